What follows belongs to an exercise in optimizing a design on an open flow for small area; a production flow would make more cautious choices. Function was checked by simulation only, so behaviour that the tests miss may differ from the original. Order is by start time. A run may have started before the one above it ended, and the first run may already hold edits. Not every run is shown, and edits may drop behaviour that the tests do not exercise. No activity file was given, so power comes from the tool's default toggle rates.

==> flow/design.v <==
module MUX8(s,l,r,o);
input signed [7:0] l, r;
input s;
output signed [7:0] o;
reg signed [7:0] o;
always @ (*)
begin
    case(s)
        1'b0 : o = l;
        1'b1 : o = r;
    endcase
end
endmodule
module MUX16(s,l,r,o);
input signed [15:0] l, r;
input s;
output signed [15:0] o;
reg signed [15:0] o;
always @ (*)
begin
    case(s)
        1'b0 : o = l;
        1'b1 : o = r;
    endcase
end
endmodule
module MUX24(s,l,r,o);
input signed [23:0] l, r;
input s;
output signed [23:0] o;
reg signed [23:0] o;
always @ (*)
begin
    case(s)
        1'b0 : o = l;
        1'b1 : o = r;
    endcase
end
endmodule
module REG8_hold(clk,rst_n,in,out,s);
parameter N=8;
input clk,s,rst_n;
input signed [N-1:0] in;
output signed [N-1:0] out;
reg signed [N-1:0] in_wire;
reg signed [N-1:0] out;
always @ (*)
begin
    case(s)
    1'b0:in_wire <= in;
    1'b1:in_wire <= out;
    endcase
end
always @ (posedge clk or negedge rst_n)
begin
    if (!rst_n) out <= {N{1'b0}};
    else out <= in_wire;
end
endmodule
module REG24_hold(clk,rst_n,in,out,s);
parameter N=24;
input clk,s,rst_n;
input signed [N-1:0] in;
output signed [N-1:0] out;
reg signed [N-1:0] in_wire;
reg signed [N-1:0] out;
always @ (*)
begin
    case(s)
    1'b0:in_wire <= in;
    1'b1:in_wire <= out;
    endcase
end
always @ (posedge clk or negedge rst_n)
begin
    if (!rst_n) out <= {N{1'b0}};
    else out <= in_wire;
end
endmodule
module PE(Err_mac, Err_mult, w_in, a_in, c_in, c_out);
input signed [7:0] w_in, a_in;
input signed [23:0] c_in;
input Err_mac , Err_mult;
output signed [23:0] c_out;
wire signed [15:0] product;
wire signed [7:0] shift;
wire signed [15:0] acc_in;
wire signed [23:0] acc_out;
assign product = w_in * a_in;
MUX8 sft(w_in[1],{1'b0,a_in[6:0]},{a_in[6:0],1'b0},shift);
MUX16 bypass_mult(Err_mult,product,{8'h00,shift},acc_in);
MUX24 bypass_MAC(Err_mac,acc_out,c_in,c_out);
assign acc_out = c_in + acc_in;
endmodule
module PEreg(Err_mac, Err_mult, w_in, a_in, c_in, w_out, a_out, c_out, clk, rst_n, hold);
input signed [7:0] w_in, a_in;
input signed [23:0] c_in;
input Err_mac , Err_mult;
input clk;
input rst_n;
input hold;
output signed [7:0] w_out, a_out;
output signed [23:0] c_out;
wire signed [23:0] p_sum;
PE PE_no_reg(Err_mac, Err_mult, w_out, a_out, c_in, p_sum);
REG8_hold regW(clk, rst_n, w_in, w_out, hold);
REG8_hold regA(clk, rst_n, a_in, a_out, 1'b0);
REG24_hold regC(clk, rst_n, p_sum, c_out, 1'b0);
endmodule
module Arr4x4(Err_mac, Err_mult,
             w1_in, w2_in, w3_in, w4_in,
             a1_in, a2_in, a3_in, a4_in,
             w1_out, w2_out, w3_out, w4_out,
             a1_out, a2_out, a3_out, a4_out,
             c1_out, c2_out, c3_out, c4_out,
             clk, rst_n, hold);
input [7:0] w1_in, w2_in, w3_in, w4_in;
input [7:0] a1_in, a2_in, a3_in, a4_in;
input clk, rst_n, hold;
input [15:0] Err_mac, Err_mult;
output [7:0] w1_out, w2_out, w3_out, w4_out;
output [7:0] a1_out, a2_out, a3_out, a4_out;
output [23:0] c1_out, c2_out, c3_out, c4_out;
wire [7:0]  w11_out, w21_out, w31_out, w41_out,
            w12_out, w22_out, w32_out, w42_out,
            w13_out, w23_out, w33_out, w43_out,
            w14_out, w24_out, w34_out, w44_out;
wire [7:0]  a11_out, a21_out, a31_out, a41_out,
            a12_out, a22_out, a32_out, a42_out,
            a13_out, a23_out, a33_out, a43_out,
            a14_out, a24_out, a34_out, a44_out;
wire [23:0] c11_out, c21_out, c31_out, c41_out,
            c12_out, c22_out, c32_out, c42_out,
            c13_out, c23_out, c33_out, c43_out,
            c14_out, c24_out, c34_out, c44_out;
PEreg PE11( Err_mac[0],  Err_mult[0], w1_in, a1_in,   24'sh00_0000, w11_out, a11_out, c11_out, clk, rst_n, hold);
PEreg PE21( Err_mac[1],  Err_mult[1], w2_in, a11_out, 24'sh00_0000, w21_out, a21_out, c21_out, clk, rst_n, hold);
PEreg PE31( Err_mac[2],  Err_mult[2], w3_in, a21_out, 24'sh00_0000, w31_out, a31_out, c31_out, clk, rst_n, hold);
PEreg PE41( Err_mac[3],  Err_mult[3], w4_in, a31_out, 24'sh00_0000, w41_out, a41_out, c41_out, clk, rst_n, hold);
PEreg PE12( Err_mac[4],  Err_mult[4], w11_out, a2_in,   c11_out, w12_out, a12_out, c12_out, clk, rst_n, hold);
PEreg PE22( Err_mac[5],  Err_mult[5], w21_out, a12_out, c21_out, w22_out, a22_out, c22_out, clk, rst_n, hold);
PEreg PE32( Err_mac[6],  Err_mult[6], w31_out, a22_out, c31_out, w32_out, a32_out, c32_out, clk, rst_n, hold);
PEreg PE42( Err_mac[7],  Err_mult[7], w41_out, a32_out, c41_out, w42_out, a42_out, c42_out, clk, rst_n, hold);
PEreg PE13( Err_mac[8],  Err_mult[8], w12_out, a3_in,   c12_out, w13_out, a13_out, c13_out, clk, rst_n, hold);
PEreg PE23( Err_mac[9],  Err_mult[9], w22_out, a13_out, c22_out, w23_out, a23_out, c23_out, clk, rst_n, hold);
PEreg PE33(Err_mac[10], Err_mult[10], w32_out, a23_out, c32_out, w33_out, a33_out, c33_out, clk, rst_n, hold);
PEreg PE43(Err_mac[11], Err_mult[11], w42_out, a33_out, c42_out, w43_out, a43_out, c43_out, clk, rst_n, hold);
PEreg PE14(Err_mac[12], Err_mult[12], w13_out, a4_in,   c13_out, w14_out, a14_out, c14_out, clk, rst_n, hold);
PEreg PE24(Err_mac[13], Err_mult[13], w23_out, a14_out, c23_out, w24_out, a24_out, c24_out, clk, rst_n, hold);
PEreg PE34(Err_mac[14], Err_mult[14], w33_out, a24_out, c33_out, w34_out, a34_out, c34_out, clk, rst_n, hold);
PEreg PE44(Err_mac[15], Err_mult[15], w43_out, a34_out, c43_out, w44_out, a44_out, c44_out, clk, rst_n, hold);
assign c1_out = c14_out;
assign c2_out = c24_out;
assign c3_out = c34_out;
assign c4_out = c44_out;
assign w1_out = w14_out;
assign w2_out = w24_out;
assign w3_out = w34_out;
assign w4_out = w44_out;
assign a1_out = a41_out;
assign a2_out = a42_out;
assign a3_out = a43_out;
assign a4_out = a44_out;
endmodule
==> flow/run.sh <==
#!/bin/bash
# synth_recipe.tcl (not shown) runs the flow's synth.tcl, then flattens the netlist and writes it again
# the make line also repeats each setting of config.mk as NAME=value (left out here)
make -C /OpenROAD-flow-scripts/flow DESIGN_CONFIG=/design/flow/config.mk WORK_HOME=/design/flow/orfs CLKGATE_MAP_FILE= SYNTH_SCRIPT=/design/flow/synth_recipe.tcl finish
==> flow/config.mk <==
export PLATFORM = sky130hd
export DESIGN_NAME = Arr4x4
export DESIGN_NICKNAME = Arr4x4
export VERILOG_FILES = /design/flow/design.v
export SDC_FILE = /design/flow/constraint.sdc
export NUM_CORES = 4
export LEC_CHECK = 0
export CAP_MARGIN = 20
export CORE_MARGIN = 2
export CORE_UTILIZATION = 40
export SLEW_MARGIN = 20
==> flow/constraint.sdc <==
create_clock -name core_clock -period 7.5 [get_ports {clk}]
set_input_delay 1.5000 -clock core_clock [delete_from_list [all_inputs] [get_ports {clk}]]
set_output_delay 1.5000 -clock core_clock [all_outputs]
set_load 0.01 [all_outputs]
==> qor.log, run 1 <==
INFO  status         status=no timing/DRC/antenna violations
INFO  setup_path     cp_top_delay_family=adder cells
INFO  setup_path     criticalPathCategory=flip-flop to flip-flop
INFO  global_route   first_global_vias=55.5k
INFO  drt            route.detailed.wl_per_inst=17.0um
INFO  synth          synth_sequential_area_ratio=20.9%
INFO  synth          synth_async_sr_flop_share=100%
INFO  sta            period_minus_slack=7.01ns
INFO  drt            dr.first_iter.drc_count=2724
INFO  synth          netlist_area_before_placement=72800um^2
INFO  clocking       clock_sinks=608
INFO  clocking       cts_tree=done
INFO  sta            max_slew_margin_vs_limit=33.4%
INFO  clocking       post-cts-setup-buffers=0
INFO  global_route   gr-usage-all-layers=19.7%
INFO  floorplanning  fp-row-count=156
INFO  setup_path     critical-path-max-stage-delay=0.54ns
INFO  final_layout   mostFrequentLayoutCells=1436 x sky130_fd_sc_hd__inv_1, 892 x sky130_fd_sc_hd__fa_1, 712 x sky130_fd_sc_hd__ha_1
INFO  sta            setup_violations=0
INFO  global_route   met3_track_demand_over_resource_in_global_routing=1.82%
INFO  worst_hold_path path_class_of_the_lowest_slack_min_delay_path=flip-flop to flip-flop
INFO  setup_path     worst_path_max_delay_cell=sky130_fd_sc_hd__fa_1
INFO  global_route   globalRoute.totalOverflow=0
INFO  synth          synth-edff-count=0
INFO  sta            rsz0062_at_grt=no
INFO  setup_path     cp.required=8.11ns
INFO  placed_design  gp_congestion=0.872
INFO  drt            first_pass_iters=7
INFO  final_layout   final_layout_size_suffix_gt1_share=4.83%
INFO  clocking       buffer_type_at_the_clock_tree_root=sky130_fd_sc_hd__clkbuf_16
INFO  drt            route.vias.total=53.1k
INFO  placed_design  placed_area=78000um^2
INFO  drt            vias_per_cell=5.05
INFO  global_route   grtUsageMet2=34.8%
INFO  final_layout   final_common_cell=sky130_fd_sc_hd__inv_1
INFO  floorplanning  die_area=186000um^2
INFO  sta            layout_worst_path_cycle_share=93.5%
INFO  clocking       cts_hold_repair.buffers=0
INFO  placed_design  portBuffers=258
INFO  drt            route.antenna.remaining_nets=0
INFO  clocking       cts.htree.levels=3
INFO  global_route   antenna_found_initial=27
INFO  floorplanning  die_y=431um
INFO  clocking       post_cts_resized=0
INFO  setup_path     cp-start-kind=flip-flop
INFO  synth          synth.ff_latch_count=608
INFO  floorplanning  initial_core_util=40.3%
INFO  clocking       clk_transition_reported_paths=0.06ns
INFO  synth          synthFlopType=sky130_fd_sc_hd__dfrtp_1
INFO  run            drv.max_cap_violation_count=0
INFO  synth          netlist-cell-type-count=81
INFO  floorplanning  coreArea=181000um^2
INFO  global_route   grt.met1_usage=25.8%
INFO  sta            final-max-slew-violation-count=0
INFO  global_route   global_route.peak_usage_layer=met2
INFO  final_layout   fin_nets=9774
INFO  sta            tightest_slew=0.995ns
INFO  sta            tns=0ns
INFO  drt            route.final.wire_length=179mm
INFO  setup_path     arrival=7.63ns
INFO  setup_path     worstSetupEndpointType=flip-flop
INFO  sta            max_clock_freq=143MHz
INFO  sta            worst_clock_skew=0.0379ns
INFO  synth          ys_warn_count=5
INFO  setup_path     critPathBufInv=4
INFO  placed_design  detailed_place_hpwl=144mm
INFO  clocking       ctsLongestPathBuffers=3
INFO  floorplanning  dieWidth=431um
INFO  clocking       cts-buffers-inserted=79
INFO  setup_path     cp_max_fo=10
INFO  final_layout   area_growth_syn_to_layout=11.0%
INFO  synth          syn_avg_cell_area=9.23um^2
INFO  drt            drc=0
INFO  global_route   grt_start_max_net_pins=168
INFO  final_layout   stdcell_area=80900um^2
INFO  clocking       clk_latency=0.72ns
INFO  global_route   grt_first_pass_wirelength=295mm
INFO  synth          synthesized_netlist_cell_count=7893
INFO  sta            hold_viol_final=0
INFO  floorplanning  num_io_pins=259
## cell families (layout without fill, tap and decap cells)
group / count (synthesis) / after routing / synth area share (%)
compound gates: 1310 / 1310 / 11.1
xor+xnor: 414 / 414 / 4.98
mux: 199 / 199 / 3.02
fa+ha+maj: 1604 / 1604 / 36.7
other cells: 0 / 12 / 0
buf+inv: 1642 / 1886 / 8.48
simple gates: 2116 / 2116 / 14.8
flops: 608 / 608 / 20.9
## registers in the layout, indices dropped and copies added (netlist names), 16 cells and up
register	flops
PE11.regC.out	16
PE14.regC.out	24
PE31.regC.out	16
PE44.regC.out	24
PE34.regC.out	24
PE13.regC.out	24
PE32.regC.out	24
PE41.regC.out	16
PE21.regC.out	16
PE43.regC.out	24
PE33.regC.out	24
PE23.regC.out	24
PE42.regC.out	24
PE24.regC.out	24
PE22.regC.out	24
PE12.regC.out	24
## worst register-to-register path: cells and delay by family (launching register included)
family / cells / cell delay [ns]
mux: 1 / 0.35
buf+inv: 4 / 0.20
flops: 1 / 0.52
compound gates: 12 / 2.29
xor+xnor: 1 / 0.16
fa+ha+maj: 6 / 2.68
simple gates: 4 / 0.73
## synth_stat cells (125+ instances only)
library cell	instances	share of area, %
sky130_fd_sc_hd__and2_1	690	5.9
sky130_fd_sc_hd__xnor2_1	289	3.5
sky130_fd_sc_hd__o21ai_0	312	2.1
sky130_fd_sc_hd__clkbuf_1	184	0.95
sky130_fd_sc_hd__fa_1	892	25
sky130_fd_sc_hd__mux2_2	167	2.6
sky130_fd_sc_hd__ha_1	712	12
sky130_fd_sc_hd__inv_1	1436	7.4
sky130_fd_sc_hd__a21oi_1	437	3.0
sky130_fd_sc_hd__nand2_1	601	3.1
sky130_fd_sc_hd__nor2_1	332	1.7
sky130_fd_sc_hd__xor2_1	125	1.5
sky130_fd_sc_hd__dfrtp_1	608	21
## layer usage
metal	vias to the layer above	wire [um]
li1	25600	-
met1	26300	79400
met2	878	89700
met3	225	5360
met4	2	4090
met5	-	11
## per-stage QoR
step,setup slack [ns],hold slack (ns),util (%),instances
3_5_place_dp,0.356,0.431,43.1,10400
3_3_place_gp,0.322,0.428,43.1,10400
6_report,0.487,0.440,44.7,10500
5_1_grt,0.0412,0.464,44.7,10500
2_1_floorplan,0.923,0.352,-,7893
4_1_cts,0.322,0.443,44.7,10500
## final timing paths
kind / startpoint / to / slack (ns) / cells after the start
worst max-delay path: PE44.regW.out[4] / PE44.regC.out[23] / 0.49 / 28
worst min-delay path: PE43.regC.out[23] / PE44.regC.out[23] / 0.44 / 1
worst max register to register: PE44.regW.out[4] / PE44.regC.out[23] / 0.49 / 28
worst min register to register: PE43.regC.out[23] / PE44.regC.out[23] / 0.44 / 1
max in group asynchronous: rst_n / PE24.regW.out[2] / 5.18 / 2
min in group asynchronous: rst_n / PE11.regA.out[6] / 0.82 / 1
## layout make-up
| cell class | count | area (um^2) |
|---|---|---|
| Inverter | 1440 | 5410 |
| Timing Repair Buffer | 299 | 2920 |
| Clock inverter | 48 | 661 |
| Sequential cell | 608 | 15200 |
| Multi-Input combinational cell | 5643 | 51500 |
| Clock buffer | 99 | 2180 |
| Antenna cell | 12 | 30.0 |
| Tap cell | 2370 | 2970 |
| Fill cell | 17300 | 100000 |
Power of run 1 is not shown: default switching activity piles up to over one toggle a cycle in this logic, so the estimate is an artifact.
==> run 2: changes to the inputs <==
==> flow/design.v (replaced) <==
module REG8_hold(clk,rst_n,in,out,s);
parameter N=8;
input clk,s,rst_n;
input [N-1:0] in;
output [N-1:0] out;
reg [N-1:0] out;
always @ (posedge clk or negedge rst_n)
begin
    if (!rst_n) out <= {N{1'b0}};
    else if (!s) out <= in;
end
endmodule
module REG24_hold(clk,rst_n,in,out);
parameter N=24;
input clk,rst_n;
input [N-1:0] in;
output [N-1:0] out;
reg [N-1:0] out;
always @ (posedge clk or negedge rst_n)
begin
    if (!rst_n) out <= {N{1'b0}};
    else out <= in;
end
endmodule
module FA(a, b, c, s, co);
input a, b, c;
output s, co;
assign s = a ^ b ^ c;
assign co = (a & b) | (a & c) | (b & c);
endmodule
module HA(a, b, s, co);
input a, b;
output s, co;
assign s = a ^ b;
assign co = a & b;
endmodule
module PE_c1(Err_mac, Err_mult, w, a, c_out);
input Err_mac, Err_mult;
input [7:0] w, a;
output [15:0] c_out;
wire [7:0] x = {a[7] & ~(Err_mac | Err_mult), a[6:0] & {7{~Err_mac}}};
wire [7:0] y = {w[7:2] & {6{~Err_mult}}, w[1], Err_mult ? ~w[1] : w[0]};
  wire n65, n66, n67, n68, n69, n70, n71, n72, n73, n74, n75, n76, n77, n78, n79, n80, n81, n82, n83, n84, n85, n86, n87, n88, n89, n90, n91, n92, n93, n94, n95, n96, n97, n98, n99, n100, n101, n102, n103, n104, n105, n106, n107, n108, n109, n110, n111, n112, n113, n114, n115, n116, n117, n118, n119, n120, n121, n122, n123, n124, n125, n126, n127, n128, n129, n130, n131, n132, n133, n134, n135, n136, n137, n138, n139, n140, n141, n142, n143, n144, n145, n146, n147, n148, n150, n151, n152, n153, n154, n155, n156, n157, n158, n159, n160, n161, n162, n163, n164, n165, n166, n167, n168, n169, n170, n171, n172, n173, n174, n175, n176, n177;
  wire n1 = (x[0] & y[0]);
  wire n2 = (x[0] & y[1]);
  wire n3 = (x[1] & y[0]);
  wire n4 = (x[0] & y[2]);
  wire n5 = (x[1] & y[1]);
  wire n6 = (x[2] & y[0]);
  wire n7 = (x[0] & y[3]);
  wire n8 = (x[1] & y[2]);
  wire n9 = (x[2] & y[1]);
  wire n10 = (x[3] & y[0]);
  wire n11 = (x[0] & y[4]);
  wire n12 = (x[1] & y[3]);
  wire n13 = (x[2] & y[2]);
  wire n14 = (x[3] & y[1]);
  wire n15 = (x[4] & y[0]);
  wire n16 = (x[0] & y[5]);
  wire n17 = (x[1] & y[4]);
  wire n18 = (x[2] & y[3]);
  wire n19 = (x[3] & y[2]);
  wire n20 = (x[4] & y[1]);
  wire n21 = (x[5] & y[0]);
  wire n22 = (x[0] & y[6]);
  wire n23 = (x[1] & y[5]);
  wire n24 = (x[2] & y[4]);
  wire n25 = (x[3] & y[3]);
  wire n26 = (x[4] & y[2]);
  wire n27 = (x[5] & y[1]);
  wire n28 = (x[6] & y[0]);
  wire n29 = ~(x[0] & y[7]);
  wire n30 = (x[1] & y[6]);
  wire n31 = (x[2] & y[5]);
  wire n32 = (x[3] & y[4]);
  wire n33 = (x[4] & y[3]);
  wire n34 = (x[5] & y[2]);
  wire n35 = (x[6] & y[1]);
  wire n36 = ~(x[7] & y[0]);
  wire n37 = ~(x[1] & y[7]);
  wire n38 = (x[2] & y[6]);
  wire n39 = (x[3] & y[5]);
  wire n40 = (x[4] & y[4]);
  wire n41 = (x[5] & y[3]);
  wire n42 = (x[6] & y[2]);
  wire n43 = ~(x[7] & y[1]);
  wire n44 = ~(x[2] & y[7]);
  wire n45 = (x[3] & y[6]);
  wire n46 = (x[4] & y[5]);
  wire n47 = (x[5] & y[4]);
  wire n48 = (x[6] & y[3]);
  wire n49 = ~(x[7] & y[2]);
  wire n50 = ~(x[3] & y[7]);
  wire n51 = (x[4] & y[6]);
  wire n52 = (x[5] & y[5]);
  wire n53 = (x[6] & y[4]);
  wire n54 = ~(x[7] & y[3]);
  wire n55 = ~(x[4] & y[7]);
  wire n56 = (x[5] & y[6]);
  wire n57 = (x[6] & y[5]);
  wire n58 = ~(x[7] & y[4]);
  wire n59 = ~(x[5] & y[7]);
  wire n60 = (x[6] & y[6]);
  wire n61 = ~(x[7] & y[5]);
  wire n62 = ~(x[6] & y[7]);
  wire n63 = ~(x[7] & y[6]);
  wire n64 = (x[7] & y[7]);
  HA u_n65 (n22, n23, n65, n66);
  FA u_n67 (n29, n30, n31, n67, n68);
  HA u_n69 (n32, n33, n69, n70);
  FA u_n71 (n37, n38, n39, n71, n72);
  FA u_n73 (n40, n41, n42, n73, n74);
  FA u_n75 (n44, n45, n46, n75, n76);
  HA u_n77 (n11, n12, n77, n78);
  FA u_n79 (n16, n17, n18, n79, n80);
  HA u_n81 (n19, n20, n81, n82);
  FA u_n83 (n65, n24, n25, n83, n84);
  FA u_n85 (n26, n27, n28, n85, n86);
  FA u_n87 (n66, n67, n69, n87, n88);
  FA u_n89 (n34, n35, n36, n89, n90);
  FA u_n91 (n68, n70, n71, n91, n92);
  FA u_n93 (n73, n43, 1'b1, n93, n94);
  FA u_n95 (n72, n74, n75, n95, n96);
  FA u_n97 (n47, n48, n49, n97, n98);
  FA u_n99 (n76, n50, n51, n99, n100);
  FA u_n101 (n52, n53, n54, n101, n102);
  FA u_n103 (n55, n56, n57, n103, n104);
  HA u_n105 (n7, n8, n105, n106);
  FA u_n107 (n77, n13, n14, n107, n108);
  FA u_n109 (n78, n79, n81, n109, n110);
  FA u_n111 (n80, n82, n83, n111, n112);
  FA u_n113 (n84, n86, n87, n113, n114);
  FA u_n115 (n88, n90, n91, n115, n116);
  FA u_n117 (n92, n94, n95, n117, n118);
  FA u_n119 (n96, n98, n99, n119, n120);
  FA u_n121 (n100, n102, n103, n121, n122);
  FA u_n123 (n104, n59, n60, n123, n124);
  HA u_n125 (n4, n5, n125, n126);
  FA u_n127 (n105, n9, n10, n127, n128);
  FA u_n129 (n106, n107, n15, n129, n130);
  FA u_n131 (n108, n109, n21, n131, n132);
  FA u_n133 (n110, n111, n85, n133, n134);
  FA u_n135 (n112, n113, n89, n135, n136);
  FA u_n137 (n114, n115, n93, n137, n138);
  FA u_n139 (n116, n117, n97, n139, n140);
  FA u_n141 (n118, n119, n101, n141, n142);
  FA u_n143 (n120, n121, n58, n143, n144);
  FA u_n145 (n122, n123, n61, n145, n146);
  FA u_n147 (n124, n62, n63, n147, n148);
  wire n149 = n1;
  HA u_n150 (n2, n3, n150, n151);
  FA u_n152 (n125, n6, n151, n152, n153);
  FA u_n154 (n126, n127, n153, n154, n155);
  FA u_n156 (n128, n129, n155, n156, n157);
  FA u_n158 (n130, n131, n157, n158, n159);
  FA u_n160 (n132, n133, n159, n160, n161);
  FA u_n162 (n134, n135, n161, n162, n163);
  FA u_n164 (n136, n137, n163, n164, n165);
  FA u_n166 (n138, n139, n165, n166, n167);
  FA u_n168 (n140, n141, n167, n168, n169);
  FA u_n170 (n142, n143, n169, n170, n171);
  FA u_n172 (n144, n145, n171, n172, n173);
  FA u_n174 (n146, n147, n173, n174, n175);
  FA u_n176 (n148, n64, n175, n176, n177);
  wire n178 = 1'b1 ^ n177;
assign c_out = {n178, n176, n174, n172, n170, n168, n166, n164, n162, n160, n158, n156, n154, n152, n150, n149};
endmodule
module PE_c2(Err_mac, Err_mult, w, a, c_in, c_out);
input Err_mac, Err_mult;
input [7:0] w, a;
input [15:0] c_in;
output [16:0] c_out;
wire [7:0] x = {a[7] & ~(Err_mac | Err_mult), a[6:0] & {7{~Err_mac}}};
wire [7:0] y = {w[7:2] & {6{~Err_mult}}, w[1], Err_mult ? ~w[1] : w[0]};
  wire n66, n67, n68, n69, n70, n71, n72, n73, n74, n75, n76, n77, n78, n79, n80, n81, n82, n83, n84, n85, n86, n87, n88, n89, n90, n91, n92, n93, n94, n95, n96, n97, n98, n99, n100, n101, n102, n103, n104, n105, n106, n107, n108, n109, n110, n111, n112, n113, n114, n115, n116, n117, n118, n119, n120, n121, n122, n123, n124, n125, n126, n127, n128, n129, n130, n131, n132, n133, n134, n135, n136, n137, n138, n139, n140, n141, n142, n143, n144, n145, n146, n147, n148, n149, n150, n151, n152, n153, n154, n155, n156, n157, n158, n159, n160, n161, n162, n163, n164, n165, n166, n167, n168, n169, n170, n171, n172, n173, n174, n175, n176, n177, n178, n179, n180, n181, n182, n183, n184, n185, n186, n187, n188, n189, n190, n191, n192, n193, n194, n195, n196, n197, n198, n199, n200, n201, n202, n203, n204, n205, n206, n207, n208, n209;
  wire n1 = (x[0] & y[0]);
  wire n2 = (x[0] & y[1]);
  wire n3 = (x[1] & y[0]);
  wire n4 = (x[0] & y[2]);
  wire n5 = (x[1] & y[1]);
  wire n6 = (x[2] & y[0]);
  wire n7 = (x[0] & y[3]);
  wire n8 = (x[1] & y[2]);
  wire n9 = (x[2] & y[1]);
  wire n10 = (x[3] & y[0]);
  wire n11 = (x[0] & y[4]);
  wire n12 = (x[1] & y[3]);
  wire n13 = (x[2] & y[2]);
  wire n14 = (x[3] & y[1]);
  wire n15 = (x[4] & y[0]);
  wire n16 = (x[0] & y[5]);
  wire n17 = (x[1] & y[4]);
  wire n18 = (x[2] & y[3]);
  wire n19 = (x[3] & y[2]);
  wire n20 = (x[4] & y[1]);
  wire n21 = (x[5] & y[0]);
  wire n22 = (x[0] & y[6]);
  wire n23 = (x[1] & y[5]);
  wire n24 = (x[2] & y[4]);
  wire n25 = (x[3] & y[3]);
  wire n26 = (x[4] & y[2]);
  wire n27 = (x[5] & y[1]);
  wire n28 = (x[6] & y[0]);
  wire n29 = ~(x[0] & y[7]);
  wire n30 = (x[1] & y[6]);
  wire n31 = (x[2] & y[5]);
  wire n32 = (x[3] & y[4]);
  wire n33 = (x[4] & y[3]);
  wire n34 = (x[5] & y[2]);
  wire n35 = (x[6] & y[1]);
  wire n36 = ~(x[7] & y[0]);
  wire n37 = ~(x[1] & y[7]);
  wire n38 = (x[2] & y[6]);
  wire n39 = (x[3] & y[5]);
  wire n40 = (x[4] & y[4]);
  wire n41 = (x[5] & y[3]);
  wire n42 = (x[6] & y[2]);
  wire n43 = ~(x[7] & y[1]);
  wire n44 = ~(x[2] & y[7]);
  wire n45 = (x[3] & y[6]);
  wire n46 = (x[4] & y[5]);
  wire n47 = (x[5] & y[4]);
  wire n48 = (x[6] & y[3]);
  wire n49 = ~(x[7] & y[2]);
  wire n50 = ~(x[3] & y[7]);
  wire n51 = (x[4] & y[6]);
  wire n52 = (x[5] & y[5]);
  wire n53 = (x[6] & y[4]);
  wire n54 = ~(x[7] & y[3]);
  wire n55 = ~(x[4] & y[7]);
  wire n56 = (x[5] & y[6]);
  wire n57 = (x[6] & y[5]);
  wire n58 = ~(x[7] & y[4]);
  wire n59 = ~(x[5] & y[7]);
  wire n60 = (x[6] & y[6]);
  wire n61 = ~(x[7] & y[5]);
  wire n62 = ~(x[6] & y[7]);
  wire n63 = ~(x[7] & y[6]);
  wire n64 = (x[7] & y[7]);
  wire n65 = ~c_in[15];
  HA u_n66 (n16, n17, n66, n67);
  FA u_n68 (n22, n23, n24, n68, n69);
  HA u_n70 (n25, n26, n70, n71);
  FA u_n72 (n29, n30, n31, n72, n73);
  FA u_n74 (n32, n33, n34, n74, n75);
  HA u_n76 (n35, n36, n76, n77);
  FA u_n78 (n37, n38, n39, n78, n79);
  FA u_n80 (n40, n41, n42, n80, n81);
  FA u_n82 (n43, c_in[8], 1'b1, n82, n83);
  FA u_n84 (n44, n45, n46, n84, n85);
  FA u_n86 (n47, n48, n49, n86, n87);
  FA u_n88 (n50, n51, n52, n88, n89);
  HA u_n90 (n7, n8, n90, n91);
  FA u_n92 (n11, n12, n13, n92, n93);
  HA u_n94 (n14, n15, n94, n95);
  FA u_n96 (n66, n18, n19, n96, n97);
  FA u_n98 (n20, n21, c_in[5], n98, n99);
  FA u_n100 (n67, n68, n70, n100, n101);
  FA u_n102 (n27, n28, c_in[6], n102, n103);
  FA u_n104 (n69, n71, n72, n104, n105);
  FA u_n106 (n74, n76, c_in[7], n106, n107);
  FA u_n108 (n73, n75, n77, n108, n109);
  FA u_n110 (n78, n80, n82, n110, n111);
  FA u_n112 (n79, n81, n83, n112, n113);
  FA u_n114 (n84, n86, c_in[9], n114, n115);
  FA u_n116 (n85, n87, n88, n116, n117);
  FA u_n118 (n53, n54, c_in[10], n118, n119);
  FA u_n120 (n89, n55, n56, n120, n121);
  FA u_n122 (n57, n58, c_in[11], n122, n123);
  FA u_n124 (n59, n60, n61, n124, n125);
  HA u_n126 (n4, n5, n126, n127);
  FA u_n128 (n90, n9, n10, n128, n129);
  FA u_n130 (n91, n92, n94, n130, n131);
  FA u_n132 (n93, n95, n96, n132, n133);
  FA u_n134 (n97, n99, n100, n134, n135);
  FA u_n136 (n101, n103, n104, n136, n137);
  FA u_n138 (n105, n107, n108, n138, n139);
  FA u_n140 (n109, n111, n112, n140, n141);
  FA u_n142 (n113, n115, n116, n142, n143);
  FA u_n144 (n117, n119, n120, n144, n145);
  FA u_n146 (n121, n123, n124, n146, n147);
  FA u_n148 (n125, n62, n63, n148, n149);
  HA u_n150 (n2, n3, n150, n151);
  FA u_n152 (n126, n6, c_in[2], n152, n153);
  FA u_n154 (n127, n128, c_in[3], n154, n155);
  FA u_n156 (n129, n130, c_in[4], n156, n157);
  FA u_n158 (n131, n132, n98, n158, n159);
  FA u_n160 (n133, n134, n102, n160, n161);
  FA u_n162 (n135, n136, n106, n162, n163);
  FA u_n164 (n137, n138, n110, n164, n165);
  FA u_n166 (n139, n140, n114, n166, n167);
  FA u_n168 (n141, n142, n118, n168, n169);
  FA u_n170 (n143, n144, n122, n170, n171);
  FA u_n172 (n145, n146, c_in[12], n172, n173);
  FA u_n174 (n147, n148, c_in[13], n174, n175);
  FA u_n176 (n149, n64, c_in[14], n176, n177);
  HA u_n178 (n1, c_in[0], n178, n179);
  FA u_n180 (n150, c_in[1], n179, n180, n181);
  FA u_n182 (n151, n152, n181, n182, n183);
  FA u_n184 (n153, n154, n183, n184, n185);
  FA u_n186 (n155, n156, n185, n186, n187);
  FA u_n188 (n157, n158, n187, n188, n189);
  FA u_n190 (n159, n160, n189, n190, n191);
  FA u_n192 (n161, n162, n191, n192, n193);
  FA u_n194 (n163, n164, n193, n194, n195);
  FA u_n196 (n165, n166, n195, n196, n197);
  FA u_n198 (n167, n168, n197, n198, n199);
  FA u_n200 (n169, n170, n199, n200, n201);
  FA u_n202 (n171, n172, n201, n202, n203);
  FA u_n204 (n173, n174, n203, n204, n205);
  FA u_n206 (n175, n176, n205, n206, n207);
  FA u_n208 (n177, n65, n207, n208, n209);
  wire n210 = 1'b1 ^ n209;
assign c_out = {n210, n208, n206, n204, n202, n200, n198, n196, n194, n192, n190, n188, n186, n184, n182, n180, n178};
endmodule
module PE_c3(Err_mac, Err_mult, w, a, c_in, c_out);
input Err_mac, Err_mult;
input [7:0] w, a;
input [16:0] c_in;
output [16:0] c_out;
wire [7:0] x = {a[7] & ~(Err_mac | Err_mult), a[6:0] & {7{~Err_mac}}};
wire [7:0] y = {w[7:2] & {6{~Err_mult}}, w[1], Err_mult ? ~w[1] : w[0]};
  wire n66, n67, n68, n69, n70, n71, n72, n73, n74, n75, n76, n77, n78, n79, n80, n81, n82, n83, n84, n85, n86, n87, n88, n89, n90, n91, n92, n93, n94, n95, n96, n97, n98, n99, n100, n101, n102, n103, n104, n105, n106, n107, n108, n109, n110, n111, n112, n113, n114, n115, n116, n117, n118, n119, n120, n121, n122, n123, n124, n125, n126, n127, n128, n129, n130, n131, n132, n133, n134, n135, n136, n137, n138, n139, n140, n141, n142, n143, n144, n145, n146, n147, n148, n149, n150, n151, n152, n153, n154, n155, n156, n157, n158, n159, n160, n161, n162, n163, n164, n165, n166, n167, n168, n169, n170, n171, n172, n173, n174, n175, n176, n177, n178, n179, n180, n181, n182, n183, n184, n185, n186, n187, n188, n189, n190, n191, n192, n193, n194, n195, n196, n197, n198, n199, n200, n201, n202, n203, n204, n205, n206, n207, n208, n209, n210, n211;
  wire n1 = (x[0] & y[0]);
  wire n2 = (x[0] & y[1]);
  wire n3 = (x[1] & y[0]);
  wire n4 = (x[0] & y[2]);
  wire n5 = (x[1] & y[1]);
  wire n6 = (x[2] & y[0]);
  wire n7 = (x[0] & y[3]);
  wire n8 = (x[1] & y[2]);
  wire n9 = (x[2] & y[1]);
  wire n10 = (x[3] & y[0]);
  wire n11 = (x[0] & y[4]);
  wire n12 = (x[1] & y[3]);
  wire n13 = (x[2] & y[2]);
  wire n14 = (x[3] & y[1]);
  wire n15 = (x[4] & y[0]);
  wire n16 = (x[0] & y[5]);
  wire n17 = (x[1] & y[4]);
  wire n18 = (x[2] & y[3]);
  wire n19 = (x[3] & y[2]);
  wire n20 = (x[4] & y[1]);
  wire n21 = (x[5] & y[0]);
  wire n22 = (x[0] & y[6]);
  wire n23 = (x[1] & y[5]);
  wire n24 = (x[2] & y[4]);
  wire n25 = (x[3] & y[3]);
  wire n26 = (x[4] & y[2]);
  wire n27 = (x[5] & y[1]);
  wire n28 = (x[6] & y[0]);
  wire n29 = ~(x[0] & y[7]);
  wire n30 = (x[1] & y[6]);
  wire n31 = (x[2] & y[5]);
  wire n32 = (x[3] & y[4]);
  wire n33 = (x[4] & y[3]);
  wire n34 = (x[5] & y[2]);
  wire n35 = (x[6] & y[1]);
  wire n36 = ~(x[7] & y[0]);
  wire n37 = ~(x[1] & y[7]);
  wire n38 = (x[2] & y[6]);
  wire n39 = (x[3] & y[5]);
  wire n40 = (x[4] & y[4]);
  wire n41 = (x[5] & y[3]);
  wire n42 = (x[6] & y[2]);
  wire n43 = ~(x[7] & y[1]);
  wire n44 = ~(x[2] & y[7]);
  wire n45 = (x[3] & y[6]);
  wire n46 = (x[4] & y[5]);
  wire n47 = (x[5] & y[4]);
  wire n48 = (x[6] & y[3]);
  wire n49 = ~(x[7] & y[2]);
  wire n50 = ~(x[3] & y[7]);
  wire n51 = (x[4] & y[6]);
  wire n52 = (x[5] & y[5]);
  wire n53 = (x[6] & y[4]);
  wire n54 = ~(x[7] & y[3]);
  wire n55 = ~(x[4] & y[7]);
  wire n56 = (x[5] & y[6]);
  wire n57 = (x[6] & y[5]);
  wire n58 = ~(x[7] & y[4]);
  wire n59 = ~(x[5] & y[7]);
  wire n60 = (x[6] & y[6]);
  wire n61 = ~(x[7] & y[5]);
  wire n62 = ~(x[6] & y[7]);
  wire n63 = ~(x[7] & y[6]);
  wire n64 = (x[7] & y[7]);
  wire n65 = ~c_in[16];
  HA u_n66 (n16, n17, n66, n67);
  FA u_n68 (n22, n23, n24, n68, n69);
  HA u_n70 (n25, n26, n70, n71);
  FA u_n72 (n29, n30, n31, n72, n73);
  FA u_n74 (n32, n33, n34, n74, n75);
  HA u_n76 (n35, n36, n76, n77);
  FA u_n78 (n37, n38, n39, n78, n79);
  FA u_n80 (n40, n41, n42, n80, n81);
  FA u_n82 (n43, c_in[8], 1'b1, n82, n83);
  FA u_n84 (n44, n45, n46, n84, n85);
  FA u_n86 (n47, n48, n49, n86, n87);
  FA u_n88 (n50, n51, n52, n88, n89);
  HA u_n90 (n7, n8, n90, n91);
  FA u_n92 (n11, n12, n13, n92, n93);
  HA u_n94 (n14, n15, n94, n95);
  FA u_n96 (n66, n18, n19, n96, n97);
  FA u_n98 (n20, n21, c_in[5], n98, n99);
  FA u_n100 (n67, n68, n70, n100, n101);
  FA u_n102 (n27, n28, c_in[6], n102, n103);
  FA u_n104 (n69, n71, n72, n104, n105);
  FA u_n106 (n74, n76, c_in[7], n106, n107);
  FA u_n108 (n73, n75, n77, n108, n109);
  FA u_n110 (n78, n80, n82, n110, n111);
  FA u_n112 (n79, n81, n83, n112, n113);
  FA u_n114 (n84, n86, c_in[9], n114, n115);
  FA u_n116 (n85, n87, n88, n116, n117);
  FA u_n118 (n53, n54, c_in[10], n118, n119);
  FA u_n120 (n89, n55, n56, n120, n121);
  FA u_n122 (n57, n58, c_in[11], n122, n123);
  FA u_n124 (n59, n60, n61, n124, n125);
  HA u_n126 (n4, n5, n126, n127);
  FA u_n128 (n90, n9, n10, n128, n129);
  FA u_n130 (n91, n92, n94, n130, n131);
  FA u_n132 (n93, n95, n96, n132, n133);
  FA u_n134 (n97, n99, n100, n134, n135);
  FA u_n136 (n101, n103, n104, n136, n137);
  FA u_n138 (n105, n107, n108, n138, n139);
  FA u_n140 (n109, n111, n112, n140, n141);
  FA u_n142 (n113, n115, n116, n142, n143);
  FA u_n144 (n117, n119, n120, n144, n145);
  FA u_n146 (n121, n123, n124, n146, n147);
  FA u_n148 (n125, n62, n63, n148, n149);
  HA u_n150 (n2, n3, n150, n151);
  FA u_n152 (n126, n6, c_in[2], n152, n153);
  FA u_n154 (n127, n128, c_in[3], n154, n155);
  FA u_n156 (n129, n130, c_in[4], n156, n157);
  FA u_n158 (n131, n132, n98, n158, n159);
  FA u_n160 (n133, n134, n102, n160, n161);
  FA u_n162 (n135, n136, n106, n162, n163);
  FA u_n164 (n137, n138, n110, n164, n165);
  FA u_n166 (n139, n140, n114, n166, n167);
  FA u_n168 (n141, n142, n118, n168, n169);
  FA u_n170 (n143, n144, n122, n170, n171);
  FA u_n172 (n145, n146, c_in[12], n172, n173);
  FA u_n174 (n147, n148, c_in[13], n174, n175);
  FA u_n176 (n149, n64, c_in[14], n176, n177);
  HA u_n178 (c_in[15], 1'b1, n178, n179);
  HA u_n180 (n1, c_in[0], n180, n181);
  FA u_n182 (n150, c_in[1], n181, n182, n183);
  FA u_n184 (n151, n152, n183, n184, n185);
  FA u_n186 (n153, n154, n185, n186, n187);
  FA u_n188 (n155, n156, n187, n188, n189);
  FA u_n190 (n157, n158, n189, n190, n191);
  FA u_n192 (n159, n160, n191, n192, n193);
  FA u_n194 (n161, n162, n193, n194, n195);
  FA u_n196 (n163, n164, n195, n196, n197);
  FA u_n198 (n165, n166, n197, n198, n199);
  FA u_n200 (n167, n168, n199, n200, n201);
  FA u_n202 (n169, n170, n201, n202, n203);
  FA u_n204 (n171, n172, n203, n204, n205);
  FA u_n206 (n173, n174, n205, n206, n207);
  FA u_n208 (n175, n176, n207, n208, n209);
  FA u_n210 (n177, n178, n209, n210, n211);
  wire n212 = n179 ^ n65 ^ n211;
assign c_out = {n212, n210, n208, n206, n204, n202, n200, n198, n196, n194, n192, n190, n188, n186, n184, n182, n180};
endmodule
module PE_c4(Err_mac, Err_mult, w, a, c_in, c_out);
input Err_mac, Err_mult;
input [7:0] w, a;
input [16:0] c_in;
output [17:0] c_out;
wire [7:0] x = {a[7] & ~(Err_mac | Err_mult), a[6:0] & {7{~Err_mac}}};
wire [7:0] y = {w[7:2] & {6{~Err_mult}}, w[1], Err_mult ? ~w[1] : w[0]};
  wire n66, n67, n68, n69, n70, n71, n72, n73, n74, n75, n76, n77, n78, n79, n80, n81, n82, n83, n84, n85, n86, n87, n88, n89, n90, n91, n92, n93, n94, n95, n96, n97, n98, n99, n100, n101, n102, n103, n104, n105, n106, n107, n108, n109, n110, n111, n112, n113, n114, n115, n116, n117, n118, n119, n120, n121, n122, n123, n124, n125, n126, n127, n128, n129, n130, n131, n132, n133, n134, n135, n136, n137, n138, n139, n140, n141, n142, n143, n144, n145, n146, n147, n148, n149, n150, n151, n152, n153, n154, n155, n156, n157, n158, n159, n160, n161, n162, n163, n164, n165, n166, n167, n168, n169, n170, n171, n172, n173, n174, n175, n176, n177, n178, n179, n180, n181, n182, n183, n184, n185, n186, n187, n188, n189, n190, n191, n192, n193, n194, n195, n196, n197, n198, n199, n200, n201, n202, n203, n204, n205, n206, n207, n208, n209, n210, n211, n212, n213;
  wire n1 = (x[0] & y[0]);
  wire n2 = (x[0] & y[1]);
  wire n3 = (x[1] & y[0]);
  wire n4 = (x[0] & y[2]);
  wire n5 = (x[1] & y[1]);
  wire n6 = (x[2] & y[0]);
  wire n7 = (x[0] & y[3]);
  wire n8 = (x[1] & y[2]);
  wire n9 = (x[2] & y[1]);
  wire n10 = (x[3] & y[0]);
  wire n11 = (x[0] & y[4]);
  wire n12 = (x[1] & y[3]);
  wire n13 = (x[2] & y[2]);
  wire n14 = (x[3] & y[1]);
  wire n15 = (x[4] & y[0]);
  wire n16 = (x[0] & y[5]);
  wire n17 = (x[1] & y[4]);
  wire n18 = (x[2] & y[3]);
  wire n19 = (x[3] & y[2]);
  wire n20 = (x[4] & y[1]);
  wire n21 = (x[5] & y[0]);
  wire n22 = (x[0] & y[6]);
  wire n23 = (x[1] & y[5]);
  wire n24 = (x[2] & y[4]);
  wire n25 = (x[3] & y[3]);
  wire n26 = (x[4] & y[2]);
  wire n27 = (x[5] & y[1]);
  wire n28 = (x[6] & y[0]);
  wire n29 = ~(x[0] & y[7]);
  wire n30 = (x[1] & y[6]);
  wire n31 = (x[2] & y[5]);
  wire n32 = (x[3] & y[4]);
  wire n33 = (x[4] & y[3]);
  wire n34 = (x[5] & y[2]);
  wire n35 = (x[6] & y[1]);
  wire n36 = ~(x[7] & y[0]);
  wire n37 = ~(x[1] & y[7]);
  wire n38 = (x[2] & y[6]);
  wire n39 = (x[3] & y[5]);
  wire n40 = (x[4] & y[4]);
  wire n41 = (x[5] & y[3]);
  wire n42 = (x[6] & y[2]);
  wire n43 = ~(x[7] & y[1]);
  wire n44 = ~(x[2] & y[7]);
  wire n45 = (x[3] & y[6]);
  wire n46 = (x[4] & y[5]);
  wire n47 = (x[5] & y[4]);
  wire n48 = (x[6] & y[3]);
  wire n49 = ~(x[7] & y[2]);
  wire n50 = ~(x[3] & y[7]);
  wire n51 = (x[4] & y[6]);
  wire n52 = (x[5] & y[5]);
  wire n53 = (x[6] & y[4]);
  wire n54 = ~(x[7] & y[3]);
  wire n55 = ~(x[4] & y[7]);
  wire n56 = (x[5] & y[6]);
  wire n57 = (x[6] & y[5]);
  wire n58 = ~(x[7] & y[4]);
  wire n59 = ~(x[5] & y[7]);
  wire n60 = (x[6] & y[6]);
  wire n61 = ~(x[7] & y[5]);
  wire n62 = ~(x[6] & y[7]);
  wire n63 = ~(x[7] & y[6]);
  wire n64 = (x[7] & y[7]);
  wire n65 = ~c_in[16];
  HA u_n66 (n16, n17, n66, n67);
  FA u_n68 (n22, n23, n24, n68, n69);
  HA u_n70 (n25, n26, n70, n71);
  FA u_n72 (n29, n30, n31, n72, n73);
  FA u_n74 (n32, n33, n34, n74, n75);
  HA u_n76 (n35, n36, n76, n77);
  FA u_n78 (n37, n38, n39, n78, n79);
  FA u_n80 (n40, n41, n42, n80, n81);
  FA u_n82 (n43, c_in[8], 1'b1, n82, n83);
  FA u_n84 (n44, n45, n46, n84, n85);
  FA u_n86 (n47, n48, n49, n86, n87);
  FA u_n88 (n50, n51, n52, n88, n89);
  HA u_n90 (n7, n8, n90, n91);
  FA u_n92 (n11, n12, n13, n92, n93);
  HA u_n94 (n14, n15, n94, n95);
  FA u_n96 (n66, n18, n19, n96, n97);
  FA u_n98 (n20, n21, c_in[5], n98, n99);
  FA u_n100 (n67, n68, n70, n100, n101);
  FA u_n102 (n27, n28, c_in[6], n102, n103);
  FA u_n104 (n69, n71, n72, n104, n105);
  FA u_n106 (n74, n76, c_in[7], n106, n107);
  FA u_n108 (n73, n75, n77, n108, n109);
  FA u_n110 (n78, n80, n82, n110, n111);
  FA u_n112 (n79, n81, n83, n112, n113);
  FA u_n114 (n84, n86, c_in[9], n114, n115);
  FA u_n116 (n85, n87, n88, n116, n117);
  FA u_n118 (n53, n54, c_in[10], n118, n119);
  FA u_n120 (n89, n55, n56, n120, n121);
  FA u_n122 (n57, n58, c_in[11], n122, n123);
  FA u_n124 (n59, n60, n61, n124, n125);
  HA u_n126 (n4, n5, n126, n127);
  FA u_n128 (n90, n9, n10, n128, n129);
  FA u_n130 (n91, n92, n94, n130, n131);
  FA u_n132 (n93, n95, n96, n132, n133);
  FA u_n134 (n97, n99, n100, n134, n135);
  FA u_n136 (n101, n103, n104, n136, n137);
  FA u_n138 (n105, n107, n108, n138, n139);
  FA u_n140 (n109, n111, n112, n140, n141);
  FA u_n142 (n113, n115, n116, n142, n143);
  FA u_n144 (n117, n119, n120, n144, n145);
  FA u_n146 (n121, n123, n124, n146, n147);
  FA u_n148 (n125, n62, n63, n148, n149);
  HA u_n150 (n2, n3, n150, n151);
  FA u_n152 (n126, n6, c_in[2], n152, n153);
  FA u_n154 (n127, n128, c_in[3], n154, n155);
  FA u_n156 (n129, n130, c_in[4], n156, n157);
  FA u_n158 (n131, n132, n98, n158, n159);
  FA u_n160 (n133, n134, n102, n160, n161);
  FA u_n162 (n135, n136, n106, n162, n163);
  FA u_n164 (n137, n138, n110, n164, n165);
  FA u_n166 (n139, n140, n114, n166, n167);
  FA u_n168 (n141, n142, n118, n168, n169);
  FA u_n170 (n143, n144, n122, n170, n171);
  FA u_n172 (n145, n146, c_in[12], n172, n173);
  FA u_n174 (n147, n148, c_in[13], n174, n175);
  FA u_n176 (n149, n64, c_in[14], n176, n177);
  HA u_n178 (c_in[15], 1'b1, n178, n179);
  HA u_n180 (n1, c_in[0], n180, n181);
  FA u_n182 (n150, c_in[1], n181, n182, n183);
  FA u_n184 (n151, n152, n183, n184, n185);
  FA u_n186 (n153, n154, n185, n186, n187);
  FA u_n188 (n155, n156, n187, n188, n189);
  FA u_n190 (n157, n158, n189, n190, n191);
  FA u_n192 (n159, n160, n191, n192, n193);
  FA u_n194 (n161, n162, n193, n194, n195);
  FA u_n196 (n163, n164, n195, n196, n197);
  FA u_n198 (n165, n166, n197, n198, n199);
  FA u_n200 (n167, n168, n199, n200, n201);
  FA u_n202 (n169, n170, n201, n202, n203);
  FA u_n204 (n171, n172, n203, n204, n205);
  FA u_n206 (n173, n174, n205, n206, n207);
  FA u_n208 (n175, n176, n207, n208, n209);
  FA u_n210 (n177, n178, n209, n210, n211);
  FA u_n212 (n179, n65, n211, n212, n213);
  wire n214 = 1'b1 ^ n213;
assign c_out = {n214, n212, n210, n208, n206, n204, n202, n200, n198, n196, n194, n192, n190, n188, n186, n184, n182, n180};
endmodule
module PEreg_c1(Err_mac, Err_mult, w_in, a_in, w_out, a_out, c_out, clk, rst_n, hold);
input [7:0] w_in, a_in;
input Err_mac, Err_mult, clk, rst_n, hold;
output [7:0] w_out, a_out;
output [15:0] c_out;
wire [15:0] p_sum;
PE_c1 PE_no_reg(Err_mac, Err_mult, w_out, a_out, p_sum);
REG8_hold regW(clk, rst_n, w_in, w_out, hold);
REG8_hold regA(clk, rst_n, a_in, a_out, 1'b0);
REG24_hold #(16) regC(clk, rst_n, p_sum, c_out);
endmodule
module PEreg_c2(Err_mac, Err_mult, w_in, a_in, c_in, w_out, a_out, c_out, clk, rst_n, hold);
input [7:0] w_in, a_in;
input [15:0] c_in;
input Err_mac, Err_mult, clk, rst_n, hold;
output [7:0] w_out, a_out;
output [16:0] c_out;
wire [16:0] p_sum;
PE_c2 PE_no_reg(Err_mac, Err_mult, w_out, a_out, c_in, p_sum);
REG8_hold regW(clk, rst_n, w_in, w_out, hold);
REG8_hold regA(clk, rst_n, a_in, a_out, 1'b0);
REG24_hold #(17) regC(clk, rst_n, p_sum, c_out);
endmodule
module PEreg_c3(Err_mac, Err_mult, w_in, a_in, c_in, w_out, a_out, c_out, clk, rst_n, hold);
input [7:0] w_in, a_in;
input [16:0] c_in;
input Err_mac, Err_mult, clk, rst_n, hold;
output [7:0] w_out, a_out;
output [16:0] c_out;
wire [16:0] p_sum;
PE_c3 PE_no_reg(Err_mac, Err_mult, w_out, a_out, c_in, p_sum);
REG8_hold regW(clk, rst_n, w_in, w_out, hold);
REG8_hold regA(clk, rst_n, a_in, a_out, 1'b0);
REG24_hold #(17) regC(clk, rst_n, p_sum, c_out);
endmodule
module PEreg_c4(Err_mac, Err_mult, w_in, a_in, c_in, w_out, a_out, c_out, clk, rst_n, hold);
input [7:0] w_in, a_in;
input [16:0] c_in;
input Err_mac, Err_mult, clk, rst_n, hold;
output [7:0] w_out, a_out;
output [17:0] c_out;
wire [17:0] p_sum;
PE_c4 PE_no_reg(Err_mac, Err_mult, w_out, a_out, c_in, p_sum);
REG8_hold regW(clk, rst_n, w_in, w_out, hold);
REG8_hold regA(clk, rst_n, a_in, a_out, 1'b0);
REG24_hold #(18) regC(clk, rst_n, p_sum, c_out);
endmodule
module Arr4x4(Err_mac, Err_mult,
             w1_in, w2_in, w3_in, w4_in,
             a1_in, a2_in, a3_in, a4_in,
             w1_out, w2_out, w3_out, w4_out,
             a1_out, a2_out, a3_out, a4_out,
             c1_out, c2_out, c3_out, c4_out,
             clk, rst_n, hold);
input [7:0] w1_in, w2_in, w3_in, w4_in;
input [7:0] a1_in, a2_in, a3_in, a4_in;
input clk, rst_n, hold;
input [15:0] Err_mac, Err_mult;
output [7:0] w1_out, w2_out, w3_out, w4_out;
output [7:0] a1_out, a2_out, a3_out, a4_out;
output [23:0] c1_out, c2_out, c3_out, c4_out;
wire [7:0] w11, a11;
wire [15:0] c11;
wire [7:0] w12, a12;
wire [16:0] c12;
wire [7:0] w13, a13;
wire [16:0] c13;
wire [7:0] w14, a14;
wire [17:0] c14;
wire [7:0] w21, a21;
wire [15:0] c21;
wire [7:0] w22, a22;
wire [16:0] c22;
wire [7:0] w23, a23;
wire [16:0] c23;
wire [7:0] w24, a24;
wire [17:0] c24;
wire [7:0] w31, a31;
wire [15:0] c31;
wire [7:0] w32, a32;
wire [16:0] c32;
wire [7:0] w33, a33;
wire [16:0] c33;
wire [7:0] w34, a34;
wire [17:0] c34;
wire [7:0] w41, a41;
wire [15:0] c41;
wire [7:0] w42, a42;
wire [16:0] c42;
wire [7:0] w43, a43;
wire [16:0] c43;
wire [7:0] w44, a44;
wire [17:0] c44;
PEreg_c1 PE11(Err_mac[0], Err_mult[0], w1_in, a1_in, w11, a11, c11, clk, rst_n, hold);
PEreg_c1 PE21(Err_mac[1], Err_mult[1], w2_in, a11, w21, a21, c21, clk, rst_n, hold);
PEreg_c1 PE31(Err_mac[2], Err_mult[2], w3_in, a21, w31, a31, c31, clk, rst_n, hold);
PEreg_c1 PE41(Err_mac[3], Err_mult[3], w4_in, a31, w41, a41, c41, clk, rst_n, hold);
PEreg_c2 PE12(Err_mac[4], Err_mult[4], w11, a2_in, c11, w12, a12, c12, clk, rst_n, hold);
PEreg_c2 PE22(Err_mac[5], Err_mult[5], w21, a12, c21, w22, a22, c22, clk, rst_n, hold);
PEreg_c2 PE32(Err_mac[6], Err_mult[6], w31, a22, c31, w32, a32, c32, clk, rst_n, hold);
PEreg_c2 PE42(Err_mac[7], Err_mult[7], w41, a32, c41, w42, a42, c42, clk, rst_n, hold);
PEreg_c3 PE13(Err_mac[8], Err_mult[8], w12, a3_in, c12, w13, a13, c13, clk, rst_n, hold);
PEreg_c3 PE23(Err_mac[9], Err_mult[9], w22, a13, c22, w23, a23, c23, clk, rst_n, hold);
PEreg_c3 PE33(Err_mac[10], Err_mult[10], w32, a23, c32, w33, a33, c33, clk, rst_n, hold);
PEreg_c3 PE43(Err_mac[11], Err_mult[11], w42, a33, c42, w43, a43, c43, clk, rst_n, hold);
PEreg_c4 PE14(Err_mac[12], Err_mult[12], w13, a4_in, c13, w14, a14, c14, clk, rst_n, hold);
PEreg_c4 PE24(Err_mac[13], Err_mult[13], w23, a14, c23, w24, a24, c24, clk, rst_n, hold);
PEreg_c4 PE34(Err_mac[14], Err_mult[14], w33, a24, c33, w34, a34, c34, clk, rst_n, hold);
PEreg_c4 PE44(Err_mac[15], Err_mult[15], w43, a34, c43, w44, a44, c44, clk, rst_n, hold);
assign c1_out = {{6{c14[17]}}, c14};
assign w1_out = w14;
assign a1_out = a41;
assign c2_out = {{6{c24[17]}}, c24};
assign w2_out = w24;
assign a2_out = a42;
assign c3_out = {{6{c34[17]}}, c34};
assign w3_out = w34;
assign a3_out = a43;
assign c4_out = {{6{c44[17]}}, c44};
assign w4_out = w44;
assign a4_out = a44;
endmodule
==> qor.log, run 2 <==
INFO  setup_path     cp.required=8.07ns [was 8.11 ns]
INFO  placed_design  gp_congestion=0.908 [was 0.872]
INFO  final_layout   fillers=10.6k [was 17.3k]
INFO  placed_design  detailed_place_hpwl=94.0mm [was 144 mm]
INFO  setup_path     crit-reg2reg-launch=PE24.regA.out[0] [was PE44.regW.out[4]]
INFO  drt            drc=0 [unchanged]
INFO  drt            route.detailed.wl_per_inst=17.3um [was 17.0 um]
INFO  pwr            p_int=10900uW
INFO  placed_design  place_worst_setup_slack=-1.48ns [was 0.356 ns]
INFO  setup_path     cp_num_cells=24 [was 28]
INFO  setup_path     crit_path_top_cell_by_count=sky130_fd_sc_hd__fa_2
INFO  global_route   globalRoute.totalOverflow=0 [unchanged]
INFO  synth          synth.ff_latch_count=528 [was 608]
INFO  synth          post-synth-top-area-fraction=40.0% [was 24.5%]
INFO  setup_path     critPathBufInv=5 [was 4]
INFO  synth          netlist_area_before_placement=47600um^2 [was 72800 um^2]
INFO  clocking       clk_latency=0.64ns [was 0.72 ns]
INFO  final_layout   multi_input_comb_area=30900um^2 [was 51500 um^2]
INFO  global_route   antenna_found_initial=6 [was 27]
INFO  pwr            seqPwrFrac=25.9%
INFO  drt            route.final.wire_length=113mm [was 179 mm]
INFO  floorplanning  num_io_pins=259 [unchanged]
INFO  pwr            clock_network_fraction_of_design_power=20.3%
INFO  worst_hold_path timing.hold.worst_endpoint=PE24.regA.out[7] [was PE44.regC.out[23]]
INFO  final_layout   final_common_cell=sky130_fd_sc_hd__inv_1 [unchanged]
INFO  final_layout   fin_nets=6096 [was 9774]
INFO  pwr            power_switching=6900uW
INFO  sta            hold_viol_final=0 [unchanged]
INFO  synth          ys_top_cells_by_count=1064 x sky130_fd_sc_hd__inv_1, 952 x sky130_fd_sc_hd__fa_1, 528 x sky130_fd_sc_hd__dfrtp_1 [was 1436 x sky130_fd_sc_hd__inv_1, 892 x sky130_fd_sc_hd__fa_1, 712 x sky130_fd_sc_hd__ha_1]
INFO  sta            rsz0062_at_grt=yes [was no]
INFO  final_layout   area_growth_syn_to_layout=21.9% [was 11.0%]
INFO  sta            period_minus_slack=7.85ns [was 7.01 ns]
INFO  setup_path     r2r_setup_slack=0.16ns [was 0.49 ns]
INFO  sta            worst_clock_skew=0.0290ns [was 0.0379 ns]
INFO  setup_path     criticalPathCategory=primary input to flip-flop [was flip-flop to flip-flop]
INFO  floorplanning  dieWidth=349um [was 431 um]
INFO  drt            dr.first_iter.drc_count=1546 [was 2724]
INFO  synth          synthFlopType=sky130_fd_sc_hd__dfrtp_1 [unchanged]
INFO  sta            layout_worst_path_cycle_share=105% [was 93.5%]
INFO  drt            vias_per_cell=4.56 [was 5.05]
INFO  worst_hold_path holdCritStartpoint=PE14.regA.out[7] [was PE43.regC.out[23]]
INFO  sta            tns=-0.992ns [was 0 ns]
INFO  setup_path     reg2reg_to=PE24.regC.out[16] [was PE44.regC.out[23]]
INFO  drt            first_pass_iters=5 [was 7]
INFO  sta            finalWorstSetupSlack=-0.346ns [was 0.487 ns]
INFO  setup_path     cp_cell_sequence=buf_12, nor3b_4, and2_1, ha_1, inv_2, fa_1, inv_1, fa_1, fa_2, fa_2, fa_2, fa_2, fa_2, fa_2, fa_2, fa_2, fa_2, fa_2, fa_2, fa_2, fa_2, inv_2, fa_2, inv_2
INFO  synth          synth.largest_area_cell=sky130_fd_sc_hd__fa_1 [unchanged]
INFO  clocking       cts-buffers-inserted=69 [was 79]
INFO  setup_path     cp-start-kind=primary input [was flip-flop]
INFO  clocking       ctsLongestPathBuffers=3 [unchanged]
INFO  setup_path     cp_top_delay_family=adder cells [unchanged]
INFO  global_route   gr-usage-all-layers=19.4% [was 19.7%]
INFO  synth          ys_warn_count=4 [was 5]
INFO  pwr            tot_pwr=17800uW
INFO  floorplanning  die_area=122000um^2 [was 186000 um^2]
INFO  synth          syn_avg_cell_area=11.0um^2 [was 9.23 um^2]
INFO  synth          synth_async_sr_flop_share=100% [unchanged]
INFO  final_layout   layout.cells.non_filler=6495 [was 10.5k]
INFO  clocking       clock_sinks=528 [was 608]
INFO  final_layout   sequential_cell_area=13200um^2 [was 15200 um^2]
INFO  setup_path     length_in_cells_of_the_worst_reg_to_reg_path=23 [was 28]
INFO  drt            route.antenna.remaining_nets=0 [unchanged]
INFO  setup_path     worstSetupEndpointType=flip-flop [unchanged]
INFO  synth          yosysMostFrequentCell=sky130_fd_sc_hd__inv_1 [unchanged]
INFO  clocking       cts.htree.levels=3 [unchanged]
INFO  synth          post_synth_main_area_contributors=sky130_fd_sc_hd__fa_1 40%, sky130_fd_sc_hd__dfrtp_1 28%, sky130_fd_sc_hd__inv_1 8.4% [was sky130_fd_sc_hd__fa_1 25%, sky130_fd_sc_hd__dfrtp_1 21%, sky130_fd_sc_hd__ha_1 12%]
INFO  status           check.faults=setup timing
INFO  synth          synth-edff-count=0 [unchanged]
INFO  setup_path     cp_max_fo=5 [was 10]
INFO  setup_path     critical-path-max-stage-delay=0.53ns [was 0.54 ns]
INFO  floorplanning  die_y=349um [was 431 um]
INFO  floorplanning  initial_core_util=40.3% [about the same]
INFO  run            drv.max_cap_violation_count=0 [unchanged]
INFO  global_route   first_global_vias=33.1k [was 55.5k]
INFO  final_layout   mostFrequentLayoutCells=1040 x sky130_fd_sc_hd__inv_1, 756 x sky130_fd_sc_hd__fa_1, 528 x sky130_fd_sc_hd__dfrtp_1 [was 1436 x sky130_fd_sc_hd__inv_1, 892 x sky130_fd_sc_hd__fa_1, 712 x sky130_fd_sc_hd__ha_1]
INFO  worst_hold_path path_class_of_the_lowest_slack_min_delay_path=flip-flop to flip-flop [unchanged]
INFO  pwr            comb_power_share=53.8%
INFO  pwr            power_switching_share=38.7%
INFO  sta            final-max-slew-violation-count=0 [unchanged]
INFO  sta            setup_violations=6 [was 0]
INFO  pwr            vdd.ir_drop.worst=0.000194V
INFO  sta            max_clock_freq=127MHz [was 143 MHz]
INFO  clocking       buffer_type_at_the_clock_tree_root=sky130_fd_sc_hd__clkbuf_16 [unchanged]
INFO  pwr            power-per-cell-area=307nW/um^2
INFO  clocking       clk_transition_reported_paths=0.06ns [about the same]
INFO  sta            tightest_slew=0.920ns [was 0.995 ns]
INFO  pwr            leakage=0.0271uW
INFO  final_layout   final_layout_size_suffix_gt1_share=21.0% [was 4.83%]
INFO  final_layout   antenna_cells=0 [was 12]
INFO  status         status=complete, but fails checks [was no timing/DRC/antenna violations]
INFO  placed_design  post-place-cells=6354 [was 10.4k]
INFO  clocking       cts_tree=done [unchanged]
INFO  floorplanning  coreArea=118000um^2 [was 181000 um^2]
INFO  floorplanning  fp-row-count=126 [was 156]
INFO  synth          netlist-cell-type-count=39 [was 81]
INFO  synth          synthesized_netlist_cell_count=4324 [was 7893]
INFO  worst_hold_path worst_hold_path.num_cells=0 [was 1]
INFO  global_route   grt_first_pass_wirelength=184mm [was 295 mm]
INFO  drt            route.vias.total=29.6k [was 53.1k]
INFO  sta            max_slew_margin_vs_limit=38.7% [was 33.4%]
INFO  synth          synth_sequential_area_ratio=27.8% [was 20.9%]
INFO  global_route   grt_start_max_net_pins=146 [was 168]
INFO  setup_path     worst_path_max_delay_cell=sky130_fd_sc_hd__fa_1 [unchanged]
INFO  placed_design  portBuffers=258 [unchanged]
INFO  setup_path     arrival=8.42ns [was 7.63 ns]
run 2: changes by cell type after synthesis, moves of 136 or more:
cell and change:
sky130_fd_sc_hd__and2_1 -574, sky130_fd_sc_hd__ha_1 -572, sky130_fd_sc_hd__nand2_1 -519, sky130_fd_sc_hd__inv_1 -372, sky130_fd_sc_hd__a21oi_1 -364, sky130_fd_sc_hd__o21ai_0 -287
sky130_fd_sc_hd__xnor2_1 -284, sky130_fd_sc_hd__nand2b_1 +207, sky130_fd_sc_hd__clkbuf_1 -136
run 2: kinds of logic after synthesis:
family                     after synthesis  synth area share, %
xor gates and xnor gates                 8                0.147
buffers and inverters                 1188                 9.80
muxes                                  126                 2.98
and+or+nand+nor                       1275                 14.4
DFF                                    528                 27.8
adders and majority gates             1092                 43.7
AOI/OAI and AO/OA                      107                 1.18
run 2: worst max path at each step:
stage                             from                end  slack (ns)
after floorplan           Err_mult[13]  PE24.regC.out[16]       -0.68
after global placement    Err_mult[13]  PE24.regC.out[16]       -1.45
after detailed placement  Err_mult[13]  PE24.regC.out[16]       -1.48
after CTS                  Err_mac[13]  PE24.regC.out[16]       -0.46
after global routing      Err_mult[13]  PE24.regC.out[16]       -0.58
final                     Err_mult[13]  PE24.regC.out[16]       -0.35
run 2: per-stage QoR:
step	hold WS, ns	util [%]	cell area (um^2)
2_1_floorplan	0.355	-	48700
5_1_grt	0.394	49.1	58000
3_3_place_gp	0.381	46.6	55000
6_report	0.387	49.1	58000
3_5_place_dp	0.385	46.6	55000
4_1_cts	0.391	48.9	57700
run 2: timing repair:
action,4_1_cts,5_1_grt
setup endpoints to repair,37,31
pin swaps,53,50
setup buffers,8,8
gates cloned,0,1
hold buffers,0,0
gates resized for setup,147,115
run 2: final cells by class:
type | count | area share (%)
clock buffers | 91 | 3.38
clock inverters | 34 | 0.929
inverters | 1064 | 6.88
multi-input cells | 2608 | 53.2
flip-flops and latches | 528 | 22.8
well taps | 1536 | 3.31
repair buffers | 634 | 9.52
run 2: routing by layer:
layer  vias up  wire length [um]  GRT usage (%)
met4        10              3530           6.16
met1     15200             52200           27.6
met2       509             52200           30.8
met5         -                63              0
li1      13700                 -              -
met3       181              4550           2.94
run 2: power groups by stage:
| stage | Sequential (uW) | Clock [uW] | Combinational (uW) |
|---|---|---|---|
| finish | 4630 | 3610 | 9600 |
| global route | 4720 | 3860 | 11300 |
| CTS | 4630 | 3730 | 9920 |
| detailed placement | 4670 | 0 | 9880 |
| global placement | 4670 | 0 | 9530 |
| floorplan | 4480 | 0 | 6330 |
==> run 3: changes to the inputs <==
--- a/flow/config.mk
+++ b/flow/config.mk
@@ -6,4 +6,5 @@
 export NUM_CORES = 4
 export LEC_CHECK = 0
+export ABC_AREA = 1
 export CAP_MARGIN = 20
 export CORE_MARGIN = 2
==> qor.log, run 3 <==
INFO  placed_design  detailed_place_hpwl=98.3mm [was 94.0 mm]
INFO  final_layout   mostFrequentLayoutCells=1265 x sky130_fd_sc_hd__inv_1, 769 x sky130_fd_sc_hd__fa_1, 766 x sky130_fd_sc_hd__nor2_1 [was 1040 x sky130_fd_sc_hd__inv_1, 756 x sky130_fd_sc_hd__fa_1, 528 x sky130_fd_sc_hd__dfrtp_1]
INFO  clocking       clock_sinks=528 [unchanged]
INFO  synth          ys_top_cells_by_count=1330 x sky130_fd_sc_hd__inv_1, 952 x sky130_fd_sc_hd__fa_1, 828 x sky130_fd_sc_hd__nor2_1 [was 1064 x sky130_fd_sc_hd__inv_1, 952 x sky130_fd_sc_hd__fa_1, 528 x sky130_fd_sc_hd__dfrtp_1]
INFO  status           check.faults=setup timing [unchanged]
INFO  sta            tightest_slew=0.947ns [was 0.920 ns]
INFO  synth          post_synth_main_area_contributors=sky130_fd_sc_hd__fa_1 42%, sky130_fd_sc_hd__dfrtp_1 29%, sky130_fd_sc_hd__inv_1 11% [was sky130_fd_sc_hd__fa_1 40%, sky130_fd_sc_hd__dfrtp_1 28%, sky130_fd_sc_hd__inv_1 8.4%]
INFO  sta            layout_worst_path_cycle_share=103% [was 105%]
INFO  clocking       cts_tree=done [unchanged]
INFO  pwr            tot_pwr=16800uW [was 17800 uW]
INFO  drt            route.antenna.remaining_nets=0 [unchanged]
INFO  final_layout   antenna_cells=0 [unchanged]
INFO  placed_design  place_worst_setup_slack=-1.42ns [was -1.48 ns]
INFO  placed_design  placed_area=54400um^2 [was 55000 um^2]
INFO  floorplanning  fp-row-count=123 [was 126]
INFO  synth          synthesized_netlist_cell_count=4586 [was 4324]
INFO  drt            vias_per_cell=4.44 [was 4.56]
INFO  floorplanning  die_area=117000um^2 [was 122000 um^2]
INFO  floorplanning  coreArea=113000um^2 [was 118000 um^2]
INFO  floorplanning  initial_core_util=40.5% [was 40.3%]
INFO  sta            hold_viol_final=0 [unchanged]
INFO  sta            setup_violations=5 [was 6]
INFO  synth          synth.largest_area_cell=sky130_fd_sc_hd__fa_1 [unchanged]
INFO  pwr            leakage=0.0281uW [was 0.0271 uW]
INFO  synth          syn_avg_cell_area=9.96um^2 [was 11.0 um^2]
INFO  setup_path     r2r_setup_slack=0.33ns [was 0.16 ns]
INFO  global_route   first_global_vias=34.4k [was 33.1k]
INFO  placed_design  gp_congestion=0.945 [was 0.908]
INFO  clocking       cts.htree.levels=3 [unchanged]
INFO  clocking       clk_transition_reported_paths=0.06ns [about the same]
INFO  sta            final-max-slew-violation-count=0 [unchanged]
INFO  drt            route.detailed.wl_per_inst=16.7um [was 17.3 um]
INFO  global_route   grt_start_max_net_pins=132 [was 146]
INFO  final_layout   area_growth_syn_to_layout=25.9% [was 21.9%]
INFO  worst_hold_path holdCritStartpoint=PE11.regA.out[5] [was PE14.regA.out[7]]
INFO  global_route   grt.met1_usage=28.8% [was 27.6%]
INFO  sta            finalWorstSetupSlack=-0.233ns [was -0.346 ns]
INFO  drt            dr.first_iter.drc_count=1542 [was 1546]
INFO  sta            rsz0062_at_grt=yes [unchanged]
INFO  global_route   globalRoute.totalOverflow=0 [unchanged]
INFO  synth          synth_async_sr_flop_share=100% [unchanged]
INFO  setup_path     cp.required=8.07ns [about the same]
INFO  synth          netlist-cell-type-count=19 [was 39]
INFO  synth          synthFlopType=sky130_fd_sc_hd__dfrtp_1 [unchanged]
INFO  drt            route.vias.total=30.8k [was 29.6k]
INFO  sta            max_clock_freq=129MHz [was 127 MHz]
INFO  global_route   met3_track_demand_over_resource_in_global_routing=2.96% [was 2.94%]
INFO  synth          yosysMostFrequentCell=sky130_fd_sc_hd__inv_1 [unchanged]
INFO  global_route   grtUsageMet2=33.6% [was 30.8%]
INFO  drt            drc=0 [unchanged]
INFO  synth          netlist_area_before_placement=45700um^2 [was 47600 um^2]
INFO  pwr            power-per-cell-area=292nW/um^2 [was 307 nW/um^2]
INFO  synth          synth_sequential_area_ratio=28.9% [was 27.8%]
INFO  worst_hold_path timing.hold.worst_endpoint=PE21.regA.out[5] [was PE24.regA.out[7]]
INFO  clocking       cts-buffers-inserted=68 [was 69]
INFO  pwr            vdd.ir_drop.worst=0.000191V [was 0.000194 V]
INFO  setup_path     length_in_cells_of_the_worst_reg_to_reg_path=23 [unchanged]
INFO  setup_path     criticalPathCategory=primary input to flip-flop [unchanged]
INFO  setup_path     reg2reg_to=PE34.regC.out[16] [was PE24.regC.out[16]]
INFO  synth          synth.ff_latch_count=528 [unchanged]
INFO  drt            route.final.wire_length=116mm [was 113 mm]
INFO  setup_path     crit-reg2reg-launch=PE34.regA.out[0] [was PE24.regA.out[0]]
INFO  global_route   global_route.peak_usage_layer=met2 [unchanged]
INFO  final_layout   final_common_cell=sky130_fd_sc_hd__inv_1 [unchanged]
INFO  clocking       clk_latency=0.63ns [was 0.64 ns]
INFO  global_route   antenna_found_initial=3 [was 6]
INFO  drt            first_pass_iters=5 [unchanged]
INFO  worst_hold_path worst_hold_path.num_cells=0 [unchanged]
INFO  run            drv.max_cap_violation_count=0 [unchanged]
INFO  sta            max_slew_margin_vs_limit=36.8% [was 38.7%]
INFO  floorplanning  num_io_pins=259 [unchanged]
INFO  floorplanning  die_y=342um [was 349 um]
INFO  clocking       ctsLongestPathBuffers=3 [unchanged]
INFO  final_layout   stdcell_area=57500um^2 [was 58000 um^2]
INFO  sta            period_minus_slack=7.73ns [was 7.85 ns]
INFO  synth          post-synth-top-area-fraction=41.7% [was 40.0%]
INFO  final_layout   final_layout_size_suffix_gt1_share=19.7% [was 21.0%]
INFO  placed_design  portBuffers=258 [unchanged]
INFO  final_layout   fin_nets=6568 [was 6096]
INFO  status         status=complete, but fails checks [unchanged]
INFO  synth          synth-edff-count=0 [unchanged]
INFO  setup_path     cp_max_fo=6 [was 5]
INFO  setup_path     arrival=8.31ns [was 8.42 ns]
INFO  floorplanning  dieWidth=342um [was 349 um]
INFO  global_route   gr-usage-all-layers=20.7% [was 19.4%]
INFO  global_route   grt_first_pass_wirelength=187mm [was 184 mm]
INFO  sta            worst_clock_skew=0.0192ns [was 0.0290 ns]
INFO  setup_path     cp-start-kind=primary input [unchanged]
INFO  setup_path     worstSetupEndpointType=flip-flop [unchanged]
INFO  worst_hold_path path_class_of_the_lowest_slack_min_delay_path=flip-flop to flip-flop [unchanged]
INFO  clocking       buffer_type_at_the_clock_tree_root=sky130_fd_sc_hd__clkbuf_16 [unchanged]
INFO  synth          ys_warn_count=4 [unchanged]
[run 3: kinds of logic (layout without fill, tap and decap cells)]
family          Yosys count  count (layout)  synth area share (%)
compound gates          141             141                  1.58
fa+ha+maj              1092            1092                  45.6
buf+inv                1399            2240                  11.9
flops                   528             528                  28.9
simple gates           1426            1426                  12.0
[run 3: layer usage]
metal	vias up	wire, um
li1	14500	-
met1	15500	52300
met2	631	54600
met3	187	4860
met4	6	4140
met5	-	44
[run 3: final cells by class]
cell class / instances / area [um^2]
Clock inverter: 26 / 345
Fill cell: 10300 / 55300
Tap cell: 1500 / 1880
Multi-Input combinational cell: 2659 / 28300
Sequential cell: 528 / 13200
Timing Repair Buffer: 775 / 6560
Clock buffer: 94 / 2010
Inverter: 1345 / 5210
[run 3: power by group]
part	switching, uW	internal (uW)
clock	1310	2110
combinational	4610	4280
sequential	579	3880
total	6500	10300
[run 3: what timing repair did]
item	in CTS	in global routing
setup buffers	28	16
gates resized for setup	154	170
pin swaps	47	70
endpoints found under the setup margin	44	33
hold buffers	0	0
[run 3: worst max-delay path by stage]
stage            startpoint                 to  slack (ns)
2_1_floorplan  Err_mult[15]  PE44.regC.out[16]       -0.62
3_3_place_gp   Err_mult[13]  PE24.regC.out[16]       -1.39
3_5_place_dp   Err_mult[14]  PE34.regC.out[16]       -1.42
4_1_cts          Err_mac[9]  PE23.regC.out[15]       -0.27
5_1_grt        Err_mult[13]  PE24.regC.out[16]       -0.43
6_report       Err_mult[13]  PE24.regC.out[16]       -0.23
[run 3: worst max-delay path, cell delays in order]
cell	delay [ns]
sky130_fd_sc_hd__buf_8	0.10
sky130_fd_sc_hd__buf_4	0.13
sky130_fd_sc_hd__buf_4	0.13
sky130_fd_sc_hd__nand2_1	0.05
sky130_fd_sc_hd__o21ai_1	0.06
sky130_fd_sc_hd__buf_4	0.16
sky130_fd_sc_hd__inv_2	0.05
sky130_fd_sc_hd__nand2_1	0.06
sky130_fd_sc_hd__fa_1	0.48
sky130_fd_sc_hd__inv_1	0.05
sky130_fd_sc_hd__fa_1	0.46
sky130_fd_sc_hd__fa_2	0.37
sky130_fd_sc_hd__fa_2	0.35
sky130_fd_sc_hd__fa_2	0.35
sky130_fd_sc_hd__fa_2	0.35
sky130_fd_sc_hd__fa_2	0.36
sky130_fd_sc_hd__fa_2	0.35
sky130_fd_sc_hd__fa_2	0.35
sky130_fd_sc_hd__fa_2	0.35
sky130_fd_sc_hd__fa_2	0.35
sky130_fd_sc_hd__fa_2	0.34
sky130_fd_sc_hd__fa_2	0.35
sky130_fd_sc_hd__fa_2	0.36
sky130_fd_sc_hd__fa_2	0.36
sky130_fd_sc_hd__inv_2	0.06
sky130_fd_sc_hd__fa_1	0.38
sky130_fd_sc_hd__inv_1	0.06
[run 3: stage by stage]
step | TNS, ns | cells | hold WS [ns] | util, %
floorplan | -8.65 | 4586 | 0.354 | -
global placement | -53.65 | 6766 | 0.362 | 48.2
detailed placement | -56.68 | 6766 | 0.370 | 48.2
CTS | -1.60 | 6914 | 0.383 | 50.5
global route | -2.70 | 6927 | 0.394 | 51.0
finish | -0.798 | 6927 | 0.380 | 51.0
--- run 4: outline of the changes from run 3 ---
flow/design.v: 736 -> 805 lines; modules unchanged: 4
  PE_c1: edited, 131 -> 132 lines, not shown
  PE_c2: edited, 148 -> 156 lines, not shown
  PE_c3: edited, 149 -> 156 lines, not shown
  PE_c4: edited, 150 -> 157 lines, shown in part
  CSUM_out: new, 15 lines
  PEreg_c1: edited, 11 -> 14 lines
  PEreg_c2: edited, 12 -> 16 lines
  PEreg_c3: edited, 12 -> 16 lines, not shown
  PEreg_c4: edited, 12 -> 16 lines, not shown
  Arr4x4: edited, 75 -> 91 lines, not shown
==> module PE_c4 as of run 4, first 19 of 157 lines <==
module PE_c4(Err_mac, Err_mult, w, a, c_in, k_in, c_out, k_out);
input Err_mac, Err_mult;
input [7:0] w, a;
input [16:0] c_in;
input [0:0] k_in;
output [17:0] c_out;
output [0:0] k_out;
wire [7:0] x = {a[7] & ~(Err_mac | Err_mult), a[6:0] & {7{~Err_mac}}};
wire [7:0] y = {w[7:2] & {6{~Err_mult}}, w[1], Err_mult ? ~w[1] : w[0]};
wire n1, n2, n3, n4, n5, n6, n7, n8, n9, n10, n11, n12, n13, n14, n15, n16, n17, n18, n19, n20, n21, n22, n23, n24, n25, n26, n27, n28, n29, n30, n31, n32, n33, n34, n35, n36, n37, n38, n39, n40, n41, n42, n43, n44, n45, n46, n47, n48, n49, n50, n51, n52, n53, n54, n55, n56, n57, n58, n59, n60, n61, n62, n63, n64, n65, n66, n67, n68, n69, n70, n71, n72, n73, n74, n75, n76, n77, n78, n79, n80, n81, n82, n83, n84, n85, n86, n87, n88, n89, n90, n91, n92, n93, n94, n95, n96, n97, n98, n99, n100, n101, n102, n103, n104, n105, n106, n107, n108, n109, n110, n111, n112, n113, n114, n115, n116, n117, n118, n119, n120, n121, n122, n123, n124, n125, n126, n127, n128, n129, n130, n131, n132, n133, n134, n135, n136, n137, n138, n139, n140, n141, n142, n143, n144, n145, n146, n147, n148, n149, n150, n151, n152, n153, n154, n155, n156, n157, n158, n159, n160, n161, n162, n163, n164, n165, n166, n167, n168, n169, n170, n171, n172, n173, n174, n175, n176, n177, n178, n179, n180, n181, n182, n183, n184, n185, n186, n187, n188, n189, n190, n191, n192, n193, n194, n195, n196, n197, n198, n199, n200, n201, n202, n203, n204, n205, n206, n207, n208, n209, n210, n211, n212, n213, n214, n215, n216, n217, n218, n219, n220, n221, n222;
assign n1 = x[0] & y[0];
assign n2 = x[0] & y[1];
assign n3 = x[0] & y[2];
assign n4 = x[0] & y[3];
assign n5 = x[0] & y[4];
assign n6 = x[0] & y[5];
assign n7 = x[0] & y[6];
assign n8 = ~(x[0] & y[7]);
assign n9 = x[1] & y[0];
==> module CSUM_out as of run 4 <==
module CSUM_out(s, k, c);
input [17:0] s;
input [0:0] k;
output [23:0] c;
wire n1, n2, n3, n4, n5, n6, n7, n8, n9, n10, n11, n12, n13;
HA u_n1 (s[11], k[0], n1, n2);
HA u_n3 (s[12], n2, n3, n4);
HA u_n5 (s[13], n4, n5, n6);
HA u_n7 (s[14], n6, n7, n8);
HA u_n9 (s[15], n8, n9, n10);
HA u_n11 (s[16], n10, n11, n12);
assign n13 = s[17] ^ n12;
wire [17:0] r = {n13, n11, n9, n7, n5, n3, n1, s[10], s[9], s[8], s[7], s[6], s[5], s[4], s[3], s[2], s[1], s[0]};
assign c = {{6{r[17]}}, r};
endmodule
==> module PEreg_c1 as of run 4 <==
module PEreg_c1(Err_mac, Err_mult, w_in, a_in, w_out, a_out, c_out, k_out, clk, rst_n, hold);
input [7:0] w_in, a_in;
input Err_mac, Err_mult, clk, rst_n, hold;
output [7:0] w_out, a_out;
output [15:0] c_out;
output [0:0] k_out;
wire [15:0] p_sum;
wire [0:0] p_k;
PE_c1 PE_no_reg(Err_mac, Err_mult, w_out, a_out, p_sum, p_k);
REG8_hold regW(clk, rst_n, w_in, w_out, hold);
REG8_hold regA(clk, rst_n, a_in, a_out, 1'b0);
REG24_hold #(16) regC(clk, rst_n, p_sum, c_out);
REG24_hold #(1) regK(clk, rst_n, p_k, k_out);
endmodule
==> module PEreg_c2 as of run 4 <==
module PEreg_c2(Err_mac, Err_mult, w_in, a_in, c_in, k_in, w_out, a_out, c_out, k_out, clk, rst_n, hold);
input [7:0] w_in, a_in;
input [15:0] c_in;
input [0:0] k_in;
input Err_mac, Err_mult, clk, rst_n, hold;
output [7:0] w_out, a_out;
output [16:0] c_out;
output [0:0] k_out;
wire [16:0] p_sum;
wire [0:0] p_k;
PE_c2 PE_no_reg(Err_mac, Err_mult, w_out, a_out, c_in, k_in, p_sum, p_k);
REG8_hold regW(clk, rst_n, w_in, w_out, hold);
REG8_hold regA(clk, rst_n, a_in, a_out, 1'b0);
REG24_hold #(17) regC(clk, rst_n, p_sum, c_out);
REG24_hold #(1) regK(clk, rst_n, p_k, k_out);
endmodule
new, not shown: flow/flow/invpush.py
removed: flow/run.sh
==> flow/flow/run.sh (new file) <==
#!/bin/bash
# Standard layout, with one netlist step added after synthesis: invpush.py
# removes inverters around full-adder cells (a full adder is self-dual), which
# leaves the logic and every register unchanged.
set -euo pipefail
W=$(pwd)
R=$W/orfs/results/$FLOW_PLATFORM/Arr4x4/base
bash standard.sh synth > $W/synth.log 2>&1
python3 $W/flow/invpush.py $R/1_2_yosys.v $R/1_2_yosys_invpush.v > $W/invpush.log 2>&1
cp $R/1_2_yosys.v $W/1_2_yosys_standard.v
mv $R/1_2_yosys_invpush.v $R/1_2_yosys.v
rm -f $R/1_synth.odb $R/1_synth.sdc
bash standard.sh > $W/layout.log 2>&1
==> flow/standard.sh (new file) <==
#!/bin/bash
# synth_recipe.tcl (not shown) runs the flow's synth.tcl, then flattens the netlist and writes it again
# the make line also repeats each setting of config.mk as NAME=value (left out here)
make -C /OpenROAD-flow-scripts/flow DESIGN_CONFIG=/design/flow/config.mk WORK_HOME=/design/flow/orfs CLKGATE_MAP_FILE= SYNTH_SCRIPT=/design/flow/synth_recipe.tcl "${@:-finish}"
==> qor.log, run 4 <==
INFO  status         status=no timing/DRC/antenna violations [was complete, but fails checks]
INFO  floorplanning  coreArea=112000um^2 [was 113000 um^2]
INFO  placed_design  detailed_place_hpwl=95.9mm [was 98.3 mm]
INFO  drt            first_pass_iters=5 [unchanged]
INFO  global_route   grt_first_pass_wirelength=183mm [was 187 mm]
INFO  drt            dr.first_iter.drc_count=1662 [was 1542]
INFO  clocking       cts.htree.levels=3 [unchanged]
INFO  worst_hold_path path_class_of_the_lowest_slack_min_delay_path=flip-flop to flip-flop [unchanged]
INFO  floorplanning  die_area=116000um^2 [was 117000 um^2]
INFO  clocking       ctsLongestPathBuffers=3 [unchanged]
INFO  sta            tightest_slew=0.952ns [was 0.947 ns]
INFO  final_layout   final_layout_size_suffix_gt1_share=4.64% [was 19.7%]
INFO  sta            finalHoldWorstSlack=0.383ns [was 0.380 ns]
INFO  sta            period_minus_slack=6.85ns [was 7.73 ns]
INFO  sta            rsz0062_at_grt=no [was yes]
INFO  clocking       post_cts_resized=0 [was 154]
INFO  pwr            leakage=0.0261uW [was 0.0281 uW]
INFO  setup_path     arrival=7.35ns [was 8.31 ns]
INFO  final_layout   fin_nets=5748 [was 6568]
INFO  sta            max_clock_freq=146MHz [was 129 MHz]
INFO  placed_design  portBuffers=258 [unchanged]
INFO  placed_design  placed_area=49600um^2 [was 54400 um^2]
INFO  synth          ys_warn_count=5 [was 4]
INFO  clocking       cts_tree=done [unchanged]
INFO  setup_path     cp_max_fo=5 [was 6]
INFO  sta            layout_worst_path_cycle_share=91.4% [was 103%]
INFO  final_layout   final_common_cell=sky130_fd_sc_hd__fa_1 [was sky130_fd_sc_hd__inv_1]
INFO  floorplanning  fp-row-count=123 [unchanged]
INFO  floorplanning  num_io_pins=259 [unchanged]
INFO  drt            route.vias.total=28.1k [was 30.8k]
INFO  setup_path     criticalPathCategory=primary input to flip-flop [unchanged]
INFO  final_layout   area_growth_syn_to_layout=14.7% [was 25.9%]
INFO  clocking       buffer_type_at_the_clock_tree_root=sky130_fd_sc_hd__clkbuf_16 [unchanged]
INFO  drt            route.final.wire_length=113mm [was 116 mm]
INFO  floorplanning  initial_core_util=40.3% [was 40.5%]
INFO  drt            route.antenna.remaining_nets=0 [unchanged]
INFO  global_route   grt_start_max_net_pins=153 [was 132]
INFO  floorplanning  die_y=341um [was 342 um]
INFO  sta            max_slew_margin_vs_limit=36.5% [was 36.8%]
INFO  run            drv.max_cap_violation_count=0 [unchanged]
INFO  setup_path     cp-start-kind=primary input [unchanged]
INFO  placed_design  place_worst_setup_slack=-0.0441ns [was -1.42 ns]
INFO  final_layout   fillers=10.5k [was 10.3k]
INFO  setup_path     cp.required=8.00ns [was 8.07 ns]
INFO  setup_path     worstSetupEndpointType=flip-flop [unchanged]
INFO  synth          syn_avg_cell_area=10.8um^2 [was 9.96 um^2]
INFO  global_route   gr-usage-all-layers=20.5% [was 20.7%]
INFO  clocking       cts_hold_repair.buffers=0 [unchanged]
INFO  global_route   antenna_found_initial=2 [was 3]
INFO  floorplanning  dieWidth=341um [was 342 um]
INFO  sta            worst_clock_skew=0.0231ns [was 0.0192 ns]
INFO  sta            setup_violations=0 [was 5]
INFO  sta            hold_viol_final=0 [unchanged]
INFO  global_route   globalRoute.totalOverflow=0 [unchanged]
INFO  synth          synthesized_netlist_cell_count=4185 [was 4586]
INFO  synth          netlist_area_before_placement=45400um^2 [was 45700 um^2]
INFO  drt            vias_per_cell=4.67 [was 4.44]
INFO  global_route   first_global_vias=31.9k [was 34.4k]
INFO  drt            drc=0 [unchanged]
INFO  clocking       post-cts-setup-buffers=0 [was 28]
INFO  clocking       clk_transition_reported_paths=0.06ns [about the same]
INFO  clocking       cts-buffers-inserted=70 [was 68]
INFO  placed_design  gp_congestion=0.936 [was 0.945]
INFO  pwr            power-per-cell-area=319nW/um^2 [was 292 nW/um^2]
INFO  clocking       clock_sinks=544 [was 528]
INFO  final_layout   mostFrequentLayoutCells=936 x sky130_fd_sc_hd__fa_1, 750 x sky130_fd_sc_hd__inv_1, 687 x sky130_fd_sc_hd__nor2_1 [was 1265 x sky130_fd_sc_hd__inv_1, 769 x sky130_fd_sc_hd__fa_1, 766 x sky130_fd_sc_hd__nor2_1]
INFO  final_layout   layout.core_utilization=46.3% [was 51.0%]
INFO  sta            finalWorstSetupSlack=0.647ns [was -0.233 ns]
INFO  pwr            vdd.ir_drop.worst=0.000206V [was 0.000191 V]
INFO  sta            final-max-slew-violation-count=0 [unchanged]
INFO  drt            route.detailed.wl_per_inst=18.8um [was 16.7 um]
INFO  clocking       clk_latency=0.64ns [was 0.63 ns]
INFO  final_layout   stdcell_area=52000um^2 [was 57500 um^2]
## run 4: changes by cell type in the layout (fill, tap and decap cells not counted), moves of 32 or more
cell / previous run / this run
sky130_fd_sc_hd__fa_2: 183 / 0
sky130_fd_sc_hd__nor2_2: 47 / 2
sky130_fd_sc_hd__inv_1: 1265 / 750
sky130_fd_sc_hd__fa_1: 769 / 936
sky130_fd_sc_hd__clkdlybuf4s50_1: 224 / 256
sky130_fd_sc_hd__ha_1: 135 / 240
sky130_fd_sc_hd__nand2_1: 429 / 662
sky130_fd_sc_hd__nor2_1: 766 / 687
sky130_fd_sc_hd__inv_2: 47 / 0
sky130_fd_sc_hd__nand2_4: 51 / 0
sky130_fd_sc_hd__buf_4: 509 / 88
## run 4: power by group
part	switching (uW)	total [uW]	internal (uW)
combinational	4440	8440	4000
sequential	586	4600	4020
clock	1330	3540	2210
## run 4: critical path, stage by stage
cell                              delay (ns)
sky130_fd_sc_hd__clkdlybuf4s50_1        0.52
sky130_fd_sc_hd__buf_4                  0.20
sky130_fd_sc_hd__nor2_1                 0.24
sky130_fd_sc_hd__nand2_1                0.12
sky130_fd_sc_hd__fa_1                   0.49
sky130_fd_sc_hd__inv_1                  0.06
sky130_fd_sc_hd__fa_1                   0.53
sky130_fd_sc_hd__fa_1                   0.45
sky130_fd_sc_hd__fa_1                   0.44
sky130_fd_sc_hd__fa_1                   0.47
sky130_fd_sc_hd__fa_1                   0.46
sky130_fd_sc_hd__fa_1                   0.47
sky130_fd_sc_hd__fa_1                   0.46
sky130_fd_sc_hd__fa_1                   0.46
sky130_fd_sc_hd__fa_1                   0.49
## run 4: path summary, 6_finish.rpt
path | from | end | slack [ns] | cells past startpoint
max | Err_mult[8] | PE13.regC.out[10] | 0.65 | 15
min | PE21.regA.out[1] | PE31.regA.out[1] | 0.38 | 0
max reg2reg | PE12.regW.out[1] | PE12.regC.out[10] | 1.58 | 15
min reg2reg | PE21.regA.out[1] | PE31.regA.out[1] | 0.38 | 0
max in group asynchronous | rst_n | PE44.regC.out[9] | 5.24 | 2
min in group asynchronous | rst_n | PE11.regC.out[15] | 0.90 | 1
## run 4: metal layers
layer	routed length [um]	share of wire [%]	global-route usage, %
met1	51600	46	28.9
met2	53200	47	32.7
met3	4870	4.3	2.81
met4	3750	3.3	6.87
met5	13	0.011	0
## run 4: metrics by stage
step                      TNS (ns)  total power, uW  cells
after CTS                        0            17000   6022
final                            0            16600   6023
after detailed placement   -0.0521            13300   5901
after global placement           0            13000   5901
after floorplan                  0            10300   4185
after global routing             0            18300   6022
## run 4: cell type report
cell class / count / area, um^2 / area share (%)
Clock inverter: 33 / 457 / 0.878
Timing Repair Buffer: 348 / 3290 / 6.33
Tap cell: 1500 / 1880 / 3.61
Sequential cell: 544 / 13600 / 26.2
Clock buffer: 88 / 1970 / 3.79
Antenna cell: 1 / 2.50 / 0.00481
Inverter: 755 / 2830 / 5.45
Multi-Input combinational cell: 2754 / 28000 / 53.8
--- run 5: outline of the changes from run 4 ---
flow/design.v: 805 -> 817 lines; modules unchanged: 4
  PE_c1: edited, 132 -> 132 lines, not shown
  PE_c2: edited, 156 -> 159 lines, not shown
  PE_c3: edited, 156 -> 159 lines, not shown
  PE_c4: edited, 157 -> 160 lines, shown in part
  CSUM_out: edited, 15 -> 18 lines, not shown
  PEreg_c1: edited, 14 -> 14 lines
  PEreg_c2: edited, 16 -> 16 lines
  PEreg_c3: edited, 16 -> 16 lines
  PEreg_c4: edited, 16 -> 16 lines
  Arr4x4: edited, 91 -> 91 lines, not shown
==> module PE_c4 as of run 5, first 18 of 160 lines <==
module PE_c4(Err_mac, Err_mult, w, a, c_in, k_in, c_out, k_out);
input Err_mac, Err_mult;
input [7:0] w, a;
input [16:0] c_in;
input [1:0] k_in;
output [17:0] c_out;
output [1:0] k_out;
wire [7:0] x = {a[7] & ~(Err_mac | Err_mult), a[6:0] & {7{~Err_mac}}};
wire [7:0] y = {w[7:2] & {6{~Err_mult}}, w[1], Err_mult ? ~w[1] : w[0]};
wire n1, n2, n3, n4, n5, n6, n7, n8, n9, n10, n11, n12, n13, n14, n15, n16, n17, n18, n19, n20, n21, n22, n23, n24, n25, n26, n27, n28, n29, n30, n31, n32, n33, n34, n35, n36, n37, n38, n39, n40, n41, n42, n43, n44, n45, n46, n47, n48, n49, n50, n51, n52, n53, n54, n55, n56, n57, n58, n59, n60, n61, n62, n63, n64, n65, n66, n67, n68, n69, n70, n71, n72, n73, n74, n75, n76, n77, n78, n79, n80, n81, n82, n83, n84, n85, n86, n87, n88, n89, n90, n91, n92, n93, n94, n95, n96, n97, n98, n99, n100, n101, n102, n103, n104, n105, n106, n107, n108, n109, n110, n111, n112, n113, n114, n115, n116, n117, n118, n119, n120, n121, n122, n123, n124, n125, n126, n127, n128, n129, n130, n131, n132, n133, n134, n135, n136, n137, n138, n139, n140, n141, n142, n143, n144, n145, n146, n147, n148, n149, n150, n151, n152, n153, n154, n155, n156, n157, n158, n159, n160, n161, n162, n163, n164, n165, n166, n167, n168, n169, n170, n171, n172, n173, n174, n175, n176, n177, n178, n179, n180, n181, n182, n183, n184, n185, n186, n187, n188, n189, n190, n191, n192, n193, n194, n195, n196, n197, n198, n199, n200, n201, n202, n203, n204, n205, n206, n207, n208, n209, n210, n211, n212, n213, n214, n215, n216, n217, n218, n219, n220, n221, n222, n223, n224, n225, n226, n227, n228;
assign n1 = x[0] & y[0];
assign n2 = x[0] & y[1];
assign n3 = x[0] & y[2];
assign n4 = x[0] & y[3];
assign n5 = x[0] & y[4];
assign n6 = x[0] & y[5];
assign n7 = x[0] & y[6];
assign n8 = ~(x[0] & y[7]);
==> module PEreg_c1 as of run 5 <==
module PEreg_c1(Err_mac, Err_mult, w_in, a_in, w_out, a_out, c_out, k_out, clk, rst_n, hold);
input [7:0] w_in, a_in;
input Err_mac, Err_mult, clk, rst_n, hold;
output [7:0] w_out, a_out;
output [15:0] c_out;
output [1:0] k_out;
wire [15:0] p_sum;
wire [1:0] p_k;
PE_c1 PE_no_reg(Err_mac, Err_mult, w_out, a_out, p_sum, p_k);
REG8_hold regW(clk, rst_n, w_in, w_out, hold);
REG8_hold regA(clk, rst_n, a_in, a_out, 1'b0);
REG24_hold #(16) regC(clk, rst_n, p_sum, c_out);
REG24_hold #(2) regK(clk, rst_n, p_k, k_out);
endmodule
==> module PEreg_c2 as of run 5 <==
module PEreg_c2(Err_mac, Err_mult, w_in, a_in, c_in, k_in, w_out, a_out, c_out, k_out, clk, rst_n, hold);
input [7:0] w_in, a_in;
input [15:0] c_in;
input [1:0] k_in;
input Err_mac, Err_mult, clk, rst_n, hold;
output [7:0] w_out, a_out;
output [16:0] c_out;
output [1:0] k_out;
wire [16:0] p_sum;
wire [1:0] p_k;
PE_c2 PE_no_reg(Err_mac, Err_mult, w_out, a_out, c_in, k_in, p_sum, p_k);
REG8_hold regW(clk, rst_n, w_in, w_out, hold);
REG8_hold regA(clk, rst_n, a_in, a_out, 1'b0);
REG24_hold #(17) regC(clk, rst_n, p_sum, c_out);
REG24_hold #(2) regK(clk, rst_n, p_k, k_out);
endmodule
==> module PEreg_c3 as of run 5 <==
module PEreg_c3(Err_mac, Err_mult, w_in, a_in, c_in, k_in, w_out, a_out, c_out, k_out, clk, rst_n, hold);
input [7:0] w_in, a_in;
input [16:0] c_in;
input [1:0] k_in;
input Err_mac, Err_mult, clk, rst_n, hold;
output [7:0] w_out, a_out;
output [16:0] c_out;
output [1:0] k_out;
wire [16:0] p_sum;
wire [1:0] p_k;
PE_c3 PE_no_reg(Err_mac, Err_mult, w_out, a_out, c_in, k_in, p_sum, p_k);
REG8_hold regW(clk, rst_n, w_in, w_out, hold);
REG8_hold regA(clk, rst_n, a_in, a_out, 1'b0);
REG24_hold #(17) regC(clk, rst_n, p_sum, c_out);
REG24_hold #(2) regK(clk, rst_n, p_k, k_out);
endmodule
==> module PEreg_c4 as of run 5 <==
module PEreg_c4(Err_mac, Err_mult, w_in, a_in, c_in, k_in, w_out, a_out, c_out, k_out, clk, rst_n, hold);
input [7:0] w_in, a_in;
input [16:0] c_in;
input [1:0] k_in;
input Err_mac, Err_mult, clk, rst_n, hold;
output [7:0] w_out, a_out;
output [17:0] c_out;
output [1:0] k_out;
wire [17:0] p_sum;
wire [1:0] p_k;
PE_c4 PE_no_reg(Err_mac, Err_mult, w_out, a_out, c_in, k_in, p_sum, p_k);
REG8_hold regW(clk, rst_n, w_in, w_out, hold);
REG8_hold regA(clk, rst_n, a_in, a_out, 1'b0);
REG24_hold #(18) regC(clk, rst_n, p_sum, c_out);
REG24_hold #(2) regK(clk, rst_n, p_k, k_out);
endmodule
==> qor.log, run 5 <==
INFO  status         status=no timing/DRC/antenna violations [unchanged]
INFO  drt            vias_per_cell=4.75 [was 4.67]
INFO  floorplanning  fp-row-count=124 [was 123]
INFO  placed_design  detailed_place_hpwl=95.7mm [was 95.9 mm]
INFO  pwr            vdd.ir_drop.worst=0.000191V [was 0.000206 V]
INFO  pwr            leakage=0.0255uW [was 0.0261 uW]
INFO  drt            drc=0 [unchanged]
INFO  final_layout   fillers=10.6k [was 10.5k]
INFO  setup_path     arrival=6.79ns [was 7.35 ns]
INFO  clocking       clock_sinks=560 [was 544]
INFO  placed_design  placed_area=49700um^2 [was 49600 um^2]
INFO  floorplanning  die_y=344um [was 341 um]
INFO  final_layout   area_growth_syn_to_layout=12.9% [was 14.7%]
INFO  synth          ys_warn_count=5 [unchanged]
INFO  placed_design  gp_congestion=0.937 [was 0.936]
INFO  sta            max_slew_margin_vs_limit=32.4% [was 36.5%]
INFO  clocking       cts-buffers-inserted=70 [unchanged]
INFO  placed_design  place_worst_setup_slack=0.556ns [was -0.0441 ns]
INFO  setup_path     startpoint=Err_mac[10] [was Err_mult[8]]
INFO  final_layout   final_layout_size_suffix_gt1_share=2.95% [was 4.64%]
INFO  clocking       post-cts-setup-buffers=0 [unchanged]
INFO  clocking       clk_latency=0.64ns [about the same]
INFO  clocking       ctsLongestPathBuffers=3 [unchanged]
INFO  sta            setup_violations=0 [unchanged]
INFO  sta            max_clock_freq=159MHz [was 146 MHz]
INFO  sta            rsz0062_at_grt=no [unchanged]
INFO  placed_design  post-place-cells=5789 [was 5901]
INFO  sta            final-max-slew-violation-count=0 [unchanged]
INFO  setup_path     reg2reg_to=PE14.regC.out[12] [was PE12.regC.out[10]]
INFO  sta            finalWorstSetupSlack=1.22ns [was 0.647 ns]
INFO  global_route   first_global_vias=31.4k [was 31.9k]
INFO  clocking       buffer_type_at_the_clock_tree_root=sky130_fd_sc_hd__clkbuf_16 [unchanged]
INFO  drt            route.final.wire_length=114mm [was 113 mm]
INFO  sta            period_minus_slack=6.28ns [was 6.85 ns]
INFO  setup_path     criticalPathCategory=primary input to flip-flop [unchanged]
INFO  sta            tns=0ns [unchanged]
INFO  clocking       cts_tree=done [unchanged]
INFO  synth          synthesized_netlist_cell_count=4145 [was 4185]
INFO  pwr            power-per-cell-area=330nW/um^2 [was 319 nW/um^2]
INFO  setup_path     cp-start-kind=primary input [unchanged]
INFO  global_route   globalRoute.totalOverflow=0 [unchanged]
INFO  global_route   antenna_found_initial=4 [was 2]
INFO  setup_path     r2r_setup_slack=2.31ns [was 1.58 ns]
INFO  worst_hold_path timing.hold.worst_endpoint=PE31.regA.out[1] [unchanged]
INFO  clocking       post_cts_resized=0 [unchanged]
INFO  sta            tightest_slew=1.01ns [was 0.952 ns]
INFO  final_layout   mostFrequentLayoutCells=936 x sky130_fd_sc_hd__fa_1, 756 x sky130_fd_sc_hd__nor2_1, 641 x sky130_fd_sc_hd__inv_1 [was 936 x sky130_fd_sc_hd__fa_1, 750 x sky130_fd_sc_hd__inv_1, 687 x sky130_fd_sc_hd__nor2_1]
INFO  worst_hold_path holdCritStartpoint=PE21.regA.out[1] [unchanged]
INFO  drt            route.vias.total=28.1k [about the same]
INFO  worst_hold_path worst_hold_path.num_cells=0 [unchanged]
INFO  setup_path     cp.required=8.01ns [was 8.00 ns]
INFO  floorplanning  die_area=118000um^2 [was 116000 um^2]
INFO  synth          syn_avg_cell_area=11.1um^2 [was 10.8 um^2]
INFO  setup_path     crit-reg2reg-launch=PE14.regW.out[7] [was PE12.regW.out[1]]
INFO  drt            dr.first_iter.drc_count=1717 [was 1662]
INFO  final_layout   fin_nets=5672 [was 5748]
INFO  clocking       cts.htree.levels=3 [unchanged]
INFO  final_layout   layout.cells.non_filler=5914 [was 6023]
INFO  floorplanning  initial_core_util=40.3% [about the same]
INFO  floorplanning  dieWidth=344um [was 341 um]
INFO  worst_hold_path path_class_of_the_lowest_slack_min_delay_path=flip-flop to flip-flop [unchanged]
INFO  pwr            tot_pwr=17200uW [was 16600 uW]
INFO  final_layout   final_common_cell=sky130_fd_sc_hd__fa_1 [unchanged]
INFO  sta            worst_clock_skew=0.0219ns [was 0.0231 ns]
INFO  run            drv.max_cap_violation_count=0 [unchanged]
INFO  drt            route.antenna.remaining_nets=0 [unchanged]
INFO  floorplanning  num_io_pins=259 [unchanged]
INFO  clocking       cts_hold_repair.buffers=0 [unchanged]
INFO  sta            layout_worst_path_cycle_share=83.8% [was 91.4%]
INFO  sta            hold_viol_final=0 [unchanged]
INFO  setup_path     cp_max_fo=10 [was 5]
INFO  setup_path     worstSetupEndpointType=flip-flop [unchanged]
INFO  setup_path     length_in_cells_of_the_worst_reg_to_reg_path=12 [was 15]
INFO  global_route   grt_start_max_net_pins=147 [was 153]
INFO  final_layout   stdcell_area=52100um^2 [was 52000 um^2]
INFO  drt            route.detailed.wl_per_inst=19.2um [was 18.8 um]
INFO  clocking       clk_transition_reported_paths=0.05ns [was 0.06 ns]
INFO  floorplanning  coreArea=114000um^2 [was 112000 um^2]
INFO  drt            first_pass_iters=6 [was 5]
INFO  placed_design  portBuffers=258 [unchanged]
INFO  synth          netlist_area_before_placement=46100um^2 [was 45400 um^2]
INFO  global_route   grt_first_pass_wirelength=182mm [was 183 mm]
INFO  global_route   gr-usage-all-layers=20.2% [was 20.5%]
## run 5: worst max-delay path by stage
stage	end	cells after the start
2_1_floorplan	PE11.regC.out[12]	13
3_3_place_gp	PE33.regC.out[12]	14
3_5_place_dp	PE33.regC.out[12]	14
4_1_cts	PE33.regC.out[12]	14
5_1_grt	PE33.regC.out[12]	14
6_report	PE33.regC.out[12]	14
## run 5: area by class of cell
type,instances,area (um^2),share of cell area (%)
multi-input combinational,2797,28600,55.0
sequential,560,14000,26.9
timing repair buffer,269,2710,5.21
inverter,651,2440,4.69
clock buffer,97,2030,3.89
tap,1512,1890,3.63
clock inverter,27,338,0.649
antenna,1,2.50,0.00481
## run 5: metal layers
metal,GRT usage (%),routed length (um),vias to the layer above
li1,-,-,12700
met1,29.4,52700,14500
met2,31.4,52200,689
met3,2.74,5220,178
met4,6.81,3640,4
met5,0,32,-
## run 5: critical path, stage by stage
cell	delay, ns
sky130_fd_sc_hd__clkdlybuf4s50_1	0.65
sky130_fd_sc_hd__clkinv_1	0.33
sky130_fd_sc_hd__nand2_1	0.32
sky130_fd_sc_hd__inv_1	0.09
sky130_fd_sc_hd__nand2_1	0.07
sky130_fd_sc_hd__ha_1	0.25
sky130_fd_sc_hd__fa_1	0.51
sky130_fd_sc_hd__fa_1	0.46
sky130_fd_sc_hd__fa_1	0.54
sky130_fd_sc_hd__fa_1	0.44
sky130_fd_sc_hd__fa_1	0.42
sky130_fd_sc_hd__fa_1	0.38
sky130_fd_sc_hd__fa_1	0.39
sky130_fd_sc_hd__fa_1	0.43
## run 5: stage by stage
stage                     utilization, %  hold slack [ns]
final                               45.5            0.377
after global routing                45.5            0.396
after CTS                           45.5            0.377
after detailed placement            43.5            0.365
after global placement              43.5            0.365
after floorplan                        -            0.354
## run 5: where the power goes
group | internal [uW] | switching [uW] | total (uW)
Combinational | 4250 | 4750 | 9000
Sequential | 4130 | 584 | 4720
Clock | 2130 | 1340 | 3470
==> run 6: changes to the inputs <==
==> flow/design.v (replaced) <==
module REG8_hold(clk,rst_n,in,out,s);
parameter N=8;
input clk,s,rst_n;
input [N-1:0] in;
output [N-1:0] out;
reg [N-1:0] out;
always @ (posedge clk or negedge rst_n)
begin
    if (!rst_n) out <= {N{1'b0}};
    else if (!s) out <= in;
end
endmodule
module REG24_hold(clk,rst_n,in,out);
parameter N=24;
input clk,rst_n;
input [N-1:0] in;
output [N-1:0] out;
reg [N-1:0] out;
always @ (posedge clk or negedge rst_n)
begin
    if (!rst_n) out <= {N{1'b0}};
    else out <= in;
end
endmodule
module FA(a, b, c, s, co);
input a, b, c;
output s, co;
assign s = a ^ b ^ c;
assign co = (a & b) | (a & c) | (b & c);
endmodule
module HA(a, b, s, co);
input a, b;
output s, co;
assign s = a ^ b;
assign co = a & b;
endmodule
module PE_c2(Err_mac, Err_mult, w, a, w1, a1, mac1, mult1, c_out, k_out);
input Err_mac, Err_mult;
input [7:0] w, a;
output [16:0] c_out;
output [0:0] k_out;
wire [7:0] x = {a[7] & ~(Err_mac | Err_mult), a[6:0] & {7{~Err_mac}}};
wire [7:0] y = {w[7:2] & {6{~Err_mult}}, w[1], Err_mult ? ~w[1] : w[0]};
input [7:0] w1, a1;
input mac1, mult1;
wire [7:0] x1 = {a1[7] & ~(mac1 | mult1), a1[6:0] & {7{~mac1}}};
wire [7:0] y1 = {w1[7:2] & {6{~mult1}}, w1[1], mult1 ? ~w1[1] : w1[0]};
wire n1, n2, n3, n4, n5, n6, n7, n8, n9, n10, n11, n12, n13, n14, n15, n16, n17, n18, n19, n20, n21, n22, n23, n24, n25, n26, n27, n28, n29, n30, n31, n32, n33, n34, n35, n36, n37, n38, n39, n40, n41, n42, n43, n44, n45, n46, n47, n48, n49, n50, n51, n52, n53, n54, n55, n56, n57, n58, n59, n60, n61, n62, n63, n64, n65, n66, n67, n68, n69, n70, n71, n72, n73, n74, n75, n76, n77, n78, n79, n80, n81, n82, n83, n84, n85, n86, n87, n88, n89, n90, n91, n92, n93, n94, n95, n96, n97, n98, n99, n100, n101, n102, n103, n104, n105, n106, n107, n108, n109, n110, n111, n112, n113, n114, n115, n116, n117, n118, n119, n120, n121, n122, n123, n124, n125, n126, n127, n128, n129, n130, n131, n132, n133, n134, n135, n136, n137, n138, n139, n140, n141, n142, n143, n144, n145, n146, n147, n148, n149, n150, n151, n152, n153, n154, n155, n156, n157, n158, n159, n160, n161, n162, n163, n164, n165, n166, n167, n168, n169, n170, n171, n172, n173, n174, n175, n176, n177, n178, n179, n180, n181, n182, n183, n184, n185, n186, n187, n188, n189, n190, n191, n192, n193, n194, n195, n196, n197, n198, n199, n200, n201, n202, n203, n204, n205, n206, n207, n208, n209, n210, n211, n212, n213, n214, n215, n216, n217, n218, n219, n220, n221, n222, n223, n224, n225, n226, n227, n228, n229, n230, n231, n232, n233, n234, n235, n236, n237, n238, n239, n240, n241, n242, n243, n244, n245, n246, n247, n248, n249, n250, n251, n252, n253, n254, n255, n256, n257, n258, n259, n260, n261, n262, n263, n264, n265, n266, n267, n268, n269, n270, n271, n272, n273, n274, n275, n276, n277, n278, n279, n280, n281, n282, n283, n284, n285, n286, n287, n288, n289, n290, n291, n292, n293, n294, n295, n296, n297, n298, n299, n300, n301, n302, n303, n304, n305, n306, n307, n308, n309, n310, n311, n312, n313, n314, n315, n316, n317, n318, n319, n320, n321, n322, n323, n324, n325, n326, n327, n328, n329, n330, n331, n332, n333, n334, n335, n336, n337, n338, n339, n340, n341, n342, n343, n344, n345, n346, n347, n348, n349, n350, n351, n352, n353, n354, n355, n356, n357, n358, n359, n360, n361, n362, n363, n364, n365, n366, n367, n368, n369, n370, n371;
assign n1 = x[0] & y[0];
assign n2 = x[0] & y[1];
assign n3 = x[0] & y[2];
assign n4 = x[0] & y[3];
assign n5 = x[0] & y[4];
assign n6 = x[0] & y[5];
assign n7 = x[0] & y[6];
assign n8 = ~(x[0] & y[7]);
assign n9 = x[1] & y[0];
assign n10 = x[1] & y[1];
assign n11 = x[1] & y[2];
assign n12 = x[1] & y[3];
assign n13 = x[1] & y[4];
assign n14 = x[1] & y[5];
assign n15 = x[1] & y[6];
assign n16 = ~(x[1] & y[7]);
assign n17 = x[2] & y[0];
assign n18 = x[2] & y[1];
assign n19 = x[2] & y[2];
assign n20 = x[2] & y[3];
assign n21 = x[2] & y[4];
assign n22 = x[2] & y[5];
assign n23 = x[2] & y[6];
assign n24 = ~(x[2] & y[7]);
assign n25 = x[3] & y[0];
assign n26 = x[3] & y[1];
assign n27 = x[3] & y[2];
assign n28 = x[3] & y[3];
assign n29 = x[3] & y[4];
assign n30 = x[3] & y[5];
assign n31 = x[3] & y[6];
assign n32 = ~(x[3] & y[7]);
assign n33 = x[4] & y[0];
assign n34 = x[4] & y[1];
assign n35 = x[4] & y[2];
assign n36 = x[4] & y[3];
assign n37 = x[4] & y[4];
assign n38 = x[4] & y[5];
assign n39 = x[4] & y[6];
assign n40 = ~(x[4] & y[7]);
assign n41 = x[5] & y[0];
assign n42 = x[5] & y[1];
assign n43 = x[5] & y[2];
assign n44 = x[5] & y[3];
assign n45 = x[5] & y[4];
assign n46 = x[5] & y[5];
assign n47 = x[5] & y[6];
assign n48 = ~(x[5] & y[7]);
assign n49 = x[6] & y[0];
assign n50 = x[6] & y[1];
assign n51 = x[6] & y[2];
assign n52 = x[6] & y[3];
assign n53 = x[6] & y[4];
assign n54 = x[6] & y[5];
assign n55 = x[6] & y[6];
assign n56 = ~(x[6] & y[7]);
assign n57 = ~(x[7] & y[0]);
assign n58 = ~(x[7] & y[1]);
assign n59 = ~(x[7] & y[2]);
assign n60 = ~(x[7] & y[3]);
assign n61 = ~(x[7] & y[4]);
assign n62 = ~(x[7] & y[5]);
assign n63 = ~(x[7] & y[6]);
assign n64 = x[7] & y[7];
assign n65 = x1[0] & y1[0];
assign n66 = x1[0] & y1[1];
assign n67 = x1[0] & y1[2];
assign n68 = x1[0] & y1[3];
assign n69 = x1[0] & y1[4];
assign n70 = x1[0] & y1[5];
assign n71 = x1[0] & y1[6];
assign n72 = ~(x1[0] & y1[7]);
assign n73 = x1[1] & y1[0];
assign n74 = x1[1] & y1[1];
assign n75 = x1[1] & y1[2];
assign n76 = x1[1] & y1[3];
assign n77 = x1[1] & y1[4];
assign n78 = x1[1] & y1[5];
assign n79 = x1[1] & y1[6];
assign n80 = ~(x1[1] & y1[7]);
assign n81 = x1[2] & y1[0];
assign n82 = x1[2] & y1[1];
assign n83 = x1[2] & y1[2];
assign n84 = x1[2] & y1[3];
assign n85 = x1[2] & y1[4];
assign n86 = x1[2] & y1[5];
assign n87 = x1[2] & y1[6];
assign n88 = ~(x1[2] & y1[7]);
assign n89 = x1[3] & y1[0];
assign n90 = x1[3] & y1[1];
assign n91 = x1[3] & y1[2];
assign n92 = x1[3] & y1[3];
assign n93 = x1[3] & y1[4];
assign n94 = x1[3] & y1[5];
assign n95 = x1[3] & y1[6];
assign n96 = ~(x1[3] & y1[7]);
assign n97 = x1[4] & y1[0];
assign n98 = x1[4] & y1[1];
assign n99 = x1[4] & y1[2];
assign n100 = x1[4] & y1[3];
assign n101 = x1[4] & y1[4];
assign n102 = x1[4] & y1[5];
assign n103 = x1[4] & y1[6];
assign n104 = ~(x1[4] & y1[7]);
assign n105 = x1[5] & y1[0];
assign n106 = x1[5] & y1[1];
assign n107 = x1[5] & y1[2];
assign n108 = x1[5] & y1[3];
assign n109 = x1[5] & y1[4];
assign n110 = x1[5] & y1[5];
assign n111 = x1[5] & y1[6];
assign n112 = ~(x1[5] & y1[7]);
assign n113 = x1[6] & y1[0];
assign n114 = x1[6] & y1[1];
assign n115 = x1[6] & y1[2];
assign n116 = x1[6] & y1[3];
assign n117 = x1[6] & y1[4];
assign n118 = x1[6] & y1[5];
assign n119 = x1[6] & y1[6];
assign n120 = ~(x1[6] & y1[7]);
assign n121 = ~(x1[7] & y1[0]);
assign n122 = ~(x1[7] & y1[1]);
assign n123 = ~(x1[7] & y1[2]);
assign n124 = ~(x1[7] & y1[3]);
assign n125 = ~(x1[7] & y1[4]);
assign n126 = ~(x1[7] & y1[5]);
assign n127 = ~(x1[7] & y1[6]);
assign n128 = x1[7] & y1[7];
HA u_n129 (n7, n14, n129, n130);
FA u_n131 (n8, n15, n22, n131, n132);
FA u_n133 (n29, n36, n43, n133, n134);
FA u_n135 (n16, n23, n30, n135, n136);
HA u_n137 (n37, n44, n137, n138);
FA u_n139 (n24, n31, n38, n139, n140);
HA u_n141 (n5, n12, n141, n142);
FA u_n143 (n6, n13, n20, n143, n144);
FA u_n145 (n27, n34, n41, n145, n146);
FA u_n147 (n129, n21, n28, n147, n148);
FA u_n149 (n35, n42, n49, n149, n150);
FA u_n151 (n71, n78, n85, n151, n152);
FA u_n153 (n130, n131, n133, n153, n154);
FA u_n155 (n50, n57, n72, n155, n156);
FA u_n157 (n79, n86, n93, n157, n158);
HA u_n159 (n100, n107, n159, n160);
FA u_n161 (n132, n134, n135, n161, n162);
FA u_n163 (n137, n51, n58, n163, n164);
FA u_n165 (n80, n87, n94, n165, n166);
FA u_n167 (n101, n108, n115, n167, n168);
FA u_n169 (n136, n138, n139, n169, n170);
FA u_n171 (n45, n52, n59, n171, n172);
FA u_n173 (n88, n95, n102, n173, n174);
FA u_n175 (n109, n116, n123, n175, n176);
FA u_n177 (n140, n32, n39, n177, n178);
FA u_n179 (n46, n53, n60, n179, n180);
FA u_n181 (n96, n103, n110, n181, n182);
FA u_n183 (n40, n47, n54, n183, n184);
FA u_n185 (n4, n11, n18, n185, n186);
FA u_n187 (n141, n19, n26, n187, n188);
FA u_n189 (n33, n69, n76, n189, n190);
FA u_n191 (n142, n143, n145, n191, n192);
FA u_n193 (n70, n77, n84, n193, n194);
HA u_n195 (n91, n98, n195, n196);
FA u_n197 (n144, n146, n147, n197, n198);
FA u_n199 (n149, n151, n92, n199, n200);
FA u_n201 (n99, n106, n113, n201, n202);
FA u_n203 (n148, n150, n152, n203, n204);
FA u_n205 (n153, n155, n157, n205, n206);
FA u_n207 (n159, n114, n121, n207, n208);
FA u_n209 (n154, n156, n158, n209, n210);
FA u_n211 (n160, n161, n163, n211, n212);
FA u_n213 (n165, n167, n122, n213, n214);
FA u_n215 (n162, n164, n166, n215, n216);
FA u_n217 (n168, n169, n171, n217, n218);
FA u_n219 (n173, n175, 1'b1, n219, n220);
FA u_n221 (n170, n172, n174, n221, n222);
FA u_n223 (n176, n177, n179, n223, n224);
FA u_n225 (n181, n117, n124, n225, n226);
FA u_n227 (n178, n180, n182, n227, n228);
FA u_n229 (n183, n61, n104, n229, n230);
FA u_n231 (n111, n118, n125, n231, n232);
FA u_n233 (n184, n48, n55, n233, n234);
FA u_n235 (n62, n112, n119, n235, n236);
FA u_n237 (n3, n10, n17, n237, n238);
FA u_n239 (n185, n25, n68, n239, n240);
HA u_n241 (n75, n82, n241, n242);
FA u_n243 (n186, n187, n189, n243, n244);
FA u_n245 (n83, n90, n97, n245, n246);
FA u_n247 (n188, n190, n191, n247, n248);
FA u_n249 (n193, n195, n105, n249, n250);
FA u_n251 (n192, n194, n196, n251, n252);
FA u_n253 (n197, n199, n201, n253, n254);
FA u_n255 (n198, n200, n202, n255, n256);
FA u_n257 (n203, n205, n207, n257, n258);
FA u_n259 (n204, n206, n208, n259, n260);
FA u_n261 (n209, n211, n213, n261, n262);
FA u_n263 (n210, n212, n214, n263, n264);
FA u_n265 (n215, n217, n219, n265, n266);
FA u_n267 (n216, n218, n220, n267, n268);
FA u_n269 (n221, n223, n225, n269, n270);
FA u_n271 (n222, n224, n226, n271, n272);
FA u_n273 (n227, n229, n231, n273, n274);
FA u_n275 (n228, n230, n232, n275, n276);
FA u_n277 (n233, n235, n126, n277, n278);
FA u_n279 (n234, n236, n56, n279, n280);
FA u_n281 (n63, n120, n127, n281, n282);
HA u_n283 (n2, n9, n283, n284);
FA u_n285 (n237, n67, n74, n285, n286);
FA u_n287 (n238, n239, n241, n287, n288);
FA u_n289 (n240, n242, n243, n289, n290);
FA u_n291 (n244, n246, n247, n291, n292);
FA u_n293 (n248, n250, n251, n293, n294);
FA u_n295 (n252, n254, n255, n295, n296);
FA u_n297 (n256, n258, n259, n297, n298);
FA u_n299 (n260, n262, n263, n299, n300);
FA u_n301 (n264, n266, n267, n301, n302);
FA u_n303 (n268, n270, n271, n303, n304);
FA u_n305 (n272, n274, n275, n305, n306);
FA u_n307 (n276, n278, n279, n307, n308);
FA u_n309 (n280, n282, n64, n309, n310);
HA u_n311 (n283, n66, n311, n312);
FA u_n313 (n284, n285, n81, n313, n314);
FA u_n315 (n286, n287, n89, n315, n316);
FA u_n317 (n288, n289, n245, n317, n318);
FA u_n319 (n290, n291, n249, n319, n320);
FA u_n321 (n292, n293, n253, n321, n322);
FA u_n323 (n294, n295, n257, n323, n324);
FA u_n325 (n296, n297, n261, n325, n326);
FA u_n327 (n298, n299, n265, n327, n328);
FA u_n329 (n300, n301, n269, n329, n330);
FA u_n331 (n302, n303, n273, n331, n332);
FA u_n333 (n304, n305, n277, n333, n334);
FA u_n335 (n306, n307, n281, n335, n336);
FA u_n337 (n308, n309, n128, n337, n338);
HA u_n339 (n1, n65, n339, n340);
FA u_n341 (n311, n73, n340, n341, n342);
FA u_n343 (n312, n313, n342, n343, n344);
FA u_n345 (n314, n315, n344, n345, n346);
FA u_n347 (n316, n317, n346, n347, n348);
FA u_n349 (n318, n319, n348, n349, n350);
FA u_n351 (n320, n321, n350, n351, n352);
FA u_n353 (n322, n323, n352, n353, n354);
FA u_n355 (n324, n325, n354, n355, n356);
FA u_n357 (n326, n327, n356, n357, n358);
FA u_n359 (n328, n329, n358, n359, n360);
HA u_n361 (n330, n331, n361, n362);
FA u_n363 (n332, n333, n362, n363, n364);
FA u_n365 (n334, n335, n364, n365, n366);
FA u_n367 (n336, n337, n366, n367, n368);
FA u_n369 (n338, n310, n368, n369, n370);
assign n371 = 1'b1 ^ n370;
assign c_out = {n371, n369, n367, n365, n363, n361, n359, n357, n355, n353, n351, n349, n347, n345, n343, n341, n339};
assign k_out = {n360};
endmodule
module PE_c3(Err_mac, Err_mult, w, a, c_in, k_in, c_out, k_out);
input Err_mac, Err_mult;
input [7:0] w, a;
input [16:0] c_in;
input [0:0] k_in;
output [16:0] c_out;
output [0:0] k_out;
wire [7:0] x = {a[7] & ~(Err_mac | Err_mult), a[6:0] & {7{~Err_mac}}};
wire [7:0] y = {w[7:2] & {6{~Err_mult}}, w[1], Err_mult ? ~w[1] : w[0]};
wire n1, n2, n3, n4, n5, n6, n7, n8, n9, n10, n11, n12, n13, n14, n15, n16, n17, n18, n19, n20, n21, n22, n23, n24, n25, n26, n27, n28, n29, n30, n31, n32, n33, n34, n35, n36, n37, n38, n39, n40, n41, n42, n43, n44, n45, n46, n47, n48, n49, n50, n51, n52, n53, n54, n55, n56, n57, n58, n59, n60, n61, n62, n63, n64, n65, n66, n67, n68, n69, n70, n71, n72, n73, n74, n75, n76, n77, n78, n79, n80, n81, n82, n83, n84, n85, n86, n87, n88, n89, n90, n91, n92, n93, n94, n95, n96, n97, n98, n99, n100, n101, n102, n103, n104, n105, n106, n107, n108, n109, n110, n111, n112, n113, n114, n115, n116, n117, n118, n119, n120, n121, n122, n123, n124, n125, n126, n127, n128, n129, n130, n131, n132, n133, n134, n135, n136, n137, n138, n139, n140, n141, n142, n143, n144, n145, n146, n147, n148, n149, n150, n151, n152, n153, n154, n155, n156, n157, n158, n159, n160, n161, n162, n163, n164, n165, n166, n167, n168, n169, n170, n171, n172, n173, n174, n175, n176, n177, n178, n179, n180, n181, n182, n183, n184, n185, n186, n187, n188, n189, n190, n191, n192, n193, n194, n195, n196, n197, n198, n199, n200, n201, n202, n203, n204, n205, n206, n207, n208, n209, n210, n211, n212, n213, n214, n215, n216, n217, n218, n219, n220;
assign n1 = x[0] & y[0];
assign n2 = x[0] & y[1];
assign n3 = x[0] & y[2];
assign n4 = x[0] & y[3];
assign n5 = x[0] & y[4];
assign n6 = x[0] & y[5];
assign n7 = x[0] & y[6];
assign n8 = ~(x[0] & y[7]);
assign n9 = x[1] & y[0];
assign n10 = x[1] & y[1];
assign n11 = x[1] & y[2];
assign n12 = x[1] & y[3];
assign n13 = x[1] & y[4];
assign n14 = x[1] & y[5];
assign n15 = x[1] & y[6];
assign n16 = ~(x[1] & y[7]);
assign n17 = x[2] & y[0];
assign n18 = x[2] & y[1];
assign n19 = x[2] & y[2];
assign n20 = x[2] & y[3];
assign n21 = x[2] & y[4];
assign n22 = x[2] & y[5];
assign n23 = x[2] & y[6];
assign n24 = ~(x[2] & y[7]);
assign n25 = x[3] & y[0];
assign n26 = x[3] & y[1];
assign n27 = x[3] & y[2];
assign n28 = x[3] & y[3];
assign n29 = x[3] & y[4];
assign n30 = x[3] & y[5];
assign n31 = x[3] & y[6];
assign n32 = ~(x[3] & y[7]);
assign n33 = x[4] & y[0];
assign n34 = x[4] & y[1];
assign n35 = x[4] & y[2];
assign n36 = x[4] & y[3];
assign n37 = x[4] & y[4];
assign n38 = x[4] & y[5];
assign n39 = x[4] & y[6];
assign n40 = ~(x[4] & y[7]);
assign n41 = x[5] & y[0];
assign n42 = x[5] & y[1];
assign n43 = x[5] & y[2];
assign n44 = x[5] & y[3];
assign n45 = x[5] & y[4];
assign n46 = x[5] & y[5];
assign n47 = x[5] & y[6];
assign n48 = ~(x[5] & y[7]);
assign n49 = x[6] & y[0];
assign n50 = x[6] & y[1];
assign n51 = x[6] & y[2];
assign n52 = x[6] & y[3];
assign n53 = x[6] & y[4];
assign n54 = x[6] & y[5];
assign n55 = x[6] & y[6];
assign n56 = ~(x[6] & y[7]);
assign n57 = ~(x[7] & y[0]);
assign n58 = ~(x[7] & y[1]);
assign n59 = ~(x[7] & y[2]);
assign n60 = ~(x[7] & y[3]);
assign n61 = ~(x[7] & y[4]);
assign n62 = ~(x[7] & y[5]);
assign n63 = ~(x[7] & y[6]);
assign n64 = x[7] & y[7];
assign n65 = ~c_in[16];
HA u_n66 (n6, n13, n66, n67);
FA u_n68 (n7, n14, n21, n68, n69);
HA u_n70 (n28, n35, n70, n71);
FA u_n72 (n8, n15, n22, n72, n73);
FA u_n74 (n29, n36, n43, n74, n75);
HA u_n76 (n50, n57, n76, n77);
FA u_n78 (n16, n23, n30, n78, n79);
FA u_n80 (n37, n44, n51, n80, n81);
FA u_n82 (n58, c_in[8], 1'b1, n82, n83);
FA u_n84 (n24, n31, n38, n84, n85);
FA u_n86 (n45, n52, n59, n86, n87);
FA u_n88 (n32, n39, n46, n88, n89);
HA u_n90 (n40, n47, n90, n91);
HA u_n92 (n4, n11, n92, n93);
FA u_n94 (n5, n12, n19, n94, n95);
HA u_n96 (n26, n33, n96, n97);
FA u_n98 (n66, n20, n27, n98, n99);
FA u_n100 (n34, n41, c_in[5], n100, n101);
FA u_n102 (n67, n68, n70, n102, n103);
FA u_n104 (n42, n49, c_in[6], n104, n105);
FA u_n106 (n69, n71, n72, n106, n107);
FA u_n108 (n74, n76, c_in[7], n108, n109);
FA u_n110 (n73, n75, n77, n110, n111);
FA u_n112 (n78, n80, n82, n112, n113);
FA u_n114 (n79, n81, n83, n114, n115);
FA u_n116 (n84, n86, c_in[9], n116, n117);
FA u_n118 (n85, n87, n88, n118, n119);
FA u_n120 (n53, n60, c_in[10], n120, n121);
FA u_n122 (n89, n90, n54, n122, n123);
FA u_n124 (n61, c_in[11], k_in[0], n124, n125);
FA u_n126 (n91, n48, n55, n126, n127);
HA u_n128 (n62, c_in[12], n128, n129);
HA u_n130 (n56, n63, n130, n131);
HA u_n132 (n3, n10, n132, n133);
FA u_n134 (n92, n18, n25, n134, n135);
FA u_n136 (n93, n94, n96, n136, n137);
FA u_n138 (n95, n97, n98, n138, n139);
FA u_n140 (n99, n101, n102, n140, n141);
FA u_n142 (n103, n105, n106, n142, n143);
FA u_n144 (n107, n109, n110, n144, n145);
FA u_n146 (n111, n113, n114, n146, n147);
FA u_n148 (n115, n117, n118, n148, n149);
FA u_n150 (n119, n121, n122, n150, n151);
FA u_n152 (n123, n125, n126, n152, n153);
FA u_n154 (n127, n129, n130, n154, n155);
HA u_n156 (n131, n64, n156, n157);
HA u_n158 (n2, n9, n158, n159);
FA u_n160 (n132, n17, c_in[2], n160, n161);
FA u_n162 (n133, n134, c_in[3], n162, n163);
FA u_n164 (n135, n136, c_in[4], n164, n165);
FA u_n166 (n137, n138, n100, n166, n167);
FA u_n168 (n139, n140, n104, n168, n169);
FA u_n170 (n141, n142, n108, n170, n171);
FA u_n172 (n143, n144, n112, n172, n173);
FA u_n174 (n145, n146, n116, n174, n175);
FA u_n176 (n147, n148, n120, n176, n177);
FA u_n178 (n149, n150, n124, n178, n179);
FA u_n180 (n151, n152, n128, n180, n181);
FA u_n182 (n153, n154, c_in[13], n182, n183);
FA u_n184 (n155, n156, c_in[14], n184, n185);
FA u_n186 (n157, c_in[15], 1'b1, n186, n187);
HA u_n188 (n1, c_in[0], n188, n189);
FA u_n190 (n158, c_in[1], n189, n190, n191);
FA u_n192 (n159, n160, n191, n192, n193);
FA u_n194 (n161, n162, n193, n194, n195);
FA u_n196 (n163, n164, n195, n196, n197);
FA u_n198 (n165, n166, n197, n198, n199);
FA u_n200 (n167, n168, n199, n200, n201);
FA u_n202 (n169, n170, n201, n202, n203);
FA u_n204 (n171, n172, n203, n204, n205);
FA u_n206 (n173, n174, n205, n206, n207);
FA u_n208 (n175, n176, n207, n208, n209);
HA u_n210 (n177, n178, n210, n211);
FA u_n212 (n179, n180, n211, n212, n213);
FA u_n214 (n181, n182, n213, n214, n215);
FA u_n216 (n183, n184, n215, n216, n217);
FA u_n218 (n185, n186, n217, n218, n219);
assign n220 = n187 ^ n65 ^ n219;
assign c_out = {n220, n218, n216, n214, n212, n210, n208, n206, n204, n202, n200, n198, n196, n194, n192, n190, n188};
assign k_out = {n209};
endmodule
module PE_c4(Err_mac, Err_mult, w, a, c_in, k_in, c_out, k_out);
input Err_mac, Err_mult;
input [7:0] w, a;
input [16:0] c_in;
input [0:0] k_in;
output [17:0] c_out;
output [0:0] k_out;
wire [7:0] x = {a[7] & ~(Err_mac | Err_mult), a[6:0] & {7{~Err_mac}}};
wire [7:0] y = {w[7:2] & {6{~Err_mult}}, w[1], Err_mult ? ~w[1] : w[0]};
wire n1, n2, n3, n4, n5, n6, n7, n8, n9, n10, n11, n12, n13, n14, n15, n16, n17, n18, n19, n20, n21, n22, n23, n24, n25, n26, n27, n28, n29, n30, n31, n32, n33, n34, n35, n36, n37, n38, n39, n40, n41, n42, n43, n44, n45, n46, n47, n48, n49, n50, n51, n52, n53, n54, n55, n56, n57, n58, n59, n60, n61, n62, n63, n64, n65, n66, n67, n68, n69, n70, n71, n72, n73, n74, n75, n76, n77, n78, n79, n80, n81, n82, n83, n84, n85, n86, n87, n88, n89, n90, n91, n92, n93, n94, n95, n96, n97, n98, n99, n100, n101, n102, n103, n104, n105, n106, n107, n108, n109, n110, n111, n112, n113, n114, n115, n116, n117, n118, n119, n120, n121, n122, n123, n124, n125, n126, n127, n128, n129, n130, n131, n132, n133, n134, n135, n136, n137, n138, n139, n140, n141, n142, n143, n144, n145, n146, n147, n148, n149, n150, n151, n152, n153, n154, n155, n156, n157, n158, n159, n160, n161, n162, n163, n164, n165, n166, n167, n168, n169, n170, n171, n172, n173, n174, n175, n176, n177, n178, n179, n180, n181, n182, n183, n184, n185, n186, n187, n188, n189, n190, n191, n192, n193, n194, n195, n196, n197, n198, n199, n200, n201, n202, n203, n204, n205, n206, n207, n208, n209, n210, n211, n212, n213, n214, n215, n216, n217, n218, n219, n220, n221, n222;
assign n1 = x[0] & y[0];
assign n2 = x[0] & y[1];
assign n3 = x[0] & y[2];
assign n4 = x[0] & y[3];
assign n5 = x[0] & y[4];
assign n6 = x[0] & y[5];
assign n7 = x[0] & y[6];
assign n8 = ~(x[0] & y[7]);
assign n9 = x[1] & y[0];
assign n10 = x[1] & y[1];
assign n11 = x[1] & y[2];
assign n12 = x[1] & y[3];
assign n13 = x[1] & y[4];
assign n14 = x[1] & y[5];
assign n15 = x[1] & y[6];
assign n16 = ~(x[1] & y[7]);
assign n17 = x[2] & y[0];
assign n18 = x[2] & y[1];
assign n19 = x[2] & y[2];
assign n20 = x[2] & y[3];
assign n21 = x[2] & y[4];
assign n22 = x[2] & y[5];
assign n23 = x[2] & y[6];
assign n24 = ~(x[2] & y[7]);
assign n25 = x[3] & y[0];
assign n26 = x[3] & y[1];
assign n27 = x[3] & y[2];
assign n28 = x[3] & y[3];
assign n29 = x[3] & y[4];
assign n30 = x[3] & y[5];
assign n31 = x[3] & y[6];
assign n32 = ~(x[3] & y[7]);
assign n33 = x[4] & y[0];
assign n34 = x[4] & y[1];
assign n35 = x[4] & y[2];
assign n36 = x[4] & y[3];
assign n37 = x[4] & y[4];
assign n38 = x[4] & y[5];
assign n39 = x[4] & y[6];
assign n40 = ~(x[4] & y[7]);
assign n41 = x[5] & y[0];
assign n42 = x[5] & y[1];
assign n43 = x[5] & y[2];
assign n44 = x[5] & y[3];
assign n45 = x[5] & y[4];
assign n46 = x[5] & y[5];
assign n47 = x[5] & y[6];
assign n48 = ~(x[5] & y[7]);
assign n49 = x[6] & y[0];
assign n50 = x[6] & y[1];
assign n51 = x[6] & y[2];
assign n52 = x[6] & y[3];
assign n53 = x[6] & y[4];
assign n54 = x[6] & y[5];
assign n55 = x[6] & y[6];
assign n56 = ~(x[6] & y[7]);
assign n57 = ~(x[7] & y[0]);
assign n58 = ~(x[7] & y[1]);
assign n59 = ~(x[7] & y[2]);
assign n60 = ~(x[7] & y[3]);
assign n61 = ~(x[7] & y[4]);
assign n62 = ~(x[7] & y[5]);
assign n63 = ~(x[7] & y[6]);
assign n64 = x[7] & y[7];
assign n65 = ~c_in[16];
HA u_n66 (n6, n13, n66, n67);
FA u_n68 (n7, n14, n21, n68, n69);
HA u_n70 (n28, n35, n70, n71);
FA u_n72 (n8, n15, n22, n72, n73);
FA u_n74 (n29, n36, n43, n74, n75);
HA u_n76 (n50, n57, n76, n77);
FA u_n78 (n16, n23, n30, n78, n79);
FA u_n80 (n37, n44, n51, n80, n81);
FA u_n82 (n58, c_in[8], 1'b1, n82, n83);
FA u_n84 (n24, n31, n38, n84, n85);
FA u_n86 (n45, n52, n59, n86, n87);
FA u_n88 (n32, n39, n46, n88, n89);
HA u_n90 (n40, n47, n90, n91);
HA u_n92 (n4, n11, n92, n93);
FA u_n94 (n5, n12, n19, n94, n95);
HA u_n96 (n26, n33, n96, n97);
FA u_n98 (n66, n20, n27, n98, n99);
FA u_n100 (n34, n41, c_in[5], n100, n101);
FA u_n102 (n67, n68, n70, n102, n103);
FA u_n104 (n42, n49, c_in[6], n104, n105);
FA u_n106 (n69, n71, n72, n106, n107);
FA u_n108 (n74, n76, c_in[7], n108, n109);
FA u_n110 (n73, n75, n77, n110, n111);
FA u_n112 (n78, n80, n82, n112, n113);
FA u_n114 (n79, n81, n83, n114, n115);
FA u_n116 (n84, n86, c_in[9], n116, n117);
FA u_n118 (n85, n87, n88, n118, n119);
FA u_n120 (n53, n60, c_in[10], n120, n121);
FA u_n122 (n89, n90, n54, n122, n123);
FA u_n124 (n61, c_in[11], k_in[0], n124, n125);
FA u_n126 (n91, n48, n55, n126, n127);
HA u_n128 (n62, c_in[12], n128, n129);
HA u_n130 (n56, n63, n130, n131);
HA u_n132 (n3, n10, n132, n133);
FA u_n134 (n92, n18, n25, n134, n135);
FA u_n136 (n93, n94, n96, n136, n137);
FA u_n138 (n95, n97, n98, n138, n139);
FA u_n140 (n99, n101, n102, n140, n141);
FA u_n142 (n103, n105, n106, n142, n143);
FA u_n144 (n107, n109, n110, n144, n145);
FA u_n146 (n111, n113, n114, n146, n147);
FA u_n148 (n115, n117, n118, n148, n149);
FA u_n150 (n119, n121, n122, n150, n151);
FA u_n152 (n123, n125, n126, n152, n153);
FA u_n154 (n127, n129, n130, n154, n155);
HA u_n156 (n131, n64, n156, n157);
HA u_n158 (n2, n9, n158, n159);
FA u_n160 (n132, n17, c_in[2], n160, n161);
FA u_n162 (n133, n134, c_in[3], n162, n163);
FA u_n164 (n135, n136, c_in[4], n164, n165);
FA u_n166 (n137, n138, n100, n166, n167);
FA u_n168 (n139, n140, n104, n168, n169);
FA u_n170 (n141, n142, n108, n170, n171);
FA u_n172 (n143, n144, n112, n172, n173);
FA u_n174 (n145, n146, n116, n174, n175);
FA u_n176 (n147, n148, n120, n176, n177);
FA u_n178 (n149, n150, n124, n178, n179);
FA u_n180 (n151, n152, n128, n180, n181);
FA u_n182 (n153, n154, c_in[13], n182, n183);
FA u_n184 (n155, n156, c_in[14], n184, n185);
FA u_n186 (n157, c_in[15], 1'b1, n186, n187);
HA u_n188 (n1, c_in[0], n188, n189);
FA u_n190 (n158, c_in[1], n189, n190, n191);
FA u_n192 (n159, n160, n191, n192, n193);
FA u_n194 (n161, n162, n193, n194, n195);
FA u_n196 (n163, n164, n195, n196, n197);
FA u_n198 (n165, n166, n197, n198, n199);
FA u_n200 (n167, n168, n199, n200, n201);
FA u_n202 (n169, n170, n201, n202, n203);
FA u_n204 (n171, n172, n203, n204, n205);
FA u_n206 (n173, n174, n205, n206, n207);
FA u_n208 (n175, n176, n207, n208, n209);
HA u_n210 (n177, n178, n210, n211);
FA u_n212 (n179, n180, n211, n212, n213);
FA u_n214 (n181, n182, n213, n214, n215);
FA u_n216 (n183, n184, n215, n216, n217);
FA u_n218 (n185, n186, n217, n218, n219);
FA u_n220 (n187, n65, n219, n220, n221);
assign n222 = 1'b1 ^ n221;
assign c_out = {n222, n220, n218, n216, n214, n212, n210, n208, n206, n204, n202, n200, n198, n196, n194, n192, n190, n188};
assign k_out = {n209};
endmodule
module CSUM_out(s, k, c);
input [17:0] s;
input [0:0] k;
output [23:0] c;
wire n1, n2, n3, n4, n5, n6, n7, n8, n9, n10, n11, n12, n13;
HA u_n1 (s[11], k[0], n1, n2);
HA u_n3 (s[12], n2, n3, n4);
HA u_n5 (s[13], n4, n5, n6);
HA u_n7 (s[14], n6, n7, n8);
HA u_n9 (s[15], n8, n9, n10);
HA u_n11 (s[16], n10, n11, n12);
assign n13 = s[17] ^ n12;
wire [17:0] r = {n13, n11, n9, n7, n5, n3, n1, s[10], s[9], s[8], s[7], s[6], s[5], s[4], s[3], s[2], s[1], s[0]};
assign c = {{6{r[17]}}, r};
endmodule
module PEreg_c1(Err_mac, Err_mult, w_in, a_in, w_out, a_out, mac_d, mult_d, clk, rst_n, hold);
input [7:0] w_in, a_in;
input Err_mac, Err_mult, clk, rst_n, hold;
output [7:0] w_out, a_out;
output mac_d, mult_d;
REG8_hold regW(clk, rst_n, w_in, w_out, hold);
REG8_hold regA(clk, rst_n, a_in, a_out, 1'b0);
REG24_hold #(2) regE(clk, rst_n, {Err_mac, Err_mult}, {mac_d, mult_d});
endmodule
module PEreg_c2(Err_mac, Err_mult, w_in, a_in, a1, mac1, mult1, hold_d, w_out, a_out, c_out, k_out, clk, rst_n, hold);
input [7:0] w_in, a_in;
input Err_mac, Err_mult, clk, rst_n, hold;
output [7:0] w_out, a_out;
output [16:0] c_out;
output [0:0] k_out;
wire [16:0] p_sum;
wire [0:0] p_k;
input [7:0] a1;
input mac1, mult1, hold_d;
wire [7:0] w1 = hold_d ? w_in : w_out;
PE_c2 PE_no_reg(Err_mac, Err_mult, w_out, a_out, w1, a1, mac1, mult1, p_sum, p_k);
REG8_hold regW(clk, rst_n, w_in, w_out, hold);
REG8_hold regA(clk, rst_n, a_in, a_out, 1'b0);
REG24_hold #(17) regC(clk, rst_n, p_sum, c_out);
REG24_hold #(1) regK(clk, rst_n, p_k, k_out);
endmodule
module PEreg_c3(Err_mac, Err_mult, w_in, a_in, c_in, k_in, w_out, a_out, c_out, k_out, clk, rst_n, hold);
input [7:0] w_in, a_in;
input [16:0] c_in;
input [0:0] k_in;
input Err_mac, Err_mult, clk, rst_n, hold;
output [7:0] w_out, a_out;
output [16:0] c_out;
output [0:0] k_out;
wire [16:0] p_sum;
wire [0:0] p_k;
PE_c3 PE_no_reg(Err_mac, Err_mult, w_out, a_out, c_in, k_in, p_sum, p_k);
REG8_hold regW(clk, rst_n, w_in, w_out, hold);
REG8_hold regA(clk, rst_n, a_in, a_out, 1'b0);
REG24_hold #(17) regC(clk, rst_n, p_sum, c_out);
REG24_hold #(1) regK(clk, rst_n, p_k, k_out);
endmodule
module PEreg_c4(Err_mac, Err_mult, w_in, a_in, c_in, k_in, w_out, a_out, c_out, k_out, clk, rst_n, hold);
input [7:0] w_in, a_in;
input [16:0] c_in;
input [0:0] k_in;
input Err_mac, Err_mult, clk, rst_n, hold;
output [7:0] w_out, a_out;
output [17:0] c_out;
output [0:0] k_out;
wire [17:0] p_sum;
wire [0:0] p_k;
PE_c4 PE_no_reg(Err_mac, Err_mult, w_out, a_out, c_in, k_in, p_sum, p_k);
REG8_hold regW(clk, rst_n, w_in, w_out, hold);
REG8_hold regA(clk, rst_n, a_in, a_out, 1'b0);
REG24_hold #(18) regC(clk, rst_n, p_sum, c_out);
REG24_hold #(1) regK(clk, rst_n, p_k, k_out);
endmodule
module Arr4x4(Err_mac, Err_mult,
             w1_in, w2_in, w3_in, w4_in,
             a1_in, a2_in, a3_in, a4_in,
             w1_out, w2_out, w3_out, w4_out,
             a1_out, a2_out, a3_out, a4_out,
             c1_out, c2_out, c3_out, c4_out,
             clk, rst_n, hold);
input [7:0] w1_in, w2_in, w3_in, w4_in;
input [7:0] a1_in, a2_in, a3_in, a4_in;
input clk, rst_n, hold;
input [15:0] Err_mac, Err_mult;
output [7:0] w1_out, w2_out, w3_out, w4_out;
output [7:0] a1_out, a2_out, a3_out, a4_out;
output [23:0] c1_out, c2_out, c3_out, c4_out;
wire [7:0] w11, a11;
wire [15:0] c11;
wire [0:0] k11;
wire [7:0] w12, a12;
wire [16:0] c12;
wire [0:0] k12;
wire [7:0] w13, a13;
wire [16:0] c13;
wire [0:0] k13;
wire [7:0] w14, a14;
wire [17:0] c14;
wire [0:0] k14;
wire [7:0] w21, a21;
wire [15:0] c21;
wire [0:0] k21;
wire [7:0] w22, a22;
wire [16:0] c22;
wire [0:0] k22;
wire [7:0] w23, a23;
wire [16:0] c23;
wire [0:0] k23;
wire [7:0] w24, a24;
wire [17:0] c24;
wire [0:0] k24;
wire [7:0] w31, a31;
wire [15:0] c31;
wire [0:0] k31;
wire [7:0] w32, a32;
wire [16:0] c32;
wire [0:0] k32;
wire [7:0] w33, a33;
wire [16:0] c33;
wire [0:0] k33;
wire [7:0] w34, a34;
wire [17:0] c34;
wire [0:0] k34;
wire [7:0] w41, a41;
wire [15:0] c41;
wire [0:0] k41;
wire [7:0] w42, a42;
wire [16:0] c42;
wire [0:0] k42;
wire [7:0] w43, a43;
wire [16:0] c43;
wire [0:0] k43;
wire [7:0] w44, a44;
wire [17:0] c44;
wire [0:0] k44;
wire hold_d;
wire [7:0] a51;
REG24_hold #(1) regH(clk, rst_n, hold, hold_d);
REG8_hold regA5(clk, rst_n, a41, a51, 1'b0);
wire mac11, mult11;
wire mac21, mult21;
wire mac31, mult31;
wire mac41, mult41;
PEreg_c1 PE11(Err_mac[0], Err_mult[0], w1_in, a1_in, w11, a11, mac11, mult11, clk, rst_n, hold);
PEreg_c1 PE21(Err_mac[1], Err_mult[1], w2_in, a11, w21, a21, mac21, mult21, clk, rst_n, hold);
PEreg_c1 PE31(Err_mac[2], Err_mult[2], w3_in, a21, w31, a31, mac31, mult31, clk, rst_n, hold);
PEreg_c1 PE41(Err_mac[3], Err_mult[3], w4_in, a31, w41, a41, mac41, mult41, clk, rst_n, hold);
PEreg_c2 PE12(Err_mac[4], Err_mult[4], w11, a2_in, a21, mac11, mult11, hold_d, w12, a12, c12, k12, clk, rst_n, hold);
PEreg_c2 PE22(Err_mac[5], Err_mult[5], w21, a12, a31, mac21, mult21, hold_d, w22, a22, c22, k22, clk, rst_n, hold);
PEreg_c2 PE32(Err_mac[6], Err_mult[6], w31, a22, a41, mac31, mult31, hold_d, w32, a32, c32, k32, clk, rst_n, hold);
PEreg_c2 PE42(Err_mac[7], Err_mult[7], w41, a32, a51, mac41, mult41, hold_d, w42, a42, c42, k42, clk, rst_n, hold);
PEreg_c3 PE13(Err_mac[8], Err_mult[8], w12, a3_in, c12, k12, w13, a13, c13, k13, clk, rst_n, hold);
PEreg_c3 PE23(Err_mac[9], Err_mult[9], w22, a13, c22, k22, w23, a23, c23, k23, clk, rst_n, hold);
PEreg_c3 PE33(Err_mac[10], Err_mult[10], w32, a23, c32, k32, w33, a33, c33, k33, clk, rst_n, hold);
PEreg_c3 PE43(Err_mac[11], Err_mult[11], w42, a33, c42, k42, w43, a43, c43, k43, clk, rst_n, hold);
PEreg_c4 PE14(Err_mac[12], Err_mult[12], w13, a4_in, c13, k13, w14, a14, c14, k14, clk, rst_n, hold);
PEreg_c4 PE24(Err_mac[13], Err_mult[13], w23, a14, c23, k23, w24, a24, c24, k24, clk, rst_n, hold);
PEreg_c4 PE34(Err_mac[14], Err_mult[14], w33, a24, c33, k33, w34, a34, c34, k34, clk, rst_n, hold);
PEreg_c4 PE44(Err_mac[15], Err_mult[15], w43, a34, c43, k43, w44, a44, c44, k44, clk, rst_n, hold);
CSUM_out out1(c14, k14, c1_out);
assign w1_out = w14;
assign a1_out = a41;
CSUM_out out2(c24, k24, c2_out);
assign w2_out = w24;
assign a2_out = a42;
CSUM_out out3(c34, k34, c3_out);
assign w3_out = w34;
assign a3_out = a43;
CSUM_out out4(c44, k44, c4_out);
assign w4_out = w44;
assign a4_out = a44;
endmodule
--- a/flow/flow/run.sh
+++ b/flow/flow/run.sh
@@ -2,5 +2,5 @@
 # Standard layout, with one netlist step added after synthesis: invpush.py
 # removes inverters around full-adder cells (a full adder is self-dual), which
-# leaves the logic and every register unchanged.
+# leaves the logic and every register unchanged. Ports are buffered with buf_1.
 set -euo pipefail
 W=$(pwd)
@@ -11,3 +11,3 @@
 mv $R/1_2_yosys_invpush.v $R/1_2_yosys.v
 rm -f $R/1_synth.odb $R/1_synth.sdc
-bash standard.sh > $W/layout.log 2>&1
+bash standard.sh "BUFFER_PORTS_ARGS=-buffer_cell sky130_fd_sc_hd__buf_1" finish > $W/layout.log 2>&1
==> qor.log, run 6 <==
INFO  placed_design  place_worst_setup_slack=-0.0922ns [was 0.556 ns]
INFO  clocking       clk_latency=0.69ns [was 0.64 ns]
INFO  setup_path     startpoint=Err_mac[5] [was Err_mac[10]]
INFO  global_route   antenna_found_initial=5 [was 4]
INFO  final_layout   final_layout_size_suffix_gt1_share=4.60% [was 2.95%]
INFO  placed_design  portBuffers=258 [unchanged]
INFO  clocking       buffer_type_at_the_clock_tree_root=sky130_fd_sc_hd__clkbuf_16 [unchanged]
INFO  placed_design  detailed_place_hpwl=102mm [was 95.7 mm]
INFO  global_route   first_global_vias=31.2k [was 31.4k]
INFO  drt            route.final.wire_length=119mm [was 114 mm]
INFO  worst_hold_path path_class_of_the_lowest_slack_min_delay_path=flip-flop to flip-flop [unchanged]
INFO  sta            tns=0ns [unchanged]
INFO  drt            route.vias.total=28.3k [was 28.1k]
INFO  setup_path     cp.required=8.03ns [was 8.01 ns]
INFO  sta            tightest_slew=0.900ns [was 1.01 ns]
INFO  synth          syn_avg_cell_area=10.6um^2 [was 11.1 um^2]
INFO  global_route   grt_start_max_net_pins=148 [was 147]
INFO  setup_path     crit-reg2reg-launch=regH.out [was PE14.regW.out[7]]
INFO  clocking       ctsLongestPathBuffers=3 [unchanged]
INFO  floorplanning  fp-row-count=121 [was 124]
INFO  sta            hold_viol_final=0 [unchanged]
INFO  drt            vias_per_cell=4.81 [was 4.75]
INFO  setup_path     cp_max_fo=5 [was 10]
INFO  final_layout   stdcell_area=48500um^2 [was 52100 um^2]
INFO  clocking       cts_hold_repair.buffers=0 [unchanged]
INFO  setup_path     worstSetupEndpointType=flip-flop [unchanged]
INFO  setup_path     cp-start-kind=primary input [unchanged]
INFO  floorplanning  dieWidth=335um [was 344 um]
INFO  drt            route.antenna.remaining_nets=0 [unchanged]
INFO  clocking       cts_tree=done [unchanged]
INFO  sta            worst_clock_skew=0.0392ns [was 0.0219 ns]
INFO  drt            first_pass_iters=6 [unchanged]
INFO  floorplanning  die_area=113000um^2 [was 118000 um^2]
INFO  synth          ys_warn_count=5 [unchanged]
INFO  final_layout   final_common_cell=sky130_fd_sc_hd__fa_1 [unchanged]
INFO  clocking       post_cts_resized=0 [unchanged]
INFO  synth          netlist_area_before_placement=43900um^2 [was 46100 um^2]
INFO  global_route   grt_first_pass_wirelength=187mm [was 182 mm]
INFO  setup_path     arrival=7.45ns [was 6.79 ns]
INFO  clocking       clock_sinks=493 [was 560]
INFO  setup_path     criticalPathCategory=primary input to flip-flop [unchanged]
INFO  clocking       clk_transition_reported_paths=0.06ns [was 0.05 ns]
INFO  run            drv.max_cap_violation_count=0 [unchanged]
INFO  drt            route.detailed.wl_per_inst=20.3um [was 19.2 um]
INFO  pwr            vdd.ir_drop.worst=0.000227V [was 0.000191 V]
INFO  sta            period_minus_slack=6.92ns [was 6.28 ns]
INFO  clocking       cts.htree.levels=2 [was 3]
INFO  final_layout   mostFrequentLayoutCells=940 x sky130_fd_sc_hd__fa_1, 719 x sky130_fd_sc_hd__inv_1, 716 x sky130_fd_sc_hd__nor2_1 [was 936 x sky130_fd_sc_hd__fa_1, 756 x sky130_fd_sc_hd__nor2_1, 641 x sky130_fd_sc_hd__inv_1]
INFO  sta            layout_worst_path_cycle_share=92.3% [was 83.8%]
INFO  floorplanning  initial_core_util=40.4% [was 40.3%]
INFO  placed_design  placed_area=46300um^2 [was 49700 um^2]
INFO  status         status=no timing/DRC/antenna violations [unchanged]
INFO  sta            setup_violations=0 [unchanged]
INFO  floorplanning  die_y=335um [was 344 um]
INFO  sta            final-max-slew-violation-count=0 [unchanged]
INFO  global_route   globalRoute.totalOverflow=0 [unchanged]
INFO  sta            max_slew_margin_vs_limit=40.0% [was 32.4%]
INFO  drt            drc=0 [unchanged]
INFO  global_route   gr-usage-all-layers=22.1% [was 20.2%]
INFO  final_layout   fin_nets=5638 [was 5672]
INFO  sta            finalWorstSetupSlack=0.581ns [was 1.22 ns]
INFO  drt            dr.first_iter.drc_count=1898 [was 1717]
INFO  clocking       cts-buffers-inserted=59 [was 70]
INFO  sta            rsz0062_at_grt=no [unchanged]
INFO  sta            max_clock_freq=145MHz [was 159 MHz]
INFO  pwr            leakage=0.0240uW [was 0.0255 uW]
INFO  clocking       post-cts-setup-buffers=0 [unchanged]
INFO  pwr            power-per-cell-area=311nW/um^2 [was 330 nW/um^2]
INFO  placed_design  gp_congestion=0.962 [was 0.937]
INFO  floorplanning  coreArea=109000um^2 [was 114000 um^2]
INFO  final_layout   area_growth_syn_to_layout=10.4% [was 12.9%]
INFO  synth          synthesized_netlist_cell_count=4162 [was 4145]
INFO  floorplanning  num_io_pins=259 [unchanged]
INFO  worst_hold_path holdCritStartpoint=PE11.regA.out[3] [was PE21.regA.out[1]]
run 6: worst paths after layout:
kind	endpoint	slack [ns]	cells after the start
max	PE22.regC.out[10]	0.58	18
min	PE21.regA.out[3]	0.34	0
max reg2reg	PE42.regC.out[10]	0.80	17
min reg2reg	PE21.regA.out[3]	0.34	0
max in group asynchronous	PE23.regC.out[1]	5.51	2
min in group asynchronous	PE13.regC.out[16]	0.78	1
run 6: final cells by class:
type                    instances  area (um^2)
fillers                     10500        60300
multi-input cells            2808        27900
flip-flops and latches        493        12300
inverters                     723         2710
well taps                    1414         1770
clock buffers                  73         1630
repair buffers                326         1530
clock inverters                35          584
diodes                          1         2.50
run 6: power breakdown:
group          leakage, uW  internal, uW  switching [uW]
logic               0.0172          3380            4370
registers          0.00578          3580             484
clock network      0.00109          2030            1240
run 6: through the flow:
stage               util [%]  power [uW]  std cells  hold WS, ns
global placement        42.5       11800       5764        0.335
detailed placement      42.5       12100       5764        0.336
global route            44.6       16700       5873        0.354
CTS                     44.6       15400       5872        0.354
floorplan                  -        9640       4162        0.331
finish                  44.6       15100       5873        0.345
run 6: layer usage:
metal	vias up	GRT usage (%)	routed length [um]
met2	771	34.6	55400
met3	140	3.75	7210
met1	14700	32.0	53700
met5	-	0	10
li1	12700	-	-
met4	2	5.63	3060
run 6: worst max-delay path, stage by stage:
cell,delay [ns]
sky130_fd_sc_hd__buf_1,0.16
sky130_fd_sc_hd__inv_1,0.20
sky130_fd_sc_hd__nand2_1,0.10
sky130_fd_sc_hd__inv_1,0.09
sky130_fd_sc_hd__nand2_1,0.08
sky130_fd_sc_hd__fa_1,0.51
sky130_fd_sc_hd__fa_1,0.57
sky130_fd_sc_hd__inv_1,0.06
sky130_fd_sc_hd__fa_1,0.52
sky130_fd_sc_hd__fa_1,0.44
sky130_fd_sc_hd__fa_1,0.42
sky130_fd_sc_hd__fa_1,0.39
sky130_fd_sc_hd__fa_1,0.40
sky130_fd_sc_hd__fa_1,0.39
sky130_fd_sc_hd__fa_1,0.39
sky130_fd_sc_hd__fa_1,0.38
sky130_fd_sc_hd__fa_1,0.38
sky130_fd_sc_hd__fa_1,0.43
==> run 7: changes to the inputs <==
--- a/flow/config.mk
+++ b/flow/config.mk
@@ -9,4 +9,4 @@
 export CAP_MARGIN = 20
 export CORE_MARGIN = 2
-export CORE_UTILIZATION = 40
+export CORE_UTILIZATION = 60
 export SLEW_MARGIN = 20
==> qor.log, run 7 <==
INFO  setup_path     crit_path_top_cell_by_count=sky130_fd_sc_hd__fa_1 [unchanged]
INFO  floorplanning  num_io_pins=259 [unchanged]
INFO  sta            tightest_slew=1.01ns [was 0.900 ns]
INFO  floorplanning  fp-row-count=99 [was 121]
INFO  synth          netlist_area_before_placement=43900um^2 [unchanged]
INFO  pwr            vdd.ir_drop.worst=0.000328V [was 0.000227 V]
INFO  sta            hold_viol_final=0 [unchanged]
INFO  global_route   gr-usage-all-layers=31.9% [was 22.1%]
INFO  clocking       cts.htree.levels=2 [unchanged]
INFO  sta            period_minus_slack=6.97ns [was 6.92 ns]
INFO  setup_path     critical-path-max-stage-delay=0.55ns [was 0.57 ns]
INFO  sta            tns=0ns [unchanged]
INFO  sta            final-max-slew-violation-count=0 [unchanged]
INFO  sta            worst_clock_skew=0.0214ns [was 0.0392 ns]
INFO  worst_hold_path path_class_of_the_lowest_slack_min_delay_path=flip-flop to flip-flop [unchanged]
INFO  setup_path     critPathBufInv=4 [unchanged]
INFO  drt            route.antenna.remaining_nets=0 [unchanged]
INFO  global_route   globalRoute.totalOverflow=0 [unchanged]
INFO  pwr            power-per-cell-area=306nW/um^2 [was 311 nW/um^2]
INFO  drt            vias_per_cell=5.31 [was 4.81]
INFO  sta            layout_worst_path_cycle_share=93.0% [was 92.3%]
INFO  placed_design  place_worst_setup_slack=-0.0749ns [was -0.0922 ns]
INFO  pwr            tot_pwr=14600uW [was 15100 uW]
INFO  final_layout   final_common_cell=sky130_fd_sc_hd__fa_1 [unchanged]
INFO  status         status=no timing/DRC/antenna violations [unchanged]
INFO  synth          synthesized_netlist_cell_count=4162 [unchanged]
INFO  placed_design  gp_congestion=0.983 [was 0.962]
INFO  setup_path     cp.required=7.99ns [was 8.03 ns]
INFO  global_route   grt_start_max_net_pins=189 [was 148]
INFO  sta            max_clock_freq=143MHz [was 145 MHz]
INFO  sta            finalWorstSetupSlack=0.526ns [was 0.581 ns]
INFO  sta            setup_violations=0 [unchanged]
INFO  clocking       ctsLongestPathBuffers=3 [unchanged]
INFO  run            drv.max_cap_violation_count=0 [unchanged]
INFO  clocking       buffer_type_at_the_clock_tree_root=sky130_fd_sc_hd__clkbuf_16 [unchanged]
INFO  final_layout   layout.cells.non_filler=5422 [was 5873]
INFO  floorplanning  initial_core_util=60.4% [was 40.4%]
INFO  global_route   first_global_vias=31.0k [was 31.2k]
INFO  drt            route.vias.total=28.8k [was 28.3k]
INFO  drt            route.final.wire_length=114mm [was 119 mm]
INFO  sta            max_slew_margin_vs_limit=32.8% [was 40.0%]
INFO  global_route   grt_first_pass_wirelength=178mm [was 187 mm]
INFO  final_layout   stdcell_area=47700um^2 [was 48500 um^2]
INFO  placed_design  detailed_place_hpwl=96.6mm [was 102 mm]
INFO  pwr            leakage=0.0239uW [was 0.0240 uW]
INFO  clocking       cts-buffers-inserted=56 [was 59]
INFO  setup_path     worst_path_max_delay_cell=sky130_fd_sc_hd__fa_1 [unchanged]
INFO  setup_path     worstSetupEndpointType=flip-flop [unchanged]
INFO  clocking       post-cts-setup-buffers=0 [unchanged]
INFO  placed_design  portBuffers=258 [unchanged]
INFO  clocking       cts_tree=done [unchanged]
INFO  clocking       clk_transition_reported_paths=0.06ns [about the same]
INFO  drt            dr.first_iter.drc_count=2534 [was 1898]
INFO  synth          ys_warn_count=5 [unchanged]
INFO  clocking       cts_hold_repair.buffers=0 [unchanged]
INFO  setup_path     cp_max_fo=4 [was 5]
INFO  drt            route.detailed.wl_per_inst=21.0um [was 20.3 um]
INFO  placed_design  placed_area=45800um^2 [was 46300 um^2]
INFO  final_layout   final_layout_size_suffix_gt1_share=4.66% [was 4.60%]
INFO  setup_path     criticalPathCategory=primary input to flip-flop [unchanged]
INFO  floorplanning  coreArea=72700um^2 [was 109000 um^2]
INFO  final_layout   mostFrequentLayoutCells=940 x sky130_fd_sc_hd__fa_1, 719 x sky130_fd_sc_hd__inv_1, 716 x sky130_fd_sc_hd__nor2_1 [unchanged]
INFO  drt            first_pass_iters=6 [unchanged]
INFO  drt            drc=0 [unchanged]
INFO  setup_path     arrival=7.47ns [was 7.45 ns]
INFO  setup_path     cp_cell_sequence=buf_1, inv_1, nand2_1, inv_1, nand2_1, fa_1, fa_1, inv_1, fa_1, fa_1, fa_1, fa_1, fa_1, fa_1, fa_1, fa_1, fa_1, fa_1 [unchanged]
INFO  placed_design  post-place-cells=5315 [was 5764]
INFO  final_layout   area_growth_syn_to_layout=8.65% [was 10.4%]
INFO  synth          syn_avg_cell_area=10.6um^2 [unchanged]
INFO  clocking       clk_latency=0.64ns [was 0.69 ns]
INFO  floorplanning  die_area=75400um^2 [was 113000 um^2]
INFO  global_route   antenna_found_initial=4 [was 5]
INFO  clocking       post_cts_resized=0 [unchanged]
INFO  setup_path     cp_top_delay_family=adder cells [unchanged]
INFO  floorplanning  die_y=275um [was 335 um]
INFO  sta            rsz0062_at_grt=no [unchanged]
INFO  clocking       clock_sinks=493 [unchanged]
INFO  setup_path     cp-start-kind=primary input [unchanged]
INFO  final_layout   fin_nets=5641 [was 5638]
INFO  floorplanning  dieWidth=275um [was 335 um]
-- run 7: changes by cell type in the layout (fill, tap and decap cells not counted), sizes merged --
cell / previous run / this run
buf: 324 / 330
bufinv: 14 / 8
clkbuf: 75 / 71
clkinv: 16 / 19
clkinvlp: 1 / 4
diode: 1 / 2
inv: 727 / 728
-- run 7: final timing paths --
path / from / to / slack [ns] / cells after the start
max: Err_mult[7] / PE42.regC.out[10] / 0.53 / 18
min: PE11.regA.out[0] / PE21.regA.out[0] / 0.34 / 0
max reg2reg: PE41.regE.out[0] / PE42.regC.out[10] / 0.79 / 16
min reg2reg: PE11.regA.out[0] / PE21.regA.out[0] / 0.34 / 0
max in group asynchronous: rst_n / PE13.regW.out[5] / 4.92 / 3
min in group asynchronous: rst_n / PE24.regC.out[10] / 0.95 / 1
-- run 7: area by class of cell --
class	instances	area, um^2
diodes	2	5.00
clock buffers	69	1520
clock inverters	36	453
fillers	5821	25000
inverters	723	2710
multi-input cells	2808	27900
flip-flops and latches	493	12300
well taps	959	1200
repair buffers	332	1570
-- run 7: stage by stage --
| step | hold slack [ns] | utilization, % |
|---|---|---|
| 3_5_place_dp | 0.336 | 62.9 |
| 4_1_cts | 0.346 | 65.7 |
| 5_1_grt | 0.355 | 65.7 |
| 3_3_place_gp | 0.334 | 62.9 |
| 6_report | 0.345 | 65.7 |
| 2_1_floorplan | 0.331 | - |
-- run 7: worst reg2reg max path, stage by stage, from the launching register on --
cell	delay [ns]
sky130_fd_sc_hd__dfrtp_1	0.60
sky130_fd_sc_hd__inv_1	0.42
sky130_fd_sc_hd__o21ai_0	0.15
sky130_fd_sc_hd__nor2_1	0.40
sky130_fd_sc_hd__nand2_1	0.13
sky130_fd_sc_hd__fa_1	0.50
sky130_fd_sc_hd__inv_1	0.05
sky130_fd_sc_hd__fa_1	0.53
sky130_fd_sc_hd__fa_1	0.44
sky130_fd_sc_hd__fa_1	0.41
sky130_fd_sc_hd__fa_1	0.39
sky130_fd_sc_hd__fa_1	0.48
sky130_fd_sc_hd__fa_1	0.42
sky130_fd_sc_hd__fa_1	0.39
sky130_fd_sc_hd__fa_1	0.39
sky130_fd_sc_hd__fa_1	0.40
sky130_fd_sc_hd__fa_1	0.44
-- run 7: power by group --
group | switching [uW] | internal, uW
clock network | 1190 | 1730
logic | 4290 | 3370
registers | 476 | 3580
-- run 7: per-layer routing --
metal  wire length (um)  GRT usage, %  up-vias
li1                   -             -    12700
met1              50400          48.4    14700
met2              50100          46.5     1188
met3              10000          7.86      195
met4               3510          8.78        2
met5                 13             0        -
==> run 8: changes to the inputs <==
--- a/flow/design.v
+++ b/flow/design.v
@@ -40,10 +40,10 @@
 output [16:0] c_out;
 output [0:0] k_out;
-wire [7:0] x = {a[7] & ~(Err_mac | Err_mult), a[6:0] & {7{~Err_mac}}};
-wire [7:0] y = {w[7:2] & {6{~Err_mult}}, w[1], Err_mult ? ~w[1] : w[0]};
+wire [7:0] x = {a[7] & ~Err_mult, a[6:0]};
+wire [7:0] y = {w[7:2] & {6{~(Err_mac | Err_mult)}}, w[1] & ~Err_mac, ~Err_mac & (Err_mult ? ~w[1] : w[0])};
 input [7:0] w1, a1;
 input mac1, mult1;
-wire [7:0] x1 = {a1[7] & ~(mac1 | mult1), a1[6:0] & {7{~mac1}}};
-wire [7:0] y1 = {w1[7:2] & {6{~mult1}}, w1[1], mult1 ? ~w1[1] : w1[0]};
+wire [7:0] x1 = {a1[7] & ~mult1, a1[6:0]};
+wire [7:0] y1 = {w1[7:2] & {6{~(mac1 | mult1)}}, w1[1] & ~mac1, ~mac1 & (mult1 ? ~w1[1] : w1[0])};
 wire n1, n2, n3, n4, n5, n6, n7, n8, n9, n10, n11, n12, n13, n14, n15, n16, n17, n18, n19, n20, n21, n22, n23, n24, n25, n26, n27, n28, n29, n30, n31, n32, n33, n34, n35, n36, n37, n38, n39, n40, n41, n42, n43, n44, n45, n46, n47, n48, n49, n50, n51, n52, n53, n54, n55, n56, n57, n58, n59, n60, n61, n62, n63, n64, n65, n66, n67, n68, n69, n70, n71, n72, n73, n74, n75, n76, n77, n78, n79, n80, n81, n82, n83, n84, n85, n86, n87, n88, n89, n90, n91, n92, n93, n94, n95, n96, n97, n98, n99, n100, n101, n102, n103, n104, n105, n106, n107, n108, n109, n110, n111, n112, n113, n114, n115, n116, n117, n118, n119, n120, n121, n122, n123, n124, n125, n126, n127, n128, n129, n130, n131, n132, n133, n134, n135, n136, n137, n138, n139, n140, n141, n142, n143, n144, n145, n146, n147, n148, n149, n150, n151, n152, n153, n154, n155, n156, n157, n158, n159, n160, n161, n162, n163, n164, n165, n166, n167, n168, n169, n170, n171, n172, n173, n174, n175, n176, n177, n178, n179, n180, n181, n182, n183, n184, n185, n186, n187, n188, n189, n190, n191, n192, n193, n194, n195, n196, n197, n198, n199, n200, n201, n202, n203, n204, n205, n206, n207, n208, n209, n210, n211, n212, n213, n214, n215, n216, n217, n218, n219, n220, n221, n222, n223, n224, n225, n226, n227, n228, n229, n230, n231, n232, n233, n234, n235, n236, n237, n238, n239, n240, n241, n242, n243, n244, n245, n246, n247, n248, n249, n250, n251, n252, n253, n254, n255, n256, n257, n258, n259, n260, n261, n262, n263, n264, n265, n266, n267, n268, n269, n270, n271, n272, n273, n274, n275, n276, n277, n278, n279, n280, n281, n282, n283, n284, n285, n286, n287, n288, n289, n290, n291, n292, n293, n294, n295, n296, n297, n298, n299, n300, n301, n302, n303, n304, n305, n306, n307, n308, n309, n310, n311, n312, n313, n314, n315, n316, n317, n318, n319, n320, n321, n322, n323, n324, n325, n326, n327, n328, n329, n330, n331, n332, n333, n334, n335, n336, n337, n338, n339, n340, n341, n342, n343, n344, n345, n346, n347, n348, n349, n350, n351, n352, n353, n354, n355, n356, n357, n358, n359, n360, n361, n362, n363, n364, n365, n366, n367, n368, n369, n370, n371;
 assign n1 = x[0] & y[0];
@@ -307,6 +307,6 @@
 output [16:0] c_out;
 output [0:0] k_out;
-wire [7:0] x = {a[7] & ~(Err_mac | Err_mult), a[6:0] & {7{~Err_mac}}};
-wire [7:0] y = {w[7:2] & {6{~Err_mult}}, w[1], Err_mult ? ~w[1] : w[0]};
+wire [7:0] x = {a[7] & ~Err_mult, a[6:0]};
+wire [7:0] y = {w[7:2] & {6{~(Err_mac | Err_mult)}}, w[1] & ~Err_mac, ~Err_mac & (Err_mult ? ~w[1] : w[0])};
 wire n1, n2, n3, n4, n5, n6, n7, n8, n9, n10, n11, n12, n13, n14, n15, n16, n17, n18, n19, n20, n21, n22, n23, n24, n25, n26, n27, n28, n29, n30, n31, n32, n33, n34, n35, n36, n37, n38, n39, n40, n41, n42, n43, n44, n45, n46, n47, n48, n49, n50, n51, n52, n53, n54, n55, n56, n57, n58, n59, n60, n61, n62, n63, n64, n65, n66, n67, n68, n69, n70, n71, n72, n73, n74, n75, n76, n77, n78, n79, n80, n81, n82, n83, n84, n85, n86, n87, n88, n89, n90, n91, n92, n93, n94, n95, n96, n97, n98, n99, n100, n101, n102, n103, n104, n105, n106, n107, n108, n109, n110, n111, n112, n113, n114, n115, n116, n117, n118, n119, n120, n121, n122, n123, n124, n125, n126, n127, n128, n129, n130, n131, n132, n133, n134, n135, n136, n137, n138, n139, n140, n141, n142, n143, n144, n145, n146, n147, n148, n149, n150, n151, n152, n153, n154, n155, n156, n157, n158, n159, n160, n161, n162, n163, n164, n165, n166, n167, n168, n169, n170, n171, n172, n173, n174, n175, n176, n177, n178, n179, n180, n181, n182, n183, n184, n185, n186, n187, n188, n189, n190, n191, n192, n193, n194, n195, n196, n197, n198, n199, n200, n201, n202, n203, n204, n205, n206, n207, n208, n209, n210, n211, n212, n213, n214, n215, n216, n217, n218, n219, n220;
 assign n1 = x[0] & y[0];
@@ -463,6 +463,6 @@
 output [17:0] c_out;
 output [0:0] k_out;
-wire [7:0] x = {a[7] & ~(Err_mac | Err_mult), a[6:0] & {7{~Err_mac}}};
-wire [7:0] y = {w[7:2] & {6{~Err_mult}}, w[1], Err_mult ? ~w[1] : w[0]};
+wire [7:0] x = {a[7] & ~Err_mult, a[6:0]};
+wire [7:0] y = {w[7:2] & {6{~(Err_mac | Err_mult)}}, w[1] & ~Err_mac, ~Err_mac & (Err_mult ? ~w[1] : w[0])};
 wire n1, n2, n3, n4, n5, n6, n7, n8, n9, n10, n11, n12, n13, n14, n15, n16, n17, n18, n19, n20, n21, n22, n23, n24, n25, n26, n27, n28, n29, n30, n31, n32, n33, n34, n35, n36, n37, n38, n39, n40, n41, n42, n43, n44, n45, n46, n47, n48, n49, n50, n51, n52, n53, n54, n55, n56, n57, n58, n59, n60, n61, n62, n63, n64, n65, n66, n67, n68, n69, n70, n71, n72, n73, n74, n75, n76, n77, n78, n79, n80, n81, n82, n83, n84, n85, n86, n87, n88, n89, n90, n91, n92, n93, n94, n95, n96, n97, n98, n99, n100, n101, n102, n103, n104, n105, n106, n107, n108, n109, n110, n111, n112, n113, n114, n115, n116, n117, n118, n119, n120, n121, n122, n123, n124, n125, n126, n127, n128, n129, n130, n131, n132, n133, n134, n135, n136, n137, n138, n139, n140, n141, n142, n143, n144, n145, n146, n147, n148, n149, n150, n151, n152, n153, n154, n155, n156, n157, n158, n159, n160, n161, n162, n163, n164, n165, n166, n167, n168, n169, n170, n171, n172, n173, n174, n175, n176, n177, n178, n179, n180, n181, n182, n183, n184, n185, n186, n187, n188, n189, n190, n191, n192, n193, n194, n195, n196, n197, n198, n199, n200, n201, n202, n203, n204, n205, n206, n207, n208, n209, n210, n211, n212, n213, n214, n215, n216, n217, n218, n219, n220, n221, n222;
 assign n1 = x[0] & y[0];
--- a/flow/config.mk
+++ b/flow/config.mk
@@ -10,3 +10,4 @@
 export CORE_MARGIN = 2
 export CORE_UTILIZATION = 60
+export CTS_BUF_LIST = sky130_fd_sc_hd__clkbuf_4
 export SLEW_MARGIN = 20
==> qor.log, run 8 <==
INFO  clocking       clk_latency=1.03ns [was 0.64 ns]
INFO  clocking       clk_transition_reported_paths=0.07ns [was 0.06 ns]
INFO  synth          synthesized_netlist_cell_count=4007 [was 4162]
INFO  sta            rsz0062_at_grt=no [unchanged]
INFO  final_layout   stdcell_area=47100um^2 [was 47700 um^2]
INFO  setup_path     criticalPathCategory=primary input to flip-flop [unchanged]
INFO  global_route   globalRoute.totalOverflow=0 [unchanged]
INFO  pwr            power_switching_share=42.4% [was 40.7%]
INFO  drt            route.final.wire_length=108mm [was 114 mm]
INFO  synth          netlist_area_before_placement=43500um^2 [was 43900 um^2]
INFO  pwr            vdd.ir_drop.worst=0.000409V [was 0.000328 V]
INFO  global_route   first_global_vias=30.6k [was 31.0k]
INFO  setup_path     crit-reg2reg-launch=regH.out [was PE41.regE.out[0]]
INFO  clocking       clock_sinks=493 [unchanged]
INFO  clocking       ctsLongestPathBuffers=3 [unchanged]
INFO  run            drv.max_cap_violation_count=0 [unchanged]
INFO  sta            final-max-slew-violation-count=0 [unchanged]
INFO  setup_path     worstSetupEndpointType=flip-flop [unchanged]
INFO  setup_path     reg2reg_to=PE22.regC.out[10] [was PE42.regC.out[10]]
INFO  global_route   antenna_found_initial=5 [was 4]
INFO  pwr            power_switching=6270uW [was 5950 uW]
INFO  setup_path     r2r_setup_slack=0.95ns [was 0.79 ns]
INFO  clocking       post-cts-setup-buffers=0 [unchanged]
INFO  sta            setup_violations=0 [unchanged]
INFO  sta            hold_viol_final=0 [unchanged]
INFO  setup_path     startpoint=Err_mac[5] [was Err_mult[7]]
INFO  placed_design  post-place-cells=5152 [was 5315]
INFO  floorplanning  initial_core_util=60.8% [was 60.4%]
INFO  final_layout   layout.cells.non_filler=5395 [was 5422]
INFO  sta            period_minus_slack=6.60ns [was 6.97 ns]
INFO  setup_path     cp-start-kind=primary input [unchanged]
INFO  final_layout   final_common_cell=sky130_fd_sc_hd__fa_1 [unchanged]
INFO  drt            route.antenna.remaining_nets=0 [unchanged]
INFO  status         status=no timing/DRC/antenna violations [unchanged]
INFO  floorplanning  die_area=74700um^2 [was 75400 um^2]
INFO  clocking       cts.htree.levels=4 [was 2]
INFO  drt            first_pass_iters=6 [unchanged]
INFO  floorplanning  num_io_pins=259 [unchanged]
INFO  sta            tightest_slew=0.920ns [was 1.01 ns]
INFO  final_layout   final_layout_size_suffix_gt1_share=7.91% [was 4.66%]
INFO  drt            dr.first_iter.drc_count=2403 [was 2534]
INFO  setup_path     arrival=7.43ns [was 7.47 ns]
INFO  clocking       cts_hold_repair.buffers=0 [unchanged]
INFO  global_route   grt_first_pass_wirelength=172mm [was 178 mm]
INFO  setup_path     cp.required=8.34ns [was 7.99 ns]
INFO  drt            drc=0 [unchanged]
INFO  clocking       cts-buffers-inserted=138 [was 56]
INFO  sta            layout_worst_path_cycle_share=88.0% [was 93.0%]
INFO  pwr            clock_network_fraction_of_design_power=17.4% [was 19.9%]
INFO  sta            max_slew_margin_vs_limit=38.7% [was 32.8%]
INFO  pwr            leakage=0.0241uW [was 0.0239 uW]
INFO  final_layout   fillers=5892 [was 5821]
INFO  pwr            power-per-cell-area=314nW/um^2 [was 306 nW/um^2]
INFO  pwr            p_int=8520uW [was 8680 uW]
INFO  final_layout   area_growth_syn_to_layout=8.19% [was 8.65%]
INFO  worst_hold_path path_class_of_the_lowest_slack_min_delay_path=flip-flop to flip-flop [unchanged]
INFO  drt            route.detailed.wl_per_inst=20.0um [was 21.0 um]
INFO  global_route   grt_start_max_net_pins=176 [was 189]
INFO  setup_path     length_in_cells_of_the_worst_reg_to_reg_path=18 [was 16]
INFO  floorplanning  die_y=273um [was 275 um]
INFO  floorplanning  coreArea=71600um^2 [was 72700 um^2]
INFO  final_layout   multi_input_comb_area=27600um^2 [was 27900 um^2]
INFO  final_layout   sequential_cell_area=12300um^2 [about the same]
INFO  sta            finalWorstSetupSlack=0.901ns [was 0.526 ns]
INFO  clocking       cts_tree=done [unchanged]
INFO  final_layout   mostFrequentLayoutCells=940 x sky130_fd_sc_hd__fa_1, 753 x sky130_fd_sc_hd__nor2_1, 675 x sky130_fd_sc_hd__inv_1 [was 940 x sky130_fd_sc_hd__fa_1, 719 x sky130_fd_sc_hd__inv_1, 716 x sky130_fd_sc_hd__nor2_1]
INFO  placed_design  detailed_place_hpwl=90.1mm [was 96.6 mm]
INFO  final_layout   fin_nets=5569 [was 5641]
INFO  sta            max_clock_freq=152MHz [was 143 MHz]
INFO  pwr            comb_power_share=54.8% [was 52.3%]
INFO  drt            vias_per_cell=5.22 [was 5.31]
INFO  clocking       buffer_type_at_the_clock_tree_root=sky130_fd_sc_hd__clkbuf_4 [was sky130_fd_sc_hd__clkbuf_16]
INFO  placed_design  gp_congestion=0.978 [was 0.983]
INFO  synth          syn_avg_cell_area=10.9um^2 [was 10.6 um^2]
INFO  placed_design  placed_area=45300um^2 [was 45800 um^2]
INFO  sta            finalHoldWorstSlack=0.326ns [was 0.345 ns]
INFO  placed_design  portBuffers=258 [unchanged]
INFO  sta            tns=0ns [unchanged]
INFO  sta            worst_clock_skew=0.0760ns [was 0.0214 ns]
INFO  setup_path     cp-endpoint=PE22.regC.out[10] [was PE42.regC.out[10]]
INFO  drt            route.vias.total=28.2k [was 28.8k]
INFO  floorplanning  dieWidth=273um [was 275 um]
INFO  clocking       post_cts_resized=0 [unchanged]
INFO  global_route   gr-usage-all-layers=30.8% [was 31.9%]
INFO  setup_path     cp_max_fo=4 [unchanged]
INFO  placed_design  place_worst_setup_slack=-0.0409ns [was -0.0749 ns]
INFO  pwr            seqPwrFrac=27.8% [was 27.7%]
INFO  synth          ys_warn_count=5 [unchanged]
INFO  floorplanning  fp-row-count=98 [was 99]
==> run 8: power groups by stage <==
| stage | clock (uW) | combinational (uW) | sequential (uW) |
|---|---|---|---|
| CTS | 2650 | 8260 | 4100 |
| floorplan | 0 | 5690 | 3900 |
| detailed placement | 0 | 8240 | 4150 |
| global route | 2800 | 9350 | 4180 |
| global placement | 0 | 7950 | 4140 |
| finish | 2580 | 8110 | 4110 |
==> run 8: through the flow <==
stage,total power (uW),utilization [%]
global placement,12100,63.2
global route,16300,65.8
floorplan,9590,-
CTS,15000,65.7
detailed placement,12400,63.2
finish,14800,65.8
==> run 8: worst min path at each step <==
stage	slack, ns	cells past startpoint	to	startpoint
2_1_floorplan	0.33	0	PE21.regA.out[0]	PE11.regA.out[0]
3_3_place_gp	0.33	0	PE21.regA.out[1]	PE11.regA.out[1]
3_5_place_dp	0.33	0	PE21.regA.out[2]	PE11.regA.out[2]
4_1_cts	0.33	0	PE21.regA.out[1]	PE11.regA.out[1]
5_1_grt	0.34	0	PE21.regA.out[1]	PE11.regA.out[1]
6_report	0.33	0	PE21.regA.out[1]	PE11.regA.out[1]
==> run 8: final cells by class <==
cell class                      count  share of cell area [%]
Antenna cell                        8                  0.0425
Clock buffer                      191                    3.04
Clock inverter                     44                   0.749
Inverter                          689                    5.51
Multi-Input combinational cell   2695                    58.7
Sequential cell                   493                    26.2
Tap cell                          950                    2.52
Timing Repair Buffer              325                    3.25
==> run 8: worst max-delay path: stages <==
cell                      delay [ns]
sky130_fd_sc_hd__buf_1          0.10
sky130_fd_sc_hd__nor2_1         0.21
sky130_fd_sc_hd__nand2_1        0.16
sky130_fd_sc_hd__nor2_1         0.16
sky130_fd_sc_hd__fa_1           0.48
sky130_fd_sc_hd__fa_1           0.58
sky130_fd_sc_hd__fa_1           0.46
sky130_fd_sc_hd__fa_1           0.50
sky130_fd_sc_hd__fa_1           0.42
sky130_fd_sc_hd__fa_1           0.39
sky130_fd_sc_hd__fa_1           0.47
sky130_fd_sc_hd__fa_1           0.41
sky130_fd_sc_hd__fa_1           0.39
sky130_fd_sc_hd__fa_1           0.39
sky130_fd_sc_hd__fa_1           0.39
sky130_fd_sc_hd__fa_1           0.43
==> run 8: per-layer routing <==
| metal | vias up | global-route usage (%) | routed length [um] |
|---|---|---|---|
| met2 | 1146 | 42.9 | 46100 |
| met1 | 14400 | 47.3 | 48700 |
| met4 | 4 | 9.36 | 2720 |
| met5 | - | 0 | 23 |
| met3 | 201 | 8.96 | 10100 |
| li1 | 12500 | - | - |
==> run 9: changes to the inputs <==
--- a/flow/config.mk
+++ b/flow/config.mk
@@ -7,7 +7,7 @@
 export LEC_CHECK = 0
 export ABC_AREA = 1
-export CAP_MARGIN = 20
+export CAP_MARGIN = 10
 export CORE_MARGIN = 2
 export CORE_UTILIZATION = 60
-export CTS_BUF_LIST = sky130_fd_sc_hd__clkbuf_4
-export SLEW_MARGIN = 20
+export CTS_BUF_LIST = sky130_fd_sc_hd__clkbuf_8
+export SLEW_MARGIN = 10
==> qor.log, run 9 <==
INFO  synth          ys_warn_count=5 [unchanged]
INFO  global_route   gr-usage-all-layers=30.5% [was 30.8%]
INFO  sta            layout_worst_path_cycle_share=91.3% [was 88.0%]
INFO  setup_path     criticalPathCategory=primary input to flip-flop [unchanged]
INFO  floorplanning  dieWidth=273um [unchanged]
INFO  clocking       buffer_type_at_the_clock_tree_root=sky130_fd_sc_hd__clkbuf_8 [was sky130_fd_sc_hd__clkbuf_4]
INFO  placed_design  detailed_place_hpwl=90.1mm [unchanged]
INFO  floorplanning  num_io_pins=259 [unchanged]
INFO  drt            route.detailed.wl_per_inst=20.2um [was 20.0 um]
INFO  pwr            power-per-cell-area=317nW/um^2 [was 314 nW/um^2]
INFO  drt            route.vias.total=27.9k [was 28.2k]
INFO  clocking       post-cts-setup-buffers=0 [unchanged]
INFO  setup_path     worst_path_max_delay_cell=sky130_fd_sc_hd__fa_1 [unchanged]
INFO  setup_path     cp_cell_sequence=buf_1, nor2_1, nand2_1, nor2_1, fa_1, fa_1, fa_1, fa_1, fa_1, fa_1, fa_1, fa_1, fa_1, fa_1, fa_1, fa_1 [unchanged]
INFO  sta            setup_violations=0 [unchanged]
INFO  sta            hold_viol_final=0 [unchanged]
INFO  floorplanning  coreArea=71600um^2 [unchanged]
INFO  synth          syn_avg_cell_area=10.9um^2 [unchanged]
INFO  setup_path     arrival=7.40ns [was 7.43 ns]
INFO  clocking       cts_hold_repair.buffers=0 [unchanged]
INFO  clocking       clk_latency=0.70ns [was 1.03 ns]
INFO  setup_path     critPathBufInv=1 [unchanged]
INFO  sta            tightest_slew=0.932ns [was 0.920 ns]
INFO  global_route   grt_start_max_net_pins=176 [unchanged]
INFO  drt            dr.first_iter.drc_count=2313 [was 2403]
INFO  synth          synthesized_netlist_cell_count=4007 [unchanged]
INFO  pwr            leakage=0.0241uW [about the same]
INFO  final_layout   final_common_cell=sky130_fd_sc_hd__fa_1 [unchanged]
INFO  global_route   globalRoute.totalOverflow=0 [unchanged]
INFO  floorplanning  initial_core_util=60.8% [unchanged]
INFO  final_layout   final_layout_size_suffix_gt1_share=6.18% [was 7.91%]
INFO  sta            rsz0062_at_grt=no [unchanged]
INFO  sta            finalWorstSetupSlack=0.654ns [was 0.901 ns]
INFO  final_layout   area_growth_syn_to_layout=8.33% [was 8.19%]
INFO  clocking       ctsLongestPathBuffers=3 [unchanged]
INFO  setup_path     crit_path_top_cell_by_count=sky130_fd_sc_hd__fa_1 [unchanged]
INFO  sta            max_slew_margin_vs_limit=37.9% [was 38.7%]
INFO  global_route   antenna_found_initial=5 [unchanged]
INFO  clocking       cts_tree=done [unchanged]
INFO  drt            first_pass_iters=5 [was 6]
INFO  pwr            vdd.ir_drop.worst=0.000404V [was 0.000409 V]
INFO  synth          netlist_area_before_placement=43500um^2 [unchanged]
INFO  setup_path     cp_top_delay_family=adder cells [unchanged]
INFO  setup_path     cp.required=8.05ns [was 8.34 ns]
INFO  setup_path     critical-path-max-stage-delay=0.58ns [about the same]
INFO  floorplanning  die_y=273um [unchanged]
INFO  drt            drc=0 [unchanged]
INFO  sta            worst_clock_skew=0.0488ns [was 0.0760 ns]
INFO  clocking       clk_transition_reported_paths=0.06ns [was 0.07 ns]
INFO  clocking       cts-buffers-inserted=87 [was 138]
INFO  run            drv.max_cap_violation_count=0 [unchanged]
INFO  worst_hold_path path_class_of_the_lowest_slack_min_delay_path=flip-flop to flip-flop [unchanged]
INFO  global_route   grt_first_pass_wirelength=171mm [was 172 mm]
INFO  drt            route.antenna.remaining_nets=0 [unchanged]
INFO  floorplanning  fp-row-count=98 [unchanged]
INFO  setup_path     cp-start-kind=primary input [unchanged]
INFO  setup_path     worstSetupEndpointType=flip-flop [unchanged]
INFO  sta            finalHoldWorstSlack=0.345ns [was 0.326 ns]
INFO  sta            period_minus_slack=6.85ns [was 6.60 ns]
INFO  final_layout   mostFrequentLayoutCells=940 x sky130_fd_sc_hd__fa_1, 753 x sky130_fd_sc_hd__nor2_1, 697 x sky130_fd_sc_hd__inv_1 [was 940 x sky130_fd_sc_hd__fa_1, 753 x sky130_fd_sc_hd__nor2_1, 675 x sky130_fd_sc_hd__inv_1]
INFO  floorplanning  die_area=74700um^2 [unchanged]
INFO  placed_design  portBuffers=258 [unchanged]
INFO  sta            final-max-slew-violation-count=0 [unchanged]
INFO  drt            vias_per_cell=5.25 [was 5.22]
INFO  setup_path     r2r_setup_slack=0.95ns [about the same]
INFO  clocking       post_cts_resized=0 [unchanged]
INFO  final_layout   fin_nets=5518 [was 5569]
INFO  global_route   first_global_vias=30.1k [was 30.6k]
INFO  sta            tns=0ns [unchanged]
INFO  clocking       cts.htree.levels=3 [was 4]
INFO  placed_design  gp_congestion=0.978 [unchanged]
INFO  setup_path     cp_max_fo=4 [unchanged]
INFO  placed_design  place_worst_setup_slack=-0.0409ns [unchanged]
INFO  sta            max_clock_freq=146MHz [was 152 MHz]
INFO  status         status=no timing/DRC/antenna violations [unchanged]
INFO  drt            route.final.wire_length=107mm [was 108 mm]
INFO  clocking       clock_sinks=493 [unchanged]
## run 9: final timing paths
check,end,start,cells past startpoint
max,PE22.regC.out[10],Err_mac[5],16
min,PE21.regA.out[7],PE11.regA.out[7],0
max reg2reg,PE42.regC.out[10],regH.out,14
min reg2reg,PE21.regA.out[7],PE11.regA.out[7],0
max in group asynchronous,PE12.regW.out[2],rst_n,3
min in group asynchronous,PE14.regC.out[8],rst_n,1
## run 9: layout make-up
class / count / area (um^2)
fillers: 5840 / 24500
well taps: 950 / 1190
clock buffers: 104 / 1430
clock inverters: 48 / 430
multi-input cells: 2695 / 27600
diodes: 2 / 5.00
flip-flops and latches: 493 / 12300
repair buffers: 325 / 1530
inverters: 689 / 2590
## run 9: per-stage QoR
stage	total power (uW)	cell area (um^2)	util, %	std cells
CTS	15100	47100	65.8	5304
floorplan	9590	43500	-	4007
global placement	12100	45300	63.2	5152
finish	14900	47200	65.8	5306
global route	16400	47200	65.8	5306
detailed placement	12400	45300	63.2	5152
## run 9: routing by layer
metal / global-route usage, % / part of all wire (%) / vias up
met2: 43.0 / 43 / 1114
li1: - / - / 12300
met5: 0 / 0.037 / -
met1: 47.7 / 45 / 14300
met3: 7.68 / 9.1 / 181
met4: 8.20 / 2.5 / 6
## run 9: report_power, final
group	internal, uW	total (uW)	switching (uW)
registers	3590	4110	526
logic	3560	8150	4590
clock network	1530	2670	1140
total	8680	14900	6250
==> run 10: changes to the inputs <==
==> flow/flow/run.sh (replaced) <==
#!/bin/bash
# Standard layout, with one netlist step added after synthesis: invpush2.py
# removes inverters around full-adder cells (a full adder is self-dual), which
# leaves the logic and every register unchanged. Ports are buffered with buf_1.
set -euo pipefail
W=$(pwd)
R=$W/orfs/results/$FLOW_PLATFORM/Arr4x4/base
bash standard.sh synth > $W/synth.log 2>&1
python3 $W/flow/invpush2.py $R/1_2_yosys.v $R/1_2_yosys_invpush.v > $W/invpush.log 2>&1
cp $R/1_2_yosys.v $W/1_2_yosys_standard.v
mv $R/1_2_yosys_invpush.v $R/1_2_yosys.v
rm -f $R/1_synth.odb $R/1_synth.sdc
bash standard.sh "BUFFER_PORTS_ARGS=-buffer_cell sky130_fd_sc_hd__buf_1" REMOVE_ABC_BUFFERS=1 finish > $W/layout.log 2>&1
==> flow/flow/invpush2.py (new file) <==
#!/usr/bin/env python3
"""Remove inverters around full-adder cells in a flat Yosys netlist.

A full adder is self-dual: FA(~a, ~b, ~c) = (~sum, ~cout). Synthesis leaves
inverters on many full-adder inputs and outputs. This pass flips the polarity
of full adders (the inversion moves from inputs to outputs or back) whenever
that lowers the cell area: an inverter that is no longer needed is removed, a
single-load driver gate is swapped for its complement (xor2/xnor2, nand2/and2,
nor2/or2) instead of adding an inverter, and an xor2/xnor2 load takes the
inversion by swapping type. The logic function does not change; registers are
not touched.

usage: invpush2.py IN.v OUT.v
"""
import random
import re
import sys
from collections import defaultdict

P = "sky130_fd_sc_hd__"
OUT_PINS = {"X", "Y", "Q", "Q_N", "SUM", "COUT", "HI", "LO"}
INV_RE = re.compile(P + r"(inv|clkinv)_\d+$")
FA_RE = re.compile(P + r"fa_\d+$")
AREA = {"inv_1": 3.7536, "xor2_1": 8.7584, "xnor2_1": 8.7584, "nand2_1": 3.7536,
        "and2_1": 6.256, "and2_0": 6.256, "nor2_1": 3.7536, "or2_1": 6.256, "or2_0": 6.256}
# complement cell (same inputs, inverted output) and output pin names
COMP = {"xor2_1": ("xnor2_1", "X", "Y"), "xnor2_1": ("xor2_1", "Y", "X"),
        "nand2_1": ("and2_1", "Y", "X"), "and2_1": ("nand2_1", "X", "Y"),
        "and2_0": ("nand2_1", "X", "Y"),
        "nor2_1": ("or2_1", "Y", "X"), "or2_1": ("nor2_1", "X", "Y"), "or2_0": ("nor2_1", "X", "Y")}
# cells where inverting one input equals taking the complement cell
INPUT_COMP = {"xor2_1", "xnor2_1"}
INV_A = AREA["inv_1"]

src = open(sys.argv[1]).read()
src = re.sub(r"^\s*\(\*.*?\*\)\s*\n", "", src, flags=re.M)
m = re.search(r"^module\s+(\S+)\s*\(", src, re.M)
mod_start = m.start()
end = src.index("endmodule", mod_start)
body = src[mod_start:end]

cell_re = re.compile(r"^  (" + P + r"\w+)\s+(\S+)\s*\((.*?)\);\n", re.M | re.S)
pin_re = re.compile(r"\.(\w+)\(([^()]*)\)")
cells = {}
order = []
spans = []
for cm in cell_re.finditer(body):
    typ, name, pins = cm.group(1), cm.group(2), cm.group(3)
    cells[name] = [typ, {p: n.strip() for p, n in pin_re.findall(pins)}]
    order.append(name)
    spans.append((cm.start(), cm.end()))
rest = body
for s, e in reversed(spans):
    rest = rest[:s] + rest[e:]
fixed = set()
for am in re.finditer(r"assign\s+(.*?);", rest, re.S):
    for tok in re.findall(r"\\\S+(?:\s*\[\d+\])?|[A-Za-z_][\w$]*(?:\s*\[\d+\])?", am.group(1)):
        fixed.add(tok.strip())
for pm in re.finditer(r"^\s*(input|output|inout)\s+(?:\[(\d+):(\d+)\]\s+)?(\S+)\s*;", rest, re.M):
    nm = pm.group(4)
    if pm.group(2) is not None:
        a, b = int(pm.group(2)), int(pm.group(3))
        for i in range(min(a, b), max(a, b) + 1):
            fixed.add(f"{nm} [{i}]")
            fixed.add(f"{nm}[{i}]")
    else:
        fixed.add(nm)

drv = {}
loads = defaultdict(set)
for name, (typ, pd) in cells.items():
    for p, n in pd.items():
        if p in OUT_PINS:
            drv[n] = (name, p)
        else:
            loads[n].add((name, p))

cnt = [0]
new_wires = []


def fresh():
    cnt[0] += 1
    w = f"_ip_{cnt[0]}_"
    new_wires.append(w)
    return w


def short(c):
    return cells[c][0][len(P):]


def is_inv(c):
    return c in cells and INV_RE.match(cells[c][0])


def outnet(c):
    for p, n in cells[c][1].items():
        if p in OUT_PINS:
            return n


def inv_of(net):
    for (c, p) in loads.get(net, ()):
        if is_inv(c) and outnet(c) not in fixed:
            return c
    return None


def connect(c, p, net):
    old = cells[c][1][p]
    loads[old].discard((c, p))
    cells[c][1][p] = net
    loads[net].add((c, p))


def remove(c):
    for p, n in cells[c][1].items():
        if p in OUT_PINS:
            drv.pop(n, None)
        else:
            loads[n].discard((c, p))
    del cells[c]


def add_inv(a, y=None):
    cnt[0] += 1
    name = f"_ip_inv_{cnt[0]}_"
    if y is None:
        y = fresh()
    cells[name] = [P + "inv_1", {"A": a, "Y": y}]
    loads[a].add((name, "A"))
    drv[y] = (name, "Y")
    order.append(name)
    return name, y


def swap_type(c):
    """replace c by its complement cell, keeping its output net name"""
    typ, pd = cells[c]
    new, op, np_ = COMP[short(c)]
    n = pd.pop(op)
    pd[np_] = n
    cells[c][0] = P + new
    drv[n] = (c, np_)


def in_cost(n):
    """area change to make ~n available for one load that now takes n"""
    if n in fixed:
        return INV_A
    d = drv.get(n)
    if d and is_inv(d[0]):
        return -INV_A if len(loads[n]) == 1 else 0.0
    if d and short(d[0]) in COMP and len(loads[n]) == 1:
        new = COMP[short(d[0])][0]
        return AREA[new] - AREA[short(d[0])]
    if inv_of(n) is not None:
        return 0.0
    return INV_A


def out_cost(o):
    """area change when the net o (driven by a flipped FA) changes polarity"""
    g = 0.0
    other = o in fixed
    for (c, q) in loads[o]:
        if is_inv(c) and outnet(c) not in fixed:
            g -= INV_A
        elif short(c) in INPUT_COMP:
            g += 0.0
        else:
            other = True
    if other:
        g += INV_A
    return g


def gain(f):
    pd = cells[f][1]
    ins = [pd["A"], pd["B"], pd["CIN"]]
    cost = 0.0
    seen = defaultdict(int)
    for n in ins:
        seen[n] += 1
    for n, k in seen.items():
        d = drv.get(n)
        if d and is_inv(d[0]) and n not in fixed:
            cost += -INV_A if len(loads[n]) == k else 0.0
        elif k == 1:
            cost += in_cost(n)
        else:
            cost += INV_A if inv_of(n) is None else 0.0
    cost += out_cost(pd["SUM"]) + out_cost(pd["COUT"])
    return -cost


def flip(f):
    pd = cells[f][1]
    for p in ("A", "B", "CIN"):
        n = pd[p]
        d = drv.get(n)
        if d and is_inv(d[0]) and n not in fixed:
            i = d[0]
            connect(f, p, cells[i][1]["A"])
            if not loads[n]:
                remove(i)
        elif d and short(d[0]) in COMP and len(loads[n]) == 1 and n not in fixed \
                and AREA[COMP[short(d[0])][0]] - AREA[short(d[0])] < INV_A and inv_of(n) is None:
            swap_type(d[0])
        else:
            j = inv_of(n)
            if j is None:
                j, _ = add_inv(n)
            connect(f, p, outnet(j))
    for p in ("SUM", "COUT"):
        o = pd[p]
        no = fresh()
        drv.pop(o, None)
        pd[p] = no
        drv[no] = (f, p)
        keep = o in fixed
        for (c, q) in list(loads[o]):
            if is_inv(c) and outnet(c) not in fixed:
                y = outnet(c)
                for (c2, q2) in list(loads[y]):
                    connect(c2, q2, no)
                remove(c)
            elif short(c) in INPUT_COMP:
                connect(c, q, no)
                swap_type(c)
            else:
                keep = True
        if keep:
            add_inv(no, o)


def area():
    return sum(AREA.get(short(c), 0.0) for c in cells)


def ninv():
    return sum(1 for c in cells if is_inv(c))


before = (ninv(), area())
rng = random.Random(1)
fas = [c for c in cells if FA_RE.match(cells[c][0])]
for it in range(200):
    changed = 0
    for f in fas:
        if f in cells and gain(f) > 1e-6:
            flip(f)
            changed += 1
    if not changed:
        break
for c in list(cells):
    if c in cells and is_inv(c) and not loads[outnet(c)] and outnet(c) not in fixed:
        remove(c)
after = (ninv(), area())
sys.stderr.write(f"invpush2: inverters {before[0]} -> {after[0]}, "
                 f"area of touched cell kinds {before[1]:.1f} -> {after[1]:.1f}\n")

decl = "".join(f"  wire {w};\n" for w in new_wires)
inst = []
for name in order:
    if name not in cells:
        continue
    typ, pd = cells[name]
    pins = ",\n".join(f"    .{p}({n}{' ' if n.startswith(chr(92)) else ''})" for p, n in pd.items())
    inst.append(f"  {typ} {name} (\n{pins}\n  );\n")
hdr_end = rest.index(";") + 1
out_body = rest[:hdr_end] + "\n" + decl + rest[hdr_end:]
out_body = out_body.rstrip() + "\n" + "".join(inst)
open(sys.argv[2], "w").write(src[:mod_start] + out_body + src[end:])
--- a/flow/config.mk
+++ b/flow/config.mk
@@ -7,7 +7,9 @@
 export LEC_CHECK = 0
 export ABC_AREA = 1
-export CAP_MARGIN = 10
+export CAP_MARGIN = 20
 export CORE_MARGIN = 2
 export CORE_UTILIZATION = 60
-export CTS_BUF_LIST = sky130_fd_sc_hd__clkbuf_8
-export SLEW_MARGIN = 10
+export CTS_BUF_LIST = sky130_fd_sc_hd__clkbuf_16
+export CTS_CLUSTER_DIAMETER = 100
+export CTS_CLUSTER_SIZE = 20
+export SLEW_MARGIN = 20
removed: flow/flow/invpush.py
==> qor.log, run 10 <==
INFO  status         status=no timing/DRC/antenna violations [unchanged]
INFO  setup_path     length_in_cells_of_the_worst_reg_to_reg_path=16 [was 14]
INFO  clocking       cts_tree=done [unchanged]
INFO  placed_design  portBuffers=258 [unchanged]
INFO  setup_path     worst_path_max_delay_cell=sky130_fd_sc_hd__fa_1 [unchanged]
INFO  setup_path     cp-start-kind=primary input [unchanged]
INFO  floorplanning  num_io_pins=259 [unchanged]
INFO  clocking       cts_hold_repair.buffers=0 [unchanged]
INFO  global_route   globalRoute.totalOverflow=0 [unchanged]
INFO  final_layout   stdcell_area=46200um^2 [was 47200 um^2]
INFO  final_layout   multi_input_comb_area=28000um^2 [was 27600 um^2]
INFO  placed_design  detailed_place_hpwl=88.9mm [was 90.1 mm]
INFO  sta            max_clock_freq=142MHz [was 146 MHz]
INFO  sta            tightest_slew=0.857ns [was 0.932 ns]
INFO  drt            route.final.wire_length=105mm [was 107 mm]
INFO  clocking       clk_transition_reported_paths=0.08ns [was 0.06 ns]
INFO  sta            period_minus_slack=7.06ns [was 6.85 ns]
INFO  sta            rsz0062_at_grt=no [unchanged]
INFO  setup_path     cp_top_delay_family=adder cells [unchanged]
INFO  synth          ys_warn_count=5 [unchanged]
INFO  setup_path     r2r_setup_slack=1.08ns [was 0.95 ns]
INFO  placed_design  placed_area=45200um^2 [was 45300 um^2]
INFO  run            drv.max_cap_violation_count=0 [unchanged]
INFO  setup_path     arrival=7.51ns [was 7.40 ns]
INFO  clocking       buffer_type_at_the_clock_tree_root=sky130_fd_sc_hd__clkbuf_16 [was sky130_fd_sc_hd__clkbuf_8]
INFO  global_route   grt_start_max_net_pins=170 [was 176]
INFO  sta            hold_viol_final=0 [unchanged]
INFO  clocking       clk_latency=0.58ns [was 0.70 ns]
INFO  final_layout   mostFrequentLayoutCells=940 x sky130_fd_sc_hd__fa_1, 725 x sky130_fd_sc_hd__nor2_1, 539 x sky130_fd_sc_hd__inv_1 [was 940 x sky130_fd_sc_hd__fa_1, 753 x sky130_fd_sc_hd__nor2_1, 697 x sky130_fd_sc_hd__inv_1]
INFO  setup_path     reg2reg_to=PE12.regC.out[10] [was PE42.regC.out[10]]
INFO  pwr            tot_pwr=13500uW [was 14900 uW]
INFO  placed_design  gp_congestion=0.981 [was 0.978]
INFO  setup_path     crit-reg2reg-launch=PE12.regW.out[1] [was regH.out]
INFO  sta            worst_clock_skew=0.0209ns [was 0.0488 ns]
INFO  floorplanning  fp-row-count=98 [unchanged]
INFO  setup_path     startpoint=Err_mac[7] [was Err_mac[5]]
INFO  floorplanning  dieWidth=273um [about the same]
INFO  final_layout   antenna_cells=0 [was 2]
INFO  final_layout   area_growth_syn_to_layout=6.69% [was 8.33%]
INFO  setup_path     criticalPathCategory=primary input to flip-flop [unchanged]
INFO  clocking       cts-buffers-inserted=34 [was 87]
INFO  clocking       post_cts_resized=0 [unchanged]
INFO  drt            route.antenna.remaining_nets=0 [unchanged]
INFO  final_layout   fin_nets=5337 [was 5518]
INFO  pwr            vdd.ir_drop.worst=0.000455V [was 0.000404 V]
INFO  pwr            power-per-cell-area=292nW/um^2 [was 317 nW/um^2]
INFO  setup_path     cp.required=7.96ns [was 8.05 ns]
INFO  final_layout   sequential_cell_area=12300um^2 [unchanged]
INFO  global_route   first_global_vias=29.8k [was 30.1k]
INFO  worst_hold_path path_class_of_the_lowest_slack_min_delay_path=flip-flop to flip-flop [unchanged]
INFO  drt            dr.first_iter.drc_count=2108 [was 2313]
INFO  global_route   gr-usage-all-layers=30.1% [was 30.5%]
INFO  setup_path     cp_cell_sequence=buf_1, nor2_1, nand2_1, nor2_1, fa_1, fa_1, fa_1, fa_1, fa_1, fa_1, fa_1, fa_1, fa_1, fa_1, fa_1, fa_1 [unchanged]
INFO  clocking       cts.htree.levels=2 [was 3]
INFO  sta            max_slew_margin_vs_limit=42.8% [was 37.9%]
INFO  floorplanning  die_y=273um [about the same]
INFO  drt            drc=0 [unchanged]
INFO  setup_path     worstSetupEndpointType=flip-flop [unchanged]
INFO  floorplanning  coreArea=71500um^2 [was 71600 um^2]
INFO  placed_design  place_worst_setup_slack=-0.116ns [was -0.0409 ns]
INFO  global_route   antenna_found_initial=2 [was 5]
INFO  worst_hold_path worst_hold_path.num_cells=0 [unchanged]
INFO  setup_path     critPathBufInv=1 [unchanged]
INFO  drt            vias_per_cell=5.35 [was 5.25]
INFO  final_layout   final_layout_size_suffix_gt1_share=4.73% [was 6.18%]
INFO  drt            route.vias.total=27.1k [was 27.9k]
INFO  sta            final-max-slew-violation-count=0 [unchanged]
INFO  sta            finalWorstSetupSlack=0.443ns [was 0.654 ns]
INFO  sta            finalHoldWorstSlack=0.353ns [was 0.345 ns]
INFO  floorplanning  initial_core_util=60.6% [was 60.8%]
INFO  setup_path     critical-path-max-stage-delay=0.58ns [about the same]
INFO  synth          netlist_area_before_placement=43300um^2 [was 43500 um^2]
INFO  pwr            leakage=0.0228uW [was 0.0241 uW]
INFO  synth          synthesized_netlist_cell_count=3867 [was 4007]
INFO  clocking       post-cts-setup-buffers=0 [unchanged]
INFO  clocking       clock_sinks=493 [unchanged]
INFO  setup_path     cp_max_fo=6 [was 4]
INFO  floorplanning  die_area=74400um^2 [was 74700 um^2]
INFO  sta            setup_violations=0 [unchanged]
INFO  drt            first_pass_iters=6 [was 5]
INFO  drt            route.detailed.wl_per_inst=20.7um [was 20.2 um]
INFO  worst_hold_path holdCritStartpoint=PE11.regA.out[7] [unchanged]
INFO  final_layout   final_common_cell=sky130_fd_sc_hd__fa_1 [unchanged]
INFO  setup_path     crit_path_top_cell_by_count=sky130_fd_sc_hd__fa_1 [unchanged]
INFO  sta            layout_worst_path_cycle_share=94.1% [was 91.3%]
INFO  final_layout   fillers=5844 [was 5840]
INFO  clocking       ctsLongestPathBuffers=3 [unchanged]
INFO  synth          syn_avg_cell_area=11.2um^2 [was 10.9 um^2]
INFO  worst_hold_path timing.hold.worst_endpoint=PE21.regA.out[7] [unchanged]
INFO  global_route   grt_first_pass_wirelength=168mm [was 171 mm]
run 10: area by class of cell:
type | count | share of cell area [%]
inverters | 549 | 4.47
multi-input cells | 2695 | 60.5
well taps | 950 | 2.57
flip-flops and latches | 493 | 26.7
clock buffers | 37 | 2.00
clock inverters | 11 | 0.271
repair buffers | 337 | 3.50
run 10: how the worst max path moves through the flow:
stage | to | slack (ns) | depth (start not counted)
global route | PE42.regC.out[10] | 0.24 | 16
global placement | PE42.regC.out[10] | -0.09 | 16
finish | PE42.regC.out[10] | 0.44 | 16
CTS | PE42.regC.out[10] | 0.51 | 16
detailed placement | PE42.regC.out[10] | -0.12 | 16
floorplan | PE12.regC.out[10] | 0.24 | 15
run 10: power breakdown:
part           internal, uW  total (uW)  switching [uW]
registers              3580        4060             485
logic                  3370        7510            4150
clock network           910        1910             999
run 10: routing by layer:
layer | up-vias | track usage (%) | wire length (um)
met1 | 14300 | 41.0 | 42100
met5 | - | 0 | 21
met4 | 4 | 9.75 | 3730
met2 | 772 | 51.0 | 53900
met3 | 163 | 3.72 | 5290
li1 | 11900 | - | -
run 10: stage by stage:
stage	setup TNS (ns)	utilization [%]	cells
floorplan	0	-	3737
detailed placement	-0.258	63.2	5024
CTS	0	64.7	5072
global placement	-0.112	63.2	5024
finish	0	64.7	5072
global route	0	64.7	5072
==> run 11: changes to the inputs <==
--- a/flow/config.mk
+++ b/flow/config.mk
@@ -10,6 +10,6 @@
 export CORE_MARGIN = 2
 export CORE_UTILIZATION = 60
-export CTS_BUF_LIST = sky130_fd_sc_hd__clkbuf_16
-export CTS_CLUSTER_DIAMETER = 100
-export CTS_CLUSTER_SIZE = 20
+export CTS_BUF_LIST = sky130_fd_sc_hd__clkbuf_8
+export CTS_CLUSTER_DIAMETER = 60
+export CTS_CLUSTER_SIZE = 12
 export SLEW_MARGIN = 20
==> qor.log, run 11 <==
INFO  pwr            power-per-cell-area=292nW/um^2 [about the same]
INFO  clocking       cts_hold_repair.buffers=0 [unchanged]
INFO  sta            hold_viol_final=0 [unchanged]
INFO  setup_path     critical-path-max-stage-delay=0.58ns [about the same]
INFO  setup_path     worstSetupEndpointType=flip-flop [unchanged]
INFO  sta            final-max-slew-violation-count=0 [unchanged]
INFO  clocking       buffer_type_at_the_clock_tree_root=sky130_fd_sc_hd__clkbuf_8 [was sky130_fd_sc_hd__clkbuf_16]
INFO  pwr            comb_power_share=55.1% [was 55.7%]
INFO  floorplanning  coreArea=71500um^2 [unchanged]
INFO  placed_design  detailed_place_hpwl=88.9mm [unchanged]
INFO  placed_design  placed_area=45200um^2 [unchanged]
INFO  setup_path     cp_num_cells=16 [unchanged]
INFO  sta            worst_clock_skew=0.0331ns [was 0.0209 ns]
INFO  pwr            leakage=0.0229uW [was 0.0228 uW]
INFO  setup_path     r2r_setup_slack=1.11ns [was 1.08 ns]
INFO  floorplanning  num_io_pins=259 [unchanged]
INFO  final_layout   final_layout_size_suffix_gt1_share=5.63% [was 4.73%]
INFO  final_layout   fin_nets=5360 [was 5337]
INFO  sta            period_minus_slack=6.95ns [was 7.06 ns]
INFO  global_route   gr-usage-all-layers=30.0% [was 30.1%]
INFO  pwr            power_switching=5650uW [was 5630 uW]
INFO  drt            route.final.wire_length=105mm [about the same]
INFO  final_layout   fillers=5884 [was 5844]
INFO  sta            finalHoldWorstSlack=0.354ns [was 0.353 ns]
INFO  global_route   antenna_found_initial=3 [was 2]
INFO  setup_path     cp.required=8.07ns [was 7.96 ns]
INFO  sta            tightest_slew=0.835ns [was 0.857 ns]
INFO  setup_path     critPathBufInv=1 [unchanged]
INFO  setup_path     cp-start-kind=primary input [unchanged]
INFO  drt            vias_per_cell=5.30 [was 5.35]
INFO  clocking       ctsLongestPathBuffers=3 [unchanged]
INFO  floorplanning  dieWidth=273um [unchanged]
INFO  clocking       cts.htree.levels=2 [unchanged]
INFO  setup_path     cp-endpoint=PE42.regC.out[10] [unchanged]
INFO  pwr            clock_network_fraction_of_design_power=14.9% [was 14.2%]
INFO  setup_path     criticalPathCategory=primary input to flip-flop [unchanged]
INFO  clocking       clk_transition_reported_paths=0.08ns [about the same]
INFO  placed_design  gp_congestion=0.981 [unchanged]
INFO  run            drv.max_cap_violation_count=0 [unchanged]
INFO  sta            max_slew_margin_vs_limit=44.3% [was 42.8%]
INFO  synth          netlist_area_before_placement=43300um^2 [unchanged]
INFO  pwr            p_int=7910uW [was 7850 uW]
INFO  drt            route.vias.total=27.1k [about the same]
INFO  worst_hold_path path_class_of_the_lowest_slack_min_delay_path=flip-flop to flip-flop [unchanged]
INFO  setup_path     crit-reg2reg-launch=PE12.regW.out[1] [unchanged]
INFO  placed_design  portBuffers=258 [unchanged]
INFO  synth          ys_warn_count=5 [unchanged]
INFO  setup_path     crit_path_top_cell_by_count=sky130_fd_sc_hd__fa_1 [unchanged]
INFO  floorplanning  die_y=273um [unchanged]
INFO  global_route   grt_start_max_net_pins=170 [unchanged]
INFO  clocking       clock_sinks=493 [unchanged]
INFO  drt            route.detailed.wl_per_inst=20.5um [was 20.7 um]
INFO  setup_path     length_in_cells_of_the_worst_reg_to_reg_path=16 [unchanged]
INFO  floorplanning  die_area=74400um^2 [unchanged]
INFO  floorplanning  fp-row-count=98 [unchanged]
INFO  final_layout   area_growth_syn_to_layout=6.99% [was 6.69%]
INFO  final_layout   mostFrequentLayoutCells=940 x sky130_fd_sc_hd__fa_1, 725 x sky130_fd_sc_hd__nor2_1, 538 x sky130_fd_sc_hd__inv_1 [was 940 x sky130_fd_sc_hd__fa_1, 725 x sky130_fd_sc_hd__nor2_1, 539 x sky130_fd_sc_hd__inv_1]
INFO  setup_path     startpoint=Err_mac[7] [unchanged]
INFO  status         status=no timing/DRC/antenna violations [unchanged]
INFO  sta            max_clock_freq=144MHz [was 142 MHz]
INFO  drt            drc=0 [unchanged]
INFO  clocking       cts-buffers-inserted=57 [was 34]
INFO  global_route   grt_first_pass_wirelength=168mm [about the same]
INFO  sta            rsz0062_at_grt=no [unchanged]
INFO  setup_path     worst_path_max_delay_cell=sky130_fd_sc_hd__fa_1 [unchanged]
INFO  final_layout   layout.core_utilization=64.9% [was 64.7%]
INFO  drt            dr.first_iter.drc_count=2054 [was 2108]
INFO  global_route   globalRoute.totalOverflow=0 [unchanged]
INFO  sta            setup_violations=0 [unchanged]
INFO  final_layout   final_common_cell=sky130_fd_sc_hd__fa_1 [unchanged]
INFO  drt            first_pass_iters=8 [was 6]
INFO  pwr            power_switching_share=41.7% [was 41.8%]
INFO  clocking       post-cts-setup-buffers=0 [unchanged]
INFO  pwr            seqPwrFrac=30.0% [was 30.1%]
INFO  setup_path     arrival=7.52ns [was 7.51 ns]
INFO  setup_path     cp_top_delay_family=adder cells [unchanged]
INFO  setup_path     cp_cell_sequence=buf_1, nor2_1, nand2_1, nor2_1, fa_1, fa_1, fa_1, fa_1, fa_1, fa_1, fa_1, fa_1, fa_1, fa_1, fa_1, fa_1 [unchanged]
INFO  clocking       cts_tree=done [unchanged]
INFO  synth          syn_avg_cell_area=11.2um^2 [unchanged]
INFO  clocking       clk_latency=0.71ns [was 0.58 ns]
INFO  setup_path     cp_max_fo=6 [unchanged]
INFO  pwr            vdd.ir_drop.worst=0.000469V [was 0.000455 V]
INFO  clocking       post_cts_resized=0 [unchanged]
INFO  drt            route.antenna.remaining_nets=0 [unchanged]
INFO  setup_path     reg2reg_to=PE12.regC.out[10] [unchanged]
INFO  floorplanning  initial_core_util=60.6% [unchanged]
INFO  final_layout   stdcell_area=46400um^2 [was 46200 um^2]
INFO  synth          synthesized_netlist_cell_count=3867 [unchanged]
INFO  sta            layout_worst_path_cycle_share=92.7% [was 94.1%]
INFO  global_route   first_global_vias=29.8k [about the same]
run 11: metrics by stage:
stage | cells | setup WS, ns | power (uW) | setup TNS [ns]
after floorplan | 3737 | 0.240 | 9170 | 0
after global placement | 5024 | -0.0924 | 11600 | -0.112
after detailed placement | 5024 | -0.116 | 11900 | -0.258
after CTS | 5110 | 0.651 | 13900 | 0
after global routing | 5111 | 0.386 | 15100 | 0
final | 5111 | 0.546 | 13600 | 0
run 11: worst min-delay path by stage:
stage	startpoint	to	cells past startpoint
5_1_grt	PE11.regA.out[0]	PE21.regA.out[0]	0
3_5_place_dp	PE11.regA.out[7]	PE21.regA.out[7]	0
6_report	PE11.regA.out[7]	PE21.regA.out[7]	0
4_1_cts	PE11.regA.out[7]	PE21.regA.out[7]	0
2_1_floorplan	PE11.regA.out[0]	PE21.regA.out[0]	0
3_3_place_gp	PE11.regA.out[2]	PE21.regA.out[2]	0
run 11: area by class of cell:
class | count | area [um^2] | share of cell area [%]
Tap cell | 950 | 1190 | 2.56
Antenna cell | 1 | 2.50 | 0.00540
Clock buffer | 61 | 840 | 1.81
Inverter | 549 | 2070 | 4.46
Multi-Input combinational cell | 2695 | 28000 | 60.3
Clock inverter | 25 | 340 | 0.734
Timing Repair Buffer | 337 | 1620 | 3.49
Sequential cell | 493 | 12300 | 26.6
run 11: power by group through the flow:
stage	Combinational [uW]	Clock, uW	Sequential [uW]
floorplan	5200	0	3970
detailed placement	7730	0	4130
global route	8800	2190	4130
global placement	7490	0	4130
CTS	7780	2090	4080
finish	7480	2020	4070
run 11: per-layer routing:
metal | share of wire (%) | wire [um] | GRT usage [%] | vias to the layer above
met5 | 0.017 | 18 | 0 | -
met4 | 3.5 | 3620 | 9.63 | 4
met3 | 5.1 | 5380 | 3.76 | 169
met2 | 51 | 53800 | 50.9 | 801
met1 | 40 | 41900 | 40.9 | 14200
li1 | - | - | - | 11900
==> run 12: changes to the inputs <==
==> flow/flow/run.sh (replaced) <==
#!/bin/bash
# Standard layout, with one netlist step added after synthesis: invpush4.py
# removes inverters around full-adder cells (a full adder is self-dual, and a
# nand2 of two signals is a nor2 of their complements), which
# leaves the logic and every register unchanged. Ports are buffered with buf_1.
set -euo pipefail
W=$(pwd)
R=$W/orfs/results/$FLOW_PLATFORM/Arr4x4/base
bash standard.sh synth > $W/synth.log 2>&1
python3 $W/flow/invpush4.py $R/1_2_yosys.v $R/1_2_yosys_invpush.v > $W/invpush.log 2>&1
cp $R/1_2_yosys.v $W/1_2_yosys_standard.v
mv $R/1_2_yosys_invpush.v $R/1_2_yosys.v
rm -f $R/1_synth.odb $R/1_synth.sdc
bash standard.sh "BUFFER_PORTS_ARGS=-buffer_cell sky130_fd_sc_hd__buf_1" REMOVE_ABC_BUFFERS=1 finish > $W/layout.log 2>&1
==> flow/flow/invpush4.py (new file) <==
#!/usr/bin/env python3
"""Remove inverters around full-adder cells in a flat Yosys netlist.

A full adder is self-dual: FA(~a, ~b, ~c) = (~sum, ~cout). Synthesis leaves
inverters on many full-adder inputs and outputs. This pass flips the polarity
of full adders (the inversion moves from inputs to outputs or back) whenever
that lowers the cell area: an inverter that is no longer needed is removed, a
single-load driver gate is swapped for its complement (xor2/xnor2, nand2/and2,
nor2/or2) instead of adding an inverter, and an xor2/xnor2 load takes the
inversion by swapping type, and a single-load nand2/nor2 whose input
complements already exist is swapped for nor2/nand2 of the complements. The
logic function does not change; registers are not touched.

usage: invpush4.py IN.v OUT.v
"""
import random
import re
import sys
from collections import defaultdict

P = "sky130_fd_sc_hd__"
OUT_PINS = {"X", "Y", "Q", "Q_N", "SUM", "COUT", "HI", "LO"}
INV_RE = re.compile(P + r"(inv|clkinv)_\d+$")
FA_RE = re.compile(P + r"fa_\d+$")
AREA = {"inv_1": 3.7536, "xor2_1": 8.7584, "xnor2_1": 8.7584, "nand2_1": 3.7536,
        "and2_1": 6.256, "and2_0": 6.256, "nor2_1": 3.7536, "or2_1": 6.256, "or2_0": 6.256}
# complement cell (same inputs, inverted output) and output pin names
COMP = {"xor2_1": ("xnor2_1", "X", "Y"), "xnor2_1": ("xor2_1", "Y", "X"),
        "nand2_1": ("and2_1", "Y", "X"), "and2_1": ("nand2_1", "X", "Y"),
        "and2_0": ("nand2_1", "X", "Y"),
        "nor2_1": ("or2_1", "Y", "X"), "or2_1": ("nor2_1", "X", "Y"), "or2_0": ("nor2_1", "X", "Y")}
# cells where inverting one input equals taking the complement cell
INPUT_COMP = {"xor2_1", "xnor2_1"}
INV_A = AREA["inv_1"]

src = open(sys.argv[1]).read()
src = re.sub(r"^\s*\(\*.*?\*\)\s*\n", "", src, flags=re.M)
m = re.search(r"^module\s+(\S+)\s*\(", src, re.M)
mod_start = m.start()
end = src.index("endmodule", mod_start)
body = src[mod_start:end]

cell_re = re.compile(r"^  (" + P + r"\w+)\s+(\S+)\s*\((.*?)\);\n", re.M | re.S)
pin_re = re.compile(r"\.(\w+)\(([^()]*)\)")
cells = {}
order = []
spans = []
for cm in cell_re.finditer(body):
    typ, name, pins = cm.group(1), cm.group(2), cm.group(3)
    cells[name] = [typ, {p: n.strip() for p, n in pin_re.findall(pins)}]
    order.append(name)
    spans.append((cm.start(), cm.end()))
rest = body
for s, e in reversed(spans):
    rest = rest[:s] + rest[e:]
fixed = set()
for am in re.finditer(r"assign\s+(.*?);", rest, re.S):
    for tok in re.findall(r"\\\S+(?:\s*\[\d+\])?|[A-Za-z_][\w$]*(?:\s*\[\d+\])?", am.group(1)):
        fixed.add(tok.strip())
for pm in re.finditer(r"^\s*(input|output|inout)\s+(?:\[(\d+):(\d+)\]\s+)?(\S+)\s*;", rest, re.M):
    nm = pm.group(4)
    if pm.group(2) is not None:
        a, b = int(pm.group(2)), int(pm.group(3))
        for i in range(min(a, b), max(a, b) + 1):
            fixed.add(f"{nm} [{i}]")
            fixed.add(f"{nm}[{i}]")
    else:
        fixed.add(nm)

drv = {}
loads = defaultdict(set)
for name, (typ, pd) in cells.items():
    for p, n in pd.items():
        if p in OUT_PINS:
            drv[n] = (name, p)
        else:
            loads[n].add((name, p))

cnt = [0]
new_wires = []


def fresh():
    cnt[0] += 1
    w = f"_ip_{cnt[0]}_"
    new_wires.append(w)
    return w


def short(c):
    return cells[c][0][len(P):]


def is_inv(c):
    return c in cells and INV_RE.match(cells[c][0])


def outnet(c):
    for p, n in cells[c][1].items():
        if p in OUT_PINS:
            return n


def inv_of(net):
    for (c, p) in loads.get(net, ()):
        if is_inv(c) and outnet(c) not in fixed:
            return c
    return None


def connect(c, p, net):
    old = cells[c][1][p]
    loads[old].discard((c, p))
    cells[c][1][p] = net
    loads[net].add((c, p))


def remove(c):
    for p, n in cells[c][1].items():
        if p in OUT_PINS:
            drv.pop(n, None)
        else:
            loads[n].discard((c, p))
    del cells[c]


def add_inv(a, y=None):
    cnt[0] += 1
    name = f"_ip_inv_{cnt[0]}_"
    if y is None:
        y = fresh()
    cells[name] = [P + "inv_1", {"A": a, "Y": y}]
    loads[a].add((name, "A"))
    drv[y] = (name, "Y")
    order.append(name)
    return name, y


def swap_type(c):
    """replace c by its complement cell, keeping its output net name"""
    typ, pd = cells[c]
    new, op, np_ = COMP[short(c)]
    n = pd.pop(op)
    pd[np_] = n
    cells[c][0] = P + new
    drv[n] = (c, np_)


DEMORGAN = {"nand2_1": "nor2_1", "nor2_1": "nand2_1"}


def comp_net(i):
    """a net that carries ~i without new cells, or None"""
    if i in fixed:
        j = inv_of(i)
        return outnet(j) if j else None
    d = drv.get(i)
    if d and is_inv(d[0]):
        return cells[d[0]][1]["A"]
    j = inv_of(i)
    return outnet(j) if j else None


def demorgan_ok(c):
    if short(c) not in DEMORGAN:
        return False
    pd = cells[c][1]
    return comp_net(pd["A"]) is not None and comp_net(pd["B"]) is not None


def demorgan_gain(c):
    """area freed by inverters that lose their last load when c swaps inputs"""
    pd = cells[c][1]
    g = 0.0
    for p in ("A", "B"):
        i = pd[p]
        d = drv.get(i)
        if d and is_inv(d[0]) and len(loads[i]) == 1 and i not in fixed:
            g += INV_A
    return g


def demorgan(c):
    pd = cells[c][1]
    na, nb = comp_net(pd["A"]), comp_net(pd["B"])
    olds = [pd["A"], pd["B"]]
    connect(c, "A", na)
    connect(c, "B", nb)
    cells[c][0] = P + DEMORGAN[short(c)]
    for i in olds:
        d = drv.get(i)
        if d and is_inv(d[0]) and not loads[i] and i not in fixed:
            remove(d[0])


def in_cost(n):
    """area change to make ~n available for one load that now takes n"""
    if n in fixed:
        return INV_A
    d = drv.get(n)
    if d and is_inv(d[0]):
        return -INV_A if len(loads[n]) == 1 else 0.0
    if d and len(loads[n]) == 1 and demorgan_ok(d[0]):
        return -demorgan_gain(d[0])
    if d and short(d[0]) in COMP and len(loads[n]) == 1:
        new = COMP[short(d[0])][0]
        return AREA[new] - AREA[short(d[0])]
    if inv_of(n) is not None:
        return 0.0
    return INV_A


def out_cost(o):
    """area change when the net o (driven by a flipped FA) changes polarity"""
    g = 0.0
    other = o in fixed
    for (c, q) in loads[o]:
        if is_inv(c) and outnet(c) not in fixed:
            g -= INV_A
        elif short(c) in INPUT_COMP:
            g += 0.0
        else:
            other = True
    if other:
        g += INV_A
    return g


def gain(f):
    pd = cells[f][1]
    ins = [pd["A"], pd["B"], pd["CIN"]]
    cost = 0.0
    seen = defaultdict(int)
    for n in ins:
        seen[n] += 1
    for n, k in seen.items():
        d = drv.get(n)
        if d and is_inv(d[0]) and n not in fixed:
            cost += -INV_A if len(loads[n]) == k else 0.0
        elif k == 1:
            cost += in_cost(n)
        else:
            cost += INV_A if inv_of(n) is None else 0.0
    cost += out_cost(pd["SUM"]) + out_cost(pd["COUT"])
    return -cost


def flip(f):
    pd = cells[f][1]
    for p in ("A", "B", "CIN"):
        n = pd[p]
        d = drv.get(n)
        if d and is_inv(d[0]) and n not in fixed:
            i = d[0]
            connect(f, p, cells[i][1]["A"])
            if not loads[n]:
                remove(i)
        elif d and len(loads[n]) == 1 and n not in fixed and demorgan_ok(d[0]):
            demorgan(d[0])
        elif d and short(d[0]) in COMP and len(loads[n]) == 1 and n not in fixed \
                and AREA[COMP[short(d[0])][0]] - AREA[short(d[0])] < INV_A and inv_of(n) is None:
            swap_type(d[0])
        else:
            j = inv_of(n)
            if j is None:
                j, _ = add_inv(n)
            connect(f, p, outnet(j))
    for p in ("SUM", "COUT"):
        o = pd[p]
        no = fresh()
        drv.pop(o, None)
        pd[p] = no
        drv[no] = (f, p)
        keep = o in fixed
        for (c, q) in list(loads[o]):
            if is_inv(c) and outnet(c) not in fixed:
                y = outnet(c)
                for (c2, q2) in list(loads[y]):
                    connect(c2, q2, no)
                remove(c)
            elif short(c) in INPUT_COMP:
                connect(c, q, no)
                swap_type(c)
            else:
                keep = True
        if keep:
            add_inv(no, o)


def area():
    return sum(AREA.get(short(c), 0.0) for c in cells)


def ninv():
    return sum(1 for c in cells if is_inv(c))


before = (ninv(), area())
rng = random.Random(1)
fas = [c for c in cells if FA_RE.match(cells[c][0])]
for it in range(200):
    changed = 0
    for f in fas:
        if f in cells and gain(f) > 1e-6:
            flip(f)
            changed += 1
    if not changed:
        break


def snapshot():
    return ({k: [v[0], dict(v[1])] for k, v in cells.items()}, list(order), list(new_wires))


def restore(s):
    cells.clear()
    cells.update({k: [v[0], dict(v[1])] for k, v in s[0].items()})
    order[:] = s[1]
    new_wires[:] = s[2]
    drv.clear()
    loads.clear()
    for name, (typ, pd) in cells.items():
        for p, n in pd.items():
            if p in OUT_PINS:
                drv[n] = (name, p)
            else:
                loads[n].add((name, p))


def fa_neighbours(f):
    """full adders joined to f by a net, directly or through one inverter"""
    out = set()
    pd = cells[f][1]
    for p in ("A", "B", "CIN"):
        n = pd[p]
        d = drv.get(n)
        if d and is_inv(d[0]):
            d = drv.get(cells[d[0]][1]["A"])
        if d and FA_RE.match(cells[d[0]][0]):
            out.add(d[0])
    for p in ("SUM", "COUT"):
        for (c, q) in loads[pd[p]]:
            if is_inv(c):
                for (c2, q2) in loads[outnet(c)]:
                    if FA_RE.match(cells[c2][0]):
                        out.add(c2)
            elif FA_RE.match(cells[c][0]):
                out.add(c)
    out.discard(f)
    return out


# neighbourhood moves: flip a full adder even at a loss, then flip its
# neighbours greedily; keep the result only if the total area went down
for rnd in range(3):
    improved = 0
    for f in fas:
        if f not in cells:
            continue
        a0 = area()
        s = snapshot()
        flip(f)
        for g in sorted(fa_neighbours(f)):
            if g in cells and gain(g) > 1e-6:
                flip(g)
        for g in fas:
            pass
        if area() < a0 - 1e-6:
            improved += 1
        else:
            restore(s)
    if not improved:
        break
    for f in fas:
        if f in cells and gain(f) > 1e-6:
            flip(f)

for c in list(cells):
    if c in cells and is_inv(c) and not loads[outnet(c)] and outnet(c) not in fixed:
        remove(c)
after = (ninv(), area())
sys.stderr.write(f"invpush4: inverters {before[0]} -> {after[0]}, "
                 f"area of touched cell kinds {before[1]:.1f} -> {after[1]:.1f}\n")

decl = "".join(f"  wire {w};\n" for w in new_wires)
inst = []
for name in order:
    if name not in cells:
        continue
    typ, pd = cells[name]
    pins = ",\n".join(f"    .{p}({n}{' ' if n.startswith(chr(92)) else ''})" for p, n in pd.items())
    inst.append(f"  {typ} {name} (\n{pins}\n  );\n")
hdr_end = rest.index(";") + 1
out_body = rest[:hdr_end] + "\n" + decl + rest[hdr_end:]
out_body = out_body.rstrip() + "\n" + "".join(inst)
open(sys.argv[2], "w").write(src[:mod_start] + out_body + src[end:])
--- a/flow/config.mk
+++ b/flow/config.mk
@@ -10,6 +10,6 @@
 export CORE_MARGIN = 2
 export CORE_UTILIZATION = 60
-export CTS_BUF_LIST = sky130_fd_sc_hd__clkbuf_8
-export CTS_CLUSTER_DIAMETER = 60
-export CTS_CLUSTER_SIZE = 12
+export CTS_BUF_LIST = sky130_fd_sc_hd__clkbuf_16
+export CTS_CLUSTER_DIAMETER = 100
+export CTS_CLUSTER_SIZE = 30
 export SLEW_MARGIN = 20
removed: flow/flow/invpush2.py
==> qor.log, run 12 <==
INFO  status         status=no timing/DRC/antenna violations [unchanged]
INFO  synth          syn_avg_cell_area=11.4um^2 [was 11.2 um^2]
INFO  sta            setup_violations=0 [unchanged]
INFO  sta            final-max-slew-violation-count=0 [unchanged]
INFO  setup_path     cp_top_delay_family=adder cells [unchanged]
INFO  final_layout   final_layout_size_suffix_gt1_share=4.55% [was 5.63%]
INFO  setup_path     crit-reg2reg-launch=PE12.regW.out[1] [unchanged]
INFO  clocking       cts.htree.levels=1 [was 2]
INFO  drt            route.detailed.wl_per_inst=21.1um [was 20.5 um]
INFO  sta            hold_viol_final=0 [unchanged]
INFO  clocking       cts-buffers-inserted=28 [was 57]
INFO  synth          netlist_area_before_placement=42700um^2 [was 43300 um^2]
INFO  setup_path     arrival=7.34ns [was 7.52 ns]
INFO  setup_path     cp_max_fo=3 [was 6]
INFO  global_route   globalRoute.totalOverflow=0 [unchanged]
INFO  setup_path     critPathBufInv=1 [unchanged]
INFO  drt            route.antenna.remaining_nets=0 [unchanged]
INFO  global_route   first_global_vias=30.5k [was 29.8k]
INFO  clocking       clk_latency=0.62ns [was 0.71 ns]
INFO  clocking       clock_sinks=493 [unchanged]
INFO  global_route   grt_first_pass_wirelength=169mm [was 168 mm]
INFO  global_route   global_route.peak_usage_layer=met2 [unchanged]
INFO  setup_path     cp_cell_sequence=buf_1, nor2_1, nand2_1, nor2_1, fa_1, fa_1, fa_1, fa_1, fa_1, fa_1, fa_1, fa_1, fa_1, fa_1, fa_1, fa_1 [unchanged]
INFO  floorplanning  die_y=271um [was 273 um]
INFO  sta            rsz0062_at_grt=no [unchanged]
INFO  worst_hold_path holdCritStartpoint=PE11.regA.out[1] [was PE11.regA.out[7]]
INFO  setup_path     cp-start-kind=primary input [unchanged]
INFO  final_layout   area_growth_syn_to_layout=6.55% [was 6.99%]
INFO  worst_hold_path path_class_of_the_lowest_slack_min_delay_path=flip-flop to flip-flop [unchanged]
INFO  floorplanning  dieWidth=271um [was 273 um]
INFO  drt            route.vias.total=27.0k [was 27.1k]
INFO  sta            layout_worst_path_cycle_share=91.2% [was 92.7%]
INFO  clocking       cts_hold_repair.buffers=0 [unchanged]
INFO  pwr            power-per-cell-area=295nW/um^2 [was 292 nW/um^2]
INFO  global_route   gr-usage-all-layers=30.2% [was 30.0%]
INFO  drt            dr.first_iter.drc_count=2044 [was 2054]
INFO  pwr            leakage=0.0221uW [was 0.0229 uW]
INFO  floorplanning  coreArea=70100um^2 [was 71500 um^2]
INFO  floorplanning  initial_core_util=60.8% [was 60.6%]
INFO  global_route   grtUsageMet2=52.5% [was 50.9%]
INFO  final_layout   fillers=5581 [was 5884]
INFO  sta            period_minus_slack=6.84ns [was 6.95 ns]
INFO  setup_path     worst_path_max_delay_cell=sky130_fd_sc_hd__fa_1 [unchanged]
INFO  floorplanning  num_io_pins=259 [unchanged]
INFO  global_route   met3_track_demand_over_resource_in_global_routing=3.20% [was 3.76%]
INFO  sta            worst_clock_skew=0.0203ns [was 0.0331 ns]
INFO  setup_path     cp.required=7.99ns [was 8.07 ns]
INFO  final_layout   final_common_cell=sky130_fd_sc_hd__fa_1 [unchanged]
INFO  final_layout   mostFrequentLayoutCells=940 x sky130_fd_sc_hd__fa_1, 893 x sky130_fd_sc_hd__nor2_1, 492 x sky130_fd_sc_hd__dfrtp_1 [was 940 x sky130_fd_sc_hd__fa_1, 725 x sky130_fd_sc_hd__nor2_1, 538 x sky130_fd_sc_hd__inv_1]
INFO  setup_path     worstSetupEndpointType=flip-flop [unchanged]
INFO  floorplanning  fp-row-count=97 [was 98]
INFO  setup_path     crit_path_top_cell_by_count=sky130_fd_sc_hd__fa_1 [unchanged]
INFO  drt            route.final.wire_length=104mm [was 105 mm]
INFO  final_layout   fin_nets=5204 [was 5360]
INFO  placed_design  portBuffers=258 [unchanged]
INFO  global_route   antenna_found_initial=4 [was 3]
INFO  clocking       ctsLongestPathBuffers=3 [unchanged]
INFO  final_layout   multi_input_comb_area=27700um^2 [was 28000 um^2]
INFO  clocking       clk_transition_reported_paths=0.11ns [was 0.08 ns]
INFO  sta            tightest_slew=0.996ns [was 0.835 ns]
INFO  placed_design  gp_congestion=0.956 [was 0.981]
INFO  clocking       post-cts-setup-buffers=0 [unchanged]
INFO  clocking       buffer_type_at_the_clock_tree_root=sky130_fd_sc_hd__clkbuf_16 [was sky130_fd_sc_hd__clkbuf_8]
INFO  drt            vias_per_cell=5.46 [was 5.30]
INFO  drt            drc=0 [unchanged]
INFO  placed_design  detailed_place_hpwl=89.0mm [was 88.9 mm]
INFO  floorplanning  die_area=73200um^2 [was 74400 um^2]
INFO  pwr            tot_pwr=13400uW [was 13600 uW]
INFO  pwr            vdd.ir_drop.worst=0.000340V [was 0.000469 V]
INFO  synth          synthesized_netlist_cell_count=3755 [was 3867]
INFO  drt            first_pass_iters=5 [was 8]
INFO  sta            max_clock_freq=146MHz [was 144 MHz]
INFO  clocking       cts_tree=done [unchanged]
INFO  final_layout   sequential_cell_area=12300um^2 [unchanged]
INFO  run            drv.max_cap_violation_count=0 [unchanged]
INFO  setup_path     critical-path-max-stage-delay=0.57ns [was 0.58 ns]
INFO  clocking       post_cts_resized=0 [unchanged]
INFO  global_route   grt.met1_usage=40.7% [was 40.9%]
INFO  setup_path     criticalPathCategory=primary input to flip-flop [unchanged]
INFO  synth          ys_warn_count=5 [unchanged]
INFO  global_route   grt_start_max_net_pins=179 [was 170]
INFO  setup_path     startpoint=Err_mac[7] [unchanged]
INFO  sta            max_slew_margin_vs_limit=33.6% [was 44.3%]
INFO  final_layout   layout.core_utilization=64.8% [was 64.9%]
-- run 12: layout make-up --
class                           count  area share [%]
Multi-Input combinational cell   2695            61.0
Sequential cell                   493            27.1
Inverter                          437            3.63
Timing Repair Buffer              322            3.33
Tap cell                          940            2.59
Clock buffer                       29            1.60
Clock inverter                     23           0.732
Antenna cell                        2          0.0110
-- run 12: routing by layer --
metal | vias to the layer above | share of wire [%]
met5 | - | 0
li1 | 11600 | -
met3 | 167 | 5.4
met1 | 14300 | 39
met4 | 0 | 3.6
met2 | 912 | 52
-- run 12: worst paths after layout --
path                                endpoint  slack, ns  cells after the start
setup / recovery           PE42.regC.out[10]       0.66                     16
hold / removal              PE21.regA.out[1]       0.36                      0
setup reg to reg           PE12.regC.out[10]       1.10                     16
hold reg to reg             PE21.regA.out[1]       0.36                      0
max in group asynchronous   PE11.regA.out[7]       5.05                      3
min in group asynchronous   PE34.regC.out[6]       0.95                      1
-- run 12: worst register-to-register path, cell delays in order, from the launching register on --
cell and delay (ns):
sky130_fd_sc_hd__dfrtp_1 0.49, sky130_fd_sc_hd__inv_1 0.15, sky130_fd_sc_hd__nor2_1 0.15, sky130_fd_sc_hd__inv_1 0.15
sky130_fd_sc_hd__nor2_1 0.15, sky130_fd_sc_hd__fa_1 0.46, sky130_fd_sc_hd__fa_1 0.58, sky130_fd_sc_hd__fa_1 0.44
sky130_fd_sc_hd__fa_1 0.49, sky130_fd_sc_hd__fa_1 0.42, sky130_fd_sc_hd__fa_1 0.39, sky130_fd_sc_hd__fa_1 0.40
sky130_fd_sc_hd__fa_1 0.40, sky130_fd_sc_hd__fa_1 0.39, sky130_fd_sc_hd__fa_1 0.39, sky130_fd_sc_hd__fa_1 0.39
sky130_fd_sc_hd__fa_1 0.43
-- run 12: power by group --
group | internal [uW] | total [uW] | switching, uW
clock | 825 | 1890 | 1070
sequential | 3570 | 4030 | 453
combinational | 3350 | 7510 | 4160
total | 7750 | 13400 | 5680
-- run 12: metrics by stage --
stage / std cells / worst slack, ns / instance area [um^2] / hold WS (ns) / TNS, ns
3_5_place_dp: 4886 / -0.0000475 / 44400 / 0.335 / -0.0000475
5_1_grt: 4940 / 0.441 / 45400 / 0.367 / 0
4_1_cts: 4938 / 0.658 / 45400 / 0.359 / 0
3_3_place_gp: 4886 / 0.0987 / 44400 / 0.333 / 0
2_1_floorplan: 3625 / 0.221 / 41700 / 0.331 / 0
6_report: 4941 / 0.657 / 45400 / 0.358 / 0
==> run 13: changes to the inputs <==
--- a/flow/config.mk
+++ b/flow/config.mk
@@ -7,9 +7,9 @@
 export LEC_CHECK = 0
 export ABC_AREA = 1
-export CAP_MARGIN = 20
+export CAP_MARGIN = 5
 export CORE_MARGIN = 2
 export CORE_UTILIZATION = 60
 export CTS_BUF_LIST = sky130_fd_sc_hd__clkbuf_16
 export CTS_CLUSTER_DIAMETER = 100
-export CTS_CLUSTER_SIZE = 30
-export SLEW_MARGIN = 20
+export CTS_CLUSTER_SIZE = 20
+export SLEW_MARGIN = 5
==> qor.log, run 13 <==
INFO  status         status=no timing/DRC/antenna violations [unchanged]
INFO  floorplanning  num_io_pins=259 [unchanged]
INFO  sta            period_minus_slack=6.84ns [about the same]
INFO  drt            detailroute.wirelength.met2=54.0mm [was 54.1 mm]
INFO  drt            vias_per_cell=5.47 [was 5.46]
INFO  setup_path     crit_path_top_cell_by_count=sky130_fd_sc_hd__fa_1 [unchanged]
INFO  sta            max_clock_freq=146MHz [about the same]
INFO  sta            tightest_slew=0.980ns [was 0.996 ns]
INFO  floorplanning  coreArea=70100um^2 [unchanged]
INFO  sta            final-max-slew-violation-count=0 [unchanged]
INFO  setup_path     critPathBufInv=2 [was 1]
INFO  synth          ys_warn_count=5 [unchanged]
INFO  setup_path     cp.required=8.01ns [was 7.99 ns]
INFO  setup_path     worstSetupEndpointType=flip-flop [unchanged]
INFO  sta            hold_viol_final=0 [unchanged]
INFO  sta            rsz0062_at_grt=no [unchanged]
INFO  clocking       clk_latency=0.65ns [was 0.62 ns]
INFO  drt            route.antenna.remaining_nets=0 [unchanged]
INFO  drt            top_layer_used_by_detailed_routing=met4 [unchanged]
INFO  final_layout   layout.core_utilization=64.6% [was 64.8%]
INFO  setup_path     startpoint=Err_mult[5] [was Err_mac[7]]
INFO  global_route   first_global_vias=30.6k [was 30.5k]
INFO  floorplanning  dieWidth=271um [unchanged]
INFO  worst_hold_path path_class_of_the_lowest_slack_min_delay_path=flip-flop to flip-flop [unchanged]
INFO  pwr            vdd.ir_drop.worst=0.000337V [was 0.000340 V]
INFO  global_route   globalRoute.totalOverflow=0 [unchanged]
INFO  clocking       buffer_type_at_the_clock_tree_root=sky130_fd_sc_hd__clkbuf_16 [unchanged]
INFO  clocking       cts.htree.levels=1 [unchanged]
INFO  pwr            power-per-cell-area=294nW/um^2 [was 295 nW/um^2]
INFO  synth          syn_avg_cell_area=11.4um^2 [unchanged]
INFO  synth          synthesized_netlist_cell_count=3755 [unchanged]
INFO  setup_path     criticalPathCategory=primary input to flip-flop [unchanged]
INFO  sta            setup_violations=0 [unchanged]
INFO  drt            wl_met1=40.8mm [was 40.7 mm]
INFO  clocking       cts_tree=done [unchanged]
INFO  global_route   grt_first_pass_wirelength=169mm [about the same]
INFO  pwr            leakage=0.0220uW [was 0.0221 uW]
INFO  drt            dr.first_iter.drc_count=1910 [was 2044]
INFO  synth          netlist_area_before_placement=42700um^2 [unchanged]
INFO  setup_path     worst_path_max_delay_cell=sky130_fd_sc_hd__fa_1 [unchanged]
INFO  drt            route.final.wire_length=104mm [about the same]
INFO  floorplanning  fp-row-count=97 [unchanged]
INFO  sta            layout_worst_path_cycle_share=91.2% [about the same]
INFO  setup_path     cp_cell_sequence=buf_1, nor2_1, buf_4, nand2_1, nor2_1, fa_1, fa_1, fa_1, fa_1, fa_1, fa_1, fa_1, fa_1, fa_1, fa_1, fa_1, fa_1 [was buf_1, nor2_1, nand2_1, nor2_1, fa_1, fa_1, fa_1, fa_1, fa_1, fa_1, fa_1, fa_1, fa_1, fa_1, fa_1, fa_1]
INFO  drt            route.detailed.wl_per_inst=21.2um [was 21.1 um]
INFO  drt            route.vias.total=27.0k [about the same]
INFO  sta            worst_clock_skew=0.0375ns [was 0.0203 ns]
INFO  global_route   grt_start_max_net_pins=179 [unchanged]
INFO  global_route   antenna_found_initial=3 [was 4]
INFO  final_layout   fin_nets=5206 [was 5204]
INFO  sta            max_slew_margin_vs_limit=34.7% [was 33.6%]
INFO  setup_path     cp-start-kind=primary input [unchanged]
INFO  floorplanning  die_area=73200um^2 [unchanged]
INFO  clocking       cts_hold_repair.buffers=0 [unchanged]
INFO  clocking       ctsLongestPathBuffers=3 [unchanged]
INFO  clocking       post_cts_resized=0 [unchanged]
INFO  setup_path     crit-reg2reg-launch=PE12.regW.out[1] [unchanged]
INFO  drt            drc=0 [unchanged]
INFO  clocking       clk_transition_reported_paths=0.08ns [was 0.11 ns]
INFO  drt            detailroute.wirelength.met3=5.55mm [was 5.68 mm]
INFO  sta            finalWorstSetupSlack=0.659ns [was 0.657 ns]
INFO  setup_path     arrival=7.35ns [was 7.34 ns]
INFO  placed_design  detailed_place_hpwl=89.0mm [unchanged]
INFO  final_layout   area_growth_syn_to_layout=6.20% [was 6.55%]
INFO  pwr            power_switching=5550uW [was 5680 uW]
INFO  pwr            p_int=7750uW [about the same]
INFO  setup_path     cp_max_fo=6 [was 3]
INFO  pwr            power_switching_share=41.7% [was 42.3%]
INFO  clocking       clock_sinks=493 [unchanged]
INFO  worst_hold_path holdCritStartpoint=PE11.regA.out[1] [unchanged]
INFO  drt            first_pass_iters=7 [was 5]
INFO  placed_design  portBuffers=258 [unchanged]
INFO  floorplanning  die_y=271um [unchanged]
INFO  final_layout   final_common_cell=sky130_fd_sc_hd__fa_1 [unchanged]
INFO  placed_design  place_worst_setup_slack=-0.0000475ns [unchanged]
INFO  setup_path     cp_top_delay_family=adder cells [unchanged]
INFO  setup_path     critical-path-max-stage-delay=0.58ns [was 0.57 ns]
INFO  floorplanning  initial_core_util=60.8% [unchanged]
INFO  final_layout   mostFrequentLayoutCells=940 x sky130_fd_sc_hd__fa_1, 893 x sky130_fd_sc_hd__nor2_1, 492 x sky130_fd_sc_hd__dfrtp_1 [unchanged]
INFO  clocking       post-cts-setup-buffers=0 [unchanged]
INFO  clocking       cts-buffers-inserted=31 [was 28]
INFO  pwr            comb_power_share=56.3% [was 55.9%]
INFO  global_route   gr-usage-all-layers=30.3% [was 30.2%]
INFO  placed_design  gp_congestion=0.956 [unchanged]
INFO  pwr            seqPwrFrac=30.3% [was 30.0%]
INFO  pwr            clock_network_fraction_of_design_power=13.4% [was 14.1%]
INFO  run            drv.max_cap_violation_count=0 [unchanged]
INFO  final_layout   final_layout_size_suffix_gt1_share=4.34% [was 4.55%]
-- run 13: worst paths after layout --
| kind | depth (start not counted) | slack, ns | to |
|---|---|---|---|
| min in group asynchronous | 1 | 0.92 | PE34.regC.out[6] |
| max in group asynchronous | 2 | 5.08 | PE12.regA.out[6] |
| hold / removal | 0 | 0.35 | PE21.regA.out[1] |
| setup reg to reg | 16 | 1.11 | PE12.regC.out[10] |
| setup / recovery | 17 | 0.66 | PE22.regC.out[10] |
| hold reg to reg | 0 | 0.35 | PE21.regA.out[1] |
-- run 13: layout make-up --
class                      instances  area [um^2]
antenna                            2         5.00
clock buffer                      31          776
clock inverter                    12          161
fill                            5607        24900
inverter                         437         1650
multi-input combinational       2695        27700
sequential                       493        12300
tap                              940         1180
timing repair buffer             321         1490
-- run 13: power groups by stage --
stage	registers (uW)	clock network (uW)	logic [uW]
floorplan	3960	0	5200
global placement	4090	0	7490
detailed placement	4100	0	7760
CTS	4050	1830	7820
global route	4090	1940	8810
finish	4030	1780	7490
-- run 13: worst reg2reg max path, stage by stage, from the launching register on --
cell	delay [ns]
sky130_fd_sc_hd__dfrtp_1	0.48
sky130_fd_sc_hd__inv_1	0.15
sky130_fd_sc_hd__nor2_1	0.15
sky130_fd_sc_hd__inv_1	0.15
sky130_fd_sc_hd__nor2_1	0.15
sky130_fd_sc_hd__fa_1	0.46
sky130_fd_sc_hd__fa_1	0.58
sky130_fd_sc_hd__fa_1	0.44
sky130_fd_sc_hd__fa_1	0.49
sky130_fd_sc_hd__fa_1	0.42
sky130_fd_sc_hd__fa_1	0.39
sky130_fd_sc_hd__fa_1	0.40
sky130_fd_sc_hd__fa_1	0.40
sky130_fd_sc_hd__fa_1	0.39
sky130_fd_sc_hd__fa_1	0.39
sky130_fd_sc_hd__fa_1	0.39
sky130_fd_sc_hd__fa_1	0.43
-- run 13: per-stage QoR --
| step | hold WS [ns] | power, uW | setup TNS [ns] | instance area [um^2] | instances |
|---|---|---|---|---|---|
| floorplan | 0.331 | 9170 | 0 | 41700 | 3625 |
| finish | 0.352 | 13300 | 0 | 45300 | 4931 |
| detailed placement | 0.335 | 11900 | -0.0000475 | 44400 | 4886 |
| global route | 0.359 | 14800 | 0 | 45300 | 4930 |
| global placement | 0.333 | 11600 | 0 | 44400 | 4886 |
| CTS | 0.353 | 13700 | 0 | 45300 | 4929 |
-- run 13: per-layer routing --
layer  global-route usage [%]  vias up
li1                         -    11600
met1                     40.6    14200
met2                     52.5      906
met3                     2.94      188
met4                     9.89        0
met5                        0        -
==> run 14: changes to the inputs <==
==> flow/design.v (replaced) <==
module REG8_hold(clk,rst_n,in,out,s);
parameter N=8;
input clk,s,rst_n;
input [N-1:0] in;
output [N-1:0] out;
reg [N-1:0] out;
always @ (posedge clk or negedge rst_n)
begin
    if (!rst_n) out <= {N{1'b0}};
    else if (!s) out <= in;
end
endmodule
module REG24_hold(clk,rst_n,in,out);
parameter N=24;
input clk,rst_n;
input [N-1:0] in;
output [N-1:0] out;
reg [N-1:0] out;
always @ (posedge clk or negedge rst_n)
begin
    if (!rst_n) out <= {N{1'b0}};
    else out <= in;
end
endmodule
module FA(a, b, c, s, co);
input a, b, c;
output s, co;
assign s = a ^ b ^ c;
assign co = (a & b) | (a & c) | (b & c);
endmodule
module HA(a, b, s, co);
input a, b;
output s, co;
assign s = a ^ b;
assign co = a & b;
endmodule
module PE_c2(Err_mac, Err_mult, w, a, w1, a1, mac1, mult1, c_out, k_out);
input Err_mac, Err_mult;
input [7:0] w, a;
output [16:0] c_out;
output [0:0] k_out;
wire [7:0] x = {a[7] & ~Err_mult, a[6:0]};
wire [7:0] y = {w[7:2] & {6{~(Err_mac | Err_mult)}}, w[1] & ~Err_mac, ~Err_mac & (Err_mult ? ~w[1] : w[0])};
input [7:0] w1, a1;
input mac1, mult1;
wire [7:0] x1 = {a1[7] & ~mult1, a1[6:0]};
wire [7:0] y1 = {w1[7:2] & {6{~(mac1 | mult1)}}, w1[1] & ~mac1, ~mac1 & (mult1 ? ~w1[1] : w1[0])};
wire n1, n2, n3, n4, n5, n6, n7, n8, n9, n10, n11, n12, n13, n14, n15, n16, n17, n18, n19, n20, n21, n22, n23, n24, n25, n26, n27, n28, n29, n30, n31, n32, n33, n34, n35, n36, n37, n38, n39, n40, n41, n42, n43, n44, n45, n46, n47, n48, n49, n50, n51, n52, n53, n54, n55, n56, n57, n58, n59, n60, n61, n62, n63, n64, n65, n66, n67, n68, n69, n70, n71, n72, n73, n74, n75, n76, n77, n78, n79, n80, n81, n82, n83, n84, n85, n86, n87, n88, n89, n90, n91, n92, n93, n94, n95, n96, n97, n98, n99, n100, n101, n102, n103, n104, n105, n106, n107, n108, n109, n110, n111, n112, n113, n114, n115, n116, n117, n118, n119, n120, n121, n122, n123, n124, n125, n126, n127, n128, n129, n130, n131, n132, n133, n134, n135, n136, n137, n138, n139, n140, n141, n142, n143, n144, n145, n146, n147, n148, n149, n150, n151, n152, n153, n154, n155, n156, n157, n158, n159, n160, n161, n162, n163, n164, n165, n166, n167, n168, n169, n170, n171, n172, n173, n174, n175, n176, n177, n178, n179, n180, n181, n182, n183, n184, n185, n186, n187, n188, n189, n190, n191, n192, n193, n194, n195, n196, n197, n198, n199, n200, n201, n202, n203, n204, n205, n206, n207, n208, n209, n210, n211, n212, n213, n214, n215, n216, n217, n218, n219, n220, n221, n222, n223, n224, n225, n226, n227, n228, n229, n230, n231, n232, n233, n234, n235, n236, n237, n238, n239, n240, n241, n242, n243, n244, n245, n246, n247, n248, n249, n250, n251, n252, n253, n254, n255, n256, n257, n258, n259, n260, n261, n262, n263, n264, n265, n266, n267, n268, n269, n270, n271, n272, n273, n274, n275, n276, n277, n278, n279, n280, n281, n282, n283, n284, n285, n286, n287, n288, n289, n290, n291, n292, n293, n294, n295, n296, n297, n298, n299, n300, n301, n302, n303, n304, n305, n306, n307, n308, n309, n310, n311, n312, n313, n314, n315, n316, n317, n318, n319, n320, n321, n322, n323, n324, n325, n326, n327, n328, n329, n330, n331, n332, n333, n334, n335, n336, n337, n338, n339, n340, n341, n342, n343, n344, n345, n346, n347, n348, n349, n350, n351, n352, n353, n354, n355, n356, n357, n358, n359, n360, n361, n362, n363, n364, n365, n366, n367, n368, n369;
assign n1 = x[0] & y[0];
assign n2 = x[0] & y[1];
assign n3 = x[0] & y[2];
assign n4 = x[0] & y[3];
assign n5 = x[0] & y[4];
assign n6 = x[0] & y[5];
assign n7 = x[0] & y[6];
assign n8 = ~(x[0] & y[7]);
assign n9 = x[1] & y[0];
assign n10 = x[1] & y[1];
assign n11 = x[1] & y[2];
assign n12 = x[1] & y[3];
assign n13 = x[1] & y[4];
assign n14 = x[1] & y[5];
assign n15 = x[1] & y[6];
assign n16 = ~(x[1] & y[7]);
assign n17 = x[2] & y[0];
assign n18 = x[2] & y[1];
assign n19 = x[2] & y[2];
assign n20 = x[2] & y[3];
assign n21 = x[2] & y[4];
assign n22 = x[2] & y[5];
assign n23 = x[2] & y[6];
assign n24 = ~(x[2] & y[7]);
assign n25 = x[3] & y[0];
assign n26 = x[3] & y[1];
assign n27 = x[3] & y[2];
assign n28 = x[3] & y[3];
assign n29 = x[3] & y[4];
assign n30 = x[3] & y[5];
assign n31 = x[3] & y[6];
assign n32 = ~(x[3] & y[7]);
assign n33 = x[4] & y[0];
assign n34 = x[4] & y[1];
assign n35 = x[4] & y[2];
assign n36 = x[4] & y[3];
assign n37 = x[4] & y[4];
assign n38 = x[4] & y[5];
assign n39 = x[4] & y[6];
assign n40 = ~(x[4] & y[7]);
assign n41 = x[5] & y[0];
assign n42 = x[5] & y[1];
assign n43 = x[5] & y[2];
assign n44 = x[5] & y[3];
assign n45 = x[5] & y[4];
assign n46 = x[5] & y[5];
assign n47 = x[5] & y[6];
assign n48 = ~(x[5] & y[7]);
assign n49 = x[6] & y[0];
assign n50 = x[6] & y[1];
assign n51 = x[6] & y[2];
assign n52 = x[6] & y[3];
assign n53 = x[6] & y[4];
assign n54 = x[6] & y[5];
assign n55 = x[6] & y[6];
assign n56 = ~(x[6] & y[7]);
assign n57 = ~(x[7] & y[0]);
assign n58 = ~(x[7] & y[1]);
assign n59 = ~(x[7] & y[2]);
assign n60 = ~(x[7] & y[3]);
assign n61 = ~(x[7] & y[4]);
assign n62 = ~(x[7] & y[5]);
assign n63 = ~(x[7] & y[6]);
assign n64 = x[7] & y[7];
assign n65 = x1[0] & y1[0];
assign n66 = x1[0] & y1[1];
assign n67 = x1[0] & y1[2];
assign n68 = x1[0] & y1[3];
assign n69 = x1[0] & y1[4];
assign n70 = x1[0] & y1[5];
assign n71 = x1[0] & y1[6];
assign n72 = ~(x1[0] & y1[7]);
assign n73 = x1[1] & y1[0];
assign n74 = x1[1] & y1[1];
assign n75 = x1[1] & y1[2];
assign n76 = x1[1] & y1[3];
assign n77 = x1[1] & y1[4];
assign n78 = x1[1] & y1[5];
assign n79 = x1[1] & y1[6];
assign n80 = ~(x1[1] & y1[7]);
assign n81 = x1[2] & y1[0];
assign n82 = x1[2] & y1[1];
assign n83 = x1[2] & y1[2];
assign n84 = x1[2] & y1[3];
assign n85 = x1[2] & y1[4];
assign n86 = x1[2] & y1[5];
assign n87 = x1[2] & y1[6];
assign n88 = ~(x1[2] & y1[7]);
assign n89 = x1[3] & y1[0];
assign n90 = x1[3] & y1[1];
assign n91 = x1[3] & y1[2];
assign n92 = x1[3] & y1[3];
assign n93 = x1[3] & y1[4];
assign n94 = x1[3] & y1[5];
assign n95 = x1[3] & y1[6];
assign n96 = ~(x1[3] & y1[7]);
assign n97 = x1[4] & y1[0];
assign n98 = x1[4] & y1[1];
assign n99 = x1[4] & y1[2];
assign n100 = x1[4] & y1[3];
assign n101 = x1[4] & y1[4];
assign n102 = x1[4] & y1[5];
assign n103 = x1[4] & y1[6];
assign n104 = ~(x1[4] & y1[7]);
assign n105 = x1[5] & y1[0];
assign n106 = x1[5] & y1[1];
assign n107 = x1[5] & y1[2];
assign n108 = x1[5] & y1[3];
assign n109 = x1[5] & y1[4];
assign n110 = x1[5] & y1[5];
assign n111 = x1[5] & y1[6];
assign n112 = ~(x1[5] & y1[7]);
assign n113 = x1[6] & y1[0];
assign n114 = x1[6] & y1[1];
assign n115 = x1[6] & y1[2];
assign n116 = x1[6] & y1[3];
assign n117 = x1[6] & y1[4];
assign n118 = x1[6] & y1[5];
assign n119 = x1[6] & y1[6];
assign n120 = ~(x1[6] & y1[7]);
assign n121 = ~(x1[7] & y1[0]);
assign n122 = ~(x1[7] & y1[1]);
assign n123 = ~(x1[7] & y1[2]);
assign n124 = ~(x1[7] & y1[3]);
assign n125 = ~(x1[7] & y1[4]);
assign n126 = ~(x1[7] & y1[5]);
assign n127 = ~(x1[7] & y1[6]);
assign n128 = x1[7] & y1[7];
FA u_n129 (n2, n9, n66, n129, n130);
FA u_n131 (n3, n10, n17, n131, n132);
FA u_n133 (n67, n74, n81, n133, n134);
FA u_n135 (n4, n11, n18, n135, n136);
FA u_n137 (n25, n68, n75, n137, n138);
FA u_n139 (n5, n12, n19, n139, n140);
FA u_n141 (n26, n33, n69, n141, n142);
FA u_n143 (n76, n83, n90, n143, n144);
FA u_n145 (n6, n13, n20, n145, n146);
FA u_n147 (n27, n34, n41, n147, n148);
FA u_n149 (n70, n77, n84, n149, n150);
FA u_n151 (n91, n98, n105, n151, n152);
FA u_n153 (n7, n14, n21, n153, n154);
FA u_n155 (n28, n35, n42, n155, n156);
FA u_n157 (n49, n71, n78, n157, n158);
FA u_n159 (n85, n92, n99, n159, n160);
FA u_n161 (n8, n15, n22, n161, n162);
FA u_n163 (n29, n36, n43, n163, n164);
FA u_n165 (n50, n57, n72, n165, n166);
FA u_n167 (n79, n86, n93, n167, n168);
FA u_n169 (n100, n107, n114, n169, n170);
FA u_n171 (n16, n23, n30, n171, n172);
FA u_n173 (n37, n44, n51, n173, n174);
FA u_n175 (n58, n80, n87, n175, n176);
FA u_n177 (n94, n101, n108, n177, n178);
FA u_n179 (n24, n31, n38, n179, n180);
FA u_n181 (n45, n52, n59, n181, n182);
FA u_n183 (n88, n95, n102, n183, n184);
FA u_n185 (n109, n116, n123, n185, n186);
FA u_n187 (n32, n39, n46, n187, n188);
FA u_n189 (n53, n60, n96, n189, n190);
FA u_n191 (n103, n110, n117, n191, n192);
FA u_n193 (n40, n47, n54, n193, n194);
FA u_n195 (n61, n104, n111, n195, n196);
FA u_n197 (n48, n55, n62, n197, n198);
FA u_n199 (n112, n119, n126, n199, n200);
FA u_n201 (n56, n63, n120, n201, n202);
FA u_n203 (n130, n131, n133, n203, n204);
FA u_n205 (n132, n134, n135, n205, n206);
FA u_n207 (n137, n82, n89, n207, n208);
FA u_n209 (n136, n138, n139, n209, n210);
FA u_n211 (n141, n143, n97, n211, n212);
FA u_n213 (n140, n142, n144, n213, n214);
FA u_n215 (n145, n147, n149, n215, n216);
FA u_n217 (n146, n148, n150, n217, n218);
FA u_n219 (n152, n153, n155, n219, n220);
FA u_n221 (n157, n159, n106, n221, n222);
FA u_n223 (n154, n156, n158, n223, n224);
FA u_n225 (n160, n161, n163, n225, n226);
FA u_n227 (n165, n167, n169, n227, n228);
FA u_n229 (n162, n164, n166, n229, n230);
FA u_n231 (n168, n170, n171, n231, n232);
FA u_n233 (n173, n175, n177, n233, n234);
FA u_n235 (n172, n174, n176, n235, n236);
FA u_n237 (n178, n179, n181, n237, n238);
FA u_n239 (n183, n185, 1'b1, n239, n240);
FA u_n241 (n180, n182, n184, n241, n242);
FA u_n243 (n186, n187, n189, n243, n244);
FA u_n245 (n188, n190, n192, n245, n246);
FA u_n247 (n193, n195, n118, n247, n248);
FA u_n249 (n194, n196, n197, n249, n250);
FA u_n251 (n198, n200, n201, n251, n252);
FA u_n253 (n202, n64, n128, n253, n254);
FA u_n255 (n204, n205, n207, n255, n256);
FA u_n257 (n206, n208, n209, n257, n258);
FA u_n259 (n210, n212, n213, n259, n260);
FA u_n261 (n214, n216, n217, n261, n262);
FA u_n263 (n219, n221, n113, n263, n264);
FA u_n265 (n218, n220, n222, n265, n266);
FA u_n267 (n223, n225, n227, n267, n268);
FA u_n269 (n224, n226, n228, n269, n270);
FA u_n271 (n229, n231, n233, n271, n272);
FA u_n273 (n230, n232, n234, n273, n274);
FA u_n275 (n235, n237, n239, n275, n276);
FA u_n277 (n236, n238, n240, n277, n278);
FA u_n279 (n241, n243, n191, n279, n280);
FA u_n281 (n242, n244, n245, n281, n282);
FA u_n283 (n246, n248, n249, n283, n284);
FA u_n285 (n250, n251, n127, n285, n286);
FA u_n287 (n256, n257, n211, n287, n288);
FA u_n289 (n258, n259, n215, n289, n290);
FA u_n291 (n260, n261, n263, n291, n292);
FA u_n293 (n262, n264, n265, n293, n294);
FA u_n295 (n266, n268, n269, n295, n296);
FA u_n297 (n271, n115, n122, n297, n298);
FA u_n299 (n270, n272, n273, n299, n300);
FA u_n301 (n274, n276, n277, n301, n302);
FA u_n303 (n278, n280, n281, n303, n304);
FA u_n305 (n282, n283, n199, n305, n306);
FA u_n307 (n286, n252, n253, n307, n308);
FA u_n309 (n288, n289, n151, n309, n310);
FA u_n311 (n292, n293, n267, n311, n312);
FA u_n313 (n294, n295, n297, n313, n314);
FA u_n315 (n296, n298, n299, n315, n316);
FA u_n317 (n300, n301, n279, n317, n318);
FA u_n319 (n302, n303, n247, n319, n320);
FA u_n321 (n306, n284, n285, n321, n322);
FA u_n323 (n310, n290, n291, n323, n324);
FA u_n325 (n314, n315, n275, n325, n326);
FA u_n327 (n316, n317, n124, n327, n328);
FA u_n329 (n318, n319, n125, n329, n330);
FA u_n331 (n320, n304, n305, n331, n332);
FA u_n333 (n324, n311, n121, n333, n334);
FA u_n335 (n334, n312, n313, n335, n336);
HA u_n337 (n1, n65, n337, n338);
FA u_n339 (n129, n73, n338, n339, n340);
HA u_n341 (n203, n340, n341, n342);
HA u_n343 (n255, n342, n343, n344);
HA u_n345 (n287, n344, n345, n346);
HA u_n347 (n309, n346, n347, n348);
HA u_n349 (n323, n348, n349, n350);
HA u_n351 (n333, n350, n351, n352);
HA u_n353 (n335, n352, n353, n354);
FA u_n355 (n336, n325, n354, n355, n356);
FA u_n357 (n326, n327, n356, n357, n358);
HA u_n359 (n328, n329, n359, n360);
FA u_n361 (n330, n331, n360, n361, n362);
FA u_n363 (n332, n321, n362, n363, n364);
FA u_n365 (n322, n307, n364, n365, n366);
FA u_n367 (n308, n254, n366, n367, n368);
assign n369 = 1'b1 ^ n368;
assign c_out = {n369, n367, n365, n363, n361, n359, n357, n355, n353, n351, n349, n347, n345, n343, n341, n339, n337};
assign k_out = {n358};
endmodule
module PE_c3(Err_mac, Err_mult, w, a, c_in, k_in, c_out, k_out);
input Err_mac, Err_mult;
input [7:0] w, a;
input [16:0] c_in;
input [0:0] k_in;
output [16:0] c_out;
output [0:0] k_out;
wire [7:0] x = {a[7] & ~Err_mult, a[6:0]};
wire [7:0] y = {w[7:2] & {6{~(Err_mac | Err_mult)}}, w[1] & ~Err_mac, ~Err_mac & (Err_mult ? ~w[1] : w[0])};
wire n1, n2, n3, n4, n5, n6, n7, n8, n9, n10, n11, n12, n13, n14, n15, n16, n17, n18, n19, n20, n21, n22, n23, n24, n25, n26, n27, n28, n29, n30, n31, n32, n33, n34, n35, n36, n37, n38, n39, n40, n41, n42, n43, n44, n45, n46, n47, n48, n49, n50, n51, n52, n53, n54, n55, n56, n57, n58, n59, n60, n61, n62, n63, n64, n65, n66, n67, n68, n69, n70, n71, n72, n73, n74, n75, n76, n77, n78, n79, n80, n81, n82, n83, n84, n85, n86, n87, n88, n89, n90, n91, n92, n93, n94, n95, n96, n97, n98, n99, n100, n101, n102, n103, n104, n105, n106, n107, n108, n109, n110, n111, n112, n113, n114, n115, n116, n117, n118, n119, n120, n121, n122, n123, n124, n125, n126, n127, n128, n129, n130, n131, n132, n133, n134, n135, n136, n137, n138, n139, n140, n141, n142, n143, n144, n145, n146, n147, n148, n149, n150, n151, n152, n153, n154, n155, n156, n157, n158, n159, n160, n161, n162, n163, n164, n165, n166, n167, n168, n169, n170, n171, n172, n173, n174, n175, n176, n177, n178, n179, n180, n181, n182, n183, n184, n185, n186, n187, n188, n189, n190, n191, n192, n193, n194, n195, n196, n197, n198, n199, n200, n201, n202, n203, n204, n205, n206, n207, n208, n209, n210, n211, n212;
assign n1 = x[0] & y[0];
assign n2 = x[0] & y[1];
assign n3 = x[0] & y[2];
assign n4 = x[0] & y[3];
assign n5 = x[0] & y[4];
assign n6 = x[0] & y[5];
assign n7 = x[0] & y[6];
assign n8 = ~(x[0] & y[7]);
assign n9 = x[1] & y[0];
assign n10 = x[1] & y[1];
assign n11 = x[1] & y[2];
assign n12 = x[1] & y[3];
assign n13 = x[1] & y[4];
assign n14 = x[1] & y[5];
assign n15 = x[1] & y[6];
assign n16 = ~(x[1] & y[7]);
assign n17 = x[2] & y[0];
assign n18 = x[2] & y[1];
assign n19 = x[2] & y[2];
assign n20 = x[2] & y[3];
assign n21 = x[2] & y[4];
assign n22 = x[2] & y[5];
assign n23 = x[2] & y[6];
assign n24 = ~(x[2] & y[7]);
assign n25 = x[3] & y[0];
assign n26 = x[3] & y[1];
assign n27 = x[3] & y[2];
assign n28 = x[3] & y[3];
assign n29 = x[3] & y[4];
assign n30 = x[3] & y[5];
assign n31 = x[3] & y[6];
assign n32 = ~(x[3] & y[7]);
assign n33 = x[4] & y[0];
assign n34 = x[4] & y[1];
assign n35 = x[4] & y[2];
assign n36 = x[4] & y[3];
assign n37 = x[4] & y[4];
assign n38 = x[4] & y[5];
assign n39 = x[4] & y[6];
assign n40 = ~(x[4] & y[7]);
assign n41 = x[5] & y[0];
assign n42 = x[5] & y[1];
assign n43 = x[5] & y[2];
assign n44 = x[5] & y[3];
assign n45 = x[5] & y[4];
assign n46 = x[5] & y[5];
assign n47 = x[5] & y[6];
assign n48 = ~(x[5] & y[7]);
assign n49 = x[6] & y[0];
assign n50 = x[6] & y[1];
assign n51 = x[6] & y[2];
assign n52 = x[6] & y[3];
assign n53 = x[6] & y[4];
assign n54 = x[6] & y[5];
assign n55 = x[6] & y[6];
assign n56 = ~(x[6] & y[7]);
assign n57 = ~(x[7] & y[0]);
assign n58 = ~(x[7] & y[1]);
assign n59 = ~(x[7] & y[2]);
assign n60 = ~(x[7] & y[3]);
assign n61 = ~(x[7] & y[4]);
assign n62 = ~(x[7] & y[5]);
assign n63 = ~(x[7] & y[6]);
assign n64 = x[7] & y[7];
assign n65 = ~c_in[16];
FA u_n66 (n2, n9, c_in[1], n66, n67);
FA u_n68 (n3, n10, n17, n68, n69);
FA u_n70 (n4, n11, n18, n70, n71);
FA u_n72 (n5, n12, n19, n72, n73);
FA u_n74 (n26, n33, c_in[4], n74, n75);
FA u_n76 (n6, n13, n20, n76, n77);
FA u_n78 (n27, n34, n41, n78, n79);
FA u_n80 (n7, n14, n21, n80, n81);
FA u_n82 (n28, n35, n42, n82, n83);
FA u_n84 (n8, n15, n22, n84, n85);
FA u_n86 (n29, n36, n43, n86, n87);
FA u_n88 (n50, n57, c_in[7], n88, n89);
FA u_n90 (n16, n23, n30, n90, n91);
FA u_n92 (n37, n44, n51, n92, n93);
FA u_n94 (n58, c_in[8], 1'b1, n94, n95);
FA u_n96 (n24, n31, n38, n96, n97);
FA u_n98 (n45, n52, n59, n98, n99);
FA u_n100 (n32, n39, n46, n100, n101);
FA u_n102 (n53, n60, c_in[10], n102, n103);
FA u_n104 (n40, n47, n54, n104, n105);
FA u_n106 (n61, c_in[11], k_in[0], n106, n107);
FA u_n108 (n48, n55, n62, n108, n109);
FA u_n110 (n56, n63, c_in[13], n110, n111);
FA u_n112 (n67, n68, c_in[2], n112, n113);
FA u_n114 (n69, n70, n25, n114, n115);
FA u_n116 (n71, n72, n74, n116, n117);
FA u_n118 (n73, n75, n76, n118, n119);
FA u_n120 (n77, n79, n80, n120, n121);
FA u_n122 (n82, n49, c_in[6], n122, n123);
FA u_n124 (n81, n83, n84, n124, n125);
FA u_n126 (n85, n87, n89, n126, n127);
FA u_n128 (n90, n92, n94, n128, n129);
FA u_n130 (n91, n93, n95, n130, n131);
FA u_n132 (n96, n98, c_in[9], n132, n133);
FA u_n134 (n97, n99, n100, n134, n135);
FA u_n136 (n101, n103, n104, n136, n137);
FA u_n138 (n105, n107, n108, n138, n139);
FA u_n140 (n111, n64, c_in[14], n140, n141);
FA u_n142 (n113, n114, c_in[3], n142, n143);
FA u_n144 (n117, n118, n78, n144, n145);
FA u_n146 (n119, n120, n122, n146, n147);
FA u_n148 (n121, n123, n124, n148, n149);
FA u_n150 (n125, n126, n128, n150, n151);
FA u_n152 (n127, n129, n130, n152, n153);
FA u_n154 (n131, n133, n134, n154, n155);
FA u_n156 (n135, n136, n106, n156, n157);
FA u_n158 (n137, n138, c_in[12], n158, n159);
FA u_n160 (n139, n109, n110, n160, n161);
FA u_n162 (n141, c_in[15], 1'b1, n162, n163);
FA u_n164 (n143, n115, n116, n164, n165);
FA u_n166 (n147, n148, n86, n166, n167);
FA u_n168 (n151, n152, n132, n168, n169);
FA u_n170 (n153, n154, n102, n170, n171);
FA u_n172 (n165, n144, c_in[5], n172, n173);
FA u_n174 (n167, n149, n150, n174, n175);
FA u_n176 (n171, n155, n156, n176, n177);
FA u_n178 (n173, n145, n146, n178, n179);
FA u_n180 (n177, n157, n158, n180, n181);
FA u_n182 (n179, n166, n88, n182, n183);
FA u_n184 (n181, n159, n160, n184, n185);
FA u_n186 (n185, n161, n140, n186, n187);
HA u_n188 (n1, c_in[0], n188, n189);
HA u_n190 (n66, n189, n190, n191);
HA u_n192 (n112, n191, n192, n193);
HA u_n194 (n142, n193, n194, n195);
HA u_n196 (n164, n195, n196, n197);
HA u_n198 (n172, n197, n198, n199);
HA u_n200 (n178, n199, n200, n201);
HA u_n202 (n182, n201, n202, n203);
FA u_n204 (n183, n174, n203, n204, n205);
FA u_n206 (n175, n168, n205, n206, n207);
FA u_n208 (n169, n170, n207, n208, n209);
HA u_n210 (n187, n162, n210, n211);
assign n212 = n163 ^ n65 ^ n211;
assign c_out = {n212, n210, n186, n184, n180, n176, n208, n206, n204, n202, n200, n198, n196, n194, n192, n190, n188};
assign k_out = {n209};
endmodule
module PE_c4(Err_mac, Err_mult, w, a, c_in, k_in, c_out, k_out);
input Err_mac, Err_mult;
input [7:0] w, a;
input [16:0] c_in;
input [0:0] k_in;
output [17:0] c_out;
output [0:0] k_out;
wire [7:0] x = {a[7] & ~Err_mult, a[6:0]};
wire [7:0] y = {w[7:2] & {6{~(Err_mac | Err_mult)}}, w[1] & ~Err_mac, ~Err_mac & (Err_mult ? ~w[1] : w[0])};
wire n1, n2, n3, n4, n5, n6, n7, n8, n9, n10, n11, n12, n13, n14, n15, n16, n17, n18, n19, n20, n21, n22, n23, n24, n25, n26, n27, n28, n29, n30, n31, n32, n33, n34, n35, n36, n37, n38, n39, n40, n41, n42, n43, n44, n45, n46, n47, n48, n49, n50, n51, n52, n53, n54, n55, n56, n57, n58, n59, n60, n61, n62, n63, n64, n65, n66, n67, n68, n69, n70, n71, n72, n73, n74, n75, n76, n77, n78, n79, n80, n81, n82, n83, n84, n85, n86, n87, n88, n89, n90, n91, n92, n93, n94, n95, n96, n97, n98, n99, n100, n101, n102, n103, n104, n105, n106, n107, n108, n109, n110, n111, n112, n113, n114, n115, n116, n117, n118, n119, n120, n121, n122, n123, n124, n125, n126, n127, n128, n129, n130, n131, n132, n133, n134, n135, n136, n137, n138, n139, n140, n141, n142, n143, n144, n145, n146, n147, n148, n149, n150, n151, n152, n153, n154, n155, n156, n157, n158, n159, n160, n161, n162, n163, n164, n165, n166, n167, n168, n169, n170, n171, n172, n173, n174, n175, n176, n177, n178, n179, n180, n181, n182, n183, n184, n185, n186, n187, n188, n189, n190, n191, n192, n193, n194, n195, n196, n197, n198, n199, n200, n201, n202, n203, n204, n205, n206, n207, n208, n209, n210, n211, n212, n213, n214;
assign n1 = x[0] & y[0];
assign n2 = x[0] & y[1];
assign n3 = x[0] & y[2];
assign n4 = x[0] & y[3];
assign n5 = x[0] & y[4];
assign n6 = x[0] & y[5];
assign n7 = x[0] & y[6];
assign n8 = ~(x[0] & y[7]);
assign n9 = x[1] & y[0];
assign n10 = x[1] & y[1];
assign n11 = x[1] & y[2];
assign n12 = x[1] & y[3];
assign n13 = x[1] & y[4];
assign n14 = x[1] & y[5];
assign n15 = x[1] & y[6];
assign n16 = ~(x[1] & y[7]);
assign n17 = x[2] & y[0];
assign n18 = x[2] & y[1];
assign n19 = x[2] & y[2];
assign n20 = x[2] & y[3];
assign n21 = x[2] & y[4];
assign n22 = x[2] & y[5];
assign n23 = x[2] & y[6];
assign n24 = ~(x[2] & y[7]);
assign n25 = x[3] & y[0];
assign n26 = x[3] & y[1];
assign n27 = x[3] & y[2];
assign n28 = x[3] & y[3];
assign n29 = x[3] & y[4];
assign n30 = x[3] & y[5];
assign n31 = x[3] & y[6];
assign n32 = ~(x[3] & y[7]);
assign n33 = x[4] & y[0];
assign n34 = x[4] & y[1];
assign n35 = x[4] & y[2];
assign n36 = x[4] & y[3];
assign n37 = x[4] & y[4];
assign n38 = x[4] & y[5];
assign n39 = x[4] & y[6];
assign n40 = ~(x[4] & y[7]);
assign n41 = x[5] & y[0];
assign n42 = x[5] & y[1];
assign n43 = x[5] & y[2];
assign n44 = x[5] & y[3];
assign n45 = x[5] & y[4];
assign n46 = x[5] & y[5];
assign n47 = x[5] & y[6];
assign n48 = ~(x[5] & y[7]);
assign n49 = x[6] & y[0];
assign n50 = x[6] & y[1];
assign n51 = x[6] & y[2];
assign n52 = x[6] & y[3];
assign n53 = x[6] & y[4];
assign n54 = x[6] & y[5];
assign n55 = x[6] & y[6];
assign n56 = ~(x[6] & y[7]);
assign n57 = ~(x[7] & y[0]);
assign n58 = ~(x[7] & y[1]);
assign n59 = ~(x[7] & y[2]);
assign n60 = ~(x[7] & y[3]);
assign n61 = ~(x[7] & y[4]);
assign n62 = ~(x[7] & y[5]);
assign n63 = ~(x[7] & y[6]);
assign n64 = x[7] & y[7];
assign n65 = ~c_in[16];
FA u_n66 (n2, n9, c_in[1], n66, n67);
FA u_n68 (n3, n10, n17, n68, n69);
FA u_n70 (n4, n11, n18, n70, n71);
FA u_n72 (n5, n12, n19, n72, n73);
FA u_n74 (n26, n33, c_in[4], n74, n75);
FA u_n76 (n6, n13, n20, n76, n77);
FA u_n78 (n27, n34, n41, n78, n79);
FA u_n80 (n7, n14, n21, n80, n81);
FA u_n82 (n28, n35, n42, n82, n83);
FA u_n84 (n8, n15, n22, n84, n85);
FA u_n86 (n29, n36, n43, n86, n87);
FA u_n88 (n50, n57, c_in[7], n88, n89);
FA u_n90 (n16, n23, n30, n90, n91);
FA u_n92 (n37, n44, n51, n92, n93);
FA u_n94 (n58, c_in[8], 1'b1, n94, n95);
FA u_n96 (n24, n31, n38, n96, n97);
FA u_n98 (n45, n52, n59, n98, n99);
FA u_n100 (n32, n39, n46, n100, n101);
FA u_n102 (n53, n60, c_in[10], n102, n103);
FA u_n104 (n40, n47, n54, n104, n105);
FA u_n106 (n61, c_in[11], k_in[0], n106, n107);
FA u_n108 (n48, n55, n62, n108, n109);
FA u_n110 (n56, n63, c_in[13], n110, n111);
FA u_n112 (n67, n68, c_in[2], n112, n113);
FA u_n114 (n69, n70, n25, n114, n115);
FA u_n116 (n71, n72, n74, n116, n117);
FA u_n118 (n73, n75, n76, n118, n119);
FA u_n120 (n77, n79, n80, n120, n121);
FA u_n122 (n82, n49, c_in[6], n122, n123);
FA u_n124 (n81, n83, n84, n124, n125);
FA u_n126 (n85, n87, n89, n126, n127);
FA u_n128 (n90, n92, n94, n128, n129);
FA u_n130 (n91, n93, n95, n130, n131);
FA u_n132 (n96, n98, c_in[9], n132, n133);
FA u_n134 (n97, n99, n100, n134, n135);
FA u_n136 (n101, n103, n104, n136, n137);
FA u_n138 (n105, n107, n108, n138, n139);
FA u_n140 (n111, n64, c_in[14], n140, n141);
FA u_n142 (n113, n114, c_in[3], n142, n143);
FA u_n144 (n117, n118, n78, n144, n145);
FA u_n146 (n119, n120, n122, n146, n147);
FA u_n148 (n121, n123, n124, n148, n149);
FA u_n150 (n125, n126, n128, n150, n151);
FA u_n152 (n127, n129, n130, n152, n153);
FA u_n154 (n131, n133, n134, n154, n155);
FA u_n156 (n135, n136, n106, n156, n157);
FA u_n158 (n137, n138, c_in[12], n158, n159);
FA u_n160 (n139, n109, n110, n160, n161);
FA u_n162 (n141, c_in[15], 1'b1, n162, n163);
FA u_n164 (n143, n115, n116, n164, n165);
FA u_n166 (n147, n148, n86, n166, n167);
FA u_n168 (n151, n152, n132, n168, n169);
FA u_n170 (n153, n154, n102, n170, n171);
FA u_n172 (n165, n144, c_in[5], n172, n173);
FA u_n174 (n167, n149, n150, n174, n175);
FA u_n176 (n171, n155, n156, n176, n177);
FA u_n178 (n173, n145, n146, n178, n179);
FA u_n180 (n177, n157, n158, n180, n181);
FA u_n182 (n179, n166, n88, n182, n183);
FA u_n184 (n181, n159, n160, n184, n185);
FA u_n186 (n185, n161, n140, n186, n187);
HA u_n188 (n1, c_in[0], n188, n189);
HA u_n190 (n66, n189, n190, n191);
HA u_n192 (n112, n191, n192, n193);
HA u_n194 (n142, n193, n194, n195);
HA u_n196 (n164, n195, n196, n197);
HA u_n198 (n172, n197, n198, n199);
HA u_n200 (n178, n199, n200, n201);
HA u_n202 (n182, n201, n202, n203);
FA u_n204 (n183, n174, n203, n204, n205);
FA u_n206 (n175, n168, n205, n206, n207);
FA u_n208 (n169, n170, n207, n208, n209);
HA u_n210 (n187, n162, n210, n211);
FA u_n212 (n163, n65, n211, n212, n213);
assign n214 = 1'b1 ^ n213;
assign c_out = {n214, n212, n210, n186, n184, n180, n176, n208, n206, n204, n202, n200, n198, n196, n194, n192, n190, n188};
assign k_out = {n209};
endmodule
module CSUM_out(s, k, c);
input [17:0] s;
input [0:0] k;
output [23:0] c;
wire n1, n2, n3, n4, n5, n6, n7, n8, n9, n10, n11, n12, n13;
HA u_n1 (s[11], k[0], n1, n2);
HA u_n3 (s[12], n2, n3, n4);
HA u_n5 (s[13], n4, n5, n6);
HA u_n7 (s[14], n6, n7, n8);
HA u_n9 (s[15], n8, n9, n10);
HA u_n11 (s[16], n10, n11, n12);
assign n13 = s[17] ^ n12;
wire [17:0] r = {n13, n11, n9, n7, n5, n3, n1, s[10], s[9], s[8], s[7], s[6], s[5], s[4], s[3], s[2], s[1], s[0]};
assign c = {{6{r[17]}}, r};
endmodule
module PEreg_c1(Err_mac, Err_mult, w_in, a_in, w_out, a_out, mac_d, mult_d, clk, rst_n, hold);
input [7:0] w_in, a_in;
input Err_mac, Err_mult, clk, rst_n, hold;
output [7:0] w_out, a_out;
output mac_d, mult_d;
REG8_hold regW(clk, rst_n, w_in, w_out, hold);
REG8_hold regA(clk, rst_n, a_in, a_out, 1'b0);
REG24_hold #(2) regE(clk, rst_n, {Err_mac, Err_mult}, {mac_d, mult_d});
endmodule
module PEreg_c2(Err_mac, Err_mult, w_in, a_in, a1, mac1, mult1, hold_d, w_out, a_out, c_out, k_out, clk, rst_n, hold);
input [7:0] w_in, a_in;
input Err_mac, Err_mult, clk, rst_n, hold;
output [7:0] w_out, a_out;
output [16:0] c_out;
output [0:0] k_out;
wire [16:0] p_sum;
wire [0:0] p_k;
input [7:0] a1;
input mac1, mult1, hold_d;
wire [7:0] w1 = hold_d ? w_in : w_out;
PE_c2 PE_no_reg(Err_mac, Err_mult, w_out, a_out, w1, a1, mac1, mult1, p_sum, p_k);
REG8_hold regW(clk, rst_n, w_in, w_out, hold);
REG8_hold regA(clk, rst_n, a_in, a_out, 1'b0);
REG24_hold #(17) regC(clk, rst_n, p_sum, c_out);
REG24_hold #(1) regK(clk, rst_n, p_k, k_out);
endmodule
module PEreg_c3(Err_mac, Err_mult, w_in, a_in, c_in, k_in, w_out, a_out, c_out, k_out, clk, rst_n, hold);
input [7:0] w_in, a_in;
input [16:0] c_in;
input [0:0] k_in;
input Err_mac, Err_mult, clk, rst_n, hold;
output [7:0] w_out, a_out;
output [16:0] c_out;
output [0:0] k_out;
wire [16:0] p_sum;
wire [0:0] p_k;
PE_c3 PE_no_reg(Err_mac, Err_mult, w_out, a_out, c_in, k_in, p_sum, p_k);
REG8_hold regW(clk, rst_n, w_in, w_out, hold);
REG8_hold regA(clk, rst_n, a_in, a_out, 1'b0);
REG24_hold #(17) regC(clk, rst_n, p_sum, c_out);
REG24_hold #(1) regK(clk, rst_n, p_k, k_out);
endmodule
module PEreg_c4(Err_mac, Err_mult, w_in, a_in, c_in, k_in, w_out, a_out, c_out, k_out, clk, rst_n, hold);
input [7:0] w_in, a_in;
input [16:0] c_in;
input [0:0] k_in;
input Err_mac, Err_mult, clk, rst_n, hold;
output [7:0] w_out, a_out;
output [17:0] c_out;
output [0:0] k_out;
wire [17:0] p_sum;
wire [0:0] p_k;
PE_c4 PE_no_reg(Err_mac, Err_mult, w_out, a_out, c_in, k_in, p_sum, p_k);
REG8_hold regW(clk, rst_n, w_in, w_out, hold);
REG8_hold regA(clk, rst_n, a_in, a_out, 1'b0);
REG24_hold #(18) regC(clk, rst_n, p_sum, c_out);
REG24_hold #(1) regK(clk, rst_n, p_k, k_out);
endmodule
module Arr4x4(Err_mac, Err_mult,
             w1_in, w2_in, w3_in, w4_in,
             a1_in, a2_in, a3_in, a4_in,
             w1_out, w2_out, w3_out, w4_out,
             a1_out, a2_out, a3_out, a4_out,
             c1_out, c2_out, c3_out, c4_out,
             clk, rst_n, hold);
input [7:0] w1_in, w2_in, w3_in, w4_in;
input [7:0] a1_in, a2_in, a3_in, a4_in;
input clk, rst_n, hold;
input [15:0] Err_mac, Err_mult;
output [7:0] w1_out, w2_out, w3_out, w4_out;
output [7:0] a1_out, a2_out, a3_out, a4_out;
output [23:0] c1_out, c2_out, c3_out, c4_out;
wire [7:0] w11, a11;
wire [15:0] c11;
wire [0:0] k11;
wire [7:0] w12, a12;
wire [16:0] c12;
wire [0:0] k12;
wire [7:0] w13, a13;
wire [16:0] c13;
wire [0:0] k13;
wire [7:0] w14, a14;
wire [17:0] c14;
wire [0:0] k14;
wire [7:0] w21, a21;
wire [15:0] c21;
wire [0:0] k21;
wire [7:0] w22, a22;
wire [16:0] c22;
wire [0:0] k22;
wire [7:0] w23, a23;
wire [16:0] c23;
wire [0:0] k23;
wire [7:0] w24, a24;
wire [17:0] c24;
wire [0:0] k24;
wire [7:0] w31, a31;
wire [15:0] c31;
wire [0:0] k31;
wire [7:0] w32, a32;
wire [16:0] c32;
wire [0:0] k32;
wire [7:0] w33, a33;
wire [16:0] c33;
wire [0:0] k33;
wire [7:0] w34, a34;
wire [17:0] c34;
wire [0:0] k34;
wire [7:0] w41, a41;
wire [15:0] c41;
wire [0:0] k41;
wire [7:0] w42, a42;
wire [16:0] c42;
wire [0:0] k42;
wire [7:0] w43, a43;
wire [16:0] c43;
wire [0:0] k43;
wire [7:0] w44, a44;
wire [17:0] c44;
wire [0:0] k44;
wire hold_d;
wire [7:0] a51;
REG24_hold #(1) regH(clk, rst_n, hold, hold_d);
REG8_hold regA5(clk, rst_n, a41, a51, 1'b0);
wire mac11, mult11;
wire mac21, mult21;
wire mac31, mult31;
wire mac41, mult41;
PEreg_c1 PE11(Err_mac[0], Err_mult[0], w1_in, a1_in, w11, a11, mac11, mult11, clk, rst_n, hold);
PEreg_c1 PE21(Err_mac[1], Err_mult[1], w2_in, a11, w21, a21, mac21, mult21, clk, rst_n, hold);
PEreg_c1 PE31(Err_mac[2], Err_mult[2], w3_in, a21, w31, a31, mac31, mult31, clk, rst_n, hold);
PEreg_c1 PE41(Err_mac[3], Err_mult[3], w4_in, a31, w41, a41, mac41, mult41, clk, rst_n, hold);
PEreg_c2 PE12(Err_mac[4], Err_mult[4], w11, a2_in, a21, mac11, mult11, hold_d, w12, a12, c12, k12, clk, rst_n, hold);
PEreg_c2 PE22(Err_mac[5], Err_mult[5], w21, a12, a31, mac21, mult21, hold_d, w22, a22, c22, k22, clk, rst_n, hold);
PEreg_c2 PE32(Err_mac[6], Err_mult[6], w31, a22, a41, mac31, mult31, hold_d, w32, a32, c32, k32, clk, rst_n, hold);
PEreg_c2 PE42(Err_mac[7], Err_mult[7], w41, a32, a51, mac41, mult41, hold_d, w42, a42, c42, k42, clk, rst_n, hold);
PEreg_c3 PE13(Err_mac[8], Err_mult[8], w12, a3_in, c12, k12, w13, a13, c13, k13, clk, rst_n, hold);
PEreg_c3 PE23(Err_mac[9], Err_mult[9], w22, a13, c22, k22, w23, a23, c23, k23, clk, rst_n, hold);
PEreg_c3 PE33(Err_mac[10], Err_mult[10], w32, a23, c32, k32, w33, a33, c33, k33, clk, rst_n, hold);
PEreg_c3 PE43(Err_mac[11], Err_mult[11], w42, a33, c42, k42, w43, a43, c43, k43, clk, rst_n, hold);
PEreg_c4 PE14(Err_mac[12], Err_mult[12], w13, a4_in, c13, k13, w14, a14, c14, k14, clk, rst_n, hold);
PEreg_c4 PE24(Err_mac[13], Err_mult[13], w23, a14, c23, k23, w24, a24, c24, k24, clk, rst_n, hold);
PEreg_c4 PE34(Err_mac[14], Err_mult[14], w33, a24, c33, k33, w34, a34, c34, k34, clk, rst_n, hold);
PEreg_c4 PE44(Err_mac[15], Err_mult[15], w43, a34, c43, k43, w44, a44, c44, k44, clk, rst_n, hold);
CSUM_out out1(c14, k14, c1_out);
assign w1_out = w14;
assign a1_out = a41;
CSUM_out out2(c24, k24, c2_out);
assign w2_out = w24;
assign a2_out = a42;
CSUM_out out3(c34, k34, c3_out);
assign w3_out = w34;
assign a3_out = a43;
CSUM_out out4(c44, k44, c4_out);
assign w4_out = w44;
assign a4_out = a44;
endmodule
--- a/flow/config.mk
+++ b/flow/config.mk
@@ -12,4 +12,4 @@
 export CTS_BUF_LIST = sky130_fd_sc_hd__clkbuf_16
 export CTS_CLUSTER_DIAMETER = 100
-export CTS_CLUSTER_SIZE = 20
+export CTS_CLUSTER_SIZE = 25
 export SLEW_MARGIN = 5
==> qor.log, run 14 <==
INFO  placed_design  gp_congestion=0.970 [was 0.956]
INFO  drt            route.final.wire_length=104mm [about the same]
INFO  floorplanning  die_area=73000um^2 [was 73200 um^2]
INFO  global_route   gr-usage-all-layers=30.4% [was 30.3%]
INFO  pwr            power_switching_share=42.6% [was 41.7%]
INFO  status         status=no timing/DRC/antenna violations [unchanged]
INFO  final_layout   final_common_cell=sky130_fd_sc_hd__fa_1 [unchanged]
INFO  sta            period_minus_slack=6.64ns [was 6.84 ns]
INFO  setup_path     arrival=7.15ns [was 7.35 ns]
INFO  sta            worst_clock_skew=0.0274ns [was 0.0375 ns]
INFO  clocking       post-cts-setup-buffers=0 [unchanged]
INFO  global_route   globalRoute.totalOverflow=0 [unchanged]
INFO  drt            first_pass_iters=6 [was 7]
INFO  placed_design  detailed_place_hpwl=87.9mm [was 89.0 mm]
INFO  setup_path     cp.required=8.00ns [was 8.01 ns]
INFO  final_layout   sequential_cell_area=12300um^2 [unchanged]
INFO  drt            detailroute.wirelength.met3=5.74mm [was 5.55 mm]
INFO  setup_path     startpoint=Err_mac[11] [was Err_mult[5]]
INFO  global_route   antenna_found_initial=2 [was 3]
INFO  drt            detailroute.wirelength.met2=54.4mm [was 54.0 mm]
INFO  floorplanning  die_y=270um [was 271 um]
INFO  sta            layout_worst_path_cycle_share=88.6% [was 91.2%]
INFO  floorplanning  dieWidth=270um [was 271 um]
INFO  synth          synthesized_netlist_cell_count=3784 [was 3755]
INFO  setup_path     worstSetupEndpointType=flip-flop [unchanged]
INFO  final_layout   multi_input_comb_area=27400um^2 [was 27700 um^2]
INFO  clocking       cts.htree.levels=1 [unchanged]
INFO  floorplanning  fp-row-count=97 [unchanged]
INFO  worst_hold_path worst_hold_path.num_cells=0 [unchanged]
INFO  sta            setup_violations=0 [unchanged]
INFO  drt            top_layer_used_by_detailed_routing=met5 [was met4]
INFO  clocking       clock_sinks=493 [unchanged]
INFO  setup_path     crit-reg2reg-launch=regH.out [was PE12.regW.out[1]]
INFO  synth          netlist_area_before_placement=42500um^2 [was 42700 um^2]
INFO  sta            tns=0ns [unchanged]
INFO  clocking       clk_latency=0.65ns [about the same]
INFO  worst_hold_path timing.hold.worst_endpoint=PE21.regA.out[1] [unchanged]
INFO  clocking       cts-buffers-inserted=30 [was 31]
INFO  clocking       clk_transition_reported_paths=0.10ns [was 0.08 ns]
INFO  worst_hold_path holdCritStartpoint=PE11.regA.out[1] [unchanged]
INFO  final_layout   mostFrequentLayoutCells=940 x sky130_fd_sc_hd__fa_1, 734 x sky130_fd_sc_hd__nor2_1, 537 x sky130_fd_sc_hd__nand2_1 [was 940 x sky130_fd_sc_hd__fa_1, 893 x sky130_fd_sc_hd__nor2_1, 492 x sky130_fd_sc_hd__dfrtp_1]
INFO  setup_path     cp_max_fo=7 [was 6]
INFO  pwr            comb_power_share=57.1% [was 56.3%]
INFO  synth          ys_warn_count=5 [unchanged]
INFO  pwr            power-per-cell-area=305nW/um^2 [was 294 nW/um^2]
INFO  final_layout   fillers=5756 [was 5607]
INFO  drt            dr.first_iter.drc_count=2280 [was 1910]
INFO  final_layout   layout.core_utilization=64.2% [was 64.6%]
INFO  sta            max_clock_freq=151MHz [was 146 MHz]
INFO  pwr            power_switching=5860uW [was 5550 uW]
INFO  drt            route.vias.total=26.8k [was 27.0k]
INFO  sta            max_slew_margin_vs_limit=41.0% [was 34.7%]
INFO  drt            route.antenna.remaining_nets=0 [unchanged]
INFO  drt            drc=0 [unchanged]
INFO  worst_hold_path path_class_of_the_lowest_slack_min_delay_path=flip-flop to flip-flop [unchanged]
INFO  global_route   grt_first_pass_wirelength=169mm [about the same]
INFO  pwr            clock_network_fraction_of_design_power=13.5% [was 13.4%]
INFO  pwr            vdd.ir_drop.worst=0.000394V [was 0.000337 V]
INFO  placed_design  portBuffers=258 [unchanged]
INFO  floorplanning  initial_core_util=60.6% [was 60.8%]
INFO  clocking       buffer_type_at_the_clock_tree_root=sky130_fd_sc_hd__clkbuf_16 [unchanged]
INFO  setup_path     length_in_cells_of_the_worst_reg_to_reg_path=14 [was 16]
INFO  floorplanning  coreArea=70100um^2 [unchanged]
INFO  setup_path     r2r_setup_slack=1.00ns [was 1.11 ns]
INFO  floorplanning  num_io_pins=259 [unchanged]
INFO  drt            wl_met1=39.7mm [was 40.8 mm]
INFO  sta            tightest_slew=0.885ns [was 0.980 ns]
INFO  clocking       ctsLongestPathBuffers=3 [unchanged]
INFO  global_route   grt_start_max_net_pins=157 [was 179]
INFO  clocking       post_cts_resized=0 [unchanged]
INFO  clocking       cts_tree=done [unchanged]
INFO  pwr            leakage=0.0212uW [was 0.0220 uW]
INFO  clocking       cts_hold_repair.buffers=0 [unchanged]
INFO  final_layout   final_layout_size_suffix_gt1_share=3.73% [was 4.34%]
INFO  final_layout   fin_nets=5161 [was 5206]
INFO  setup_path     cp-start-kind=primary input [unchanged]
INFO  sta            final-max-slew-violation-count=0 [unchanged]
INFO  sta            rsz0062_at_grt=no [unchanged]
INFO  global_route   first_global_vias=30.7k [was 30.6k]
INFO  final_layout   area_growth_syn_to_layout=5.88% [was 6.20%]
INFO  pwr            seqPwrFrac=29.5% [was 30.3%]
INFO  synth          syn_avg_cell_area=11.2um^2 [was 11.4 um^2]
INFO  sta            hold_viol_final=0 [unchanged]
INFO  drt            route.detailed.wl_per_inst=21.1um [was 21.2 um]
INFO  setup_path     criticalPathCategory=primary input to flip-flop [unchanged]
INFO  run            drv.max_cap_violation_count=0 [unchanged]
INFO  pwr            p_int=7880uW [was 7750 uW]
INFO  drt            vias_per_cell=5.44 [was 5.47]
INFO  setup_path     reg2reg_to=PE42.regC.out[10] [was PE12.regC.out[10]]
==> run 14: layout make-up <==
cell class                      count  share of cell area, %
Clock inverter                     23                  0.611
Clock buffer                       30                   1.67
Sequential cell                   493                   27.4
Multi-Input combinational cell   2658                   60.8
Tap cell                          940                   2.61
Inverter                          504                   4.23
Timing Repair Buffer              283                   2.70
Antenna cell                        1                0.00556
==> run 14: critical path, cell delays in order <==
cell and delay (ns):
sky130_fd_sc_hd__buf_1 0.10, sky130_fd_sc_hd__nor2_1 0.36, sky130_fd_sc_hd__nand2_1 0.24, sky130_fd_sc_hd__nor2_1 0.19, sky130_fd_sc_hd__fa_1 0.47, sky130_fd_sc_hd__fa_1 0.51
sky130_fd_sc_hd__fa_1 0.43, sky130_fd_sc_hd__fa_1 0.47, sky130_fd_sc_hd__fa_1 0.47, sky130_fd_sc_hd__fa_1 0.47, sky130_fd_sc_hd__fa_1 0.49, sky130_fd_sc_hd__ha_1 0.23
sky130_fd_sc_hd__fa_1 0.38, sky130_fd_sc_hd__fa_1 0.39, sky130_fd_sc_hd__fa_1 0.45
==> run 14: how the worst max path moves through the flow <==
| stage | endpoint | slack (ns) | depth (start not counted) |
|---|---|---|---|
| final | PE43.regC.out[10] | 0.86 | 15 |
| after global routing | PE43.regC.out[10] | 0.59 | 15 |
| after CTS | PE43.regC.out[10] | 0.85 | 15 |
| after detailed placement | PE43.regC.out[10] | 0.18 | 15 |
| after global placement | PE14.regC.out[10] | 0.26 | 15 |
| after floorplan | PE12.regC.out[10] | 0.54 | 14 |
==> run 14: stage by stage <==
stage	instances	cell area, um^2	worst slack (ns)	power [uW]	hold slack [ns]
2_1_floorplan	3655	41600	0.535	9400	0.331
3_3_place_gp	4878	44000	0.264	11900	0.337
3_5_place_dp	4878	44000	0.180	12200	0.335
4_1_cts	4931	45000	0.853	14100	0.359
5_1_grt	4931	45000	0.592	15300	0.365
6_report	4932	45000	0.856	13700	0.356
==> run 14: layer usage <==
layer	GRT usage (%)	vias up
met5	0	-
met4	10.4	4
met2	52.6	902
met3	3.96	213
met1	40.0	14200
li1	-	11500
==> run 14: power by group through the flow <==
stage                     combinational [uW]  clock (uW)  sequential (uW)
final                                   7840        1850             4050
after global routing                    9210        2020             4110
after CTS                               8170        1920             4060
after detailed placement                8100           0             4110
after global placement                  7750           0             4100
after floorplan                         5420           0             3980
==> run 15: changes to the inputs <==
--- a/flow/config.mk
+++ b/flow/config.mk
@@ -7,9 +7,9 @@
 export LEC_CHECK = 0
 export ABC_AREA = 1
-export CAP_MARGIN = 5
+export CAP_MARGIN = 0
 export CORE_MARGIN = 2
 export CORE_UTILIZATION = 60
 export CTS_BUF_LIST = sky130_fd_sc_hd__clkbuf_16
 export CTS_CLUSTER_DIAMETER = 100
-export CTS_CLUSTER_SIZE = 25
-export SLEW_MARGIN = 5
+export CTS_CLUSTER_SIZE = 20
+export SLEW_MARGIN = 0
==> qor.log, run 15 <==
INFO  setup_path     crit_path_top_cell_by_count=sky130_fd_sc_hd__fa_1 [unchanged]
INFO  setup_path     cp.required=7.94ns [was 8.00 ns]
INFO  drt            first_pass_iters=6 [unchanged]
INFO  worst_hold_path holdCritStartpoint=PE11.regA.out[0] [was PE11.regA.out[1]]
INFO  sta            layout_worst_path_cycle_share=89.7% [was 88.6%]
INFO  pwr            power_switching=5810uW [was 5860 uW]
INFO  clocking       clk_transition_reported_paths=0.08ns [was 0.10 ns]
INFO  clocking       cts_tree=done [unchanged]
INFO  final_layout   fillers=5777 [was 5756]
INFO  floorplanning  die_area=73000um^2 [unchanged]
INFO  pwr            clock_network_fraction_of_design_power=14.0% [was 13.5%]
INFO  drt            route.antenna.remaining_nets=0 [unchanged]
INFO  synth          ys_warn_count=5 [unchanged]
INFO  sta            tns=0ns [unchanged]
INFO  final_layout   final_common_cell=sky130_fd_sc_hd__fa_1 [unchanged]
INFO  setup_path     worst_path_max_delay_cell=sky130_fd_sc_hd__fa_1 [unchanged]
INFO  placed_design  portBuffers=258 [unchanged]
INFO  pwr            vdd.ir_drop.worst=0.000362V [was 0.000394 V]
INFO  setup_path     cp_cell_sequence=buf_1, nor2_1, buf_4, nand2_1, inv_1, nand2_1, fa_1, fa_1, fa_1, fa_1, fa_1, fa_1, ha_1, fa_1, fa_1, fa_1, fa_1 [was buf_1, nor2_1, nand2_1, nor2_1, fa_1, fa_1, fa_1, fa_1, fa_1, fa_1, fa_1, ha_1, fa_1, fa_1, fa_1]
INFO  sta            hold_viol_final=0 [unchanged]
INFO  floorplanning  initial_core_util=60.6% [unchanged]
INFO  status         status=no timing/DRC/antenna violations [unchanged]
INFO  final_layout   fin_nets=5165 [was 5161]
INFO  setup_path     cp_max_fo=8 [was 7]
INFO  placed_design  gp_congestion=0.970 [unchanged]
INFO  floorplanning  fp-row-count=97 [unchanged]
INFO  global_route   grt_start_max_net_pins=157 [unchanged]
INFO  setup_path     r2r_setup_slack=0.99ns [was 1.00 ns]
INFO  final_layout   final_layout_size_suffix_gt1_share=3.74% [was 3.73%]
INFO  run            drv.max_cap_violation_count=0 [unchanged]
INFO  pwr            power_switching_share=42.0% [was 42.6%]
INFO  global_route   grt_first_pass_wirelength=170mm [was 169 mm]
INFO  global_route   antenna_found_initial=2 [unchanged]
INFO  global_route   global_route.peak_usage_layer=met2 [unchanged]
INFO  floorplanning  dieWidth=270um [unchanged]
INFO  synth          syn_avg_cell_area=11.2um^2 [unchanged]
INFO  sta            tightest_slew=0.885ns [about the same]
INFO  setup_path     arrival=7.17ns [was 7.15 ns]
INFO  pwr            tot_pwr=13800uW [was 13700 uW]
INFO  floorplanning  num_io_pins=259 [unchanged]
INFO  setup_path     cp_num_cells=17 [was 15]
INFO  drt            vias_per_cell=5.47 [was 5.44]
INFO  drt            route.vias.total=26.9k [was 26.8k]
INFO  global_route   first_global_vias=30.7k [about the same]
INFO  global_route   gr-usage-all-layers=30.5% [was 30.4%]
INFO  pwr            comb_power_share=56.7% [was 57.1%]
INFO  sta            worst_clock_skew=0.0216ns [was 0.0274 ns]
INFO  placed_design  placed_area=44000um^2 [unchanged]
INFO  sta            final-max-slew-violation-count=0 [unchanged]
INFO  clocking       clock_sinks=493 [unchanged]
INFO  setup_path     length_in_cells_of_the_worst_reg_to_reg_path=14 [unchanged]
INFO  setup_path     reg2reg_to=PE42.regC.out[10] [unchanged]
INFO  setup_path     worstSetupEndpointType=flip-flop [unchanged]
INFO  pwr            p_int=8010uW [was 7880 uW]
INFO  clocking       post_cts_resized=0 [unchanged]
INFO  clocking       cts-buffers-inserted=34 [was 30]
INFO  worst_hold_path worst_hold_path.num_cells=0 [unchanged]
INFO  setup_path     critical-path-max-stage-delay=0.59ns [was 0.51 ns]
INFO  clocking       post-cts-setup-buffers=0 [unchanged]
INFO  setup_path     critPathBufInv=3 [was 1]
INFO  drt            route.detailed.wl_per_inst=21.2um [was 21.1 um]
INFO  synth          synthesized_netlist_cell_count=3784 [unchanged]
INFO  setup_path     crit-reg2reg-launch=regH.out [unchanged]
INFO  worst_hold_path path_class_of_the_lowest_slack_min_delay_path=flip-flop to flip-flop [unchanged]
INFO  sta            max_clock_freq=149MHz [was 151 MHz]
INFO  global_route   globalRoute.totalOverflow=0 [unchanged]
INFO  pwr            seqPwrFrac=29.3% [was 29.5%]
INFO  final_layout   mostFrequentLayoutCells=940 x sky130_fd_sc_hd__fa_1, 734 x sky130_fd_sc_hd__nor2_1, 537 x sky130_fd_sc_hd__nand2_1 [unchanged]
INFO  synth          netlist_area_before_placement=42500um^2 [unchanged]
INFO  clocking       cts.htree.levels=2 [was 1]
INFO  drt            dr.first_iter.drc_count=2165 [was 2280]
INFO  floorplanning  die_y=270um [unchanged]
INFO  pwr            leakage=0.0212uW [about the same]
INFO  sta            rsz0062_at_grt=no [unchanged]
INFO  final_layout   stdcell_area=45000um^2 [about the same]
INFO  final_layout   layout.cells.non_filler=4927 [was 4932]
INFO  sta            setup_violations=0 [unchanged]
INFO  sta            period_minus_slack=6.72ns [was 6.64 ns]
INFO  setup_path     criticalPathCategory=primary input to flip-flop [unchanged]
INFO  global_route   met3_track_demand_over_resource_in_global_routing=3.89% [was 3.96%]
INFO  floorplanning  coreArea=70100um^2 [unchanged]
INFO  setup_path     cp_top_delay_family=adder cells [unchanged]
INFO  drt            drc=0 [unchanged]
INFO  clocking       buffer_type_at_the_clock_tree_root=sky130_fd_sc_hd__clkbuf_16 [unchanged]
INFO  global_route   grt.met1_usage=40.2% [was 40.0%]
INFO  setup_path     cp-start-kind=primary input [unchanged]
INFO  final_layout   area_growth_syn_to_layout=5.93% [was 5.88%]
INFO  worst_hold_path timing.hold.worst_endpoint=PE21.regA.out[0] [was PE21.regA.out[1]]
INFO  placed_design  detailed_place_hpwl=87.9mm [unchanged]
INFO  clocking       cts_hold_repair.buffers=0 [unchanged]
INFO  sta            max_slew_margin_vs_limit=41.0% [about the same]
INFO  global_route   grtUsageMet2=52.5% [was 52.6%]
INFO  placed_design  post-place-cells=4878 [unchanged]
INFO  clocking       clk_latency=0.58ns [was 0.65 ns]
INFO  clocking       ctsLongestPathBuffers=3 [unchanged]
INFO  pwr            power-per-cell-area=307nW/um^2 [was 305 nW/um^2]
INFO  drt            route.final.wire_length=104mm [about the same]
INFO  final_layout   layout.core_utilization=64.2% [about the same]
## run 15: worst max-delay path by stage
| stage | end | slack, ns | from |
|---|---|---|---|
| 2_1_floorplan | PE12.regC.out[10] | 0.54 | Err_mult[4] |
| 3_3_place_gp | PE14.regC.out[10] | 0.26 | Err_mult[12] |
| 3_5_place_dp | PE43.regC.out[10] | 0.18 | Err_mac[11] |
| 4_1_cts | PE43.regC.out[10] | 0.80 | Err_mac[11] |
| 5_1_grt | PE43.regC.out[10] | 0.54 | Err_mult[11] |
| 6_report | PE12.regC.out[15] | 0.78 | Err_mult[4] |
## run 15: metrics by stage
step	setup WS [ns]	hold slack, ns
after floorplan	0.535	0.331
after global placement	0.264	0.337
after detailed placement	0.180	0.335
after CTS	0.795	0.353
after global routing	0.536	0.361
final	0.776	0.351
## run 15: area by class of cell
type / count / area, um^2 / share of cell area [%]
Inverter: 504 / 1900 / 4.23
Antenna cell: 1 / 2.50 / 0.00556
Sequential cell: 493 / 12300 / 27.4
Clock inverter: 13 / 170 / 0.378
Clock buffer: 35 / 876 / 1.94
Multi-Input combinational cell: 2658 / 27400 / 60.7
Timing Repair Buffer: 283 / 1210 / 2.69
Tap cell: 940 / 1180 / 2.61
## run 15: power by group through the flow
| stage | clock (uW) | combinational, uW | sequential (uW) |
|---|---|---|---|
| detailed placement | 0 | 8100 | 4110 |
| floorplan | 0 | 5420 | 3980 |
| global route | 2090 | 9220 | 4110 |
| global placement | 0 | 7750 | 4100 |
| finish | 1930 | 7840 | 4050 |
| CTS | 1990 | 8170 | 4060 |
## run 15: per-layer routing
layer	part of all wire (%)	vias up
met3	5.4	208
met2	52	912
li1	-	11500
met1	38	14300
met5	0.015	-
met4	4.1	4
==> run 16: changes to the inputs <==
--- a/flow/config.mk
+++ b/flow/config.mk
@@ -7,9 +7,10 @@
 export LEC_CHECK = 0
 export ABC_AREA = 1
-export CAP_MARGIN = 0
+export CAP_MARGIN = 5
 export CORE_MARGIN = 2
 export CORE_UTILIZATION = 60
 export CTS_BUF_LIST = sky130_fd_sc_hd__clkbuf_16
 export CTS_CLUSTER_DIAMETER = 100
-export CTS_CLUSTER_SIZE = 20
-export SLEW_MARGIN = 0
+export CTS_CLUSTER_SIZE = 25
+export GPL_TIMING_DRIVEN = 0
+export SLEW_MARGIN = 5
==> qor.log, run 16 <==
INFO  synth          synthesized_netlist_cell_count=3784 [unchanged]
INFO  drt            drc=0 [unchanged]
INFO  drt            vias_per_cell=5.43 [was 5.47]
INFO  clocking       clk_transition_reported_paths=0.10ns [was 0.08 ns]
INFO  synth          netlist_area_before_placement=42500um^2 [unchanged]
INFO  setup_path     arrival=7.58ns [was 7.17 ns]
INFO  placed_design  portBuffers=258 [unchanged]
INFO  floorplanning  die_area=73000um^2 [unchanged]
INFO  clocking       cts-buffers-inserted=30 [was 34]
INFO  final_layout   stdcell_area=45200um^2 [was 45000 um^2]
INFO  sta            finalHoldWorstSlack=0.355ns [was 0.351 ns]
INFO  clocking       post-cts-setup-buffers=0 [unchanged]
INFO  floorplanning  num_io_pins=259 [unchanged]
INFO  global_route   grt_start_max_net_pins=59 [was 157]
INFO  final_layout   layout.cells.non_filler=4924 [was 4927]
INFO  setup_path     worst_path_max_delay_cell=sky130_fd_sc_hd__fa_1 [unchanged]
INFO  final_layout   fin_nets=5153 [was 5165]
INFO  final_layout   fillers=5622 [was 5777]
INFO  pwr            vdd.ir_drop.worst=0.000330V [was 0.000362 V]
INFO  pwr            power-per-cell-area=305nW/um^2 [was 307 nW/um^2]
INFO  placed_design  post-place-cells=4870 [was 4878]
INFO  setup_path     cp_max_fo=8 [unchanged]
INFO  final_layout   antenna_cells=0 [was 1]
INFO  sta            tightest_slew=0.799ns [was 0.885 ns]
INFO  setup_path     crit_path_top_cell_by_count=sky130_fd_sc_hd__fa_1 [unchanged]
INFO  floorplanning  coreArea=70100um^2 [unchanged]
INFO  sta            layout_worst_path_cycle_share=94.2% [was 89.7%]
INFO  placed_design  placed_area=44100um^2 [was 44000 um^2]
INFO  global_route   gr-usage-all-layers=29.6% [was 30.5%]
INFO  drt            route.detailed.wl_per_inst=20.7um [was 21.2 um]
INFO  sta            setup_violations=0 [unchanged]
INFO  setup_path     cp_cell_sequence=buf_1, nor2_1, nand2_1, nor2_1, fa_1, fa_1, fa_1, fa_1, fa_1, fa_1, fa_1, fa_1, ha_1, fa_1, fa_1 [was buf_1, nor2_1, buf_4, nand2_1, inv_1, nand2_1, fa_1, fa_1, fa_1, fa_1, fa_1, fa_1, ha_1, fa_1, fa_1, fa_1, fa_1]
INFO  global_route   globalRoute.totalOverflow=0 [unchanged]
INFO  floorplanning  die_y=270um [unchanged]
INFO  setup_path     worstSetupEndpointType=flip-flop [unchanged]
INFO  global_route   antenna_found_initial=3 [was 2]
INFO  floorplanning  dieWidth=270um [unchanged]
INFO  drt            first_pass_iters=6 [unchanged]
INFO  run            drv.max_cap_violation_count=0 [unchanged]
INFO  setup_path     cp-start-kind=primary input [unchanged]
INFO  final_layout   layout.core_utilization=64.4% [was 64.2%]
INFO  status         status=no timing/DRC/antenna violations [unchanged]
INFO  sta            max_slew_margin_vs_limit=46.7% [was 41.0%]
INFO  sta            rsz0062_at_grt=no [unchanged]
INFO  final_layout   final_common_cell=sky130_fd_sc_hd__fa_1 [unchanged]
INFO  sta            final-max-slew-violation-count=0 [unchanged]
INFO  setup_path     critical-path-max-stage-delay=0.58ns [was 0.59 ns]
INFO  clocking       cts_tree=done [unchanged]
INFO  sta            max_clock_freq=141MHz [was 149 MHz]
INFO  clocking       buffer_type_at_the_clock_tree_root=sky130_fd_sc_hd__clkbuf_16 [unchanged]
INFO  drt            route.vias.total=26.7k [was 26.9k]
INFO  clocking       ctsLongestPathBuffers=3 [unchanged]
INFO  placed_design  gp_congestion=0.951 [was 0.970]
INFO  placed_design  detailed_place_hpwl=87.0mm [was 87.9 mm]
INFO  final_layout   final_layout_size_suffix_gt1_share=3.64% [was 3.74%]
INFO  pwr            leakage=0.0213uW [was 0.0212 uW]
INFO  clocking       cts.htree.levels=1 [was 2]
INFO  drt            route.antenna.remaining_nets=0 [unchanged]
INFO  synth          ys_warn_count=5 [unchanged]
INFO  synth          syn_avg_cell_area=11.2um^2 [unchanged]
INFO  worst_hold_path path_class_of_the_lowest_slack_min_delay_path=flip-flop to flip-flop [unchanged]
INFO  clocking       clock_sinks=493 [unchanged]
INFO  drt            route.final.wire_length=102mm [was 104 mm]
INFO  sta            worst_clock_skew=0.0272ns [was 0.0216 ns]
INFO  clocking       clk_latency=0.65ns [was 0.58 ns]
INFO  sta            hold_viol_final=0 [unchanged]
INFO  final_layout   mostFrequentLayoutCells=940 x sky130_fd_sc_hd__fa_1, 733 x sky130_fd_sc_hd__nor2_1, 537 x sky130_fd_sc_hd__nand2_1 [was 940 x sky130_fd_sc_hd__fa_1, 734 x sky130_fd_sc_hd__nor2_1, 537 x sky130_fd_sc_hd__nand2_1]
INFO  sta            period_minus_slack=7.07ns [was 6.72 ns]
INFO  setup_path     cp.required=8.01ns [was 7.94 ns]
INFO  floorplanning  fp-row-count=97 [unchanged]
INFO  global_route   first_global_vias=30.3k [was 30.7k]
INFO  global_route   grt_first_pass_wirelength=166mm [was 170 mm]
INFO  drt            dr.first_iter.drc_count=2091 [was 2165]
INFO  floorplanning  initial_core_util=60.6% [unchanged]
INFO  setup_path     criticalPathCategory=primary input to flip-flop [unchanged]
INFO  final_layout   area_growth_syn_to_layout=6.28% [was 5.93%]
[run 16: repair_timing]
action                                  CTS  global route
resized for setup                         0             1
hold buffers                              0             0
endpoints found under the setup margin    0             1
[run 16: cell type report]
cell class	instances	area [um^2]	area share, %
clock buffer	31	776	1.72
timing repair buffer	275	1310	2.90
multi-input combinational	2658	27400	60.5
inverter	504	1900	4.21
tap	940	1180	2.60
clock inverter	23	323	0.714
sequential	493	12300	27.3
[run 16: per-layer routing]
metal	share of wire (%)	vias up	track usage, %	wire (um)
met5	0.033	-	0	34
met4	3.9	6	9.51	3940
met3	5.2	239	3.36	5310
met2	52	898	51.4	53400
met1	38	14100	39.7	39100
li1	-	11500	-	-
[run 16: power by group]
part / switching, uW / leakage, uW / total, uW / internal [uW]
registers: 459 / 0.00578 / 4040 / 3580
logic: 4290 / 0.0149 / 7770 / 3480
clock network: 1030 / 0.000543 / 1970 / 936
[run 16: worst paths after layout]
check	startpoint	to	slack, ns	cells past startpoint
max	Err_mult[5]	PE22.regC.out[10]	0.43	15
min	PE11.regA.out[2]	PE21.regA.out[2]	0.35	0
max reg2reg	regH.out	PE42.regC.out[10]	0.62	15
min reg2reg	PE11.regA.out[2]	PE21.regA.out[2]	0.35	0
max in group asynchronous	rst_n	regA5.out[5]	5.01	5
min in group asynchronous	rst_n	PE34.regC.out[4]	0.95	1
[run 16: worst max-delay path: cells and delay by family]
kind                       cells  cell delay (ns)
and+or+nand+nor                3             1.17
buffers and inverters          1             0.12
adders and majority gates     11             4.77
[run 16: stage by stage]
| stage | worst slack, ns | setup TNS, ns | power [uW] |
|---|---|---|---|
| after floorplan | 0.535 | 0 | 9400 |
| after detailed placement | -0.465 | -2.52 | 12200 |
| after global placement | -18.94 | -9516.00 | 11900 |
| after global routing | 0.215 | 0 | 15500 |
| after CTS | 0.217 | 0 | 14200 |
| final | 0.432 | 0 | 13800 |
==> run 17: changes to the inputs <==
--- a/flow/config.mk
+++ b/flow/config.mk
@@ -9,8 +9,8 @@
 export CAP_MARGIN = 5
 export CORE_MARGIN = 2
-export CORE_UTILIZATION = 60
+export CORE_UTILIZATION = 70
 export CTS_BUF_LIST = sky130_fd_sc_hd__clkbuf_16
 export CTS_CLUSTER_DIAMETER = 100
 export CTS_CLUSTER_SIZE = 25
-export GPL_TIMING_DRIVEN = 0
+export PLACE_DENSITY = 0.8
 export SLEW_MARGIN = 5
==> qor.log, run 17 <==
INFO  floorplanning  dieWidth=250um [was 270 um]
INFO  clocking       cts-buffers-inserted=31 [was 30]
INFO  clocking       cts_hold_repair.buffers=0 [unchanged]
INFO  setup_path     worstSetupEndpointType=flip-flop [unchanged]
INFO  sta            setup_violations=0 [unchanged]
INFO  placed_design  detailed_place_hpwl=84.5mm [was 87.0 mm]
INFO  final_layout   mostFrequentLayoutCells=940 x sky130_fd_sc_hd__fa_1, 734 x sky130_fd_sc_hd__nor2_1, 537 x sky130_fd_sc_hd__nand2_1 [was 940 x sky130_fd_sc_hd__fa_1, 733 x sky130_fd_sc_hd__nor2_1, 537 x sky130_fd_sc_hd__nand2_1]
INFO  worst_hold_path path_class_of_the_lowest_slack_min_delay_path=flip-flop to flip-flop [unchanged]
INFO  setup_path     arrival=7.26ns [was 7.58 ns]
INFO  clocking       cts.htree.levels=1 [unchanged]
INFO  global_route   globalRoute.totalOverflow=0 [unchanged]
INFO  pwr            power_switching_share=42.8% [was 42.0%]
INFO  placed_design  place_worst_setup_slack=0.119ns [was -0.465 ns]
INFO  clocking       ctsLongestPathBuffers=3 [unchanged]
INFO  sta            tightest_slew=0.930ns [was 0.799 ns]
INFO  sta            period_minus_slack=6.76ns [was 7.07 ns]
INFO  pwr            p_int=7940uW [was 8000 uW]
INFO  synth          netlist_area_before_placement=42500um^2 [unchanged]
INFO  clocking       clk_latency=0.63ns [was 0.65 ns]
INFO  clocking       cts_tree=done [unchanged]
INFO  pwr            leakage=0.0213uW [about the same]
INFO  global_route   antenna_found_initial=6 [was 3]
INFO  final_layout   multi_input_comb_area=27400um^2 [about the same]
INFO  clocking       buffer_type_at_the_clock_tree_root=sky130_fd_sc_hd__clkbuf_16 [unchanged]
INFO  floorplanning  die_y=250um [was 270 um]
INFO  setup_path     criticalPathCategory=primary input to flip-flop [unchanged]
INFO  pwr            vdd.ir_drop.worst=0.000430V [was 0.000330 V]
INFO  drt            route.final.wire_length=103mm [was 102 mm]
INFO  clocking       clk_transition_reported_paths=0.09ns [was 0.10 ns]
INFO  synth          synthesized_netlist_cell_count=3784 [unchanged]
INFO  floorplanning  num_io_pins=259 [unchanged]
INFO  run            drv.max_cap_violation_count=0 [unchanged]
INFO  global_route   gr-usage-all-layers=35.0% [was 29.6%]
INFO  sta            max_clock_freq=148MHz [was 141 MHz]
INFO  sta            rsz0062_at_grt=no [unchanged]
INFO  drt            route.antenna.remaining_nets=0 [unchanged]
INFO  sta            layout_worst_path_cycle_share=90.1% [was 94.2%]
INFO  pwr            clock_network_fraction_of_design_power=13.8% [was 14.3%]
INFO  pwr            seqPwrFrac=29.2% [was 29.3%]
INFO  floorplanning  fp-row-count=90 [was 97]
INFO  final_layout   area_growth_syn_to_layout=5.74% [was 6.28%]
INFO  pwr            comb_power_share=57.0% [was 56.4%]
INFO  drt            drc=0 [unchanged]
INFO  floorplanning  coreArea=60200um^2 [was 70100 um^2]
INFO  global_route   first_global_vias=30.5k [was 30.3k]
INFO  status         status=no timing/DRC/antenna violations [unchanged]
INFO  drt            dr.first_iter.drc_count=2293 [was 2091]
INFO  clocking       post-cts-setup-buffers=0 [unchanged]
INFO  sta            tns=0ns [unchanged]
INFO  sta            hold_viol_final=0 [unchanged]
INFO  synth          ys_warn_count=5 [unchanged]
INFO  drt            first_pass_iters=6 [unchanged]
INFO  synth          syn_avg_cell_area=11.2um^2 [unchanged]
INFO  sta            worst_clock_skew=0.0249ns [was 0.0272 ns]
INFO  setup_path     cp_max_fo=5 [was 8]
INFO  final_layout   sequential_cell_area=12300um^2 [unchanged]
INFO  placed_design  portBuffers=258 [unchanged]
INFO  sta            max_slew_margin_vs_limit=38.0% [was 46.7%]
INFO  final_layout   final_common_cell=sky130_fd_sc_hd__fa_1 [unchanged]
INFO  drt            vias_per_cell=5.73 [was 5.43]
INFO  setup_path     cp.required=8.01ns [about the same]
INFO  pwr            power-per-cell-area=309nW/um^2 [was 305 nW/um^2]
INFO  clocking       post_cts_resized=0 [unchanged]
INFO  sta            final-max-slew-violation-count=0 [unchanged]
INFO  drt            route.detailed.wl_per_inst=21.5um [was 20.7 um]
INFO  global_route   grt_first_pass_wirelength=166mm [about the same]
INFO  floorplanning  initial_core_util=70.6% [was 60.6%]
INFO  final_layout   fin_nets=5177 [was 5153]
INFO  pwr            power_switching=5940uW [was 5780 uW]
INFO  global_route   grt_start_max_net_pins=174 [was 59]
INFO  sta            finalWorstSetupSlack=0.744ns [was 0.432 ns]
INFO  placed_design  gp_congestion=0.965 [was 0.951]
INFO  final_layout   final_layout_size_suffix_gt1_share=4.12% [was 3.64%]
INFO  final_layout   fillers=4158 [was 5622]
INFO  drt            route.vias.total=27.4k [was 26.7k]
INFO  setup_path     cp-start-kind=primary input [unchanged]
INFO  floorplanning  die_area=62700um^2 [was 73000 um^2]
INFO  clocking       clock_sinks=493 [unchanged]
## run 17: metrics by stage
stage | utilization (%) | hold slack (ns) | total power (uW) | instance area, um^2 | instances
after CTS | 74.6 | 0.355 | 14100 | 44900 | 4783
after global routing | 74.6 | 0.369 | 15400 | 45000 | 4784
after detailed placement | 72.9 | 0.335 | 12200 | 43900 | 4735
after floorplan | - | 0.331 | 9400 | 41600 | 3655
after global placement | 72.9 | 0.331 | 11700 | 43900 | 4735
final | 74.6 | 0.354 | 13900 | 45000 | 4786
## run 17: power groups by stage
stage | sequential (uW) | combinational (uW) | clock (uW)
2_1_floorplan | 3980 | 5420 | 0
3_3_place_gp | 4100 | 7630 | 0
6_report | 4050 | 7920 | 1910
5_1_grt | 4110 | 9240 | 2050
4_1_cts | 4060 | 8140 | 1950
3_5_place_dp | 4110 | 8110 | 0
## run 17: final timing paths
check                                      start                end  slack, ns  cells after the start
min in group asynchronous                  rst_n   PE34.regC.out[9]       0.81                      1
worst min register to register  PE11.regA.out[4]   PE21.regA.out[4]       0.35                      0
worst max-delay path                  Err_mac[7]  PE42.regC.out[15]       0.74                     18
worst max register to register          regH.out  PE42.regC.out[10]       0.82                     14
max in group asynchronous                  rst_n   PE42.regW.out[4]       5.09                      3
worst min-delay path            PE11.regA.out[4]   PE21.regA.out[4]       0.35                      0
## run 17: final cells by class
cell class | instances | share of cell area [%]
antenna | 3 | 0.0167
sequential | 493 | 27.4
tap | 782 | 2.18
multi-input combinational | 2658 | 60.9
inverter | 504 | 4.24
timing repair buffer | 298 | 2.95
clock inverter | 17 | 0.598
clock buffer | 31 | 1.73
## run 17: critical path, stage by stage
cell and delay (ns):
sky130_fd_sc_hd__buf_1 0.10, sky130_fd_sc_hd__nor2_1 0.29, sky130_fd_sc_hd__buf_4 0.20, sky130_fd_sc_hd__nand2_1 0.14, sky130_fd_sc_hd__buf_4 0.21, sky130_fd_sc_hd__inv_1 0.05
sky130_fd_sc_hd__nand2_1 0.06, sky130_fd_sc_hd__fa_1 0.54, sky130_fd_sc_hd__fa_1 0.45, sky130_fd_sc_hd__fa_1 0.44, sky130_fd_sc_hd__fa_1 0.50, sky130_fd_sc_hd__fa_1 0.55
sky130_fd_sc_hd__fa_1 0.42, sky130_fd_sc_hd__ha_1 0.21, sky130_fd_sc_hd__fa_1 0.38, sky130_fd_sc_hd__fa_1 0.39, sky130_fd_sc_hd__fa_1 0.39, sky130_fd_sc_hd__fa_1 0.44
## run 17: routing by layer
| layer | up-vias | wire length (um) | global-route usage (%) |
|---|---|---|---|
| li1 | 11600 | - | - |
| met1 | 14400 | 38700 | 47.8 |
| met2 | 1167 | 52600 | 58.3 |
| met3 | 280 | 7000 | 5.49 |
| met4 | 6 | 4350 | 12.3 |
| met5 | - | 44 | 0 |
==> run 18: changes to the inputs <==
--- a/flow/flow/run.sh
+++ b/flow/flow/run.sh
@@ -1,4 +1,4 @@
 #!/bin/bash
-# Standard layout, with one netlist step added after synthesis: invpush4.py
+# Standard layout, with one netlist step added after synthesis: invpush6.py
 # removes inverters around full-adder cells (a full adder is self-dual, and a
 # nand2 of two signals is a nor2 of their complements), which
@@ -8,5 +8,5 @@
 R=$W/orfs/results/$FLOW_PLATFORM/Arr4x4/base
 bash standard.sh synth > $W/synth.log 2>&1
-python3 $W/flow/invpush4.py $R/1_2_yosys.v $R/1_2_yosys_invpush.v > $W/invpush.log 2>&1
+python3 $W/flow/invpush6.py $R/1_2_yosys.v $R/1_2_yosys_invpush.v 6 150000 > $W/invpush.log 2>&1
 cp $R/1_2_yosys.v $W/1_2_yosys_standard.v
 mv $R/1_2_yosys_invpush.v $R/1_2_yosys.v
==> flow/flow/invpush6.py (new file) <==
#!/usr/bin/env python3
"""Remove inverters around full-adder cells in a flat Yosys netlist.

A full adder is self-dual: FA(~a, ~b, ~c) = (~sum, ~cout). Synthesis leaves
inverters on many full-adder inputs and outputs. This pass flips the polarity
of full adders (the inversion moves from inputs to outputs or back) whenever
that lowers the cell area: an inverter that is no longer needed is removed, a
single-load driver gate is swapped for its complement (xor2/xnor2, nand2/and2,
nor2/or2) instead of adding an inverter, and an xor2/xnor2 load takes the
inversion by swapping type, and a single-load nand2/nor2 whose input
complements already exist is swapped for nor2/nand2 of the complements.
After a greedy pass, simulated annealing over the flips (fixed seed) looks for
a better polarity assignment; the best netlist seen is kept. The logic
function does not change; registers are not touched.

usage: invpush6.py IN.v OUT.v [temperature] [steps]
"""
import random
import re
import sys
from collections import defaultdict

P = "sky130_fd_sc_hd__"
OUT_PINS = {"X", "Y", "Q", "Q_N", "SUM", "COUT", "HI", "LO"}
INV_RE = re.compile(P + r"(inv|clkinv)_\d+$")
FA_RE = re.compile(P + r"fa_\d+$")
AREA = {"inv_1": 3.7536, "xor2_1": 8.7584, "xnor2_1": 8.7584, "nand2_1": 3.7536,
        "and2_1": 6.256, "and2_0": 6.256, "nor2_1": 3.7536, "or2_1": 6.256, "or2_0": 6.256}
# complement cell (same inputs, inverted output) and output pin names
COMP = {"xor2_1": ("xnor2_1", "X", "Y"), "xnor2_1": ("xor2_1", "Y", "X"),
        "nand2_1": ("and2_1", "Y", "X"), "and2_1": ("nand2_1", "X", "Y"),
        "and2_0": ("nand2_1", "X", "Y"),
        "nor2_1": ("or2_1", "Y", "X"), "or2_1": ("nor2_1", "X", "Y"), "or2_0": ("nor2_1", "X", "Y")}
# cells where inverting one input equals taking the complement cell
INPUT_COMP = {"xor2_1", "xnor2_1"}
INV_A = AREA["inv_1"]

src = open(sys.argv[1]).read()
src = re.sub(r"^\s*\(\*.*?\*\)\s*\n", "", src, flags=re.M)
m = re.search(r"^module\s+(\S+)\s*\(", src, re.M)
mod_start = m.start()
end = src.index("endmodule", mod_start)
body = src[mod_start:end]

cell_re = re.compile(r"^  (" + P + r"\w+)\s+(\S+)\s*\((.*?)\);\n", re.M | re.S)
pin_re = re.compile(r"\.(\w+)\(([^()]*)\)")
cells = {}
order = []
spans = []
for cm in cell_re.finditer(body):
    typ, name, pins = cm.group(1), cm.group(2), cm.group(3)
    cells[name] = [typ, {p: n.strip() for p, n in pin_re.findall(pins)}]
    order.append(name)
    spans.append((cm.start(), cm.end()))
rest = body
for s, e in reversed(spans):
    rest = rest[:s] + rest[e:]
fixed = set()
for am in re.finditer(r"assign\s+(.*?);", rest, re.S):
    for tok in re.findall(r"\\\S+(?:\s*\[\d+\])?|[A-Za-z_][\w$]*(?:\s*\[\d+\])?", am.group(1)):
        fixed.add(tok.strip())
for pm in re.finditer(r"^\s*(input|output|inout)\s+(?:\[(\d+):(\d+)\]\s+)?(\S+)\s*;", rest, re.M):
    nm = pm.group(4)
    if pm.group(2) is not None:
        a, b = int(pm.group(2)), int(pm.group(3))
        for i in range(min(a, b), max(a, b) + 1):
            fixed.add(f"{nm} [{i}]")
            fixed.add(f"{nm}[{i}]")
    else:
        fixed.add(nm)

drv = {}
loads = defaultdict(set)
for name, (typ, pd) in cells.items():
    for p, n in pd.items():
        if p in OUT_PINS:
            drv[n] = (name, p)
        else:
            loads[n].add((name, p))

cnt = [0]
new_wires = []


def fresh():
    cnt[0] += 1
    w = f"_ip_{cnt[0]}_"
    new_wires.append(w)
    return w


def short(c):
    return cells[c][0][len(P):]


def is_inv(c):
    return c in cells and INV_RE.match(cells[c][0])


def outnet(c):
    for p, n in cells[c][1].items():
        if p in OUT_PINS:
            return n


def inv_of(net):
    for (c, p) in loads.get(net, ()):
        if is_inv(c) and outnet(c) not in fixed:
            return c
    return None


def connect(c, p, net):
    old = cells[c][1][p]
    loads[old].discard((c, p))
    cells[c][1][p] = net
    loads[net].add((c, p))


def remove(c):
    for p, n in cells[c][1].items():
        if p in OUT_PINS:
            drv.pop(n, None)
        else:
            loads[n].discard((c, p))
    del cells[c]


def add_inv(a, y=None):
    cnt[0] += 1
    name = f"_ip_inv_{cnt[0]}_"
    if y is None:
        y = fresh()
    cells[name] = [P + "inv_1", {"A": a, "Y": y}]
    loads[a].add((name, "A"))
    drv[y] = (name, "Y")
    order.append(name)
    return name, y


def swap_type(c):
    """replace c by its complement cell, keeping its output net name"""
    typ, pd = cells[c]
    new, op, np_ = COMP[short(c)]
    n = pd.pop(op)
    pd[np_] = n
    cells[c][0] = P + new
    drv[n] = (c, np_)


DEMORGAN = {"nand2_1": "nor2_1", "nor2_1": "nand2_1"}


def comp_net(i):
    """a net that carries ~i without new cells, or None"""
    if i in fixed:
        j = inv_of(i)
        return outnet(j) if j else None
    d = drv.get(i)
    if d and is_inv(d[0]):
        return cells[d[0]][1]["A"]
    j = inv_of(i)
    return outnet(j) if j else None


def demorgan_ok(c):
    if short(c) not in DEMORGAN:
        return False
    pd = cells[c][1]
    return comp_net(pd["A"]) is not None and comp_net(pd["B"]) is not None


def demorgan_gain(c):
    """area freed by inverters that lose their last load when c swaps inputs"""
    pd = cells[c][1]
    g = 0.0
    for p in ("A", "B"):
        i = pd[p]
        d = drv.get(i)
        if d and is_inv(d[0]) and len(loads[i]) == 1 and i not in fixed:
            g += INV_A
    return g


def demorgan(c):
    pd = cells[c][1]
    na, nb = comp_net(pd["A"]), comp_net(pd["B"])
    olds = [pd["A"], pd["B"]]
    connect(c, "A", na)
    connect(c, "B", nb)
    cells[c][0] = P + DEMORGAN[short(c)]
    for i in olds:
        d = drv.get(i)
        if d and is_inv(d[0]) and not loads[i] and i not in fixed:
            remove(d[0])


def in_cost(n):
    """area change to make ~n available for one load that now takes n"""
    if n in fixed:
        return INV_A
    d = drv.get(n)
    if d and is_inv(d[0]):
        return -INV_A if len(loads[n]) == 1 else 0.0
    if d and len(loads[n]) == 1 and demorgan_ok(d[0]):
        return -demorgan_gain(d[0])
    if d and short(d[0]) in COMP and len(loads[n]) == 1:
        new = COMP[short(d[0])][0]
        return AREA[new] - AREA[short(d[0])]
    if inv_of(n) is not None:
        return 0.0
    return INV_A


def out_cost(o):
    """area change when the net o (driven by a flipped FA) changes polarity"""
    g = 0.0
    other = o in fixed
    for (c, q) in loads[o]:
        if is_inv(c) and outnet(c) not in fixed:
            g -= INV_A
        elif short(c) in INPUT_COMP:
            g += 0.0
        else:
            other = True
    if other:
        g += INV_A
    return g


def gain(f):
    pd = cells[f][1]
    ins = [pd["A"], pd["B"], pd["CIN"]]
    cost = 0.0
    seen = defaultdict(int)
    for n in ins:
        seen[n] += 1
    for n, k in seen.items():
        d = drv.get(n)
        if d and is_inv(d[0]) and n not in fixed:
            cost += -INV_A if len(loads[n]) == k else 0.0
        elif k == 1:
            cost += in_cost(n)
        else:
            cost += INV_A if inv_of(n) is None else 0.0
    cost += out_cost(pd["SUM"]) + out_cost(pd["COUT"])
    return -cost


def flip(f):
    pd = cells[f][1]
    for p in ("A", "B", "CIN"):
        n = pd[p]
        d = drv.get(n)
        if d and is_inv(d[0]) and n not in fixed:
            i = d[0]
            connect(f, p, cells[i][1]["A"])
            if not loads[n]:
                remove(i)
        elif d and len(loads[n]) == 1 and n not in fixed and demorgan_ok(d[0]):
            demorgan(d[0])
        elif d and short(d[0]) in COMP and len(loads[n]) == 1 and n not in fixed \
                and AREA[COMP[short(d[0])][0]] - AREA[short(d[0])] < INV_A and inv_of(n) is None:
            swap_type(d[0])
        else:
            j = inv_of(n)
            if j is None:
                j, _ = add_inv(n)
            connect(f, p, outnet(j))
    for p in ("SUM", "COUT"):
        o = pd[p]
        no = fresh()
        drv.pop(o, None)
        pd[p] = no
        drv[no] = (f, p)
        keep = o in fixed
        for (c, q) in list(loads[o]):
            if is_inv(c) and outnet(c) not in fixed:
                y = outnet(c)
                for (c2, q2) in list(loads[y]):
                    connect(c2, q2, no)
                remove(c)
            elif short(c) in INPUT_COMP:
                connect(c, q, no)
                swap_type(c)
            else:
                keep = True
        if keep:
            add_inv(no, o)


def area():
    return sum(AREA.get(short(c), 0.0) for c in cells)


def ninv():
    return sum(1 for c in cells if is_inv(c))


before = (ninv(), area())
rng = random.Random(1)
fas = [c for c in cells if FA_RE.match(cells[c][0])]
for it in range(200):
    changed = 0
    for f in fas:
        if f in cells and gain(f) > 1e-6:
            flip(f)
            changed += 1
    if not changed:
        break


def snapshot():
    return ({k: [v[0], dict(v[1])] for k, v in cells.items()}, list(order), list(new_wires))


def restore(s):
    cells.clear()
    cells.update({k: [v[0], dict(v[1])] for k, v in s[0].items()})
    order[:] = s[1]
    new_wires[:] = s[2]
    drv.clear()
    loads.clear()
    for name, (typ, pd) in cells.items():
        for p, n in pd.items():
            if p in OUT_PINS:
                drv[n] = (name, p)
            else:
                loads[n].add((name, p))


def fa_neighbours(f):
    """full adders joined to f by a net, directly or through one inverter"""
    out = set()
    pd = cells[f][1]
    for p in ("A", "B", "CIN"):
        n = pd[p]
        d = drv.get(n)
        if d and is_inv(d[0]):
            d = drv.get(cells[d[0]][1]["A"])
        if d and FA_RE.match(cells[d[0]][0]):
            out.add(d[0])
    for p in ("SUM", "COUT"):
        for (c, q) in loads[pd[p]]:
            if is_inv(c):
                for (c2, q2) in loads[outnet(c)]:
                    if FA_RE.match(cells[c2][0]):
                        out.add(c2)
            elif FA_RE.match(cells[c][0]):
                out.add(c)
    out.discard(f)
    return out


# neighbourhood moves: flip a full adder even at a loss, then flip its
# neighbours greedily; keep the result only if the total area went down
for rnd in range(3):
    improved = 0
    for f in fas:
        if f not in cells:
            continue
        a0 = area()
        s = snapshot()
        flip(f)
        for g in sorted(fa_neighbours(f)):
            if g in cells and gain(g) > 1e-6:
                flip(g)
        for g in fas:
            pass
        if area() < a0 - 1e-6:
            improved += 1
        else:
            restore(s)
    if not improved:
        break
    for f in fas:
        if f in cells and gain(f) > 1e-6:
            flip(f)



def cleanup():
    for c in list(cells):
        if c in cells and is_inv(c) and not loads[outnet(c)] and outnet(c) not in fixed:
            remove(c)


# simulated annealing over full-adder flips; keep the best netlist seen
cleanup()
best_area = area()
best = snapshot()
T0 = float(sys.argv[3]) if len(sys.argv) > 3 else 2.0
steps = int(sys.argv[4]) if len(sys.argv) > 4 else 20000
live = [f for f in fas if f in cells]
for step in range(steps):
    T = T0 * (1 - step / steps) + 1e-3
    f = rng.choice(live)
    g = gain(f)
    if g > 1e-6 or rng.random() < pow(2.718, g / T):
        flip(f)
    if step % 2000 == 1999:
        cleanup()
        a = area()
        if a < best_area - 1e-6:
            best_area = a
            best = snapshot()
# finish greedily from the best state
restore(best)
for it in range(50):
    ch = 0
    for f in fas:
        if f in cells and gain(f) > 1e-6:
            flip(f)
            ch += 1
    if not ch:
        break
cleanup()
if area() > best_area + 1e-6:
    restore(best)
after = (ninv(), area())
sys.stderr.write(f"invpush6: inverters {before[0]} -> {after[0]}, "
                 f"area of touched cell kinds {before[1]:.1f} -> {after[1]:.1f}\n")

decl = "".join(f"  wire {w};\n" for w in new_wires)
inst = []
for name in order:
    if name not in cells:
        continue
    typ, pd = cells[name]
    pins = ",\n".join(f"    .{p}({n}{' ' if n.startswith(chr(92)) else ''})" for p, n in pd.items())
    inst.append(f"  {typ} {name} (\n{pins}\n  );\n")
hdr_end = rest.index(";") + 1
out_body = rest[:hdr_end] + "\n" + decl + rest[hdr_end:]
out_body = out_body.rstrip() + "\n" + "".join(inst)
open(sys.argv[2], "w").write(src[:mod_start] + out_body + src[end:])
--- a/flow/config.mk
+++ b/flow/config.mk
@@ -9,8 +9,7 @@
 export CAP_MARGIN = 5
 export CORE_MARGIN = 2
-export CORE_UTILIZATION = 70
+export CORE_UTILIZATION = 60
 export CTS_BUF_LIST = sky130_fd_sc_hd__clkbuf_16
 export CTS_CLUSTER_DIAMETER = 100
 export CTS_CLUSTER_SIZE = 25
-export PLACE_DENSITY = 0.8
 export SLEW_MARGIN = 5
removed: flow/flow/invpush4.py
==> qor.log, run 18 <==
INFO  clocking       cts-buffers-inserted=28 [was 31]
INFO  drt            route.antenna.remaining_nets=0 [unchanged]
INFO  worst_hold_path path_class_of_the_lowest_slack_min_delay_path=flip-flop to flip-flop [unchanged]
INFO  clocking       cts_hold_repair.buffers=0 [unchanged]
INFO  floorplanning  die_y=269um [was 250 um]
INFO  placed_design  portBuffers=258 [unchanged]
INFO  floorplanning  fp-row-count=97 [was 90]
INFO  drt            route.final.wire_length=103mm [about the same]
INFO  clocking       post_cts_resized=0 [unchanged]
INFO  drt            drc=0 [unchanged]
INFO  drt            first_pass_iters=8 [was 6]
INFO  sta            max_clock_freq=146MHz [was 148 MHz]
INFO  setup_path     reg2reg_to=PE22.regC.out[10] [was PE42.regC.out[10]]
INFO  setup_path     length_in_cells_of_the_worst_reg_to_reg_path=14 [unchanged]
INFO  run            drv.max_cap_violation_count=0 [unchanged]
INFO  floorplanning  coreArea=69800um^2 [was 60200 um^2]
INFO  global_route   antenna_found_initial=5 [was 6]
INFO  sta            final-max-slew-violation-count=0 [unchanged]
INFO  pwr            power-per-cell-area=302nW/um^2 [was 309 nW/um^2]
INFO  setup_path     worstSetupEndpointType=flip-flop [unchanged]
INFO  sta            layout_worst_path_cycle_share=91.5% [was 90.1%]
INFO  final_layout   multi_input_comb_area=27500um^2 [was 27400 um^2]
INFO  sta            worst_clock_skew=0.0237ns [was 0.0249 ns]
INFO  clocking       clock_sinks=493 [unchanged]
INFO  drt            route.vias.total=26.3k [was 27.4k]
INFO  final_layout   sequential_cell_area=12300um^2 [unchanged]
INFO  setup_path     crit-reg2reg-launch=PE21.regE.out[1] [was regH.out]
INFO  final_layout   final_common_cell=sky130_fd_sc_hd__fa_1 [unchanged]
INFO  drt            dr.first_iter.drc_count=1797 [was 2293]
INFO  final_layout   fillers=5585 [was 4158]
INFO  drt            vias_per_cell=5.50 [was 5.73]
INFO  setup_path     arrival=7.36ns [was 7.26 ns]
INFO  global_route   grt_start_max_net_pins=171 [was 174]
INFO  sta            tns=0ns [unchanged]
INFO  sta            setup_violations=0 [unchanged]
INFO  setup_path     cp.required=8.00ns [was 8.01 ns]
INFO  final_layout   final_layout_size_suffix_gt1_share=4.06% [was 4.12%]
INFO  final_layout   layout.core_utilization=63.9% [was 74.6%]
INFO  sta            max_slew_margin_vs_limit=33.0% [was 38.0%]
INFO  final_layout   layout.cells.non_filler=4780 [was 4786]
INFO  placed_design  detailed_place_hpwl=86.0mm [was 84.5 mm]
INFO  pwr            vdd.ir_drop.worst=0.000357V [was 0.000430 V]
INFO  clocking       ctsLongestPathBuffers=3 [unchanged]
INFO  global_route   first_global_vias=29.6k [was 30.5k]
INFO  worst_hold_path holdCritStartpoint=PE11.regA.out[4] [unchanged]
INFO  clocking       clk_transition_reported_paths=0.10ns [was 0.09 ns]
INFO  clocking       clk_latency=0.61ns [was 0.63 ns]
INFO  drt            route.detailed.wl_per_inst=21.5um [about the same]
INFO  final_layout   fin_nets=5017 [was 5177]
INFO  final_layout   area_growth_syn_to_layout=5.88% [was 5.74%]
INFO  synth          ys_warn_count=5 [unchanged]
INFO  setup_path     r2r_setup_slack=1.01ns [was 0.82 ns]
INFO  global_route   gr-usage-all-layers=30.2% [was 35.0%]
INFO  clocking       post-cts-setup-buffers=0 [unchanged]
INFO  pwr            leakage=0.0211uW [was 0.0213 uW]
INFO  final_layout   antenna_cells=0 [was 3]
INFO  floorplanning  die_area=72300um^2 [was 62700 um^2]
INFO  synth          synthesized_netlist_cell_count=3626 [was 3784]
INFO  global_route   grt_first_pass_wirelength=164mm [was 166 mm]
INFO  worst_hold_path worst_hold_path.num_cells=0 [unchanged]
INFO  worst_hold_path timing.hold.worst_endpoint=PE21.regA.out[4] [unchanged]
INFO  floorplanning  dieWidth=269um [was 250 um]
INFO  global_route   globalRoute.totalOverflow=0 [unchanged]
INFO  clocking       cts.htree.levels=1 [unchanged]
INFO  clocking       cts_tree=done [unchanged]
INFO  final_layout   mostFrequentLayoutCells=940 x sky130_fd_sc_hd__fa_1, 908 x sky130_fd_sc_hd__nor2_1, 492 x sky130_fd_sc_hd__dfrtp_1 [was 940 x sky130_fd_sc_hd__fa_1, 734 x sky130_fd_sc_hd__nor2_1, 537 x sky130_fd_sc_hd__nand2_1]
INFO  clocking       buffer_type_at_the_clock_tree_root=sky130_fd_sc_hd__clkbuf_16 [unchanged]
INFO  placed_design  gp_congestion=0.977 [was 0.965]
INFO  sta            period_minus_slack=6.86ns [was 6.76 ns]
INFO  floorplanning  num_io_pins=259 [unchanged]
INFO  sta            hold_viol_final=0 [unchanged]
INFO  sta            rsz0062_at_grt=no [unchanged]
INFO  setup_path     criticalPathCategory=primary input to flip-flop [unchanged]
INFO  setup_path     cp-start-kind=primary input [unchanged]
INFO  sta            tightest_slew=1.01ns [was 0.930 ns]
INFO  setup_path     cp_max_fo=8 [was 5]
INFO  synth          syn_avg_cell_area=11.6um^2 [was 11.2 um^2]
INFO  status         status=no timing/DRC/antenna violations [unchanged]
INFO  placed_design  post-place-cells=4736 [was 4735]
INFO  floorplanning  initial_core_util=60.3% [was 70.6%]
INFO  synth          netlist_area_before_placement=42100um^2 [was 42500 um^2]
INFO  sta            finalHoldWorstSlack=0.352ns [was 0.354 ns]
run 18: how the worst max path moves through the flow:
stage	start	endpoint	slack [ns]	depth (start not counted)
floorplan	Err_mac[6]	PE32.regC.out[15]	0.52	14
global placement	Err_mult[6]	PE32.regC.out[15]	0.12	15
detailed placement	Err_mult[6]	PE32.regC.out[15]	0.05	15
CTS	Err_mult[6]	PE32.regC.out[15]	0.68	15
global route	Err_mac[6]	PE32.regC.out[10]	0.46	15
finish	Err_mult[6]	PE32.regC.out[15]	0.64	15
run 18: per-stage QoR:
| stage | power [uW] | setup slack [ns] | area, um^2 |
|---|---|---|---|
| finish | 13500 | 0.641 | 44600 |
| global route | 15000 | 0.462 | 44600 |
| CTS | 13800 | 0.681 | 44600 |
| detailed placement | 12100 | 0.0520 | 43700 |
| global placement | 11800 | 0.123 | 43700 |
| floorplan | 9360 | 0.519 | 41200 |
run 18: power by group:
group          internal, uW  switching [uW]
Combinational          3500            4240
Sequential             3580             445
Clock                   736             973
run 18: cell type report:
class | count | area share [%]
clock buffers | 29 | 1.63
clock inverters | 15 | 0.379
inverters | 346 | 2.94
multi-input cells | 2658 | 61.8
flip-flops and latches | 493 | 27.7
well taps | 940 | 2.64
repair buffers | 299 | 2.96
run 18: metal layers:
layer | track usage [%] | vias to the layer above | part of all wire, %
met1 | 40.5 | 14000 | 39
met4 | 9.80 | 4 | 3.8
met2 | 52.2 | 844 | 52
met5 | 0 | - | 0.017
met3 | 3.47 | 191 | 5.0
li1 | - | 11200 | -
run 18: critical path, cell delays in order:
cell	delay [ns]
sky130_fd_sc_hd__buf_1	0.12
sky130_fd_sc_hd__nor2_1	0.38
sky130_fd_sc_hd__nand2_1	0.29
sky130_fd_sc_hd__or2_1	0.32
sky130_fd_sc_hd__fa_1	0.58
sky130_fd_sc_hd__fa_1	0.46
sky130_fd_sc_hd__fa_1	0.44
sky130_fd_sc_hd__fa_1	0.50
sky130_fd_sc_hd__fa_1	0.55
sky130_fd_sc_hd__fa_1	0.42
sky130_fd_sc_hd__ha_1	0.21
sky130_fd_sc_hd__fa_1	0.38
sky130_fd_sc_hd__fa_1	0.38
sky130_fd_sc_hd__fa_1	0.39
sky130_fd_sc_hd__fa_1	0.43
==> run 19: changes to the inputs <==
==> flow/design.v (replaced) <==
module REG8_hold(clk,rst_n,in,out,s);
parameter N=8;
input clk,s,rst_n;
input [N-1:0] in;
output [N-1:0] out;
reg [N-1:0] out;
always @ (posedge clk or negedge rst_n)
begin
    if (!rst_n) out <= {N{1'b0}};
    else if (!s) out <= in;
end
endmodule
module REG24_hold(clk,rst_n,in,out);
parameter N=24;
input clk,rst_n;
input [N-1:0] in;
output [N-1:0] out;
reg [N-1:0] out;
always @ (posedge clk or negedge rst_n)
begin
    if (!rst_n) out <= {N{1'b0}};
    else out <= in;
end
endmodule
module FA(a, b, c, s, co);
input a, b, c;
output s, co;
assign s = a ^ b ^ c;
assign co = (a & b) | (a & c) | (b & c);
endmodule
module HA(a, b, s, co);
input a, b;
output s, co;
assign s = a ^ b;
assign co = a & b;
endmodule
module PE_c3(Err_mac, Err_mult, w, a, w1, a1, mac1, mult1, w2, a2, mac2, mult2, c_out, k_out);
input Err_mac, Err_mult;
input [7:0] w, a;
output [16:0] c_out;
output [0:0] k_out;
wire [7:0] x = {a[7] & ~Err_mult, a[6:0]};
wire [7:0] y = {w[7:2] & {6{~(Err_mac | Err_mult)}}, w[1] & ~Err_mac, ~Err_mac & (Err_mult ? ~w[1] : w[0])};
input [7:0] w1, a1;
input mac1, mult1;
wire [7:0] x1 = {a1[7] & ~mult1, a1[6:0]};
wire [7:0] y1 = {w1[7:2] & {6{~(mac1 | mult1)}}, w1[1] & ~mac1, ~mac1 & (mult1 ? ~w1[1] : w1[0])};
input [7:0] w2, a2;
input mac2, mult2;
wire [7:0] x2 = {a2[7] & ~mult2, a2[6:0]};
wire [7:0] y2 = {w2[7:2] & {6{~(mac2 | mult2)}}, w2[1] & ~mac2, ~mac2 & (mult2 ? ~w2[1] : w2[0])};
wire n1, n2, n3, n4, n5, n6, n7, n8, n9, n10, n11, n12, n13, n14, n15, n16, n17, n18, n19, n20, n21, n22, n23, n24, n25, n26, n27, n28, n29, n30, n31, n32, n33, n34, n35, n36, n37, n38, n39, n40, n41, n42, n43, n44, n45, n46, n47, n48, n49, n50, n51, n52, n53, n54, n55, n56, n57, n58, n59, n60, n61, n62, n63, n64, n65, n66, n67, n68, n69, n70, n71, n72, n73, n74, n75, n76, n77, n78, n79, n80, n81, n82, n83, n84, n85, n86, n87, n88, n89, n90, n91, n92, n93, n94, n95, n96, n97, n98, n99, n100, n101, n102, n103, n104, n105, n106, n107, n108, n109, n110, n111, n112, n113, n114, n115, n116, n117, n118, n119, n120, n121, n122, n123, n124, n125, n126, n127, n128, n129, n130, n131, n132, n133, n134, n135, n136, n137, n138, n139, n140, n141, n142, n143, n144, n145, n146, n147, n148, n149, n150, n151, n152, n153, n154, n155, n156, n157, n158, n159, n160, n161, n162, n163, n164, n165, n166, n167, n168, n169, n170, n171, n172, n173, n174, n175, n176, n177, n178, n179, n180, n181, n182, n183, n184, n185, n186, n187, n188, n189, n190, n191, n192, n193, n194, n195, n196, n197, n198, n199, n200, n201, n202, n203, n204, n205, n206, n207, n208, n209, n210, n211, n212, n213, n214, n215, n216, n217, n218, n219, n220, n221, n222, n223, n224, n225, n226, n227, n228, n229, n230, n231, n232, n233, n234, n235, n236, n237, n238, n239, n240, n241, n242, n243, n244, n245, n246, n247, n248, n249, n250, n251, n252, n253, n254, n255, n256, n257, n258, n259, n260, n261, n262, n263, n264, n265, n266, n267, n268, n269, n270, n271, n272, n273, n274, n275, n276, n277, n278, n279, n280, n281, n282, n283, n284, n285, n286, n287, n288, n289, n290, n291, n292, n293, n294, n295, n296, n297, n298, n299, n300, n301, n302, n303, n304, n305, n306, n307, n308, n309, n310, n311, n312, n313, n314, n315, n316, n317, n318, n319, n320, n321, n322, n323, n324, n325, n326, n327, n328, n329, n330, n331, n332, n333, n334, n335, n336, n337, n338, n339, n340, n341, n342, n343, n344, n345, n346, n347, n348, n349, n350, n351, n352, n353, n354, n355, n356, n357, n358, n359, n360, n361, n362, n363, n364, n365, n366, n367, n368, n369, n370, n371, n372, n373, n374, n375, n376, n377, n378, n379, n380, n381, n382, n383, n384, n385, n386, n387, n388, n389, n390, n391, n392, n393, n394, n395, n396, n397, n398, n399, n400, n401, n402, n403, n404, n405, n406, n407, n408, n409, n410, n411, n412, n413, n414, n415, n416, n417, n418, n419, n420, n421, n422, n423, n424, n425, n426, n427, n428, n429, n430, n431, n432, n433, n434, n435, n436, n437, n438, n439, n440, n441, n442, n443, n444, n445, n446, n447, n448, n449, n450, n451, n452, n453, n454, n455, n456, n457, n458, n459, n460, n461, n462, n463, n464, n465, n466, n467, n468, n469, n470, n471, n472, n473, n474, n475, n476, n477, n478, n479, n480, n481, n482, n483, n484, n485, n486, n487, n488, n489, n490, n491, n492, n493, n494, n495, n496, n497, n498, n499, n500, n501, n502, n503, n504, n505, n506, n507, n508, n509, n510, n511, n512, n513, n514, n515, n516, n517, n518, n519, n520, n521, n522, n523, n524, n525, n526, n527, n528, n529, n530, n531, n532, n533, n534, n535, n536, n537, n538, n539, n540, n541, n542, n543, n544, n545, n546, n547, n548, n549, n550, n551, n552, n553, n554, n555, n556, n557, n558, n559, n560, n561;
assign n1 = x[0] & y[0];
assign n2 = x[0] & y[1];
assign n3 = x[0] & y[2];
assign n4 = x[0] & y[3];
assign n5 = x[0] & y[4];
assign n6 = x[0] & y[5];
assign n7 = x[0] & y[6];
assign n8 = ~(x[0] & y[7]);
assign n9 = x[1] & y[0];
assign n10 = x[1] & y[1];
assign n11 = x[1] & y[2];
assign n12 = x[1] & y[3];
assign n13 = x[1] & y[4];
assign n14 = x[1] & y[5];
assign n15 = x[1] & y[6];
assign n16 = ~(x[1] & y[7]);
assign n17 = x[2] & y[0];
assign n18 = x[2] & y[1];
assign n19 = x[2] & y[2];
assign n20 = x[2] & y[3];
assign n21 = x[2] & y[4];
assign n22 = x[2] & y[5];
assign n23 = x[2] & y[6];
assign n24 = ~(x[2] & y[7]);
assign n25 = x[3] & y[0];
assign n26 = x[3] & y[1];
assign n27 = x[3] & y[2];
assign n28 = x[3] & y[3];
assign n29 = x[3] & y[4];
assign n30 = x[3] & y[5];
assign n31 = x[3] & y[6];
assign n32 = ~(x[3] & y[7]);
assign n33 = x[4] & y[0];
assign n34 = x[4] & y[1];
assign n35 = x[4] & y[2];
assign n36 = x[4] & y[3];
assign n37 = x[4] & y[4];
assign n38 = x[4] & y[5];
assign n39 = x[4] & y[6];
assign n40 = ~(x[4] & y[7]);
assign n41 = x[5] & y[0];
assign n42 = x[5] & y[1];
assign n43 = x[5] & y[2];
assign n44 = x[5] & y[3];
assign n45 = x[5] & y[4];
assign n46 = x[5] & y[5];
assign n47 = x[5] & y[6];
assign n48 = ~(x[5] & y[7]);
assign n49 = x[6] & y[0];
assign n50 = x[6] & y[1];
assign n51 = x[6] & y[2];
assign n52 = x[6] & y[3];
assign n53 = x[6] & y[4];
assign n54 = x[6] & y[5];
assign n55 = x[6] & y[6];
assign n56 = ~(x[6] & y[7]);
assign n57 = ~(x[7] & y[0]);
assign n58 = ~(x[7] & y[1]);
assign n59 = ~(x[7] & y[2]);
assign n60 = ~(x[7] & y[3]);
assign n61 = ~(x[7] & y[4]);
assign n62 = ~(x[7] & y[5]);
assign n63 = ~(x[7] & y[6]);
assign n64 = x[7] & y[7];
assign n65 = x1[0] & y1[0];
assign n66 = x1[0] & y1[1];
assign n67 = x1[0] & y1[2];
assign n68 = x1[0] & y1[3];
assign n69 = x1[0] & y1[4];
assign n70 = x1[0] & y1[5];
assign n71 = x1[0] & y1[6];
assign n72 = ~(x1[0] & y1[7]);
assign n73 = x1[1] & y1[0];
assign n74 = x1[1] & y1[1];
assign n75 = x1[1] & y1[2];
assign n76 = x1[1] & y1[3];
assign n77 = x1[1] & y1[4];
assign n78 = x1[1] & y1[5];
assign n79 = x1[1] & y1[6];
assign n80 = ~(x1[1] & y1[7]);
assign n81 = x1[2] & y1[0];
assign n82 = x1[2] & y1[1];
assign n83 = x1[2] & y1[2];
assign n84 = x1[2] & y1[3];
assign n85 = x1[2] & y1[4];
assign n86 = x1[2] & y1[5];
assign n87 = x1[2] & y1[6];
assign n88 = ~(x1[2] & y1[7]);
assign n89 = x1[3] & y1[0];
assign n90 = x1[3] & y1[1];
assign n91 = x1[3] & y1[2];
assign n92 = x1[3] & y1[3];
assign n93 = x1[3] & y1[4];
assign n94 = x1[3] & y1[5];
assign n95 = x1[3] & y1[6];
assign n96 = ~(x1[3] & y1[7]);
assign n97 = x1[4] & y1[0];
assign n98 = x1[4] & y1[1];
assign n99 = x1[4] & y1[2];
assign n100 = x1[4] & y1[3];
assign n101 = x1[4] & y1[4];
assign n102 = x1[4] & y1[5];
assign n103 = x1[4] & y1[6];
assign n104 = ~(x1[4] & y1[7]);
assign n105 = x1[5] & y1[0];
assign n106 = x1[5] & y1[1];
assign n107 = x1[5] & y1[2];
assign n108 = x1[5] & y1[3];
assign n109 = x1[5] & y1[4];
assign n110 = x1[5] & y1[5];
assign n111 = x1[5] & y1[6];
assign n112 = ~(x1[5] & y1[7]);
assign n113 = x1[6] & y1[0];
assign n114 = x1[6] & y1[1];
assign n115 = x1[6] & y1[2];
assign n116 = x1[6] & y1[3];
assign n117 = x1[6] & y1[4];
assign n118 = x1[6] & y1[5];
assign n119 = x1[6] & y1[6];
assign n120 = ~(x1[6] & y1[7]);
assign n121 = ~(x1[7] & y1[0]);
assign n122 = ~(x1[7] & y1[1]);
assign n123 = ~(x1[7] & y1[2]);
assign n124 = ~(x1[7] & y1[3]);
assign n125 = ~(x1[7] & y1[4]);
assign n126 = ~(x1[7] & y1[5]);
assign n127 = ~(x1[7] & y1[6]);
assign n128 = x1[7] & y1[7];
assign n129 = x2[0] & y2[0];
assign n130 = x2[0] & y2[1];
assign n131 = x2[0] & y2[2];
assign n132 = x2[0] & y2[3];
assign n133 = x2[0] & y2[4];
assign n134 = x2[0] & y2[5];
assign n135 = x2[0] & y2[6];
assign n136 = ~(x2[0] & y2[7]);
assign n137 = x2[1] & y2[0];
assign n138 = x2[1] & y2[1];
assign n139 = x2[1] & y2[2];
assign n140 = x2[1] & y2[3];
assign n141 = x2[1] & y2[4];
assign n142 = x2[1] & y2[5];
assign n143 = x2[1] & y2[6];
assign n144 = ~(x2[1] & y2[7]);
assign n145 = x2[2] & y2[0];
assign n146 = x2[2] & y2[1];
assign n147 = x2[2] & y2[2];
assign n148 = x2[2] & y2[3];
assign n149 = x2[2] & y2[4];
assign n150 = x2[2] & y2[5];
assign n151 = x2[2] & y2[6];
assign n152 = ~(x2[2] & y2[7]);
assign n153 = x2[3] & y2[0];
assign n154 = x2[3] & y2[1];
assign n155 = x2[3] & y2[2];
assign n156 = x2[3] & y2[3];
assign n157 = x2[3] & y2[4];
assign n158 = x2[3] & y2[5];
assign n159 = x2[3] & y2[6];
assign n160 = ~(x2[3] & y2[7]);
assign n161 = x2[4] & y2[0];
assign n162 = x2[4] & y2[1];
assign n163 = x2[4] & y2[2];
assign n164 = x2[4] & y2[3];
assign n165 = x2[4] & y2[4];
assign n166 = x2[4] & y2[5];
assign n167 = x2[4] & y2[6];
assign n168 = ~(x2[4] & y2[7]);
assign n169 = x2[5] & y2[0];
assign n170 = x2[5] & y2[1];
assign n171 = x2[5] & y2[2];
assign n172 = x2[5] & y2[3];
assign n173 = x2[5] & y2[4];
assign n174 = x2[5] & y2[5];
assign n175 = x2[5] & y2[6];
assign n176 = ~(x2[5] & y2[7]);
assign n177 = x2[6] & y2[0];
assign n178 = x2[6] & y2[1];
assign n179 = x2[6] & y2[2];
assign n180 = x2[6] & y2[3];
assign n181 = x2[6] & y2[4];
assign n182 = x2[6] & y2[5];
assign n183 = x2[6] & y2[6];
assign n184 = ~(x2[6] & y2[7]);
assign n185 = ~(x2[7] & y2[0]);
assign n186 = ~(x2[7] & y2[1]);
assign n187 = ~(x2[7] & y2[2]);
assign n188 = ~(x2[7] & y2[3]);
assign n189 = ~(x2[7] & y2[4]);
assign n190 = ~(x2[7] & y2[5]);
assign n191 = ~(x2[7] & y2[6]);
assign n192 = x2[7] & y2[7];
FA u_n193 (n1, n65, n129, n193, n194);
FA u_n195 (n2, n9, n66, n195, n196);
FA u_n197 (n73, n130, n137, n197, n198);
FA u_n199 (n3, n10, n17, n199, n200);
FA u_n201 (n67, n74, n81, n201, n202);
FA u_n203 (n131, n138, n145, n203, n204);
FA u_n205 (n4, n11, n18, n205, n206);
FA u_n207 (n25, n68, n75, n207, n208);
FA u_n209 (n82, n89, n132, n209, n210);
FA u_n211 (n139, n146, n153, n211, n212);
FA u_n213 (n5, n12, n19, n213, n214);
FA u_n215 (n26, n33, n69, n215, n216);
FA u_n217 (n76, n83, n90, n217, n218);
FA u_n219 (n97, n133, n140, n219, n220);
FA u_n221 (n147, n154, n161, n221, n222);
FA u_n223 (n6, n13, n20, n223, n224);
FA u_n225 (n27, n34, n41, n225, n226);
FA u_n227 (n70, n77, n84, n227, n228);
FA u_n229 (n91, n98, n105, n229, n230);
FA u_n231 (n134, n141, n148, n231, n232);
FA u_n233 (n155, n162, n169, n233, n234);
FA u_n235 (n7, n14, n21, n235, n236);
FA u_n237 (n28, n35, n42, n237, n238);
FA u_n239 (n49, n71, n78, n239, n240);
FA u_n241 (n85, n92, n99, n241, n242);
FA u_n243 (n106, n113, n135, n243, n244);
FA u_n245 (n142, n149, n156, n245, n246);
FA u_n247 (n163, n170, n177, n247, n248);
FA u_n249 (n8, n15, n22, n249, n250);
FA u_n251 (n29, n36, n43, n251, n252);
FA u_n253 (n50, n57, n72, n253, n254);
FA u_n255 (n79, n86, n93, n255, n256);
FA u_n257 (n100, n107, n114, n257, n258);
FA u_n259 (n121, n136, n143, n259, n260);
FA u_n261 (n150, n157, n164, n261, n262);
FA u_n263 (n171, n178, n185, n263, n264);
FA u_n265 (n16, n23, n30, n265, n266);
FA u_n267 (n37, n44, n51, n267, n268);
FA u_n269 (n58, n80, n87, n269, n270);
FA u_n271 (n94, n101, n108, n271, n272);
FA u_n273 (n115, n122, n144, n273, n274);
FA u_n275 (n151, n158, n165, n275, n276);
FA u_n277 (n172, n179, n186, n277, n278);
FA u_n279 (n24, n31, n38, n279, n280);
FA u_n281 (n45, n52, n59, n281, n282);
FA u_n283 (n88, n95, n102, n283, n284);
FA u_n285 (n109, n116, n123, n285, n286);
FA u_n287 (n152, n159, n166, n287, n288);
FA u_n289 (n173, n180, n187, n289, n290);
FA u_n291 (n32, n39, n46, n291, n292);
FA u_n293 (n53, n60, n96, n293, n294);
FA u_n295 (n103, n110, n117, n295, n296);
FA u_n297 (n124, n160, n167, n297, n298);
FA u_n299 (n174, n181, n188, n299, n300);
FA u_n301 (n40, n47, n54, n301, n302);
FA u_n303 (n61, n104, n111, n303, n304);
FA u_n305 (n118, n125, n168, n305, n306);
FA u_n307 (n175, n182, n189, n307, n308);
FA u_n309 (n48, n55, n62, n309, n310);
FA u_n311 (n112, n119, n126, n311, n312);
FA u_n313 (n176, n183, n190, n313, n314);
FA u_n315 (n56, n63, n120, n315, n316);
FA u_n317 (n127, n184, n191, n317, n318);
FA u_n319 (n64, n128, n192, n319, n320);
FA u_n321 (n194, n195, n197, n321, n322);
FA u_n323 (n196, n198, n199, n323, n324);
FA u_n325 (n200, n202, n204, n325, n326);
FA u_n327 (n205, n207, n209, n327, n328);
FA u_n329 (n206, n208, n210, n329, n330);
FA u_n331 (n212, n213, n215, n331, n332);
FA u_n333 (n217, n219, n221, n333, n334);
FA u_n335 (n214, n216, n218, n335, n336);
FA u_n337 (n220, n222, n223, n337, n338);
FA u_n339 (n225, n227, n229, n339, n340);
FA u_n341 (n224, n226, n228, n341, n342);
FA u_n343 (n230, n232, n234, n343, n344);
FA u_n345 (n235, n237, n239, n345, n346);
FA u_n347 (n241, n243, n245, n347, n348);
FA u_n349 (n236, n238, n240, n349, n350);
FA u_n351 (n242, n244, n246, n351, n352);
FA u_n353 (n248, n249, n251, n353, n354);
FA u_n355 (n253, n255, n257, n355, n356);
FA u_n357 (n259, n261, n263, n357, n358);
FA u_n359 (n250, n252, n254, n359, n360);
FA u_n361 (n256, n258, n260, n361, n362);
FA u_n363 (n262, n264, n265, n363, n364);
FA u_n365 (n267, n269, n271, n365, n366);
FA u_n367 (n273, n275, n277, n367, n368);
FA u_n369 (n266, n268, n270, n369, n370);
FA u_n371 (n272, n274, n276, n371, n372);
FA u_n373 (n278, n279, n281, n373, n374);
FA u_n375 (n283, n285, n287, n375, n376);
FA u_n377 (n280, n282, n284, n377, n378);
FA u_n379 (n286, n288, n290, n379, n380);
FA u_n381 (n291, n293, n295, n381, n382);
FA u_n383 (n292, n294, n296, n383, n384);
FA u_n385 (n298, n300, n301, n385, n386);
FA u_n387 (n303, n305, n307, n387, n388);
FA u_n389 (n302, n304, n306, n389, n390);
FA u_n391 (n308, n309, n311, n391, n392);
FA u_n393 (n310, n312, n314, n393, n394);
FA u_n395 (n316, n318, n319, n395, n396);
FA u_n397 (n322, n323, n201, n397, n398);
FA u_n399 (n324, n325, n327, n399, n400);
FA u_n401 (n326, n328, n329, n401, n402);
FA u_n403 (n330, n332, n334, n403, n404);
FA u_n405 (n335, n337, n339, n405, n406);
FA u_n407 (n336, n338, n340, n407, n408);
FA u_n409 (n341, n343, n345, n409, n410);
FA u_n411 (n342, n344, n346, n411, n412);
FA u_n413 (n348, n349, n351, n413, n414);
FA u_n415 (n353, n355, n357, n415, n416);
FA u_n417 (n350, n352, n354, n417, n418);
FA u_n419 (n356, n358, n359, n419, n420);
FA u_n421 (n361, n363, n365, n421, n422);
FA u_n423 (n360, n362, n364, n423, n424);
FA u_n425 (n366, n368, n369, n425, n426);
FA u_n427 (n371, n373, n375, n427, n428);
FA u_n429 (n370, n372, n374, n429, n430);
FA u_n431 (n376, n377, n379, n431, n432);
FA u_n433 (n381, n297, n299, n433, n434);
FA u_n435 (n378, n380, n382, n435, n436);
FA u_n437 (n383, n385, n387, n437, n438);
FA u_n439 (n384, n386, n388, n439, n440);
FA u_n441 (n389, n391, n313, n441, n442);
FA u_n443 (n390, n392, n393, n443, n444);
FA u_n445 (n396, n320, 1'b1, n445, n446);
FA u_n447 (n398, n399, n211, n447, n448);
FA u_n449 (n400, n401, n331, n449, n450);
FA u_n451 (n402, n403, n405, n451, n452);
FA u_n453 (n404, n406, n407, n453, n454);
FA u_n455 (n409, n347, n247, n455, n456);
FA u_n457 (n408, n410, n411, n457, n458);
FA u_n459 (n412, n414, n416, n459, n460);
FA u_n461 (n417, n419, n421, n461, n462);
FA u_n463 (n418, n420, n422, n463, n464);
FA u_n465 (n423, n425, n427, n465, n466);
FA u_n467 (n424, n426, n428, n467, n468);
FA u_n469 (n429, n431, n433, n469, n470);
FA u_n471 (n430, n432, n434, n471, n472);
FA u_n473 (n436, n438, n439, n473, n474);
FA u_n475 (n440, n442, n443, n475, n476);
FA u_n477 (n444, n394, n395, n477, n478);
FA u_n479 (n448, n449, n333, n479, n480);
FA u_n481 (n450, n451, n231, n481, n482);
FA u_n483 (n452, n453, n455, n483, n484);
FA u_n485 (n454, n456, n457, n485, n486);
FA u_n487 (n458, n459, n461, n487, n488);
FA u_n489 (n460, n462, n463, n489, n490);
FA u_n491 (n465, n289, 1'b1, n491, n492);
FA u_n493 (n464, n466, n467, n493, n494);
FA u_n495 (n468, n470, n471, n495, n496);
FA u_n497 (n472, n473, n441, n497, n498);
FA u_n499 (n474, n475, n315, n499, n500);
FA u_n501 (n480, n481, n233, n501, n502);
FA u_n503 (n484, n485, n413, n503, n504);
FA u_n505 (n486, n487, n367, n505, n506);
FA u_n507 (n488, n489, n491, n507, n508);
FA u_n509 (n490, n492, n493, n509, n510);
FA u_n511 (n494, n495, n435, n511, n512);
FA u_n513 (n498, n499, n317, n513, n514);
FA u_n515 (n500, n476, n477, n515, n516);
FA u_n517 (n502, n482, n483, n517, n518);
FA u_n519 (n504, n505, 1'b1, n519, n520);
FA u_n521 (n508, n509, n469, n521, n522);
FA u_n523 (n510, n511, n437, n523, n524);
FA u_n525 (n512, n496, n497, n525, n526);
FA u_n527 (n516, n478, n445, n527, n528);
FA u_n529 (n518, n503, n415, n529, n530);
FA u_n531 (n520, n506, n507, n531, n532);
HA u_n533 (n397, n203, n533, n534);
HA u_n535 (n447, n534, n535, n536);
HA u_n537 (n479, n536, n537, n538);
HA u_n539 (n501, n538, n539, n540);
HA u_n541 (n517, n540, n541, n542);
HA u_n543 (n529, n542, n543, n544);
FA u_n545 (n530, n519, n544, n545, n546);
HA u_n547 (n531, n546, n547, n548);
FA u_n549 (n532, n521, n548, n549, n550);
HA u_n551 (n522, n523, n551, n552);
FA u_n553 (n524, n525, n552, n553, n554);
FA u_n555 (n526, n513, n554, n555, n556);
FA u_n557 (n514, n515, n556, n557, n558);
HA u_n559 (n527, n558, n559, n560);
assign n561 = n528 ^ n446 ^ n560;
assign c_out = {n561, n559, n557, n555, n553, n551, n549, n547, n545, n543, n541, n539, n537, n535, n533, n321, n193};
assign k_out = {n550};
endmodule
module PE_c4(Err_mac, Err_mult, w, a, c_in, k_in, c_out, k_out);
input Err_mac, Err_mult;
input [7:0] w, a;
input [16:0] c_in;
input [0:0] k_in;
output [17:0] c_out;
output [0:0] k_out;
wire [7:0] x = {a[7] & ~Err_mult, a[6:0]};
wire [7:0] y = {w[7:2] & {6{~(Err_mac | Err_mult)}}, w[1] & ~Err_mac, ~Err_mac & (Err_mult ? ~w[1] : w[0])};
wire n1, n2, n3, n4, n5, n6, n7, n8, n9, n10, n11, n12, n13, n14, n15, n16, n17, n18, n19, n20, n21, n22, n23, n24, n25, n26, n27, n28, n29, n30, n31, n32, n33, n34, n35, n36, n37, n38, n39, n40, n41, n42, n43, n44, n45, n46, n47, n48, n49, n50, n51, n52, n53, n54, n55, n56, n57, n58, n59, n60, n61, n62, n63, n64, n65, n66, n67, n68, n69, n70, n71, n72, n73, n74, n75, n76, n77, n78, n79, n80, n81, n82, n83, n84, n85, n86, n87, n88, n89, n90, n91, n92, n93, n94, n95, n96, n97, n98, n99, n100, n101, n102, n103, n104, n105, n106, n107, n108, n109, n110, n111, n112, n113, n114, n115, n116, n117, n118, n119, n120, n121, n122, n123, n124, n125, n126, n127, n128, n129, n130, n131, n132, n133, n134, n135, n136, n137, n138, n139, n140, n141, n142, n143, n144, n145, n146, n147, n148, n149, n150, n151, n152, n153, n154, n155, n156, n157, n158, n159, n160, n161, n162, n163, n164, n165, n166, n167, n168, n169, n170, n171, n172, n173, n174, n175, n176, n177, n178, n179, n180, n181, n182, n183, n184, n185, n186, n187, n188, n189, n190, n191, n192, n193, n194, n195, n196, n197, n198, n199, n200, n201, n202, n203, n204, n205, n206, n207, n208, n209, n210, n211, n212, n213, n214;
assign n1 = x[0] & y[0];
assign n2 = x[0] & y[1];
assign n3 = x[0] & y[2];
assign n4 = x[0] & y[3];
assign n5 = x[0] & y[4];
assign n6 = x[0] & y[5];
assign n7 = x[0] & y[6];
assign n8 = ~(x[0] & y[7]);
assign n9 = x[1] & y[0];
assign n10 = x[1] & y[1];
assign n11 = x[1] & y[2];
assign n12 = x[1] & y[3];
assign n13 = x[1] & y[4];
assign n14 = x[1] & y[5];
assign n15 = x[1] & y[6];
assign n16 = ~(x[1] & y[7]);
assign n17 = x[2] & y[0];
assign n18 = x[2] & y[1];
assign n19 = x[2] & y[2];
assign n20 = x[2] & y[3];
assign n21 = x[2] & y[4];
assign n22 = x[2] & y[5];
assign n23 = x[2] & y[6];
assign n24 = ~(x[2] & y[7]);
assign n25 = x[3] & y[0];
assign n26 = x[3] & y[1];
assign n27 = x[3] & y[2];
assign n28 = x[3] & y[3];
assign n29 = x[3] & y[4];
assign n30 = x[3] & y[5];
assign n31 = x[3] & y[6];
assign n32 = ~(x[3] & y[7]);
assign n33 = x[4] & y[0];
assign n34 = x[4] & y[1];
assign n35 = x[4] & y[2];
assign n36 = x[4] & y[3];
assign n37 = x[4] & y[4];
assign n38 = x[4] & y[5];
assign n39 = x[4] & y[6];
assign n40 = ~(x[4] & y[7]);
assign n41 = x[5] & y[0];
assign n42 = x[5] & y[1];
assign n43 = x[5] & y[2];
assign n44 = x[5] & y[3];
assign n45 = x[5] & y[4];
assign n46 = x[5] & y[5];
assign n47 = x[5] & y[6];
assign n48 = ~(x[5] & y[7]);
assign n49 = x[6] & y[0];
assign n50 = x[6] & y[1];
assign n51 = x[6] & y[2];
assign n52 = x[6] & y[3];
assign n53 = x[6] & y[4];
assign n54 = x[6] & y[5];
assign n55 = x[6] & y[6];
assign n56 = ~(x[6] & y[7]);
assign n57 = ~(x[7] & y[0]);
assign n58 = ~(x[7] & y[1]);
assign n59 = ~(x[7] & y[2]);
assign n60 = ~(x[7] & y[3]);
assign n61 = ~(x[7] & y[4]);
assign n62 = ~(x[7] & y[5]);
assign n63 = ~(x[7] & y[6]);
assign n64 = x[7] & y[7];
assign n65 = ~c_in[16];
FA u_n66 (n2, n9, c_in[1], n66, n67);
FA u_n68 (n3, n10, n17, n68, n69);
FA u_n70 (n4, n11, n18, n70, n71);
FA u_n72 (n5, n12, n19, n72, n73);
FA u_n74 (n26, n33, c_in[4], n74, n75);
FA u_n76 (n6, n13, n20, n76, n77);
FA u_n78 (n27, n34, n41, n78, n79);
FA u_n80 (n7, n14, n21, n80, n81);
FA u_n82 (n28, n35, n42, n82, n83);
FA u_n84 (n8, n15, n22, n84, n85);
FA u_n86 (n29, n36, n43, n86, n87);
FA u_n88 (n50, n57, c_in[7], n88, n89);
FA u_n90 (n16, n23, n30, n90, n91);
FA u_n92 (n37, n44, n51, n92, n93);
FA u_n94 (n58, c_in[8], 1'b1, n94, n95);
FA u_n96 (n24, n31, n38, n96, n97);
FA u_n98 (n45, n52, n59, n98, n99);
FA u_n100 (n32, n39, n46, n100, n101);
FA u_n102 (n53, n60, c_in[10], n102, n103);
FA u_n104 (n40, n47, n54, n104, n105);
FA u_n106 (n61, c_in[11], k_in[0], n106, n107);
FA u_n108 (n48, n55, n62, n108, n109);
FA u_n110 (n56, n63, c_in[13], n110, n111);
FA u_n112 (n67, n68, c_in[2], n112, n113);
FA u_n114 (n69, n70, n25, n114, n115);
FA u_n116 (n71, n72, n74, n116, n117);
FA u_n118 (n73, n75, n76, n118, n119);
FA u_n120 (n77, n79, n80, n120, n121);
FA u_n122 (n82, n49, c_in[6], n122, n123);
FA u_n124 (n81, n83, n84, n124, n125);
FA u_n126 (n85, n87, n89, n126, n127);
FA u_n128 (n90, n92, n94, n128, n129);
FA u_n130 (n91, n93, n95, n130, n131);
FA u_n132 (n96, n98, c_in[9], n132, n133);
FA u_n134 (n97, n99, n100, n134, n135);
FA u_n136 (n101, n103, n104, n136, n137);
FA u_n138 (n105, n107, n108, n138, n139);
FA u_n140 (n111, n64, c_in[14], n140, n141);
FA u_n142 (n113, n114, c_in[3], n142, n143);
FA u_n144 (n117, n118, n78, n144, n145);
FA u_n146 (n119, n120, n122, n146, n147);
FA u_n148 (n121, n123, n124, n148, n149);
FA u_n150 (n125, n126, n128, n150, n151);
FA u_n152 (n127, n129, n130, n152, n153);
FA u_n154 (n131, n133, n134, n154, n155);
FA u_n156 (n135, n136, n106, n156, n157);
FA u_n158 (n137, n138, c_in[12], n158, n159);
FA u_n160 (n139, n109, n110, n160, n161);
FA u_n162 (n141, c_in[15], 1'b1, n162, n163);
FA u_n164 (n143, n115, n116, n164, n165);
FA u_n166 (n147, n148, n86, n166, n167);
FA u_n168 (n151, n152, n132, n168, n169);
FA u_n170 (n153, n154, n102, n170, n171);
FA u_n172 (n165, n144, c_in[5], n172, n173);
FA u_n174 (n167, n149, n150, n174, n175);
FA u_n176 (n171, n155, n156, n176, n177);
FA u_n178 (n173, n145, n146, n178, n179);
FA u_n180 (n177, n157, n158, n180, n181);
FA u_n182 (n179, n166, n88, n182, n183);
FA u_n184 (n181, n159, n160, n184, n185);
FA u_n186 (n185, n161, n140, n186, n187);
HA u_n188 (n1, c_in[0], n188, n189);
HA u_n190 (n66, n189, n190, n191);
HA u_n192 (n112, n191, n192, n193);
HA u_n194 (n142, n193, n194, n195);
HA u_n196 (n164, n195, n196, n197);
HA u_n198 (n172, n197, n198, n199);
HA u_n200 (n178, n199, n200, n201);
HA u_n202 (n182, n201, n202, n203);
FA u_n204 (n183, n174, n203, n204, n205);
FA u_n206 (n175, n168, n205, n206, n207);
FA u_n208 (n169, n170, n207, n208, n209);
HA u_n210 (n187, n162, n210, n211);
FA u_n212 (n163, n65, n211, n212, n213);
assign n214 = 1'b1 ^ n213;
assign c_out = {n214, n212, n210, n186, n184, n180, n176, n208, n206, n204, n202, n200, n198, n196, n194, n192, n190, n188};
assign k_out = {n209};
endmodule
module CSUM_out(s, k, c);
input [17:0] s;
input [0:0] k;
output [23:0] c;
wire n1, n2, n3, n4, n5, n6, n7, n8, n9, n10, n11, n12, n13;
HA u_n1 (s[11], k[0], n1, n2);
HA u_n3 (s[12], n2, n3, n4);
HA u_n5 (s[13], n4, n5, n6);
HA u_n7 (s[14], n6, n7, n8);
HA u_n9 (s[15], n8, n9, n10);
HA u_n11 (s[16], n10, n11, n12);
assign n13 = s[17] ^ n12;
wire [17:0] r = {n13, n11, n9, n7, n5, n3, n1, s[10], s[9], s[8], s[7], s[6], s[5], s[4], s[3], s[2], s[1], s[0]};
assign c = {{6{r[17]}}, r};
endmodule
module PEreg_c1(Err_mac, Err_mult, w_in, a_in, w_out, a_out, mac_d, mult_d, clk, rst_n, hold);
input [7:0] w_in, a_in;
input Err_mac, Err_mult, clk, rst_n, hold;
output [7:0] w_out, a_out;
output mac_d, mult_d;
REG8_hold regW(clk, rst_n, w_in, w_out, hold);
REG8_hold regA(clk, rst_n, a_in, a_out, 1'b0);
wire [1:0] e1;
REG24_hold #(2) regE1(clk, rst_n, {Err_mac, Err_mult}, e1);
wire [1:0] e2;
REG24_hold #(2) regE2(clk, rst_n, e1, e2);
assign {mac_d, mult_d} = e2;
endmodule
module PEreg_c2(Err_mac, Err_mult, w_in, a_in, w_out, a_out, mac_d, mult_d, clk, rst_n, hold);
input [7:0] w_in, a_in;
input Err_mac, Err_mult, clk, rst_n, hold;
output [7:0] w_out, a_out;
output mac_d, mult_d;
REG8_hold regW(clk, rst_n, w_in, w_out, hold);
REG8_hold regA(clk, rst_n, a_in, a_out, 1'b0);
wire [1:0] e1;
REG24_hold #(2) regE1(clk, rst_n, {Err_mac, Err_mult}, e1);
assign {mac_d, mult_d} = e1;
endmodule
module PEreg_c3(Err_mac, Err_mult, w_in, a_in, w1, a1, mac1, mult1, w2, a2, mac2, mult2, w_out, a_out, c_out, k_out, clk, rst_n, hold);
input [7:0] w_in, a_in;
input Err_mac, Err_mult, clk, rst_n, hold;
output [7:0] w_out, a_out;
output [16:0] c_out;
output [0:0] k_out;
wire [16:0] p_sum;
wire [0:0] p_k;
input [7:0] w1, a1;
input mac1, mult1;
input [7:0] w2, a2;
input mac2, mult2;
PE_c3 PE_no_reg(Err_mac, Err_mult, w_out, a_out, w1, a1, mac1, mult1, w2, a2, mac2, mult2, p_sum, p_k);
REG8_hold regW(clk, rst_n, w_in, w_out, hold);
REG8_hold regA(clk, rst_n, a_in, a_out, 1'b0);
REG24_hold #(17) regC(clk, rst_n, p_sum, c_out);
REG24_hold #(1) regK(clk, rst_n, p_k, k_out);
endmodule
module PEreg_c4(Err_mac, Err_mult, w_in, a_in, c_in, k_in, w_out, a_out, c_out, k_out, clk, rst_n, hold);
input [7:0] w_in, a_in;
input [16:0] c_in;
input [0:0] k_in;
input Err_mac, Err_mult, clk, rst_n, hold;
output [7:0] w_out, a_out;
output [17:0] c_out;
output [0:0] k_out;
wire [17:0] p_sum;
wire [0:0] p_k;
PE_c4 PE_no_reg(Err_mac, Err_mult, w_out, a_out, c_in, k_in, p_sum, p_k);
REG8_hold regW(clk, rst_n, w_in, w_out, hold);
REG8_hold regA(clk, rst_n, a_in, a_out, 1'b0);
REG24_hold #(18) regC(clk, rst_n, p_sum, c_out);
REG24_hold #(1) regK(clk, rst_n, p_k, k_out);
endmodule
module Arr4x4(Err_mac, Err_mult,
             w1_in, w2_in, w3_in, w4_in,
             a1_in, a2_in, a3_in, a4_in,
             w1_out, w2_out, w3_out, w4_out,
             a1_out, a2_out, a3_out, a4_out,
             c1_out, c2_out, c3_out, c4_out,
             clk, rst_n, hold);
input [7:0] w1_in, w2_in, w3_in, w4_in;
input [7:0] a1_in, a2_in, a3_in, a4_in;
input clk, rst_n, hold;
input [15:0] Err_mac, Err_mult;
output [7:0] w1_out, w2_out, w3_out, w4_out;
output [7:0] a1_out, a2_out, a3_out, a4_out;
output [23:0] c1_out, c2_out, c3_out, c4_out;
wire [7:0] w11, a11;
wire mac11, mult11;
wire [7:0] w12, a12;
wire mac12, mult12;
wire [7:0] w13, a13;
wire [16:0] c13;
wire [0:0] k13;
wire [7:0] w14, a14;
wire [17:0] c14;
wire [0:0] k14;
wire [7:0] w21, a21;
wire mac21, mult21;
wire [7:0] w22, a22;
wire mac22, mult22;
wire [7:0] w23, a23;
wire [16:0] c23;
wire [0:0] k23;
wire [7:0] w24, a24;
wire [17:0] c24;
wire [0:0] k24;
wire [7:0] w31, a31;
wire mac31, mult31;
wire [7:0] w32, a32;
wire mac32, mult32;
wire [7:0] w33, a33;
wire [16:0] c33;
wire [0:0] k33;
wire [7:0] w34, a34;
wire [17:0] c34;
wire [0:0] k34;
wire [7:0] w41, a41;
wire mac41, mult41;
wire [7:0] w42, a42;
wire mac42, mult42;
wire [7:0] w43, a43;
wire [16:0] c43;
wire [0:0] k43;
wire [7:0] w44, a44;
wire [17:0] c44;
wire [0:0] k44;
wire [1:0] hold_d;
REG24_hold #(1) regH1(clk, rst_n, hold, hold_d[0]);
REG24_hold #(1) regH2(clk, rst_n, hold_d[0], hold_d[1]);
wire [7:0] a51;
REG8_hold regA51(clk, rst_n, a41, a51, 1'b0);
wire [7:0] a61;
REG8_hold regA61(clk, rst_n, a51, a61, 1'b0);
wire [7:0] a52;
REG8_hold regA52(clk, rst_n, a42, a52, 1'b0);
PEreg_c1 PE11(Err_mac[0], Err_mult[0], w1_in, a1_in, w11, a11, mac11, mult11, clk, rst_n, hold);
PEreg_c1 PE21(Err_mac[1], Err_mult[1], w2_in, a11, w21, a21, mac21, mult21, clk, rst_n, hold);
PEreg_c1 PE31(Err_mac[2], Err_mult[2], w3_in, a21, w31, a31, mac31, mult31, clk, rst_n, hold);
PEreg_c1 PE41(Err_mac[3], Err_mult[3], w4_in, a31, w41, a41, mac41, mult41, clk, rst_n, hold);
PEreg_c2 PE12(Err_mac[4], Err_mult[4], w11, a2_in, w12, a12, mac12, mult12, clk, rst_n, hold);
PEreg_c2 PE22(Err_mac[5], Err_mult[5], w21, a12, w22, a22, mac22, mult22, clk, rst_n, hold);
PEreg_c2 PE32(Err_mac[6], Err_mult[6], w31, a22, w32, a32, mac32, mult32, clk, rst_n, hold);
PEreg_c2 PE42(Err_mac[7], Err_mult[7], w41, a32, w42, a42, mac42, mult42, clk, rst_n, hold);
wire [1:0] n11 = {1'b0, ~hold_d[0]} + {1'b0, ~hold_d[1]};
wire [7:0] wsel11 = (n11 == 2'd0) ? w11 : (n11 == 2'd1) ? w12 : w13;
wire [1:0] n12 = {1'b0, ~hold_d[0]};
wire [7:0] wsel12 = (n12 == 2'd0) ? w12 : w13;
PEreg_c3 PE13(Err_mac[8], Err_mult[8], w12, a3_in, wsel11, a31, mac11, mult11, wsel12, a22, mac12, mult12, w13, a13, c13, k13, clk, rst_n, hold);
wire [1:0] n21 = {1'b0, ~hold_d[0]} + {1'b0, ~hold_d[1]};
wire [7:0] wsel21 = (n21 == 2'd0) ? w21 : (n21 == 2'd1) ? w22 : w23;
wire [1:0] n22 = {1'b0, ~hold_d[0]};
wire [7:0] wsel22 = (n22 == 2'd0) ? w22 : w23;
PEreg_c3 PE23(Err_mac[9], Err_mult[9], w22, a13, wsel21, a41, mac21, mult21, wsel22, a32, mac22, mult22, w23, a23, c23, k23, clk, rst_n, hold);
wire [1:0] n31 = {1'b0, ~hold_d[0]} + {1'b0, ~hold_d[1]};
wire [7:0] wsel31 = (n31 == 2'd0) ? w31 : (n31 == 2'd1) ? w32 : w33;
wire [1:0] n32 = {1'b0, ~hold_d[0]};
wire [7:0] wsel32 = (n32 == 2'd0) ? w32 : w33;
PEreg_c3 PE33(Err_mac[10], Err_mult[10], w32, a23, wsel31, a51, mac31, mult31, wsel32, a42, mac32, mult32, w33, a33, c33, k33, clk, rst_n, hold);
wire [1:0] n41 = {1'b0, ~hold_d[0]} + {1'b0, ~hold_d[1]};
wire [7:0] wsel41 = (n41 == 2'd0) ? w41 : (n41 == 2'd1) ? w42 : w43;
wire [1:0] n42 = {1'b0, ~hold_d[0]};
wire [7:0] wsel42 = (n42 == 2'd0) ? w42 : w43;
PEreg_c3 PE43(Err_mac[11], Err_mult[11], w42, a33, wsel41, a61, mac41, mult41, wsel42, a52, mac42, mult42, w43, a43, c43, k43, clk, rst_n, hold);
PEreg_c4 PE14(Err_mac[12], Err_mult[12], w13, a4_in, c13, k13, w14, a14, c14, k14, clk, rst_n, hold);
PEreg_c4 PE24(Err_mac[13], Err_mult[13], w23, a14, c23, k23, w24, a24, c24, k24, clk, rst_n, hold);
PEreg_c4 PE34(Err_mac[14], Err_mult[14], w33, a24, c33, k33, w34, a34, c34, k34, clk, rst_n, hold);
PEreg_c4 PE44(Err_mac[15], Err_mult[15], w43, a34, c43, k43, w44, a44, c44, k44, clk, rst_n, hold);
CSUM_out out1(c14, k14, c1_out);
assign w1_out = w14;
assign a1_out = a41;
CSUM_out out2(c24, k24, c2_out);
assign w2_out = w24;
assign a2_out = a42;
CSUM_out out3(c34, k34, c3_out);
assign w3_out = w34;
assign a3_out = a43;
CSUM_out out4(c44, k44, c4_out);
assign w4_out = w44;
assign a4_out = a44;
endmodule
==> qor.log, run 19 <==
INFO  floorplanning  coreArea=68600um^2 [was 69800 um^2]
INFO  placed_design  gp_congestion=1.00 [was 0.977]
INFO  placed_design  placed_area=43500um^2 [was 43700 um^2]
INFO  pwr            leakage=0.0190uW [was 0.0211 uW]
INFO  sta            period_minus_slack=7.23ns [was 6.86 ns]
INFO  worst_hold_path worst_hold_path.num_cells=0 [unchanged]
INFO  setup_path     length_in_cells_of_the_worst_reg_to_reg_path=22 [was 14]
INFO  final_layout   antenna_cells=0 [unchanged]
INFO  floorplanning  fp-row-count=96 [was 97]
INFO  synth          netlist_area_before_placement=41500um^2 [was 42100 um^2]
INFO  setup_path     r2r_setup_slack=0.27ns [was 1.01 ns]
INFO  drt            route.vias.total=27.5k [was 26.3k]
INFO  global_route   antenna_found_initial=4 [was 5]
INFO  setup_path     critical-path-max-stage-delay=0.54ns [was 0.58 ns]
INFO  global_route   grt_first_pass_wirelength=183mm [was 164 mm]
INFO  status         status=no timing/DRC/antenna violations [unchanged]
INFO  setup_path     cp_max_fo=42 [was 8]
INFO  worst_hold_path holdCritStartpoint=PE12.regA.out[4] [was PE11.regA.out[4]]
INFO  final_layout   layout.core_utilization=65.0% [was 63.9%]
INFO  sta            hold_viol_final=0 [unchanged]
INFO  pwr            power-per-cell-area=339nW/um^2 [was 302 nW/um^2]
INFO  placed_design  detailed_place_hpwl=97.0mm [was 86.0 mm]
INFO  clocking       clk_transition_reported_paths=0.10ns [about the same]
INFO  clocking       clk_latency=0.63ns [was 0.61 ns]
INFO  run            drv.max_cap_violation_count=0 [unchanged]
INFO  setup_path     cp.required=8.00ns [about the same]
INFO  drt            dr.first_iter.drc_count=2405 [was 1797]
INFO  drt            route.final.wire_length=116mm [was 103 mm]
INFO  setup_path     worstSetupEndpointType=flip-flop [unchanged]
INFO  clocking       cts_tree=done [unchanged]
INFO  placed_design  post-place-cells=4862 [was 4736]
INFO  drt            vias_per_cell=5.61 [was 5.50]
INFO  final_layout   fin_nets=5118 [was 5017]
INFO  final_layout   sequential_cell_area=11400um^2 [was 12300 um^2]
INFO  clocking       cts-buffers-inserted=28 [unchanged]
INFO  drt            drc=0 [unchanged]
INFO  clocking       clock_sinks=454 [was 493]
INFO  floorplanning  dieWidth=267um [was 269 um]
INFO  floorplanning  initial_core_util=60.5% [was 60.3%]
INFO  pwr            vdd.ir_drop.worst=0.000489V [was 0.000357 V]
INFO  clocking       buffer_type_at_the_clock_tree_root=sky130_fd_sc_hd__clkbuf_16 [unchanged]
INFO  sta            layout_worst_path_cycle_share=96.4% [was 91.5%]
INFO  final_layout   fillers=5419 [was 5585]
INFO  setup_path     worst_path_max_delay_cell=sky130_fd_sc_hd__fa_1 [unchanged]
INFO  drt            route.antenna.remaining_nets=0 [unchanged]
INFO  final_layout   stdcell_area=44600um^2 [about the same]
INFO  final_layout   final_layout_size_suffix_gt1_share=5.61% [was 4.06%]
INFO  setup_path     reg2reg_to=PE43.regC.out[16] [was PE22.regC.out[10]]
INFO  sta            max_clock_freq=138MHz [was 146 MHz]
INFO  sta            max_slew_margin_vs_limit=36.3% [was 33.0%]
INFO  global_route   grt_start_max_net_pins=166 [was 171]
INFO  worst_hold_path path_class_of_the_lowest_slack_min_delay_path=flip-flop to flip-flop [unchanged]
INFO  worst_hold_path timing.hold.worst_endpoint=PE22.regA.out[4] [was PE21.regA.out[4]]
INFO  global_route   first_global_vias=30.9k [was 29.6k]
INFO  final_layout   layout.cells.non_filler=4908 [was 4780]
INFO  synth          ys_warn_count=5 [unchanged]
INFO  floorplanning  num_io_pins=259 [unchanged]
INFO  final_layout   multi_input_comb_area=27600um^2 [was 27500 um^2]
INFO  setup_path     cp-start-kind=flip-flop [was primary input]
INFO  sta            finalWorstSetupSlack=0.270ns [was 0.641 ns]
INFO  sta            tightest_slew=0.955ns [was 1.01 ns]
INFO  placed_design  portBuffers=258 [unchanged]
INFO  floorplanning  die_y=267um [was 269 um]
INFO  clocking       ctsLongestPathBuffers=3 [unchanged]
INFO  setup_path     arrival=7.73ns [was 7.36 ns]
INFO  sta            final-max-slew-violation-count=0 [unchanged]
INFO  final_layout   final_common_cell=sky130_fd_sc_hd__fa_1 [unchanged]
INFO  global_route   globalRoute.totalOverflow=0 [unchanged]
INFO  final_layout   mostFrequentLayoutCells=940 x sky130_fd_sc_hd__fa_1, 758 x sky130_fd_sc_hd__nand2_1, 454 x sky130_fd_sc_hd__dfrtp_1 [was 940 x sky130_fd_sc_hd__fa_1, 908 x sky130_fd_sc_hd__nor2_1, 492 x sky130_fd_sc_hd__dfrtp_1]
INFO  synth          synthesized_netlist_cell_count=3713 [was 3626]
INFO  setup_path     criticalPathCategory=flip-flop to flip-flop [was primary input to flip-flop]
INFO  drt            first_pass_iters=5 [was 8]
INFO  clocking       cts.htree.levels=1 [unchanged]
INFO  final_layout   area_growth_syn_to_layout=7.34% [was 5.88%]
INFO  floorplanning  die_area=71300um^2 [was 72300 um^2]
INFO  global_route   gr-usage-all-layers=34.8% [was 30.2%]
INFO  synth          syn_avg_cell_area=11.2um^2 [was 11.6 um^2]
INFO  sta            setup_violations=0 [unchanged]
INFO  drt            route.detailed.wl_per_inst=23.6um [was 21.5 um]
INFO  sta            worst_clock_skew=0.0225ns [was 0.0237 ns]
INFO  setup_path     crit-reg2reg-launch=regH1.out [was PE21.regE.out[1]]
INFO  sta            rsz0062_at_grt=yes [was no]
INFO  clocking       cts_hold_repair.buffers=0 [unchanged]
INFO  placed_design  place_worst_setup_slack=-0.355ns [was 0.0520 ns]
INFO  setup_path     cp_cell_sequence=ha_2, buf_12, nand2_1, o211ai_1, nand2_1, inv_2, nand2_1, fa_1, fa_1, fa_1, fa_1, fa_1, fa_1, inv_1, fa_1, ha_1, fa_1, fa_1, fa_1, ha_1, xnor2_1, xor2_1 [was buf_1, nor2_1, nand2_1, or2_1, fa_1, fa_1, fa_1, fa_1, fa_1, fa_1, ha_1, fa_1, fa_1, fa_1, fa_1]
INFO  setup_path     crit_path_top_cell_by_count=sky130_fd_sc_hd__fa_1 [unchanged]
INFO  sta            tns=0ns [unchanged]
## run 19: metal layers
metal  vias to the layer above  routed length [um]  part of all wire [%]  track usage, %
met5                         -                  24                 0.021               0
met1                     14400               45400                    39            48.2
met2                      1253               56300                    49            55.5
met4                         4                5390                   4.6            14.2
met3                       272                8920                   7.7            5.79
li1                      11600                   -                     -               -
## run 19: critical path, delay by kind of cell, from the launching register on
kind / cells / cell delay [ns]
compound gates: 1 / 0.10
xor+xnor: 2 / 0.27
fa+ha+maj: 13 / 5.34
buf+inv: 3 / 0.53
flops: 1 / 0.41
simple gates: 3 / 0.43
## run 19: report_power, final
part / leakage [uW] / internal [uW] / total (uW) / switching [uW]
clock network: 0.000482 / 822 / 1790 / 967
registers: 0.00531 / 3250 / 3630 / 386
logic: 0.0133 / 4240 / 9670 / 5430
total: 0.0190 / 8300 / 15100 / 6780
## run 19: stage by stage
step                      hold WS, ns  power (uW)
final                           0.346       15100
after global routing            0.359       16700
after CTS                       0.345       15400
after detailed placement        0.335       13500
after global placement          0.332       13100
after floorplan                 0.331        9950
## run 19: what timing repair did
| item | CTS | global route |
|---|---|---|
| setup buffers | 0 | 1 |
| resized for setup | 0 | 24 |
| endpoints found under the setup margin | 0 | 8 |
## run 19: worst max path at each step
stage	startpoint	end	slack [ns]	depth (start not counted)
6_report	regH1.out	PE43.regC.out[16]	0.27	22
5_1_grt	regH1.out	PE43.regC.out[16]	-0.02	22
4_1_cts	regH1.out	PE33.regC.out[16]	0.06	22
3_5_place_dp	Err_mac[10]	PE33.regC.out[16]	-0.35	20
3_3_place_gp	Err_mac[10]	PE33.regC.out[16]	-0.28	20
2_1_floorplan	regH1.out	PE33.regC.out[16]	-0.51	21
## run 19: final cells by class
cell class / count / share of cell area [%]
well taps: 931 / 2.61
multi-input cells: 2701 / 62.0
inverters: 415 / 3.53
clock buffers: 29 / 1.63
clock inverters: 16 / 0.573
repair buffers: 362 / 4.18
flip-flops and latches: 454 / 25.5
--- run 20: outline of the changes from run 19 ---
flow/design.v: 766 -> 764 lines; modules unchanged: 9
  PE_c3: edited, 396 -> 396 lines, shown in part
  PE_c4: edited, 153 -> 153 lines, not shown
  CSUM_out: edited, 15 -> 13 lines
==> module PE_c3, changes in run 20, first 44 of 376 lines <==
@@ -207,190 +207,190 @@
 assign n191 = ~(x2[7] & y2[6]);
 assign n192 = x2[7] & y2[7];
-FA u_n193 (n1, n65, n129, n193, n194);
-FA u_n195 (n2, n9, n66, n195, n196);
-FA u_n197 (n73, n130, n137, n197, n198);
-FA u_n199 (n3, n10, n17, n199, n200);
+FA u_n193 (n65, n129, n1, n193, n194);
+FA u_n195 (n66, n73, n130, n195, n196);
+FA u_n197 (n137, n195, n2, n197, n198);
+FA u_n199 (n9, n194, n197, n199, n200);
 FA u_n201 (n67, n74, n81, n201, n202);
 FA u_n203 (n131, n138, n145, n203, n204);
-FA u_n205 (n4, n11, n18, n205, n206);
-FA u_n207 (n25, n68, n75, n207, n208);
-FA u_n209 (n82, n89, n132, n209, n210);
-FA u_n211 (n139, n146, n153, n211, n212);
-FA u_n213 (n5, n12, n19, n213, n214);
-FA u_n215 (n26, n33, n69, n215, n216);
-FA u_n217 (n76, n83, n90, n217, n218);
-FA u_n219 (n97, n133, n140, n219, n220);
-FA u_n221 (n147, n154, n161, n221, n222);
-FA u_n223 (n6, n13, n20, n223, n224);
-FA u_n225 (n27, n34, n41, n225, n226);
-FA u_n227 (n70, n77, n84, n227, n228);
-FA u_n229 (n91, n98, n105, n229, n230);
-FA u_n231 (n134, n141, n148, n231, n232);
-FA u_n233 (n155, n162, n169, n233, n234);
-FA u_n235 (n7, n14, n21, n235, n236);
-FA u_n237 (n28, n35, n42, n237, n238);
-FA u_n239 (n49, n71, n78, n239, n240);
-FA u_n241 (n85, n92, n99, n241, n242);
-FA u_n243 (n106, n113, n135, n243, n244);
-FA u_n245 (n142, n149, n156, n245, n246);
-FA u_n247 (n163, n170, n177, n247, n248);
-FA u_n249 (n8, n15, n22, n249, n250);
-FA u_n251 (n29, n36, n43, n251, n252);
-FA u_n253 (n50, n57, n72, n253, n254);
-FA u_n255 (n79, n86, n93, n255, n256);
-FA u_n257 (n100, n107, n114, n257, n258);
-FA u_n259 (n121, n136, n143, n259, n260);
-FA u_n261 (n150, n157, n164, n261, n262);
-FA u_n263 (n171, n178, n185, n263, n264);
-FA u_n265 (n16, n23, n30, n265, n266);
==> module CSUM_out as of run 20 <==
module CSUM_out(s, k, c);
input [17:0] s;
input [0:0] k;
output [23:0] c;
wire n1, n2, n3, n4, n5, n6, n7, n8, n9;
HA u_n1 (s[13], k[0], n1, n2);
HA u_n3 (s[14], n2, n3, n4);
HA u_n5 (s[15], n4, n5, n6);
HA u_n7 (s[16], n6, n7, n8);
assign n9 = s[17] ^ n8;
wire [17:0] r = {n9, n7, n5, n3, n1, s[12], s[11], s[10], s[9], s[8], s[7], s[6], s[5], s[4], s[3], s[2], s[1], s[0]};
assign c = {{6{r[17]}}, r};
endmodule
new, not shown: flow/flow/invpush7.py
removed: flow/flow/invpush6.py
--- a/flow/flow/run.sh
+++ b/flow/flow/run.sh
@@ -1,4 +1,4 @@
 #!/bin/bash
-# Standard layout, with one netlist step added after synthesis: invpush6.py
+# Standard layout, with one netlist step added after synthesis: invpush7.py
 # removes inverters around full-adder cells (a full adder is self-dual, and a
 # nand2 of two signals is a nor2 of their complements), which
@@ -8,5 +8,5 @@
 R=$W/orfs/results/$FLOW_PLATFORM/Arr4x4/base
 bash standard.sh synth > $W/synth.log 2>&1
-python3 $W/flow/invpush6.py $R/1_2_yosys.v $R/1_2_yosys_invpush.v 6 150000 > $W/invpush.log 2>&1
+python3 $W/flow/invpush7.py $R/1_2_yosys.v $R/1_2_yosys_invpush.v 6 150000 > $W/invpush.log 2>&1
 cp $R/1_2_yosys.v $W/1_2_yosys_standard.v
 mv $R/1_2_yosys_invpush.v $R/1_2_yosys.v
==> qor.log, run 20 <==
INFO  setup_path     criticalPathCategory=flip-flop to flip-flop [unchanged]
INFO  setup_path     cp_max_fo=5 [was 42]
INFO  clocking       clk_transition_reported_paths=0.10ns [about the same]
INFO  sta            layout_worst_path_cycle_share=97.5% [was 96.4%]
INFO  setup_path     arrival=7.82ns [was 7.73 ns]
INFO  final_layout   fin_nets=5226 [was 5118]
INFO  global_route   gr-usage-all-layers=34.5% [was 34.8%]
INFO  final_layout   area_growth_syn_to_layout=8.79% [was 7.34%]
INFO  clocking       cts_tree=done [unchanged]
INFO  setup_path     reg2reg_to=PE43.regC.out[12] [was PE43.regC.out[16]]
INFO  placed_design  post-place-cells=4925 [was 4862]
INFO  final_layout   layout.core_utilization=65.7% [was 65.0%]
INFO  run            drv.max_cap_violation_count=0 [unchanged]
INFO  worst_hold_path path_class_of_the_lowest_slack_min_delay_path=flip-flop to flip-flop [unchanged]
INFO  setup_path     startpoint=regH1.out [unchanged]
INFO  placed_design  detailed_place_hpwl=98.2mm [was 97.0 mm]
INFO  final_layout   final_layout_size_suffix_gt1_share=8.29% [was 5.61%]
INFO  global_route   grt_start_max_net_pins=132 [was 166]
INFO  drt            first_pass_iters=8 [was 5]
INFO  placed_design  gp_congestion=1.01 [was 1.00]
INFO  final_layout   mostFrequentLayoutCells=919 x sky130_fd_sc_hd__fa_1, 728 x sky130_fd_sc_hd__nand2_1, 560 x sky130_fd_sc_hd__nor2_1 [was 940 x sky130_fd_sc_hd__fa_1, 758 x sky130_fd_sc_hd__nand2_1, 454 x sky130_fd_sc_hd__dfrtp_1]
INFO  sta            hold_viol_final=0 [unchanged]
INFO  worst_hold_path timing.hold.worst_endpoint=PE31.regA.out[3] [was PE22.regA.out[4]]
INFO  pwr            vdd.ir_drop.worst=0.000409V [was 0.000489 V]
INFO  final_layout   fillers=5422 [was 5419]
INFO  drt            dr.first_iter.drc_count=2508 [was 2405]
INFO  synth          netlist_area_before_placement=41300um^2 [was 41500 um^2]
INFO  synth          synthesized_netlist_cell_count=3739 [was 3713]
INFO  sta            setup_violations=0 [unchanged]
INFO  final_layout   layout.cells.non_filler=4970 [was 4908]
INFO  drt            vias_per_cell=5.63 [was 5.61]
INFO  clocking       clock_sinks=454 [unchanged]
INFO  setup_path     crit_path_top_cell_by_count=sky130_fd_sc_hd__fa_1 [unchanged]
INFO  placed_design  placed_area=43800um^2 [was 43500 um^2]
INFO  drt            route.antenna.remaining_nets=0 [unchanged]
INFO  setup_path     cp.required=8.00ns [about the same]
INFO  setup_path     length_in_cells_of_the_worst_reg_to_reg_path=24 [was 22]
INFO  sta            period_minus_slack=7.31ns [was 7.23 ns]
INFO  global_route   first_global_vias=30.9k [about the same]
INFO  drt            route.final.wire_length=116mm [about the same]
INFO  final_layout   antenna_cells=0 [unchanged]
INFO  drt            route.vias.total=28.0k [was 27.5k]
INFO  setup_path     worst_path_max_delay_cell=sky130_fd_sc_hd__fa_1 [unchanged]
INFO  pwr            leakage=0.0197uW [was 0.0190 uW]
INFO  pwr            tot_pwr=14600uW [was 15100 uW]
INFO  setup_path     cp-start-kind=flip-flop [unchanged]
INFO  floorplanning  die_area=70900um^2 [was 71300 um^2]
INFO  worst_hold_path holdCritStartpoint=PE21.regA.out[3] [was PE12.regA.out[4]]
INFO  clocking       clk_latency=0.63ns [about the same]
INFO  floorplanning  coreArea=68300um^2 [was 68600 um^2]
INFO  sta            worst_clock_skew=0.0204ns [was 0.0225 ns]
INFO  worst_hold_path worst_hold_path.num_cells=0 [unchanged]
INFO  setup_path     crit-reg2reg-launch=regH1.out [unchanged]
INFO  floorplanning  dieWidth=266um [was 267 um]
INFO  setup_path     worstSetupEndpointType=flip-flop [unchanged]
INFO  drt            route.detailed.wl_per_inst=23.4um [was 23.6 um]
INFO  pwr            power-per-cell-area=326nW/um^2 [was 339 nW/um^2]
INFO  final_layout   sequential_cell_area=11400um^2 [about the same]
INFO  sta            tns=0ns [unchanged]
INFO  placed_design  portBuffers=258 [unchanged]
INFO  clocking       cts.htree.levels=1 [unchanged]
INFO  sta            tightest_slew=0.916ns [was 0.955 ns]
INFO  final_layout   final_common_cell=sky130_fd_sc_hd__fa_1 [unchanged]
INFO  clocking       cts_hold_repair.buffers=0 [unchanged]
INFO  status         status=no timing/DRC/antenna violations [unchanged]
INFO  clocking       ctsLongestPathBuffers=3 [unchanged]
INFO  clocking       cts-buffers-inserted=26 [was 28]
INFO  global_route   globalRoute.totalOverflow=0 [unchanged]
INFO  synth          ys_warn_count=5 [unchanged]
INFO  global_route   grt_first_pass_wirelength=181mm [was 183 mm]
INFO  final_layout   multi_input_comb_area=27400um^2 [was 27600 um^2]
INFO  sta            max_slew_margin_vs_limit=38.9% [was 36.3%]
INFO  global_route   antenna_found_initial=6 [was 4]
INFO  drt            drc=0 [unchanged]
INFO  floorplanning  initial_core_util=60.4% [was 60.5%]
INFO  sta            max_clock_freq=137MHz [was 138 MHz]
INFO  setup_path     r2r_setup_slack=0.19ns [was 0.27 ns]
INFO  floorplanning  num_io_pins=259 [unchanged]
INFO  clocking       buffer_type_at_the_clock_tree_root=sky130_fd_sc_hd__clkbuf_16 [unchanged]
INFO  floorplanning  die_y=266um [was 267 um]
INFO  setup_path     critical-path-max-stage-delay=0.58ns [was 0.54 ns]
INFO  synth          syn_avg_cell_area=11.0um^2 [was 11.2 um^2]
INFO  floorplanning  fp-row-count=96 [unchanged]
INFO  setup_path     cp_cell_sequence=ha_4, buf_8, nand2_1, nand2_1, nand2_2, nand2_1, nand2_1, inv_2, nand2_1, fa_1, fa_1, fa_1, fa_1, fa_1, fa_2, fa_2, fa_1, inv_1, ha_1, fa_1, ha_1, fa_1, fa_1, fa_1 [was ha_2, buf_12, nand2_1, o211ai_1, nand2_1, inv_2, nand2_1, fa_1, fa_1, fa_1, fa_1, fa_1, fa_1, inv_1, fa_1, ha_1, fa_1, fa_1, fa_1, ha_1, xnor2_1, xor2_1]
INFO  sta            final-max-slew-violation-count=0 [unchanged]
INFO  final_layout   stdcell_area=44900um^2 [was 44600 um^2]
==> run 20: how the worst max path moves through the flow <==
stage / end / slack [ns]
2_1_floorplan: PE23.regC.out[12] / -1.12
3_3_place_gp: PE13.regC.out[12] / 0.009
3_5_place_dp: PE13.regC.out[12] / -0.21
4_1_cts: PE43.regC.out[12] / 0.04
5_1_grt: PE43.regC.out[12] / -0.03
6_report: PE43.regC.out[12] / 0.19
==> run 20: final cells by class <==
type / count / share of cell area (%)
Clock inverter: 11 / 0.340
Clock buffer: 27 / 1.51
Timing Repair Buffer: 455 / 5.77
Multi-Input combinational cell: 2708 / 61.0
Inverter: 433 / 3.63
Sequential cell: 454 / 25.3
Tap cell: 882 / 2.46
==> run 20: repair_timing <==
item,4_1_cts,5_1_grt
gates resized for setup,7,43
setup endpoints to repair,4,8
cloned,0,1
setup buffers,0,6
pin swaps,2,23
==> run 20: critical path, delay by kind of cell (launching register included) <==
family                   cells  cell delay (ns)
adder cells (fa/ha/maj)     15             5.91
buffers and inverters        3             0.31
flip-flops                   1             0.45
AND/OR/NAND/NOR              6             0.52
==> run 20: metal layers <==
metal / GRT usage, % / vias up / part of all wire (%)
met1: 47.6 / 14600 / 39
met3: 5.84 / 249 / 7.6
met4: 13.9 / 2 / 5.2
met2: 55.2 / 1326 / 48
met5: 0 / - / 0.011
li1: - / 11800 / -
==> run 20: metrics by stage <==
| stage | setup WS (ns) | hold WS [ns] |
|---|---|---|
| 2_1_floorplan | -1.12 | 0.331 |
| 5_1_grt | -0.0269 | 0.362 |
| 6_report | 0.188 | 0.355 |
| 3_5_place_dp | -0.205 | 0.335 |
| 3_3_place_gp | 0.00877 | 0.332 |
| 4_1_cts | 0.0353 | 0.356 |
==> run 20: where the power goes <==
part,switching (uW),internal [uW],total (uW)
clock network,917,685,1600
registers,356,3240,3590
logic,5210,4230,9440
==> run 21: changes to the inputs <==
--- a/flow/design.v
+++ b/flow/design.v
@@ -243,191 +243,191 @@
 assign n191 = ~(x2[7] & y2[6]);
 assign n192 = x2[7] & y2[7];
-FA u_n193 (n65, n129, n1, n193, n194);
-FA u_n195 (n66, n73, n130, n195, n196);
-FA u_n197 (n137, n195, n2, n197, n198);
-FA u_n199 (n9, n194, n197, n199, n200);
-FA u_n201 (n67, n74, n81, n201, n202);
-FA u_n203 (n131, n138, n145, n203, n204);
-FA u_n205 (n196, n203, n201, n205, n206);
-FA u_n207 (n3, n10, n17, n207, n208);
-FA u_n209 (n205, n198, n207, n209, n210);
-FA u_n211 (n68, n75, n82, n211, n212);
-FA u_n213 (n89, n132, n139, n213, n214);
-FA u_n215 (n146, n153, n204, n215, n216);
-FA u_n217 (n202, n213, n211, n217, n218);
-FA u_n219 (n4, n11, n18, n219, n220);
-FA u_n221 (n25, n215, n206, n221, n222);
-FA u_n223 (n217, n208, n219, n223, n224);
-FA u_n225 (n221, n210, n223, n225, n226);
-FA u_n227 (n69, n76, n83, n227, n228);
-FA u_n229 (n90, n97, n133, n229, n230);
-FA u_n231 (n140, n147, n154, n231, n232);
-FA u_n233 (n161, n214, n212, n233, n234);
-FA u_n235 (n231, n229, n227, n235, n236);
-FA u_n237 (n5, n12, n19, n237, n238);
-FA u_n239 (n26, n33, n216, n239, n240);
-FA u_n241 (n233, n218, n235, n241, n242);
-FA u_n243 (n220, n237, n239, n243, n244);
-FA u_n245 (n222, n241, n224, n245, n246);
-FA u_n247 (n243, n245, n226, n247, n248);
-FA u_n249 (n70, n77, n84, n249, n250);
-FA u_n251 (n91, n98, n105, n251, n252);
-FA u_n253 (n134, n141, n148, n253, n254);
-FA u_n255 (n155, n162, n169, n255, n256);
-FA u_n257 (n232, n230, n228, n257, n258);
-FA u_n259 (n255, n253, n251, n259, n260);
-FA u_n261 (n249, n6, n13, n261, n262);
-FA u_n263 (n20, n27, n34, n263, n264);
-FA u_n265 (n41, n234, n257, n265, n266);
-FA u_n267 (n236, n259, n238, n267, n268);
-FA u_n269 (n240, n263, n261, n269, n270);
-FA u_n271 (n265, n242, n267, n271, n272);
-FA u_n273 (n244, n269, n246, n273, n274);
-FA u_n275 (n271, n273, n248, n275, n276);
-FA u_n277 (n71, n78, n85, n277, n278);
-FA u_n279 (n92, n99, n106, n279, n280);
-FA u_n281 (n113, n135, n142, n281, n282);
-FA u_n283 (n149, n156, n163, n283, n284);
-FA u_n285 (n170, n177, n256, n285, n286);
-FA u_n287 (n254, n252, n250, n287, n288);
-FA u_n289 (n283, n281, n279, n289, n290);
-FA u_n291 (n277, n7, n14, n291, n292);
-FA u_n293 (n21, n28, n35, n293, n294);
-FA u_n295 (n42, n49, n258, n295, n296);
-FA u_n297 (n287, n285, n260, n297, n298);
-FA u_n299 (n289, n264, n262, n299, n300);
-FA u_n301 (n293, n291, n295, n301, n302);
-FA u_n303 (n266, n297, n268, n303, n304);
-FA u_n305 (n299, n270, n301, n305, n306);
-FA u_n307 (n303, n272, n305, n307, n308);
-FA u_n309 (n274, n307, n276, n309, n310);
-FA u_n311 (n72, n79, n86, n311, n312);
-FA u_n313 (n93, n100, n107, n313, n314);
-FA u_n315 (n114, n121, n136, n315, n316);
-FA u_n317 (n143, n150, n157, n317, n318);
-FA u_n319 (n164, n171, n178, n319, n320);
-FA u_n321 (n185, n284, n282, n321, n322);
-FA u_n323 (n280, n278, n319, n323, n324);
-FA u_n325 (n317, n315, n313, n325, n326);
-FA u_n327 (n311, n8, n15, n327, n328);
-FA u_n329 (n22, n29, n36, n329, n330);
-FA u_n331 (n43, n50, n57, n331, n332);
-FA u_n333 (n288, n286, n321, n333, n334);
-FA u_n335 (n290, n325, n323, n335, n336);
-FA u_n337 (n294, n292, n296, n337, n338);
-FA u_n339 (n331, n329, n327, n339, n340);
-FA u_n341 (n298, n333, n335, n341, n342);
-FA u_n343 (n300, n337, n302, n343, n344);
-FA u_n345 (n339, n304, n341, n345, n346);
-FA u_n347 (n343, n306, n345, n347, n348);
-FA u_n349 (n308, n347, n310, n349, n350);
-FA u_n351 (1'b1, n80, n87, n351, n352);
-FA u_n353 (n94, n101, n108, n353, n354);
-FA u_n355 (n115, n122, n144, n355, n356);
-FA u_n357 (n151, n158, n165, n357, n358);
-FA u_n359 (n172, n179, n186, n359, n360);
-FA u_n361 (n320, n318, n316, n361, n362);
-FA u_n363 (n314, n312, n359, n363, n364);
-FA u_n365 (n357, n355, n353, n365, n366);
-FA u_n367 (n351, n16, n23, n367, n368);
-FA u_n369 (n30, n37, n44, n369, n370);
-FA u_n371 (n51, n58, n322, n371, n372);
-FA u_n373 (n361, n326, n324, n373, n374);
-FA u_n375 (n365, n363, n332, n375, n376);
-FA u_n377 (n330, n328, n369, n377, n378);
-FA u_n379 (n367, n371, n334, n379, n380);
-FA u_n381 (n373, n336, n338, n381, n382);
-FA u_n383 (n375, n340, n377, n383, n384);
-FA u_n385 (n379, n342, n381, n385, n386);
-FA u_n387 (n344, n383, n346, n387, n388);
-FA u_n389 (n385, n387, n348, n389, n390);
-FA u_n391 (1'b1, n88, n95, n391, n392);
-FA u_n393 (n102, n109, n116, n393, n394);
-FA u_n395 (n123, n152, n159, n395, n396);
-FA u_n397 (n166, n173, n180, n397, n398);
-FA u_n399 (n187, n360, n358, n399, n400);
-FA u_n401 (n356, n354, n352, n401, n402);
-FA u_n403 (n397, n395, n393, n403, n404);
-FA u_n405 (n391, n24, n31, n405, n406);
-FA u_n407 (n38, n45, n52, n407, n408);
-FA u_n409 (n59, n362, n401, n409, n410);
-FA u_n411 (n399, n366, n364, n411, n412);
-FA u_n413 (n403, n370, n368, n413, n414);
-FA u_n415 (n372, n407, n405, n415, n416);
-FA u_n417 (n374, n411, n409, n417, n418);
-FA u_n419 (n376, n413, n378, n419, n420);
-FA u_n421 (n380, n415, n417, n421, n422);
-FA u_n423 (n382, n419, n384, n423, n424);
-FA u_n425 (n421, n386, n423, n425, n426);
-FA u_n427 (n388, n425, n390, n427, n428);
-FA u_n429 (n96, n103, n110, n429, n430);
-FA u_n431 (n117, n124, n160, n431, n432);
-FA u_n433 (n167, n174, n181, n433, n434);
-FA u_n435 (n188, n398, n396, n435, n436);
-FA u_n437 (n394, n392, n433, n437, n438);
-FA u_n439 (n431, n429, n32, n439, n440);
-FA u_n441 (n39, n46, n53, n441, n442);
-FA u_n443 (n60, n402, n400, n443, n444);
-FA u_n445 (n435, n404, n437, n445, n446);
-FA u_n447 (n408, n406, n441, n447, n448);
-FA u_n449 (n439, n443, n412, n449, n450);
-FA u_n451 (n410, n445, n414, n451, n452);
-FA u_n453 (n416, n447, n449, n453, n454);
-FA u_n455 (n418, n451, n420, n455, n456);
-FA u_n457 (n453, n422, n455, n457, n458);
-FA u_n459 (n424, n457, n426, n459, n460);
-FA u_n461 (n104, n111, n118, n461, n462);
-FA u_n463 (n125, n168, n175, n463, n464);
-FA u_n465 (n182, n189, n434, n465, n466);
-FA u_n467 (n432, n430, n463, n467, n468);
-FA u_n469 (n461, n40, n47, n469, n470);
-FA u_n471 (n54, n61, n436, n471, n472);
-FA u_n473 (n465, n438, n467, n473, n474);
-FA u_n475 (n442, n440, n444, n475, n476);
-FA u_n477 (n469, n471, n446, n477, n478);
-FA u_n479 (n473, n448, n475, n479, n480);
-FA u_n481 (n450, n477, n452, n481, n482);
-FA u_n483 (n479, n454, n481, n483, n484);
-FA u_n485 (n456, n483, n458, n485, n486);
-FA u_n487 (n112, n119, n126, n487, n488);
-FA u_n489 (n176, n183, n190, n489, n490);
-FA u_n491 (n464, n462, n489, n491, n492);
-FA u_n493 (n487, n48, n55, n493, n494);
-FA u_n495 (n62, n466, n468, n495, n496);
-FA u_n497 (n491, n470, n472, n497, n498);
-FA u_n499 (n493, n495, n474, n499, n500);
-FA u_n501 (n476, n497, n478, n501, n502);
-FA u_n503 (n499, n480, n501, n503, n504);
-FA u_n505 (n482, n503, n484, n505, n506);
-FA u_n507 (n120, n127, n184, n507, n508);
-FA u_n509 (n191, n490, n488, n509, n510);
-FA u_n511 (n507, n56, n63, n511, n512);
-FA u_n513 (n509, n492, n494, n513, n514);
-FA u_n515 (n511, n496, n498, n515, n516);
-FA u_n517 (n513, n500, n515, n517, n518);
-FA u_n519 (n502, n517, n504, n519, n520);
-FA u_n521 (n128, n192, n508, n521, n522);
-FA u_n523 (n64, n510, n521, n523, n524);
-FA u_n525 (n512, n523, n514, n525, n526);
-FA u_n527 (n516, n525, n518, n527, n528);
-FA u_n529 (1'b1, n522, n524, n529, n530);
-FA u_n531 (n529, n526, n528, n531, n532);
-HA u_n533 (n200, n209, n533, n534);
-HA u_n535 (n225, n534, n535, n536);
-HA u_n537 (n247, n536, n537, n538);
-HA u_n539 (n275, n538, n539, n540);
-HA u_n541 (n309, n540, n541, n542);
-HA u_n543 (n349, n542, n543, n544);
-FA u_n545 (n389, n350, n544, n545, n546);
-HA u_n547 (n427, n546, n547, n548);
-FA u_n549 (n459, n428, n548, n549, n550);
-FA u_n551 (n485, n460, n550, n551, n552);
-FA u_n553 (n505, n486, n552, n553, n554);
-HA u_n555 (n519, n506, n555, n556);
-FA u_n557 (n527, n520, n556, n557, n558);
-HA u_n559 (n531, n558, n559, n560);
-assign n561 = n530 ^ n532 ^ n560;
-assign c_out = {n561, n559, n557, n555, n553, n551, n549, n547, n545, n543, n541, n539, n537, n535, n533, n199, n193};
-assign k_out = {n554};
+FA u_n193 (n66, n73, n130, n193, n194);
+FA u_n195 (n137, n193, n2, n195, n196);
+FA u_n197 (n67, n74, n81, n197, n198);
+FA u_n199 (n131, n138, n145, n199, n200);
+FA u_n201 (n194, n199, n197, n201, n202);
+FA u_n203 (n3, n10, n17, n203, n204);
+FA u_n205 (n201, n196, n203, n205, n206);
+FA u_n207 (n68, n75, n82, n207, n208);
+FA u_n209 (n89, n132, n139, n209, n210);
+FA u_n211 (n146, n153, n200, n211, n212);
+FA u_n213 (n198, n209, n207, n213, n214);
+FA u_n215 (n4, n11, n18, n215, n216);
+FA u_n217 (n25, n211, n202, n217, n218);
+FA u_n219 (n213, n204, n215, n219, n220);
+FA u_n221 (n217, n206, n219, n221, n222);
+FA u_n223 (n69, n76, n83, n223, n224);
+FA u_n225 (n90, n97, n133, n225, n226);
+FA u_n227 (n140, n147, n154, n227, n228);
+FA u_n229 (n161, n210, n208, n229, n230);
+FA u_n231 (n227, n225, n223, n231, n232);
+FA u_n233 (n5, n12, n19, n233, n234);
+FA u_n235 (n26, n33, n212, n235, n236);
+FA u_n237 (n229, n214, n231, n237, n238);
+FA u_n239 (n216, n233, n235, n239, n240);
+FA u_n241 (n218, n237, n220, n241, n242);
+FA u_n243 (n239, n241, n222, n243, n244);
+FA u_n245 (n70, n77, n84, n245, n246);
+FA u_n247 (n91, n98, n105, n247, n248);
+FA u_n249 (n134, n141, n148, n249, n250);
+FA u_n251 (n155, n162, n169, n251, n252);
+FA u_n253 (n228, n226, n224, n253, n254);
+FA u_n255 (n251, n249, n247, n255, n256);
+FA u_n257 (n245, n6, n13, n257, n258);
+FA u_n259 (n20, n27, n34, n259, n260);
+FA u_n261 (n41, n230, n253, n261, n262);
+FA u_n263 (n232, n255, n234, n263, n264);
+FA u_n265 (n236, n259, n257, n265, n266);
+FA u_n267 (n261, n238, n263, n267, n268);
+FA u_n269 (n240, n265, n242, n269, n270);
+FA u_n271 (n267, n269, n244, n271, n272);
+FA u_n273 (n71, n78, n85, n273, n274);
+FA u_n275 (n92, n99, n106, n275, n276);
+FA u_n277 (n113, n135, n142, n277, n278);
+FA u_n279 (n149, n156, n163, n279, n280);
+FA u_n281 (n170, n177, n252, n281, n282);
+FA u_n283 (n250, n248, n246, n283, n284);
+FA u_n285 (n279, n277, n275, n285, n286);
+FA u_n287 (n273, n7, n14, n287, n288);
+FA u_n289 (n21, n28, n35, n289, n290);
+FA u_n291 (n42, n49, n254, n291, n292);
+FA u_n293 (n283, n281, n256, n293, n294);
+FA u_n295 (n285, n260, n258, n295, n296);
+FA u_n297 (n289, n287, n291, n297, n298);
+FA u_n299 (n262, n293, n264, n299, n300);
+FA u_n301 (n295, n266, n297, n301, n302);
+FA u_n303 (n299, n268, n301, n303, n304);
+FA u_n305 (n270, n303, n272, n305, n306);
+FA u_n307 (n72, n79, n86, n307, n308);
+FA u_n309 (n93, n100, n107, n309, n310);
+FA u_n311 (n114, n121, n136, n311, n312);
+FA u_n313 (n143, n150, n157, n313, n314);
+FA u_n315 (n164, n171, n178, n315, n316);
+FA u_n317 (n185, n280, n278, n317, n318);
+FA u_n319 (n276, n274, n315, n319, n320);
+FA u_n321 (n313, n311, n309, n321, n322);
+FA u_n323 (n307, n8, n15, n323, n324);
+FA u_n325 (n22, n29, n36, n325, n326);
+FA u_n327 (n43, n50, n57, n327, n328);
+FA u_n329 (n284, n282, n317, n329, n330);
+FA u_n331 (n286, n321, n319, n331, n332);
+FA u_n333 (n290, n288, n292, n333, n334);
+FA u_n335 (n327, n325, n323, n335, n336);
+FA u_n337 (n294, n329, n331, n337, n338);
+FA u_n339 (n296, n333, n298, n339, n340);
+FA u_n341 (n335, n300, n337, n341, n342);
+FA u_n343 (n339, n302, n341, n343, n344);
+FA u_n345 (n304, n343, n306, n345, n346);
+FA u_n347 (1'b1, n80, n87, n347, n348);
+FA u_n349 (n94, n101, n108, n349, n350);
+FA u_n351 (n115, n122, n144, n351, n352);
+FA u_n353 (n151, n158, n165, n353, n354);
+FA u_n355 (n172, n179, n186, n355, n356);
+FA u_n357 (n316, n314, n312, n357, n358);
+FA u_n359 (n310, n308, n355, n359, n360);
+FA u_n361 (n353, n351, n349, n361, n362);
+FA u_n363 (n347, n16, n23, n363, n364);
+FA u_n365 (n30, n37, n44, n365, n366);
+FA u_n367 (n51, n58, n318, n367, n368);
+FA u_n369 (n357, n322, n320, n369, n370);
+FA u_n371 (n361, n359, n328, n371, n372);
+FA u_n373 (n326, n324, n365, n373, n374);
+FA u_n375 (n363, n367, n330, n375, n376);
+FA u_n377 (n369, n332, n334, n377, n378);
+FA u_n379 (n371, n336, n373, n379, n380);
+FA u_n381 (n375, n338, n377, n381, n382);
+FA u_n383 (n340, n379, n342, n383, n384);
+FA u_n385 (n381, n383, n344, n385, n386);
+FA u_n387 (1'b1, n88, n95, n387, n388);
+FA u_n389 (n102, n109, n116, n389, n390);
+FA u_n391 (n123, n152, n159, n391, n392);
+FA u_n393 (n166, n173, n180, n393, n394);
+FA u_n395 (n187, n356, n354, n395, n396);
+FA u_n397 (n352, n350, n348, n397, n398);
+FA u_n399 (n393, n391, n389, n399, n400);
+FA u_n401 (n387, n24, n31, n401, n402);
+FA u_n403 (n38, n45, n52, n403, n404);
+FA u_n405 (n59, n358, n397, n405, n406);
+FA u_n407 (n395, n362, n360, n407, n408);
+FA u_n409 (n399, n366, n364, n409, n410);
+FA u_n411 (n368, n403, n401, n411, n412);
+FA u_n413 (n370, n407, n405, n413, n414);
+FA u_n415 (n372, n409, n374, n415, n416);
+FA u_n417 (n376, n411, n413, n417, n418);
+FA u_n419 (n378, n415, n380, n419, n420);
+FA u_n421 (n417, n382, n419, n421, n422);
+FA u_n423 (n384, n421, n386, n423, n424);
+FA u_n425 (n96, n103, n110, n425, n426);
+FA u_n427 (n117, n124, n160, n427, n428);
+FA u_n429 (n167, n174, n181, n429, n430);
+FA u_n431 (n188, n394, n392, n431, n432);
+FA u_n433 (n390, n388, n429, n433, n434);
+FA u_n435 (n427, n425, n32, n435, n436);
+FA u_n437 (n39, n46, n53, n437, n438);
+FA u_n439 (n60, n398, n396, n439, n440);
+FA u_n441 (n431, n400, n433, n441, n442);
+FA u_n443 (n404, n402, n437, n443, n444);
+FA u_n445 (n435, n439, n408, n445, n446);
+FA u_n447 (n406, n441, n410, n447, n448);
+FA u_n449 (n412, n443, n445, n449, n450);
+FA u_n451 (n414, n447, n416, n451, n452);
+FA u_n453 (n449, n418, n451, n453, n454);
+FA u_n455 (n420, n453, n422, n455, n456);
+FA u_n457 (n104, n111, n118, n457, n458);
+FA u_n459 (n125, n168, n175, n459, n460);
+FA u_n461 (n182, n189, n430, n461, n462);
+FA u_n463 (n428, n426, n459, n463, n464);
+FA u_n465 (n457, n40, n47, n465, n466);
+FA u_n467 (n54, n61, n432, n467, n468);
+FA u_n469 (n461, n434, n463, n469, n470);
+FA u_n471 (n438, n436, n440, n471, n472);
+FA u_n473 (n465, n467, n442, n473, n474);
+FA u_n475 (n469, n444, n471, n475, n476);
+FA u_n477 (n446, n473, n448, n477, n478);
+FA u_n479 (n475, n450, n477, n479, n480);
+FA u_n481 (n452, n479, n454, n481, n482);
+FA u_n483 (n112, n119, n126, n483, n484);
+FA u_n485 (n176, n183, n190, n485, n486);
+FA u_n487 (n460, n458, n485, n487, n488);
+FA u_n489 (n483, n48, n55, n489, n490);
+FA u_n491 (n62, n462, n464, n491, n492);
+FA u_n493 (n487, n466, n468, n493, n494);
+FA u_n495 (n489, n491, n470, n495, n496);
+FA u_n497 (n472, n493, n474, n497, n498);
+FA u_n499 (n495, n476, n497, n499, n500);
+FA u_n501 (n478, n499, n480, n501, n502);
+FA u_n503 (n120, n127, n184, n503, n504);
+FA u_n505 (n191, n486, n484, n505, n506);
+FA u_n507 (n503, n56, n63, n507, n508);
+FA u_n509 (n505, n488, n490, n509, n510);
+FA u_n511 (n507, n492, n494, n511, n512);
+FA u_n513 (n509, n496, n511, n513, n514);
+FA u_n515 (n498, n513, n500, n515, n516);
+FA u_n517 (n128, n192, n504, n517, n518);
+FA u_n519 (n64, n506, n517, n519, n520);
+FA u_n521 (n508, n519, n510, n521, n522);
+FA u_n523 (n512, n521, n514, n523, n524);
+FA u_n525 (1'b1, n518, n520, n525, n526);
+FA u_n527 (n525, n522, n524, n527, n528);
+FA u_n529 (n65, n129, n1, n529, n530);
+FA u_n531 (n9, n195, n530, n531, n532);
+HA u_n533 (n205, n532, n533, n534);
+HA u_n535 (n221, n534, n535, n536);
+HA u_n537 (n243, n536, n537, n538);
+HA u_n539 (n271, n538, n539, n540);
+HA u_n541 (n305, n540, n541, n542);
+HA u_n543 (n345, n542, n543, n544);
+FA u_n545 (n385, n346, n544, n545, n546);
+HA u_n547 (n423, n546, n547, n548);
+FA u_n549 (n455, n424, n548, n549, n550);
+HA u_n551 (n481, n456, n551, n552);
+FA u_n553 (n501, n482, n552, n553, n554);
+FA u_n555 (n515, n502, n554, n555, n556);
+FA u_n557 (n523, n516, n556, n557, n558);
+HA u_n559 (n527, n558, n559, n560);
+assign n561 = n526 ^ n528 ^ n560;
+assign c_out = {n561, n559, n557, n555, n553, n551, n549, n547, n545, n543, n541, n539, n537, n535, n533, n531, n529};
+assign k_out = {n550};
 endmodule
 module PE_c4(Err_mac, Err_mult, w, a, c_in, k_in, c_out, k_out);
@@ -552,35 +552,35 @@
 FA u_n154 (n148, n141, n143, n154, n155);
 FA u_n156 (n152, n145, n154, n156, n157);
-FA u_n158 (c_in[11], n40, n47, n158, n159);
-FA u_n160 (n54, n61, n151, n160, n161);
-FA u_n162 (n149, n158, n160, n162, n163);
-FA u_n164 (n153, n155, n162, n164, n165);
+FA u_n158 (c_in[11], k_in[0], n40, n158, n159);
+FA u_n160 (n47, n54, n61, n160, n161);
+FA u_n162 (n151, n149, n160, n162, n163);
+FA u_n164 (n158, n153, n162, n164, n165);
 FA u_n166 (c_in[12], n48, n55, n166, n167);
-FA u_n168 (n62, n159, n166, n168, n169);
-FA u_n170 (n161, n168, n163, n170, n171);
-FA u_n172 (c_in[13], k_in[0], n56, n172, n173);
-FA u_n174 (n63, n167, n172, n174, n175);
-FA u_n176 (n169, n174, n171, n176, n177);
-FA u_n178 (c_in[14], n64, n173, n178, n179);
-FA u_n180 (n178, n175, n177, n180, n181);
-FA u_n182 (1'b1, c_in[15], n179, n182, n183);
-HA u_n184 (c_in[0], n1, n184, n185);
-HA u_n186 (n66, n185, n186, n187);
-HA u_n188 (n70, n187, n188, n189);
-HA u_n190 (n76, n189, n190, n191);
-HA u_n192 (n84, n191, n192, n193);
-HA u_n194 (n94, n193, n194, n195);
-HA u_n196 (n106, n195, n196, n197);
-HA u_n198 (n120, n197, n198, n199);
-FA u_n200 (n134, n121, n199, n200, n201);
-FA u_n202 (n146, n135, n201, n202, n203);
-FA u_n204 (n147, n156, n203, n204, n205);
-FA u_n206 (n157, n164, n205, n206, n207);
-FA u_n208 (n170, n165, n207, n208, n209);
-HA u_n210 (n182, n181, n210, n211);
-FA u_n212 (n65, n183, n211, n212, n213);
+FA u_n168 (n62, n161, n159, n168, n169);
+FA u_n170 (n166, n168, n163, n170, n171);
+FA u_n172 (c_in[13], n56, n63, n172, n173);
+FA u_n174 (n167, n172, n169, n174, n175);
+FA u_n176 (c_in[14], n64, n173, n176, n177);
+FA u_n178 (1'b1, c_in[15], n177, n178, n179);
+HA u_n180 (c_in[0], n1, n180, n181);
+HA u_n182 (n66, n181, n182, n183);
+HA u_n184 (n70, n183, n184, n185);
+HA u_n186 (n76, n185, n186, n187);
+HA u_n188 (n84, n187, n188, n189);
+HA u_n190 (n94, n189, n190, n191);
+HA u_n192 (n106, n191, n192, n193);
+HA u_n194 (n120, n193, n194, n195);
+FA u_n196 (n134, n121, n195, n196, n197);
+FA u_n198 (n146, n135, n197, n198, n199);
+FA u_n200 (n147, n156, n199, n200, n201);
+FA u_n202 (n155, n164, n157, n202, n203);
+FA u_n204 (n170, n165, n203, n204, n205);
+FA u_n206 (n174, n171, n205, n206, n207);
+FA u_n208 (n176, n175, n207, n208, n209);
+HA u_n210 (n178, n209, n210, n211);
+FA u_n212 (n65, n179, n211, n212, n213);
 assign n214 = 1'b1 ^ n213;
-assign c_out = {n214, n212, n210, n180, n176, n208, n206, n204, n202, n200, n198, n196, n194, n192, n190, n188, n186, n184};
-assign k_out = {n209};
+assign c_out = {n214, n212, n210, n208, n206, n204, n202, n200, n198, n196, n194, n192, n190, n188, n186, n184, n182, n180};
+assign k_out = {n201};
 endmodule
 module CSUM_out(s, k, c);
@@ -588,11 +588,13 @@
 input [0:0] k;
 output [23:0] c;
-wire n1, n2, n3, n4, n5, n6, n7, n8, n9;
-HA u_n1 (s[13], k[0], n1, n2);
-HA u_n3 (s[14], n2, n3, n4);
-HA u_n5 (s[15], n4, n5, n6);
-HA u_n7 (s[16], n6, n7, n8);
-assign n9 = s[17] ^ n8;
-wire [17:0] r = {n9, n7, n5, n3, n1, s[12], s[11], s[10], s[9], s[8], s[7], s[6], s[5], s[4], s[3], s[2], s[1], s[0]};
+wire n1, n2, n3, n4, n5, n6, n7, n8, n9, n10, n11, n12, n13;
+HA u_n1 (s[11], k[0], n1, n2);
+HA u_n3 (s[12], n2, n3, n4);
+HA u_n5 (s[13], n4, n5, n6);
+HA u_n7 (s[14], n6, n7, n8);
+HA u_n9 (s[15], n8, n9, n10);
+HA u_n11 (s[16], n10, n11, n12);
+assign n13 = s[17] ^ n12;
+wire [17:0] r = {n13, n11, n9, n7, n5, n3, n1, s[10], s[9], s[8], s[7], s[6], s[5], s[4], s[3], s[2], s[1], s[0]};
 assign c = {{6{r[17]}}, r};
 endmodule
==> qor.log, run 21 <==
INFO  final_layout   layout.cells.non_filler=4758 [was 4970]
INFO  setup_path     startpoint=regH1.out [unchanged]
INFO  drt            route.antenna.remaining_nets=0 [unchanged]
INFO  floorplanning  num_io_pins=259 [unchanged]
INFO  clocking       post_cts_resized=0 [was 7]
INFO  global_route   grt_first_pass_wirelength=172mm [was 181 mm]
INFO  placed_design  portBuffers=258 [unchanged]
INFO  sta            setup_violations=0 [unchanged]
INFO  global_route   antenna_found_initial=8 [was 6]
INFO  sta            tns=0ns [unchanged]
INFO  floorplanning  dieWidth=266um [about the same]
INFO  worst_hold_path path_class_of_the_lowest_slack_min_delay_path=flip-flop to flip-flop [unchanged]
INFO  run            drv.max_cap_violation_count=0 [unchanged]
INFO  sta            rsz0062_at_grt=no
INFO  synth          syn_avg_cell_area=11.1um^2 [was 11.0 um^2]
INFO  drt            dr.first_iter.drc_count=2766 [was 2508]
INFO  sta            tightest_slew=1.03ns [was 0.916 ns]
INFO  final_layout   final_layout_size_suffix_gt1_share=3.30% [was 8.29%]
INFO  clocking       clk_transition_reported_paths=0.10ns [about the same]
INFO  clocking       cts_hold_repair.buffers=0 [unchanged]
INFO  setup_path     cp_max_fo=56 [was 5]
INFO  final_layout   stdcell_area=43300um^2 [was 44900 um^2]
INFO  sta            worst_clock_skew=0.0311ns [was 0.0204 ns]
INFO  clocking       cts.htree.levels=1 [unchanged]
INFO  clocking       clk_latency=0.61ns [was 0.63 ns]
INFO  global_route   first_global_vias=29.6k [was 30.9k]
INFO  clocking       post-cts-setup-buffers=0 [unchanged]
INFO  clocking       cts-buffers-inserted=25 [was 26]
INFO  floorplanning  initial_core_util=60.8% [was 60.4%]
INFO  global_route   globalRoute.totalOverflow=0 [unchanged]
INFO  setup_path     crit-reg2reg-launch=regH1.out [unchanged]
INFO  setup_path     crit_path_top_cell_by_count=sky130_fd_sc_hd__fa_1 [unchanged]
INFO  final_layout   mostFrequentLayoutCells=940 x sky130_fd_sc_hd__fa_1, 809 x sky130_fd_sc_hd__nor2_1, 510 x sky130_fd_sc_hd__nand2_1 [was 919 x sky130_fd_sc_hd__fa_1, 728 x sky130_fd_sc_hd__nand2_1, 560 x sky130_fd_sc_hd__nor2_1]
INFO  sta            max_slew_margin_vs_limit=31.7% [was 38.9%]
INFO  sta            max_clock_freq=140MHz [was 137 MHz]
INFO  worst_hold_path holdCritStartpoint=PE11.regA.out[1] [was PE21.regA.out[3]]
INFO  synth          synthesized_netlist_cell_count=3690 [was 3739]
INFO  drt            vias_per_cell=5.67 [was 5.63]
INFO  setup_path     arrival=7.68ns [was 7.82 ns]
INFO  final_layout   fin_nets=5025 [was 5226]
INFO  pwr            leakage=0.0197uW [about the same]
INFO  global_route   gr-usage-all-layers=32.7% [was 34.5%]
INFO  clocking       cts_tree=done [unchanged]
INFO  synth          ys_warn_count=5 [unchanged]
INFO  final_layout   area_growth_syn_to_layout=5.36% [was 8.79%]
INFO  clocking       ctsLongestPathBuffers=3 [unchanged]
INFO  final_layout   final_common_cell=sky130_fd_sc_hd__fa_1 [unchanged]
INFO  sta            final-max-slew-violation-count=0 [unchanged]
INFO  setup_path     cp_cell_sequence=ha_2, buf_12, nand2_1, nand2_1, nand2_1, nand2_1, nand2_1, or2_1, fa_1, fa_1, fa_1, fa_1, fa_1, fa_1, fa_1, ha_1, fa_1, fa_1, fa_1, ha_1, xnor2_1, xor2_1 [was ha_4, buf_8, nand2_1, nand2_1, nand2_2, nand2_1, nand2_1, inv_2, nand2_1, fa_1, fa_1, fa_1, fa_1, fa_1, fa_2, fa_2, fa_1, inv_1, ha_1, fa_1, ha_1, fa_1, fa_1, fa_1]
INFO  drt            drc=0 [unchanged]
INFO  floorplanning  coreArea=67500um^2 [was 68300 um^2]
INFO  placed_design  detailed_place_hpwl=92.8mm [was 98.2 mm]
INFO  floorplanning  die_y=266um [about the same]
INFO  sta            period_minus_slack=7.14ns [was 7.31 ns]
INFO  sta            finalHoldWorstSlack=0.351ns [was 0.355 ns]
INFO  drt            route.vias.total=27.0k [was 28.0k]
INFO  setup_path     criticalPathCategory=flip-flop to flip-flop [unchanged]
INFO  drt            route.final.wire_length=110mm [was 116 mm]
INFO  placed_design  gp_congestion=1.00 [was 1.01]
INFO  setup_path     cp.required=8.04ns [was 8.00 ns]
INFO  placed_design  placed_area=42500um^2 [was 43800 um^2]
INFO  setup_path     cp_top_delay_family=adder cells [unchanged]
INFO  drt            route.detailed.wl_per_inst=23.0um [was 23.4 um]
INFO  sta            hold_viol_final=0 [unchanged]
INFO  clocking       buffer_type_at_the_clock_tree_root=sky130_fd_sc_hd__clkbuf_16 [unchanged]
INFO  drt            first_pass_iters=8 [unchanged]
INFO  setup_path     cp-start-kind=flip-flop [unchanged]
INFO  clocking       clock_sinks=454 [unchanged]
INFO  pwr            power-per-cell-area=321nW/um^2 [was 326 nW/um^2]
INFO  sta            layout_worst_path_cycle_share=95.3% [was 97.5%]
INFO  setup_path     worst_path_max_delay_cell=sky130_fd_sc_hd__fa_1 [unchanged]
INFO  synth          netlist_area_before_placement=41100um^2 [was 41300 um^2]
INFO  floorplanning  fp-row-count=95 [was 96]
INFO  setup_path     critPathBufInv=1 [was 3]
INFO  status         status=no timing/DRC/antenna violations [unchanged]
INFO  floorplanning  die_area=70600um^2 [was 70900 um^2]
INFO  setup_path     critical-path-max-stage-delay=0.52ns [was 0.58 ns]
INFO  pwr            vdd.ir_drop.worst=0.000297V [was 0.000409 V]
INFO  placed_design  post-place-cells=4715 [was 4925]
INFO  setup_path     worstSetupEndpointType=flip-flop [unchanged]
INFO  final_layout   layout.core_utilization=64.1% [was 65.7%]
INFO  global_route   grt_start_max_net_pins=173 [was 132]
[run 21: worst reg2reg max path, cell delays in order, from the launching register on]
cell	delay (ns)
sky130_fd_sc_hd__dfrtp_2	0.44
sky130_fd_sc_hd__ha_2	0.36
sky130_fd_sc_hd__buf_12	0.28
sky130_fd_sc_hd__nand2_1	0.10
sky130_fd_sc_hd__nand2_1	0.07
sky130_fd_sc_hd__nand2_1	0.07
sky130_fd_sc_hd__nand2_1	0.06
sky130_fd_sc_hd__nand2_1	0.19
sky130_fd_sc_hd__or2_1	0.31
sky130_fd_sc_hd__fa_1	0.50
sky130_fd_sc_hd__fa_1	0.52
sky130_fd_sc_hd__fa_1	0.48
sky130_fd_sc_hd__fa_1	0.47
sky130_fd_sc_hd__fa_1	0.52
sky130_fd_sc_hd__fa_1	0.44
sky130_fd_sc_hd__fa_1	0.40
sky130_fd_sc_hd__ha_1	0.20
sky130_fd_sc_hd__fa_1	0.38
sky130_fd_sc_hd__fa_1	0.38
sky130_fd_sc_hd__fa_1	0.37
sky130_fd_sc_hd__ha_1	0.20
sky130_fd_sc_hd__xnor2_1	0.16
sky130_fd_sc_hd__xor2_1	0.16
[run 21: metrics by stage]
step                      power, uW  setup slack, ns
final                         13900            0.355
after global routing          15600           0.0266
after CTS                     14300            0.346
after detailed placement      12700            0.242
after global placement        12400            0.331
after floorplan                9910           -0.668
[run 21: worst paths after layout]
path	endpoint	slack, ns	cells after the start
worst max-delay path	PE43.regC.out[16]	0.36	22
worst min-delay path	PE21.regA.out[1]	0.35	0
worst max register to register	PE43.regC.out[16]	0.36	22
worst min register to register	PE21.regA.out[1]	0.35	0
max in group asynchronous	PE31.regE2.out[1]	5.08	2
min in group asynchronous	PE44.regC.out[4]	0.98	1
[run 21: layout make-up]
class	count	area [um^2]
antenna	3	7.51
clock buffer	25	626
clock inverter	15	143
fill	5475	24200
inverter	370	1390
multi-input combinational	2722	27300
sequential	454	11400
tap	873	1090
timing repair buffer	296	1310
[run 21: power by group]
part	internal [uW]	total (uW)	switching [uW]
combinational	3990	8790	4800
clock	634	1530	893
sequential	3230	3580	350
total	7860	13900	6050
[run 21: per-layer routing]
metal  share of wire (%)  GRT usage [%]
met1                  40           47.0
met2                  48           51.9
met3                 7.5           5.02
met4                 4.4           11.3
met5                   0              0
==> run 22: changes to the inputs <==
--- a/flow/config.mk
+++ b/flow/config.mk
@@ -12,4 +12,4 @@
 export CTS_BUF_LIST = sky130_fd_sc_hd__clkbuf_16
 export CTS_CLUSTER_DIAMETER = 100
-export CTS_CLUSTER_SIZE = 25
+export CTS_CLUSTER_SIZE = 30
 export SLEW_MARGIN = 5
==> qor.log, run 22 <==
INFO  drt            dr.first_iter.drc_count=2613 [was 2766]
INFO  floorplanning  die_area=70600um^2 [unchanged]
INFO  clocking       clk_transition_reported_paths=0.11ns [was 0.10 ns]
INFO  clocking       cts_hold_repair.buffers=0 [unchanged]
INFO  global_route   first_global_vias=29.6k [about the same]
INFO  clocking       post-cts-setup-buffers=0 [unchanged]
INFO  drt            first_pass_iters=8 [unchanged]
INFO  setup_path     critical-path-max-stage-delay=0.52ns [about the same]
INFO  sta            rsz0062_at_grt=no [unchanged]
INFO  clocking       clock_sinks=454 [unchanged]
INFO  final_layout   final_layout_size_suffix_gt1_share=3.45% [was 3.30%]
INFO  global_route   globalRoute.totalOverflow=0 [unchanged]
INFO  setup_path     crit_path_top_cell_by_count=sky130_fd_sc_hd__fa_1 [unchanged]
INFO  clocking       ctsLongestPathBuffers=3 [unchanged]
INFO  sta            tightest_slew=0.992ns [was 1.03 ns]
INFO  final_layout   sequential_cell_area=11400um^2 [unchanged]
INFO  floorplanning  dieWidth=266um [unchanged]
INFO  setup_path     cp.required=8.05ns [was 8.04 ns]
INFO  sta            worst_clock_skew=0.0273ns [was 0.0311 ns]
INFO  final_layout   fin_nets=5024 [was 5025]
INFO  clocking       post_cts_resized=0 [unchanged]
INFO  synth          syn_avg_cell_area=11.1um^2 [unchanged]
INFO  final_layout   area_growth_syn_to_layout=5.57% [was 5.36%]
INFO  floorplanning  initial_core_util=60.8% [unchanged]
INFO  setup_path     length_in_cells_of_the_worst_reg_to_reg_path=22 [unchanged]
INFO  final_layout   layout.core_utilization=64.2% [was 64.1%]
INFO  placed_design  portBuffers=258 [unchanged]
INFO  floorplanning  num_io_pins=259 [unchanged]
INFO  final_layout   mostFrequentLayoutCells=940 x sky130_fd_sc_hd__fa_1, 809 x sky130_fd_sc_hd__nor2_1, 510 x sky130_fd_sc_hd__nand2_1 [unchanged]
INFO  drt            route.vias.total=27.0k [about the same]
INFO  sta            final-max-slew-violation-count=0 [unchanged]
INFO  final_layout   fillers=5450 [was 5475]
INFO  sta            hold_viol_final=0 [unchanged]
INFO  sta            max_clock_freq=140MHz [about the same]
INFO  sta            layout_worst_path_cycle_share=95.3% [about the same]
INFO  worst_hold_path path_class_of_the_lowest_slack_min_delay_path=flip-flop to flip-flop [unchanged]
INFO  run            drv.max_cap_violation_count=0 [unchanged]
INFO  sta            max_slew_margin_vs_limit=33.9% [was 31.7%]
INFO  setup_path     cp_cell_sequence=ha_2, buf_12, nand2_1, nand2_1, nand2_1, nand2_1, nand2_1, or2_1, fa_1, fa_1, fa_1, fa_1, fa_1, fa_1, fa_1, ha_1, fa_1, fa_1, fa_1, ha_1, xnor2_1, xor2_1 [unchanged]
INFO  worst_hold_path timing.hold.worst_endpoint=PE21.regA.out[3] [was PE21.regA.out[1]]
INFO  clocking       clk_latency=0.62ns [was 0.61 ns]
INFO  global_route   antenna_found_initial=7 [was 8]
INFO  global_route   grt_start_max_net_pins=173 [unchanged]
INFO  setup_path     crit-reg2reg-launch=regH1.out [unchanged]
INFO  final_layout   layout.cells.non_filler=4756 [was 4758]
INFO  synth          netlist_area_before_placement=41100um^2 [unchanged]
INFO  setup_path     arrival=7.70ns [was 7.68 ns]
INFO  drt            route.antenna.remaining_nets=0 [unchanged]
INFO  sta            period_minus_slack=7.15ns [was 7.14 ns]
INFO  clocking       buffer_type_at_the_clock_tree_root=sky130_fd_sc_hd__clkbuf_16 [unchanged]
INFO  setup_path     worst_path_max_delay_cell=sky130_fd_sc_hd__fa_1 [unchanged]
INFO  setup_path     cp_max_fo=56 [unchanged]
INFO  placed_design  post-place-cells=4715 [unchanged]
INFO  setup_path     worstSetupEndpointType=flip-flop [unchanged]
INFO  placed_design  gp_congestion=1.00 [unchanged]
INFO  worst_hold_path worst_hold_path.num_cells=0 [unchanged]
INFO  global_route   grt_first_pass_wirelength=172mm [about the same]
INFO  placed_design  detailed_place_hpwl=92.8mm [unchanged]
INFO  drt            drc=0 [unchanged]
INFO  final_layout   multi_input_comb_area=27300um^2 [unchanged]
INFO  global_route   gr-usage-all-layers=32.7% [about the same]
INFO  floorplanning  coreArea=67500um^2 [unchanged]
INFO  drt            vias_per_cell=5.69 [was 5.67]
INFO  synth          ys_warn_count=5 [unchanged]
INFO  setup_path     cp-start-kind=flip-flop [unchanged]
INFO  setup_path     criticalPathCategory=flip-flop to flip-flop [unchanged]
INFO  pwr            vdd.ir_drop.worst=0.000293V [was 0.000297 V]
INFO  pwr            leakage=0.0197uW [about the same]
INFO  final_layout   final_common_cell=sky130_fd_sc_hd__fa_1 [unchanged]
INFO  synth          synthesized_netlist_cell_count=3690 [unchanged]
INFO  clocking       cts-buffers-inserted=24 [was 25]
INFO  worst_hold_path holdCritStartpoint=PE11.regA.out[3] [was PE11.regA.out[1]]
INFO  sta            setup_violations=0 [unchanged]
INFO  floorplanning  die_y=266um [unchanged]
INFO  setup_path     r2r_setup_slack=0.35ns [was 0.36 ns]
INFO  drt            route.detailed.wl_per_inst=23.0um [about the same]
INFO  drt            route.final.wire_length=110mm [about the same]
INFO  clocking       cts_tree=done [unchanged]
INFO  setup_path     reg2reg_to=PE43.regC.out[16] [unchanged]
INFO  clocking       cts.htree.levels=1 [unchanged]
INFO  status         status=no timing/DRC/antenna violations [unchanged]
INFO  floorplanning  fp-row-count=95 [unchanged]
INFO  pwr            power-per-cell-area=324nW/um^2 [was 321 nW/um^2]
run 22: power breakdown:
part	switching (uW)	total, uW	internal (uW)
clock	953	1650	696
sequential	349	3580	3230
combinational	4810	8810	3990
run 22: worst max-delay path, delay by kind of cell (launching register included):
kind,cells,cell delay [ns]
simple gates,6,0.78
xor+xnor,2,0.32
fa+ha+maj,13,5.23
buf+inv,1,0.28
flops,1,0.45
run 22: cell type report:
cell class,count,area share [%]
antenna,1,0.00577
clock buffer,25,1.44
clock inverter,15,0.543
inverter,370,3.21
multi-input combinational,2722,63.0
sequential,454,26.2
tap,873,2.52
timing repair buffer,296,3.02
run 22: layer usage:
metal  track usage [%]  part of all wire (%)
met1              47.0                    40
met2              51.9                    48
met3              5.08                   7.7
met4              11.3                   4.5
met5                 0                     0
run 22: worst max path at each step:
stage | slack (ns) | cells after the start | endpoint | from
floorplan | -0.67 | 24 | PE13.regC.out[16] | regH1.out
global placement | 0.33 | 19 | PE33.regC.out[16] | Err_mult[10]
detailed placement | 0.24 | 19 | PE33.regC.out[16] | Err_mult[10]
CTS | 0.35 | 22 | PE43.regC.out[16] | regH1.out
global route | 0.03 | 22 | PE43.regC.out[16] | regH1.out
finish | 0.35 | 22 | PE43.regC.out[16] | regH1.out
run 22: stage by stage:
step           total power [uW]  TNS (ns)  hold WS, ns  cell area [um^2]  setup slack (ns)
6_report                  14000         0        0.355             43400             0.352
2_1_floorplan              9910     -6.87        0.331             40100            -0.668
3_5_place_dp              12700         0        0.335             42500             0.242
4_1_cts                   14400         0        0.358             43400             0.351
3_3_place_gp              12400         0        0.334             42500             0.331
5_1_grt                   15800         0        0.371             43400            0.0327
==> run 23: changes to the inputs <==
--- a/flow/flow/run.sh
+++ b/flow/flow/run.sh
@@ -1,4 +1,4 @@
 #!/bin/bash
-# Standard layout, with one netlist step added after synthesis: invpush7.py
+# Standard layout, with one netlist step added after synthesis: invpush9.py
 # removes inverters around full-adder cells (a full adder is self-dual, and a
 # nand2 of two signals is a nor2 of their complements), which
@@ -8,5 +8,5 @@
 R=$W/orfs/results/$FLOW_PLATFORM/Arr4x4/base
 bash standard.sh synth > $W/synth.log 2>&1
-python3 $W/flow/invpush7.py $R/1_2_yosys.v $R/1_2_yosys_invpush.v 6 150000 > $W/invpush.log 2>&1
+python3 $W/flow/invpush9.py $R/1_2_yosys.v $R/1_2_yosys_invpush.v 6 150000 > $W/invpush.log 2>&1
 cp $R/1_2_yosys.v $W/1_2_yosys_standard.v
 mv $R/1_2_yosys_invpush.v $R/1_2_yosys.v
==> flow/flow/invpush9.py (new file) <==
#!/usr/bin/env python3
"""Remove inverters around full-adder cells in a flat Yosys netlist.

A full adder is self-dual: FA(~a, ~b, ~c) = (~sum, ~cout). Synthesis leaves
inverters on many full-adder inputs and outputs. This pass flips the polarity
of full adders (the inversion moves from inputs to outputs or back) whenever
that lowers the cell area: an inverter that is no longer needed is removed, a
single-load driver gate is swapped for its complement (xor2/xnor2, nand2/and2,
nor2/or2) instead of adding an inverter, and an xor2/xnor2 load takes the
inversion by swapping type, and a single-load nand2/nor2 whose input
complements already exist is swapped for nor2/nand2 of the complements.
After a greedy pass, simulated annealing over the flips (fixed seed) looks for
a better polarity assignment; the best netlist seen is kept. Then and2/or2
gates become nor2/nand2 of their inputs' complements where those exist (or
where one added inverter serves two or more gates). Last, combinational cells
that synthesis upsized go back to their smallest size (the layout's repair
steps resize and buffer where needed). The logic function does not change;
registers are not touched.

usage: invpush9.py IN.v OUT.v [temperature] [steps]
"""
import random
import re
import sys
from collections import defaultdict

P = "sky130_fd_sc_hd__"
OUT_PINS = {"X", "Y", "Q", "Q_N", "SUM", "COUT", "HI", "LO"}
INV_RE = re.compile(P + r"(inv|clkinv)_\d+$")
FA_RE = re.compile(P + r"fa_\d+$")
AREA = {"inv_1": 3.7536, "xor2_1": 8.7584, "xnor2_1": 8.7584, "nand2_1": 3.7536,
        "and2_1": 6.256, "and2_0": 6.256, "nor2_1": 3.7536, "or2_1": 6.256, "or2_0": 6.256}
# complement cell (same inputs, inverted output) and output pin names
COMP = {"xor2_1": ("xnor2_1", "X", "Y"), "xnor2_1": ("xor2_1", "Y", "X"),
        "nand2_1": ("and2_1", "Y", "X"), "and2_1": ("nand2_1", "X", "Y"),
        "and2_0": ("nand2_1", "X", "Y"),
        "nor2_1": ("or2_1", "Y", "X"), "or2_1": ("nor2_1", "X", "Y"), "or2_0": ("nor2_1", "X", "Y")}
# cells where inverting one input equals taking the complement cell
INPUT_COMP = {"xor2_1", "xnor2_1"}
INV_A = AREA["inv_1"]

DOWNSIZE = int(__import__('os').environ.get('DOWNSIZE', '1'))
LIB = '/OpenROAD-flow-scripts/flow/platforms/sky130hd/lib/sky130_fd_sc_hd__tt_025C_1v80.lib'
DONT = set()
src = open(sys.argv[1]).read()
src = re.sub(r"^\s*\(\*.*?\*\)\s*\n", "", src, flags=re.M)
m = re.search(r"^module\s+(\S+)\s*\(", src, re.M)
mod_start = m.start()
end = src.index("endmodule", mod_start)
body = src[mod_start:end]

cell_re = re.compile(r"^  (" + P + r"\w+)\s+(\S+)\s*\((.*?)\);\n", re.M | re.S)
pin_re = re.compile(r"\.(\w+)\(([^()]*)\)")
cells = {}
order = []
spans = []
for cm in cell_re.finditer(body):
    typ, name, pins = cm.group(1), cm.group(2), cm.group(3)
    cells[name] = [typ, {p: n.strip() for p, n in pin_re.findall(pins)}]
    order.append(name)
    spans.append((cm.start(), cm.end()))
rest = body
for s, e in reversed(spans):
    rest = rest[:s] + rest[e:]
fixed = set()
for am in re.finditer(r"assign\s+(.*?);", rest, re.S):
    for tok in re.findall(r"\\\S+(?:\s*\[\d+\])?|[A-Za-z_][\w$]*(?:\s*\[\d+\])?", am.group(1)):
        fixed.add(tok.strip())
for pm in re.finditer(r"^\s*(input|output|inout)\s+(?:\[(\d+):(\d+)\]\s+)?(\S+)\s*;", rest, re.M):
    nm = pm.group(4)
    if pm.group(2) is not None:
        a, b = int(pm.group(2)), int(pm.group(3))
        for i in range(min(a, b), max(a, b) + 1):
            fixed.add(f"{nm} [{i}]")
            fixed.add(f"{nm}[{i}]")
    else:
        fixed.add(nm)

drv = {}
loads = defaultdict(set)
for name, (typ, pd) in cells.items():
    for p, n in pd.items():
        if p in OUT_PINS:
            drv[n] = (name, p)
        else:
            loads[n].add((name, p))

cnt = [0]
new_wires = []


def fresh():
    cnt[0] += 1
    w = f"_ip_{cnt[0]}_"
    new_wires.append(w)
    return w


def short(c):
    return cells[c][0][len(P):]


def is_inv(c):
    return c in cells and INV_RE.match(cells[c][0])


def outnet(c):
    for p, n in cells[c][1].items():
        if p in OUT_PINS:
            return n


def inv_of(net):
    for (c, p) in loads.get(net, ()):
        if is_inv(c) and outnet(c) not in fixed:
            return c
    return None


def connect(c, p, net):
    old = cells[c][1][p]
    loads[old].discard((c, p))
    cells[c][1][p] = net
    loads[net].add((c, p))


def remove(c):
    for p, n in cells[c][1].items():
        if p in OUT_PINS:
            drv.pop(n, None)
        else:
            loads[n].discard((c, p))
    del cells[c]


def add_inv(a, y=None):
    cnt[0] += 1
    name = f"_ip_inv_{cnt[0]}_"
    if y is None:
        y = fresh()
    cells[name] = [P + "inv_1", {"A": a, "Y": y}]
    loads[a].add((name, "A"))
    drv[y] = (name, "Y")
    order.append(name)
    return name, y


def swap_type(c):
    """replace c by its complement cell, keeping its output net name"""
    typ, pd = cells[c]
    new, op, np_ = COMP[short(c)]
    n = pd.pop(op)
    pd[np_] = n
    cells[c][0] = P + new
    drv[n] = (c, np_)


DEMORGAN = {"nand2_1": "nor2_1", "nor2_1": "nand2_1"}


def comp_net(i):
    """a net that carries ~i without new cells, or None"""
    if i in fixed:
        j = inv_of(i)
        return outnet(j) if j else None
    d = drv.get(i)
    if d and is_inv(d[0]):
        return cells[d[0]][1]["A"]
    j = inv_of(i)
    return outnet(j) if j else None


def demorgan_ok(c):
    if short(c) not in DEMORGAN:
        return False
    pd = cells[c][1]
    return comp_net(pd["A"]) is not None and comp_net(pd["B"]) is not None


def demorgan_gain(c):
    """area freed by inverters that lose their last load when c swaps inputs"""
    pd = cells[c][1]
    g = 0.0
    for p in ("A", "B"):
        i = pd[p]
        d = drv.get(i)
        if d and is_inv(d[0]) and len(loads[i]) == 1 and i not in fixed:
            g += INV_A
    return g


def demorgan(c):
    pd = cells[c][1]
    na, nb = comp_net(pd["A"]), comp_net(pd["B"])
    olds = [pd["A"], pd["B"]]
    connect(c, "A", na)
    connect(c, "B", nb)
    cells[c][0] = P + DEMORGAN[short(c)]
    for i in olds:
        d = drv.get(i)
        if d and is_inv(d[0]) and not loads[i] and i not in fixed:
            remove(d[0])


def in_cost(n):
    """area change to make ~n available for one load that now takes n"""
    if n in fixed:
        return INV_A
    d = drv.get(n)
    if d and is_inv(d[0]):
        return -INV_A if len(loads[n]) == 1 else 0.0
    if d and len(loads[n]) == 1 and demorgan_ok(d[0]):
        return -demorgan_gain(d[0])
    if d and short(d[0]) in COMP and len(loads[n]) == 1:
        new = COMP[short(d[0])][0]
        return AREA[new] - AREA[short(d[0])]
    if inv_of(n) is not None:
        return 0.0
    return INV_A


def out_cost(o):
    """area change when the net o (driven by a flipped FA) changes polarity"""
    g = 0.0
    other = o in fixed
    for (c, q) in loads[o]:
        if is_inv(c) and outnet(c) not in fixed:
            g -= INV_A
        elif short(c) in INPUT_COMP:
            g += 0.0
        else:
            other = True
    if other:
        g += INV_A
    return g


def gain(f):
    pd = cells[f][1]
    ins = [pd["A"], pd["B"], pd["CIN"]]
    cost = 0.0
    seen = defaultdict(int)
    for n in ins:
        seen[n] += 1
    for n, k in seen.items():
        d = drv.get(n)
        if d and is_inv(d[0]) and n not in fixed:
            cost += -INV_A if len(loads[n]) == k else 0.0
        elif k == 1:
            cost += in_cost(n)
        else:
            cost += INV_A if inv_of(n) is None else 0.0
    cost += out_cost(pd["SUM"]) + out_cost(pd["COUT"])
    return -cost


def flip(f):
    pd = cells[f][1]
    for p in ("A", "B", "CIN"):
        n = pd[p]
        d = drv.get(n)
        if d and is_inv(d[0]) and n not in fixed:
            i = d[0]
            connect(f, p, cells[i][1]["A"])
            if not loads[n]:
                remove(i)
        elif d and len(loads[n]) == 1 and n not in fixed and demorgan_ok(d[0]):
            demorgan(d[0])
        elif d and short(d[0]) in COMP and len(loads[n]) == 1 and n not in fixed \
                and AREA[COMP[short(d[0])][0]] - AREA[short(d[0])] < INV_A and inv_of(n) is None:
            swap_type(d[0])
        else:
            j = inv_of(n)
            if j is None:
                j, _ = add_inv(n)
            connect(f, p, outnet(j))
    for p in ("SUM", "COUT"):
        o = pd[p]
        no = fresh()
        drv.pop(o, None)
        pd[p] = no
        drv[no] = (f, p)
        keep = o in fixed
        for (c, q) in list(loads[o]):
            if is_inv(c) and outnet(c) not in fixed:
                y = outnet(c)
                for (c2, q2) in list(loads[y]):
                    connect(c2, q2, no)
                remove(c)
            elif short(c) in INPUT_COMP:
                connect(c, q, no)
                swap_type(c)
            else:
                keep = True
        if keep:
            add_inv(no, o)


def area():
    return sum(AREA.get(short(c), 0.0) for c in cells)


def ninv():
    return sum(1 for c in cells if is_inv(c))


before = (ninv(), area())
rng = random.Random(1)
fas = [c for c in cells if FA_RE.match(cells[c][0])]
for it in range(200):
    changed = 0
    for f in fas:
        if f in cells and gain(f) > 1e-6:
            flip(f)
            changed += 1
    if not changed:
        break


def snapshot():
    return ({k: [v[0], dict(v[1])] for k, v in cells.items()}, list(order), list(new_wires))


def restore(s):
    cells.clear()
    cells.update({k: [v[0], dict(v[1])] for k, v in s[0].items()})
    order[:] = s[1]
    new_wires[:] = s[2]
    drv.clear()
    loads.clear()
    for name, (typ, pd) in cells.items():
        for p, n in pd.items():
            if p in OUT_PINS:
                drv[n] = (name, p)
            else:
                loads[n].add((name, p))


def fa_neighbours(f):
    """full adders joined to f by a net, directly or through one inverter"""
    out = set()
    pd = cells[f][1]
    for p in ("A", "B", "CIN"):
        n = pd[p]
        d = drv.get(n)
        if d and is_inv(d[0]):
            d = drv.get(cells[d[0]][1]["A"])
        if d and FA_RE.match(cells[d[0]][0]):
            out.add(d[0])
    for p in ("SUM", "COUT"):
        for (c, q) in loads[pd[p]]:
            if is_inv(c):
                for (c2, q2) in loads[outnet(c)]:
                    if FA_RE.match(cells[c2][0]):
                        out.add(c2)
            elif FA_RE.match(cells[c][0]):
                out.add(c)
    out.discard(f)
    return out


# neighbourhood moves: flip a full adder even at a loss, then flip its
# neighbours greedily; keep the result only if the total area went down
for rnd in range(3):
    improved = 0
    for f in fas:
        if f not in cells:
            continue
        a0 = area()
        s = snapshot()
        flip(f)
        for g in sorted(fa_neighbours(f)):
            if g in cells and gain(g) > 1e-6:
                flip(g)
        for g in fas:
            pass
        if area() < a0 - 1e-6:
            improved += 1
        else:
            restore(s)
    if not improved:
        break
    for f in fas:
        if f in cells and gain(f) > 1e-6:
            flip(f)



def cleanup():
    for c in list(cells):
        if c in cells and is_inv(c) and not loads[outnet(c)] and outnet(c) not in fixed:
            remove(c)


# simulated annealing over full-adder flips; keep the best netlist seen
cleanup()
best_area = area()
best = snapshot()
T0 = float(sys.argv[3]) if len(sys.argv) > 3 else 2.0
steps = int(sys.argv[4]) if len(sys.argv) > 4 else 20000
live = [f for f in fas if f in cells]
for step in range(steps):
    T = T0 * (1 - step / steps) + 1e-3
    f = rng.choice(live)
    g = gain(f)
    if g > 1e-6 or rng.random() < pow(2.718, g / T):
        flip(f)
    if step % 2000 == 1999:
        cleanup()
        a = area()
        if a < best_area - 1e-6:
            best_area = a
            best = snapshot()
# finish greedily from the best state
restore(best)
for it in range(50):
    ch = 0
    for f in fas:
        if f in cells and gain(f) > 1e-6:
            flip(f)
            ch += 1
    if not ch:
        break
cleanup()
if area() > best_area + 1e-6:
    restore(best)


# and2(x, y) = nor2(~x, ~y) and or2(x, y) = nand2(~x, ~y): where the complements
# exist (or one inverter makes them exist for several gates) use the smaller cell
DM2 = {"and2_1": "nor2_1", "and2_0": "nor2_1", "or2_1": "nand2_1", "or2_0": "nand2_1"}


def dm2_convert(c):
    pd = cells[c][1]
    na, nb = comp_net(pd["A"]), comp_net(pd["B"])
    olds = [pd["A"], pd["B"]]
    connect(c, "A", na)
    connect(c, "B", nb)
    o = pd.pop("X")
    pd["Y"] = o
    drv[o] = (c, "Y")
    cells[c][0] = P + DM2[short(c)]
    for i in olds:
        d = drv.get(i)
        if d and is_inv(d[0]) and not loads[i] and i not in fixed:
            remove(d[0])


for rnd in range(3):
    conv = 0
    for c in list(cells):
        if c in cells and short(c) in DM2:
            pd = cells[c][1]
            if comp_net(pd["A"]) is not None and comp_net(pd["B"]) is not None:
                dm2_convert(c)
                conv += 1
    # nets whose missing complement blocks two or more such gates: add an inverter
    want = defaultdict(list)
    for c in list(cells):
        if short(c) in DM2:
            pd = cells[c][1]
            ca, cb = comp_net(pd["A"]), comp_net(pd["B"])
            if ca is None and cb is not None:
                want[pd["A"]].append(c)
            elif cb is None and ca is not None:
                want[pd["B"]].append(c)
    for n, cs in want.items():
        if len(cs) >= 2 and n not in fixed:
            add_inv(n)
            for c in cs:
                if c in cells and short(c) in DM2 and comp_net(cells[c][1]["A"]) is not None \
                        and comp_net(cells[c][1]["B"]) is not None:
                    dm2_convert(c)
                    conv += 1
    sys.stderr.write(f"and2/or2 to nor2/nand2: {conv}\n")
    if not conv:
        break
AREA["nand2_1"] = AREA["nand2_1"]

# cells that synthesis upsized for fanout go back to their smallest size; the
# layout's repair steps size and buffer them again where slew or timing needs it
if DOWNSIZE:
    import glob
    libcells = set(re.findall(r'cell\s*\(\s*"?(sky130_fd_sc_hd__\w+)"?\s*\)', open(LIB).read()))
    ds = 0
    for c in cells:
        t = cells[c][0]
        m2 = re.match(r"(" + P + r"\w+?)_(\d+)$", t)
        if not m2 or t.startswith(P + "dfrtp") or t.startswith(P + "fa_") or t.startswith(P + "ha_"):
            continue
        base, size = m2.group(1), int(m2.group(2))
        for s in (1, 0):
            if s < size and f"{base}_{s}" in libcells and f"{base}_{s}" not in DONT:
                cells[c][0] = f"{base}_{s}"
                ds += 1
                break
    sys.stderr.write(f"downsized {ds} cells\n")
after = (ninv(), area())
sys.stderr.write(f"invpush9: inverters {before[0]} -> {after[0]}, "
                 f"area of touched cell kinds {before[1]:.1f} -> {after[1]:.1f}\n")

decl = "".join(f"  wire {w};\n" for w in new_wires)
inst = []
for name in order:
    if name not in cells:
        continue
    typ, pd = cells[name]
    pins = ",\n".join(f"    .{p}({n}{' ' if n.startswith(chr(92)) else ''})" for p, n in pd.items())
    inst.append(f"  {typ} {name} (\n{pins}\n  );\n")
hdr_end = rest.index(";") + 1
out_body = rest[:hdr_end] + "\n" + decl + rest[hdr_end:]
out_body = out_body.rstrip() + "\n" + "".join(inst)
open(sys.argv[2], "w").write(src[:mod_start] + out_body + src[end:])
--- a/flow/config.mk
+++ b/flow/config.mk
@@ -12,4 +12,4 @@
 export CTS_BUF_LIST = sky130_fd_sc_hd__clkbuf_16
 export CTS_CLUSTER_DIAMETER = 100
-export CTS_CLUSTER_SIZE = 30
+export CTS_CLUSTER_SIZE = 25
 export SLEW_MARGIN = 5
removed: flow/flow/invpush7.py
==> qor.log, run 23 <==
INFO  status         status=no timing/DRC/antenna violations [unchanged]
INFO  drt            route.detailed.wl_per_inst=23.2um [was 23.0 um]
INFO  setup_path     cp_max_fo=44 [was 56]
INFO  clocking       clk_transition_reported_paths=0.10ns [was 0.11 ns]
INFO  worst_hold_path holdCritStartpoint=PE21.regA.out[6] [was PE11.regA.out[3]]
INFO  synth          synthesized_netlist_cell_count=3690 [unchanged]
INFO  placed_design  detailed_place_hpwl=92.9mm [was 92.8 mm]
INFO  sta            max_slew_margin_vs_limit=36.1% [was 33.9%]
INFO  placed_design  placed_area=42400um^2 [was 42500 um^2]
INFO  pwr            vdd.ir_drop.worst=0.000507V [was 0.000293 V]
INFO  clocking       ctsLongestPathBuffers=3 [unchanged]
INFO  clocking       clk_latency=0.63ns [was 0.62 ns]
INFO  sta            period_minus_slack=7.22ns [was 7.15 ns]
INFO  global_route   antenna_found_initial=6 [was 7]
INFO  setup_path     crit-reg2reg-launch=regH1.out [unchanged]
INFO  drt            wl_met1=43.3mm [was 43.6 mm]
INFO  sta            hold_viol_final=0 [unchanged]
INFO  worst_hold_path timing.hold.worst_endpoint=PE31.regA.out[6] [was PE21.regA.out[3]]
INFO  drt            route.final.wire_length=110mm [about the same]
INFO  sta            rsz0062_at_grt=no [unchanged]
INFO  floorplanning  num_io_pins=259 [unchanged]
INFO  setup_path     length_in_cells_of_the_worst_reg_to_reg_path=21 [was 22]
INFO  synth          ys_warn_count=5 [unchanged]
INFO  floorplanning  fp-row-count=95 [unchanged]
INFO  sta            worst_clock_skew=0.0283ns [was 0.0273 ns]
INFO  pwr            p_int=7920uW [about the same]
INFO  sta            tightest_slew=0.958ns [was 0.992 ns]
INFO  floorplanning  dieWidth=264um [was 266 um]
INFO  pwr            seqPwrFrac=25.2% [was 25.5%]
INFO  pwr            clock_network_fraction_of_design_power=10.9% [was 11.8%]
INFO  drt            top_layer_used_by_detailed_routing=met4 [unchanged]
INFO  placed_design  portBuffers=258 [unchanged]
INFO  drt            first_pass_iters=6 [was 8]
INFO  pwr            comb_power_share=63.9% [was 62.7%]
INFO  synth          netlist_area_before_placement=40500um^2 [was 41100 um^2]
INFO  setup_path     reg2reg_to=PE43.regC.out[16] [unchanged]
INFO  clocking       clock_sinks=454 [unchanged]
INFO  worst_hold_path worst_hold_path.num_cells=0 [unchanged]
INFO  global_route   first_global_vias=30.2k [was 29.6k]
INFO  final_layout   area_growth_syn_to_layout=6.71% [was 5.57%]
INFO  sta            finalHoldWorstSlack=0.341ns [was 0.355 ns]
INFO  placed_design  gp_congestion=0.975 [was 1.00]
INFO  global_route   gr-usage-all-layers=33.4% [was 32.7%]
INFO  worst_hold_path path_class_of_the_lowest_slack_min_delay_path=flip-flop to flip-flop [unchanged]
INFO  final_layout   stdcell_area=43200um^2 [was 43400 um^2]
INFO  pwr            power-per-cell-area=326nW/um^2 [was 324 nW/um^2]
INFO  pwr            power_switching=6170uW [was 6110 uW]
INFO  floorplanning  coreArea=66900um^2 [was 67500 um^2]
INFO  setup_path     worstSetupEndpointType=flip-flop [unchanged]
INFO  global_route   grt_start_max_net_pins=169 [was 173]
INFO  sta            final-max-slew-violation-count=0 [unchanged]
INFO  final_layout   final_common_cell=sky130_fd_sc_hd__fa_1 [unchanged]
INFO  clocking       cts_tree=done [unchanged]
INFO  setup_path     r2r_setup_slack=0.28ns [was 0.35 ns]
INFO  clocking       cts-buffers-inserted=25 [was 24]
INFO  setup_path     cp-start-kind=flip-flop [unchanged]
INFO  drt            vias_per_cell=5.67 [was 5.69]
INFO  setup_path     arrival=7.76ns [was 7.70 ns]
INFO  final_layout   mostFrequentLayoutCells=940 x sky130_fd_sc_hd__fa_1, 811 x sky130_fd_sc_hd__nor2_1, 510 x sky130_fd_sc_hd__nand2_1 [was 940 x sky130_fd_sc_hd__fa_1, 809 x sky130_fd_sc_hd__nor2_1, 510 x sky130_fd_sc_hd__nand2_1]
INFO  drt            detailroute.wirelength.met2=55.0mm [was 52.6 mm]
INFO  setup_path     criticalPathCategory=flip-flop to flip-flop [unchanged]
INFO  sta            setup_violations=0 [unchanged]
INFO  drt            drc=0 [unchanged]
INFO  synth          syn_avg_cell_area=11.0um^2 [was 11.1 um^2]
INFO  drt            dr.first_iter.drc_count=2117 [was 2613]
INFO  final_layout   fin_nets=5026 [was 5024]
INFO  global_route   grt_first_pass_wirelength=174mm [was 172 mm]
INFO  floorplanning  die_area=69500um^2 [was 70600 um^2]
INFO  sta            layout_worst_path_cycle_share=96.2% [was 95.3%]
INFO  drt            route.antenna.remaining_nets=0 [unchanged]
INFO  clocking       cts.htree.levels=1 [unchanged]
INFO  sta            max_clock_freq=139MHz [was 140 MHz]
INFO  clocking       buffer_type_at_the_clock_tree_root=sky130_fd_sc_hd__clkbuf_16 [unchanged]
INFO  drt            route.vias.total=27.0k [about the same]
INFO  pwr            power_switching_share=43.8% [was 43.6%]
INFO  setup_path     cp.required=8.05ns [about the same]
INFO  final_layout   final_layout_size_suffix_gt1_share=2.01% [was 3.45%]
INFO  pwr            leakage=0.0196uW [was 0.0197 uW]
INFO  run            drv.max_cap_violation_count=0 [unchanged]
INFO  floorplanning  die_y=264um [was 266 um]
INFO  final_layout   fillers=5325 [was 5450]
INFO  global_route   globalRoute.totalOverflow=0 [unchanged]
INFO  floorplanning  initial_core_util=60.5% [was 60.8%]
INFO  drt            detailroute.wirelength.met3=7.15mm [was 8.47 mm]
run 23: metal layers:
metal	GRT usage [%]	up-vias
met5	0	-
li1	-	11400
met3	4.76	243
met2	55.6	1141
met1	45.5	14200
met4	12.0	0
run 23: power groups by stage:
stage,Clock (uW),Combinational (uW),Sequential (uW)
detailed placement,0,9160,3600
finish,1530,9010,3550
CTS,1570,9270,3550
global route,1650,10500,3600
floorplan,0,6340,3550
global placement,0,8770,3590
run 23: metrics by stage:
step	total power (uW)	setup TNS, ns	instances	util (%)	setup WS (ns)
3_5_place_dp	12800	0	4716	63.4	0.183
2_1_floorplan	9890	-6.18	3546	-	-0.581
4_1_cts	14400	0	4754	64.5	0.237
3_3_place_gp	12400	0	4716	63.4	0.419
6_report	14100	0	4756	64.5	0.282
5_1_grt	15700	0	4754	64.5	0.00763
run 23: cell type report:
| type | count | area [um^2] | share of cell area [%] |
|---|---|---|---|
| multi-input combinational | 2722 | 27200 | 62.9 |
| tap | 873 | 1090 | 2.53 |
| antenna | 2 | 5.00 | 0.0116 |
| clock buffer | 25 | 626 | 1.45 |
| sequential | 454 | 11400 | 26.3 |
| clock inverter | 13 | 146 | 0.339 |
| inverter | 370 | 1390 | 3.22 |
| timing repair buffer | 297 | 1380 | 3.20 |
run 23: how the worst max path moves through the flow:
stage | startpoint | endpoint | slack (ns)
floorplan | regH1.out | PE13.regC.out[16] | -0.58
finish | regH1.out | PE43.regC.out[16] | 0.28
detailed placement | Err_mac[9] | PE23.regC.out[16] | 0.18
CTS | regH1.out | PE43.regC.out[16] | 0.24
global route | regH1.out | PE43.regC.out[16] | 0.008
global placement | Err_mult[8] | PE13.regC.out[16] | 0.42
run 23: what timing repair did:
item / CTS / global route
endpoints found under the setup margin: 0 / 1
buffers inserted: 0 / 0
hold buffers: 0 / 0
resized for setup: 0 / 1
run 23: critical path, stage by stage, from the launching register on:
cell,delay [ns]
sky130_fd_sc_hd__dfrtp_1,0.43
sky130_fd_sc_hd__buf_12,0.22
sky130_fd_sc_hd__inv_1,0.14
sky130_fd_sc_hd__buf_12,0.20
sky130_fd_sc_hd__nor2_1,0.06
sky130_fd_sc_hd__nor3_1,0.37
sky130_fd_sc_hd__inv_1,0.28
sky130_fd_sc_hd__nor2_1,0.18
sky130_fd_sc_hd__fa_1,0.47
sky130_fd_sc_hd__fa_1,0.45
sky130_fd_sc_hd__fa_1,0.50
sky130_fd_sc_hd__fa_1,0.51
sky130_fd_sc_hd__fa_1,0.53
sky130_fd_sc_hd__fa_1,0.44
sky130_fd_sc_hd__fa_1,0.41
sky130_fd_sc_hd__ha_1,0.21
sky130_fd_sc_hd__fa_1,0.38
sky130_fd_sc_hd__fa_1,0.39
sky130_fd_sc_hd__fa_1,0.37
sky130_fd_sc_hd__ha_1,0.20
sky130_fd_sc_hd__xnor2_1,0.16
sky130_fd_sc_hd__xor2_1,0.19
## Run 24: large edit since run 23, in outline
flow/design.v: 766 -> 1391 lines; modules unchanged: 4
  PE_c2_e1: new, 264 lines, not shown
  PE_c3_e1: new, 152 lines, not shown
  PE_c4_e1: new, 155 lines, not shown
  PE_c3_e2: new, 396 lines, shown in part
  PE_c4_e2: new, 155 lines, not shown
  CSUM_out: edited, 15 -> 13 lines
  PEreg_c1_e1: new, 11 lines
  PEreg_c2_e1: new, 16 lines, not shown
  PEreg_c3_e1: new, 16 lines, not shown
  PEreg_c4_e1: new, 16 lines, not shown
  PEreg_c1_e2: new, 13 lines
  PEreg_c2_e2: new, 11 lines
  PEreg_c3_e2: new, 18 lines, not shown
  PEreg_c4_e2: new, 16 lines, not shown
  Arr4x4: edited, 108 -> 103 lines, not shown
  removed: PE_c3, PE_c4, PEreg_c1, PEreg_c2, PEreg_c3, PEreg_c4
==> module PE_c3_e2 as of run 24, first 15 of 396 lines <==
module PE_c3_e2(Err_mac, Err_mult, w, a, w1, a1, mac1, mult1, w2, a2, mac2, mult2, c_out, k_out);
input Err_mac, Err_mult;
input [7:0] w, a;
output [16:0] c_out;
output [0:0] k_out;
wire [7:0] x = {a[7] & ~Err_mult, a[6:0]};
wire [7:0] y = {w[7:2] & {6{~(Err_mac | Err_mult)}}, w[1] & ~Err_mac, ~Err_mac & (Err_mult ? ~w[1] : w[0])};
input [7:0] w1, a1;
input mac1, mult1;
wire [7:0] x1 = {a1[7] & ~mult1, a1[6:0]};
wire [7:0] y1 = {w1[7:2] & {6{~(mac1 | mult1)}}, w1[1] & ~mac1, ~mac1 & (mult1 ? ~w1[1] : w1[0])};
input [7:0] w2, a2;
input mac2, mult2;
wire [7:0] x2 = {a2[7] & ~mult2, a2[6:0]};
wire [7:0] y2 = {w2[7:2] & {6{~(mac2 | mult2)}}, w2[1] & ~mac2, ~mac2 & (mult2 ? ~w2[1] : w2[0])};
==> module CSUM_out as of run 24 <==
module CSUM_out(s, k, c);
input [17:0] s;
input [0:0] k;
output [23:0] c;
wire n1, n2, n3, n4, n5, n6, n7, n8, n9;
HA u_n1 (s[13], k[0], n1, n2);
HA u_n3 (s[14], n2, n3, n4);
HA u_n5 (s[15], n4, n5, n6);
HA u_n7 (s[16], n6, n7, n8);
assign n9 = s[17] ^ n8;
wire [17:0] r = {n9, n7, n5, n3, n1, s[12], s[11], s[10], s[9], s[8], s[7], s[6], s[5], s[4], s[3], s[2], s[1], s[0]};
assign c = {{6{r[17]}}, r};
endmodule
==> module PEreg_c1_e1 as of run 24 <==
module PEreg_c1_e1(Err_mac, Err_mult, w_in, a_in, w_out, a_out, mac_d, mult_d, clk, rst_n, hold);
input [7:0] w_in, a_in;
input Err_mac, Err_mult, clk, rst_n, hold;
output [7:0] w_out, a_out;
output mac_d, mult_d;
REG8_hold regW(clk, rst_n, w_in, w_out, hold);
REG8_hold regA(clk, rst_n, a_in, a_out, 1'b0);
wire [1:0] e1;
REG24_hold #(2) regE1(clk, rst_n, {Err_mac, Err_mult}, e1);
assign {mac_d, mult_d} = e1;
endmodule
==> module PEreg_c1_e2 as of run 24 <==
module PEreg_c1_e2(Err_mac, Err_mult, w_in, a_in, w_out, a_out, mac_d, mult_d, clk, rst_n, hold);
input [7:0] w_in, a_in;
input Err_mac, Err_mult, clk, rst_n, hold;
output [7:0] w_out, a_out;
output mac_d, mult_d;
REG8_hold regW(clk, rst_n, w_in, w_out, hold);
REG8_hold regA(clk, rst_n, a_in, a_out, 1'b0);
wire [1:0] e1;
REG24_hold #(2) regE1(clk, rst_n, {Err_mac, Err_mult}, e1);
wire [1:0] e2;
REG24_hold #(2) regE2(clk, rst_n, e1, e2);
assign {mac_d, mult_d} = e2;
endmodule
==> module PEreg_c2_e2 as of run 24 <==
module PEreg_c2_e2(Err_mac, Err_mult, w_in, a_in, w_out, a_out, mac_d, mult_d, clk, rst_n, hold);
input [7:0] w_in, a_in;
input Err_mac, Err_mult, clk, rst_n, hold;
output [7:0] w_out, a_out;
output mac_d, mult_d;
REG8_hold regW(clk, rst_n, w_in, w_out, hold);
REG8_hold regA(clk, rst_n, a_in, a_out, 1'b0);
wire [1:0] e1;
REG24_hold #(2) regE1(clk, rst_n, {Err_mac, Err_mult}, e1);
assign {mac_d, mult_d} = e1;
endmodule
--- a/flow/flow/invpush9.py
+++ b/flow/flow/invpush9.py
@@ -41,5 +41,5 @@
 
 DOWNSIZE = int(__import__('os').environ.get('DOWNSIZE', '1'))
-LIB = '/OpenROAD-flow-scripts/flow/platforms/sky130hd/lib/sky130_fd_sc_hd__tt_025C_1v80.lib'
+LIB = __import__('os').path.join(__import__('os').environ.get('FLOW_HOME', '/OpenROAD-flow-scripts/flow'), 'platforms/sky130hd/lib/sky130_fd_sc_hd__tt_025C_1v80.lib')
 DONT = set()
 src = open(sys.argv[1]).read()
==> qor.log, run 24 <==
INFO  status         status=no timing/DRC/antenna violations [unchanged]
INFO  final_layout   layout.core_utilization=64.8% [was 64.5%]
INFO  global_route   grt_start_max_net_pins=159 [was 169]
INFO  final_layout   multi_input_comb_area=26900um^2 [was 27200 um^2]
INFO  setup_path     worst_path_max_delay_cell=sky130_fd_sc_hd__fa_1 [unchanged]
INFO  global_route   first_global_vias=30.4k [was 30.2k]
INFO  clocking       clk_transition_reported_paths=0.11ns [was 0.10 ns]
INFO  sta            setup_violations=0 [unchanged]
INFO  clocking       cts-buffers-inserted=30 [was 25]
INFO  setup_path     crit-reg2reg-launch=regH1.out [unchanged]
INFO  placed_design  place_worst_setup_slack=0.316ns [was 0.183 ns]
INFO  clocking       cts_tree=done [unchanged]
INFO  clocking       cts.htree.levels=1 [unchanged]
INFO  drt            first_pass_iters=6 [unchanged]
INFO  final_layout   final_layout_size_suffix_gt1_share=2.12% [was 2.01%]
INFO  sta            max_clock_freq=140MHz [was 139 MHz]
INFO  clocking       clk_latency=0.65ns [was 0.63 ns]
INFO  setup_path     length_in_cells_of_the_worst_reg_to_reg_path=22 [was 21]
INFO  floorplanning  num_io_pins=259 [unchanged]
INFO  setup_path     crit_path_top_cell_by_count=sky130_fd_sc_hd__fa_1 [unchanged]
INFO  setup_path     startpoint=regH1.out [unchanged]
INFO  drt            drc=0 [unchanged]
INFO  sta            max_slew_margin_vs_limit=35.8% [was 36.1%]
INFO  synth          ys_warn_count=5 [unchanged]
INFO  pwr            power-per-cell-area=339nW/um^2 [was 326 nW/um^2]
INFO  worst_hold_path path_class_of_the_lowest_slack_min_delay_path=flip-flop to flip-flop [unchanged]
INFO  placed_design  gp_congestion=0.973 [was 0.975]
INFO  setup_path     arrival=7.70ns [was 7.76 ns]
INFO  setup_path     r2r_setup_slack=0.35ns [was 0.28 ns]
INFO  floorplanning  die_area=69900um^2 [was 69500 um^2]
INFO  setup_path     cp_max_fo=14 [was 44]
INFO  worst_hold_path worst_hold_path.num_cells=0 [unchanged]
INFO  global_route   gr-usage-all-layers=32.8% [was 33.4%]
INFO  clocking       post-cts-setup-buffers=0 [unchanged]
INFO  pwr            leakage=0.0205uW [was 0.0196 uW]
INFO  drt            route.detailed.wl_per_inst=22.6um [was 23.2 um]
INFO  clocking       post_cts_resized=0 [unchanged]
INFO  floorplanning  fp-row-count=95 [unchanged]
INFO  clocking       cts_hold_repair.buffers=0 [unchanged]
INFO  setup_path     criticalPathCategory=flip-flop to flip-flop [unchanged]
INFO  sta            finalWorstSetupSlack=0.346ns [was 0.282 ns]
INFO  sta            layout_worst_path_cycle_share=95.4% [was 96.2%]
INFO  pwr            vdd.ir_drop.worst=0.000550V [was 0.000507 V]
INFO  drt            dr.first_iter.drc_count=2255 [was 2117]
INFO  final_layout   mostFrequentLayoutCells=940 x sky130_fd_sc_hd__fa_1, 840 x sky130_fd_sc_hd__nor2_1, 494 x sky130_fd_sc_hd__nand2_1 [was 940 x sky130_fd_sc_hd__fa_1, 811 x sky130_fd_sc_hd__nor2_1, 510 x sky130_fd_sc_hd__nand2_1]
INFO  synth          synthesized_netlist_cell_count=3779 [was 3690]
INFO  drt            vias_per_cell=5.63 [was 5.67]
INFO  final_layout   sequential_cell_area=11300um^2 [was 11400 um^2]
INFO  setup_path     reg2reg_to=PE13.regC.out[16] [was PE43.regC.out[16]]
INFO  sta            period_minus_slack=7.15ns [was 7.22 ns]
INFO  final_layout   fin_nets=5113 [was 5026]
INFO  floorplanning  dieWidth=264um [about the same]
INFO  floorplanning  die_y=264um [about the same]
INFO  final_layout   antenna_cells=0 [was 2]
INFO  clocking       ctsLongestPathBuffers=3 [unchanged]
INFO  final_layout   fillers=5363 [was 5325]
INFO  final_layout   stdcell_area=43500um^2 [was 43200 um^2]
INFO  run            drv.max_cap_violation_count=0 [unchanged]
INFO  floorplanning  initial_core_util=60.5% [about the same]
INFO  clocking       clock_sinks=452 [was 454]
INFO  sta            rsz0062_at_grt=no [unchanged]
INFO  setup_path     worstSetupEndpointType=flip-flop [unchanged]
INFO  setup_path     cp-start-kind=flip-flop [unchanged]
INFO  global_route   globalRoute.totalOverflow=0 [unchanged]
INFO  drt            route.final.wire_length=110mm [about the same]
INFO  placed_design  placed_area=42400um^2 [about the same]
INFO  synth          netlist_area_before_placement=40700um^2 [was 40500 um^2]
INFO  setup_path     cp_cell_sequence=ha_1, buf_4, o211ai_1, nand2_1, inv_1, nand2_1, fa_1, fa_1, fa_1, fa_1, inv_1, fa_1, fa_1, inv_1, fa_1, ha_1, fa_1, fa_1, fa_1, ha_1, xnor2_1, xor2_1 [was buf_12, inv_1, buf_12, nor2_1, nor3_1, inv_1, nor2_1, fa_1, fa_1, fa_1, fa_1, fa_1, fa_1, fa_1, ha_1, fa_1, fa_1, fa_1, ha_1, xnor2_1, xor2_1]
INFO  global_route   grt_first_pass_wirelength=172mm [was 174 mm]
INFO  sta            worst_clock_skew=0.0391ns [was 0.0283 ns]
INFO  sta            tightest_slew=0.964ns [was 0.958 ns]
INFO  final_layout   final_common_cell=sky130_fd_sc_hd__fa_1 [unchanged]
INFO  sta            final-max-slew-violation-count=0 [unchanged]
INFO  drt            route.antenna.remaining_nets=0 [unchanged]
INFO  sta            hold_viol_final=0 [unchanged]
INFO  synth          syn_avg_cell_area=10.8um^2 [was 11.0 um^2]
INFO  sta            finalHoldWorstSlack=0.352ns [was 0.341 ns]
INFO  placed_design  detailed_place_hpwl=92.5mm [was 92.9 mm]
INFO  setup_path     cp-endpoint=PE13.regC.out[16] [was PE43.regC.out[16]]
INFO  drt            route.vias.total=27.3k [was 27.0k]
INFO  setup_path     critical-path-max-stage-delay=0.57ns [was 0.53 ns]
INFO  sta            tns=0ns [unchanged]
INFO  clocking       buffer_type_at_the_clock_tree_root=sky130_fd_sc_hd__clkbuf_16 [unchanged]
INFO  setup_path     cp.required=8.05ns [about the same]
INFO  placed_design  portBuffers=258 [unchanged]
INFO  final_layout   area_growth_syn_to_layout=7.03% [was 6.71%]
INFO  floorplanning  coreArea=67200um^2 [was 66900 um^2]
INFO  global_route   antenna_found_initial=3 [was 6]
run 24: per-layer routing:
| layer | share of wire, % | routed length [um] | up-vias | global-route usage [%] |
|---|---|---|---|---|
| li1 | - | - | 11500 | - |
| met1 | 38 | 42200 | 14300 | 43.6 |
| met2 | 50 | 54500 | 1189 | 54.8 |
| met3 | 6.6 | 7230 | 268 | 4.97 |
| met4 | 5.1 | 5630 | 4 | 14.0 |
| met5 | 0.019 | 21 | - | 0 |
run 24: cell type report:
class / instances / share of cell area (%)
well taps: 873 / 2.51
inverters: 492 / 4.24
repair buffers: 290 / 2.91
clock inverters: 22 / 0.742
clock buffers: 30 / 1.73
multi-input cells: 2682 / 61.9
flip-flops and latches: 452 / 26.0
run 24: worst max-delay path: cells and delay by family, from the launching register on:
kind / cells / cell delay [ns]
buf+inv: 4 / 0.55
flops: 1 / 0.42
compound gates: 1 / 0.18
fa+ha+maj: 13 / 5.21
simple gates: 2 / 0.29
xor+xnor: 2 / 0.36
run 24: worst min path at each step:
stage	slack [ns]	start	to
after CTS	0.35	PE21.regA.out[3]	PE31.regA.out[3]
after detailed placement	0.34	PE12.regA.out[5]	PE22.regA.out[5]
after global placement	0.33	PE11.regA.out[2]	PE21.regA.out[2]
after global routing	0.36	PE12.regA.out[6]	PE22.regA.out[6]
after floorplan	0.33	PE11.regE1.out[0]	PE11.regE2.out[0]
final	0.35	PE21.regA.out[3]	PE31.regA.out[3]
run 24: per-stage QoR:
step                instances  power (uW)
finish                   4841       14800
global route             4841       16300
CTS                      4841       15100
detailed placement       4789       13200
global placement         4789       12800
floorplan                3626        9700
run 24: report_power, final:
part / total, uW / internal, uW / switching, uW
Combinational: 9300 / 4090 / 5210
Sequential: 3610 / 3250 / 355
Clock: 1860 / 833 / 1030
==> run 25: changes to the inputs <==
==> flow/design.v: back to that of run 21 <==
--- a/flow/config.mk
+++ b/flow/config.mk
@@ -13,3 +13,4 @@
 export CTS_CLUSTER_DIAMETER = 100
 export CTS_CLUSTER_SIZE = 25
+export PLACE_DENSITY = 0.72
 export SLEW_MARGIN = 5
==> qor.log, run 25 <==
INFO  status         status=no timing/DRC/antenna violations [unchanged]
INFO  drt            route.detailed.wl_per_inst=22.5um [was 22.6 um]
INFO  final_layout   area_growth_syn_to_layout=6.92% [was 7.03%]
INFO  clocking       ctsLongestPathBuffers=3 [unchanged]
INFO  synth          synthesized_netlist_cell_count=3690 [was 3779]
INFO  final_layout   final_layout_size_suffix_gt1_share=2.39% [was 2.12%]
INFO  global_route   gr-usage-all-layers=32.7% [was 32.8%]
INFO  drt            dr.first_iter.drc_count=2118 [was 2255]
INFO  drt            vias_per_cell=5.63 [about the same]
INFO  synth          ys_warn_count=5 [unchanged]
INFO  placed_design  post-place-cells=4724 [was 4789]
INFO  sta            hold_viol_final=0 [unchanged]
INFO  setup_path     critical-path-max-stage-delay=0.57ns [about the same]
INFO  final_layout   fillers=5393 [was 5363]
INFO  setup_path     arrival=7.79ns [was 7.70 ns]
INFO  sta            layout_worst_path_cycle_share=96.7% [was 95.4%]
INFO  final_layout   multi_input_comb_area=27200um^2 [was 26900 um^2]
INFO  setup_path     worstSetupEndpointType=flip-flop [unchanged]
INFO  setup_path     cp_max_fo=28 [was 14]
INFO  drt            route.vias.total=26.8k [was 27.3k]
INFO  global_route   grt_start_max_net_pins=205 [was 159]
INFO  sta            setup_violations=0 [unchanged]
INFO  drt            drc=0 [unchanged]
INFO  clocking       cts.htree.levels=1 [unchanged]
INFO  global_route   grt_first_pass_wirelength=170mm [was 172 mm]
INFO  floorplanning  initial_core_util=60.5% [about the same]
INFO  pwr            power-per-cell-area=320nW/um^2 [was 339 nW/um^2]
INFO  floorplanning  fp-row-count=95 [unchanged]
INFO  global_route   antenna_found_initial=0 [was 3]
INFO  setup_path     cp-start-kind=flip-flop [unchanged]
INFO  final_layout   layout.cells.non_filler=4768 [was 4841]
INFO  setup_path     crit_path_top_cell_by_count=sky130_fd_sc_hd__fa_1 [unchanged]
INFO  synth          syn_avg_cell_area=11.0um^2 [was 10.8 um^2]
INFO  floorplanning  dieWidth=264um [about the same]
INFO  synth          netlist_area_before_placement=40500um^2 [was 40700 um^2]
INFO  placed_design  gp_congestion=1.02 [was 0.973]
INFO  sta            tns=0ns [unchanged]
INFO  pwr            leakage=0.0197uW [was 0.0205 uW]
INFO  placed_design  portBuffers=258 [unchanged]
INFO  sta            period_minus_slack=7.25ns [was 7.15 ns]
INFO  clocking       cts-buffers-inserted=26 [was 30]
INFO  drt            first_pass_iters=6 [unchanged]
INFO  final_layout   mostFrequentLayoutCells=940 x sky130_fd_sc_hd__fa_1, 811 x sky130_fd_sc_hd__nor2_1, 511 x sky130_fd_sc_hd__nand2_1 [was 940 x sky130_fd_sc_hd__fa_1, 840 x sky130_fd_sc_hd__nor2_1, 494 x sky130_fd_sc_hd__nand2_1]
INFO  sta            worst_clock_skew=0.0142ns [was 0.0391 ns]
INFO  final_layout   final_common_cell=sky130_fd_sc_hd__fa_1 [unchanged]
INFO  run            drv.max_cap_violation_count=0 [unchanged]
INFO  setup_path     worst_path_max_delay_cell=sky130_fd_sc_hd__fa_1 [unchanged]
INFO  floorplanning  coreArea=66900um^2 [was 67200 um^2]
INFO  global_route   first_global_vias=29.4k [was 30.4k]
INFO  sta            max_clock_freq=138MHz [was 140 MHz]
INFO  sta            final-max-slew-violation-count=0 [unchanged]
INFO  setup_path     cp_cell_sequence=ha_2, buf_4, nand2_1, nand2_1, nand2_1, nand2_1, nand2_1, or2_0, fa_1, fa_1, fa_1, fa_1, fa_1, fa_1, fa_1, ha_1, fa_1, fa_1, fa_1, ha_1, xnor2_1, xor2_1 [was ha_1, buf_4, o211ai_1, nand2_1, inv_1, nand2_1, fa_1, fa_1, fa_1, fa_1, inv_1, fa_1, fa_1, inv_1, fa_1, ha_1, fa_1, fa_1, fa_1, ha_1, xnor2_1, xor2_1]
INFO  clocking       clk_latency=0.62ns [was 0.65 ns]
INFO  setup_path     cp.required=8.04ns [was 8.05 ns]
INFO  sta            max_slew_margin_vs_limit=34.4% [was 35.8%]
INFO  floorplanning  die_y=264um [about the same]
INFO  drt            route.antenna.remaining_nets=0 [unchanged]
INFO  drt            route.final.wire_length=107mm [was 110 mm]
INFO  floorplanning  die_area=69500um^2 [was 69900 um^2]
INFO  worst_hold_path path_class_of_the_lowest_slack_min_delay_path=flip-flop to flip-flop [unchanged]
INFO  final_layout   fin_nets=5035 [was 5113]
INFO  setup_path     criticalPathCategory=flip-flop to flip-flop [unchanged]
INFO  pwr            vdd.ir_drop.worst=0.000270V [was 0.000550 V]
INFO  clocking       clk_transition_reported_paths=0.09ns [was 0.11 ns]
INFO  sta            rsz0062_at_grt=yes [was no]
INFO  placed_design  detailed_place_hpwl=89.5mm [was 92.5 mm]
INFO  clocking       buffer_type_at_the_clock_tree_root=sky130_fd_sc_hd__clkbuf_16 [unchanged]
INFO  global_route   globalRoute.totalOverflow=0 [unchanged]
INFO  floorplanning  num_io_pins=259 [unchanged]
INFO  sta            tightest_slew=0.984ns [was 0.964 ns]
INFO  final_layout   sequential_cell_area=11400um^2 [was 11300 um^2]
INFO  sta            finalHoldWorstSlack=0.353ns [was 0.352 ns]
INFO  clocking       cts_tree=done [unchanged]
INFO  clocking       clock_sinks=454 [was 452]
[run 25: cell types whose count changed in the layout (fill, tap and decap cells not counted), moves of 5 or more]
cell | previous run | this run
sky130_fd_sc_hd__o211ai_1 | 20 | 27
sky130_fd_sc_hd__o21ai_0 | 100 | 78
sky130_fd_sc_hd__inv_1 | 486 | 370
sky130_fd_sc_hd__or2_0 | 3 | 43
sky130_fd_sc_hd__clkinv_1 | 8 | 0
sky130_fd_sc_hd__nand2_1 | 494 | 511
sky130_fd_sc_hd__buf_4 | 28 | 44
sky130_fd_sc_hd__o21ai_1 | 11 | 1
sky130_fd_sc_hd__ha_1 | 126 | 116
sky130_fd_sc_hd__nand4_1 | 0 | 5
sky130_fd_sc_hd__nor3_1 | 10 | 27
sky130_fd_sc_hd__and2_0 | 0 | 25
sky130_fd_sc_hd__nor2_1 | 840 | 811
[run 25: cell type report]
cell class | count | share of cell area (%)
multi-input cells | 2722 | 62.8
clock inverters | 16 | 0.466
well taps | 873 | 2.52
repair buffers | 305 | 3.16
inverters | 370 | 3.21
clock buffers | 27 | 1.56
flip-flops and latches | 454 | 26.3
diodes | 1 | 0.00578
[run 25: where the power goes]
part / switching, uW / internal, uW
combinational: 4700 / 3910
clock: 920 / 754
sequential: 315 / 3230
total: 5930 / 7900
[run 25: worst paths after layout]
kind / startpoint / end / slack [ns] / depth (start not counted)
min in group asynchronous: rst_n / PE43.regC.out[7] / 0.87 / 1
setup reg to reg: regH1.out / PE43.regC.out[16] / 0.25 / 22
hold reg to reg: PE12.regA.out[1] / PE22.regA.out[1] / 0.35 / 0
max in group asynchronous: rst_n / PE24.regC.out[17] / 5.00 / 3
setup / recovery: regH1.out / PE43.regC.out[16] / 0.25 / 22
hold / removal: PE12.regA.out[1] / PE22.regA.out[1] / 0.35 / 0
[run 25: what timing repair did]
| action | 4_1_cts | 5_1_grt |
|---|---|---|
| setup buffers | 0 | 0 |
| resized for setup | 0 | 0 |
| hold buffers | 0 | 0 |
| setup endpoints to repair | 0 | 1 |
[run 25: through the flow]
step / utilization [%] / total power (uW) / setup slack, ns / instance area [um^2]
6_report: 64.6 / 13800 / 0.247 / 43300
5_1_grt: 64.6 / 15500 / -0.00364 / 43300
4_1_cts: 64.6 / 14200 / 0.241 / 43300
3_5_place_dp: 63.3 / 12500 / 0.260 / 42400
3_3_place_gp: 63.3 / 12100 / 0.347 / 42400
2_1_floorplan: - / 9890 / -0.581 / 39900
[run 25: routing by layer]
layer	routed length (um)	vias to the layer above	global-route usage, %
met5	0	-	0
met4	4980	0	12.2
met3	8040	237	5.49
met2	51800	1175	53.1
met1	42600	14000	45.2
li1	-	11400	-
[run 25: critical path, delay by kind of cell, from the launching register on]
| kind | cells | cell delay [ns] |
|---|---|---|
| buf+inv | 1 | 0.33 |
| fa+ha+maj | 13 | 5.21 |
| xor+xnor | 2 | 0.36 |
| flops | 1 | 0.40 |
| simple gates | 6 | 0.86 |
==> run 26: changes to the inputs <==
--- a/flow/config.mk
+++ b/flow/config.mk
@@ -13,4 +13,4 @@
 export CTS_CLUSTER_DIAMETER = 100
 export CTS_CLUSTER_SIZE = 25
-export PLACE_DENSITY = 0.72
+export PLACE_DENSITY = 0.63
 export SLEW_MARGIN = 5
==> qor.log, run 26 <==
INFO  placed_design  placed_area=42300um^2 [was 42400 um^2]
INFO  drt            route.final.wire_length=110mm [was 107 mm]
INFO  global_route   grt_first_pass_wirelength=174mm [was 170 mm]
INFO  setup_path     worstSetupEndpointType=flip-flop [unchanged]
INFO  setup_path     cp.required=8.04ns [about the same]
INFO  sta            max_slew_margin_vs_limit=31.5% [was 34.4%]
INFO  global_route   antenna_found_initial=9 [was 0]
INFO  placed_design  detailed_place_hpwl=92.5mm [was 89.5 mm]
INFO  sta            rsz0062_at_grt=no [was yes]
INFO  synth          syn_avg_cell_area=11.0um^2 [unchanged]
INFO  final_layout   fin_nets=5028 [was 5035]
INFO  sta            layout_worst_path_cycle_share=96.4% [was 96.7%]
INFO  drt            first_pass_iters=6 [unchanged]
INFO  clocking       clock_sinks=454 [unchanged]
INFO  drt            route.antenna.remaining_nets=0 [unchanged]
INFO  final_layout   mostFrequentLayoutCells=940 x sky130_fd_sc_hd__fa_1, 811 x sky130_fd_sc_hd__nor2_1, 511 x sky130_fd_sc_hd__nand2_1 [unchanged]
INFO  floorplanning  num_io_pins=259 [unchanged]
INFO  global_route   grt_start_max_net_pins=183 [was 205]
INFO  sta            tightest_slew=1.03ns [was 0.984 ns]
INFO  setup_path     criticalPathCategory=flip-flop to flip-flop [unchanged]
INFO  floorplanning  dieWidth=264um [unchanged]
INFO  pwr            leakage=0.0197uW [about the same]
INFO  final_layout   fillers=5391 [was 5393]
INFO  sta            worst_clock_skew=0.0228ns [was 0.0142 ns]
INFO  floorplanning  coreArea=66900um^2 [unchanged]
INFO  clocking       clk_transition_reported_paths=0.09ns [about the same]
INFO  drt            dr.first_iter.drc_count=2050 [was 2118]
INFO  global_route   first_global_vias=30.4k [was 29.4k]
INFO  run            drv.max_cap_violation_count=0 [unchanged]
INFO  setup_path     arrival=7.78ns [was 7.79 ns]
INFO  drt            route.vias.total=27.1k [was 26.8k]
INFO  floorplanning  die_area=69500um^2 [unchanged]
INFO  pwr            vdd.ir_drop.worst=0.000447V [was 0.000270 V]
INFO  placed_design  gp_congestion=0.976 [was 1.02]
INFO  clocking       ctsLongestPathBuffers=3 [unchanged]
INFO  pwr            power-per-cell-area=324nW/um^2 [was 320 nW/um^2]
INFO  clocking       post-cts-setup-buffers=0 [unchanged]
INFO  placed_design  portBuffers=258 [unchanged]
INFO  final_layout   stdcell_area=43200um^2 [was 43300 um^2]
INFO  worst_hold_path path_class_of_the_lowest_slack_min_delay_path=flip-flop to flip-flop [unchanged]
INFO  sta            period_minus_slack=7.23ns [was 7.25 ns]
INFO  setup_path     cp-start-kind=flip-flop [unchanged]
INFO  floorplanning  fp-row-count=95 [unchanged]
INFO  final_layout   final_layout_size_suffix_gt1_share=2.19% [was 2.39%]
INFO  global_route   gr-usage-all-layers=33.2% [was 32.7%]
INFO  clocking       clk_latency=0.64ns [was 0.62 ns]
INFO  global_route   globalRoute.totalOverflow=0 [unchanged]
INFO  final_layout   area_growth_syn_to_layout=6.83% [was 6.92%]
INFO  sta            setup_violations=0 [unchanged]
INFO  synth          synthesized_netlist_cell_count=3690 [unchanged]
INFO  sta            hold_viol_final=0 [unchanged]
INFO  final_layout   final_common_cell=sky130_fd_sc_hd__fa_1 [unchanged]
INFO  drt            drc=0 [unchanged]
INFO  clocking       cts_hold_repair.buffers=0 [unchanged]
INFO  clocking       buffer_type_at_the_clock_tree_root=sky130_fd_sc_hd__clkbuf_16 [unchanged]
INFO  floorplanning  die_y=264um [unchanged]
INFO  sta            tns=0ns [unchanged]
INFO  synth          netlist_area_before_placement=40500um^2 [unchanged]
INFO  clocking       cts.htree.levels=1 [unchanged]
INFO  sta            max_clock_freq=138MHz [about the same]
INFO  floorplanning  initial_core_util=60.5% [unchanged]
INFO  synth          ys_warn_count=5 [unchanged]
INFO  clocking       cts-buffers-inserted=26 [unchanged]
INFO  status         status=no timing/DRC/antenna violations [unchanged]
INFO  sta            final-max-slew-violation-count=0 [unchanged]
INFO  setup_path     cp_max_fo=44 [was 28]
INFO  clocking       cts_tree=done [unchanged]
INFO  drt            route.detailed.wl_per_inst=23.1um [was 22.5 um]
INFO  drt            vias_per_cell=5.69 [was 5.63]
run 26: path summary, 6_finish.rpt:
path,from,endpoint,slack [ns],cells past startpoint
max in group asynchronous,rst_n,PE21.regW.out[0],5.00,2
min,PE21.regA.out[1],PE31.regA.out[1],0.35,0
min reg2reg,PE21.regA.out[1],PE31.regA.out[1],0.35,0
min in group asynchronous,rst_n,PE44.regC.out[6],1.00,1
max reg2reg,regH1.out,PE33.regC.out[16],0.27,21
max,regH1.out,PE33.regC.out[16],0.27,21
run 26: what timing repair did:
item | CTS | global route
endpoints found under the setup margin | 0 | 1
resized for setup | 0 | 2
hold endpoints to repair | 0 | 0
run 26: where the power goes:
group | internal (uW) | leakage [uW] | switching, uW | total [uW]
combinational | 3980 | 0.0140 | 4830 | 8810
sequential | 3230 | 0.00530 | 317 | 3550
clock | 736 | 0.000423 | 922 | 1660
run 26: critical path, stage by stage (launching register included):
cell                      delay [ns]
sky130_fd_sc_hd__dfrtp_1        0.36
sky130_fd_sc_hd__buf_4          0.48
sky130_fd_sc_hd__inv_1          0.12
sky130_fd_sc_hd__buf_4          0.23
sky130_fd_sc_hd__nor2_1         0.11
sky130_fd_sc_hd__nor3_1         0.06
sky130_fd_sc_hd__inv_1          0.23
sky130_fd_sc_hd__nor2_1         0.13
sky130_fd_sc_hd__fa_1           0.58
sky130_fd_sc_hd__fa_1           0.43
sky130_fd_sc_hd__fa_1           0.46
sky130_fd_sc_hd__fa_1           0.57
sky130_fd_sc_hd__fa_1           0.45
sky130_fd_sc_hd__fa_1           0.53
sky130_fd_sc_hd__fa_1           0.43
sky130_fd_sc_hd__ha_1           0.23
sky130_fd_sc_hd__fa_1           0.39
sky130_fd_sc_hd__fa_1           0.39
sky130_fd_sc_hd__fa_1           0.38
sky130_fd_sc_hd__ha_1           0.20
sky130_fd_sc_hd__xnor2_1        0.18
sky130_fd_sc_hd__xor2_1         0.18
run 26: per-stage QoR:
| stage | utilization, % | power, uW | hold slack [ns] | cells | setup WS, ns |
|---|---|---|---|---|---|
| finish | 64.6 | 14000 | 0.353 | 4760 | 0.268 |
| global route | 64.6 | 15700 | 0.358 | 4759 | 0.00542 |
| CTS | 64.6 | 14300 | 0.353 | 4759 | 0.292 |
| detailed placement | 63.3 | 12600 | 0.336 | 4717 | 0.213 |
| global placement | 63.3 | 12300 | 0.332 | 4717 | 0.297 |
| floorplan | - | 9890 | 0.331 | 3546 | -0.581 |
run 26: final cells by class:
cell class / instances / area [um^2] / share of cell area (%)
multi-input cells: 2722 / 27200 / 62.9
clock buffers: 26 / 651 / 1.51
well taps: 873 / 1090 / 2.53
repair buffers: 298 / 1330 / 3.08
inverters: 370 / 1390 / 3.21
diodes: 1 / 2.50 / 0.00579
flip-flops and latches: 454 / 11400 / 26.3
clock inverters: 16 / 221 / 0.512
run 26: routing by layer:
| layer | vias up | part of all wire, % | track usage, % |
|---|---|---|---|
| met4 | 0 | 4.4 | 12.2 |
| li1 | 11400 | - | - |
| met1 | 14300 | 39 | 45.6 |
| met2 | 1172 | 50 | 55.4 |
| met5 | - | 0 | 0 |
| met3 | 240 | 6.6 | 4.34 |
==> run 27: changes to the inputs <==
--- a/flow/config.mk
+++ b/flow/config.mk
@@ -9,8 +9,7 @@
 export CAP_MARGIN = 5
 export CORE_MARGIN = 2
-export CORE_UTILIZATION = 60
+export CORE_UTILIZATION = 55
 export CTS_BUF_LIST = sky130_fd_sc_hd__clkbuf_16
 export CTS_CLUSTER_DIAMETER = 100
 export CTS_CLUSTER_SIZE = 25
-export PLACE_DENSITY = 0.63
 export SLEW_MARGIN = 5
==> qor.log, run 27 <==
INFO  sta            hold_viol_final=0 [unchanged]
INFO  floorplanning  dieWidth=275um [was 264 um]
INFO  global_route   globalRoute.totalOverflow=0 [unchanged]
INFO  sta            rsz0062_at_grt=no [unchanged]
INFO  final_layout   final_common_cell=sky130_fd_sc_hd__fa_1 [unchanged]
INFO  placed_design  portBuffers=258 [unchanged]
INFO  final_layout   antenna_cells=0 [was 1]
INFO  global_route   grt_first_pass_wirelength=178mm [was 174 mm]
INFO  final_layout   layout.core_utilization=59.5% [was 64.6%]
INFO  clocking       cts-buffers-inserted=25 [was 26]
INFO  pwr            vdd.ir_drop.worst=0.000300V [was 0.000447 V]
INFO  sta            max_slew_margin_vs_limit=38.5% [was 31.5%]
INFO  pwr            power-per-cell-area=328nW/um^2 [was 324 nW/um^2]
INFO  setup_path     worstSetupEndpointType=flip-flop [unchanged]
INFO  drt            route.vias.total=26.9k [was 27.1k]
INFO  final_layout   mostFrequentLayoutCells=940 x sky130_fd_sc_hd__fa_1, 811 x sky130_fd_sc_hd__nor2_1, 511 x sky130_fd_sc_hd__nand2_1 [unchanged]
INFO  clocking       cts_hold_repair.buffers=0 [unchanged]
INFO  global_route   first_global_vias=29.6k [was 30.4k]
INFO  pwr            clock_network_fraction_of_design_power=11.4% [was 11.8%]
INFO  global_route   grt_start_max_net_pins=153 [was 183]
INFO  pwr            power_switching_share=43.7% [was 43.3%]
INFO  sta            final-max-slew-violation-count=0 [unchanged]
INFO  final_layout   fillers=6121 [was 5391]
INFO  sta            max_clock_freq=139MHz [was 138 MHz]
INFO  sta            period_minus_slack=7.21ns [was 7.23 ns]
INFO  final_layout   fin_nets=5033 [was 5028]
INFO  global_route   antenna_found_initial=10 [was 9]
INFO  sta            layout_worst_path_cycle_share=96.1% [was 96.4%]
INFO  setup_path     arrival=7.70ns [was 7.78 ns]
INFO  setup_path     criticalPathCategory=flip-flop to flip-flop [unchanged]
INFO  synth          syn_avg_cell_area=11.0um^2 [unchanged]
INFO  pwr            comb_power_share=63.5% [was 62.8%]
INFO  setup_path     cp_cell_sequence=ha_2, buf_12, nand2_1, nand2_1, nand2_1, nand2_1, nand2_1, or2_0, fa_1, fa_1, fa_1, fa_1, fa_1, fa_1, fa_1, ha_1, fa_1, fa_1, fa_1, ha_1, xnor2_1, xor2_1 [was buf_4, inv_1, buf_4, nor2_1, nor3_1, inv_1, nor2_1, fa_1, fa_1, fa_1, fa_1, fa_1, fa_1, fa_1, ha_1, fa_1, fa_1, fa_1, ha_1, xnor2_1, xor2_1]
INFO  floorplanning  fp-row-count=99 [was 95]
INFO  floorplanning  initial_core_util=55.6% [was 60.5%]
INFO  drt            dr.first_iter.drc_count=2268 [was 2050]
INFO  drt            route.detailed.wl_per_inst=23.6um [was 23.1 um]
INFO  final_layout   multi_input_comb_area=27200um^2 [about the same]
INFO  clocking       clock_sinks=454 [unchanged]
INFO  pwr            tot_pwr=14200uW [was 14000 uW]
INFO  floorplanning  coreArea=72800um^2 [was 66900 um^2]
INFO  floorplanning  die_area=75700um^2 [was 69500 um^2]
INFO  setup_path     cp.required=7.99ns [was 8.04 ns]
INFO  final_layout   final_layout_size_suffix_gt1_share=2.24% [was 2.19%]
INFO  clocking       clk_latency=0.62ns [was 0.64 ns]
INFO  setup_path     cp-start-kind=flip-flop [unchanged]
INFO  drt            route.antenna.remaining_nets=0 [unchanged]
INFO  pwr            leakage=0.0197uW [about the same]
INFO  final_layout   area_growth_syn_to_layout=7.20% [was 6.83%]
INFO  final_layout   sequential_cell_area=11400um^2 [unchanged]
INFO  clocking       clk_transition_reported_paths=0.11ns [was 0.09 ns]
INFO  pwr            power_switching=6220uW [was 6060 uW]
INFO  drt            route.final.wire_length=114mm [was 110 mm]
INFO  placed_design  gp_congestion=0.975 [was 0.976]
INFO  setup_path     critical-path-max-stage-delay=0.57ns [was 0.58 ns]
INFO  synth          ys_warn_count=5 [unchanged]
INFO  floorplanning  num_io_pins=259 [unchanged]
INFO  clocking       ctsLongestPathBuffers=3 [unchanged]
INFO  status         status=no timing/DRC/antenna violations [unchanged]
INFO  drt            drc=0 [unchanged]
INFO  clocking       cts.htree.levels=1 [unchanged]
INFO  sta            worst_clock_skew=0.0416ns [was 0.0228 ns]
INFO  worst_hold_path path_class_of_the_lowest_slack_min_delay_path=flip-flop to flip-flop [unchanged]
INFO  setup_path     crit_path_top_cell_by_count=sky130_fd_sc_hd__fa_1 [unchanged]
INFO  placed_design  detailed_place_hpwl=96.7mm [was 92.5 mm]
INFO  drt            vias_per_cell=5.55 [was 5.69]
INFO  floorplanning  die_y=275um [was 264 um]
INFO  pwr            p_int=8030uW [was 7950 uW]
INFO  synth          synthesized_netlist_cell_count=3690 [unchanged]
INFO  drt            first_pass_iters=5 [was 6]
INFO  clocking       buffer_type_at_the_clock_tree_root=sky130_fd_sc_hd__clkbuf_16 [unchanged]
INFO  sta            setup_violations=0 [unchanged]
INFO  global_route   gr-usage-all-layers=31.8% [was 33.2%]
INFO  sta            tightest_slew=0.922ns [was 1.03 ns]
INFO  synth          netlist_area_before_placement=40500um^2 [unchanged]
INFO  setup_path     worst_path_max_delay_cell=sky130_fd_sc_hd__fa_1 [unchanged]
INFO  setup_path     cp_max_fo=42 [was 44]
INFO  run            drv.max_cap_violation_count=0 [unchanged]
INFO  pwr            seqPwrFrac=25.0% [was 25.3%]
INFO  clocking       cts_tree=done [unchanged]
INFO  sta            finalHoldWorstSlack=0.341ns [was 0.353 ns]
-- run 27: worst max-delay path, delay by kind of cell, from the launching register on --
kind | cells | cell delay, ns
fa+ha+maj | 13 | 5.30
simple gates | 6 | 0.85
flops | 1 | 0.43
xor+xnor | 2 | 0.27
buf+inv | 1 | 0.22
-- run 27: routing by layer --
layer	share of wire [%]	up-vias	GRT usage, %
met1	42	14300	45.9
li1	-	11400	-
met5	0	-	0
met3	6.7	190	4.76
met4	3.4	0	9.19
met2	48	1059	50.9
-- run 27: path summary, 6_finish.rpt --
path	depth (start not counted)	to	slack [ns]	start
hold reg to reg	0	PE22.regA.out[7]	0.34	PE12.regA.out[7]
max in group asynchronous	2	PE23.regW.out[3]	5.27	rst_n
setup / recovery	22	PE43.regC.out[16]	0.29	regH1.out
setup reg to reg	22	PE43.regC.out[16]	0.29	regH1.out
min in group asynchronous	1	PE44.regC.out[6]	0.94	rst_n
hold / removal	0	PE22.regA.out[7]	0.34	PE12.regA.out[7]
-- run 27: metrics by stage --
| stage | instance area, um^2 | std cells | setup TNS [ns] | worst slack [ns] |
|---|---|---|---|---|
| floorplan | 39900 | 3546 | -6.18 | -0.581 |
| global placement | 42500 | 4809 | 0 | 0.0563 |
| detailed placement | 42500 | 4809 | 0 | 0.177 |
| CTS | 43400 | 4848 | 0 | 0.305 |
| global route | 43400 | 4848 | 0 | 0.0267 |
| finish | 43400 | 4848 | 0 | 0.293 |
-- run 27: power by group through the flow --
stage | registers [uW] | clock network (uW) | logic, uW
after global routing | 3620 | 1760 | 10600
after detailed placement | 3620 | 0 | 9260
after CTS | 3570 | 1680 | 9350
after global placement | 3610 | 0 | 8920
after floorplan | 3550 | 0 | 6340
final | 3570 | 1630 | 9050
-- run 27: cell type report --
class / instances / share of cell area [%]
well taps: 959 / 2.77
inverters: 370 / 3.21
multi-input cells: 2722 / 62.7
flip-flops and latches: 454 / 26.2
clock buffers: 25 / 1.44
repair buffers: 304 / 3.28
clock inverters: 14 / 0.453
-- run 27: repair_timing --
| action | 4_1_cts | 5_1_grt |
|---|---|---|
| endpoints found under the hold margin | 0 | 0 |
| resized for setup | 0 | 2 |
| buffers inserted | 0 | 0 |
| endpoints found under the setup margin | 0 | 1 |

afterwards: timing with drivers on the ports:
The flow's constraints put no driver on any port. The routed layouts listed below were extracted and timed again, unchanged, in two steps. Step 1 assumes that a clkbuf_16 drives the clock port and a buf_2 every other input. Step 2 also shifts input and output timing later by t, the mid clock arrival at the registers, as if the neighbouring blocks saw the same clock. a / b / c = no drivers / after step 1 / after step 2; a / b = the first two.
run	t (ns)	setup slack, ns	worst setup path after step 2
run 1	0.780	0.487 / 0.487 / 0.487	register to register
run 2	0.696	-0.346 / -0.352 / -1.048	input to register
run 3	0.686	-0.233 / -0.339 / -1.025	input to register
run 4	0.702	0.647 / 0.697 / -0.005	input to register
run 5	0.692	1.216 / 1.258 / 0.566	input to register
run 6	0.736	0.581 / 0.621 / -0.115	input to register
run 7	0.696	0.526 / 0.561 / -0.135	input to register
run 8	1.054	0.901 / 0.935 / -0.119	input to register
run 9	0.744	0.654 / 0.690 / -0.054	input to register
run 10	0.643	0.443 / 0.487 / -0.156	input to register
run 11	0.753	0.546 / 0.584 / -0.169	input to register
run 12	0.683	0.657 / 0.686 / 0.003	input to register
run 13	0.699	0.659 / 0.664 / -0.035	input to register
run 14	0.697	0.856 / 0.895 / 0.198	input to register
run 15	0.633	0.776 / 0.807 / 0.174	input to register
run 16	0.696	0.432 / 0.434 / -0.261	input to register
run 17	0.685	0.744 / 0.767 / 0.082	input to register
run 18	0.677	0.641 / 0.686 / 0.009	input to register
run 19	0.685	0.270 / 0.270 / -0.362	input to register
run 20	0.686	0.188 / 0.188 / 0.001	input to register
run 21	0.669	0.355 / 0.355 / 0.205	input to register
run 22	0.676	0.352 / 0.352 / 0.209	input to register
run 23	0.686	0.282 / 0.282 / 0.192	input to register
run 24	0.699	0.346 / 0.346 / 0.217	input to register
run 25	0.677	0.247 / 0.247 / 0.229	input to register
run 26	0.693	0.268 / 0.268 / 0.231	input to register
run 27	0.671	0.293 / 0.293 / 0.126	input to register
With both steps, setup timing fails in 10 of these runs, where it was met with ideal ports. The setup slack of run 8, which loses most, moves by +0.034 ns with the drivers and by -1.020 ns with both steps.
